Background: an optimization exercise with open tools, aiming at small area, a short achievable clock period and few clock cycles per item. Do not read the settings as production practice.
At most, simulation tests tie the RTL to the original design; equivalence was not proved.
The runs stand in the order in which they began. Some may have run side by side, so a run need not build on the results above it, and the first need not be the original design.
Not every run is shown, and edits may drop behaviour that the tests do not exercise.
No functional check of the RTL was part of runs 3 to 5 and 8 to 14.

[flow/run.sh]
#!/bin/bash
# synth_recipe.tcl (not shown) runs the flow's synth.tcl, then flattens the netlist and writes it again
# the make line also repeats each setting of config.mk as NAME=value (left out here)
make -C /OpenROAD-flow-scripts/flow DESIGN_CONFIG=/design/flow/config.mk WORK_HOME=/design/flow/orfs CLKGATE_MAP_FILE= SYNTH_SCRIPT=/design/flow/synth_recipe.tcl finish
[flow/config.mk]
export PLATFORM = sky130hd
export DESIGN_NAME = matrixProcessor
export DESIGN_NICKNAME = matrixProcessor
export VERILOG_FILES = /design/flow/design.v
export SDC_FILE = /design/flow/constraint.sdc
export NUM_CORES = 4
export LEC_CHECK = 0
export ABC_CLOCK_PERIOD_IN_PS = 16000
export CAP_MARGIN = 20
export CORE_MARGIN = 2
export CORE_UTILIZATION = 40
export SETUP_SLACK_MARGIN = 2
export SLEW_MARGIN = 20
[flow/constraint.sdc]
create_clock -name core_clock -period 20.0 [get_ports {clk}]
set_input_delay 4.0000 -clock core_clock [delete_from_list [all_inputs] [get_ports {clk}]]
set_output_delay 4.0000 -clock core_clock [all_outputs]
set_load 0.01 [all_outputs]
[flow/design.v]
`default_nettype none
module fuseMultAdd #(
	parameter WIDTH = 32
) (
	input wire clk,
	input wire rst_n,
	input wire signed [WIDTH - 1:0] a,
	input wire signed [WIDTH - 1:0] b,
	input wire signed [$clog2(WIDTH) - 1:0] scaleFactor,
	output wire signed [WIDTH - 1:0] accumulatorOut,
	input wire signed [WIDTH - 1:0] seed,
	input wire updateAccumulator,
	input wire en
);
	reg signed [WIDTH - 1:0] accumulator;
	wire signed [(2 * WIDTH) - 1:0] product;
	wire signed [WIDTH - 1:0] shiftResult;
	assign product = a * b;
	assign shiftResult = product >>> scaleFactor;
	wire signed [WIDTH - 1:0] accumulatorSrc;
	assign accumulatorSrc = (updateAccumulator) ? seed : accumulator;
	wire signed [WIDTH - 1:0] currentSum;
	assign currentSum = accumulatorSrc + shiftResult;
	assign accumulatorOut = currentSum;
	always @(posedge clk) begin
		if (~rst_n) begin
			accumulator <= 0;
		end else begin
			if (en) begin
				accumulator <= currentSum;
			end
		end
	end
endmodule
`default_nettype none
module divider #(
		parameter WIDTH=32
	) (
	input wire clk,
	input wire rst_n,
	input wire start,
	input wire signed [WIDTH - 1:0] numerator,
	input wire signed [WIDTH - 1:0] denominator, 
	output wire signed [WIDTH - 1:0] quotient,
	output wire finished
	);
	parameter WAIT = 1'b0;
	parameter DIVIDE = 1'b1;
	reg signCorrect;
	reg [(WIDTH * 2) - 1:0] quotientInternal;
	reg [(WIDTH * 2) - 1:0] dividendSignCorrect;  
	reg [WIDTH - 1:0] divisorSignCorrect;
	reg [WIDTH - 1:0] remainder;
	wire [WIDTH - 1:0] nextRemainder;
	assign quotient = signCorrect ? (~(quotientInternal[WIDTH - 1:0])) + 1 : quotientInternal[31:0];
	reg state;
	reg [$clog2(WIDTH * 2) - 1:0] count;
	assign finished = ~state;
	assign nextRemainder = {remainder, dividendSignCorrect[count]};
	always @(posedge clk) begin
		if (~rst_n) begin
			state <= WAIT;
		end else begin
		if (start) begin  
			state <= DIVIDE;
			count <= (WIDTH * 2) - 1;
			signCorrect <= numerator[31] ^ denominator[31];
			dividendSignCorrect <= (numerator[31] ? ~numerator + 1 : numerator) << 16;
			divisorSignCorrect <= (denominator[31] ? ~denominator + 1 : denominator);
			remainder <= 0;
			quotientInternal <= 0;
		end
		if (state == DIVIDE) begin  
			if (nextRemainder >= divisorSignCorrect) begin
				remainder <= nextRemainder - divisorSignCorrect;
				quotientInternal[count] <= 1;
			end else begin
				remainder <= nextRemainder;
			end
			if (count == 0) begin
				state <= WAIT;
			end
			count <= count - 1;
		end
		end
	end
endmodule
`default_nettype none
module matrixProcessorController (
	input wire clk,
	input wire rst_n,
	input wire start,
	input wire workItemCountZero,
	input wire [3:0] matrixRegValue,
	input wire divFinished,
	output logic matrixRegIncrument,
	output logic writeEn,
	output logic pmvcWriteEn,
	output logic wiSource,
	output logic wiInit,
	output logic load,
	output logic loadMatrix,
	output logic loadVector,
	output logic resetMatrixReg,
	output logic readAddrSrc,
	output logic enFMA,
	output logic startDiv
	);
	typedef enum logic [2:0] {IDLE, LOADMATRIX, LOADVECTOR, PROCESSING, STARTDIV, INVERTW, NORMALIZE} statetype;
	statetype state, nextstate;
	wire matrixMax = (matrixRegValue == 4'hF);
	wire vectorMax = (matrixRegValue == 4'h3);
	wire coordsMax = (matrixRegValue == 4'h2);  
	assign wiInit = (state == IDLE && start);
	always @(*) begin
		if (~rst_n) begin
			nextstate = IDLE;
			wiSource = 0;
			writeEn = 0;
			load = 0;
			loadMatrix = 0;
			loadVector = 0;
			matrixRegIncrument = 0;
			resetMatrixReg = 0;
			readAddrSrc = 0;
			enFMA = 0;
			pmvcWriteEn = 0;
			startDiv = 0;
		end else case (state)
			IDLE: begin
				if (start) nextstate = LOADMATRIX;
				else 	   nextstate = IDLE;
				wiSource = start;
				writeEn = 0;
				load = 0;
				loadMatrix = 0;
				loadVector = 0;
				matrixRegIncrument = 0;
				resetMatrixReg = 0;
				readAddrSrc = 0;
				enFMA = 0;
				pmvcWriteEn = 0;
				startDiv = 0;
			end
			LOADMATRIX: begin
				if (matrixMax) nextstate = LOADVECTOR;
				else 						nextstate = LOADMATRIX;
				wiSource = 0;
				writeEn = 0;
				load = 1;
				loadMatrix = 1;
				loadVector = 0;
				matrixRegIncrument = 1;
				resetMatrixReg = 0;  
				readAddrSrc = 0;
				enFMA = 0;
				pmvcWriteEn = 0;
				startDiv = 0;
			end
			LOADVECTOR: begin
				if (vectorMax)  nextstate = PROCESSING;  
				else 			nextstate = LOADVECTOR;
				wiSource = 0;
				writeEn = 0;
				load = 1;
				loadMatrix = 0;
				loadVector = 1;
				matrixRegIncrument = 1;
				resetMatrixReg = vectorMax;  
				readAddrSrc = 1;
				enFMA = 0;
				pmvcWriteEn = 0;
				startDiv = 0;
			end
			PROCESSING: begin
				if (matrixMax) 	nextstate = STARTDIV;
				else 			nextstate = PROCESSING;
				wiSource = 0;
				writeEn = 0;
				load = 1;
				loadMatrix = 0;
				loadVector = 0;
				matrixRegIncrument = 1;
				resetMatrixReg = 0;
				readAddrSrc = 0;
				enFMA = 1;
				pmvcWriteEn = (matrixRegValue[1:0] == 4'h3);
				startDiv = 0;
			end
			STARTDIV: begin
				nextstate = INVERTW;
				wiSource = 0;
				writeEn = 0;
				load = 1;
				loadMatrix = 0;
				loadVector = 0;
				matrixRegIncrument = 0;
				resetMatrixReg = 0;
				readAddrSrc = 0;
				enFMA = 0;
				pmvcWriteEn = 0;
				startDiv = 1;
			end
			INVERTW: begin
				if (divFinished) nextstate = NORMALIZE;
				else 			 nextstate = INVERTW;
				wiSource = 0;
				writeEn = 0;
				load = 0;
				loadMatrix = 0;
				loadVector = 0;
				matrixRegIncrument = 0;
				resetMatrixReg = 0;
				readAddrSrc = 0;
				enFMA = 0;
				pmvcWriteEn = 0;
				startDiv = 0;
			end
			NORMALIZE: begin
				if (workItemCountZero && vectorMax) 	nextstate = IDLE;
				else if (vectorMax)						nextstate = LOADVECTOR;
				else 									nextstate = NORMALIZE;
				wiSource = vectorMax;
				writeEn = 1;
				load = 0;
				loadMatrix = 0;
				loadVector = 0;
				matrixRegIncrument = 1;
				resetMatrixReg = vectorMax;
				readAddrSrc = 0;
				enFMA = 1;
				pmvcWriteEn = 0;
				startDiv = 0;
			end
			default: begin
				nextstate = IDLE;
				wiSource = 0;
				writeEn = 0;
				load = 0;
				loadMatrix = 0;
				loadVector = 0;
				matrixRegIncrument = 0;
				resetMatrixReg = 0;
				readAddrSrc = 0;
				enFMA = 0;
				pmvcWriteEn = 0;
				startDiv = 0;
			end
		endcase
	end
	always @(posedge clk) begin
		if (~rst_n) begin
			state <= IDLE;
		end else begin
			state <= nextstate;
		end
	end
endmodule
`default_nettype none
module matrixProcessorDatapath #(
	parameter WIDTH = 32
) (
	input wire clk,
	input wire rst_n,
	input wire start,
	input wire wiSource,
	input wire wiInit,
	input wire resetMatrixReg,
	input wire matrixRegIncrument,
	input wire load,  
	input wire loadMatrix,  
	input wire loadVector,
	input wire readAddrSrc,
	input wire enFMA,
	input wire controllerWriteEn,
	input wire pmvcWriteEn,
	input wire startDiv,
	input wire [13:0] workItemCount,  
	input wire [WIDTH - 1:0] matrixInAddr,  
	input wire [WIDTH - 1:0] dataInAddr,
	input wire [WIDTH - 1:0] dataOutAddr,
	input wire [WIDTH - 1:0] dataIn,
	output wire [WIDTH - 1:0] readAddr,
	output wire [WIDTH - 1:0] writeAddr,
	output wire [WIDTH - 1:0] writeData,
	output wire workItemCountZero,
	output wire [3:0] matrixRegValue,
	output wire writeEn,
	output wire divFinished
	);
	reg [13:0] workItemReg;
	reg [3:0] matrixReg;
	wire [13:0] workItemNext;
	wire [3:0] matrixCountNext;
	assign workItemNext = wiInit ? workItemCount : (workItemReg - 1);
	reg [3:0] matrixRegPipeline;
	reg dataConsumePipeline;
	reg loadMatrixPipeline;
	reg loadVectorPipeline;
	reg writeEnPipeline;
	wire updateAccumulator;
	reg updateAccumulatorPipeline;
	reg pmvcWriteEnPipeline;
	assign updateAccumulator = load ? (matrixReg[1:0] == 0) : 1;
	reg [WIDTH - 1:0] matrixCache [15:0];  
	reg [WIDTH - 1:0] vectorCache [3:0];  
	reg [WIDTH - 1:0] postMultVecCache [3:0];  
	reg [WIDTH - 1:0] matrixReadReg;
	reg [WIDTH - 1:0] vectorReadReg;
	wire [17:0] vectorReadIndex;
	assign vectorReadIndex = {workItemReg, matrixReg[1:0]};
	wire [17:0] vectorWriteIndex;
	assign vectorWriteIndex = {workItemReg, matrixReg[1:0]};
	wire [WIDTH - 1:0] writeAddrInternal;
	reg [WIDTH - 1:0] writeAddrPipeline;
	assign readAddr = (readAddrSrc ? (dataInAddr) : matrixInAddr) + (readAddrSrc ? (vectorReadIndex << 2) : (matrixReg << 2));
	assign writeAddrInternal = dataOutAddr + vectorWriteIndex;
	assign writeAddr = writeAddrPipeline;
	wire [WIDTH - 1:0] multResult;
	wire [WIDTH - 1:0] quotient;
	assign writeData = multResult;
	assign writeEn = writeEnPipeline;
	assign workItemCountZero = (workItemReg == 0);
	assign matrixRegValue = matrixReg;
	wire [WIDTH - 1:0] nonVecMultInput;
	wire [WIDTH - 1:0] vecMultInput;
	assign nonVecMultInput = (load && !writeEnPipeline) ? matrixReadReg : quotient;
	assign vecMultInput = (load && !writeEnPipeline) ? vectorReadReg : postMultVecCache[matrixRegPipeline[1:0]];
	wire [WIDTH - 1:0] debug = postMultVecCache[matrixRegPipeline[1:0]];
	fuseMultAdd #(.WIDTH(WIDTH)) fma(
		.clk(clk),
		.rst_n(rst_n),
		.a(nonVecMultInput),
		.b(vecMultInput),
		.scaleFactor(5'd16),
		.accumulatorOut(multResult),
		.seed(0),
		.updateAccumulator(updateAccumulatorPipeline),
		.en(enFMA)
	);
	divider #(.WIDTH(WIDTH)) div(
		.clk(clk),
		.rst_n(rst_n),
		.start(startDiv),
		.numerator(32'h10000),
		.denominator(multResult),
		.quotient(quotient),
		.finished(divFinished)
	);
	always @(posedge clk) begin
		if (~rst_n) begin
			matrixReg <= 0;
			matrixRegPipeline <= 0;
			writeEnPipeline <= 0;
			updateAccumulatorPipeline <= 0;
			dataConsumePipeline <= 0;
			loadMatrixPipeline <= 0;
			loadVectorPipeline <= 0;
		end else begin
			if (wiSource) begin
				workItemReg <= workItemNext;
			end
			if (resetMatrixReg) begin
				matrixReg <= 4'b0;
			end else if (matrixRegIncrument) begin
				matrixReg <= matrixReg + 1;
			end
			if (load) begin
				dataConsumePipeline <= 1;
				loadMatrixPipeline <= loadMatrix;
				loadVectorPipeline <= loadVector;
			end else begin
				dataConsumePipeline <= 0;
			end
			if (dataConsumePipeline && loadMatrixPipeline) begin
				matrixCache[matrixRegPipeline] <= dataIn;
			end
			if (dataConsumePipeline && loadVectorPipeline) begin
				vectorCache[matrixRegPipeline] <= dataIn;
			end
			if (controllerWriteEn) begin
				writeAddrPipeline <= writeAddrInternal;
			end
			if (pmvcWriteEnPipeline) begin
				postMultVecCache[matrixRegPipeline[3:2]] <= multResult;
			end 
			matrixRegPipeline <= matrixReg;
			writeEnPipeline <= controllerWriteEn;
			updateAccumulatorPipeline <= updateAccumulator;
			pmvcWriteEnPipeline <= pmvcWriteEn;
			matrixReadReg <= matrixCache[matrixReg];
			vectorReadReg <= vectorCache[matrixReg[1:0]];
		end
	end
endmodule
`default_nettype none
module matrixProcessor #(
	parameter WIDTH = 32
) (
	input wire clk,
	input wire rst_n,
	input wire start,
	input wire [13:0] workItemCount,  
	input wire [WIDTH - 1:0] matrixInAddr,  
	input wire [WIDTH - 1:0] dataInAddr,
	input wire [WIDTH - 1:0] dataOutAddr,
	input wire [WIDTH - 1:0] dataIn,
	output wire [WIDTH - 1:0] readAddr,
	output wire [WIDTH - 1:0] writeAddr,
	output wire [WIDTH - 1:0] writeData,
	output wire writeEn
	);
	wire controllerWriteEn, pmvcWriteEn;
	wire wiSource, wiInit;
	wire workItemCountZero;
	wire [3:0] matrixRegValue;
	wire resetMatrixReg, matrixRegIncrument;
	wire load, loadMatrix, loadVector;
	wire readAddrSrc;
	wire enFMA;
	wire startDiv;
	wire divFinished;
	matrixProcessorDatapath #(.WIDTH(WIDTH)) datapath (
		.clk(clk),
		.rst_n(rst_n),
		.start(start),
		.wiSource(wiSource),
		.wiInit(wiInit),
		.resetMatrixReg(resetMatrixReg),
		.matrixRegIncrument(matrixRegIncrument),
		.workItemCount(workItemCount),
		.matrixInAddr(matrixInAddr),
		.dataInAddr(dataInAddr),
		.dataOutAddr(dataOutAddr),
		.dataIn(dataIn),
		.readAddr(readAddr),
		.writeAddr(writeAddr),
		.writeData(writeData),
		.workItemCountZero(workItemCountZero),
		.matrixRegValue(matrixRegValue),
		.load(load),
		.loadMatrix(loadMatrix),
		.loadVector(loadVector),
		.readAddrSrc(readAddrSrc),
		.enFMA(enFMA),
		.controllerWriteEn(controllerWriteEn),
		.pmvcWriteEn(pmvcWriteEn),
		.writeEn(writeEn),
		.startDiv(startDiv),
		.divFinished(divFinished)
	);
	matrixProcessorController controller (
		.clk(clk),
		.rst_n(rst_n),
		.start(start),
		.workItemCountZero(workItemCountZero),
		.matrixRegValue(matrixRegValue),
		.divFinished(divFinished),
		.matrixRegIncrument(matrixRegIncrument),
		.writeEn(controllerWriteEn),
		.pmvcWriteEn(pmvcWriteEn),
		.wiSource(wiSource),
		.wiInit(wiInit),
		.load(load),
		.loadMatrix(loadMatrix),
		.loadVector(loadVector),
		.resetMatrixReg(resetMatrixReg),
		.readAddrSrc(readAddrSrc),
		.enFMA(enFMA),
		.startDiv(startDiv)
	);
endmodule
==> results by group, run 1 <==
Layout
  – Share of cells above drive strength 1: 18.5%
  – Most frequent cells in the layout: edfxtp_1, inv_1, fa_1, nor2_1, nand2_1
  – Layout Nets: 7815
  – Final instance area: 88000 um2
  – Commonest non-fill, non-tap cell in the layout: edfxtp_1
  – Fill cells: 16300
  – Syn-to-layout area delta: 19.4%
  – Non-Filler Instances: 9108

Hold path
  – Hold_sp: datapath.fma.accumulator[21]
  – Min-Delay Endpoint: datapath.fma.accumulator[21]
  – Hold path cells: 2
  – Hold Crit Class: flip-flop to flip-flop

Job
  – Total of max-cap violations: 0

Yosys
  – Distinct cells, synth: 84
  – Post-synth EDFFs: 981
  – Post-Syn Area: 73700 um2
  – Register area share after synthesis: 41.3%
  – Main synth FF type: edfxtp_1
  – Average size of a mapped cell: 12.2 um2
  – Yosys warning count: 4
  – Post-synthesis register bit count: 1030
  – Ys async rst share: 0%
  – Cells after Synth: 6024

Placed design
  – Placer Congestion: 1.02
  – Cell Area, Placed: 80300 um2
  – Placed Cells: 8682
  – PortBufs: 241
  – Detailed Place HPWL: 172000 um

CTS
  – Num CTS Buffers: 96
  – Clk latency of the worst-skew pair: 0.72 ns
  – CTS tree: built
  – Worst-path clk slew: 0.07 ns
  – CTS root buffer: clkbuf_16
  – CTS Buffer Depth: 3
  – H-tree levels: 3
  – Clock tree sinks: 1030

Setup path
  – R2r endpoint: datapath.div.divisorSignCorrect[31]
  – CP arrival: 14.50 ns
  – Crit Path Category: input pin to output port
  – CP max FO: 7
  – Reg-to-reg slack, setup: 3.54 ns
  – Critical Path Most Common Cell: fa_1
  – FF-to-FF Start: datapath.div.quotientInternal[0]
  – CP Capture Type: output port
  – R2R depth: 91
  – Slowest CP cell: or4b_4
  – Worst EP required: 16.00 ns
  – Max stage delay on crit path: 0.62 ns
  – Worst Setup Start Kind: input pin

STA
  – Setup_tns: 0 ns
  – Final Max Tran Viols: 0
  – Final Setup Violations: 0
  – F_max: 54.1 MHz
  – Final hold slack: 0.464 ns
  – Worst slew pin tran: 1.08 ns
  – Final Hold Fails: 0
  – Final period util: 92.5%
  – Unrepaired setup endpoints after global routing: true
  – Clock Skew: 0.0545 ns
  – Min Clock Period, post-route: 18.50 ns
  – Worst slew margin: 28.2%

Die
  – Die span in y: 433 um
  – Die width: 433 um
  – Die area: 188000 um2
  – Top Ports: 242
  – Core area: 183000 um2
  – Rows: 157
  – Initial Utilization: 40.3%

Routing
  – Post-DRT Antenna Nets: 0
  – Drt wl/cell: 25.5 um
  – Number of DRC markers in iteration 0: 4492
  – First-pass DRT Iterations: 6
  – Remaining DRCs: 0
  – DR vias/cell: 5.38
  – Final wirelength: 232000 um
  – DR vias: 49000

Global routing
  – Number of antenna violations at the first check in global routing: 10
  – First-pass GRT wire length: 339000 um
  – Gr usage total: 24.8%
  – Vias in the first global route: 50400
  – Pin count of the biggest net entering global routing: 145
  – Gr ovfl total: 0

Run status
  – Outcome: timing/DRC/antenna clean
state kept, by name, summed over array words and instances (netlist names), 3 cells and up:
signal and cells:
datapath.matrixReg 4, datapath.div.remainder 31, datapath.fma.accumulator 32, datapath.workItemReg 14, datapath.div.count 6, datapath.matrixCache 512, datapath.postMultVecCache 128, datapath.matrixRegPipeline 4
controller.state 3, datapath.writeAddrPipeline 32, datapath.div.quotientInternal 32, datapath.matrixReadReg 32, datapath.vectorCache 128, datapath.vectorReadReg 32, datapath.div.divisorSignCorrect 32
synth_stat cells, drive strengths merged (11+ instances only):
| cell type | n | area share (%) |
|---|---|---|
| o21bai | 20 | 0.20 |
| nand4 | 14 | 0.13 |
| and2 | 38 | 0.32 |
| clkbuf | 202 | 1.0 |
| fa | 842 | 23 |
| dfxtp | 49 | 1.3 |
| o21a | 26 | 0.26 |
| a31oi | 11 | 0.093 |
| nor2 | 752 | 3.8 |
| o21ai | 102 | 0.70 |
| nor3 | 38 | 0.26 |
| nand2b | 54 | 0.46 |
| inv | 898 | 4.6 |
| nand2 | 558 | 2.8 |
| a21o | 75 | 0.76 |
| mux4 | 224 | 6.8 |
| buf | 53 | 0.33 |
| nor3b | 11 | 0.11 |
| nand3 | 40 | 0.27 |
| xnor2 | 153 | 1.8 |
| mux2 | 22 | 0.34 |
| o31ai | 12 | 0.13 |
| edfxtp | 981 | 40 |
| xor2 | 96 | 1.1 |
| a32o | 17 | 0.23 |
| and3 | 17 | 0.14 |
| a22o | 14 | 0.17 |
| ha | 268 | 4.5 |
| mux2i | 68 | 0.96 |
| a21oi | 129 | 0.89 |
| or2 | 20 | 0.17 |
| a21boi | 33 | 0.34 |
| nor2b | 75 | 0.64 |
| nor4 | 16 | 0.16 |
cell families (layout without fill, tap and decap cells):
family | Yosys count | in the layout | share of synthesized area [%]
XOR/XNOR | 250 | 250 | 3.01
flip-flops | 1030 | 1030 | 41.3
buffers and inverters | 1153 | 1769 | 5.93
AND/OR/NAND/NOR | 1671 | 1672 | 9.76
other | 0 | 3 | 0
AO/OA/AOI/OAI | 496 | 496 | 4.45
adder cells (fa/ha/maj) | 1110 | 1110 | 27.4
multiplexers | 314 | 314 | 8.14
layout make-up:
cell class	count	area [um2]	share of cell area (%)
multi-input combinational	3842	40900	46.4
timing repair buffer	692	6980	7.93
inverter	898	3380	3.84
clock inverter	54	652	0.741
sequential	1030	30500	34.6
clock buffer	125	2580	2.93
tap	2464	3080	3.50
antenna	3	7.51	0.00853
worst max-delay path: cells and delay by family:
family | cells | cell delay, ns
AO/OA/AOI/OAI | 20 | 4.00
XOR/XNOR | 2 | 0.51
adder cells (fa/ha/maj) | 10 | 3.87
buffers and inverters | 9 | 0.85
AND/OR/NAND/NOR | 6 | 1.23
per-layer routing:
layer	up-vias	track usage, %	wire (um)
li1	21100	-	-
met1	25400	32.6	92400
met2	1922	40.3	111000
met3	492	3.34	14900
met4	16	12.3	13500
met5	-	0	108
worst max-delay path by stage:
stage	from	endpoint	slack (ns)	cells after the start
global placement	rst_n	writeData[31]	0.31	43
CTS	rst_n	writeData[31]	1.70	48
global route	rst_n	writeData[31]	1.26	47
detailed placement	rst_n	writeData[31]	0.15	43
finish	rst_n	writeData[31]	1.51	47
floorplan	rst_n	writeData[31]	1.73	51
per-stage QoR:
step	setup slack [ns]	utilization, %
floorplan	1.73	-
global placement	0.311	43.9
detailed placement	0.151	43.9
CTS	1.70	47.5
global route	1.26	48.1
finish	1.51	48.1
timing repair:
action / 4_1_cts / 5_1_grt
resized for setup: 391 / 163
hold buffers: 0 / 0
endpoints found under the hold margin: 0 / 0
gates cloned: 11 / 0
endpoints found under the setup margin: 27 / 28
buffers inserted: 183 / 48
pin swaps: 112 / 102
Testbench counts, summed over its fixed seeds: cycles 148,068, items 1,630.
Power of run 1 is not shown: default switching activity piles up to over one toggle a cycle in this logic, so the estimate is an artifact.
--- run 2: outline of the changes from run 1 ---
flow/design.v: 472 -> 2637 lines; modules unchanged: 0
  fxMulStage1: new, 2479 lines, shown in part
  recipStep2: new, 18 lines
  matrixProcessor: edited, 76 -> 135 lines
  removed: fuseMultAdd, divider, matrixProcessorController, matrixProcessorDatapath
==> module fxMulStage1 as of run 2, first 71 of 2479 lines <==
module fxMulStage1 (
	input wire [31:0] a,
	input wire [31:0] b,
	output wire [31:0] hi0,
	output wire [31:0] hi1,
	output wire [31:0] hi2,
	output wire [1:0] c16
);
	wire t1 = a[0] & b[0];
	wire t2 = a[1] & b[0];
	wire t3 = a[2] & b[0];
	wire t4 = a[3] & b[0];
	wire t5 = a[4] & b[0];
	wire t6 = a[5] & b[0];
	wire t7 = a[6] & b[0];
	wire t8 = a[7] & b[0];
	wire t9 = a[8] & b[0];
	wire t10 = a[9] & b[0];
	wire t11 = a[10] & b[0];
	wire t12 = a[11] & b[0];
	wire t13 = a[12] & b[0];
	wire t14 = a[13] & b[0];
	wire t15 = a[14] & b[0];
	wire t16 = a[15] & b[0];
	wire t17 = a[16] & b[0];
	wire t18 = a[17] & b[0];
	wire t19 = a[18] & b[0];
	wire t20 = a[19] & b[0];
	wire t21 = a[20] & b[0];
	wire t22 = a[21] & b[0];
	wire t23 = a[22] & b[0];
	wire t24 = a[23] & b[0];
	wire t25 = a[24] & b[0];
	wire t26 = a[25] & b[0];
	wire t27 = a[26] & b[0];
	wire t28 = a[27] & b[0];
	wire t29 = a[28] & b[0];
	wire t30 = a[29] & b[0];
	wire t31 = a[30] & b[0];
	wire t32 = ~(a[31] & b[0]);
	wire t33 = a[0] & b[1];
	wire t34 = a[1] & b[1];
	wire t35 = a[2] & b[1];
	wire t36 = a[3] & b[1];
	wire t37 = a[4] & b[1];
	wire t38 = a[5] & b[1];
	wire t39 = a[6] & b[1];
	wire t40 = a[7] & b[1];
	wire t41 = a[8] & b[1];
	wire t42 = a[9] & b[1];
	wire t43 = a[10] & b[1];
	wire t44 = a[11] & b[1];
	wire t45 = a[12] & b[1];
	wire t46 = a[13] & b[1];
	wire t47 = a[14] & b[1];
	wire t48 = a[15] & b[1];
	wire t49 = a[16] & b[1];
	wire t50 = a[17] & b[1];
	wire t51 = a[18] & b[1];
	wire t52 = a[19] & b[1];
	wire t53 = a[20] & b[1];
	wire t54 = a[21] & b[1];
	wire t55 = a[22] & b[1];
	wire t56 = a[23] & b[1];
	wire t57 = a[24] & b[1];
	wire t58 = a[25] & b[1];
	wire t59 = a[26] & b[1];
	wire t60 = a[27] & b[1];
	wire t61 = a[28] & b[1];
	wire t62 = a[29] & b[1];
	wire t63 = a[30] & b[1];
==> module recipStep2 as of run 2 <==
module recipStep2 (
	input wire [31:0] rem,
	input wire [31:0] m,
	output wire [31:0] remNext,
	output wire q1,
	output wire q0
	);
	wire [34:0] r4 = {1'b0, rem, 2'b00};
	wire [34:0] m1 = {3'b000, m};
	wire [34:0] m2 = {2'b00, m, 1'b0};
	wire [34:0] t1 = {1'b0, rem, 1'b0} - m1;       
	wire [34:0] ta = r4 - m1 - m2;                 
	wire [34:0] tb = r4 - m1;                      
	assign q1 = ~t1[34];
	assign q0 = q1 ? ~ta[34] : ~tb[34];
	assign remNext = q1 ? (q0 ? ta[31:0] : {t1[30:0], 1'b0})
	                    : (q0 ? tb[31:0] : {rem[29:0], 2'b00});
endmodule
==> module matrixProcessor as of run 2 <==
module matrixProcessor #(
	parameter WIDTH = 32
) (
	input wire clk,
	input wire rst_n,
	input wire start,
	input wire [13:0] workItemCount,
	input wire [WIDTH - 1:0] matrixInAddr,
	input wire [WIDTH - 1:0] dataInAddr,
	input wire [WIDTH - 1:0] dataOutAddr,
	input wire [WIDTH - 1:0] dataIn,
	output reg [WIDTH - 1:0] readAddr,
	output reg [WIDTH - 1:0] writeAddr,
	output reg [WIDTH - 1:0] writeData,
	output reg writeEn
	);
	reg busy;
	reg [4:0] rs;
	reg pro;           
	reg macOn;         
	reg divOn;         
	reg wrOn;          
	reg [13:0] fcnt;   
	wire finalW = busy & wrOn & ~divOn & (rs == 5'd3);
	wire accept = start & (~busy | finalW);
	wire frameEnd = (rs == 5'd19);
	wire [4:0] rsNext = accept ? 5'd16 : (frameEnd ? 5'd0 : rs + 5'd1);
	wire wrOnNext = accept ? 1'b0 : (frameEnd ? divOn : wrOn);
	wire busyNext = accept | (busy & ~finalW);
	always @(posedge clk) begin
		if (~rst_n) begin
			busy <= 1'b0;
			writeEn <= 1'b0;
		end else begin
			busy <= busyNext;
			writeEn <= busyNext & wrOnNext & (rsNext <= 5'd3);
		end
	end
	reg atRs0;     
	reg atMac;     
	reg atVLoad;   
	reg atS2Mac;   
	always @(posedge clk) begin
		atRs0 <= (rsNext == 5'd0);
		atMac <= (rsNext >= 5'd1) & (rsNext <= 5'd16);
		atVLoad <= (rsNext >= 5'd17) | (rsNext == 5'd0);
		atS2Mac <= (rsNext >= 5'd3) & (rsNext <= 5'd18);
	end
	always @(posedge clk) begin
		rs <= rsNext;
		wrOn <= wrOnNext;
		if (accept) begin
			pro <= 1'b1;
			macOn <= 1'b0;
			divOn <= 1'b0;
			fcnt <= 14'd0;
		end else if (frameEnd) begin
			pro <= 1'b0;
			divOn <= macOn;
			macOn <= pro | (macOn & (fcnt != workItemCount));
			if (~pro) fcnt <= fcnt + 14'd1;
		end
	end
	reg [WIDTH - 1:0] vptr;   
	wire [WIDTH - 1:0] readAddrInc = readAddr + 32'd4;
	always @(posedge clk) begin
		if (accept) readAddr <= dataInAddr;
		else if (frameEnd) readAddr <= matrixInAddr;
		else if (rs == 5'd15) readAddr <= vptr;
		else readAddr <= readAddrInc;
		if (frameEnd) vptr <= readAddrInc;
		writeAddr <= accept ? dataOutAddr : writeAddr + {31'd0, writeEn};
	end
	reg [WIDTH - 1:0] vb0, vb1, vb2, vb3;
	reg [WIDTH - 1:0] opA, opB;
	reg [WIDTH - 1:0] racc [0:3];
	reg [WIDTH - 1:0] rh0, rh1, rh2;   
	reg [WIDTH - 1:0] m;               
	reg wneg;                          
	reg [WIDTH - 1:0] q;               
	reg [WIDTH - 1:0] rem;
	wire [WIDTH - 1:0] qs = wneg ? (~q + 32'd1) : q;
	wire [WIDTH - 1:0] w = wneg ? (~m + 32'd1) : m;
	always @(posedge clk) begin
		vb0 <= vb1;
		vb1 <= vb2;
		vb2 <= vb3;
		vb3 <= atVLoad ? dataIn : vb0;
		opA <= atMac ? dataIn : qs;
		case (rs)
			5'd17: opB <= rh0;
			5'd18: opB <= rh1;
			5'd19: opB <= rh2;
			5'd0:  opB <= w;
			default: opB <= vb0;
		endcase
	end
	wire [WIDTH - 1:0] t0, t1, t2;
	wire [1:0] tc;
	fxMulStage1 mul1 (.a(opA), .b(opB), .hi0(t0), .hi1(t1), .hi2(t2), .c16(tc));
	reg [WIDTH - 1:0] p0, p1, p2;
	reg [1:0] pc;
	always @(posedge clk) begin
		p0 <= t0;
		p1 <= t1;
		p2 <= t2;
		pc <= tc;
	end
	wire [3:0] j2 = rs[3:0] - 4'd3;
	wire accHold = atS2Mac & (j2[1:0] != 2'd0);
	wire [WIDTH - 1:0] accIn = accHold ? writeData : {WIDTH{1'b0}};
	wire [WIDTH - 1:0] sum = accIn + p0 + p1 + p2 + {30'd0, pc};
	always @(posedge clk) begin
		writeData <= sum;
		if (atS2Mac & (j2[1:0] == 2'd3)) racc[j2[3:2]] <= sum;
	end
	wire [WIDTH - 1:0] r3 = racc[3];
	wire remInit = ~((r3 == 32'd0) | (r3 == 32'd1) | (r3 == 32'hFFFFFFFF));
	wire [WIDTH - 1:0] rem2;
	wire qb1, qb0;
	recipStep2 st (.rem(rem), .m(m), .remNext(rem2), .q1(qb1), .q0(qb0));
	always @(posedge clk) begin
		if (atRs0) begin
			rh0 <= racc[0];
			rh1 <= racc[1];
			rh2 <= racc[2];
			m <= r3[WIDTH - 1] ? (~r3 + 32'd1) : r3;
			wneg <= r3[WIDTH - 1];
			rem <= {31'd0, remInit};
		end else begin
			rem <= rem2;
		end
		if (atMac) q <= {q[WIDTH - 3:0], qb1, qb0};
	end
endmodule
--- a/flow/config.mk
+++ b/flow/config.mk
@@ -6,8 +6,7 @@
 export NUM_CORES = 4
 export LEC_CHECK = 0
-export ABC_CLOCK_PERIOD_IN_PS = 16000
+export ABC_CLOCK_PERIOD_IN_PS = 4500
 export CAP_MARGIN = 20
 export CORE_MARGIN = 2
-export CORE_UTILIZATION = 40
-export SETUP_SLACK_MARGIN = 2
+export CORE_UTILIZATION = 55
 export SLEW_MARGIN = 20
==> run 2 against run 1 <==
Against the previous run: register-to-register slack better by 8.7 ns; synthesized cell count down 4.3%; critical path type is now flip-flop to flip-flop; flip-flop and latch count fell by 262; highest routed layer unchanged; setup slack improved by 11 ns; still clean; non-clock buffer count fell by 373; sequential share of layout area decreased by 6.0 points.
==> results by group, run 2 <==
Run status
  – Outcome: timing/DRC/antenna clean

Yosys
  – Distinct cells, synth: 78 (-7.1%)
  – Leading area contributor after synthesis: fa_1
  – Top cells by area, synth: fa_1, edfxtp_1, dfxtp_1
  – Post-synth top area share: 27.6% (-12 points)
  – Average size of a mapped cell: 10.2 um2 (-16%)
  – Post-synth EDFFs: 323 (-67%)
  – Cells after Synth: 5765 (-4.3%)
  – Main synth FF type: dfxtp_1
  – Ys async rst share: 0% (unchanged)
  – Yosys warning count: 1 (-3)
  – Post-synthesis register bit count: 768 (-25%)
  – Register area share after synthesis: 31.6% (-9.7 points)
  – Commonest cells in the netlist: inv_1, fa_1, and2_1
  – Most frequent cell after synthesis: inv_1
  – Post-Syn Area: 59000 um2 (-20%)

Global routing
  – Number of antenna violations at the first check in global routing: 18 (+8)
  – Vias in the first global route: 43300 (-14%)
  – Busiest grt layer: met2
  – Met2 Usage GRT: 53.1% (+13 points)
  – Pin count of the biggest net entering global routing: 93 (-36%)
  – Gr ovfl total: 0 (unchanged)
  – Gr usage total: 33.1% (+8.4 points)
  – Met1 usage: 46.2% (+14 points)
  – First-pass GRT wire length: 273000 um (-19%)
  – Met3 GRT Util: 4.72% (+1.4 points)

Setup path
  – CP arrival: 8.27 ns (-6.23 ns)
  – Top Family by Delay on Critical Path: compound AO/OA/AOI/OAI gates
  – Buf/Inv on CP: 2 (-7)
  – Crit-path cells: inv_1, ha_1, a211oi_1, nor2_1, o311ai_0, a21oi_1, nor4_1, xnor2_1, ha_1, nand4_1, nor2_1, a211oi_1, o221a_2, a21oi_1, a41oi_1, o21a_1, nand3_1, nand2_1, inv_1, o311a_1
  – CP Depth: 20 (-57%)
  – Reg-to-reg slack, setup: 12.26 ns (+8.72 ns)
  – Crit Path Category: flip-flop to flip-flop
  – Max stage delay on crit path: 0.84 ns (+0.22 ns)
  – Slowest CP cell: nor4_1
  – R2r endpoint: rem[7]
  – CP Capture Type: flip-flop
  – R2R depth: 20 (-78%)
  – CP max FO: 18 (+11)
  – Worst Setup Start Kind: flip-flop
  – Worst EP required: 20.53 ns (+4.53 ns)
  – FF-to-FF Start: m[1]

Hold path
  – Hold Crit Class: flip-flop to flip-flop
  – Hold_sp: vb3[3]
  – Hold path cells: 0 (-2)
  – Min-Delay Endpoint: vb2[3]

STA
  – Clock Skew: 0.0325 ns (-0.0220 ns)
  – Final Setup Violations: 0 (unchanged)
  – Worst slew margin: 23.5% (-4.7 points)
  – Final period util: 38.7% (-54 points)
  – Min Clock Period, post-route: 7.74 ns (-10.76 ns)
  – F_max: 129 MHz (+140%)
  – Unrepaired setup endpoints after global routing: false
  – Final hold slack: 0.322 ns (-0.142 ns)
  – Final Hold Fails: 0 (unchanged)
  – Setup_tns: 0 ns (unchanged)
  – Final Max Tran Viols: 0 (unchanged)
  – Worst slew pin tran: 1.15 ns (+0.0704 ns)

Routing
  – Number of DRC markers in iteration 0: 3423 (-24%)
  – Remaining DRCs: 0 (unchanged)
  – DR vias: 42100 (-14%)
  – Final wirelength: 180000 um (-22%)
  – Drt wl/cell: 24.5 um (-3.8%)
  – First-pass DRT Iterations: 6 (unchanged)
  – Post-DRT Antenna Nets: 0 (unchanged)
  – DR vias/cell: 5.72 (+6.4%)

CTS
  – CTS root buffer: clkbuf_16
  – Worst-path clk slew: 0.06 ns (about the same)
  – Post-cts gate resize count: 0 (-100%)
  – Clk latency of the worst-skew pair: 0.65 ns (-0.07 ns)
  – H-tree levels: 3 (unchanged)
  – CTS tree: built
  – Post-CTS setup buffer count: 0 (-100%)
  – Clock tree sinks: 768 (-25%)
  – Num CTS Buffers: 79 (-18%)
  – CTS Buffer Depth: 3 (unchanged)
  – Post-CTS Hold Buffers: 0 (unchanged)

Die
  – Die area: 110000 um2 (-42%)
  – Top Ports: 242 (unchanged)
  – Rows: 120 (-24%)
  – Initial Utilization: 55.2% (+15 points)
  – Core area: 107000 um2 (-42%)
  – Die width: 331 um (-24%)
  – Die span in y: 331 um (-24%)

Layout
  – Syn-to-layout area delta: 10.9%
  – Share of cells above drive strength 1: 5.45% (-13 points)
  – Largest register FFs: 128 (-75%)
  – Layout Nets: 7024 (-10%)
  – Commonest non-fill, non-tap cell in the layout: inv_1
  – Most frequent cells in the layout: inv_1, fa_1, and2_1, nand2_1, dfxtp_1

Placed design
  – Detailed Place HPWL: 125000 um (-27%)
  – PortBufs: 241 (unchanged)
  – Placer Congestion: 0.947 (-7.1%)

Job
  – Total of max-cap violations: 0 (unchanged)
-- run 2: cell count changes in the layout (fill, tap and decap cells not counted), sizes merged, moves of 86 or more --
| cell | delta |
|---|---|
| dfxtp | +396 |
| and2 | +731 |
| ha | -86 |
| buf | -379 |
| mux4 | -224 |
| edfxtp | -658 |
| nor2 | -575 |
-- run 2: cell type report --
type,count,area (um2)
fill,9182,41400
multi-input combinational,3818,36000
sequential,768,18700
inverter,897,3370
timing repair buffer,319,3020
clock buffer,101,2140
tap,1403,1760
clock inverter,45,429
antenna,4,10.0
-- run 2: metrics by stage --
stage / cells / utilization [%] / instance area [um2] / setup WS, ns
2_1_floorplan: 5765 / - / 59000 / 14.73
3_3_place_gp: 7204 / 58.8 / 62800 / 12.58
3_5_place_dp: 7204 / 58.8 / 62800 / 12.48
4_1_cts: 7350 / 61.2 / 65300 / 12.45
5_1_grt: 7351 / 61.2 / 65400 / 11.89
6_report: 7355 / 61.2 / 65400 / 12.26
-- run 2: cell families (layout without fill, tap and decap cells) --
group | Yosys count | count (layout) | synth area share (%)
adders and majority gates | 996 | 996 | 31.5
and+or+nand+nor | 1738 | 1738 | 15.6
DFF | 768 | 768 | 31.6
buffers and inverters | 1179 | 1362 | 7.53
xor gates and xnor gates | 318 | 318 | 4.72
muxes | 69 | 69 | 1.25
other | 0 | 4 | 0
AOI/OAI and AO/OA | 697 | 697 | 7.84
-- run 2: worst max-delay path by stage --
stage               slack, ns       to     start
floorplan               14.73  rem[15]  st.t1[0]
global placement        12.58  rem[21]  st.t1[0]
detailed placement      12.48  rem[17]      m[1]
CTS                     12.45  rem[17]      m[1]
global route            11.89  rem[17]      m[1]
finish                  12.26   rem[7]      m[1]
-- run 2: worst register-to-register path, cell delays in order (launching register included) --
cell and delay (ns):
edfxtp_1 0.46, inv_1 0.20, ha_1 0.36, a211oi_1 0.25
nor2_1 0.13, o311ai_0 0.76, a21oi_1 0.29, nor4_1 0.84
xnor2_1 0.26, ha_1 0.44, nand4_1 0.19, nor2_1 0.07
a211oi_1 0.30, o221a_2 0.29, a21oi_1 0.13, a41oi_1 0.29
o21a_1 0.30, nand3_1 0.66, nand2_1 0.63, inv_1 0.35
o311a_1 0.42
-- run 2: routing by layer --
layer | part of all wire [%] | vias up | wire length (um)
li1 | - | 18600 | -
met1 | 42 | 21500 | 76000
met2 | 46 | 1616 | 83700
met3 | 7.2 | 351 | 13000
met4 | 4.0 | 4 | 7290
met5 | 0.014 | - | 25
Testbench counts for the RTL of run 2, summed over its fixed seeds: cycles 34,848, items 1,630.
Power of run 2 is left out for the same reason.
==> run 3: changes to the inputs <==
--- a/flow/design.v
+++ b/flow/design.v
@@ -2524,6 +2524,7 @@
 	reg wrOn;          
 	reg [13:0] fcnt;   
+	reg accept;        
+	reg notLast;       
 	wire finalW = busy & wrOn & ~divOn & (rs == 5'd3);
-	wire accept = start & (~busy | finalW);
 	wire frameEnd = (rs == 5'd19);
 	wire [4:0] rsNext = accept ? 5'd16 : (frameEnd ? 5'd0 : rs + 5'd1);
@@ -2534,5 +2535,7 @@
 			busy <= 1'b0;
 			writeEn <= 1'b0;
+			accept <= 1'b0;
 		end else begin
+			accept <= start & (~busy | finalW);
 			busy <= busyNext;
 			writeEn <= busyNext & wrOnNext & (rsNext <= 5'd3);
@@ -2550,4 +2553,5 @@
 	end
 	always @(posedge clk) begin
+		notLast <= (fcnt != workItemCount);
 		rs <= rsNext;
 		wrOn <= wrOnNext;
@@ -2560,5 +2564,5 @@
 			pro <= 1'b0;
 			divOn <= macOn;
-			macOn <= pro | (macOn & (fcnt != workItemCount));
+			macOn <= pro | (macOn & notLast);
 			if (~pro) fcnt <= fcnt + 14'd1;
 		end
--- a/flow/config.mk
+++ b/flow/config.mk
@@ -7,6 +7,6 @@
 export LEC_CHECK = 0
 export ABC_CLOCK_PERIOD_IN_PS = 4500
-export CAP_MARGIN = 20
+export CAP_MARGIN = 50
 export CORE_MARGIN = 2
 export CORE_UTILIZATION = 55
-export SLEW_MARGIN = 20
+export SLEW_MARGIN = 70
==> run 3 against run 2 <==
Against the previous run: area after synthesis shrank 0.48%; global-route usage up 0.21 points; critical path depth down 19; wire length decreased by 1.0%; worst hold slack lost 0.021 ns; utilization increased by 2.4 points; cell count down 0.58%; sequential share of layout area decreased by 0.68 points; synthesized cell count fell by 1.9%; clock skew up 0.0034 ns; die area is 0.47% lower; critical path type is now flip-flop to output port; largest cell class unchanged; highest routed layer unchanged.
==> results by group, run 3 <==
STA
  – Worst slew margin: 67.2% (+44 points)
  – Clock Skew: 0.0358 ns (+0.00337 ns)
  – Final Max Tran Viols: 0 (unchanged)
  – Setup_tns: 0 ns (unchanged)
  – Final Hold Fails: 0 (unchanged)
  – Worst slew pin tran: 0.492 ns (-0.655 ns)
  – F_max: 173 MHz (+34%)
  – Final Setup Violations: 0 (unchanged)
  – Final period util: 28.9% (-9.8 points)
  – Min Clock Period, post-route: 5.79 ns (-1.95 ns)
  – Unrepaired setup endpoints after global routing: false

Layout
  – Most frequent cells in the layout: inv_1, fa_1, and2_1, nand2_1, dfxtp_1
  – Share of cells above drive strength 1: 7.71% (+2.3 points)
  – Largest register FFs: 128 (unchanged)
  – Layout Nets: 6984 (-0.57%)
  – Syn-to-layout area delta: 14.5%
  – Register area: 18700 um2 (+0.34%)
  – Fill cells: 8694 (-5.3%)
  – Commonest non-fill, non-tap cell in the layout: inv_1
  – Area of the multi-input gates: 36200 um2 (+0.64%)

Job
  – Total of max-cap violations: 0 (unchanged)

Yosys
  – Yosys warning count: 1 (unchanged)
  – Post-synthesis compound-gate area fraction: 7.18% (-0.66 points)
  – Distinct cells, synth: 74 (-5.1%)
  – Adder-Cell Fraction of Synth Area: 31.7% (+0.15 points)
  – Post-Synth Simple-Gate Area: 14.9% (-0.74 points)
  – Commonest cells in the netlist: inv_1, fa_1, and2_1
  – Post-synth EDFFs: 323 (unchanged)
  – Cells after Synth: 5655 (-1.9%)
  – Synth Area in XOR/XNOR: 4.82% (+0.097 points)
  – Post-Syn Area: 58700 um2 (-0.48%)
  – Post-synth top area share: 27.8% (+0.13 points)
  – Main synth FF type: dfxtp_1
  – Top cells by area, synth: fa_1, edfxtp_1, dfxtp_1
  – Post-synthesis mux area share: 2.16% (+0.91 points)
  – Most frequent cell after synthesis: inv_1
  – Register area share after synthesis: 31.8% (+0.22 points)
  – Leading area contributor after synthesis: fa_1
  – Post-synthesis register bit count: 770 (+0.26%)
  – Largest family of logic cells by synthesized area: adder cells
  – Average size of a mapped cell: 10.4 um2 (+1.5%)
  – Ys async rst share: 0% (unchanged)

CTS
  – CTS root buffer: clkbuf_16
  – Post-CTS setup buffer count: 0 (unchanged)
  – Num CTS Buffers: 82 (+3.8%)
  – Clock tree sinks: 770 (+0.26%)
  – H-tree levels: 3 (unchanged)
  – Clk latency of the worst-skew pair: 0.65 ns (about the same)
  – Post-CTS Hold Buffers: 0 (unchanged)
  – CTS tree: built
  – CTS Buffer Depth: 3 (unchanged)
  – Worst-path clk slew: 0.07 ns (about the same)
  – Post-cts gate resize count: 0 (unchanged)

Global routing
  – Vias in the first global route: 42500 (-1.8%)
  – Number of antenna violations at the first check in global routing: 15 (-3)
  – Gr usage total: 33.3% (+0.21 points)
  – First-pass GRT wire length: 268000 um (-1.7%)
  – Gr ovfl total: 0 (unchanged)
  – Pin count of the biggest net entering global routing: 64 (-31%)

Die
  – Top Ports: 242 (unchanged)
  – Die area: 109000 um2 (-0.47%)
  – Rows: 119 (-0.83%)
  – Die width: 331 um (-0.24%)
  – Die span in y: 331 um (-0.24%)
  – Core area: 106000 um2 (-1.1%)
  – Initial Utilization: 55.6% (+0.35 points)

Routing
  – First-pass DRT Iterations: 5 (-1)
  – Number of DRC markers in iteration 0: 3374 (-1.4%)
  – Post-DRT Antenna Nets: 0 (unchanged)
  – Remaining DRCs: 0 (unchanged)
  – Final wirelength: 178000 um (-1.0%)
  – Drt wl/cell: 24.4 um (-0.46%)
  – DR vias: 41400 (-1.6%)
  – DR vias/cell: 5.66 (-1.0%)

Placed design
  – Detailed Place HPWL: 125000 um (+0.29%)
  – Placer Congestion: 0.909 (-3.9%)
  – PortBufs: 241 (unchanged)

Setup path
  – Top Family by Delay on Critical Path: buffers and inverters
  – Crit Path Category: flip-flop to output port
  – Worst EP required: 16.00 ns (-4.53 ns)
  – Buf/Inv on CP: 1 (-1)
  – Worst Setup Start Kind: flip-flop
  – CP max FO: 2 (-16)
  – CP arrival: 1.79 ns (-6.48 ns)
  – Crit-path cells: clkdlybuf4s50_1
  – Slowest CP cell: clkdlybuf4s50_1
  – Max stage delay on crit path: 0.61 ns (-0.23 ns)
  – CP Capture Type: output port

Run status
  – Outcome: timing/DRC/antenna clean

Hold path
  – Hold Crit Class: flip-flop to flip-flop
==> run 3: cell count changes in the layout (fill, tap and decap cells not counted), sizes merged, moves of 18 or more <==
cell and delta:
buf +47, mux2 +18, o21ai -24, nor3 -19, mux2i +33, a31oi -28
a21oi +18, nand2 -64
==> run 3: path summary, 6_finish.rpt <==
kind / startpoint / slack [ns] / depth (start not counted) / end
worst max register to register: m[1] / 14.26 / 21 / rem[24]
worst min-delay path: vb3[21] / 0.30 / 0 / vb2[21]
worst max-delay path: writeData[20] / 14.21 / 1 / writeData[20]
worst min register to register: vb3[21] / 0.30 / 0 / vb2[21]
==> run 3: per-layer routing <==
layer	vias up	track usage [%]	wire (um)
li1	18300	-	-
met1	21100	46.4	74900
met2	1669	53.2	83100
met3	348	6.17	14100
met4	4	10.5	6050
met5	-	0	23
==> run 3: worst reg2reg max path, cell delays in order, from the launching register on <==
cell	delay (ns)
edfxtp_1	0.50
inv_1	0.24
ha_1	0.32
a21oi_1	0.13
nand4b_1	0.25
a31oi_1	0.36
o21ai_0	0.21
and4_1	0.24
o21ai_1	0.32
a31oi_1	0.19
o21ai_0	0.27
xor2_1	0.24
ha_1	0.33
a21o_1	0.19
a21oi_1	0.22
o21ai_0	0.13
a211oi_2	0.36
nand3_1	0.18
nand4_1	0.13
clkbuf_8	0.38
mux2i_1	0.15
a221oi_1	0.30
==> run 3: layout make-up <==
cell class                 instances  area share [%]
clock inverter                    42           0.771
timing repair buffer             379            6.42
tap                             1391            2.59
inverter                         898            5.02
antenna                            9          0.0335
multi-input combinational       3712            53.9
sequential                       770            27.9
clock buffer                     111            3.40
==> run 3: metrics by stage <==
step	instances	cell area [um2]	setup slack [ns]	util [%]	hold WS, ns
final	7312	67200	14.21	63.6	0.301
after global routing	7306	67200	13.80	63.6	0.307
after CTS	7294	66900	14.20	63.3	0.292
after detailed placement	7141	64100	14.35	60.7	0.312
after global placement	7088	62400	13.83	59.2	0.310
after floorplan	5655	58700	14.95	-	0.310
==> run 3: logic make-up (layout without fill, tap and decap cells) <==
group                    Yosys count  after routing
AND/OR/NAND/NOR                 1626           1626
adder cells (fa/ha/maj)          996            996
flip-flops                       770            770
other                              0              9
XOR/XNOR                         323            323
AO/OA/AOI/OAI                    647            647
buffers and inverters           1173           1430
multiplexers                     120            120
Power of run 3 is left out for the same reason.
==> run 4: changes to the inputs <==
==> flow/flow/run.sh (new file) <==
#!/bin/bash
set -euo pipefail
bash standard.sh SETUP_SLACK_MARGIN=14.5 finish > flow_make.log 2>&1
==> flow/standard.sh (new file) <==
#!/bin/bash
# synth_recipe.tcl (not shown) runs the flow's synth.tcl, then flattens the netlist and writes it again
# the make line also repeats each setting of config.mk as NAME=value (left out here)
make -C /OpenROAD-flow-scripts/flow DESIGN_CONFIG=/design/flow/config.mk WORK_HOME=/design/flow/orfs CLKGATE_MAP_FILE= SYNTH_SCRIPT=/design/flow/synth_recipe.tcl "${@:-finish}"
--- a/flow/config.mk
+++ b/flow/config.mk
@@ -7,6 +7,6 @@
 export LEC_CHECK = 0
 export ABC_CLOCK_PERIOD_IN_PS = 4500
-export CAP_MARGIN = 50
+export CAP_MARGIN = 20
 export CORE_MARGIN = 2
 export CORE_UTILIZATION = 55
-export SLEW_MARGIN = 70
+export SLEW_MARGIN = 20
removed: flow/run.sh
==> run 4 against run 3 <==
Against the previous run: cell count is 0.46% lower; critical path type unchanged; still clean; synthesized cell count stayed put; fmax up 6.8%; count of clock-buffer cells in the layout down 2; wire length is 0.71% higher; sequential share of layout area increased by 0.65 points; global-route usage shrank 0.051 points; worst hold slack better by 0.0085 ns.
==> results by group, run 4 <==
Setup path
  – Reg-to-reg slack, setup: 14.67 ns (+0.41 ns)
  – Crit-path cells: dlygate4sd2_1
  – CP Launch Point: writeData[1]
  – R2R depth: 23 (+9.5%)
  – CP arrival: 1.42 ns (-0.37 ns)
  – CP Depth: 1 (unchanged)
  – Buf/Inv on CP: 1 (unchanged)
  – Top Family by Delay on Critical Path: flip-flops
  – Worst Setup Start Kind: flip-flop
  – Crit Path Category: flip-flop to output port
  – FF-to-FF Start: m[2]
  – Worst EP required: 16.00 ns (about the same)
  – CP Capture Type: output port
  – Slowest CP cell: dfxtp_1
  – R2r endpoint: rem[1]
  – CP max FO: 3 (+1)
  – Max stage delay on crit path: 0.44 ns (-0.17 ns)
  – Worst setup path end: writeData[1]

Die
  – Core area: 106000 um2 (unchanged)
  – Top Ports: 242 (unchanged)
  – Rows: 119 (unchanged)
  – Die span in y: 331 um (unchanged)
  – Initial Utilization: 55.6% (unchanged)
  – Die width: 331 um (unchanged)
  – Die area: 109000 um2 (unchanged)

Yosys
  – Ys async rst share: 0% (unchanged)
  – Leading area contributor after synthesis: fa_1
  – Yosys warning count: 1 (unchanged)
  – Top cells by area, synth: fa_1, edfxtp_1, dfxtp_1
  – Post-synth EDFFs: 323 (unchanged)
  – Synth Area in XOR/XNOR: 4.82% (unchanged)
  – Register area share after synthesis: 31.8% (unchanged)
  – Distinct cells, synth: 74 (unchanged)
  – Average size of a mapped cell: 10.4 um2 (unchanged)
  – Most frequent cell after synthesis: inv_1
  – Largest family of logic cells by synthesized area: adder cells
  – Post-synthesis mux area share: 2.16% (unchanged)
  – Commonest cells in the netlist: inv_1, fa_1, and2_1
  – Adder-Cell Fraction of Synth Area: 31.7% (unchanged)
  – Post-Syn Area: 58700 um2 (unchanged)
  – Post-Synth Simple-Gate Area: 14.9% (unchanged)
  – Main synth FF type: dfxtp_1
  – Cells after Synth: 5655 (unchanged)
  – Post-synthesis compound-gate area fraction: 7.18% (unchanged)
  – Post-synthesis register bit count: 770 (unchanged)
  – Post-synth top area share: 27.8% (unchanged)

Layout
  – Final instance area: 65800 um2 (-2.1%)
  – Most frequent cells in the layout: inv_1, fa_1, and2_1, nand2_1, dfxtp_1
  – Commonest non-fill, non-tap cell in the layout: inv_1
  – Share of cells above drive strength 1: 7.41% (-0.30 points)
  – Syn-to-layout area delta: 12.1%
  – Layout Nets: 6952 (-0.46%)
  – Largest register FFs: 128 (unchanged)

Routing
  – Number of DRC markers in iteration 0: 3671 (+8.8%)
  – DR vias/cell: 5.70 (+0.70%)
  – Final wirelength: 179000 um (+0.71%)
  – First-pass DRT Iterations: 5 (unchanged)
  – Remaining DRCs: 0 (unchanged)
  – Post-DRT Antenna Nets: 0 (unchanged)
  – DR vias: 41500 (+0.23%)
  – Drt wl/cell: 24.7 um (+1.2%)

STA
  – Min Clock Period, post-route: 5.42 ns (-0.367 ns)
  – Worst slew pin tran: 1.21 ns (+0.715 ns)
  – Unrepaired setup endpoints after global routing: false
  – Final Max Tran Viols: 0 (unchanged)
  – Final period util: 27.1% (-1.8 points)
  – F_max: 185 MHz (+6.8%)
  – Final Hold Fails: 0 (unchanged)
  – Final Setup Violations: 0 (unchanged)
  – Clock Skew: 0.0333 ns (-0.00254 ns)
  – Final hold slack: 0.310 ns (+0.00852 ns)
  – Setup_tns: 0 ns (unchanged)
  – Setup slack after layout: 14.58 ns (+0.367 ns)
  – Worst slew margin: 19.5% (-48 points)

Global routing
  – First-pass GRT wire length: 267000 um (-0.41%)
  – Number of antenna violations at the first check in global routing: 20 (+5)
  – Pin count of the biggest net entering global routing: 96 (+50%)
  – Gr usage total: 33.3% (-0.051 points)
  – Gr ovfl total: 0 (unchanged)
  – Vias in the first global route: 42200 (-0.68%)

Placed design
  – Cell Area, Placed: 62400 um2 (-2.5%)
  – Detailed Place HPWL: 121000 um (-3.5%)
  – Worst slack at placement: 13.54 ns (-0.805 ns)
  – Placer Congestion: 0.909 (unchanged)
  – PortBufs: 241 (unchanged)

CTS
  – CTS tree: built
  – Num CTS Buffers: 82 (unchanged)
  – Post-CTS Hold Buffers: 0 (unchanged)
  – CTS root buffer: clkbuf_16
  – Clk latency of the worst-skew pair: 0.66 ns (about the same)
  – CTS Buffer Depth: 3 (unchanged)
  – H-tree levels: 3 (unchanged)
  – Worst-path clk slew: 0.06 ns (about the same)
  – Clock tree sinks: 770 (unchanged)

Job
  – Total of max-cap violations: 0 (unchanged)

Run status
  – Outcome: timing/DRC/antenna clean

Hold path
  – Hold Crit Class: flip-flop to flip-flop
## run 4: logic make-up (layout without fill, tap and decap cells)
group,Yosys count,after routing
AOI/OAI and AO/OA,647,647
xor gates and xnor gates,323,323
adders and majority gates,996,996
buffers and inverters,1173,1398
DFF,770,770
muxes,120,120
other,0,6
and+or+nand+nor,1626,1627
## run 4: area by class of cell
| type | count | area, um2 |
|---|---|---|
| multi-input cells | 3713 | 35900 |
| clock inverters | 45 | 470 |
| inverters | 898 | 3370 |
| well taps | 1391 | 1740 |
| fillers | 8899 | 39800 |
| diodes | 6 | 15.0 |
| repair buffers | 346 | 3170 |
| flip-flops and latches | 770 | 18800 |
| clock buffers | 109 | 2310 |
## run 4: timing repair
| item | CTS | global route |
|---|---|---|
| pin swaps | 1 | 9 |
| gates resized for setup | 150 | 48 |
| setup buffers | 3 | 21 |
| setup endpoints to repair | 165 | 39 |
| cloned | 1 | 2 |
## run 4: metal layers
layer / track usage, % / up-vias / wire length [um]
met5: 0 / - / 0
met4: 9.76 / 0 / 5800
met3: 6.59 / 363 / 15800
met2: 53.1 / 1816 / 83100
met1: 46.3 / 21100 / 74700
li1: - / 18300 / -
## run 4: metrics by stage
stage | cells | util (%)
floorplan | 5655 | -
global route | 7273 | 62.3
CTS | 7246 | 61.8
global placement | 7088 | 59.2
finish | 7278 | 62.3
detailed placement | 7088 | 59.2
## run 4: worst min-delay path by stage
stage             from      end  cells after the start
3_3_place_gp   vb2[27]  vb1[27]                      0
5_1_grt        vb1[27]  vb0[27]                      0
4_1_cts        vb1[27]  vb0[27]                      0
6_report       vb1[27]  vb0[27]                      0
3_5_place_dp    vb1[4]   vb0[4]                      0
2_1_floorplan   vb1[0]   vb0[0]                      0
Power of run 4 is left out for the same reason.
==> run 5: changes to the inputs <==
==> flow/flow/run.sh (replaced) <==
#!/bin/bash
set -euo pipefail
bash standard.sh SETUP_SLACK_MARGIN=15.0 MATCH_CELL_FOOTPRINT=0 \
	"BUFFER_PORTS_ARGS=-buffer_cell sky130_fd_sc_hd__buf_4" finish > flow_make.log 2>&1
==> run 5 against run 4 <==
Against the previous run: sequential share of layout area down 0.26 points; cell count grew 1.6%; first-iteration DRC count fell by 8.7%; final area increased by 2.0%; setup slack better by 0.24 ns; non-clock buffer count increased by 127.
==> results by group, run 5 <==
Run status
  – Outcome: timing/DRC/antenna clean

Die
  – Die area: 109000 um2 (unchanged)
  – Rows: 119 (unchanged)
  – Initial Utilization: 55.6% (unchanged)
  – Die span in y: 331 um (unchanged)
  – Die width: 331 um (unchanged)
  – Core area: 106000 um2 (unchanged)
  – Top Ports: 242 (unchanged)

Setup path
  – CP arrival: 1.18 ns (-0.24 ns)
  – Worst Setup Start Kind: flip-flop
  – Slowest CP cell: edfxtp_1
  – Crit Path Category: flip-flop to output port
  – Worst EP required: 16.00 ns (about the same)
  – Top Family by Delay on Critical Path: flip-flops
  – Buf/Inv on CP: 1 (unchanged)
  – CP Capture Type: output port
  – CP max FO: 2 (-1)
  – Max stage delay on crit path: 0.41 ns (-0.03 ns)
  – Crit-path cells: buf_6

Layout
  – Most frequent cells in the layout: inv_1, fa_1, and2_1, nand2_1, buf_4
  – Largest register FFs: 128 (unchanged)
  – Syn-to-layout area delta: 14.3%
  – Commonest non-fill, non-tap cell in the layout: inv_1
  – Share of cells above drive strength 1: 15.2% (+7.8 points)
  – Final instance area: 67100 um2 (+2.0%)
  – Fin util: 63.5% (+1.2 points)
  – Layout Nets: 7077 (+1.8%)

Routing
  – Remaining DRCs: 0 (unchanged)
  – DR vias: 42100 (+1.4%)
  – First-pass DRT Iterations: 6 (+1)
  – DR vias/cell: 5.69 (-0.20%)
  – Number of DRC markers in iteration 0: 3350 (-8.7%)
  – Drt wl/cell: 24.7 um (+0.21%)
  – Post-DRT Antenna Nets: 0 (unchanged)
  – Final wirelength: 183000 um (+1.8%)

CTS
  – Clock tree sinks: 770 (unchanged)
  – CTS root buffer: clkbuf_16
  – Clk latency of the worst-skew pair: 0.64 ns (-0.02 ns)
  – Num CTS Buffers: 80 (-2.4%)
  – Post-CTS Hold Buffers: 0 (unchanged)
  – CTS tree: built
  – H-tree levels: 3 (unchanged)
  – Worst-path clk slew: 0.06 ns (about the same)
  – CTS Buffer Depth: 3 (unchanged)

Yosys
  – Post-synth top area share: 27.8% (unchanged)
  – Distinct cells, synth: 74 (unchanged)
  – Cells after Synth: 5655 (unchanged)
  – Post-Syn Area: 58700 um2 (unchanged)
  – Top cells by area, synth: fa_1, edfxtp_1, dfxtp_1
  – Yosys warning count: 1 (unchanged)
  – Post-synthesis register bit count: 770 (unchanged)
  – Register area share after synthesis: 31.8% (unchanged)
  – Ys async rst share: 0% (unchanged)
  – Average size of a mapped cell: 10.4 um2 (unchanged)
  – Post-synth EDFFs: 323 (unchanged)
  – Commonest cells in the netlist: inv_1, fa_1, and2_1
  – Leading area contributor after synthesis: fa_1
  – Main synth FF type: dfxtp_1
  – Most frequent cell after synthesis: inv_1

STA
  – Min Clock Period, post-route: 5.18 ns (-0.240 ns)
  – Worst slew margin: 26.8% (+7.2 points)
  – Worst slew pin tran: 1.10 ns (-0.109 ns)
  – Final Setup Violations: 0 (unchanged)
  – Final Hold Fails: 0 (unchanged)
  – Setup_tns: 0 ns (unchanged)
  – Setup slack after layout: 14.82 ns (+0.240 ns)
  – Final period util: 25.9% (-1.2 points)
  – Final Max Tran Viols: 0 (unchanged)
  – F_max: 193 MHz (+4.6%)
  – Unrepaired setup endpoints after global routing: true
  – Clock Skew: 0.0311 ns (-0.00217 ns)

Global routing
  – Gr usage total: 33.7% (+0.43 points)
  – Vias in the first global route: 43000 (+1.9%)
  – First-pass GRT wire length: 271000 um (+1.5%)
  – Number of antenna violations at the first check in global routing: 17 (-15%)
  – Pin count of the biggest net entering global routing: 96 (unchanged)
  – Gr ovfl total: 0 (unchanged)

Placed design
  – Detailed Place HPWL: 123000 um (+1.7%)
  – PortBufs: 241 (unchanged)
  – Placer Congestion: 0.909 (about the same)
  – Worst slack at placement: 13.54 ns (-0.00480 ns)
  – Cell Area, Placed: 61900 um2 (-0.83%)

Job
  – Total of max-cap violations: 0 (unchanged)

Hold path
  – Hold Crit Class: flip-flop to flip-flop
==> run 5: cell counts after synthesis <==
No cell type changed its count.
==> run 5: what timing repair did <==
action / 4_1_cts / 5_1_grt
cloned: 2 / 2
resized for setup: 304 / 84
endpoints found under the setup margin: 190 / 150
buffers inserted: 90 / 51
pin swaps: 15 / 39
==> run 5: area by class of cell <==
| type | count | area [um2] |
|---|---|---|
| multi-input combinational | 3713 | 36200 |
| antenna | 2 | 5.00 |
| tap | 1391 | 1740 |
| timing repair buffer | 473 | 4050 |
| inverter | 898 | 3370 |
| clock inverter | 46 | 514 |
| fill | 8780 | 38500 |
| sequential | 770 | 19000 |
| clock buffer | 101 | 2210 |
==> run 5: kinds of logic (layout without fill, tap and decap cells) <==
logic type	after synthesis	count (layout)	synth area share, %
buffers and inverters	1173	1518	7.54
xor gates and xnor gates	323	323	4.82
and+or+nand+nor	1626	1627	14.9
adders and majority gates	996	996	31.7
other	0	2	0
muxes	120	120	2.16
DFF	770	770	31.8
AOI/OAI and AO/OA	647	647	7.18
==> run 5: worst paths after layout <==
path / startpoint / to / slack [ns] / cells after the start
worst max-delay path: readAddr[1] / readAddr[1] / 14.82 / 1
worst min-delay path: vb3[21] / vb2[21] / 0.30 / 0
worst max register to register: m[7] / rem[3] / 15.12 / 22
worst min register to register: vb3[21] / vb2[21] / 0.30 / 0
==> run 5: layer usage <==
metal,part of all wire [%],track usage [%]
met5,0,0
met3,8.3,5.61
met2,47,55.0
met4,3.6,10.7
met1,41,46.3
==> run 5: metrics by stage <==
| stage | hold WS [ns] | instances |
|---|---|---|
| finish | 0.298 | 7394 |
| global route | 0.320 | 7393 |
| CTS | 0.299 | 7338 |
| detailed placement | 0.312 | 7099 |
| global placement | 0.310 | 7099 |
| floorplan | 0.310 | 5655 |
Power of run 5 is left out for the same reason.
==> run 6: changes to the inputs <==
--- a/flow/design.v
+++ b/flow/design.v
@@ -2568,12 +2568,14 @@
 		end
 	end
-	reg [WIDTH - 1:0] vptr;   
+	reg [WIDTH - 1:2] vptr;   
 	wire [WIDTH - 1:0] readAddrInc = readAddr + 32'd4;
+	wire readMatrixNext = (rsNext <= 5'd15);
 	always @(posedge clk) begin
-		if (accept) readAddr <= dataInAddr;
-		else if (frameEnd) readAddr <= matrixInAddr;
-		else if (rs == 5'd15) readAddr <= vptr;
-		else readAddr <= readAddrInc;
-		if (frameEnd) vptr <= readAddrInc;
+		if (accept) readAddr[31:2] <= dataInAddr[31:2];
+		else if (frameEnd) readAddr[31:2] <= matrixInAddr[31:2];
+		else if (rs == 5'd15) readAddr[31:2] <= vptr[31:2];
+		else readAddr[31:2] <= readAddrInc[31:2];
+		readAddr[1:0] <= readMatrixNext ? matrixInAddr[1:0] : dataInAddr[1:0];
+		if (frameEnd) vptr[31:2] <= readAddrInc[31:2];
 		writeAddr <= accept ? dataOutAddr : writeAddr + {31'd0, writeEn};
 	end
==> run 6 against run 5 <==
Against the previous run: still clean on timing, DRC and antenna; worst hold slack improved by 0.014 ns; wire length fell by 0.54%; die area rose by 0.45%.
==> results by group, run 6 <==
Run status
  – Outcome: timing/DRC/antenna clean

Yosys
  – Top cells by area, synth: fa_1, edfxtp_1, dfxtp_1
  – Average size of a mapped cell: 10.3 um2 (-0.98%)
  – Leading area contributor after synthesis: fa_1
  – Register area share after synthesis: 31.5% (-0.28 points)
  – Commonest cells in the netlist: inv_1, fa_1, and2_1
  – Yosys warning count: 1 (unchanged)
  – Post-Syn Area: 58900 um2 (+0.45%)
  – Main synth FF type: dfxtp_1
  – Ys async rst share: 0% (unchanged)
  – Most frequent cell after synthesis: inv_1
  – Distinct cells, synth: 82 (+11%)
  – Post-synth top area share: 27.6% (-0.13 points)
  – Post-synth EDFFs: 319 (-1.2%)
  – Cells after Synth: 5737 (+1.5%)
  – Post-synthesis register bit count: 768 (-0.26%)

Routing
  – Remaining DRCs: 0 (unchanged)
  – DR vias: 42500 (+0.99%)
  – First-pass DRT Iterations: 8 (+2)
  – DR vias/cell: 5.67 (-0.34%)
  – Post-DRT Antenna Nets: 0 (unchanged)
  – Drt wl/cell: 24.3 um (-1.9%)
  – Number of DRC markers in iteration 0: 3796 (+13%)
  – Final wirelength: 182000 um (-0.54%)

Layout
  – Fill cells: 8978 (+2.3%)
  – Fin util: 63.3% (-0.24 points)
  – Commonest non-fill, non-tap cell in the layout: inv_1
  – Layout Nets: 7156 (+1.1%)
  – Syn-to-layout area delta: 14.5%
  – Most frequent cells in the layout: inv_1, fa_1, and2_1, nand2_1, buf_4
  – Largest register FFs: 128 (unchanged)
  – Share of cells above drive strength 1: 15.4% (+0.16 points)

Die
  – Die span in y: 331 um (+0.22%)
  – Initial Utilization: 55.3% (-0.29 points)
  – Die width: 331 um (+0.22%)
  – Rows: 120 (+0.84%)
  – Top Ports: 242 (unchanged)
  – Core area: 107000 um2 (+0.98%)
  – Die area: 110000 um2 (+0.45%)

STA
  – Final hold slack: 0.312 ns (+0.0136 ns)
  – Worst slew pin tran: 1.24 ns (+0.138 ns)
  – Worst slew margin: 17.5% (-9.2 points)
  – Unrepaired setup endpoints after global routing: true
  – Clock Skew: 0.0670 ns (+0.0359 ns)
  – F_max: 191 MHz (-1.3%)
  – Final Setup Violations: 0 (unchanged)
  – Final Max Tran Viols: 0 (unchanged)
  – Final period util: 26.2% (+0.35 points)
  – Setup slack after layout: 14.75 ns (-0.0699 ns)
  – Final Hold Fails: 0 (unchanged)
  – Setup_tns: 0 ns (unchanged)
  – Min Clock Period, post-route: 5.25 ns (+0.0699 ns)

Setup path
  – Buf/Inv on CP: 1 (unchanged)
  – R2r endpoint: rem[15]
  – CP arrival: 1.25 ns (+0.07 ns)
  – Reg-to-reg slack, setup: 15.11 ns (about the same)
  – Worst Setup Start Kind: flip-flop
  – Max stage delay on crit path: 0.43 ns (+0.02 ns)
  – Worst EP required: 16.00 ns (about the same)
  – Top Family by Delay on Critical Path: flip-flops
  – R2R depth: 20 (-9.1%)
  – Crit Path Category: flip-flop to output port
  – FF-to-FF Start: m[2]
  – Slowest CP cell: dfxtp_4
  – CP Capture Type: output port
  – Crit-path cells: buf_6
  – CP max FO: 2 (unchanged)

Hold path
  – Hold path cells: 0 (unchanged)
  – Hold Crit Class: flip-flop to flip-flop
  – Min-Delay Endpoint: vb1[29]
  – Hold_sp: vb2[29]

Global routing
  – Vias in the first global route: 43100 (+0.058%)
  – First-pass GRT wire length: 272000 um (+0.31%)
  – Gr ovfl total: 0 (unchanged)
  – Pin count of the biggest net entering global routing: 74 (-23%)
  – Gr usage total: 33.2% (-0.51 points)
  – Number of antenna violations at the first check in global routing: 15 (-2)

CTS
  – CTS Buffer Depth: 3 (unchanged)
  – Num CTS Buffers: 84 (+5.0%)
  – CTS tree: built
  – CTS root buffer: clkbuf_16
  – Clock tree sinks: 768 (-0.26%)
  – Worst-path clk slew: 0.08 ns (+0.02 ns)
  – Clk latency of the worst-skew pair: 0.68 ns (+0.04 ns)
  – H-tree levels: 3 (unchanged)

Placed design
  – Worst slack at placement: 13.77 ns (+0.238 ns)
  – PortBufs: 241 (unchanged)
  – Detailed Place HPWL: 124000 um (+1.4%)
  – Placer Congestion: 0.927 (+2.1%)

Job
  – Total of max-cap violations: 0 (unchanged)
## run 6: cell types whose count changed after synthesis, sizes merged, moves of 12 or more
| cell | change |
|---|---|
| mux2i | -25 |
| xor2 | -12 |
| a21o | -17 |
| nand2 | +60 |
| a21oi | -13 |
| o21ai | +25 |
## run 6: logic make-up (layout without fill, tap and decap cells)
logic type	after synthesis	after routing	synth area share, %
AO/OA/AOI/OAI	677	677	7.57
multiplexers	102	102	1.86
flip-flops	768	768	31.5
adder cells (fa/ha/maj)	996	996	31.5
AND/OR/NAND/NOR	1699	1700	15.3
XOR/XNOR	315	315	4.74
buffers and inverters	1180	1529	7.55
other	0	3	0
## run 6: what timing repair did
item,CTS,global route
pin swaps,11,40
setup endpoints to repair,189,155
gates resized for setup,296,102
cloned,1,0
buffers inserted,91,53
hold buffers,0,0
## run 6: worst max path at each step
stage                              from             to  slack [ns]  depth (start not counted)
after global placement             m[1]        rem[27]       13.84                         22
after global routing      writeData[20]  writeData[20]       14.73                          1
final                     writeData[20]  writeData[20]       14.75                          1
after CTS                 writeData[20]  writeData[20]       14.72                          1
after detailed placement           m[1]        rem[29]       13.77                         23
after floorplan                    m[1]        rem[27]       15.20                         24
## run 6: metal layers
metal  share of wire, %  wire length [um]  GRT usage (%)
met5             0.0061                11              0
met2                 45             82600           51.7
met3                8.4             15300           5.96
met4                3.6              6540           10.6
met1                 42             77200           47.4
## run 6: layout make-up
cell class	count	area, um2	area share (%)
Multi-Input combinational cell	3790	36500	54.1
Sequential cell	768	18900	28.0
Timing Repair Buffer	468	3970	5.88
Inverter	903	3410	5.05
Clock buffer	101	2280	3.38
Tap cell	1403	1760	2.60
Clock inverter	57	648	0.961
Antenna cell	3	7.51	0.0111
## run 6: stage by stage
| stage | instances | area, um2 |
|---|---|---|
| CTS | 7436 | 66600 |
| finish | 7493 | 67500 |
| global route | 7491 | 67500 |
| global placement | 7186 | 62200 |
| floorplan | 5737 | 58900 |
| detailed placement | 7186 | 62200 |
Testbench counts for the RTL of run 6, summed over its fixed seeds: cycles 34,928, items 1,630.
Power of run 6 is left out for the same reason.
==> run 7: changes to the inputs <==
--- a/flow/config.mk
+++ b/flow/config.mk
@@ -6,4 +6,5 @@
 export NUM_CORES = 4
 export LEC_CHECK = 0
+export ABC_AREA = 1
 export ABC_CLOCK_PERIOD_IN_PS = 4500
 export CAP_MARGIN = 20
==> run 7 against run 6 <==
Against the previous run: fmax increased by 0.88%; largest cell class unchanged; critical endpoint is now writeData[14]; non-clock buffer count decreased by 51; register-to-register slack about the same; flip-flop and latch count unchanged; critical path depth unchanged; wire length increased by 11%; still clean on timing, DRC and antenna; utilization decreased by 0.46 points; worst hold slack got worse by 0.0070 ns; sequential share of layout area decreased by 0.94 points.
==> results by group, run 7 <==
Run status
  – Outcome: timing/DRC/antenna clean

STA
  – Setup_tns: 0 ns (unchanged)
  – Setup slack after layout: 14.80 ns (+0.0456 ns)
  – Clock Skew: 0.0782 ns (+0.0112 ns)
  – Final Hold Fails: 0 (unchanged)
  – F_max: 192 MHz (+0.88%)
  – Worst slew margin: 16.4% (-1.1 points)
  – Min Clock Period, post-route: 5.20 ns (-0.0456 ns)
  – Final Max Tran Viols: 0 (unchanged)
  – Unrepaired setup endpoints after global routing: true
  – Final period util: 26.0% (-0.23 points)
  – Final Setup Violations: 0 (unchanged)
  – Worst slew pin tran: 1.25 ns (+0.0167 ns)

Global routing
  – Pin count of the biggest net entering global routing: 87 (+18%)
  – Gr ovfl total: 0 (unchanged)
  – First-pass GRT wire length: 304000 um (+12%)
  – Number of antenna violations at the first check in global routing: 9 (-6)
  – Vias in the first global route: 49600 (+15%)
  – Gr usage total: 35.3% (+2.1 points)

Setup path
  – CP max FO: 2 (unchanged)
  – CP arrival: 1.20 ns (-0.05 ns)
  – Max stage delay on crit path: 0.38 ns (-0.05 ns)
  – Top Family by Delay on Critical Path: flip-flops
  – Crit Path Category: flip-flop to output port
  – Buf/Inv on CP: 1 (unchanged)
  – Slowest CP cell: dfxtp_4
  – CP Capture Type: output port
  – Crit-path cells: buf_6
  – Worst EP required: 16.00 ns (about the same)
  – Worst Setup Start Kind: flip-flop

Placed design
  – Detailed Place HPWL: 144000 um (+16%)
  – Placer Congestion: 0.958 (+3.3%)
  – Worst slack at placement: 14.34 ns (+0.568 ns)
  – Cell Area, Placed: 64800 um2 (+4.3%)
  – PortBufs: 241 (unchanged)
  – Placed Cells: 8849 (+23%)

CTS
  – Worst-path clk slew: 0.06 ns (-0.02 ns)
  – CTS root buffer: clkbuf_16
  – Clk latency of the worst-skew pair: 0.71 ns (+0.03 ns)
  – H-tree levels: 3 (unchanged)
  – Post-CTS Hold Buffers: 0 (unchanged)
  – CTS Buffer Depth: 3 (unchanged)
  – Clock tree sinks: 768 (unchanged)
  – Num CTS Buffers: 86 (+2.4%)
  – CTS tree: built

Routing
  – Remaining DRCs: 0 (unchanged)
  – Post-DRT Antenna Nets: 0 (unchanged)
  – DR vias: 48800 (+15%)
  – DR vias/cell: 5.36 (-5.5%)
  – First-pass DRT Iterations: 5 (-3)
  – Number of DRC markers in iteration 0: 4547 (+20%)
  – Final wirelength: 202000 um (+11%)
  – Drt wl/cell: 22.1 um (-8.7%)

Layout
  – Final instance area: 69600 um2 (+3.2%)
  – Most frequent cells in the layout: inv_1, nand2_1, fa_1, nor2_1, dfxtp_1
  – Fill cells: 9707 (+8.1%)
  – Commonest non-fill, non-tap cell in the layout: inv_1
  – Layout Nets: 8693 (+21%)
  – Share of cells above drive strength 1: 10.5% (-4.9 points)
  – Largest register FFs: 128 (unchanged)
  – Syn-to-layout area delta: 13.0%
  – Non-Filler Instances: 9115 (+22%)

Job
  – Total of max-cap violations: 0 (unchanged)

Yosys
  – Cells after Synth: 7315 (+28%)
  – Top cells by area, synth: fa_1, edfxtp_1, dfxtp_1
  – Commonest cells in the netlist: inv_1, nand2_1, fa_1
  – Most frequent cell after synthesis: inv_1
  – Ys async rst share: 0% (unchanged)
  – Post-Syn Area: 61600 um2 (+4.5%)
  – Post-synth EDFFs: 319 (unchanged)
  – Leading area contributor after synthesis: fa_1
  – Post-synth top area share: 26.5% (-1.2 points)
  – Main synth FF type: dfxtp_1
  – Average size of a mapped cell: 8.42 um2 (-18%)
  – Distinct cells, synth: 66 (-20%)
  – Yosys warning count: 1 (unchanged)
  – Post-synthesis register bit count: 768 (unchanged)
  – Register area share after synthesis: 30.1% (-1.4 points)

Hold path
  – Hold Crit Class: flip-flop to flip-flop

Die
  – Rows: 122 (+1.7%)
  – Die width: 339 um (+2.2%)
  – Core area: 111000 um2 (+4.0%)
  – Die area: 115000 um2 (+4.5%)
  – Top Ports: 242 (unchanged)
  – Initial Utilization: 55.6% (+0.29 points)
  – Die span in y: 339 um (+2.2%)
run 7: metal layers:
metal / vias to the layer above / track usage (%) / share of wire, %
li1: 22200 / - / -
met1: 23800 / 47.7 / 40
met2: 2318 / 55.5 / 45
met3: 493 / 7.96 / 10
met4: 4 / 13.6 / 4.3
met5: - / 0 / 0.013
run 7: final cells by class:
| class | count | area [um2] | share of cell area [%] |
|---|---|---|---|
| repair buffers | 417 | 3670 | 5.27 |
| well taps | 1488 | 1860 | 2.67 |
| diodes | 1 | 2.50 | 0.00359 |
| clock inverters | 57 | 727 | 1.04 |
| clock buffers | 105 | 2310 | 3.31 |
| inverters | 1931 | 7250 | 10.4 |
| repair inverters | 1 | 7.51 | 0.0108 |
| multi-input cells | 4347 | 35000 | 50.2 |
| flip-flops and latches | 768 | 18800 | 27.0 |
run 7: path summary, 6_finish.rpt:
check,start,end,slack [ns],depth (start not counted)
worst min-delay path,vb3[6],vb2[6],0.30,0
worst max-delay path,writeData[14],writeData[14],14.80,1
worst max register to register,opB[9],p2[18],15.12,12
worst min register to register,vb3[6],vb2[6],0.30,0
run 7: logic make-up after synthesis:
kind of cell    share of synthesized area [%]
compound gates                           6.25
xor+xnor                                 3.46
fa+ha+maj                                30.2
buf+inv                                  13.5
flops                                    30.1
mux                                     0.457
simple gates                             16.0
run 7: what timing repair did:
action / 4_1_cts / 5_1_grt
pin swaps: 4 / 10
cloned: 5 / 2
endpoints found under the setup margin: 156 / 177
endpoints found under the hold margin: 0 / 0
setup buffers: 68 / 28
gates resized for setup: 250 / 71
run 7: through the flow:
stage / util (%) / hold slack [ns]
3_3_place_gp: 58.5 / 0.310
2_1_floorplan: - / 0.310
4_1_cts: 62.4 / 0.296
6_report: 62.8 / 0.305
3_5_place_dp: 58.5 / 0.312
5_1_grt: 62.8 / 0.303
Power of run 7 is left out for the same reason.
==> run 8: changes to the inputs <==
--- a/flow/design.v
+++ b/flow/design.v
@@ -8,920 +8,920 @@
 	output wire [1:0] c16
 );
-	wire t1 = a[0] & b[0];
-	wire t2 = a[1] & b[0];
-	wire t3 = a[2] & b[0];
-	wire t4 = a[3] & b[0];
-	wire t5 = a[4] & b[0];
-	wire t6 = a[5] & b[0];
-	wire t7 = a[6] & b[0];
-	wire t8 = a[7] & b[0];
-	wire t9 = a[8] & b[0];
-	wire t10 = a[9] & b[0];
-	wire t11 = a[10] & b[0];
-	wire t12 = a[11] & b[0];
-	wire t13 = a[12] & b[0];
-	wire t14 = a[13] & b[0];
-	wire t15 = a[14] & b[0];
-	wire t16 = a[15] & b[0];
-	wire t17 = a[16] & b[0];
-	wire t18 = a[17] & b[0];
-	wire t19 = a[18] & b[0];
-	wire t20 = a[19] & b[0];
-	wire t21 = a[20] & b[0];
-	wire t22 = a[21] & b[0];
-	wire t23 = a[22] & b[0];
-	wire t24 = a[23] & b[0];
-	wire t25 = a[24] & b[0];
-	wire t26 = a[25] & b[0];
-	wire t27 = a[26] & b[0];
-	wire t28 = a[27] & b[0];
-	wire t29 = a[28] & b[0];
-	wire t30 = a[29] & b[0];
-	wire t31 = a[30] & b[0];
-	wire t32 = ~(a[31] & b[0]);
-	wire t33 = a[0] & b[1];
-	wire t34 = a[1] & b[1];
-	wire t35 = a[2] & b[1];
-	wire t36 = a[3] & b[1];
-	wire t37 = a[4] & b[1];
-	wire t38 = a[5] & b[1];
-	wire t39 = a[6] & b[1];
-	wire t40 = a[7] & b[1];
-	wire t41 = a[8] & b[1];
-	wire t42 = a[9] & b[1];
-	wire t43 = a[10] & b[1];
-	wire t44 = a[11] & b[1];
-	wire t45 = a[12] & b[1];
-	wire t46 = a[13] & b[1];
-	wire t47 = a[14] & b[1];
-	wire t48 = a[15] & b[1];
-	wire t49 = a[16] & b[1];
-	wire t50 = a[17] & b[1];
-	wire t51 = a[18] & b[1];
-	wire t52 = a[19] & b[1];
-	wire t53 = a[20] & b[1];
-	wire t54 = a[21] & b[1];
-	wire t55 = a[22] & b[1];
-	wire t56 = a[23] & b[1];
-	wire t57 = a[24] & b[1];
-	wire t58 = a[25] & b[1];
-	wire t59 = a[26] & b[1];
-	wire t60 = a[27] & b[1];
-	wire t61 = a[28] & b[1];
-	wire t62 = a[29] & b[1];
-	wire t63 = a[30] & b[1];
-	wire t64 = ~(a[31] & b[1]);
-	wire t65 = a[0] & b[2];
-	wire t66 = a[1] & b[2];
-	wire t67 = a[2] & b[2];
-	wire t68 = a[3] & b[2];
-	wire t69 = a[4] & b[2];
-	wire t70 = a[5] & b[2];
-	wire t71 = a[6] & b[2];
-	wire t72 = a[7] & b[2];
-	wire t73 = a[8] & b[2];
-	wire t74 = a[9] & b[2];
-	wire t75 = a[10] & b[2];
-	wire t76 = a[11] & b[2];
-	wire t77 = a[12] & b[2];
-	wire t78 = a[13] & b[2];
-	wire t79 = a[14] & b[2];
-	wire t80 = a[15] & b[2];
-	wire t81 = a[16] & b[2];
-	wire t82 = a[17] & b[2];
-	wire t83 = a[18] & b[2];
-	wire t84 = a[19] & b[2];
-	wire t85 = a[20] & b[2];
-	wire t86 = a[21] & b[2];
-	wire t87 = a[22] & b[2];
-	wire t88 = a[23] & b[2];
-	wire t89 = a[24] & b[2];
-	wire t90 = a[25] & b[2];
-	wire t91 = a[26] & b[2];
-	wire t92 = a[27] & b[2];
-	wire t93 = a[28] & b[2];
-	wire t94 = a[29] & b[2];
-	wire t95 = a[30] & b[2];
-	wire t96 = ~(a[31] & b[2]);
-	wire t97 = a[0] & b[3];
-	wire t98 = a[1] & b[3];
-	wire t99 = a[2] & b[3];
-	wire t100 = a[3] & b[3];
-	wire t101 = a[4] & b[3];
-	wire t102 = a[5] & b[3];
-	wire t103 = a[6] & b[3];
-	wire t104 = a[7] & b[3];
-	wire t105 = a[8] & b[3];
-	wire t106 = a[9] & b[3];
-	wire t107 = a[10] & b[3];
-	wire t108 = a[11] & b[3];
-	wire t109 = a[12] & b[3];
-	wire t110 = a[13] & b[3];
-	wire t111 = a[14] & b[3];
-	wire t112 = a[15] & b[3];
-	wire t113 = a[16] & b[3];
-	wire t114 = a[17] & b[3];
-	wire t115 = a[18] & b[3];
-	wire t116 = a[19] & b[3];
-	wire t117 = a[20] & b[3];
-	wire t118 = a[21] & b[3];
-	wire t119 = a[22] & b[3];
-	wire t120 = a[23] & b[3];
-	wire t121 = a[24] & b[3];
-	wire t122 = a[25] & b[3];
-	wire t123 = a[26] & b[3];
-	wire t124 = a[27] & b[3];
-	wire t125 = a[28] & b[3];
-	wire t126 = a[29] & b[3];
-	wire t127 = a[30] & b[3];
-	wire t128 = ~(a[31] & b[3]);
-	wire t129 = a[0] & b[4];
-	wire t130 = a[1] & b[4];
-	wire t131 = a[2] & b[4];
-	wire t132 = a[3] & b[4];
-	wire t133 = a[4] & b[4];
-	wire t134 = a[5] & b[4];
-	wire t135 = a[6] & b[4];
-	wire t136 = a[7] & b[4];
-	wire t137 = a[8] & b[4];
-	wire t138 = a[9] & b[4];
-	wire t139 = a[10] & b[4];
-	wire t140 = a[11] & b[4];
-	wire t141 = a[12] & b[4];
-	wire t142 = a[13] & b[4];
-	wire t143 = a[14] & b[4];
-	wire t144 = a[15] & b[4];
-	wire t145 = a[16] & b[4];
-	wire t146 = a[17] & b[4];
-	wire t147 = a[18] & b[4];
-	wire t148 = a[19] & b[4];
-	wire t149 = a[20] & b[4];
-	wire t150 = a[21] & b[4];
-	wire t151 = a[22] & b[4];
-	wire t152 = a[23] & b[4];
-	wire t153 = a[24] & b[4];
-	wire t154 = a[25] & b[4];
-	wire t155 = a[26] & b[4];
-	wire t156 = a[27] & b[4];
-	wire t157 = a[28] & b[4];
-	wire t158 = a[29] & b[4];
-	wire t159 = a[30] & b[4];
-	wire t160 = ~(a[31] & b[4]);
-	wire t161 = a[0] & b[5];
-	wire t162 = a[1] & b[5];
-	wire t163 = a[2] & b[5];
-	wire t164 = a[3] & b[5];
-	wire t165 = a[4] & b[5];
-	wire t166 = a[5] & b[5];
-	wire t167 = a[6] & b[5];
-	wire t168 = a[7] & b[5];
-	wire t169 = a[8] & b[5];
-	wire t170 = a[9] & b[5];
-	wire t171 = a[10] & b[5];
-	wire t172 = a[11] & b[5];
-	wire t173 = a[12] & b[5];
-	wire t174 = a[13] & b[5];
-	wire t175 = a[14] & b[5];
-	wire t176 = a[15] & b[5];
-	wire t177 = a[16] & b[5];
-	wire t178 = a[17] & b[5];
-	wire t179 = a[18] & b[5];
-	wire t180 = a[19] & b[5];
-	wire t181 = a[20] & b[5];
-	wire t182 = a[21] & b[5];
-	wire t183 = a[22] & b[5];
-	wire t184 = a[23] & b[5];
-	wire t185 = a[24] & b[5];
-	wire t186 = a[25] & b[5];
-	wire t187 = a[26] & b[5];
-	wire t188 = a[27] & b[5];
-	wire t189 = a[28] & b[5];
-	wire t190 = a[29] & b[5];
-	wire t191 = a[30] & b[5];
-	wire t192 = ~(a[31] & b[5]);
-	wire t193 = a[0] & b[6];
-	wire t194 = a[1] & b[6];
-	wire t195 = a[2] & b[6];
-	wire t196 = a[3] & b[6];
-	wire t197 = a[4] & b[6];
-	wire t198 = a[5] & b[6];
-	wire t199 = a[6] & b[6];
-	wire t200 = a[7] & b[6];
-	wire t201 = a[8] & b[6];
-	wire t202 = a[9] & b[6];
-	wire t203 = a[10] & b[6];
-	wire t204 = a[11] & b[6];
-	wire t205 = a[12] & b[6];
-	wire t206 = a[13] & b[6];
-	wire t207 = a[14] & b[6];
-	wire t208 = a[15] & b[6];
-	wire t209 = a[16] & b[6];
-	wire t210 = a[17] & b[6];
-	wire t211 = a[18] & b[6];
-	wire t212 = a[19] & b[6];
-	wire t213 = a[20] & b[6];
-	wire t214 = a[21] & b[6];
-	wire t215 = a[22] & b[6];
-	wire t216 = a[23] & b[6];
-	wire t217 = a[24] & b[6];
-	wire t218 = a[25] & b[6];
-	wire t219 = a[26] & b[6];
-	wire t220 = a[27] & b[6];
-	wire t221 = a[28] & b[6];
-	wire t222 = a[29] & b[6];
-	wire t223 = a[30] & b[6];
-	wire t224 = ~(a[31] & b[6]);
-	wire t225 = a[0] & b[7];
-	wire t226 = a[1] & b[7];
-	wire t227 = a[2] & b[7];
-	wire t228 = a[3] & b[7];
-	wire t229 = a[4] & b[7];
-	wire t230 = a[5] & b[7];
-	wire t231 = a[6] & b[7];
-	wire t232 = a[7] & b[7];
-	wire t233 = a[8] & b[7];
-	wire t234 = a[9] & b[7];
-	wire t235 = a[10] & b[7];
-	wire t236 = a[11] & b[7];
-	wire t237 = a[12] & b[7];
-	wire t238 = a[13] & b[7];
-	wire t239 = a[14] & b[7];
-	wire t240 = a[15] & b[7];
-	wire t241 = a[16] & b[7];
-	wire t242 = a[17] & b[7];
-	wire t243 = a[18] & b[7];
-	wire t244 = a[19] & b[7];
-	wire t245 = a[20] & b[7];
-	wire t246 = a[21] & b[7];
-	wire t247 = a[22] & b[7];
-	wire t248 = a[23] & b[7];
-	wire t249 = a[24] & b[7];
-	wire t250 = a[25] & b[7];
-	wire t251 = a[26] & b[7];
-	wire t252 = a[27] & b[7];
-	wire t253 = a[28] & b[7];
-	wire t254 = a[29] & b[7];
-	wire t255 = a[30] & b[7];
-	wire t256 = ~(a[31] & b[7]);
-	wire t257 = a[0] & b[8];
-	wire t258 = a[1] & b[8];
-	wire t259 = a[2] & b[8];
-	wire t260 = a[3] & b[8];
-	wire t261 = a[4] & b[8];
-	wire t262 = a[5] & b[8];
-	wire t263 = a[6] & b[8];
-	wire t264 = a[7] & b[8];
-	wire t265 = a[8] & b[8];
-	wire t266 = a[9] & b[8];
-	wire t267 = a[10] & b[8];
-	wire t268 = a[11] & b[8];
-	wire t269 = a[12] & b[8];
-	wire t270 = a[13] & b[8];
-	wire t271 = a[14] & b[8];
-	wire t272 = a[15] & b[8];
-	wire t273 = a[16] & b[8];
-	wire t274 = a[17] & b[8];
-	wire t275 = a[18] & b[8];
-	wire t276 = a[19] & b[8];
-	wire t277 = a[20] & b[8];
-	wire t278 = a[21] & b[8];
-	wire t279 = a[22] & b[8];
-	wire t280 = a[23] & b[8];
-	wire t281 = a[24] & b[8];
-	wire t282 = a[25] & b[8];
-	wire t283 = a[26] & b[8];
-	wire t284 = a[27] & b[8];
-	wire t285 = a[28] & b[8];
-	wire t286 = a[29] & b[8];
-	wire t287 = a[30] & b[8];
-	wire t288 = ~(a[31] & b[8]);
-	wire t289 = a[0] & b[9];
-	wire t290 = a[1] & b[9];
-	wire t291 = a[2] & b[9];
-	wire t292 = a[3] & b[9];
-	wire t293 = a[4] & b[9];
-	wire t294 = a[5] & b[9];
-	wire t295 = a[6] & b[9];
-	wire t296 = a[7] & b[9];
-	wire t297 = a[8] & b[9];
-	wire t298 = a[9] & b[9];
-	wire t299 = a[10] & b[9];
-	wire t300 = a[11] & b[9];
-	wire t301 = a[12] & b[9];
-	wire t302 = a[13] & b[9];
-	wire t303 = a[14] & b[9];
-	wire t304 = a[15] & b[9];
-	wire t305 = a[16] & b[9];
-	wire t306 = a[17] & b[9];
-	wire t307 = a[18] & b[9];
-	wire t308 = a[19] & b[9];
-	wire t309 = a[20] & b[9];
-	wire t310 = a[21] & b[9];
-	wire t311 = a[22] & b[9];
-	wire t312 = a[23] & b[9];
-	wire t313 = a[24] & b[9];
-	wire t314 = a[25] & b[9];
-	wire t315 = a[26] & b[9];
-	wire t316 = a[27] & b[9];
-	wire t317 = a[28] & b[9];
-	wire t318 = a[29] & b[9];
-	wire t319 = a[30] & b[9];
-	wire t320 = ~(a[31] & b[9]);
-	wire t321 = a[0] & b[10];
-	wire t322 = a[1] & b[10];
-	wire t323 = a[2] & b[10];
-	wire t324 = a[3] & b[10];
-	wire t325 = a[4] & b[10];
-	wire t326 = a[5] & b[10];
-	wire t327 = a[6] & b[10];
-	wire t328 = a[7] & b[10];
-	wire t329 = a[8] & b[10];
-	wire t330 = a[9] & b[10];
-	wire t331 = a[10] & b[10];
-	wire t332 = a[11] & b[10];
-	wire t333 = a[12] & b[10];
-	wire t334 = a[13] & b[10];
-	wire t335 = a[14] & b[10];
-	wire t336 = a[15] & b[10];
-	wire t337 = a[16] & b[10];
-	wire t338 = a[17] & b[10];
-	wire t339 = a[18] & b[10];
-	wire t340 = a[19] & b[10];
-	wire t341 = a[20] & b[10];
-	wire t342 = a[21] & b[10];
-	wire t343 = a[22] & b[10];
-	wire t344 = a[23] & b[10];
-	wire t345 = a[24] & b[10];
-	wire t346 = a[25] & b[10];
-	wire t347 = a[26] & b[10];
-	wire t348 = a[27] & b[10];
-	wire t349 = a[28] & b[10];
-	wire t350 = a[29] & b[10];
-	wire t351 = a[30] & b[10];
-	wire t352 = ~(a[31] & b[10]);
-	wire t353 = a[0] & b[11];
-	wire t354 = a[1] & b[11];
-	wire t355 = a[2] & b[11];
-	wire t356 = a[3] & b[11];
-	wire t357 = a[4] & b[11];
-	wire t358 = a[5] & b[11];
-	wire t359 = a[6] & b[11];
-	wire t360 = a[7] & b[11];
-	wire t361 = a[8] & b[11];
-	wire t362 = a[9] & b[11];
-	wire t363 = a[10] & b[11];
-	wire t364 = a[11] & b[11];
-	wire t365 = a[12] & b[11];
-	wire t366 = a[13] & b[11];
-	wire t367 = a[14] & b[11];
-	wire t368 = a[15] & b[11];
-	wire t369 = a[16] & b[11];
-	wire t370 = a[17] & b[11];
-	wire t371 = a[18] & b[11];
-	wire t372 = a[19] & b[11];
-	wire t373 = a[20] & b[11];
-	wire t374 = a[21] & b[11];
-	wire t375 = a[22] & b[11];
-	wire t376 = a[23] & b[11];
-	wire t377 = a[24] & b[11];
-	wire t378 = a[25] & b[11];
-	wire t379 = a[26] & b[11];
-	wire t380 = a[27] & b[11];
-	wire t381 = a[28] & b[11];
-	wire t382 = a[29] & b[11];
-	wire t383 = a[30] & b[11];
-	wire t384 = ~(a[31] & b[11]);
-	wire t385 = a[0] & b[12];
-	wire t386 = a[1] & b[12];
-	wire t387 = a[2] & b[12];
-	wire t388 = a[3] & b[12];
-	wire t389 = a[4] & b[12];
-	wire t390 = a[5] & b[12];
-	wire t391 = a[6] & b[12];
-	wire t392 = a[7] & b[12];
-	wire t393 = a[8] & b[12];
-	wire t394 = a[9] & b[12];
-	wire t395 = a[10] & b[12];
-	wire t396 = a[11] & b[12];
-	wire t397 = a[12] & b[12];
-	wire t398 = a[13] & b[12];
-	wire t399 = a[14] & b[12];
-	wire t400 = a[15] & b[12];
-	wire t401 = a[16] & b[12];
-	wire t402 = a[17] & b[12];
-	wire t403 = a[18] & b[12];
-	wire t404 = a[19] & b[12];
-	wire t405 = a[20] & b[12];
-	wire t406 = a[21] & b[12];
-	wire t407 = a[22] & b[12];
-	wire t408 = a[23] & b[12];
-	wire t409 = a[24] & b[12];
-	wire t410 = a[25] & b[12];
-	wire t411 = a[26] & b[12];
-	wire t412 = a[27] & b[12];
-	wire t413 = a[28] & b[12];
-	wire t414 = a[29] & b[12];
-	wire t415 = a[30] & b[12];
-	wire t416 = ~(a[31] & b[12]);
-	wire t417 = a[0] & b[13];
-	wire t418 = a[1] & b[13];
-	wire t419 = a[2] & b[13];
-	wire t420 = a[3] & b[13];
-	wire t421 = a[4] & b[13];
-	wire t422 = a[5] & b[13];
-	wire t423 = a[6] & b[13];
-	wire t424 = a[7] & b[13];
-	wire t425 = a[8] & b[13];
-	wire t426 = a[9] & b[13];
-	wire t427 = a[10] & b[13];
-	wire t428 = a[11] & b[13];
-	wire t429 = a[12] & b[13];
-	wire t430 = a[13] & b[13];
-	wire t431 = a[14] & b[13];
-	wire t432 = a[15] & b[13];
-	wire t433 = a[16] & b[13];
-	wire t434 = a[17] & b[13];
-	wire t435 = a[18] & b[13];
-	wire t436 = a[19] & b[13];
-	wire t437 = a[20] & b[13];
-	wire t438 = a[21] & b[13];
-	wire t439 = a[22] & b[13];
-	wire t440 = a[23] & b[13];
-	wire t441 = a[24] & b[13];
-	wire t442 = a[25] & b[13];
-	wire t443 = a[26] & b[13];
-	wire t444 = a[27] & b[13];
-	wire t445 = a[28] & b[13];
-	wire t446 = a[29] & b[13];
-	wire t447 = a[30] & b[13];
-	wire t448 = ~(a[31] & b[13]);
-	wire t449 = a[0] & b[14];
-	wire t450 = a[1] & b[14];
-	wire t451 = a[2] & b[14];
-	wire t452 = a[3] & b[14];
-	wire t453 = a[4] & b[14];
-	wire t454 = a[5] & b[14];
-	wire t455 = a[6] & b[14];
-	wire t456 = a[7] & b[14];
-	wire t457 = a[8] & b[14];
-	wire t458 = a[9] & b[14];
-	wire t459 = a[10] & b[14];
-	wire t460 = a[11] & b[14];
-	wire t461 = a[12] & b[14];
-	wire t462 = a[13] & b[14];
-	wire t463 = a[14] & b[14];
-	wire t464 = a[15] & b[14];
-	wire t465 = a[16] & b[14];
-	wire t466 = a[17] & b[14];
-	wire t467 = a[18] & b[14];
-	wire t468 = a[19] & b[14];
-	wire t469 = a[20] & b[14];
-	wire t470 = a[21] & b[14];
-	wire t471 = a[22] & b[14];
-	wire t472 = a[23] & b[14];
-	wire t473 = a[24] & b[14];
-	wire t474 = a[25] & b[14];
-	wire t475 = a[26] & b[14];
-	wire t476 = a[27] & b[14];
-	wire t477 = a[28] & b[14];
-	wire t478 = a[29] & b[14];
-	wire t479 = a[30] & b[14];
-	wire t480 = ~(a[31] & b[14]);
-	wire t481 = a[0] & b[15];
-	wire t482 = a[1] & b[15];
-	wire t483 = a[2] & b[15];
-	wire t484 = a[3] & b[15];
-	wire t485 = a[4] & b[15];
-	wire t486 = a[5] & b[15];
-	wire t487 = a[6] & b[15];
-	wire t488 = a[7] & b[15];
-	wire t489 = a[8] & b[15];
-	wire t490 = a[9] & b[15];
-	wire t491 = a[10] & b[15];
-	wire t492 = a[11] & b[15];
-	wire t493 = a[12] & b[15];
-	wire t494 = a[13] & b[15];
-	wire t495 = a[14] & b[15];
-	wire t496 = a[15] & b[15];
-	wire t497 = a[16] & b[15];
-	wire t498 = a[17] & b[15];
-	wire t499 = a[18] & b[15];
-	wire t500 = a[19] & b[15];
-	wire t501 = a[20] & b[15];
-	wire t502 = a[21] & b[15];
-	wire t503 = a[22] & b[15];
-	wire t504 = a[23] & b[15];
-	wire t505 = a[24] & b[15];
-	wire t506 = a[25] & b[15];
-	wire t507 = a[26] & b[15];
-	wire t508 = a[27] & b[15];
-	wire t509 = a[28] & b[15];
-	wire t510 = a[29] & b[15];
-	wire t511 = a[30] & b[15];
-	wire t512 = ~(a[31] & b[15]);
-	wire t513 = a[0] & b[16];
-	wire t514 = a[1] & b[16];
-	wire t515 = a[2] & b[16];
-	wire t516 = a[3] & b[16];
-	wire t517 = a[4] & b[16];
-	wire t518 = a[5] & b[16];
-	wire t519 = a[6] & b[16];
-	wire t520 = a[7] & b[16];
-	wire t521 = a[8] & b[16];
-	wire t522 = a[9] & b[16];
-	wire t523 = a[10] & b[16];
-	wire t524 = a[11] & b[16];
-	wire t525 = a[12] & b[16];
-	wire t526 = a[13] & b[16];
-	wire t527 = a[14] & b[16];
-	wire t528 = a[15] & b[16];
-	wire t529 = a[16] & b[16];
-	wire t530 = a[17] & b[16];
-	wire t531 = a[18] & b[16];
-	wire t532 = a[19] & b[16];
-	wire t533 = a[20] & b[16];
-	wire t534 = a[21] & b[16];
-	wire t535 = a[22] & b[16];
-	wire t536 = a[23] & b[16];
-	wire t537 = a[24] & b[16];
-	wire t538 = a[25] & b[16];
-	wire t539 = a[26] & b[16];
-	wire t540 = a[27] & b[16];
-	wire t541 = a[28] & b[16];
-	wire t542 = a[29] & b[16];
-	wire t543 = a[30] & b[16];
-	wire t544 = ~(a[31] & b[16]);
-	wire t545 = a[0] & b[17];
-	wire t546 = a[1] & b[17];
-	wire t547 = a[2] & b[17];
-	wire t548 = a[3] & b[17];
-	wire t549 = a[4] & b[17];
-	wire t550 = a[5] & b[17];
-	wire t551 = a[6] & b[17];
-	wire t552 = a[7] & b[17];
-	wire t553 = a[8] & b[17];
-	wire t554 = a[9] & b[17];
-	wire t555 = a[10] & b[17];
-	wire t556 = a[11] & b[17];
-	wire t557 = a[12] & b[17];
-	wire t558 = a[13] & b[17];
-	wire t559 = a[14] & b[17];
-	wire t560 = a[15] & b[17];
-	wire t561 = a[16] & b[17];
-	wire t562 = a[17] & b[17];
-	wire t563 = a[18] & b[17];
-	wire t564 = a[19] & b[17];
-	wire t565 = a[20] & b[17];
-	wire t566 = a[21] & b[17];
-	wire t567 = a[22] & b[17];
-	wire t568 = a[23] & b[17];
-	wire t569 = a[24] & b[17];
-	wire t570 = a[25] & b[17];
-	wire t571 = a[26] & b[17];
-	wire t572 = a[27] & b[17];
-	wire t573 = a[28] & b[17];
-	wire t574 = a[29] & b[17];
-	wire t575 = a[30] & b[17];
-	wire t576 = a[0] & b[18];
-	wire t577 = a[1] & b[18];
-	wire t578 = a[2] & b[18];
-	wire t579 = a[3] & b[18];
-	wire t580 = a[4] & b[18];
-	wire t581 = a[5] & b[18];
-	wire t582 = a[6] & b[18];
-	wire t583 = a[7] & b[18];
-	wire t584 = a[8] & b[18];
-	wire t585 = a[9] & b[18];
-	wire t586 = a[10] & b[18];
-	wire t587 = a[11] & b[18];
-	wire t588 = a[12] & b[18];
-	wire t589 = a[13] & b[18];
-	wire t590 = a[14] & b[18];
-	wire t591 = a[15] & b[18];
-	wire t592 = a[16] & b[18];
-	wire t593 = a[17] & b[18];
-	wire t594 = a[18] & b[18];
-	wire t595 = a[19] & b[18];
-	wire t596 = a[20] & b[18];
-	wire t597 = a[21] & b[18];
-	wire t598 = a[22] & b[18];
-	wire t599 = a[23] & b[18];
-	wire t600 = a[24] & b[18];
-	wire t601 = a[25] & b[18];
-	wire t602 = a[26] & b[18];
-	wire t603 = a[27] & b[18];
-	wire t604 = a[28] & b[18];
-	wire t605 = a[29] & b[18];
-	wire t606 = a[0] & b[19];
-	wire t607 = a[1] & b[19];
-	wire t608 = a[2] & b[19];
-	wire t609 = a[3] & b[19];
-	wire t610 = a[4] & b[19];
-	wire t611 = a[5] & b[19];
-	wire t612 = a[6] & b[19];
-	wire t613 = a[7] & b[19];
-	wire t614 = a[8] & b[19];
-	wire t615 = a[9] & b[19];
-	wire t616 = a[10] & b[19];
-	wire t617 = a[11] & b[19];
-	wire t618 = a[12] & b[19];
-	wire t619 = a[13] & b[19];
-	wire t620 = a[14] & b[19];
-	wire t621 = a[15] & b[19];
-	wire t622 = a[16] & b[19];
-	wire t623 = a[17] & b[19];
-	wire t624 = a[18] & b[19];
-	wire t625 = a[19] & b[19];
-	wire t626 = a[20] & b[19];
-	wire t627 = a[21] & b[19];
-	wire t628 = a[22] & b[19];
-	wire t629 = a[23] & b[19];
-	wire t630 = a[24] & b[19];
-	wire t631 = a[25] & b[19];
-	wire t632 = a[26] & b[19];
-	wire t633 = a[27] & b[19];
-	wire t634 = a[28] & b[19];
-	wire t635 = a[0] & b[20];
-	wire t636 = a[1] & b[20];
-	wire t637 = a[2] & b[20];
-	wire t638 = a[3] & b[20];
-	wire t639 = a[4] & b[20];
-	wire t640 = a[5] & b[20];
-	wire t641 = a[6] & b[20];
-	wire t642 = a[7] & b[20];
-	wire t643 = a[8] & b[20];
-	wire t644 = a[9] & b[20];
-	wire t645 = a[10] & b[20];
-	wire t646 = a[11] & b[20];
-	wire t647 = a[12] & b[20];
-	wire t648 = a[13] & b[20];
-	wire t649 = a[14] & b[20];
-	wire t650 = a[15] & b[20];
-	wire t651 = a[16] & b[20];
-	wire t652 = a[17] & b[20];
-	wire t653 = a[18] & b[20];
-	wire t654 = a[19] & b[20];
-	wire t655 = a[20] & b[20];
-	wire t656 = a[21] & b[20];
-	wire t657 = a[22] & b[20];
-	wire t658 = a[23] & b[20];
-	wire t659 = a[24] & b[20];
-	wire t660 = a[25] & b[20];
-	wire t661 = a[26] & b[20];
-	wire t662 = a[27] & b[20];
-	wire t663 = a[0] & b[21];
-	wire t664 = a[1] & b[21];
-	wire t665 = a[2] & b[21];
-	wire t666 = a[3] & b[21];
-	wire t667 = a[4] & b[21];
-	wire t668 = a[5] & b[21];
-	wire t669 = a[6] & b[21];
-	wire t670 = a[7] & b[21];
-	wire t671 = a[8] & b[21];
-	wire t672 = a[9] & b[21];
-	wire t673 = a[10] & b[21];
-	wire t674 = a[11] & b[21];
-	wire t675 = a[12] & b[21];
-	wire t676 = a[13] & b[21];
-	wire t677 = a[14] & b[21];
-	wire t678 = a[15] & b[21];
-	wire t679 = a[16] & b[21];
-	wire t680 = a[17] & b[21];
-	wire t681 = a[18] & b[21];
-	wire t682 = a[19] & b[21];
-	wire t683 = a[20] & b[21];
-	wire t684 = a[21] & b[21];
-	wire t685 = a[22] & b[21];
-	wire t686 = a[23] & b[21];
-	wire t687 = a[24] & b[21];
-	wire t688 = a[25] & b[21];
-	wire t689 = a[26] & b[21];
-	wire t690 = a[0] & b[22];
-	wire t691 = a[1] & b[22];
-	wire t692 = a[2] & b[22];
-	wire t693 = a[3] & b[22];
-	wire t694 = a[4] & b[22];
-	wire t695 = a[5] & b[22];
-	wire t696 = a[6] & b[22];
-	wire t697 = a[7] & b[22];
-	wire t698 = a[8] & b[22];
-	wire t699 = a[9] & b[22];
-	wire t700 = a[10] & b[22];
-	wire t701 = a[11] & b[22];
-	wire t702 = a[12] & b[22];
-	wire t703 = a[13] & b[22];
-	wire t704 = a[14] & b[22];
-	wire t705 = a[15] & b[22];
-	wire t706 = a[16] & b[22];
-	wire t707 = a[17] & b[22];
-	wire t708 = a[18] & b[22];
-	wire t709 = a[19] & b[22];
-	wire t710 = a[20] & b[22];
-	wire t711 = a[21] & b[22];
-	wire t712 = a[22] & b[22];
-	wire t713 = a[23] & b[22];
-	wire t714 = a[24] & b[22];
-	wire t715 = a[25] & b[22];
-	wire t716 = a[0] & b[23];
-	wire t717 = a[1] & b[23];
-	wire t718 = a[2] & b[23];
-	wire t719 = a[3] & b[23];
-	wire t720 = a[4] & b[23];
-	wire t721 = a[5] & b[23];
-	wire t722 = a[6] & b[23];
-	wire t723 = a[7] & b[23];
-	wire t724 = a[8] & b[23];
-	wire t725 = a[9] & b[23];
-	wire t726 = a[10] & b[23];
-	wire t727 = a[11] & b[23];
-	wire t728 = a[12] & b[23];
-	wire t729 = a[13] & b[23];
-	wire t730 = a[14] & b[23];
-	wire t731 = a[15] & b[23];
-	wire t732 = a[16] & b[23];
-	wire t733 = a[17] & b[23];
-	wire t734 = a[18] & b[23];
-	wire t735 = a[19] & b[23];
-	wire t736 = a[20] & b[23];
-	wire t737 = a[21] & b[23];
-	wire t738 = a[22] & b[23];
-	wire t739 = a[23] & b[23];
-	wire t740 = a[24] & b[23];
-	wire t741 = a[0] & b[24];
-	wire t742 = a[1] & b[24];
-	wire t743 = a[2] & b[24];
-	wire t744 = a[3] & b[24];
-	wire t745 = a[4] & b[24];
-	wire t746 = a[5] & b[24];
-	wire t747 = a[6] & b[24];
-	wire t748 = a[7] & b[24];
-	wire t749 = a[8] & b[24];
-	wire t750 = a[9] & b[24];
-	wire t751 = a[10] & b[24];
-	wire t752 = a[11] & b[24];
-	wire t753 = a[12] & b[24];
-	wire t754 = a[13] & b[24];
-	wire t755 = a[14] & b[24];
-	wire t756 = a[15] & b[24];
-	wire t757 = a[16] & b[24];
-	wire t758 = a[17] & b[24];
-	wire t759 = a[18] & b[24];
-	wire t760 = a[19] & b[24];
-	wire t761 = a[20] & b[24];
-	wire t762 = a[21] & b[24];
-	wire t763 = a[22] & b[24];
-	wire t764 = a[23] & b[24];
-	wire t765 = a[0] & b[25];
-	wire t766 = a[1] & b[25];
-	wire t767 = a[2] & b[25];
-	wire t768 = a[3] & b[25];
-	wire t769 = a[4] & b[25];
-	wire t770 = a[5] & b[25];
-	wire t771 = a[6] & b[25];
-	wire t772 = a[7] & b[25];
-	wire t773 = a[8] & b[25];
-	wire t774 = a[9] & b[25];
-	wire t775 = a[10] & b[25];
-	wire t776 = a[11] & b[25];
-	wire t777 = a[12] & b[25];
-	wire t778 = a[13] & b[25];
-	wire t779 = a[14] & b[25];
-	wire t780 = a[15] & b[25];
-	wire t781 = a[16] & b[25];
-	wire t782 = a[17] & b[25];
-	wire t783 = a[18] & b[25];
-	wire t784 = a[19] & b[25];
-	wire t785 = a[20] & b[25];
-	wire t786 = a[21] & b[25];
-	wire t787 = a[22] & b[25];
-	wire t788 = a[0] & b[26];
-	wire t789 = a[1] & b[26];
-	wire t790 = a[2] & b[26];
-	wire t791 = a[3] & b[26];
-	wire t792 = a[4] & b[26];
-	wire t793 = a[5] & b[26];
-	wire t794 = a[6] & b[26];
-	wire t795 = a[7] & b[26];
-	wire t796 = a[8] & b[26];
-	wire t797 = a[9] & b[26];
-	wire t798 = a[10] & b[26];
-	wire t799 = a[11] & b[26];
-	wire t800 = a[12] & b[26];
-	wire t801 = a[13] & b[26];
-	wire t802 = a[14] & b[26];
-	wire t803 = a[15] & b[26];
-	wire t804 = a[16] & b[26];
-	wire t805 = a[17] & b[26];
-	wire t806 = a[18] & b[26];
-	wire t807 = a[19] & b[26];
-	wire t808 = a[20] & b[26];
-	wire t809 = a[21] & b[26];
-	wire t810 = a[0] & b[27];
-	wire t811 = a[1] & b[27];
-	wire t812 = a[2] & b[27];
-	wire t813 = a[3] & b[27];
-	wire t814 = a[4] & b[27];
-	wire t815 = a[5] & b[27];
-	wire t816 = a[6] & b[27];
-	wire t817 = a[7] & b[27];
-	wire t818 = a[8] & b[27];
-	wire t819 = a[9] & b[27];
-	wire t820 = a[10] & b[27];
-	wire t821 = a[11] & b[27];
-	wire t822 = a[12] & b[27];
-	wire t823 = a[13] & b[27];
-	wire t824 = a[14] & b[27];
-	wire t825 = a[15] & b[27];
-	wire t826 = a[16] & b[27];
-	wire t827 = a[17] & b[27];
-	wire t828 = a[18] & b[27];
-	wire t829 = a[19] & b[27];
-	wire t830 = a[20] & b[27];
-	wire t831 = a[0] & b[28];
-	wire t832 = a[1] & b[28];
-	wire t833 = a[2] & b[28];
-	wire t834 = a[3] & b[28];
-	wire t835 = a[4] & b[28];
-	wire t836 = a[5] & b[28];
-	wire t837 = a[6] & b[28];
-	wire t838 = a[7] & b[28];
-	wire t839 = a[8] & b[28];
-	wire t840 = a[9] & b[28];
-	wire t841 = a[10] & b[28];
-	wire t842 = a[11] & b[28];
-	wire t843 = a[12] & b[28];
-	wire t844 = a[13] & b[28];
-	wire t845 = a[14] & b[28];
-	wire t846 = a[15] & b[28];
-	wire t847 = a[16] & b[28];
-	wire t848 = a[17] & b[28];
-	wire t849 = a[18] & b[28];
-	wire t850 = a[19] & b[28];
-	wire t851 = a[0] & b[29];
-	wire t852 = a[1] & b[29];
-	wire t853 = a[2] & b[29];
-	wire t854 = a[3] & b[29];
-	wire t855 = a[4] & b[29];
-	wire t856 = a[5] & b[29];
-	wire t857 = a[6] & b[29];
-	wire t858 = a[7] & b[29];
-	wire t859 = a[8] & b[29];
-	wire t860 = a[9] & b[29];
-	wire t861 = a[10] & b[29];
-	wire t862 = a[11] & b[29];
-	wire t863 = a[12] & b[29];
-	wire t864 = a[13] & b[29];
-	wire t865 = a[14] & b[29];
-	wire t866 = a[15] & b[29];
-	wire t867 = a[16] & b[29];
-	wire t868 = a[17] & b[29];
-	wire t869 = a[18] & b[29];
-	wire t870 = a[0] & b[30];
-	wire t871 = a[1] & b[30];
-	wire t872 = a[2] & b[30];
-	wire t873 = a[3] & b[30];
-	wire t874 = a[4] & b[30];
-	wire t875 = a[5] & b[30];
-	wire t876 = a[6] & b[30];
-	wire t877 = a[7] & b[30];
-	wire t878 = a[8] & b[30];
-	wire t879 = a[9] & b[30];
-	wire t880 = a[10] & b[30];
-	wire t881 = a[11] & b[30];
-	wire t882 = a[12] & b[30];
-	wire t883 = a[13] & b[30];
-	wire t884 = a[14] & b[30];
-	wire t885 = a[15] & b[30];
-	wire t886 = a[16] & b[30];
-	wire t887 = a[17] & b[30];
-	wire t888 = ~(a[0] & b[31]);
-	wire t889 = ~(a[1] & b[31]);
-	wire t890 = ~(a[2] & b[31]);
-	wire t891 = ~(a[3] & b[31]);
-	wire t892 = ~(a[4] & b[31]);
-	wire t893 = ~(a[5] & b[31]);
-	wire t894 = ~(a[6] & b[31]);
-	wire t895 = ~(a[7] & b[31]);
-	wire t896 = ~(a[8] & b[31]);
-	wire t897 = ~(a[9] & b[31]);
-	wire t898 = ~(a[10] & b[31]);
-	wire t899 = ~(a[11] & b[31]);
-	wire t900 = ~(a[12] & b[31]);
-	wire t901 = ~(a[13] & b[31]);
-	wire t902 = ~(a[14] & b[31]);
-	wire t903 = ~(a[15] & b[31]);
-	wire t904 = ~(a[16] & b[31]);
-	wire t905 = t29 ^ t60;
-	wire t906 = t29 & t60;
+	wire t1 = ~(a[0] & b[0]);
+	wire t2 = ~(a[1] & b[0]);
+	wire t3 = ~(a[2] & b[0]);
+	wire t4 = ~(a[3] & b[0]);
+	wire t5 = ~(a[4] & b[0]);
+	wire t6 = ~(a[5] & b[0]);
+	wire t7 = ~(a[6] & b[0]);
+	wire t8 = ~(a[7] & b[0]);
+	wire t9 = ~(a[8] & b[0]);
+	wire t10 = ~(a[9] & b[0]);
+	wire t11 = ~(a[10] & b[0]);
+	wire t12 = ~(a[11] & b[0]);
+	wire t13 = ~(a[12] & b[0]);
+	wire t14 = ~(a[13] & b[0]);
+	wire t15 = ~(a[14] & b[0]);
+	wire t16 = ~(a[15] & b[0]);
+	wire t17 = ~(a[16] & b[0]);
+	wire t18 = ~(a[17] & b[0]);
+	wire t19 = ~(a[18] & b[0]);
+	wire t20 = ~(a[19] & b[0]);
+	wire t21 = ~(a[20] & b[0]);
+	wire t22 = ~(a[21] & b[0]);
+	wire t23 = ~(a[22] & b[0]);
+	wire t24 = ~(a[23] & b[0]);
+	wire t25 = ~(a[24] & b[0]);
+	wire t26 = ~(a[25] & b[0]);
+	wire t27 = ~(a[26] & b[0]);
+	wire t28 = ~(a[27] & b[0]);
+	wire t29 = ~(a[28] & b[0]);
+	wire t30 = ~(a[29] & b[0]);
+	wire t31 = ~(a[30] & b[0]);
+	wire t32 = a[31] & b[0];
+	wire t33 = ~(a[0] & b[1]);
+	wire t34 = ~(a[1] & b[1]);
+	wire t35 = ~(a[2] & b[1]);
+	wire t36 = ~(a[3] & b[1]);
+	wire t37 = ~(a[4] & b[1]);
+	wire t38 = ~(a[5] & b[1]);
+	wire t39 = ~(a[6] & b[1]);
+	wire t40 = ~(a[7] & b[1]);
+	wire t41 = ~(a[8] & b[1]);
+	wire t42 = ~(a[9] & b[1]);
+	wire t43 = ~(a[10] & b[1]);
+	wire t44 = ~(a[11] & b[1]);
+	wire t45 = ~(a[12] & b[1]);
+	wire t46 = ~(a[13] & b[1]);
+	wire t47 = ~(a[14] & b[1]);
+	wire t48 = ~(a[15] & b[1]);
+	wire t49 = ~(a[16] & b[1]);
+	wire t50 = ~(a[17] & b[1]);
+	wire t51 = ~(a[18] & b[1]);
+	wire t52 = ~(a[19] & b[1]);
+	wire t53 = ~(a[20] & b[1]);
+	wire t54 = ~(a[21] & b[1]);
+	wire t55 = ~(a[22] & b[1]);
+	wire t56 = ~(a[23] & b[1]);
+	wire t57 = ~(a[24] & b[1]);
+	wire t58 = ~(a[25] & b[1]);
+	wire t59 = ~(a[26] & b[1]);
+	wire t60 = ~(a[27] & b[1]);
+	wire t61 = ~(a[28] & b[1]);
+	wire t62 = ~(a[29] & b[1]);
+	wire t63 = ~(a[30] & b[1]);
+	wire t64 = a[31] & b[1];
+	wire t65 = ~(a[0] & b[2]);
+	wire t66 = ~(a[1] & b[2]);
+	wire t67 = ~(a[2] & b[2]);
+	wire t68 = ~(a[3] & b[2]);
+	wire t69 = ~(a[4] & b[2]);
+	wire t70 = ~(a[5] & b[2]);
+	wire t71 = ~(a[6] & b[2]);
+	wire t72 = ~(a[7] & b[2]);
+	wire t73 = ~(a[8] & b[2]);
+	wire t74 = ~(a[9] & b[2]);
+	wire t75 = ~(a[10] & b[2]);
+	wire t76 = ~(a[11] & b[2]);
+	wire t77 = ~(a[12] & b[2]);
+	wire t78 = ~(a[13] & b[2]);
+	wire t79 = ~(a[14] & b[2]);
+	wire t80 = ~(a[15] & b[2]);
+	wire t81 = ~(a[16] & b[2]);
+	wire t82 = ~(a[17] & b[2]);
+	wire t83 = ~(a[18] & b[2]);
+	wire t84 = ~(a[19] & b[2]);
+	wire t85 = ~(a[20] & b[2]);
+	wire t86 = ~(a[21] & b[2]);
+	wire t87 = ~(a[22] & b[2]);
+	wire t88 = ~(a[23] & b[2]);
+	wire t89 = ~(a[24] & b[2]);
+	wire t90 = ~(a[25] & b[2]);
+	wire t91 = ~(a[26] & b[2]);
+	wire t92 = ~(a[27] & b[2]);
+	wire t93 = ~(a[28] & b[2]);
+	wire t94 = ~(a[29] & b[2]);
+	wire t95 = ~(a[30] & b[2]);
+	wire t96 = a[31] & b[2];
+	wire t97 = ~(a[0] & b[3]);
+	wire t98 = ~(a[1] & b[3]);
+	wire t99 = ~(a[2] & b[3]);
+	wire t100 = ~(a[3] & b[3]);
+	wire t101 = ~(a[4] & b[3]);
+	wire t102 = ~(a[5] & b[3]);
+	wire t103 = ~(a[6] & b[3]);
+	wire t104 = ~(a[7] & b[3]);
+	wire t105 = ~(a[8] & b[3]);
+	wire t106 = ~(a[9] & b[3]);
+	wire t107 = ~(a[10] & b[3]);
+	wire t108 = ~(a[11] & b[3]);
+	wire t109 = ~(a[12] & b[3]);
+	wire t110 = ~(a[13] & b[3]);
+	wire t111 = ~(a[14] & b[3]);
+	wire t112 = ~(a[15] & b[3]);
+	wire t113 = ~(a[16] & b[3]);
+	wire t114 = ~(a[17] & b[3]);
+	wire t115 = ~(a[18] & b[3]);
+	wire t116 = ~(a[19] & b[3]);
+	wire t117 = ~(a[20] & b[3]);
+	wire t118 = ~(a[21] & b[3]);
+	wire t119 = ~(a[22] & b[3]);
+	wire t120 = ~(a[23] & b[3]);
+	wire t121 = ~(a[24] & b[3]);
+	wire t122 = ~(a[25] & b[3]);
+	wire t123 = ~(a[26] & b[3]);
+	wire t124 = ~(a[27] & b[3]);
+	wire t125 = ~(a[28] & b[3]);
+	wire t126 = ~(a[29] & b[3]);
+	wire t127 = ~(a[30] & b[3]);
+	wire t128 = a[31] & b[3];
+	wire t129 = ~(a[0] & b[4]);
+	wire t130 = ~(a[1] & b[4]);
+	wire t131 = ~(a[2] & b[4]);
+	wire t132 = ~(a[3] & b[4]);
+	wire t133 = ~(a[4] & b[4]);
+	wire t134 = ~(a[5] & b[4]);
+	wire t135 = ~(a[6] & b[4]);
+	wire t136 = ~(a[7] & b[4]);
+	wire t137 = ~(a[8] & b[4]);
+	wire t138 = ~(a[9] & b[4]);
+	wire t139 = ~(a[10] & b[4]);
+	wire t140 = ~(a[11] & b[4]);
+	wire t141 = ~(a[12] & b[4]);
+	wire t142 = ~(a[13] & b[4]);
+	wire t143 = ~(a[14] & b[4]);
+	wire t144 = ~(a[15] & b[4]);
+	wire t145 = ~(a[16] & b[4]);
+	wire t146 = ~(a[17] & b[4]);
+	wire t147 = ~(a[18] & b[4]);
+	wire t148 = ~(a[19] & b[4]);
+	wire t149 = ~(a[20] & b[4]);
+	wire t150 = ~(a[21] & b[4]);
+	wire t151 = ~(a[22] & b[4]);
+	wire t152 = ~(a[23] & b[4]);
+	wire t153 = ~(a[24] & b[4]);
+	wire t154 = ~(a[25] & b[4]);
+	wire t155 = ~(a[26] & b[4]);
+	wire t156 = ~(a[27] & b[4]);
+	wire t157 = ~(a[28] & b[4]);
+	wire t158 = ~(a[29] & b[4]);
+	wire t159 = ~(a[30] & b[4]);
+	wire t160 = a[31] & b[4];
+	wire t161 = ~(a[0] & b[5]);
+	wire t162 = ~(a[1] & b[5]);
+	wire t163 = ~(a[2] & b[5]);
+	wire t164 = ~(a[3] & b[5]);
+	wire t165 = ~(a[4] & b[5]);
+	wire t166 = ~(a[5] & b[5]);
+	wire t167 = ~(a[6] & b[5]);
+	wire t168 = ~(a[7] & b[5]);
+	wire t169 = ~(a[8] & b[5]);
+	wire t170 = ~(a[9] & b[5]);
+	wire t171 = ~(a[10] & b[5]);
+	wire t172 = ~(a[11] & b[5]);
+	wire t173 = ~(a[12] & b[5]);
+	wire t174 = ~(a[13] & b[5]);
+	wire t175 = ~(a[14] & b[5]);
+	wire t176 = ~(a[15] & b[5]);
+	wire t177 = ~(a[16] & b[5]);
+	wire t178 = ~(a[17] & b[5]);
+	wire t179 = ~(a[18] & b[5]);
+	wire t180 = ~(a[19] & b[5]);
+	wire t181 = ~(a[20] & b[5]);
+	wire t182 = ~(a[21] & b[5]);
+	wire t183 = ~(a[22] & b[5]);
+	wire t184 = ~(a[23] & b[5]);
+	wire t185 = ~(a[24] & b[5]);
+	wire t186 = ~(a[25] & b[5]);
+	wire t187 = ~(a[26] & b[5]);
+	wire t188 = ~(a[27] & b[5]);
+	wire t189 = ~(a[28] & b[5]);
+	wire t190 = ~(a[29] & b[5]);
+	wire t191 = ~(a[30] & b[5]);
+	wire t192 = a[31] & b[5];
+	wire t193 = ~(a[0] & b[6]);
+	wire t194 = ~(a[1] & b[6]);
+	wire t195 = ~(a[2] & b[6]);
+	wire t196 = ~(a[3] & b[6]);
+	wire t197 = ~(a[4] & b[6]);
+	wire t198 = ~(a[5] & b[6]);
+	wire t199 = ~(a[6] & b[6]);
+	wire t200 = ~(a[7] & b[6]);
+	wire t201 = ~(a[8] & b[6]);
+	wire t202 = ~(a[9] & b[6]);
+	wire t203 = ~(a[10] & b[6]);
+	wire t204 = ~(a[11] & b[6]);
+	wire t205 = ~(a[12] & b[6]);
+	wire t206 = ~(a[13] & b[6]);
+	wire t207 = ~(a[14] & b[6]);
+	wire t208 = ~(a[15] & b[6]);
+	wire t209 = ~(a[16] & b[6]);
+	wire t210 = ~(a[17] & b[6]);
+	wire t211 = ~(a[18] & b[6]);
+	wire t212 = ~(a[19] & b[6]);
+	wire t213 = ~(a[20] & b[6]);
+	wire t214 = ~(a[21] & b[6]);
+	wire t215 = ~(a[22] & b[6]);
+	wire t216 = ~(a[23] & b[6]);
+	wire t217 = ~(a[24] & b[6]);
+	wire t218 = ~(a[25] & b[6]);
+	wire t219 = ~(a[26] & b[6]);
+	wire t220 = ~(a[27] & b[6]);
+	wire t221 = ~(a[28] & b[6]);
+	wire t222 = ~(a[29] & b[6]);
+	wire t223 = ~(a[30] & b[6]);
+	wire t224 = a[31] & b[6];
+	wire t225 = ~(a[0] & b[7]);
+	wire t226 = ~(a[1] & b[7]);
+	wire t227 = ~(a[2] & b[7]);
+	wire t228 = ~(a[3] & b[7]);
+	wire t229 = ~(a[4] & b[7]);
+	wire t230 = ~(a[5] & b[7]);
+	wire t231 = ~(a[6] & b[7]);
+	wire t232 = ~(a[7] & b[7]);
+	wire t233 = ~(a[8] & b[7]);
+	wire t234 = ~(a[9] & b[7]);
+	wire t235 = ~(a[10] & b[7]);
+	wire t236 = ~(a[11] & b[7]);
+	wire t237 = ~(a[12] & b[7]);
+	wire t238 = ~(a[13] & b[7]);
+	wire t239 = ~(a[14] & b[7]);
+	wire t240 = ~(a[15] & b[7]);
+	wire t241 = ~(a[16] & b[7]);
+	wire t242 = ~(a[17] & b[7]);
+	wire t243 = ~(a[18] & b[7]);
+	wire t244 = ~(a[19] & b[7]);
+	wire t245 = ~(a[20] & b[7]);
+	wire t246 = ~(a[21] & b[7]);
+	wire t247 = ~(a[22] & b[7]);
+	wire t248 = ~(a[23] & b[7]);
+	wire t249 = ~(a[24] & b[7]);
+	wire t250 = ~(a[25] & b[7]);
+	wire t251 = ~(a[26] & b[7]);
+	wire t252 = ~(a[27] & b[7]);
+	wire t253 = ~(a[28] & b[7]);
+	wire t254 = ~(a[29] & b[7]);
+	wire t255 = ~(a[30] & b[7]);
+	wire t256 = a[31] & b[7];
+	wire t257 = ~(a[0] & b[8]);
+	wire t258 = ~(a[1] & b[8]);
+	wire t259 = ~(a[2] & b[8]);
+	wire t260 = ~(a[3] & b[8]);
+	wire t261 = ~(a[4] & b[8]);
+	wire t262 = ~(a[5] & b[8]);
+	wire t263 = ~(a[6] & b[8]);
+	wire t264 = ~(a[7] & b[8]);
+	wire t265 = ~(a[8] & b[8]);
+	wire t266 = ~(a[9] & b[8]);
+	wire t267 = ~(a[10] & b[8]);
+	wire t268 = ~(a[11] & b[8]);
+	wire t269 = ~(a[12] & b[8]);
+	wire t270 = ~(a[13] & b[8]);
+	wire t271 = ~(a[14] & b[8]);
+	wire t272 = ~(a[15] & b[8]);
+	wire t273 = ~(a[16] & b[8]);
+	wire t274 = ~(a[17] & b[8]);
+	wire t275 = ~(a[18] & b[8]);
+	wire t276 = ~(a[19] & b[8]);
+	wire t277 = ~(a[20] & b[8]);
+	wire t278 = ~(a[21] & b[8]);
+	wire t279 = ~(a[22] & b[8]);
+	wire t280 = ~(a[23] & b[8]);
+	wire t281 = ~(a[24] & b[8]);
+	wire t282 = ~(a[25] & b[8]);
+	wire t283 = ~(a[26] & b[8]);
+	wire t284 = ~(a[27] & b[8]);
+	wire t285 = ~(a[28] & b[8]);
+	wire t286 = ~(a[29] & b[8]);
+	wire t287 = ~(a[30] & b[8]);
+	wire t288 = a[31] & b[8];
+	wire t289 = ~(a[0] & b[9]);
+	wire t290 = ~(a[1] & b[9]);
+	wire t291 = ~(a[2] & b[9]);
+	wire t292 = ~(a[3] & b[9]);
+	wire t293 = ~(a[4] & b[9]);
+	wire t294 = ~(a[5] & b[9]);
+	wire t295 = ~(a[6] & b[9]);
+	wire t296 = ~(a[7] & b[9]);
+	wire t297 = ~(a[8] & b[9]);
+	wire t298 = ~(a[9] & b[9]);
+	wire t299 = ~(a[10] & b[9]);
+	wire t300 = ~(a[11] & b[9]);
+	wire t301 = ~(a[12] & b[9]);
+	wire t302 = ~(a[13] & b[9]);
+	wire t303 = ~(a[14] & b[9]);
+	wire t304 = ~(a[15] & b[9]);
+	wire t305 = ~(a[16] & b[9]);
+	wire t306 = ~(a[17] & b[9]);
+	wire t307 = ~(a[18] & b[9]);
+	wire t308 = ~(a[19] & b[9]);
+	wire t309 = ~(a[20] & b[9]);
+	wire t310 = ~(a[21] & b[9]);
+	wire t311 = ~(a[22] & b[9]);
+	wire t312 = ~(a[23] & b[9]);
+	wire t313 = ~(a[24] & b[9]);
+	wire t314 = ~(a[25] & b[9]);
+	wire t315 = ~(a[26] & b[9]);
+	wire t316 = ~(a[27] & b[9]);
+	wire t317 = ~(a[28] & b[9]);
+	wire t318 = ~(a[29] & b[9]);
+	wire t319 = ~(a[30] & b[9]);
+	wire t320 = a[31] & b[9];
+	wire t321 = ~(a[0] & b[10]);
+	wire t322 = ~(a[1] & b[10]);
+	wire t323 = ~(a[2] & b[10]);
+	wire t324 = ~(a[3] & b[10]);
+	wire t325 = ~(a[4] & b[10]);
+	wire t326 = ~(a[5] & b[10]);
+	wire t327 = ~(a[6] & b[10]);
+	wire t328 = ~(a[7] & b[10]);
+	wire t329 = ~(a[8] & b[10]);
+	wire t330 = ~(a[9] & b[10]);
+	wire t331 = ~(a[10] & b[10]);
+	wire t332 = ~(a[11] & b[10]);
+	wire t333 = ~(a[12] & b[10]);
+	wire t334 = ~(a[13] & b[10]);
+	wire t335 = ~(a[14] & b[10]);
+	wire t336 = ~(a[15] & b[10]);
+	wire t337 = ~(a[16] & b[10]);
+	wire t338 = ~(a[17] & b[10]);
+	wire t339 = ~(a[18] & b[10]);
+	wire t340 = ~(a[19] & b[10]);
+	wire t341 = ~(a[20] & b[10]);
+	wire t342 = ~(a[21] & b[10]);
+	wire t343 = ~(a[22] & b[10]);
+	wire t344 = ~(a[23] & b[10]);
+	wire t345 = ~(a[24] & b[10]);
+	wire t346 = ~(a[25] & b[10]);
+	wire t347 = ~(a[26] & b[10]);
+	wire t348 = ~(a[27] & b[10]);
+	wire t349 = ~(a[28] & b[10]);
+	wire t350 = ~(a[29] & b[10]);
+	wire t351 = ~(a[30] & b[10]);
+	wire t352 = a[31] & b[10];
+	wire t353 = ~(a[0] & b[11]);
+	wire t354 = ~(a[1] & b[11]);
+	wire t355 = ~(a[2] & b[11]);
+	wire t356 = ~(a[3] & b[11]);
+	wire t357 = ~(a[4] & b[11]);
+	wire t358 = ~(a[5] & b[11]);
+	wire t359 = ~(a[6] & b[11]);
+	wire t360 = ~(a[7] & b[11]);
+	wire t361 = ~(a[8] & b[11]);
+	wire t362 = ~(a[9] & b[11]);
+	wire t363 = ~(a[10] & b[11]);
+	wire t364 = ~(a[11] & b[11]);
+	wire t365 = ~(a[12] & b[11]);
+	wire t366 = ~(a[13] & b[11]);
+	wire t367 = ~(a[14] & b[11]);
+	wire t368 = ~(a[15] & b[11]);
+	wire t369 = ~(a[16] & b[11]);
+	wire t370 = ~(a[17] & b[11]);
+	wire t371 = ~(a[18] & b[11]);
+	wire t372 = ~(a[19] & b[11]);
+	wire t373 = ~(a[20] & b[11]);
+	wire t374 = ~(a[21] & b[11]);
+	wire t375 = ~(a[22] & b[11]);
+	wire t376 = ~(a[23] & b[11]);
+	wire t377 = ~(a[24] & b[11]);
+	wire t378 = ~(a[25] & b[11]);
+	wire t379 = ~(a[26] & b[11]);
+	wire t380 = ~(a[27] & b[11]);
+	wire t381 = ~(a[28] & b[11]);
+	wire t382 = ~(a[29] & b[11]);
+	wire t383 = ~(a[30] & b[11]);
+	wire t384 = a[31] & b[11];
+	wire t385 = ~(a[0] & b[12]);
+	wire t386 = ~(a[1] & b[12]);
+	wire t387 = ~(a[2] & b[12]);
+	wire t388 = ~(a[3] & b[12]);
+	wire t389 = ~(a[4] & b[12]);
+	wire t390 = ~(a[5] & b[12]);
+	wire t391 = ~(a[6] & b[12]);
+	wire t392 = ~(a[7] & b[12]);
+	wire t393 = ~(a[8] & b[12]);
+	wire t394 = ~(a[9] & b[12]);
+	wire t395 = ~(a[10] & b[12]);
+	wire t396 = ~(a[11] & b[12]);
+	wire t397 = ~(a[12] & b[12]);
+	wire t398 = ~(a[13] & b[12]);
+	wire t399 = ~(a[14] & b[12]);
+	wire t400 = ~(a[15] & b[12]);
+	wire t401 = ~(a[16] & b[12]);
+	wire t402 = ~(a[17] & b[12]);
+	wire t403 = ~(a[18] & b[12]);
+	wire t404 = ~(a[19] & b[12]);
+	wire t405 = ~(a[20] & b[12]);
+	wire t406 = ~(a[21] & b[12]);
+	wire t407 = ~(a[22] & b[12]);
+	wire t408 = ~(a[23] & b[12]);
+	wire t409 = ~(a[24] & b[12]);
+	wire t410 = ~(a[25] & b[12]);
+	wire t411 = ~(a[26] & b[12]);
+	wire t412 = ~(a[27] & b[12]);
+	wire t413 = ~(a[28] & b[12]);
+	wire t414 = ~(a[29] & b[12]);
+	wire t415 = ~(a[30] & b[12]);
+	wire t416 = a[31] & b[12];
+	wire t417 = ~(a[0] & b[13]);
+	wire t418 = ~(a[1] & b[13]);
+	wire t419 = ~(a[2] & b[13]);
+	wire t420 = ~(a[3] & b[13]);
+	wire t421 = ~(a[4] & b[13]);
+	wire t422 = ~(a[5] & b[13]);
+	wire t423 = ~(a[6] & b[13]);
+	wire t424 = ~(a[7] & b[13]);
+	wire t425 = ~(a[8] & b[13]);
+	wire t426 = ~(a[9] & b[13]);
+	wire t427 = ~(a[10] & b[13]);
+	wire t428 = ~(a[11] & b[13]);
+	wire t429 = ~(a[12] & b[13]);
+	wire t430 = ~(a[13] & b[13]);
+	wire t431 = ~(a[14] & b[13]);
+	wire t432 = ~(a[15] & b[13]);
+	wire t433 = ~(a[16] & b[13]);
+	wire t434 = ~(a[17] & b[13]);
+	wire t435 = ~(a[18] & b[13]);
+	wire t436 = ~(a[19] & b[13]);
+	wire t437 = ~(a[20] & b[13]);
+	wire t438 = ~(a[21] & b[13]);
+	wire t439 = ~(a[22] & b[13]);
+	wire t440 = ~(a[23] & b[13]);
+	wire t441 = ~(a[24] & b[13]);
+	wire t442 = ~(a[25] & b[13]);
+	wire t443 = ~(a[26] & b[13]);
+	wire t444 = ~(a[27] & b[13]);
+	wire t445 = ~(a[28] & b[13]);
+	wire t446 = ~(a[29] & b[13]);
+	wire t447 = ~(a[30] & b[13]);
+	wire t448 = a[31] & b[13];
+	wire t449 = ~(a[0] & b[14]);
+	wire t450 = ~(a[1] & b[14]);
+	wire t451 = ~(a[2] & b[14]);
+	wire t452 = ~(a[3] & b[14]);
+	wire t453 = ~(a[4] & b[14]);
+	wire t454 = ~(a[5] & b[14]);
+	wire t455 = ~(a[6] & b[14]);
+	wire t456 = ~(a[7] & b[14]);
+	wire t457 = ~(a[8] & b[14]);
+	wire t458 = ~(a[9] & b[14]);
+	wire t459 = ~(a[10] & b[14]);
+	wire t460 = ~(a[11] & b[14]);
+	wire t461 = ~(a[12] & b[14]);
+	wire t462 = ~(a[13] & b[14]);
+	wire t463 = ~(a[14] & b[14]);
+	wire t464 = ~(a[15] & b[14]);
+	wire t465 = ~(a[16] & b[14]);
+	wire t466 = ~(a[17] & b[14]);
+	wire t467 = ~(a[18] & b[14]);
+	wire t468 = ~(a[19] & b[14]);
+	wire t469 = ~(a[20] & b[14]);
+	wire t470 = ~(a[21] & b[14]);
+	wire t471 = ~(a[22] & b[14]);
+	wire t472 = ~(a[23] & b[14]);
+	wire t473 = ~(a[24] & b[14]);
+	wire t474 = ~(a[25] & b[14]);
+	wire t475 = ~(a[26] & b[14]);
+	wire t476 = ~(a[27] & b[14]);
+	wire t477 = ~(a[28] & b[14]);
+	wire t478 = ~(a[29] & b[14]);
+	wire t479 = ~(a[30] & b[14]);
+	wire t480 = a[31] & b[14];
+	wire t481 = ~(a[0] & b[15]);
+	wire t482 = ~(a[1] & b[15]);
+	wire t483 = ~(a[2] & b[15]);
+	wire t484 = ~(a[3] & b[15]);
+	wire t485 = ~(a[4] & b[15]);
+	wire t486 = ~(a[5] & b[15]);
+	wire t487 = ~(a[6] & b[15]);
+	wire t488 = ~(a[7] & b[15]);
+	wire t489 = ~(a[8] & b[15]);
+	wire t490 = ~(a[9] & b[15]);
+	wire t491 = ~(a[10] & b[15]);
+	wire t492 = ~(a[11] & b[15]);
+	wire t493 = ~(a[12] & b[15]);
+	wire t494 = ~(a[13] & b[15]);
+	wire t495 = ~(a[14] & b[15]);
+	wire t496 = ~(a[15] & b[15]);
+	wire t497 = ~(a[16] & b[15]);
+	wire t498 = ~(a[17] & b[15]);
+	wire t499 = ~(a[18] & b[15]);
+	wire t500 = ~(a[19] & b[15]);
+	wire t501 = ~(a[20] & b[15]);
+	wire t502 = ~(a[21] & b[15]);
+	wire t503 = ~(a[22] & b[15]);
+	wire t504 = ~(a[23] & b[15]);
+	wire t505 = ~(a[24] & b[15]);
+	wire t506 = ~(a[25] & b[15]);
+	wire t507 = ~(a[26] & b[15]);
+	wire t508 = ~(a[27] & b[15]);
+	wire t509 = ~(a[28] & b[15]);
+	wire t510 = ~(a[29] & b[15]);
+	wire t511 = ~(a[30] & b[15]);
+	wire t512 = a[31] & b[15];
+	wire t513 = ~(a[0] & b[16]);
+	wire t514 = ~(a[1] & b[16]);
+	wire t515 = ~(a[2] & b[16]);
+	wire t516 = ~(a[3] & b[16]);
+	wire t517 = ~(a[4] & b[16]);
+	wire t518 = ~(a[5] & b[16]);
+	wire t519 = ~(a[6] & b[16]);
+	wire t520 = ~(a[7] & b[16]);
+	wire t521 = ~(a[8] & b[16]);
+	wire t522 = ~(a[9] & b[16]);
+	wire t523 = ~(a[10] & b[16]);
+	wire t524 = ~(a[11] & b[16]);
+	wire t525 = ~(a[12] & b[16]);
+	wire t526 = ~(a[13] & b[16]);
+	wire t527 = ~(a[14] & b[16]);
+	wire t528 = ~(a[15] & b[16]);
+	wire t529 = ~(a[16] & b[16]);
+	wire t530 = ~(a[17] & b[16]);
+	wire t531 = ~(a[18] & b[16]);
+	wire t532 = ~(a[19] & b[16]);
+	wire t533 = ~(a[20] & b[16]);
+	wire t534 = ~(a[21] & b[16]);
+	wire t535 = ~(a[22] & b[16]);
+	wire t536 = ~(a[23] & b[16]);
+	wire t537 = ~(a[24] & b[16]);
+	wire t538 = ~(a[25] & b[16]);
+	wire t539 = ~(a[26] & b[16]);
+	wire t540 = ~(a[27] & b[16]);
+	wire t541 = ~(a[28] & b[16]);
+	wire t542 = ~(a[29] & b[16]);
+	wire t543 = ~(a[30] & b[16]);
+	wire t544 = a[31] & b[16];
+	wire t545 = ~(a[0] & b[17]);
+	wire t546 = ~(a[1] & b[17]);
+	wire t547 = ~(a[2] & b[17]);
+	wire t548 = ~(a[3] & b[17]);
+	wire t549 = ~(a[4] & b[17]);
+	wire t550 = ~(a[5] & b[17]);
+	wire t551 = ~(a[6] & b[17]);
+	wire t552 = ~(a[7] & b[17]);
+	wire t553 = ~(a[8] & b[17]);
+	wire t554 = ~(a[9] & b[17]);
+	wire t555 = ~(a[10] & b[17]);
+	wire t556 = ~(a[11] & b[17]);
+	wire t557 = ~(a[12] & b[17]);
+	wire t558 = ~(a[13] & b[17]);
+	wire t559 = ~(a[14] & b[17]);
+	wire t560 = ~(a[15] & b[17]);
+	wire t561 = ~(a[16] & b[17]);
+	wire t562 = ~(a[17] & b[17]);
+	wire t563 = ~(a[18] & b[17]);
+	wire t564 = ~(a[19] & b[17]);
+	wire t565 = ~(a[20] & b[17]);
+	wire t566 = ~(a[21] & b[17]);
+	wire t567 = ~(a[22] & b[17]);
+	wire t568 = ~(a[23] & b[17]);
+	wire t569 = ~(a[24] & b[17]);
+	wire t570 = ~(a[25] & b[17]);
+	wire t571 = ~(a[26] & b[17]);
+	wire t572 = ~(a[27] & b[17]);
+	wire t573 = ~(a[28] & b[17]);
+	wire t574 = ~(a[29] & b[17]);
+	wire t575 = ~(a[30] & b[17]);
+	wire t576 = ~(a[0] & b[18]);
+	wire t577 = ~(a[1] & b[18]);
+	wire t578 = ~(a[2] & b[18]);
+	wire t579 = ~(a[3] & b[18]);
+	wire t580 = ~(a[4] & b[18]);
+	wire t581 = ~(a[5] & b[18]);
+	wire t582 = ~(a[6] & b[18]);
+	wire t583 = ~(a[7] & b[18]);
+	wire t584 = ~(a[8] & b[18]);
+	wire t585 = ~(a[9] & b[18]);
+	wire t586 = ~(a[10] & b[18]);
+	wire t587 = ~(a[11] & b[18]);
+	wire t588 = ~(a[12] & b[18]);
+	wire t589 = ~(a[13] & b[18]);
+	wire t590 = ~(a[14] & b[18]);
+	wire t591 = ~(a[15] & b[18]);
+	wire t592 = ~(a[16] & b[18]);
+	wire t593 = ~(a[17] & b[18]);
+	wire t594 = ~(a[18] & b[18]);
+	wire t595 = ~(a[19] & b[18]);
+	wire t596 = ~(a[20] & b[18]);
+	wire t597 = ~(a[21] & b[18]);
+	wire t598 = ~(a[22] & b[18]);
+	wire t599 = ~(a[23] & b[18]);
+	wire t600 = ~(a[24] & b[18]);
+	wire t601 = ~(a[25] & b[18]);
+	wire t602 = ~(a[26] & b[18]);
+	wire t603 = ~(a[27] & b[18]);
+	wire t604 = ~(a[28] & b[18]);
+	wire t605 = ~(a[29] & b[18]);
+	wire t606 = ~(a[0] & b[19]);
+	wire t607 = ~(a[1] & b[19]);
+	wire t608 = ~(a[2] & b[19]);
+	wire t609 = ~(a[3] & b[19]);
+	wire t610 = ~(a[4] & b[19]);
+	wire t611 = ~(a[5] & b[19]);
+	wire t612 = ~(a[6] & b[19]);
+	wire t613 = ~(a[7] & b[19]);
+	wire t614 = ~(a[8] & b[19]);
+	wire t615 = ~(a[9] & b[19]);
+	wire t616 = ~(a[10] & b[19]);
+	wire t617 = ~(a[11] & b[19]);
+	wire t618 = ~(a[12] & b[19]);
+	wire t619 = ~(a[13] & b[19]);
+	wire t620 = ~(a[14] & b[19]);
+	wire t621 = ~(a[15] & b[19]);
+	wire t622 = ~(a[16] & b[19]);
+	wire t623 = ~(a[17] & b[19]);
+	wire t624 = ~(a[18] & b[19]);
+	wire t625 = ~(a[19] & b[19]);
+	wire t626 = ~(a[20] & b[19]);
+	wire t627 = ~(a[21] & b[19]);
+	wire t628 = ~(a[22] & b[19]);
+	wire t629 = ~(a[23] & b[19]);
+	wire t630 = ~(a[24] & b[19]);
+	wire t631 = ~(a[25] & b[19]);
+	wire t632 = ~(a[26] & b[19]);
+	wire t633 = ~(a[27] & b[19]);
+	wire t634 = ~(a[28] & b[19]);
+	wire t635 = ~(a[0] & b[20]);
+	wire t636 = ~(a[1] & b[20]);
+	wire t637 = ~(a[2] & b[20]);
+	wire t638 = ~(a[3] & b[20]);
+	wire t639 = ~(a[4] & b[20]);
+	wire t640 = ~(a[5] & b[20]);
+	wire t641 = ~(a[6] & b[20]);
+	wire t642 = ~(a[7] & b[20]);
+	wire t643 = ~(a[8] & b[20]);
+	wire t644 = ~(a[9] & b[20]);
+	wire t645 = ~(a[10] & b[20]);
+	wire t646 = ~(a[11] & b[20]);
+	wire t647 = ~(a[12] & b[20]);
+	wire t648 = ~(a[13] & b[20]);
+	wire t649 = ~(a[14] & b[20]);
+	wire t650 = ~(a[15] & b[20]);
+	wire t651 = ~(a[16] & b[20]);
+	wire t652 = ~(a[17] & b[20]);
+	wire t653 = ~(a[18] & b[20]);
+	wire t654 = ~(a[19] & b[20]);
+	wire t655 = ~(a[20] & b[20]);
+	wire t656 = ~(a[21] & b[20]);
+	wire t657 = ~(a[22] & b[20]);
+	wire t658 = ~(a[23] & b[20]);
+	wire t659 = ~(a[24] & b[20]);
+	wire t660 = ~(a[25] & b[20]);
+	wire t661 = ~(a[26] & b[20]);
+	wire t662 = ~(a[27] & b[20]);
+	wire t663 = ~(a[0] & b[21]);
+	wire t664 = ~(a[1] & b[21]);
+	wire t665 = ~(a[2] & b[21]);
+	wire t666 = ~(a[3] & b[21]);
+	wire t667 = ~(a[4] & b[21]);
+	wire t668 = ~(a[5] & b[21]);
+	wire t669 = ~(a[6] & b[21]);
+	wire t670 = ~(a[7] & b[21]);
+	wire t671 = ~(a[8] & b[21]);
+	wire t672 = ~(a[9] & b[21]);
+	wire t673 = ~(a[10] & b[21]);
+	wire t674 = ~(a[11] & b[21]);
+	wire t675 = ~(a[12] & b[21]);
+	wire t676 = ~(a[13] & b[21]);
+	wire t677 = ~(a[14] & b[21]);
+	wire t678 = ~(a[15] & b[21]);
+	wire t679 = ~(a[16] & b[21]);
+	wire t680 = ~(a[17] & b[21]);
+	wire t681 = ~(a[18] & b[21]);
+	wire t682 = ~(a[19] & b[21]);
+	wire t683 = ~(a[20] & b[21]);
+	wire t684 = ~(a[21] & b[21]);
+	wire t685 = ~(a[22] & b[21]);
+	wire t686 = ~(a[23] & b[21]);
+	wire t687 = ~(a[24] & b[21]);
+	wire t688 = ~(a[25] & b[21]);
+	wire t689 = ~(a[26] & b[21]);
+	wire t690 = ~(a[0] & b[22]);
+	wire t691 = ~(a[1] & b[22]);
+	wire t692 = ~(a[2] & b[22]);
+	wire t693 = ~(a[3] & b[22]);
+	wire t694 = ~(a[4] & b[22]);
+	wire t695 = ~(a[5] & b[22]);
+	wire t696 = ~(a[6] & b[22]);
+	wire t697 = ~(a[7] & b[22]);
+	wire t698 = ~(a[8] & b[22]);
+	wire t699 = ~(a[9] & b[22]);
+	wire t700 = ~(a[10] & b[22]);
+	wire t701 = ~(a[11] & b[22]);
+	wire t702 = ~(a[12] & b[22]);
+	wire t703 = ~(a[13] & b[22]);
+	wire t704 = ~(a[14] & b[22]);
+	wire t705 = ~(a[15] & b[22]);
+	wire t706 = ~(a[16] & b[22]);
+	wire t707 = ~(a[17] & b[22]);
+	wire t708 = ~(a[18] & b[22]);
+	wire t709 = ~(a[19] & b[22]);
+	wire t710 = ~(a[20] & b[22]);
+	wire t711 = ~(a[21] & b[22]);
+	wire t712 = ~(a[22] & b[22]);
+	wire t713 = ~(a[23] & b[22]);
+	wire t714 = ~(a[24] & b[22]);
+	wire t715 = ~(a[25] & b[22]);
+	wire t716 = ~(a[0] & b[23]);
+	wire t717 = ~(a[1] & b[23]);
+	wire t718 = ~(a[2] & b[23]);
+	wire t719 = ~(a[3] & b[23]);
+	wire t720 = ~(a[4] & b[23]);
+	wire t721 = ~(a[5] & b[23]);
+	wire t722 = ~(a[6] & b[23]);
+	wire t723 = ~(a[7] & b[23]);
+	wire t724 = ~(a[8] & b[23]);
+	wire t725 = ~(a[9] & b[23]);
+	wire t726 = ~(a[10] & b[23]);
+	wire t727 = ~(a[11] & b[23]);
+	wire t728 = ~(a[12] & b[23]);
+	wire t729 = ~(a[13] & b[23]);
+	wire t730 = ~(a[14] & b[23]);
+	wire t731 = ~(a[15] & b[23]);
+	wire t732 = ~(a[16] & b[23]);
+	wire t733 = ~(a[17] & b[23]);
+	wire t734 = ~(a[18] & b[23]);
+	wire t735 = ~(a[19] & b[23]);
+	wire t736 = ~(a[20] & b[23]);
+	wire t737 = ~(a[21] & b[23]);
+	wire t738 = ~(a[22] & b[23]);
+	wire t739 = ~(a[23] & b[23]);
+	wire t740 = ~(a[24] & b[23]);
+	wire t741 = ~(a[0] & b[24]);
+	wire t742 = ~(a[1] & b[24]);
+	wire t743 = ~(a[2] & b[24]);
+	wire t744 = ~(a[3] & b[24]);
+	wire t745 = ~(a[4] & b[24]);
+	wire t746 = ~(a[5] & b[24]);
+	wire t747 = ~(a[6] & b[24]);
+	wire t748 = ~(a[7] & b[24]);
+	wire t749 = ~(a[8] & b[24]);
+	wire t750 = ~(a[9] & b[24]);
+	wire t751 = ~(a[10] & b[24]);
+	wire t752 = ~(a[11] & b[24]);
+	wire t753 = ~(a[12] & b[24]);
+	wire t754 = ~(a[13] & b[24]);
+	wire t755 = ~(a[14] & b[24]);
+	wire t756 = ~(a[15] & b[24]);
+	wire t757 = ~(a[16] & b[24]);
+	wire t758 = ~(a[17] & b[24]);
+	wire t759 = ~(a[18] & b[24]);
+	wire t760 = ~(a[19] & b[24]);
+	wire t761 = ~(a[20] & b[24]);
+	wire t762 = ~(a[21] & b[24]);
+	wire t763 = ~(a[22] & b[24]);
+	wire t764 = ~(a[23] & b[24]);
+	wire t765 = ~(a[0] & b[25]);
+	wire t766 = ~(a[1] & b[25]);
+	wire t767 = ~(a[2] & b[25]);
+	wire t768 = ~(a[3] & b[25]);
+	wire t769 = ~(a[4] & b[25]);
+	wire t770 = ~(a[5] & b[25]);
+	wire t771 = ~(a[6] & b[25]);
+	wire t772 = ~(a[7] & b[25]);
+	wire t773 = ~(a[8] & b[25]);
+	wire t774 = ~(a[9] & b[25]);
+	wire t775 = ~(a[10] & b[25]);
+	wire t776 = ~(a[11] & b[25]);
+	wire t777 = ~(a[12] & b[25]);
+	wire t778 = ~(a[13] & b[25]);
+	wire t779 = ~(a[14] & b[25]);
+	wire t780 = ~(a[15] & b[25]);
+	wire t781 = ~(a[16] & b[25]);
+	wire t782 = ~(a[17] & b[25]);
+	wire t783 = ~(a[18] & b[25]);
+	wire t784 = ~(a[19] & b[25]);
+	wire t785 = ~(a[20] & b[25]);
+	wire t786 = ~(a[21] & b[25]);
+	wire t787 = ~(a[22] & b[25]);
+	wire t788 = ~(a[0] & b[26]);
+	wire t789 = ~(a[1] & b[26]);
+	wire t790 = ~(a[2] & b[26]);
+	wire t791 = ~(a[3] & b[26]);
+	wire t792 = ~(a[4] & b[26]);
+	wire t793 = ~(a[5] & b[26]);
+	wire t794 = ~(a[6] & b[26]);
+	wire t795 = ~(a[7] & b[26]);
+	wire t796 = ~(a[8] & b[26]);
+	wire t797 = ~(a[9] & b[26]);
+	wire t798 = ~(a[10] & b[26]);
+	wire t799 = ~(a[11] & b[26]);
+	wire t800 = ~(a[12] & b[26]);
+	wire t801 = ~(a[13] & b[26]);
+	wire t802 = ~(a[14] & b[26]);
+	wire t803 = ~(a[15] & b[26]);
+	wire t804 = ~(a[16] & b[26]);
+	wire t805 = ~(a[17] & b[26]);
+	wire t806 = ~(a[18] & b[26]);
+	wire t807 = ~(a[19] & b[26]);
+	wire t808 = ~(a[20] & b[26]);
+	wire t809 = ~(a[21] & b[26]);
+	wire t810 = ~(a[0] & b[27]);
+	wire t811 = ~(a[1] & b[27]);
+	wire t812 = ~(a[2] & b[27]);
+	wire t813 = ~(a[3] & b[27]);
+	wire t814 = ~(a[4] & b[27]);
+	wire t815 = ~(a[5] & b[27]);
+	wire t816 = ~(a[6] & b[27]);
+	wire t817 = ~(a[7] & b[27]);
+	wire t818 = ~(a[8] & b[27]);
+	wire t819 = ~(a[9] & b[27]);
+	wire t820 = ~(a[10] & b[27]);
+	wire t821 = ~(a[11] & b[27]);
+	wire t822 = ~(a[12] & b[27]);
+	wire t823 = ~(a[13] & b[27]);
+	wire t824 = ~(a[14] & b[27]);
+	wire t825 = ~(a[15] & b[27]);
+	wire t826 = ~(a[16] & b[27]);
+	wire t827 = ~(a[17] & b[27]);
+	wire t828 = ~(a[18] & b[27]);
+	wire t829 = ~(a[19] & b[27]);
+	wire t830 = ~(a[20] & b[27]);
+	wire t831 = ~(a[0] & b[28]);
+	wire t832 = ~(a[1] & b[28]);
+	wire t833 = ~(a[2] & b[28]);
+	wire t834 = ~(a[3] & b[28]);
+	wire t835 = ~(a[4] & b[28]);
+	wire t836 = ~(a[5] & b[28]);
+	wire t837 = ~(a[6] & b[28]);
+	wire t838 = ~(a[7] & b[28]);
+	wire t839 = ~(a[8] & b[28]);
+	wire t840 = ~(a[9] & b[28]);
+	wire t841 = ~(a[10] & b[28]);
+	wire t842 = ~(a[11] & b[28]);
+	wire t843 = ~(a[12] & b[28]);
+	wire t844 = ~(a[13] & b[28]);
+	wire t845 = ~(a[14] & b[28]);
+	wire t846 = ~(a[15] & b[28]);
+	wire t847 = ~(a[16] & b[28]);
+	wire t848 = ~(a[17] & b[28]);
+	wire t849 = ~(a[18] & b[28]);
+	wire t850 = ~(a[19] & b[28]);
+	wire t851 = ~(a[0] & b[29]);
+	wire t852 = ~(a[1] & b[29]);
+	wire t853 = ~(a[2] & b[29]);
+	wire t854 = ~(a[3] & b[29]);
+	wire t855 = ~(a[4] & b[29]);
+	wire t856 = ~(a[5] & b[29]);
+	wire t857 = ~(a[6] & b[29]);
+	wire t858 = ~(a[7] & b[29]);
+	wire t859 = ~(a[8] & b[29]);
+	wire t860 = ~(a[9] & b[29]);
+	wire t861 = ~(a[10] & b[29]);
+	wire t862 = ~(a[11] & b[29]);
+	wire t863 = ~(a[12] & b[29]);
+	wire t864 = ~(a[13] & b[29]);
+	wire t865 = ~(a[14] & b[29]);
+	wire t866 = ~(a[15] & b[29]);
+	wire t867 = ~(a[16] & b[29]);
+	wire t868 = ~(a[17] & b[29]);
+	wire t869 = ~(a[18] & b[29]);
+	wire t870 = ~(a[0] & b[30]);
+	wire t871 = ~(a[1] & b[30]);
+	wire t872 = ~(a[2] & b[30]);
+	wire t873 = ~(a[3] & b[30]);
+	wire t874 = ~(a[4] & b[30]);
+	wire t875 = ~(a[5] & b[30]);
+	wire t876 = ~(a[6] & b[30]);
+	wire t877 = ~(a[7] & b[30]);
+	wire t878 = ~(a[8] & b[30]);
+	wire t879 = ~(a[9] & b[30]);
+	wire t880 = ~(a[10] & b[30]);
+	wire t881 = ~(a[11] & b[30]);
+	wire t882 = ~(a[12] & b[30]);
+	wire t883 = ~(a[13] & b[30]);
+	wire t884 = ~(a[14] & b[30]);
+	wire t885 = ~(a[15] & b[30]);
+	wire t886 = ~(a[16] & b[30]);
+	wire t887 = ~(a[17] & b[30]);
+	wire t888 = a[0] & b[31];
+	wire t889 = a[1] & b[31];
+	wire t890 = a[2] & b[31];
+	wire t891 = a[3] & b[31];
+	wire t892 = a[4] & b[31];
+	wire t893 = a[5] & b[31];
+	wire t894 = a[6] & b[31];
+	wire t895 = a[7] & b[31];
+	wire t896 = a[8] & b[31];
+	wire t897 = a[9] & b[31];
+	wire t898 = a[10] & b[31];
+	wire t899 = a[11] & b[31];
+	wire t900 = a[12] & b[31];
+	wire t901 = a[13] & b[31];
+	wire t902 = a[14] & b[31];
+	wire t903 = a[15] & b[31];
+	wire t904 = a[16] & b[31];
+	wire t905 = ~(t29 ^ t60);
+	wire t906 = t29 | t60;
 	wire t907 = t30 ^ t61 ^ t92;
 	wire t908 = (t30 & t61) | (t30 & t92) | (t61 & t92);
-	wire t909 = t123 ^ t154;
-	wire t910 = t123 & t154;
+	wire t909 = ~(t123 ^ t154);
+	wire t910 = t123 | t154;
 	wire t911 = t31 ^ t62 ^ t93;
 	wire t912 = (t31 & t62) | (t31 & t93) | (t62 & t93);
 	wire t913 = t124 ^ t155 ^ t186;
 	wire t914 = (t124 & t155) | (t124 & t186) | (t155 & t186);
-	wire t915 = t217 ^ t248;
-	wire t916 = t217 & t248;
+	wire t915 = ~(t217 ^ t248);
+	wire t916 = t217 | t248;
 	wire t917 = t32 ^ t63 ^ t94;
 	wire t918 = (t32 & t63) | (t32 & t94) | (t63 & t94);
@@ -930,6 +930,6 @@
 	wire t921 = t218 ^ t249 ^ t280;
 	wire t922 = (t218 & t249) | (t218 & t280) | (t249 & t280);
-	wire t923 = t311 ^ t342;
-	wire t924 = t311 & t342;
+	wire t923 = ~(t311 ^ t342);
+	wire t924 = t311 | t342;
 	wire t925 = t64 ^ t95 ^ t126;
 	wire t926 = (t64 & t95) | (t64 & t126) | (t95 & t126);
@@ -952,16 +952,16 @@
 	wire t943 = t160 ^ t191 ^ t222;
 	wire t944 = (t160 & t191) | (t160 & t222) | (t191 & t222);
-	wire t945 = t20 ^ t51;
-	wire t946 = t20 & t51;
+	wire t945 = ~(t20 ^ t51);
+	wire t946 = t20 | t51;
 	wire t947 = t21 ^ t52 ^ t83;
 	wire t948 = (t21 & t52) | (t21 & t83) | (t52 & t83);
-	wire t949 = t114 ^ t145;
-	wire t950 = t114 & t145;
+	wire t949 = ~(t114 ^ t145);
+	wire t950 = t114 | t145;
 	wire t951 = t22 ^ t53 ^ t84;
 	wire t952 = (t22 & t53) | (t22 & t84) | (t53 & t84);
 	wire t953 = t115 ^ t146 ^ t177;
 	wire t954 = (t115 & t146) | (t115 & t177) | (t146 & t177);
-	wire t955 = t208 ^ t239;
-	wire t956 = t208 & t239;
+	wire t955 = ~(t208 ^ t239);
+	wire t956 = t208 | t239;
 	wire t957 = t23 ^ t54 ^ t85;
 	wire t958 = (t23 & t54) | (t23 & t85) | (t54 & t85);
@@ -970,6 +970,6 @@
 	wire t961 = t209 ^ t240 ^ t271;
 	wire t962 = (t209 & t240) | (t209 & t271) | (t240 & t271);
-	wire t963 = t302 ^ t333;
-	wire t964 = t302 & t333;
+	wire t963 = ~(t302 ^ t333);
+	wire t964 = t302 | t333;
 	wire t965 = t24 ^ t55 ^ t86;
 	wire t966 = (t24 & t55) | (t24 & t86) | (t55 & t86);
@@ -980,6 +980,6 @@
 	wire t971 = t303 ^ t334 ^ t365;
 	wire t972 = (t303 & t334) | (t303 & t365) | (t334 & t365);
-	wire t973 = t396 ^ t427;
-	wire t974 = t396 & t427;
+	wire t973 = ~(t396 ^ t427);
+	wire t974 = t396 | t427;
 	wire t975 = t25 ^ t56 ^ t87;
 	wire t976 = (t25 & t56) | (t25 & t87) | (t56 & t87);
@@ -992,6 +992,6 @@
 	wire t983 = t397 ^ t428 ^ t459;
 	wire t984 = (t397 & t428) | (t397 & t459) | (t428 & t459);
-	wire t985 = t490 ^ t521;
-	wire t986 = t490 & t521;
+	wire t985 = ~(t490 ^ t521);
+	wire t986 = t490 | t521;
 	wire t987 = t26 ^ t57 ^ t88;
 	wire t988 = (t26 & t57) | (t26 & t88) | (t57 & t88);
@@ -1006,6 +1006,6 @@
 	wire t997 = t491 ^ t522 ^ t553;
 	wire t998 = (t491 & t522) | (t491 & t553) | (t522 & t553);
-	wire t999 = t583 ^ t612;
-	wire t1000 = t583 & t612;
+	wire t999 = ~(t583 ^ t612);
+	wire t1000 = t583 | t612;
 	wire t1001 = t27 ^ t58 ^ t89;
 	wire t1002 = (t27 & t58) | (t27 & t89) | (t58 & t89);
@@ -1022,6 +1022,6 @@
 	wire t1013 = t584 ^ t613 ^ t641;
 	wire t1014 = (t584 & t613) | (t584 & t641) | (t613 & t641);
-	wire t1015 = t668 ^ t694;
-	wire t1016 = t668 & t694;
+	wire t1015 = ~(t668 ^ t694);
+	wire t1016 = t668 | t694;
 	wire t1017 = t28 ^ t59 ^ t90;
 	wire t1018 = (t28 & t59) | (t28 & t90) | (t59 & t90);
@@ -1040,6 +1040,6 @@
 	wire t1031 = t669 ^ t695 ^ t720;
 	wire t1032 = (t669 & t695) | (t669 & t720) | (t695 & t720);
-	wire t1033 = t744 ^ t767;
-	wire t1034 = t744 & t767;
+	wire t1033 = ~(t744 ^ t767);
+	wire t1034 = t744 | t767;
 	wire t1035 = t91 ^ t122 ^ t153;
 	wire t1036 = (t91 & t122) | (t91 & t153) | (t122 & t153);
@@ -1126,6 +1126,6 @@
 	wire t1117 = t835 ^ t854 ^ t872;
 	wire t1118 = (t835 & t854) | (t835 & t872) | (t854 & t872);
-	wire t1119 = t889 ^ 1'b1 ^ t918;
-	wire t1120 = (t889 & 1'b1) | (t889 & t918) | (1'b1 & t918);
+	wire t1119 = t889 ^ 1'b0 ^ t918;
+	wire t1120 = (t889 & 1'b0) | (t889 & t918) | (1'b0 & t918);
 	wire t1121 = t920 ^ t922 ^ t924;
 	wire t1122 = (t920 & t922) | (t920 & t924) | (t922 & t924);
@@ -1276,16 +1276,16 @@
 	wire t1267 = t448 ^ t479 ^ t510;
 	wire t1268 = (t448 & t479) | (t448 & t510) | (t479 & t510);
-	wire t1269 = t14 ^ t45;
-	wire t1270 = t14 & t45;
+	wire t1269 = ~(t14 ^ t45);
+	wire t1270 = t14 | t45;
 	wire t1271 = t15 ^ t46 ^ t77;
 	wire t1272 = (t15 & t46) | (t15 & t77) | (t46 & t77);
-	wire t1273 = t108 ^ t139;
-	wire t1274 = t108 & t139;
+	wire t1273 = ~(t108 ^ t139);
+	wire t1274 = t108 | t139;
 	wire t1275 = t16 ^ t47 ^ t78;
 	wire t1276 = (t16 & t47) | (t16 & t78) | (t47 & t78);
 	wire t1277 = t109 ^ t140 ^ t171;
 	wire t1278 = (t109 & t140) | (t109 & t171) | (t140 & t171);
-	wire t1279 = t202 ^ t233;
-	wire t1280 = t202 & t233;
+	wire t1279 = ~(t202 ^ t233);
+	wire t1280 = t202 | t233;
 	wire t1281 = t17 ^ t48 ^ t79;
 	wire t1282 = (t17 & t48) | (t17 & t79) | (t48 & t79);
@@ -1294,6 +1294,6 @@
 	wire t1285 = t203 ^ t234 ^ t265;
 	wire t1286 = (t203 & t234) | (t203 & t265) | (t234 & t265);
-	wire t1287 = t296 ^ t327;
-	wire t1288 = t296 & t327;
+	wire t1287 = ~(t296 ^ t327);
+	wire t1288 = t296 | t327;
 	wire t1289 = t18 ^ t49 ^ t80;
 	wire t1290 = (t18 & t49) | (t18 & t80) | (t49 & t80);
@@ -1304,6 +1304,6 @@
 	wire t1295 = t297 ^ t328 ^ t359;
 	wire t1296 = (t297 & t328) | (t297 & t359) | (t328 & t359);
-	wire t1297 = t390 ^ t421;
-	wire t1298 = t390 & t421;
+	wire t1297 = ~(t390 ^ t421);
+	wire t1298 = t390 | t421;
 	wire t1299 = t19 ^ t50 ^ t81;
 	wire t1300 = (t19 & t50) | (t19 & t81) | (t50 & t81);
@@ -1316,6 +1316,6 @@
 	wire t1307 = t391 ^ t422 ^ t453;
 	wire t1308 = (t391 & t422) | (t391 & t453) | (t422 & t453);
-	wire t1309 = t484 ^ t515;
-	wire t1310 = t484 & t515;
+	wire t1309 = ~(t484 ^ t515);
+	wire t1310 = t484 | t515;
 	wire t1311 = t82 ^ t113 ^ t144;
 	wire t1312 = (t82 & t113) | (t82 & t144) | (t113 & t144);
@@ -1660,16 +1660,16 @@
 	wire t1651 = t787 ^ t809 ^ t830;
 	wire t1652 = (t787 & t809) | (t787 & t830) | (t809 & t830);
-	wire t1653 = t10 ^ t41;
-	wire t1654 = t10 & t41;
+	wire t1653 = ~(t10 ^ t41);
+	wire t1654 = t10 | t41;
 	wire t1655 = t11 ^ t42 ^ t73;
 	wire t1656 = (t11 & t42) | (t11 & t73) | (t42 & t73);
-	wire t1657 = t104 ^ t135;
-	wire t1658 = t104 & t135;
+	wire t1657 = ~(t104 ^ t135);
+	wire t1658 = t104 | t135;
 	wire t1659 = t12 ^ t43 ^ t74;
 	wire t1660 = (t12 & t43) | (t12 & t74) | (t43 & t74);
 	wire t1661 = t105 ^ t136 ^ t167;
 	wire t1662 = (t105 & t136) | (t105 & t167) | (t136 & t167);
-	wire t1663 = t198 ^ t229;
-	wire t1664 = t198 & t229;
+	wire t1663 = ~(t198 ^ t229);
+	wire t1664 = t198 | t229;
 	wire t1665 = t13 ^ t44 ^ t75;
 	wire t1666 = (t13 & t44) | (t13 & t75) | (t44 & t75);
@@ -1678,6 +1678,6 @@
 	wire t1669 = t199 ^ t230 ^ t261;
 	wire t1670 = (t199 & t230) | (t199 & t261) | (t230 & t261);
-	wire t1671 = t292 ^ t323;
-	wire t1672 = t292 & t323;
+	wire t1671 = ~(t292 ^ t323);
+	wire t1672 = t292 | t323;
 	wire t1673 = t76 ^ t107 ^ t138;
 	wire t1674 = (t76 & t107) | (t76 & t138) | (t107 & t138);
@@ -1960,16 +1960,16 @@
 	wire t1951 = t1645 ^ t1647 ^ t1649;
 	wire t1952 = (t1645 & t1647) | (t1645 & t1649) | (t1647 & t1649);
-	wire t1953 = t7 ^ t38;
-	wire t1954 = t7 & t38;
+	wire t1953 = ~(t7 ^ t38);
+	wire t1954 = t7 | t38;
 	wire t1955 = t8 ^ t39 ^ t70;
 	wire t1956 = (t8 & t39) | (t8 & t70) | (t39 & t70);
-	wire t1957 = t101 ^ t132;
-	wire t1958 = t101 & t132;
+	wire t1957 = ~(t101 ^ t132);
+	wire t1958 = t101 | t132;
 	wire t1959 = t9 ^ t40 ^ t71;
 	wire t1960 = (t9 & t40) | (t9 & t71) | (t40 & t71);
 	wire t1961 = t102 ^ t133 ^ t164;
 	wire t1962 = (t102 & t133) | (t102 & t164) | (t133 & t164);
-	wire t1963 = t195 ^ t226;
-	wire t1964 = t195 & t226;
+	wire t1963 = ~(t195 ^ t226);
+	wire t1964 = t195 | t226;
 	wire t1965 = t72 ^ t103 ^ t134;
 	wire t1966 = (t72 & t103) | (t72 & t134) | (t103 & t134);
@@ -2206,10 +2206,10 @@
 	wire t2197 = t1947 ^ t1949 ^ t1951;
 	wire t2198 = (t1947 & t1949) | (t1947 & t1951) | (t1949 & t1951);
-	wire t2199 = t5 ^ t36;
-	wire t2200 = t5 & t36;
+	wire t2199 = ~(t5 ^ t36);
+	wire t2200 = t5 | t36;
 	wire t2201 = t6 ^ t37 ^ t68;
 	wire t2202 = (t6 & t37) | (t6 & t68) | (t37 & t68);
-	wire t2203 = t99 ^ t130;
-	wire t2204 = t99 & t130;
+	wire t2203 = ~(t99 ^ t130);
+	wire t2204 = t99 | t130;
 	wire t2205 = t69 ^ t100 ^ t131;
 	wire t2206 = (t69 & t100) | (t69 & t131) | (t100 & t131);
@@ -2380,6 +2380,6 @@
 	wire t2371 = t2193 ^ t2195 ^ t2197;
 	wire t2372 = (t2193 & t2195) | (t2193 & t2197) | (t2195 & t2197);
-	wire t2373 = t4 ^ t35;
-	wire t2374 = t4 & t35;
+	wire t2373 = ~(t4 ^ t35);
+	wire t2374 = t4 | t35;
 	wire t2375 = t67 ^ t98 ^ t129;
 	wire t2376 = (t67 & t98) | (t67 & t129) | (t98 & t129);
@@ -2470,7 +2470,7 @@
 	wire t2461 = t2366 ^ t2368 ^ t2369;
 	wire t2462 = (t2366 & t2368) | (t2366 & t2369) | (t2368 & t2369);
-	wire [47:0] r0 = {t2371, t2367, t2363, t2359, t2355, t2351, t2347, t2343, t2339, t2335, t2331, t2327, t2323, t2319, t2315, t2311, t2307, t2303, t2299, t2295, t2291, t2287, t2283, t2279, t2275, t2271, t2267, t2263, t2259, t2255, t2251, t2247, t2243, t2239, t2235, t2231, t2227, t2223, t2219, t2215, t2211, t2207, t2203, t2199, t66, t3, t2, t1};
-	wire [47:0] r1 = {t2460, t2458, t2456, t2454, t2452, t2450, t2448, t2446, t2444, t2442, t2440, t2438, t2436, t2434, t2432, t2430, t2428, t2426, t2424, t2422, t2420, t2418, t2416, t2414, t2412, t2410, t2408, t2406, t2404, t2402, t2400, t2398, t2396, t2394, t2392, t2390, t2388, t2386, t2384, t2382, t2380, t2378, t2376, t2374, t97, t34, t33, 1'b0};
-	wire [47:0] r2 = {t2461, t2459, t2457, t2455, t2453, t2451, t2449, t2447, t2445, t2443, t2441, t2439, t2437, t2435, t2433, t2431, t2429, t2427, t2425, t2423, t2421, t2419, t2417, t2415, t2413, t2411, t2409, t2407, t2405, t2403, t2401, t2399, t2397, t2395, t2393, t2391, t2389, t2387, t2385, t2383, t2381, t2379, t2377, t2375, t2373, t65, 1'b0, 1'b0};
+	wire [47:0] r0 = ~{t2371, t2367, t2363, t2359, t2355, t2351, t2347, t2343, t2339, t2335, t2331, t2327, t2323, t2319, t2315, t2311, t2307, t2303, t2299, t2295, t2291, t2287, t2283, t2279, t2275, t2271, t2267, t2263, t2259, t2255, t2251, t2247, t2243, t2239, t2235, t2231, t2227, t2223, t2219, t2215, t2211, t2207, t2203, t2199, t66, t3, t2, t1};
+	wire [47:0] r1 = ~{t2460, t2458, t2456, t2454, t2452, t2450, t2448, t2446, t2444, t2442, t2440, t2438, t2436, t2434, t2432, t2430, t2428, t2426, t2424, t2422, t2420, t2418, t2416, t2414, t2412, t2410, t2408, t2406, t2404, t2402, t2400, t2398, t2396, t2394, t2392, t2390, t2388, t2386, t2384, t2382, t2380, t2378, t2376, t2374, t97, t34, t33, 1'b1};
+	wire [47:0] r2 = ~{t2461, t2459, t2457, t2455, t2453, t2451, t2449, t2447, t2445, t2443, t2441, t2439, t2437, t2435, t2433, t2431, t2429, t2427, t2425, t2423, t2421, t2419, t2417, t2415, t2413, t2411, t2409, t2407, t2405, t2403, t2401, t2399, t2397, t2395, t2393, t2391, t2389, t2387, t2385, t2383, t2381, t2379, t2377, t2375, t2373, t65, 1'b1, 1'b1};
 	wire [17:0] lo = {2'b0, r0[15:0]} + {2'b0, r1[15:0]} + {2'b0, r2[15:0]};
 	assign hi0 = r0[47:16];
@@ -2524,7 +2524,7 @@
 	reg wrOn;          
 	reg [13:0] fcnt;   
-	reg accept;        
 	reg notLast;       
 	wire finalW = busy & wrOn & ~divOn & (rs == 5'd3);
+	wire accept = start & (~busy | finalW);
 	wire frameEnd = (rs == 5'd19);
 	wire [4:0] rsNext = accept ? 5'd16 : (frameEnd ? 5'd0 : rs + 5'd1);
@@ -2535,7 +2535,5 @@
 			busy <= 1'b0;
 			writeEn <= 1'b0;
-			accept <= 1'b0;
 		end else begin
-			accept <= start & (~busy | finalW);
 			busy <= busyNext;
 			writeEn <= busyNext & wrOnNext & (rsNext <= 5'd3);
--- a/flow/config.mk
+++ b/flow/config.mk
@@ -6,5 +6,4 @@
 export NUM_CORES = 4
 export LEC_CHECK = 0
-export ABC_AREA = 1
 export ABC_CLOCK_PERIOD_IN_PS = 4500
 export CAP_MARGIN = 20
==> run 8 against run 7 <==
Against the previous run: still clean; fmax is essentially flat; cell count shrank 17%; area after synthesis shrank 4.3%; worst hold slack gained 0.014 ns; critical endpoint is now writeData[3]; largest cell class unchanged.
==> results by group, run 8 <==
Run status
  – Outcome: timing/DRC/antenna clean

CTS
  – Num CTS Buffers: 83 (-3.5%)
  – CTS tree: built
  – Clk latency of the worst-skew pair: 0.68 ns (-0.03 ns)
  – H-tree levels: 3 (unchanged)
  – Post-CTS Hold Buffers: 0 (unchanged)
  – CTS root buffer: clkbuf_16
  – Worst-path clk slew: 0.06 ns (about the same)
  – CTS Buffer Depth: 3 (unchanged)
  – Clock tree sinks: 767 (-0.13%)

Placed design
  – Placer Congestion: 0.944 (-1.5%)
  – PortBufs: 241 (unchanged)
  – Detailed Place HPWL: 127000 um (-12%)
  – Worst slack at placement: 13.85 ns (-0.490 ns)
  – Placed Cells: 7210 (-19%)

Yosys
  – Cells after Synth: 5758 (-21%)
  – Post-synth top area share: 27.7% (+1.2 points)
  – Ys async rst share: 0% (unchanged)
  – Average size of a mapped cell: 10.2 um2 (+22%)
  – Commonest cells in the netlist: inv_1, fa_1, and2_1
  – Main synth FF type: dfxtp_1
  – Adder-Cell Fraction of Synth Area: 31.5% (+1.4 points)
  – Post-synthesis mux area share: 1.66% (+1.2 points)
  – Post-synthesis register bit count: 767 (-0.13%)
  – Post-Synth Simple-Gate Area: 15.3% (-0.75 points)
  – Post-synthesis compound-gate area fraction: 7.65% (+1.4 points)
  – Largest family of logic cells by synthesized area: adder cells
  – Register area share after synthesis: 31.5% (+1.3 points)
  – Post-Syn Area: 58900 um2 (-4.3%)
  – Yosys warning count: 1 (unchanged)
  – Post-synth EDFFs: 319 (unchanged)
  – Distinct cells, synth: 89 (+35%)
  – Leading area contributor after synthesis: fa_1
  – Top cells by area, synth: fa_1, edfxtp_1, dfxtp_1
  – Most frequent cell after synthesis: inv_1
  – Synth Area in XOR/XNOR: 4.85% (+1.4 points)

Setup path
  – CP max FO: 2 (unchanged)
  – CP arrival: 1.20 ns (about the same)
  – Worst Setup Start Kind: flip-flop
  – R2R depth: 22 (+10)
  – Worst EP required: 16.00 ns (about the same)
  – CP Launch Point: writeData[3]
  – FF-to-FF Start: m[8]
  – CP Capture Type: output port
  – Buf/Inv on CP: 1 (unchanged)
  – Slowest CP cell: dfxtp_4
  – Crit Path Category: flip-flop to output port
  – Max stage delay on crit path: 0.41 ns (+0.03 ns)
  – CP Depth: 1 (unchanged)
  – Crit-path cells: buf_6
  – Top Family by Delay on Critical Path: flip-flops

Global routing
  – Number of antenna violations at the first check in global routing: 12 (+3)
  – Vias in the first global route: 43500 (-12%)
  – First-pass GRT wire length: 277000 um (-8.8%)
  – Gr usage total: 33.9% (-1.3 points)
  – Pin count of the biggest net entering global routing: 84 (-3.4%)
  – Gr ovfl total: 0 (unchanged)

Routing
  – Drt wl/cell: 25.1 um (+13%)
  – Remaining DRCs: 0 (unchanged)
  – Post-DRT Antenna Nets: 0 (unchanged)
  – Number of DRC markers in iteration 0: 3389 (-25%)
  – First-pass DRT Iterations: 5 (unchanged)
  – DR vias/cell: 5.68 (+6.0%)
  – Final wirelength: 189000 um (-6.5%)
  – DR vias: 42700 (-12%)

STA
  – Worst slew pin tran: 1.23 ns (-0.0261 ns)
  – Min Clock Period, post-route: 5.20 ns (+0.00170 ns)
  – F_max: 192 MHz (about the same)
  – Worst slew margin: 18.2% (+1.7 points)
  – Final Setup Violations: 0 (unchanged)
  – Final Hold Fails: 0 (unchanged)
  – Final period util: 26.0% (about the same)
  – Unrepaired setup endpoints after global routing: true
  – Setup_tns: 0 ns (unchanged)
  – Final Max Tran Viols: 0 (unchanged)
  – Setup slack after layout: 14.80 ns (-0.00170 ns)
  – Clock Skew: 0.0479 ns (-0.0303 ns)

Layout
  – Syn-to-layout area delta: 15.1%
  – Non-Filler Instances: 7527 (-17%)
  – Share of cells above drive strength 1: 15.0% (+4.4 points)
  – Largest register FFs: 128 (unchanged)
  – Layout Nets: 7191 (-17%)
  – Commonest non-fill, non-tap cell in the layout: inv_1
  – Most frequent cells in the layout: inv_1, fa_1, and2_1, nand2_1, buf_4
  – Fin util: 63.6% (+0.79 points)

Hold path
  – Hold_sp: vb1[0]
  – Hold Crit Class: flip-flop to flip-flop
  – Hold path cells: 0 (unchanged)

Die
  – Top Ports: 242 (unchanged)
  – Rows: 120 (-1.6%)
  – Die span in y: 331 um (-2.2%)
  – Die area: 110000 um2 (-4.3%)
  – Initial Utilization: 55.3% (-0.30 points)
  – Die width: 331 um (-2.2%)
  – Core area: 107000 um2 (-3.8%)

Job
  – Total of max-cap violations: 0 (unchanged)
[run 8: cell types whose count changed after synthesis, moves of 104 or more]
cell	previous run	this run
nor2_1	382	175
and2_1	1	758
xnor2_1	87	191
inv_1	1911	905
nand2_1	1621	502
nand3_1	195	56
[run 8: final timing paths]
path,end,slack [ns]
min reg2reg,vb0[0],0.32
max reg2reg,rem[26],14.97
min,vb0[0],0.32
max,writeData[3],14.80
[run 8: timing repair]
| action | in CTS | in global routing |
|---|---|---|
| endpoints found under the setup margin | 163 | 168 |
| setup buffers | 115 | 34 |
| cloned | 1 | 8 |
| pin swaps | 33 | 56 |
| gates resized for setup | 311 | 130 |
[run 8: final cells by class]
class,instances,area (um2)
Inverter,906,3400
Tap cell,1403,1760
Sequential cell,767,18800
Antenna cell,4,10.0
Multi-Input combinational cell,3811,36500
Fill cell,8776,38800
Timing Repair Buffer,481,4410
Clock buffer,110,2290
Clock inverter,45,608
[run 8: cell families after synthesis]
logic type / Yosys count
compound gates: 687
simple gates: 1712
xor+xnor: 322
flops: 767
buf+inv: 1181
fa+ha+maj: 996
mux: 93
[run 8: stage by stage]
stage / hold slack (ns) / area, um2
floorplan: 0.310 / 59000
global placement: 0.310 / 62200
detailed placement: 0.312 / 62200
CTS: 0.322 / 66900
global route: 0.322 / 67800
finish: 0.319 / 67800
[run 8: routing by layer]
metal | global-route usage, % | vias to the layer above | share of wire [%]
li1 | - | 18800 | -
met1 | 45.2 | 21800 | 40
met2 | 54.8 | 1714 | 47
met3 | 5.47 | 448 | 7.8
met4 | 15.4 | 2 | 5.2
met5 | 0 | - | 0.0069
Power of run 8 is left out for the same reason.
==> run 9: changes to the inputs <==
==> flow/flow/run.sh (replaced) <==
#!/bin/bash
set -euo pipefail
bash standard.sh SETUP_SLACK_MARGIN=14.85 MATCH_CELL_FOOTPRINT=0 \
	"BUFFER_PORTS_ARGS=-buffer_cell sky130_fd_sc_hd__buf_4" finish > flow_make.log 2>&1
--- a/flow/config.mk
+++ b/flow/config.mk
@@ -9,4 +9,4 @@
 export CAP_MARGIN = 20
 export CORE_MARGIN = 2
-export CORE_UTILIZATION = 55
+export CORE_UTILIZATION = 62
 export SLEW_MARGIN = 20
==> run 9 against run 8 <==
Against the previous run: via count is 0.53% higher; cell count is 2.2% lower; synthesized cell count stayed put; worst hold slack worse by 0.014 ns; area after synthesis stayed put; wire length is 5.5% lower; largest cell class unchanged.
==> results by group, run 9 <==
Yosys
  – Average size of a mapped cell: 10.2 um2 (unchanged)
  – Cells after Synth: 5758 (unchanged)
  – Most frequent cell after synthesis: inv_1
  – Post-synth EDFFs: 319 (unchanged)
  – Post-synthesis register bit count: 767 (unchanged)
  – Leading area contributor after synthesis: fa_1
  – Main synth FF type: dfxtp_1
  – Distinct cells, synth: 89 (unchanged)
  – Top cells by area, synth: fa_1, edfxtp_1, dfxtp_1
  – Post-synth top area share: 27.7% (unchanged)
  – Post-Syn Area: 58900 um2 (unchanged)
  – Ys async rst share: 0% (unchanged)
  – Commonest cells in the netlist: inv_1, fa_1, and2_1
  – Yosys warning count: 1 (unchanged)
  – Register area share after synthesis: 31.5% (unchanged)

Setup path
  – CP Capture Type: output port
  – R2r endpoint: rem[26]
  – Worst EP required: 16.00 ns (about the same)
  – Reg-to-reg slack, setup: 14.85 ns (-0.12 ns)
  – CP Launch Point: writeData[11]
  – CP arrival: 1.19 ns (about the same)
  – Worst Setup Start Kind: flip-flop
  – Buf/Inv on CP: 1 (unchanged)
  – Slowest CP cell: dfxtp_4
  – Worst setup path end: writeData[11]
  – Crit Path Category: flip-flop to output port
  – R2R depth: 22 (unchanged)
  – CP Depth: 1 (unchanged)
  – FF-to-FF Start: m[5]
  – CP max FO: 2 (unchanged)
  – Crit-path cells: buf_6
  – Max stage delay on crit path: 0.41 ns (about the same)
  – Top Family by Delay on Critical Path: flip-flops

Placed design
  – Cell Area, Placed: 62000 um2 (-0.43%)
  – Detailed Place HPWL: 121000 um (-4.2%)
  – Placer Congestion: 0.982 (+4.0%)
  – PortBufs: 241 (unchanged)

Layout
  – Most frequent cells in the layout: inv_1, fa_1, and2_1, nand2_1, buf_4
  – Commonest non-fill, non-tap cell in the layout: inv_1
  – Area of the multi-input gates: 36400 um2 (-0.37%)
  – Share of cells above drive strength 1: 14.0% (-0.95 points)
  – Layout Nets: 7161 (-0.42%)
  – Fill cells: 7137 (-19%)
  – Final instance area: 66700 um2 (-1.6%)
  – Largest register FFs: 128 (unchanged)
  – Syn-to-layout area delta: 13.2%
  – Register area: 18800 um2 (-0.23%)

STA
  – Final Hold Fails: 0 (unchanged)
  – F_max: 193 MHz (+0.34%)
  – Setup_tns: 0 ns (unchanged)
  – Min Clock Period, post-route: 5.19 ns (-0.0175 ns)
  – Worst slew margin: 14.8% (-3.4 points)
  – Worst slew pin tran: 1.28 ns (+0.0510 ns)
  – Clock Skew: 0.0328 ns (-0.0150 ns)
  – Final Setup Violations: 0 (unchanged)
  – Final period util: 25.9% (-0.087 points)
  – Unrepaired setup endpoints after global routing: true
  – Final Max Tran Viols: 0 (unchanged)

Hold path
  – Hold Crit Class: flip-flop to flip-flop

Routing
  – Number of DRC markers in iteration 0: 3966 (+17%)
  – DR vias: 43000 (+0.53%)
  – Final wirelength: 178000 um (-5.5%)
  – Post-DRT Antenna Nets: 0 (unchanged)
  – DR vias/cell: 5.84 (+2.8%)
  – Remaining DRCs: 0 (unchanged)
  – First-pass DRT Iterations: 6 (+1)
  – Drt wl/cell: 24.2 um (-3.4%)

Global routing
  – Vias in the first global route: 44000 (+1.1%)
  – Number of antenna violations at the first check in global routing: 9 (-3)
  – First-pass GRT wire length: 269000 um (-2.9%)
  – Gr usage total: 36.9% (+3.0 points)
  – Gr ovfl total: 0 (unchanged)
  – Pin count of the biggest net entering global routing: 85 (+1.2%)

CTS
  – CTS Buffer Depth: 3 (unchanged)
  – Clock tree sinks: 767 (unchanged)
  – Num CTS Buffers: 80 (-3.6%)
  – Clk latency of the worst-skew pair: 0.66 ns (-0.02 ns)
  – CTS tree: built
  – Worst-path clk slew: 0.07 ns (about the same)
  – H-tree levels: 3 (unchanged)
  – CTS root buffer: clkbuf_16
  – Post-CTS Hold Buffers: 0 (unchanged)

Run status
  – Outcome: timing/DRC/antenna clean

Job
  – Total of max-cap violations: 0 (unchanged)

Die
  – Die width: 312 um (-5.7%)
  – Core area: 94600 um2 (-11%)
  – Initial Utilization: 62.3% (+7.0 points)
  – Die area: 97500 um2 (-11%)
  – Rows: 113 (-5.8%)
  – Top Ports: 242 (unchanged)
  – Die span in y: 312 um (-5.7%)
## run 9: routing by layer
metal	vias to the layer above	GRT usage [%]	routed length, um
li1	18800	-	-
met2	2127	59.0	83300
met3	540	7.88	16100
met4	2	17.2	9210
met1	21500	48.6	69700
met5	-	0	9
## run 9: cells by family (layout without fill, tap and decap cells)
family	after synthesis	in the layout	synth area share, %
and+or+nand+nor	1712	1712	15.3
buffers and inverters	1181	1510	7.59
muxes	93	93	1.66
DFF	767	767	31.5
adders and majority gates	996	996	31.5
AOI/OAI and AO/OA	687	687	7.65
xor gates and xnor gates	322	322	4.85
other	0	8	0
## run 9: area by class of cell
class,instances,share of cell area (%)
diodes,8,0.0300
clock buffers,109,3.38
clock inverters,40,0.745
inverters,906,5.10
multi-input cells,3810,54.5
flip-flops and latches,767,28.2
well taps,1265,2.37
repair buffers,455,5.68
## run 9: through the flow
stage	worst slack [ns]	util, %	cells	hold slack (ns)
after global routing	14.65	70.5	7353	0.314
after detailed placement	13.80	65.5	7066	0.312
after global placement	13.85	65.5	7063	0.310
final	14.81	70.5	7360	0.304
after CTS	14.81	69.8	7318	0.302
after floorplan	14.86	-	5758	0.310
## run 9: worst min-delay path by stage
stage                       start       to  slack (ns)  depth (start not counted)
after floorplan            vb1[0]   vb0[0]        0.31                          0
after global placement    vb3[19]  vb2[19]        0.31                          0
after detailed placement  vb1[31]  vb0[31]        0.31                          0
after CTS                 vb2[22]  vb1[22]        0.30                          0
after global routing      vb2[22]  vb1[22]        0.31                          0
final                     vb2[22]  vb1[22]        0.30                          0
## run 9: what timing repair did
action	in CTS	in global routing
pin swaps	29	46
gates resized for setup	210	85
hold endpoints to repair	0	0
buffers inserted	103	30
setup endpoints to repair	146	79
cloned	0	2
Power of run 9 is left out for the same reason.
==> run 10: changes to the inputs <==
--- a/flow/design.v
+++ b/flow/design.v
@@ -8,920 +8,920 @@
 	output wire [1:0] c16
 );
-	wire t1 = ~(a[0] & b[0]);
-	wire t2 = ~(a[1] & b[0]);
-	wire t3 = ~(a[2] & b[0]);
-	wire t4 = ~(a[3] & b[0]);
-	wire t5 = ~(a[4] & b[0]);
-	wire t6 = ~(a[5] & b[0]);
-	wire t7 = ~(a[6] & b[0]);
-	wire t8 = ~(a[7] & b[0]);
-	wire t9 = ~(a[8] & b[0]);
-	wire t10 = ~(a[9] & b[0]);
-	wire t11 = ~(a[10] & b[0]);
-	wire t12 = ~(a[11] & b[0]);
-	wire t13 = ~(a[12] & b[0]);
-	wire t14 = ~(a[13] & b[0]);
-	wire t15 = ~(a[14] & b[0]);
-	wire t16 = ~(a[15] & b[0]);
-	wire t17 = ~(a[16] & b[0]);
-	wire t18 = ~(a[17] & b[0]);
-	wire t19 = ~(a[18] & b[0]);
-	wire t20 = ~(a[19] & b[0]);
-	wire t21 = ~(a[20] & b[0]);
-	wire t22 = ~(a[21] & b[0]);
-	wire t23 = ~(a[22] & b[0]);
-	wire t24 = ~(a[23] & b[0]);
-	wire t25 = ~(a[24] & b[0]);
-	wire t26 = ~(a[25] & b[0]);
-	wire t27 = ~(a[26] & b[0]);
-	wire t28 = ~(a[27] & b[0]);
-	wire t29 = ~(a[28] & b[0]);
-	wire t30 = ~(a[29] & b[0]);
-	wire t31 = ~(a[30] & b[0]);
-	wire t32 = a[31] & b[0];
-	wire t33 = ~(a[0] & b[1]);
-	wire t34 = ~(a[1] & b[1]);
-	wire t35 = ~(a[2] & b[1]);
-	wire t36 = ~(a[3] & b[1]);
-	wire t37 = ~(a[4] & b[1]);
-	wire t38 = ~(a[5] & b[1]);
-	wire t39 = ~(a[6] & b[1]);
-	wire t40 = ~(a[7] & b[1]);
-	wire t41 = ~(a[8] & b[1]);
-	wire t42 = ~(a[9] & b[1]);
-	wire t43 = ~(a[10] & b[1]);
-	wire t44 = ~(a[11] & b[1]);
-	wire t45 = ~(a[12] & b[1]);
-	wire t46 = ~(a[13] & b[1]);
-	wire t47 = ~(a[14] & b[1]);
-	wire t48 = ~(a[15] & b[1]);
-	wire t49 = ~(a[16] & b[1]);
-	wire t50 = ~(a[17] & b[1]);
-	wire t51 = ~(a[18] & b[1]);
-	wire t52 = ~(a[19] & b[1]);
-	wire t53 = ~(a[20] & b[1]);
-	wire t54 = ~(a[21] & b[1]);
-	wire t55 = ~(a[22] & b[1]);
-	wire t56 = ~(a[23] & b[1]);
-	wire t57 = ~(a[24] & b[1]);
-	wire t58 = ~(a[25] & b[1]);
-	wire t59 = ~(a[26] & b[1]);
-	wire t60 = ~(a[27] & b[1]);
-	wire t61 = ~(a[28] & b[1]);
-	wire t62 = ~(a[29] & b[1]);
-	wire t63 = ~(a[30] & b[1]);
-	wire t64 = a[31] & b[1];
-	wire t65 = ~(a[0] & b[2]);
-	wire t66 = ~(a[1] & b[2]);
-	wire t67 = ~(a[2] & b[2]);
-	wire t68 = ~(a[3] & b[2]);
-	wire t69 = ~(a[4] & b[2]);
-	wire t70 = ~(a[5] & b[2]);
-	wire t71 = ~(a[6] & b[2]);
-	wire t72 = ~(a[7] & b[2]);
-	wire t73 = ~(a[8] & b[2]);
-	wire t74 = ~(a[9] & b[2]);
-	wire t75 = ~(a[10] & b[2]);
-	wire t76 = ~(a[11] & b[2]);
-	wire t77 = ~(a[12] & b[2]);
-	wire t78 = ~(a[13] & b[2]);
-	wire t79 = ~(a[14] & b[2]);
-	wire t80 = ~(a[15] & b[2]);
-	wire t81 = ~(a[16] & b[2]);
-	wire t82 = ~(a[17] & b[2]);
-	wire t83 = ~(a[18] & b[2]);
-	wire t84 = ~(a[19] & b[2]);
-	wire t85 = ~(a[20] & b[2]);
-	wire t86 = ~(a[21] & b[2]);
-	wire t87 = ~(a[22] & b[2]);
-	wire t88 = ~(a[23] & b[2]);
-	wire t89 = ~(a[24] & b[2]);
-	wire t90 = ~(a[25] & b[2]);
-	wire t91 = ~(a[26] & b[2]);
-	wire t92 = ~(a[27] & b[2]);
-	wire t93 = ~(a[28] & b[2]);
-	wire t94 = ~(a[29] & b[2]);
-	wire t95 = ~(a[30] & b[2]);
-	wire t96 = a[31] & b[2];
-	wire t97 = ~(a[0] & b[3]);
-	wire t98 = ~(a[1] & b[3]);
-	wire t99 = ~(a[2] & b[3]);
-	wire t100 = ~(a[3] & b[3]);
-	wire t101 = ~(a[4] & b[3]);
-	wire t102 = ~(a[5] & b[3]);
-	wire t103 = ~(a[6] & b[3]);
-	wire t104 = ~(a[7] & b[3]);
-	wire t105 = ~(a[8] & b[3]);
-	wire t106 = ~(a[9] & b[3]);
-	wire t107 = ~(a[10] & b[3]);
-	wire t108 = ~(a[11] & b[3]);
-	wire t109 = ~(a[12] & b[3]);
-	wire t110 = ~(a[13] & b[3]);
-	wire t111 = ~(a[14] & b[3]);
-	wire t112 = ~(a[15] & b[3]);
-	wire t113 = ~(a[16] & b[3]);
-	wire t114 = ~(a[17] & b[3]);
-	wire t115 = ~(a[18] & b[3]);
-	wire t116 = ~(a[19] & b[3]);
-	wire t117 = ~(a[20] & b[3]);
-	wire t118 = ~(a[21] & b[3]);
-	wire t119 = ~(a[22] & b[3]);
-	wire t120 = ~(a[23] & b[3]);
-	wire t121 = ~(a[24] & b[3]);
-	wire t122 = ~(a[25] & b[3]);
-	wire t123 = ~(a[26] & b[3]);
-	wire t124 = ~(a[27] & b[3]);
-	wire t125 = ~(a[28] & b[3]);
-	wire t126 = ~(a[29] & b[3]);
-	wire t127 = ~(a[30] & b[3]);
-	wire t128 = a[31] & b[3];
-	wire t129 = ~(a[0] & b[4]);
-	wire t130 = ~(a[1] & b[4]);
-	wire t131 = ~(a[2] & b[4]);
-	wire t132 = ~(a[3] & b[4]);
-	wire t133 = ~(a[4] & b[4]);
-	wire t134 = ~(a[5] & b[4]);
-	wire t135 = ~(a[6] & b[4]);
-	wire t136 = ~(a[7] & b[4]);
-	wire t137 = ~(a[8] & b[4]);
-	wire t138 = ~(a[9] & b[4]);
-	wire t139 = ~(a[10] & b[4]);
-	wire t140 = ~(a[11] & b[4]);
-	wire t141 = ~(a[12] & b[4]);
-	wire t142 = ~(a[13] & b[4]);
-	wire t143 = ~(a[14] & b[4]);
-	wire t144 = ~(a[15] & b[4]);
-	wire t145 = ~(a[16] & b[4]);
-	wire t146 = ~(a[17] & b[4]);
-	wire t147 = ~(a[18] & b[4]);
-	wire t148 = ~(a[19] & b[4]);
-	wire t149 = ~(a[20] & b[4]);
-	wire t150 = ~(a[21] & b[4]);
-	wire t151 = ~(a[22] & b[4]);
-	wire t152 = ~(a[23] & b[4]);
-	wire t153 = ~(a[24] & b[4]);
-	wire t154 = ~(a[25] & b[4]);
-	wire t155 = ~(a[26] & b[4]);
-	wire t156 = ~(a[27] & b[4]);
-	wire t157 = ~(a[28] & b[4]);
-	wire t158 = ~(a[29] & b[4]);
-	wire t159 = ~(a[30] & b[4]);
-	wire t160 = a[31] & b[4];
-	wire t161 = ~(a[0] & b[5]);
-	wire t162 = ~(a[1] & b[5]);
-	wire t163 = ~(a[2] & b[5]);
-	wire t164 = ~(a[3] & b[5]);
-	wire t165 = ~(a[4] & b[5]);
-	wire t166 = ~(a[5] & b[5]);
-	wire t167 = ~(a[6] & b[5]);
-	wire t168 = ~(a[7] & b[5]);
-	wire t169 = ~(a[8] & b[5]);
-	wire t170 = ~(a[9] & b[5]);
-	wire t171 = ~(a[10] & b[5]);
-	wire t172 = ~(a[11] & b[5]);
-	wire t173 = ~(a[12] & b[5]);
-	wire t174 = ~(a[13] & b[5]);
-	wire t175 = ~(a[14] & b[5]);
-	wire t176 = ~(a[15] & b[5]);
-	wire t177 = ~(a[16] & b[5]);
-	wire t178 = ~(a[17] & b[5]);
-	wire t179 = ~(a[18] & b[5]);
-	wire t180 = ~(a[19] & b[5]);
-	wire t181 = ~(a[20] & b[5]);
-	wire t182 = ~(a[21] & b[5]);
-	wire t183 = ~(a[22] & b[5]);
-	wire t184 = ~(a[23] & b[5]);
-	wire t185 = ~(a[24] & b[5]);
-	wire t186 = ~(a[25] & b[5]);
-	wire t187 = ~(a[26] & b[5]);
-	wire t188 = ~(a[27] & b[5]);
-	wire t189 = ~(a[28] & b[5]);
-	wire t190 = ~(a[29] & b[5]);
-	wire t191 = ~(a[30] & b[5]);
-	wire t192 = a[31] & b[5];
-	wire t193 = ~(a[0] & b[6]);
-	wire t194 = ~(a[1] & b[6]);
-	wire t195 = ~(a[2] & b[6]);
-	wire t196 = ~(a[3] & b[6]);
-	wire t197 = ~(a[4] & b[6]);
-	wire t198 = ~(a[5] & b[6]);
-	wire t199 = ~(a[6] & b[6]);
-	wire t200 = ~(a[7] & b[6]);
-	wire t201 = ~(a[8] & b[6]);
-	wire t202 = ~(a[9] & b[6]);
-	wire t203 = ~(a[10] & b[6]);
-	wire t204 = ~(a[11] & b[6]);
-	wire t205 = ~(a[12] & b[6]);
-	wire t206 = ~(a[13] & b[6]);
-	wire t207 = ~(a[14] & b[6]);
-	wire t208 = ~(a[15] & b[6]);
-	wire t209 = ~(a[16] & b[6]);
-	wire t210 = ~(a[17] & b[6]);
-	wire t211 = ~(a[18] & b[6]);
-	wire t212 = ~(a[19] & b[6]);
-	wire t213 = ~(a[20] & b[6]);
-	wire t214 = ~(a[21] & b[6]);
-	wire t215 = ~(a[22] & b[6]);
-	wire t216 = ~(a[23] & b[6]);
-	wire t217 = ~(a[24] & b[6]);
-	wire t218 = ~(a[25] & b[6]);
-	wire t219 = ~(a[26] & b[6]);
-	wire t220 = ~(a[27] & b[6]);
-	wire t221 = ~(a[28] & b[6]);
-	wire t222 = ~(a[29] & b[6]);
-	wire t223 = ~(a[30] & b[6]);
-	wire t224 = a[31] & b[6];
-	wire t225 = ~(a[0] & b[7]);
-	wire t226 = ~(a[1] & b[7]);
-	wire t227 = ~(a[2] & b[7]);
-	wire t228 = ~(a[3] & b[7]);
-	wire t229 = ~(a[4] & b[7]);
-	wire t230 = ~(a[5] & b[7]);
-	wire t231 = ~(a[6] & b[7]);
-	wire t232 = ~(a[7] & b[7]);
-	wire t233 = ~(a[8] & b[7]);
-	wire t234 = ~(a[9] & b[7]);
-	wire t235 = ~(a[10] & b[7]);
-	wire t236 = ~(a[11] & b[7]);
-	wire t237 = ~(a[12] & b[7]);
-	wire t238 = ~(a[13] & b[7]);
-	wire t239 = ~(a[14] & b[7]);
-	wire t240 = ~(a[15] & b[7]);
-	wire t241 = ~(a[16] & b[7]);
-	wire t242 = ~(a[17] & b[7]);
-	wire t243 = ~(a[18] & b[7]);
-	wire t244 = ~(a[19] & b[7]);
-	wire t245 = ~(a[20] & b[7]);
-	wire t246 = ~(a[21] & b[7]);
-	wire t247 = ~(a[22] & b[7]);
-	wire t248 = ~(a[23] & b[7]);
-	wire t249 = ~(a[24] & b[7]);
-	wire t250 = ~(a[25] & b[7]);
-	wire t251 = ~(a[26] & b[7]);
-	wire t252 = ~(a[27] & b[7]);
-	wire t253 = ~(a[28] & b[7]);
-	wire t254 = ~(a[29] & b[7]);
-	wire t255 = ~(a[30] & b[7]);
-	wire t256 = a[31] & b[7];
-	wire t257 = ~(a[0] & b[8]);
-	wire t258 = ~(a[1] & b[8]);
-	wire t259 = ~(a[2] & b[8]);
-	wire t260 = ~(a[3] & b[8]);
-	wire t261 = ~(a[4] & b[8]);
-	wire t262 = ~(a[5] & b[8]);
-	wire t263 = ~(a[6] & b[8]);
-	wire t264 = ~(a[7] & b[8]);
-	wire t265 = ~(a[8] & b[8]);
-	wire t266 = ~(a[9] & b[8]);
-	wire t267 = ~(a[10] & b[8]);
-	wire t268 = ~(a[11] & b[8]);
-	wire t269 = ~(a[12] & b[8]);
-	wire t270 = ~(a[13] & b[8]);
-	wire t271 = ~(a[14] & b[8]);
-	wire t272 = ~(a[15] & b[8]);
-	wire t273 = ~(a[16] & b[8]);
-	wire t274 = ~(a[17] & b[8]);
-	wire t275 = ~(a[18] & b[8]);
-	wire t276 = ~(a[19] & b[8]);
-	wire t277 = ~(a[20] & b[8]);
-	wire t278 = ~(a[21] & b[8]);
-	wire t279 = ~(a[22] & b[8]);
-	wire t280 = ~(a[23] & b[8]);
-	wire t281 = ~(a[24] & b[8]);
-	wire t282 = ~(a[25] & b[8]);
-	wire t283 = ~(a[26] & b[8]);
-	wire t284 = ~(a[27] & b[8]);
-	wire t285 = ~(a[28] & b[8]);
-	wire t286 = ~(a[29] & b[8]);
-	wire t287 = ~(a[30] & b[8]);
-	wire t288 = a[31] & b[8];
-	wire t289 = ~(a[0] & b[9]);
-	wire t290 = ~(a[1] & b[9]);
-	wire t291 = ~(a[2] & b[9]);
-	wire t292 = ~(a[3] & b[9]);
-	wire t293 = ~(a[4] & b[9]);
-	wire t294 = ~(a[5] & b[9]);
-	wire t295 = ~(a[6] & b[9]);
-	wire t296 = ~(a[7] & b[9]);
-	wire t297 = ~(a[8] & b[9]);
-	wire t298 = ~(a[9] & b[9]);
-	wire t299 = ~(a[10] & b[9]);
-	wire t300 = ~(a[11] & b[9]);
-	wire t301 = ~(a[12] & b[9]);
-	wire t302 = ~(a[13] & b[9]);
-	wire t303 = ~(a[14] & b[9]);
-	wire t304 = ~(a[15] & b[9]);
-	wire t305 = ~(a[16] & b[9]);
-	wire t306 = ~(a[17] & b[9]);
-	wire t307 = ~(a[18] & b[9]);
-	wire t308 = ~(a[19] & b[9]);
-	wire t309 = ~(a[20] & b[9]);
-	wire t310 = ~(a[21] & b[9]);
-	wire t311 = ~(a[22] & b[9]);
-	wire t312 = ~(a[23] & b[9]);
-	wire t313 = ~(a[24] & b[9]);
-	wire t314 = ~(a[25] & b[9]);
-	wire t315 = ~(a[26] & b[9]);
-	wire t316 = ~(a[27] & b[9]);
-	wire t317 = ~(a[28] & b[9]);
-	wire t318 = ~(a[29] & b[9]);
-	wire t319 = ~(a[30] & b[9]);
-	wire t320 = a[31] & b[9];
-	wire t321 = ~(a[0] & b[10]);
-	wire t322 = ~(a[1] & b[10]);
-	wire t323 = ~(a[2] & b[10]);
-	wire t324 = ~(a[3] & b[10]);
-	wire t325 = ~(a[4] & b[10]);
-	wire t326 = ~(a[5] & b[10]);
-	wire t327 = ~(a[6] & b[10]);
-	wire t328 = ~(a[7] & b[10]);
-	wire t329 = ~(a[8] & b[10]);
-	wire t330 = ~(a[9] & b[10]);
-	wire t331 = ~(a[10] & b[10]);
-	wire t332 = ~(a[11] & b[10]);
-	wire t333 = ~(a[12] & b[10]);
-	wire t334 = ~(a[13] & b[10]);
-	wire t335 = ~(a[14] & b[10]);
-	wire t336 = ~(a[15] & b[10]);
-	wire t337 = ~(a[16] & b[10]);
-	wire t338 = ~(a[17] & b[10]);
-	wire t339 = ~(a[18] & b[10]);
-	wire t340 = ~(a[19] & b[10]);
-	wire t341 = ~(a[20] & b[10]);
-	wire t342 = ~(a[21] & b[10]);
-	wire t343 = ~(a[22] & b[10]);
-	wire t344 = ~(a[23] & b[10]);
-	wire t345 = ~(a[24] & b[10]);
-	wire t346 = ~(a[25] & b[10]);
-	wire t347 = ~(a[26] & b[10]);
-	wire t348 = ~(a[27] & b[10]);
-	wire t349 = ~(a[28] & b[10]);
-	wire t350 = ~(a[29] & b[10]);
-	wire t351 = ~(a[30] & b[10]);
-	wire t352 = a[31] & b[10];
-	wire t353 = ~(a[0] & b[11]);
-	wire t354 = ~(a[1] & b[11]);
-	wire t355 = ~(a[2] & b[11]);
-	wire t356 = ~(a[3] & b[11]);
-	wire t357 = ~(a[4] & b[11]);
-	wire t358 = ~(a[5] & b[11]);
-	wire t359 = ~(a[6] & b[11]);
-	wire t360 = ~(a[7] & b[11]);
-	wire t361 = ~(a[8] & b[11]);
-	wire t362 = ~(a[9] & b[11]);
-	wire t363 = ~(a[10] & b[11]);
-	wire t364 = ~(a[11] & b[11]);
-	wire t365 = ~(a[12] & b[11]);
-	wire t366 = ~(a[13] & b[11]);
-	wire t367 = ~(a[14] & b[11]);
-	wire t368 = ~(a[15] & b[11]);
-	wire t369 = ~(a[16] & b[11]);
-	wire t370 = ~(a[17] & b[11]);
-	wire t371 = ~(a[18] & b[11]);
-	wire t372 = ~(a[19] & b[11]);
-	wire t373 = ~(a[20] & b[11]);
-	wire t374 = ~(a[21] & b[11]);
-	wire t375 = ~(a[22] & b[11]);
-	wire t376 = ~(a[23] & b[11]);
-	wire t377 = ~(a[24] & b[11]);
-	wire t378 = ~(a[25] & b[11]);
-	wire t379 = ~(a[26] & b[11]);
-	wire t380 = ~(a[27] & b[11]);
-	wire t381 = ~(a[28] & b[11]);
-	wire t382 = ~(a[29] & b[11]);
-	wire t383 = ~(a[30] & b[11]);
-	wire t384 = a[31] & b[11];
-	wire t385 = ~(a[0] & b[12]);
-	wire t386 = ~(a[1] & b[12]);
-	wire t387 = ~(a[2] & b[12]);
-	wire t388 = ~(a[3] & b[12]);
-	wire t389 = ~(a[4] & b[12]);
-	wire t390 = ~(a[5] & b[12]);
-	wire t391 = ~(a[6] & b[12]);
-	wire t392 = ~(a[7] & b[12]);
-	wire t393 = ~(a[8] & b[12]);
-	wire t394 = ~(a[9] & b[12]);
-	wire t395 = ~(a[10] & b[12]);
-	wire t396 = ~(a[11] & b[12]);
-	wire t397 = ~(a[12] & b[12]);
-	wire t398 = ~(a[13] & b[12]);
-	wire t399 = ~(a[14] & b[12]);
-	wire t400 = ~(a[15] & b[12]);
-	wire t401 = ~(a[16] & b[12]);
-	wire t402 = ~(a[17] & b[12]);
-	wire t403 = ~(a[18] & b[12]);
-	wire t404 = ~(a[19] & b[12]);
-	wire t405 = ~(a[20] & b[12]);
-	wire t406 = ~(a[21] & b[12]);
-	wire t407 = ~(a[22] & b[12]);
-	wire t408 = ~(a[23] & b[12]);
-	wire t409 = ~(a[24] & b[12]);
-	wire t410 = ~(a[25] & b[12]);
-	wire t411 = ~(a[26] & b[12]);
-	wire t412 = ~(a[27] & b[12]);
-	wire t413 = ~(a[28] & b[12]);
-	wire t414 = ~(a[29] & b[12]);
-	wire t415 = ~(a[30] & b[12]);
-	wire t416 = a[31] & b[12];
-	wire t417 = ~(a[0] & b[13]);
-	wire t418 = ~(a[1] & b[13]);
-	wire t419 = ~(a[2] & b[13]);
-	wire t420 = ~(a[3] & b[13]);
-	wire t421 = ~(a[4] & b[13]);
-	wire t422 = ~(a[5] & b[13]);
-	wire t423 = ~(a[6] & b[13]);
-	wire t424 = ~(a[7] & b[13]);
-	wire t425 = ~(a[8] & b[13]);
-	wire t426 = ~(a[9] & b[13]);
-	wire t427 = ~(a[10] & b[13]);
-	wire t428 = ~(a[11] & b[13]);
-	wire t429 = ~(a[12] & b[13]);
-	wire t430 = ~(a[13] & b[13]);
-	wire t431 = ~(a[14] & b[13]);
-	wire t432 = ~(a[15] & b[13]);
-	wire t433 = ~(a[16] & b[13]);
-	wire t434 = ~(a[17] & b[13]);
-	wire t435 = ~(a[18] & b[13]);
-	wire t436 = ~(a[19] & b[13]);
-	wire t437 = ~(a[20] & b[13]);
-	wire t438 = ~(a[21] & b[13]);
-	wire t439 = ~(a[22] & b[13]);
-	wire t440 = ~(a[23] & b[13]);
-	wire t441 = ~(a[24] & b[13]);
-	wire t442 = ~(a[25] & b[13]);
-	wire t443 = ~(a[26] & b[13]);
-	wire t444 = ~(a[27] & b[13]);
-	wire t445 = ~(a[28] & b[13]);
-	wire t446 = ~(a[29] & b[13]);
-	wire t447 = ~(a[30] & b[13]);
-	wire t448 = a[31] & b[13];
-	wire t449 = ~(a[0] & b[14]);
-	wire t450 = ~(a[1] & b[14]);
-	wire t451 = ~(a[2] & b[14]);
-	wire t452 = ~(a[3] & b[14]);
-	wire t453 = ~(a[4] & b[14]);
-	wire t454 = ~(a[5] & b[14]);
-	wire t455 = ~(a[6] & b[14]);
-	wire t456 = ~(a[7] & b[14]);
-	wire t457 = ~(a[8] & b[14]);
-	wire t458 = ~(a[9] & b[14]);
-	wire t459 = ~(a[10] & b[14]);
-	wire t460 = ~(a[11] & b[14]);
-	wire t461 = ~(a[12] & b[14]);
-	wire t462 = ~(a[13] & b[14]);
-	wire t463 = ~(a[14] & b[14]);
-	wire t464 = ~(a[15] & b[14]);
-	wire t465 = ~(a[16] & b[14]);
-	wire t466 = ~(a[17] & b[14]);
-	wire t467 = ~(a[18] & b[14]);
-	wire t468 = ~(a[19] & b[14]);
-	wire t469 = ~(a[20] & b[14]);
-	wire t470 = ~(a[21] & b[14]);
-	wire t471 = ~(a[22] & b[14]);
-	wire t472 = ~(a[23] & b[14]);
-	wire t473 = ~(a[24] & b[14]);
-	wire t474 = ~(a[25] & b[14]);
-	wire t475 = ~(a[26] & b[14]);
-	wire t476 = ~(a[27] & b[14]);
-	wire t477 = ~(a[28] & b[14]);
-	wire t478 = ~(a[29] & b[14]);
-	wire t479 = ~(a[30] & b[14]);
-	wire t480 = a[31] & b[14];
-	wire t481 = ~(a[0] & b[15]);
-	wire t482 = ~(a[1] & b[15]);
-	wire t483 = ~(a[2] & b[15]);
-	wire t484 = ~(a[3] & b[15]);
-	wire t485 = ~(a[4] & b[15]);
-	wire t486 = ~(a[5] & b[15]);
-	wire t487 = ~(a[6] & b[15]);
-	wire t488 = ~(a[7] & b[15]);
-	wire t489 = ~(a[8] & b[15]);
-	wire t490 = ~(a[9] & b[15]);
-	wire t491 = ~(a[10] & b[15]);
-	wire t492 = ~(a[11] & b[15]);
-	wire t493 = ~(a[12] & b[15]);
-	wire t494 = ~(a[13] & b[15]);
-	wire t495 = ~(a[14] & b[15]);
-	wire t496 = ~(a[15] & b[15]);
-	wire t497 = ~(a[16] & b[15]);
-	wire t498 = ~(a[17] & b[15]);
-	wire t499 = ~(a[18] & b[15]);
-	wire t500 = ~(a[19] & b[15]);
-	wire t501 = ~(a[20] & b[15]);
-	wire t502 = ~(a[21] & b[15]);
-	wire t503 = ~(a[22] & b[15]);
-	wire t504 = ~(a[23] & b[15]);
-	wire t505 = ~(a[24] & b[15]);
-	wire t506 = ~(a[25] & b[15]);
-	wire t507 = ~(a[26] & b[15]);
-	wire t508 = ~(a[27] & b[15]);
-	wire t509 = ~(a[28] & b[15]);
-	wire t510 = ~(a[29] & b[15]);
-	wire t511 = ~(a[30] & b[15]);
-	wire t512 = a[31] & b[15];
-	wire t513 = ~(a[0] & b[16]);
-	wire t514 = ~(a[1] & b[16]);
-	wire t515 = ~(a[2] & b[16]);
-	wire t516 = ~(a[3] & b[16]);
-	wire t517 = ~(a[4] & b[16]);
-	wire t518 = ~(a[5] & b[16]);
-	wire t519 = ~(a[6] & b[16]);
-	wire t520 = ~(a[7] & b[16]);
-	wire t521 = ~(a[8] & b[16]);
-	wire t522 = ~(a[9] & b[16]);
-	wire t523 = ~(a[10] & b[16]);
-	wire t524 = ~(a[11] & b[16]);
-	wire t525 = ~(a[12] & b[16]);
-	wire t526 = ~(a[13] & b[16]);
-	wire t527 = ~(a[14] & b[16]);
-	wire t528 = ~(a[15] & b[16]);
-	wire t529 = ~(a[16] & b[16]);
-	wire t530 = ~(a[17] & b[16]);
-	wire t531 = ~(a[18] & b[16]);
-	wire t532 = ~(a[19] & b[16]);
-	wire t533 = ~(a[20] & b[16]);
-	wire t534 = ~(a[21] & b[16]);
-	wire t535 = ~(a[22] & b[16]);
-	wire t536 = ~(a[23] & b[16]);
-	wire t537 = ~(a[24] & b[16]);
-	wire t538 = ~(a[25] & b[16]);
-	wire t539 = ~(a[26] & b[16]);
-	wire t540 = ~(a[27] & b[16]);
-	wire t541 = ~(a[28] & b[16]);
-	wire t542 = ~(a[29] & b[16]);
-	wire t543 = ~(a[30] & b[16]);
-	wire t544 = a[31] & b[16];
-	wire t545 = ~(a[0] & b[17]);
-	wire t546 = ~(a[1] & b[17]);
-	wire t547 = ~(a[2] & b[17]);
-	wire t548 = ~(a[3] & b[17]);
-	wire t549 = ~(a[4] & b[17]);
-	wire t550 = ~(a[5] & b[17]);
-	wire t551 = ~(a[6] & b[17]);
-	wire t552 = ~(a[7] & b[17]);
-	wire t553 = ~(a[8] & b[17]);
-	wire t554 = ~(a[9] & b[17]);
-	wire t555 = ~(a[10] & b[17]);
-	wire t556 = ~(a[11] & b[17]);
-	wire t557 = ~(a[12] & b[17]);
-	wire t558 = ~(a[13] & b[17]);
-	wire t559 = ~(a[14] & b[17]);
-	wire t560 = ~(a[15] & b[17]);
-	wire t561 = ~(a[16] & b[17]);
-	wire t562 = ~(a[17] & b[17]);
-	wire t563 = ~(a[18] & b[17]);
-	wire t564 = ~(a[19] & b[17]);
-	wire t565 = ~(a[20] & b[17]);
-	wire t566 = ~(a[21] & b[17]);
-	wire t567 = ~(a[22] & b[17]);
-	wire t568 = ~(a[23] & b[17]);
-	wire t569 = ~(a[24] & b[17]);
-	wire t570 = ~(a[25] & b[17]);
-	wire t571 = ~(a[26] & b[17]);
-	wire t572 = ~(a[27] & b[17]);
-	wire t573 = ~(a[28] & b[17]);
-	wire t574 = ~(a[29] & b[17]);
-	wire t575 = ~(a[30] & b[17]);
-	wire t576 = ~(a[0] & b[18]);
-	wire t577 = ~(a[1] & b[18]);
-	wire t578 = ~(a[2] & b[18]);
-	wire t579 = ~(a[3] & b[18]);
-	wire t580 = ~(a[4] & b[18]);
-	wire t581 = ~(a[5] & b[18]);
-	wire t582 = ~(a[6] & b[18]);
-	wire t583 = ~(a[7] & b[18]);
-	wire t584 = ~(a[8] & b[18]);
-	wire t585 = ~(a[9] & b[18]);
-	wire t586 = ~(a[10] & b[18]);
-	wire t587 = ~(a[11] & b[18]);
-	wire t588 = ~(a[12] & b[18]);
-	wire t589 = ~(a[13] & b[18]);
-	wire t590 = ~(a[14] & b[18]);
-	wire t591 = ~(a[15] & b[18]);
-	wire t592 = ~(a[16] & b[18]);
-	wire t593 = ~(a[17] & b[18]);
-	wire t594 = ~(a[18] & b[18]);
-	wire t595 = ~(a[19] & b[18]);
-	wire t596 = ~(a[20] & b[18]);
-	wire t597 = ~(a[21] & b[18]);
-	wire t598 = ~(a[22] & b[18]);
-	wire t599 = ~(a[23] & b[18]);
-	wire t600 = ~(a[24] & b[18]);
-	wire t601 = ~(a[25] & b[18]);
-	wire t602 = ~(a[26] & b[18]);
-	wire t603 = ~(a[27] & b[18]);
-	wire t604 = ~(a[28] & b[18]);
-	wire t605 = ~(a[29] & b[18]);
-	wire t606 = ~(a[0] & b[19]);
-	wire t607 = ~(a[1] & b[19]);
-	wire t608 = ~(a[2] & b[19]);
-	wire t609 = ~(a[3] & b[19]);
-	wire t610 = ~(a[4] & b[19]);
-	wire t611 = ~(a[5] & b[19]);
-	wire t612 = ~(a[6] & b[19]);
-	wire t613 = ~(a[7] & b[19]);
-	wire t614 = ~(a[8] & b[19]);
-	wire t615 = ~(a[9] & b[19]);
-	wire t616 = ~(a[10] & b[19]);
-	wire t617 = ~(a[11] & b[19]);
-	wire t618 = ~(a[12] & b[19]);
-	wire t619 = ~(a[13] & b[19]);
-	wire t620 = ~(a[14] & b[19]);
-	wire t621 = ~(a[15] & b[19]);
-	wire t622 = ~(a[16] & b[19]);
-	wire t623 = ~(a[17] & b[19]);
-	wire t624 = ~(a[18] & b[19]);
-	wire t625 = ~(a[19] & b[19]);
-	wire t626 = ~(a[20] & b[19]);
-	wire t627 = ~(a[21] & b[19]);
-	wire t628 = ~(a[22] & b[19]);
-	wire t629 = ~(a[23] & b[19]);
-	wire t630 = ~(a[24] & b[19]);
-	wire t631 = ~(a[25] & b[19]);
-	wire t632 = ~(a[26] & b[19]);
-	wire t633 = ~(a[27] & b[19]);
-	wire t634 = ~(a[28] & b[19]);
-	wire t635 = ~(a[0] & b[20]);
-	wire t636 = ~(a[1] & b[20]);
-	wire t637 = ~(a[2] & b[20]);
-	wire t638 = ~(a[3] & b[20]);
-	wire t639 = ~(a[4] & b[20]);
-	wire t640 = ~(a[5] & b[20]);
-	wire t641 = ~(a[6] & b[20]);
-	wire t642 = ~(a[7] & b[20]);
-	wire t643 = ~(a[8] & b[20]);
-	wire t644 = ~(a[9] & b[20]);
-	wire t645 = ~(a[10] & b[20]);
-	wire t646 = ~(a[11] & b[20]);
-	wire t647 = ~(a[12] & b[20]);
-	wire t648 = ~(a[13] & b[20]);
-	wire t649 = ~(a[14] & b[20]);
-	wire t650 = ~(a[15] & b[20]);
-	wire t651 = ~(a[16] & b[20]);
-	wire t652 = ~(a[17] & b[20]);
-	wire t653 = ~(a[18] & b[20]);
-	wire t654 = ~(a[19] & b[20]);
-	wire t655 = ~(a[20] & b[20]);
-	wire t656 = ~(a[21] & b[20]);
-	wire t657 = ~(a[22] & b[20]);
-	wire t658 = ~(a[23] & b[20]);
-	wire t659 = ~(a[24] & b[20]);
-	wire t660 = ~(a[25] & b[20]);
-	wire t661 = ~(a[26] & b[20]);
-	wire t662 = ~(a[27] & b[20]);
-	wire t663 = ~(a[0] & b[21]);
-	wire t664 = ~(a[1] & b[21]);
-	wire t665 = ~(a[2] & b[21]);
-	wire t666 = ~(a[3] & b[21]);
-	wire t667 = ~(a[4] & b[21]);
-	wire t668 = ~(a[5] & b[21]);
-	wire t669 = ~(a[6] & b[21]);
-	wire t670 = ~(a[7] & b[21]);
-	wire t671 = ~(a[8] & b[21]);
-	wire t672 = ~(a[9] & b[21]);
-	wire t673 = ~(a[10] & b[21]);
-	wire t674 = ~(a[11] & b[21]);
-	wire t675 = ~(a[12] & b[21]);
-	wire t676 = ~(a[13] & b[21]);
-	wire t677 = ~(a[14] & b[21]);
-	wire t678 = ~(a[15] & b[21]);
-	wire t679 = ~(a[16] & b[21]);
-	wire t680 = ~(a[17] & b[21]);
-	wire t681 = ~(a[18] & b[21]);
-	wire t682 = ~(a[19] & b[21]);
-	wire t683 = ~(a[20] & b[21]);
-	wire t684 = ~(a[21] & b[21]);
-	wire t685 = ~(a[22] & b[21]);
-	wire t686 = ~(a[23] & b[21]);
-	wire t687 = ~(a[24] & b[21]);
-	wire t688 = ~(a[25] & b[21]);
-	wire t689 = ~(a[26] & b[21]);
-	wire t690 = ~(a[0] & b[22]);
-	wire t691 = ~(a[1] & b[22]);
-	wire t692 = ~(a[2] & b[22]);
-	wire t693 = ~(a[3] & b[22]);
-	wire t694 = ~(a[4] & b[22]);
-	wire t695 = ~(a[5] & b[22]);
-	wire t696 = ~(a[6] & b[22]);
-	wire t697 = ~(a[7] & b[22]);
-	wire t698 = ~(a[8] & b[22]);
-	wire t699 = ~(a[9] & b[22]);
-	wire t700 = ~(a[10] & b[22]);
-	wire t701 = ~(a[11] & b[22]);
-	wire t702 = ~(a[12] & b[22]);
-	wire t703 = ~(a[13] & b[22]);
-	wire t704 = ~(a[14] & b[22]);
-	wire t705 = ~(a[15] & b[22]);
-	wire t706 = ~(a[16] & b[22]);
-	wire t707 = ~(a[17] & b[22]);
-	wire t708 = ~(a[18] & b[22]);
-	wire t709 = ~(a[19] & b[22]);
-	wire t710 = ~(a[20] & b[22]);
-	wire t711 = ~(a[21] & b[22]);
-	wire t712 = ~(a[22] & b[22]);
-	wire t713 = ~(a[23] & b[22]);
-	wire t714 = ~(a[24] & b[22]);
-	wire t715 = ~(a[25] & b[22]);
-	wire t716 = ~(a[0] & b[23]);
-	wire t717 = ~(a[1] & b[23]);
-	wire t718 = ~(a[2] & b[23]);
-	wire t719 = ~(a[3] & b[23]);
-	wire t720 = ~(a[4] & b[23]);
-	wire t721 = ~(a[5] & b[23]);
-	wire t722 = ~(a[6] & b[23]);
-	wire t723 = ~(a[7] & b[23]);
-	wire t724 = ~(a[8] & b[23]);
-	wire t725 = ~(a[9] & b[23]);
-	wire t726 = ~(a[10] & b[23]);
-	wire t727 = ~(a[11] & b[23]);
-	wire t728 = ~(a[12] & b[23]);
-	wire t729 = ~(a[13] & b[23]);
-	wire t730 = ~(a[14] & b[23]);
-	wire t731 = ~(a[15] & b[23]);
-	wire t732 = ~(a[16] & b[23]);
-	wire t733 = ~(a[17] & b[23]);
-	wire t734 = ~(a[18] & b[23]);
-	wire t735 = ~(a[19] & b[23]);
-	wire t736 = ~(a[20] & b[23]);
-	wire t737 = ~(a[21] & b[23]);
-	wire t738 = ~(a[22] & b[23]);
-	wire t739 = ~(a[23] & b[23]);
-	wire t740 = ~(a[24] & b[23]);
-	wire t741 = ~(a[0] & b[24]);
-	wire t742 = ~(a[1] & b[24]);
-	wire t743 = ~(a[2] & b[24]);
-	wire t744 = ~(a[3] & b[24]);
-	wire t745 = ~(a[4] & b[24]);
-	wire t746 = ~(a[5] & b[24]);
-	wire t747 = ~(a[6] & b[24]);
-	wire t748 = ~(a[7] & b[24]);
-	wire t749 = ~(a[8] & b[24]);
-	wire t750 = ~(a[9] & b[24]);
-	wire t751 = ~(a[10] & b[24]);
-	wire t752 = ~(a[11] & b[24]);
-	wire t753 = ~(a[12] & b[24]);
-	wire t754 = ~(a[13] & b[24]);
-	wire t755 = ~(a[14] & b[24]);
-	wire t756 = ~(a[15] & b[24]);
-	wire t757 = ~(a[16] & b[24]);
-	wire t758 = ~(a[17] & b[24]);
-	wire t759 = ~(a[18] & b[24]);
-	wire t760 = ~(a[19] & b[24]);
-	wire t761 = ~(a[20] & b[24]);
-	wire t762 = ~(a[21] & b[24]);
-	wire t763 = ~(a[22] & b[24]);
-	wire t764 = ~(a[23] & b[24]);
-	wire t765 = ~(a[0] & b[25]);
-	wire t766 = ~(a[1] & b[25]);
-	wire t767 = ~(a[2] & b[25]);
-	wire t768 = ~(a[3] & b[25]);
-	wire t769 = ~(a[4] & b[25]);
-	wire t770 = ~(a[5] & b[25]);
-	wire t771 = ~(a[6] & b[25]);
-	wire t772 = ~(a[7] & b[25]);
-	wire t773 = ~(a[8] & b[25]);
-	wire t774 = ~(a[9] & b[25]);
-	wire t775 = ~(a[10] & b[25]);
-	wire t776 = ~(a[11] & b[25]);
-	wire t777 = ~(a[12] & b[25]);
-	wire t778 = ~(a[13] & b[25]);
-	wire t779 = ~(a[14] & b[25]);
-	wire t780 = ~(a[15] & b[25]);
-	wire t781 = ~(a[16] & b[25]);
-	wire t782 = ~(a[17] & b[25]);
-	wire t783 = ~(a[18] & b[25]);
-	wire t784 = ~(a[19] & b[25]);
-	wire t785 = ~(a[20] & b[25]);
-	wire t786 = ~(a[21] & b[25]);
-	wire t787 = ~(a[22] & b[25]);
-	wire t788 = ~(a[0] & b[26]);
-	wire t789 = ~(a[1] & b[26]);
-	wire t790 = ~(a[2] & b[26]);
-	wire t791 = ~(a[3] & b[26]);
-	wire t792 = ~(a[4] & b[26]);
-	wire t793 = ~(a[5] & b[26]);
-	wire t794 = ~(a[6] & b[26]);
-	wire t795 = ~(a[7] & b[26]);
-	wire t796 = ~(a[8] & b[26]);
-	wire t797 = ~(a[9] & b[26]);
-	wire t798 = ~(a[10] & b[26]);
-	wire t799 = ~(a[11] & b[26]);
-	wire t800 = ~(a[12] & b[26]);
-	wire t801 = ~(a[13] & b[26]);
-	wire t802 = ~(a[14] & b[26]);
-	wire t803 = ~(a[15] & b[26]);
-	wire t804 = ~(a[16] & b[26]);
-	wire t805 = ~(a[17] & b[26]);
-	wire t806 = ~(a[18] & b[26]);
-	wire t807 = ~(a[19] & b[26]);
-	wire t808 = ~(a[20] & b[26]);
-	wire t809 = ~(a[21] & b[26]);
-	wire t810 = ~(a[0] & b[27]);
-	wire t811 = ~(a[1] & b[27]);
-	wire t812 = ~(a[2] & b[27]);
-	wire t813 = ~(a[3] & b[27]);
-	wire t814 = ~(a[4] & b[27]);
-	wire t815 = ~(a[5] & b[27]);
-	wire t816 = ~(a[6] & b[27]);
-	wire t817 = ~(a[7] & b[27]);
-	wire t818 = ~(a[8] & b[27]);
-	wire t819 = ~(a[9] & b[27]);
-	wire t820 = ~(a[10] & b[27]);
-	wire t821 = ~(a[11] & b[27]);
-	wire t822 = ~(a[12] & b[27]);
-	wire t823 = ~(a[13] & b[27]);
-	wire t824 = ~(a[14] & b[27]);
-	wire t825 = ~(a[15] & b[27]);
-	wire t826 = ~(a[16] & b[27]);
-	wire t827 = ~(a[17] & b[27]);
-	wire t828 = ~(a[18] & b[27]);
-	wire t829 = ~(a[19] & b[27]);
-	wire t830 = ~(a[20] & b[27]);
-	wire t831 = ~(a[0] & b[28]);
-	wire t832 = ~(a[1] & b[28]);
-	wire t833 = ~(a[2] & b[28]);
-	wire t834 = ~(a[3] & b[28]);
-	wire t835 = ~(a[4] & b[28]);
-	wire t836 = ~(a[5] & b[28]);
-	wire t837 = ~(a[6] & b[28]);
-	wire t838 = ~(a[7] & b[28]);
-	wire t839 = ~(a[8] & b[28]);
-	wire t840 = ~(a[9] & b[28]);
-	wire t841 = ~(a[10] & b[28]);
-	wire t842 = ~(a[11] & b[28]);
-	wire t843 = ~(a[12] & b[28]);
-	wire t844 = ~(a[13] & b[28]);
-	wire t845 = ~(a[14] & b[28]);
-	wire t846 = ~(a[15] & b[28]);
-	wire t847 = ~(a[16] & b[28]);
-	wire t848 = ~(a[17] & b[28]);
-	wire t849 = ~(a[18] & b[28]);
-	wire t850 = ~(a[19] & b[28]);
-	wire t851 = ~(a[0] & b[29]);
-	wire t852 = ~(a[1] & b[29]);
-	wire t853 = ~(a[2] & b[29]);
-	wire t854 = ~(a[3] & b[29]);
-	wire t855 = ~(a[4] & b[29]);
-	wire t856 = ~(a[5] & b[29]);
-	wire t857 = ~(a[6] & b[29]);
-	wire t858 = ~(a[7] & b[29]);
-	wire t859 = ~(a[8] & b[29]);
-	wire t860 = ~(a[9] & b[29]);
-	wire t861 = ~(a[10] & b[29]);
-	wire t862 = ~(a[11] & b[29]);
-	wire t863 = ~(a[12] & b[29]);
-	wire t864 = ~(a[13] & b[29]);
-	wire t865 = ~(a[14] & b[29]);
-	wire t866 = ~(a[15] & b[29]);
-	wire t867 = ~(a[16] & b[29]);
-	wire t868 = ~(a[17] & b[29]);
-	wire t869 = ~(a[18] & b[29]);
-	wire t870 = ~(a[0] & b[30]);
-	wire t871 = ~(a[1] & b[30]);
-	wire t872 = ~(a[2] & b[30]);
-	wire t873 = ~(a[3] & b[30]);
-	wire t874 = ~(a[4] & b[30]);
-	wire t875 = ~(a[5] & b[30]);
-	wire t876 = ~(a[6] & b[30]);
-	wire t877 = ~(a[7] & b[30]);
-	wire t878 = ~(a[8] & b[30]);
-	wire t879 = ~(a[9] & b[30]);
-	wire t880 = ~(a[10] & b[30]);
-	wire t881 = ~(a[11] & b[30]);
-	wire t882 = ~(a[12] & b[30]);
-	wire t883 = ~(a[13] & b[30]);
-	wire t884 = ~(a[14] & b[30]);
-	wire t885 = ~(a[15] & b[30]);
-	wire t886 = ~(a[16] & b[30]);
-	wire t887 = ~(a[17] & b[30]);
-	wire t888 = a[0] & b[31];
-	wire t889 = a[1] & b[31];
-	wire t890 = a[2] & b[31];
-	wire t891 = a[3] & b[31];
-	wire t892 = a[4] & b[31];
-	wire t893 = a[5] & b[31];
-	wire t894 = a[6] & b[31];
-	wire t895 = a[7] & b[31];
-	wire t896 = a[8] & b[31];
-	wire t897 = a[9] & b[31];
-	wire t898 = a[10] & b[31];
-	wire t899 = a[11] & b[31];
-	wire t900 = a[12] & b[31];
-	wire t901 = a[13] & b[31];
-	wire t902 = a[14] & b[31];
-	wire t903 = a[15] & b[31];
-	wire t904 = a[16] & b[31];
-	wire t905 = ~(t29 ^ t60);
-	wire t906 = t29 | t60;
+	wire t1 = a[0] & b[0];
+	wire t2 = a[1] & b[0];
+	wire t3 = a[2] & b[0];
+	wire t4 = a[3] & b[0];
+	wire t5 = a[4] & b[0];
+	wire t6 = a[5] & b[0];
+	wire t7 = a[6] & b[0];
+	wire t8 = a[7] & b[0];
+	wire t9 = a[8] & b[0];
+	wire t10 = a[9] & b[0];
+	wire t11 = a[10] & b[0];
+	wire t12 = a[11] & b[0];
+	wire t13 = a[12] & b[0];
+	wire t14 = a[13] & b[0];
+	wire t15 = a[14] & b[0];
+	wire t16 = a[15] & b[0];
+	wire t17 = a[16] & b[0];
+	wire t18 = a[17] & b[0];
+	wire t19 = a[18] & b[0];
+	wire t20 = a[19] & b[0];
+	wire t21 = a[20] & b[0];
+	wire t22 = a[21] & b[0];
+	wire t23 = a[22] & b[0];
+	wire t24 = a[23] & b[0];
+	wire t25 = a[24] & b[0];
+	wire t26 = a[25] & b[0];
+	wire t27 = a[26] & b[0];
+	wire t28 = a[27] & b[0];
+	wire t29 = a[28] & b[0];
+	wire t30 = a[29] & b[0];
+	wire t31 = a[30] & b[0];
+	wire t32 = ~(a[31] & b[0]);
+	wire t33 = a[0] & b[1];
+	wire t34 = a[1] & b[1];
+	wire t35 = a[2] & b[1];
+	wire t36 = a[3] & b[1];
+	wire t37 = a[4] & b[1];
+	wire t38 = a[5] & b[1];
+	wire t39 = a[6] & b[1];
+	wire t40 = a[7] & b[1];
+	wire t41 = a[8] & b[1];
+	wire t42 = a[9] & b[1];
+	wire t43 = a[10] & b[1];
+	wire t44 = a[11] & b[1];
+	wire t45 = a[12] & b[1];
+	wire t46 = a[13] & b[1];
+	wire t47 = a[14] & b[1];
+	wire t48 = a[15] & b[1];
+	wire t49 = a[16] & b[1];
+	wire t50 = a[17] & b[1];
+	wire t51 = a[18] & b[1];
+	wire t52 = a[19] & b[1];
+	wire t53 = a[20] & b[1];
+	wire t54 = a[21] & b[1];
+	wire t55 = a[22] & b[1];
+	wire t56 = a[23] & b[1];
+	wire t57 = a[24] & b[1];
+	wire t58 = a[25] & b[1];
+	wire t59 = a[26] & b[1];
+	wire t60 = a[27] & b[1];
+	wire t61 = a[28] & b[1];
+	wire t62 = a[29] & b[1];
+	wire t63 = a[30] & b[1];
+	wire t64 = ~(a[31] & b[1]);
+	wire t65 = a[0] & b[2];
+	wire t66 = a[1] & b[2];
+	wire t67 = a[2] & b[2];
+	wire t68 = a[3] & b[2];
+	wire t69 = a[4] & b[2];
+	wire t70 = a[5] & b[2];
+	wire t71 = a[6] & b[2];
+	wire t72 = a[7] & b[2];
+	wire t73 = a[8] & b[2];
+	wire t74 = a[9] & b[2];
+	wire t75 = a[10] & b[2];
+	wire t76 = a[11] & b[2];
+	wire t77 = a[12] & b[2];
+	wire t78 = a[13] & b[2];
+	wire t79 = a[14] & b[2];
+	wire t80 = a[15] & b[2];
+	wire t81 = a[16] & b[2];
+	wire t82 = a[17] & b[2];
+	wire t83 = a[18] & b[2];
+	wire t84 = a[19] & b[2];
+	wire t85 = a[20] & b[2];
+	wire t86 = a[21] & b[2];
+	wire t87 = a[22] & b[2];
+	wire t88 = a[23] & b[2];
+	wire t89 = a[24] & b[2];
+	wire t90 = a[25] & b[2];
+	wire t91 = a[26] & b[2];
+	wire t92 = a[27] & b[2];
+	wire t93 = a[28] & b[2];
+	wire t94 = a[29] & b[2];
+	wire t95 = a[30] & b[2];
+	wire t96 = ~(a[31] & b[2]);
+	wire t97 = a[0] & b[3];
+	wire t98 = a[1] & b[3];
+	wire t99 = a[2] & b[3];
+	wire t100 = a[3] & b[3];
+	wire t101 = a[4] & b[3];
+	wire t102 = a[5] & b[3];
+	wire t103 = a[6] & b[3];
+	wire t104 = a[7] & b[3];
+	wire t105 = a[8] & b[3];
+	wire t106 = a[9] & b[3];
+	wire t107 = a[10] & b[3];
+	wire t108 = a[11] & b[3];
+	wire t109 = a[12] & b[3];
+	wire t110 = a[13] & b[3];
+	wire t111 = a[14] & b[3];
+	wire t112 = a[15] & b[3];
+	wire t113 = a[16] & b[3];
+	wire t114 = a[17] & b[3];
+	wire t115 = a[18] & b[3];
+	wire t116 = a[19] & b[3];
+	wire t117 = a[20] & b[3];
+	wire t118 = a[21] & b[3];
+	wire t119 = a[22] & b[3];
+	wire t120 = a[23] & b[3];
+	wire t121 = a[24] & b[3];
+	wire t122 = a[25] & b[3];
+	wire t123 = a[26] & b[3];
+	wire t124 = a[27] & b[3];
+	wire t125 = a[28] & b[3];
+	wire t126 = a[29] & b[3];
+	wire t127 = a[30] & b[3];
+	wire t128 = ~(a[31] & b[3]);
+	wire t129 = a[0] & b[4];
+	wire t130 = a[1] & b[4];
+	wire t131 = a[2] & b[4];
+	wire t132 = a[3] & b[4];
+	wire t133 = a[4] & b[4];
+	wire t134 = a[5] & b[4];
+	wire t135 = a[6] & b[4];
+	wire t136 = a[7] & b[4];
+	wire t137 = a[8] & b[4];
+	wire t138 = a[9] & b[4];
+	wire t139 = a[10] & b[4];
+	wire t140 = a[11] & b[4];
+	wire t141 = a[12] & b[4];
+	wire t142 = a[13] & b[4];
+	wire t143 = a[14] & b[4];
+	wire t144 = a[15] & b[4];
+	wire t145 = a[16] & b[4];
+	wire t146 = a[17] & b[4];
+	wire t147 = a[18] & b[4];
+	wire t148 = a[19] & b[4];
+	wire t149 = a[20] & b[4];
+	wire t150 = a[21] & b[4];
+	wire t151 = a[22] & b[4];
+	wire t152 = a[23] & b[4];
+	wire t153 = a[24] & b[4];
+	wire t154 = a[25] & b[4];
+	wire t155 = a[26] & b[4];
+	wire t156 = a[27] & b[4];
+	wire t157 = a[28] & b[4];
+	wire t158 = a[29] & b[4];
+	wire t159 = a[30] & b[4];
+	wire t160 = ~(a[31] & b[4]);
+	wire t161 = a[0] & b[5];
+	wire t162 = a[1] & b[5];
+	wire t163 = a[2] & b[5];
+	wire t164 = a[3] & b[5];
+	wire t165 = a[4] & b[5];
+	wire t166 = a[5] & b[5];
+	wire t167 = a[6] & b[5];
+	wire t168 = a[7] & b[5];
+	wire t169 = a[8] & b[5];
+	wire t170 = a[9] & b[5];
+	wire t171 = a[10] & b[5];
+	wire t172 = a[11] & b[5];
+	wire t173 = a[12] & b[5];
+	wire t174 = a[13] & b[5];
+	wire t175 = a[14] & b[5];
+	wire t176 = a[15] & b[5];
+	wire t177 = a[16] & b[5];
+	wire t178 = a[17] & b[5];
+	wire t179 = a[18] & b[5];
+	wire t180 = a[19] & b[5];
+	wire t181 = a[20] & b[5];
+	wire t182 = a[21] & b[5];
+	wire t183 = a[22] & b[5];
+	wire t184 = a[23] & b[5];
+	wire t185 = a[24] & b[5];
+	wire t186 = a[25] & b[5];
+	wire t187 = a[26] & b[5];
+	wire t188 = a[27] & b[5];
+	wire t189 = a[28] & b[5];
+	wire t190 = a[29] & b[5];
+	wire t191 = a[30] & b[5];
+	wire t192 = ~(a[31] & b[5]);
+	wire t193 = a[0] & b[6];
+	wire t194 = a[1] & b[6];
+	wire t195 = a[2] & b[6];
+	wire t196 = a[3] & b[6];
+	wire t197 = a[4] & b[6];
+	wire t198 = a[5] & b[6];
+	wire t199 = a[6] & b[6];
+	wire t200 = a[7] & b[6];
+	wire t201 = a[8] & b[6];
+	wire t202 = a[9] & b[6];
+	wire t203 = a[10] & b[6];
+	wire t204 = a[11] & b[6];
+	wire t205 = a[12] & b[6];
+	wire t206 = a[13] & b[6];
+	wire t207 = a[14] & b[6];
+	wire t208 = a[15] & b[6];
+	wire t209 = a[16] & b[6];
+	wire t210 = a[17] & b[6];
+	wire t211 = a[18] & b[6];
+	wire t212 = a[19] & b[6];
+	wire t213 = a[20] & b[6];
+	wire t214 = a[21] & b[6];
+	wire t215 = a[22] & b[6];
+	wire t216 = a[23] & b[6];
+	wire t217 = a[24] & b[6];
+	wire t218 = a[25] & b[6];
+	wire t219 = a[26] & b[6];
+	wire t220 = a[27] & b[6];
+	wire t221 = a[28] & b[6];
+	wire t222 = a[29] & b[6];
+	wire t223 = a[30] & b[6];
+	wire t224 = ~(a[31] & b[6]);
+	wire t225 = a[0] & b[7];
+	wire t226 = a[1] & b[7];
+	wire t227 = a[2] & b[7];
+	wire t228 = a[3] & b[7];
+	wire t229 = a[4] & b[7];
+	wire t230 = a[5] & b[7];
+	wire t231 = a[6] & b[7];
+	wire t232 = a[7] & b[7];
+	wire t233 = a[8] & b[7];
+	wire t234 = a[9] & b[7];
+	wire t235 = a[10] & b[7];
+	wire t236 = a[11] & b[7];
+	wire t237 = a[12] & b[7];
+	wire t238 = a[13] & b[7];
+	wire t239 = a[14] & b[7];
+	wire t240 = a[15] & b[7];
+	wire t241 = a[16] & b[7];
+	wire t242 = a[17] & b[7];
+	wire t243 = a[18] & b[7];
+	wire t244 = a[19] & b[7];
+	wire t245 = a[20] & b[7];
+	wire t246 = a[21] & b[7];
+	wire t247 = a[22] & b[7];
+	wire t248 = a[23] & b[7];
+	wire t249 = a[24] & b[7];
+	wire t250 = a[25] & b[7];
+	wire t251 = a[26] & b[7];
+	wire t252 = a[27] & b[7];
+	wire t253 = a[28] & b[7];
+	wire t254 = a[29] & b[7];
+	wire t255 = a[30] & b[7];
+	wire t256 = ~(a[31] & b[7]);
+	wire t257 = a[0] & b[8];
+	wire t258 = a[1] & b[8];
+	wire t259 = a[2] & b[8];
+	wire t260 = a[3] & b[8];
+	wire t261 = a[4] & b[8];
+	wire t262 = a[5] & b[8];
+	wire t263 = a[6] & b[8];
+	wire t264 = a[7] & b[8];
+	wire t265 = a[8] & b[8];
+	wire t266 = a[9] & b[8];
+	wire t267 = a[10] & b[8];
+	wire t268 = a[11] & b[8];
+	wire t269 = a[12] & b[8];
+	wire t270 = a[13] & b[8];
+	wire t271 = a[14] & b[8];
+	wire t272 = a[15] & b[8];
+	wire t273 = a[16] & b[8];
+	wire t274 = a[17] & b[8];
+	wire t275 = a[18] & b[8];
+	wire t276 = a[19] & b[8];
+	wire t277 = a[20] & b[8];
+	wire t278 = a[21] & b[8];
+	wire t279 = a[22] & b[8];
+	wire t280 = a[23] & b[8];
+	wire t281 = a[24] & b[8];
+	wire t282 = a[25] & b[8];
+	wire t283 = a[26] & b[8];
+	wire t284 = a[27] & b[8];
+	wire t285 = a[28] & b[8];
+	wire t286 = a[29] & b[8];
+	wire t287 = a[30] & b[8];
+	wire t288 = ~(a[31] & b[8]);
+	wire t289 = a[0] & b[9];
+	wire t290 = a[1] & b[9];
+	wire t291 = a[2] & b[9];
+	wire t292 = a[3] & b[9];
+	wire t293 = a[4] & b[9];
+	wire t294 = a[5] & b[9];
+	wire t295 = a[6] & b[9];
+	wire t296 = a[7] & b[9];
+	wire t297 = a[8] & b[9];
+	wire t298 = a[9] & b[9];
+	wire t299 = a[10] & b[9];
+	wire t300 = a[11] & b[9];
+	wire t301 = a[12] & b[9];
+	wire t302 = a[13] & b[9];
+	wire t303 = a[14] & b[9];
+	wire t304 = a[15] & b[9];
+	wire t305 = a[16] & b[9];
+	wire t306 = a[17] & b[9];
+	wire t307 = a[18] & b[9];
+	wire t308 = a[19] & b[9];
+	wire t309 = a[20] & b[9];
+	wire t310 = a[21] & b[9];
+	wire t311 = a[22] & b[9];
+	wire t312 = a[23] & b[9];
+	wire t313 = a[24] & b[9];
+	wire t314 = a[25] & b[9];
+	wire t315 = a[26] & b[9];
+	wire t316 = a[27] & b[9];
+	wire t317 = a[28] & b[9];
+	wire t318 = a[29] & b[9];
+	wire t319 = a[30] & b[9];
+	wire t320 = ~(a[31] & b[9]);
+	wire t321 = a[0] & b[10];
+	wire t322 = a[1] & b[10];
+	wire t323 = a[2] & b[10];
+	wire t324 = a[3] & b[10];
+	wire t325 = a[4] & b[10];
+	wire t326 = a[5] & b[10];
+	wire t327 = a[6] & b[10];
+	wire t328 = a[7] & b[10];
+	wire t329 = a[8] & b[10];
+	wire t330 = a[9] & b[10];
+	wire t331 = a[10] & b[10];
+	wire t332 = a[11] & b[10];
+	wire t333 = a[12] & b[10];
+	wire t334 = a[13] & b[10];
+	wire t335 = a[14] & b[10];
+	wire t336 = a[15] & b[10];
+	wire t337 = a[16] & b[10];
+	wire t338 = a[17] & b[10];
+	wire t339 = a[18] & b[10];
+	wire t340 = a[19] & b[10];
+	wire t341 = a[20] & b[10];
+	wire t342 = a[21] & b[10];
+	wire t343 = a[22] & b[10];
+	wire t344 = a[23] & b[10];
+	wire t345 = a[24] & b[10];
+	wire t346 = a[25] & b[10];
+	wire t347 = a[26] & b[10];
+	wire t348 = a[27] & b[10];
+	wire t349 = a[28] & b[10];
+	wire t350 = a[29] & b[10];
+	wire t351 = a[30] & b[10];
+	wire t352 = ~(a[31] & b[10]);
+	wire t353 = a[0] & b[11];
+	wire t354 = a[1] & b[11];
+	wire t355 = a[2] & b[11];
+	wire t356 = a[3] & b[11];
+	wire t357 = a[4] & b[11];
+	wire t358 = a[5] & b[11];
+	wire t359 = a[6] & b[11];
+	wire t360 = a[7] & b[11];
+	wire t361 = a[8] & b[11];
+	wire t362 = a[9] & b[11];
+	wire t363 = a[10] & b[11];
+	wire t364 = a[11] & b[11];
+	wire t365 = a[12] & b[11];
+	wire t366 = a[13] & b[11];
+	wire t367 = a[14] & b[11];
+	wire t368 = a[15] & b[11];
+	wire t369 = a[16] & b[11];
+	wire t370 = a[17] & b[11];
+	wire t371 = a[18] & b[11];
+	wire t372 = a[19] & b[11];
+	wire t373 = a[20] & b[11];
+	wire t374 = a[21] & b[11];
+	wire t375 = a[22] & b[11];
+	wire t376 = a[23] & b[11];
+	wire t377 = a[24] & b[11];
+	wire t378 = a[25] & b[11];
+	wire t379 = a[26] & b[11];
+	wire t380 = a[27] & b[11];
+	wire t381 = a[28] & b[11];
+	wire t382 = a[29] & b[11];
+	wire t383 = a[30] & b[11];
+	wire t384 = ~(a[31] & b[11]);
+	wire t385 = a[0] & b[12];
+	wire t386 = a[1] & b[12];
+	wire t387 = a[2] & b[12];
+	wire t388 = a[3] & b[12];
+	wire t389 = a[4] & b[12];
+	wire t390 = a[5] & b[12];
+	wire t391 = a[6] & b[12];
+	wire t392 = a[7] & b[12];
+	wire t393 = a[8] & b[12];
+	wire t394 = a[9] & b[12];
+	wire t395 = a[10] & b[12];
+	wire t396 = a[11] & b[12];
+	wire t397 = a[12] & b[12];
+	wire t398 = a[13] & b[12];
+	wire t399 = a[14] & b[12];
+	wire t400 = a[15] & b[12];
+	wire t401 = a[16] & b[12];
+	wire t402 = a[17] & b[12];
+	wire t403 = a[18] & b[12];
+	wire t404 = a[19] & b[12];
+	wire t405 = a[20] & b[12];
+	wire t406 = a[21] & b[12];
+	wire t407 = a[22] & b[12];
+	wire t408 = a[23] & b[12];
+	wire t409 = a[24] & b[12];
+	wire t410 = a[25] & b[12];
+	wire t411 = a[26] & b[12];
+	wire t412 = a[27] & b[12];
+	wire t413 = a[28] & b[12];
+	wire t414 = a[29] & b[12];
+	wire t415 = a[30] & b[12];
+	wire t416 = ~(a[31] & b[12]);
+	wire t417 = a[0] & b[13];
+	wire t418 = a[1] & b[13];
+	wire t419 = a[2] & b[13];
+	wire t420 = a[3] & b[13];
+	wire t421 = a[4] & b[13];
+	wire t422 = a[5] & b[13];
+	wire t423 = a[6] & b[13];
+	wire t424 = a[7] & b[13];
+	wire t425 = a[8] & b[13];
+	wire t426 = a[9] & b[13];
+	wire t427 = a[10] & b[13];
+	wire t428 = a[11] & b[13];
+	wire t429 = a[12] & b[13];
+	wire t430 = a[13] & b[13];
+	wire t431 = a[14] & b[13];
+	wire t432 = a[15] & b[13];
+	wire t433 = a[16] & b[13];
+	wire t434 = a[17] & b[13];
+	wire t435 = a[18] & b[13];
+	wire t436 = a[19] & b[13];
+	wire t437 = a[20] & b[13];
+	wire t438 = a[21] & b[13];
+	wire t439 = a[22] & b[13];
+	wire t440 = a[23] & b[13];
+	wire t441 = a[24] & b[13];
+	wire t442 = a[25] & b[13];
+	wire t443 = a[26] & b[13];
+	wire t444 = a[27] & b[13];
+	wire t445 = a[28] & b[13];
+	wire t446 = a[29] & b[13];
+	wire t447 = a[30] & b[13];
+	wire t448 = ~(a[31] & b[13]);
+	wire t449 = a[0] & b[14];
+	wire t450 = a[1] & b[14];
+	wire t451 = a[2] & b[14];
+	wire t452 = a[3] & b[14];
+	wire t453 = a[4] & b[14];
+	wire t454 = a[5] & b[14];
+	wire t455 = a[6] & b[14];
+	wire t456 = a[7] & b[14];
+	wire t457 = a[8] & b[14];
+	wire t458 = a[9] & b[14];
+	wire t459 = a[10] & b[14];
+	wire t460 = a[11] & b[14];
+	wire t461 = a[12] & b[14];
+	wire t462 = a[13] & b[14];
+	wire t463 = a[14] & b[14];
+	wire t464 = a[15] & b[14];
+	wire t465 = a[16] & b[14];
+	wire t466 = a[17] & b[14];
+	wire t467 = a[18] & b[14];
+	wire t468 = a[19] & b[14];
+	wire t469 = a[20] & b[14];
+	wire t470 = a[21] & b[14];
+	wire t471 = a[22] & b[14];
+	wire t472 = a[23] & b[14];
+	wire t473 = a[24] & b[14];
+	wire t474 = a[25] & b[14];
+	wire t475 = a[26] & b[14];
+	wire t476 = a[27] & b[14];
+	wire t477 = a[28] & b[14];
+	wire t478 = a[29] & b[14];
+	wire t479 = a[30] & b[14];
+	wire t480 = ~(a[31] & b[14]);
+	wire t481 = a[0] & b[15];
+	wire t482 = a[1] & b[15];
+	wire t483 = a[2] & b[15];
+	wire t484 = a[3] & b[15];
+	wire t485 = a[4] & b[15];
+	wire t486 = a[5] & b[15];
+	wire t487 = a[6] & b[15];
+	wire t488 = a[7] & b[15];
+	wire t489 = a[8] & b[15];
+	wire t490 = a[9] & b[15];
+	wire t491 = a[10] & b[15];
+	wire t492 = a[11] & b[15];
+	wire t493 = a[12] & b[15];
+	wire t494 = a[13] & b[15];
+	wire t495 = a[14] & b[15];
+	wire t496 = a[15] & b[15];
+	wire t497 = a[16] & b[15];
+	wire t498 = a[17] & b[15];
+	wire t499 = a[18] & b[15];
+	wire t500 = a[19] & b[15];
+	wire t501 = a[20] & b[15];
+	wire t502 = a[21] & b[15];
+	wire t503 = a[22] & b[15];
+	wire t504 = a[23] & b[15];
+	wire t505 = a[24] & b[15];
+	wire t506 = a[25] & b[15];
+	wire t507 = a[26] & b[15];
+	wire t508 = a[27] & b[15];
+	wire t509 = a[28] & b[15];
+	wire t510 = a[29] & b[15];
+	wire t511 = a[30] & b[15];
+	wire t512 = ~(a[31] & b[15]);
+	wire t513 = a[0] & b[16];
+	wire t514 = a[1] & b[16];
+	wire t515 = a[2] & b[16];
+	wire t516 = a[3] & b[16];
+	wire t517 = a[4] & b[16];
+	wire t518 = a[5] & b[16];
+	wire t519 = a[6] & b[16];
+	wire t520 = a[7] & b[16];
+	wire t521 = a[8] & b[16];
+	wire t522 = a[9] & b[16];
+	wire t523 = a[10] & b[16];
+	wire t524 = a[11] & b[16];
+	wire t525 = a[12] & b[16];
+	wire t526 = a[13] & b[16];
+	wire t527 = a[14] & b[16];
+	wire t528 = a[15] & b[16];
+	wire t529 = a[16] & b[16];
+	wire t530 = a[17] & b[16];
+	wire t531 = a[18] & b[16];
+	wire t532 = a[19] & b[16];
+	wire t533 = a[20] & b[16];
+	wire t534 = a[21] & b[16];
+	wire t535 = a[22] & b[16];
+	wire t536 = a[23] & b[16];
+	wire t537 = a[24] & b[16];
+	wire t538 = a[25] & b[16];
+	wire t539 = a[26] & b[16];
+	wire t540 = a[27] & b[16];
+	wire t541 = a[28] & b[16];
+	wire t542 = a[29] & b[16];
+	wire t543 = a[30] & b[16];
+	wire t544 = ~(a[31] & b[16]);
+	wire t545 = a[0] & b[17];
+	wire t546 = a[1] & b[17];
+	wire t547 = a[2] & b[17];
+	wire t548 = a[3] & b[17];
+	wire t549 = a[4] & b[17];
+	wire t550 = a[5] & b[17];
+	wire t551 = a[6] & b[17];
+	wire t552 = a[7] & b[17];
+	wire t553 = a[8] & b[17];
+	wire t554 = a[9] & b[17];
+	wire t555 = a[10] & b[17];
+	wire t556 = a[11] & b[17];
+	wire t557 = a[12] & b[17];
+	wire t558 = a[13] & b[17];
+	wire t559 = a[14] & b[17];
+	wire t560 = a[15] & b[17];
+	wire t561 = a[16] & b[17];
+	wire t562 = a[17] & b[17];
+	wire t563 = a[18] & b[17];
+	wire t564 = a[19] & b[17];
+	wire t565 = a[20] & b[17];
+	wire t566 = a[21] & b[17];
+	wire t567 = a[22] & b[17];
+	wire t568 = a[23] & b[17];
+	wire t569 = a[24] & b[17];
+	wire t570 = a[25] & b[17];
+	wire t571 = a[26] & b[17];
+	wire t572 = a[27] & b[17];
+	wire t573 = a[28] & b[17];
+	wire t574 = a[29] & b[17];
+	wire t575 = a[30] & b[17];
+	wire t576 = a[0] & b[18];
+	wire t577 = a[1] & b[18];
+	wire t578 = a[2] & b[18];
+	wire t579 = a[3] & b[18];
+	wire t580 = a[4] & b[18];
+	wire t581 = a[5] & b[18];
+	wire t582 = a[6] & b[18];
+	wire t583 = a[7] & b[18];
+	wire t584 = a[8] & b[18];
+	wire t585 = a[9] & b[18];
+	wire t586 = a[10] & b[18];
+	wire t587 = a[11] & b[18];
+	wire t588 = a[12] & b[18];
+	wire t589 = a[13] & b[18];
+	wire t590 = a[14] & b[18];
+	wire t591 = a[15] & b[18];
+	wire t592 = a[16] & b[18];
+	wire t593 = a[17] & b[18];
+	wire t594 = a[18] & b[18];
+	wire t595 = a[19] & b[18];
+	wire t596 = a[20] & b[18];
+	wire t597 = a[21] & b[18];
+	wire t598 = a[22] & b[18];
+	wire t599 = a[23] & b[18];
+	wire t600 = a[24] & b[18];
+	wire t601 = a[25] & b[18];
+	wire t602 = a[26] & b[18];
+	wire t603 = a[27] & b[18];
+	wire t604 = a[28] & b[18];
+	wire t605 = a[29] & b[18];
+	wire t606 = a[0] & b[19];
+	wire t607 = a[1] & b[19];
+	wire t608 = a[2] & b[19];
+	wire t609 = a[3] & b[19];
+	wire t610 = a[4] & b[19];
+	wire t611 = a[5] & b[19];
+	wire t612 = a[6] & b[19];
+	wire t613 = a[7] & b[19];
+	wire t614 = a[8] & b[19];
+	wire t615 = a[9] & b[19];
+	wire t616 = a[10] & b[19];
+	wire t617 = a[11] & b[19];
+	wire t618 = a[12] & b[19];
+	wire t619 = a[13] & b[19];
+	wire t620 = a[14] & b[19];
+	wire t621 = a[15] & b[19];
+	wire t622 = a[16] & b[19];
+	wire t623 = a[17] & b[19];
+	wire t624 = a[18] & b[19];
+	wire t625 = a[19] & b[19];
+	wire t626 = a[20] & b[19];
+	wire t627 = a[21] & b[19];
+	wire t628 = a[22] & b[19];
+	wire t629 = a[23] & b[19];
+	wire t630 = a[24] & b[19];
+	wire t631 = a[25] & b[19];
+	wire t632 = a[26] & b[19];
+	wire t633 = a[27] & b[19];
+	wire t634 = a[28] & b[19];
+	wire t635 = a[0] & b[20];
+	wire t636 = a[1] & b[20];
+	wire t637 = a[2] & b[20];
+	wire t638 = a[3] & b[20];
+	wire t639 = a[4] & b[20];
+	wire t640 = a[5] & b[20];
+	wire t641 = a[6] & b[20];
+	wire t642 = a[7] & b[20];
+	wire t643 = a[8] & b[20];
+	wire t644 = a[9] & b[20];
+	wire t645 = a[10] & b[20];
+	wire t646 = a[11] & b[20];
+	wire t647 = a[12] & b[20];
+	wire t648 = a[13] & b[20];
+	wire t649 = a[14] & b[20];
+	wire t650 = a[15] & b[20];
+	wire t651 = a[16] & b[20];
+	wire t652 = a[17] & b[20];
+	wire t653 = a[18] & b[20];
+	wire t654 = a[19] & b[20];
+	wire t655 = a[20] & b[20];
+	wire t656 = a[21] & b[20];
+	wire t657 = a[22] & b[20];
+	wire t658 = a[23] & b[20];
+	wire t659 = a[24] & b[20];
+	wire t660 = a[25] & b[20];
+	wire t661 = a[26] & b[20];
+	wire t662 = a[27] & b[20];
+	wire t663 = a[0] & b[21];
+	wire t664 = a[1] & b[21];
+	wire t665 = a[2] & b[21];
+	wire t666 = a[3] & b[21];
+	wire t667 = a[4] & b[21];
+	wire t668 = a[5] & b[21];
+	wire t669 = a[6] & b[21];
+	wire t670 = a[7] & b[21];
+	wire t671 = a[8] & b[21];
+	wire t672 = a[9] & b[21];
+	wire t673 = a[10] & b[21];
+	wire t674 = a[11] & b[21];
+	wire t675 = a[12] & b[21];
+	wire t676 = a[13] & b[21];
+	wire t677 = a[14] & b[21];
+	wire t678 = a[15] & b[21];
+	wire t679 = a[16] & b[21];
+	wire t680 = a[17] & b[21];
+	wire t681 = a[18] & b[21];
+	wire t682 = a[19] & b[21];
+	wire t683 = a[20] & b[21];
+	wire t684 = a[21] & b[21];
+	wire t685 = a[22] & b[21];
+	wire t686 = a[23] & b[21];
+	wire t687 = a[24] & b[21];
+	wire t688 = a[25] & b[21];
+	wire t689 = a[26] & b[21];
+	wire t690 = a[0] & b[22];
+	wire t691 = a[1] & b[22];
+	wire t692 = a[2] & b[22];
+	wire t693 = a[3] & b[22];
+	wire t694 = a[4] & b[22];
+	wire t695 = a[5] & b[22];
+	wire t696 = a[6] & b[22];
+	wire t697 = a[7] & b[22];
+	wire t698 = a[8] & b[22];
+	wire t699 = a[9] & b[22];
+	wire t700 = a[10] & b[22];
+	wire t701 = a[11] & b[22];
+	wire t702 = a[12] & b[22];
+	wire t703 = a[13] & b[22];
+	wire t704 = a[14] & b[22];
+	wire t705 = a[15] & b[22];
+	wire t706 = a[16] & b[22];
+	wire t707 = a[17] & b[22];
+	wire t708 = a[18] & b[22];
+	wire t709 = a[19] & b[22];
+	wire t710 = a[20] & b[22];
+	wire t711 = a[21] & b[22];
+	wire t712 = a[22] & b[22];
+	wire t713 = a[23] & b[22];
+	wire t714 = a[24] & b[22];
+	wire t715 = a[25] & b[22];
+	wire t716 = a[0] & b[23];
+	wire t717 = a[1] & b[23];
+	wire t718 = a[2] & b[23];
+	wire t719 = a[3] & b[23];
+	wire t720 = a[4] & b[23];
+	wire t721 = a[5] & b[23];
+	wire t722 = a[6] & b[23];
+	wire t723 = a[7] & b[23];
+	wire t724 = a[8] & b[23];
+	wire t725 = a[9] & b[23];
+	wire t726 = a[10] & b[23];
+	wire t727 = a[11] & b[23];
+	wire t728 = a[12] & b[23];
+	wire t729 = a[13] & b[23];
+	wire t730 = a[14] & b[23];
+	wire t731 = a[15] & b[23];
+	wire t732 = a[16] & b[23];
+	wire t733 = a[17] & b[23];
+	wire t734 = a[18] & b[23];
+	wire t735 = a[19] & b[23];
+	wire t736 = a[20] & b[23];
+	wire t737 = a[21] & b[23];
+	wire t738 = a[22] & b[23];
+	wire t739 = a[23] & b[23];
+	wire t740 = a[24] & b[23];
+	wire t741 = a[0] & b[24];
+	wire t742 = a[1] & b[24];
+	wire t743 = a[2] & b[24];
+	wire t744 = a[3] & b[24];
+	wire t745 = a[4] & b[24];
+	wire t746 = a[5] & b[24];
+	wire t747 = a[6] & b[24];
+	wire t748 = a[7] & b[24];
+	wire t749 = a[8] & b[24];
+	wire t750 = a[9] & b[24];
+	wire t751 = a[10] & b[24];
+	wire t752 = a[11] & b[24];
+	wire t753 = a[12] & b[24];
+	wire t754 = a[13] & b[24];
+	wire t755 = a[14] & b[24];
+	wire t756 = a[15] & b[24];
+	wire t757 = a[16] & b[24];
+	wire t758 = a[17] & b[24];
+	wire t759 = a[18] & b[24];
+	wire t760 = a[19] & b[24];
+	wire t761 = a[20] & b[24];
+	wire t762 = a[21] & b[24];
+	wire t763 = a[22] & b[24];
+	wire t764 = a[23] & b[24];
+	wire t765 = a[0] & b[25];
+	wire t766 = a[1] & b[25];
+	wire t767 = a[2] & b[25];
+	wire t768 = a[3] & b[25];
+	wire t769 = a[4] & b[25];
+	wire t770 = a[5] & b[25];
+	wire t771 = a[6] & b[25];
+	wire t772 = a[7] & b[25];
+	wire t773 = a[8] & b[25];
+	wire t774 = a[9] & b[25];
+	wire t775 = a[10] & b[25];
+	wire t776 = a[11] & b[25];
+	wire t777 = a[12] & b[25];
+	wire t778 = a[13] & b[25];
+	wire t779 = a[14] & b[25];
+	wire t780 = a[15] & b[25];
+	wire t781 = a[16] & b[25];
+	wire t782 = a[17] & b[25];
+	wire t783 = a[18] & b[25];
+	wire t784 = a[19] & b[25];
+	wire t785 = a[20] & b[25];
+	wire t786 = a[21] & b[25];
+	wire t787 = a[22] & b[25];
+	wire t788 = a[0] & b[26];
+	wire t789 = a[1] & b[26];
+	wire t790 = a[2] & b[26];
+	wire t791 = a[3] & b[26];
+	wire t792 = a[4] & b[26];
+	wire t793 = a[5] & b[26];
+	wire t794 = a[6] & b[26];
+	wire t795 = a[7] & b[26];
+	wire t796 = a[8] & b[26];
+	wire t797 = a[9] & b[26];
+	wire t798 = a[10] & b[26];
+	wire t799 = a[11] & b[26];
+	wire t800 = a[12] & b[26];
+	wire t801 = a[13] & b[26];
+	wire t802 = a[14] & b[26];
+	wire t803 = a[15] & b[26];
+	wire t804 = a[16] & b[26];
+	wire t805 = a[17] & b[26];
+	wire t806 = a[18] & b[26];
+	wire t807 = a[19] & b[26];
+	wire t808 = a[20] & b[26];
+	wire t809 = a[21] & b[26];
+	wire t810 = a[0] & b[27];
+	wire t811 = a[1] & b[27];
+	wire t812 = a[2] & b[27];
+	wire t813 = a[3] & b[27];
+	wire t814 = a[4] & b[27];
+	wire t815 = a[5] & b[27];
+	wire t816 = a[6] & b[27];
+	wire t817 = a[7] & b[27];
+	wire t818 = a[8] & b[27];
+	wire t819 = a[9] & b[27];
+	wire t820 = a[10] & b[27];
+	wire t821 = a[11] & b[27];
+	wire t822 = a[12] & b[27];
+	wire t823 = a[13] & b[27];
+	wire t824 = a[14] & b[27];
+	wire t825 = a[15] & b[27];
+	wire t826 = a[16] & b[27];
+	wire t827 = a[17] & b[27];
+	wire t828 = a[18] & b[27];
+	wire t829 = a[19] & b[27];
+	wire t830 = a[20] & b[27];
+	wire t831 = a[0] & b[28];
+	wire t832 = a[1] & b[28];
+	wire t833 = a[2] & b[28];
+	wire t834 = a[3] & b[28];
+	wire t835 = a[4] & b[28];
+	wire t836 = a[5] & b[28];
+	wire t837 = a[6] & b[28];
+	wire t838 = a[7] & b[28];
+	wire t839 = a[8] & b[28];
+	wire t840 = a[9] & b[28];
+	wire t841 = a[10] & b[28];
+	wire t842 = a[11] & b[28];
+	wire t843 = a[12] & b[28];
+	wire t844 = a[13] & b[28];
+	wire t845 = a[14] & b[28];
+	wire t846 = a[15] & b[28];
+	wire t847 = a[16] & b[28];
+	wire t848 = a[17] & b[28];
+	wire t849 = a[18] & b[28];
+	wire t850 = a[19] & b[28];
+	wire t851 = a[0] & b[29];
+	wire t852 = a[1] & b[29];
+	wire t853 = a[2] & b[29];
+	wire t854 = a[3] & b[29];
+	wire t855 = a[4] & b[29];
+	wire t856 = a[5] & b[29];
+	wire t857 = a[6] & b[29];
+	wire t858 = a[7] & b[29];
+	wire t859 = a[8] & b[29];
+	wire t860 = a[9] & b[29];
+	wire t861 = a[10] & b[29];
+	wire t862 = a[11] & b[29];
+	wire t863 = a[12] & b[29];
+	wire t864 = a[13] & b[29];
+	wire t865 = a[14] & b[29];
+	wire t866 = a[15] & b[29];
+	wire t867 = a[16] & b[29];
+	wire t868 = a[17] & b[29];
+	wire t869 = a[18] & b[29];
+	wire t870 = a[0] & b[30];
+	wire t871 = a[1] & b[30];
+	wire t872 = a[2] & b[30];
+	wire t873 = a[3] & b[30];
+	wire t874 = a[4] & b[30];
+	wire t875 = a[5] & b[30];
+	wire t876 = a[6] & b[30];
+	wire t877 = a[7] & b[30];
+	wire t878 = a[8] & b[30];
+	wire t879 = a[9] & b[30];
+	wire t880 = a[10] & b[30];
+	wire t881 = a[11] & b[30];
+	wire t882 = a[12] & b[30];
+	wire t883 = a[13] & b[30];
+	wire t884 = a[14] & b[30];
+	wire t885 = a[15] & b[30];
+	wire t886 = a[16] & b[30];
+	wire t887 = a[17] & b[30];
+	wire t888 = ~(a[0] & b[31]);
+	wire t889 = ~(a[1] & b[31]);
+	wire t890 = ~(a[2] & b[31]);
+	wire t891 = ~(a[3] & b[31]);
+	wire t892 = ~(a[4] & b[31]);
+	wire t893 = ~(a[5] & b[31]);
+	wire t894 = ~(a[6] & b[31]);
+	wire t895 = ~(a[7] & b[31]);
+	wire t896 = ~(a[8] & b[31]);
+	wire t897 = ~(a[9] & b[31]);
+	wire t898 = ~(a[10] & b[31]);
+	wire t899 = ~(a[11] & b[31]);
+	wire t900 = ~(a[12] & b[31]);
+	wire t901 = ~(a[13] & b[31]);
+	wire t902 = ~(a[14] & b[31]);
+	wire t903 = ~(a[15] & b[31]);
+	wire t904 = ~(a[16] & b[31]);
+	wire t905 = t29 ^ t60;
+	wire t906 = t29 & t60;
 	wire t907 = t30 ^ t61 ^ t92;
 	wire t908 = (t30 & t61) | (t30 & t92) | (t61 & t92);
-	wire t909 = ~(t123 ^ t154);
-	wire t910 = t123 | t154;
+	wire t909 = t123 ^ t154;
+	wire t910 = t123 & t154;
 	wire t911 = t31 ^ t62 ^ t93;
 	wire t912 = (t31 & t62) | (t31 & t93) | (t62 & t93);
 	wire t913 = t124 ^ t155 ^ t186;
 	wire t914 = (t124 & t155) | (t124 & t186) | (t155 & t186);
-	wire t915 = ~(t217 ^ t248);
-	wire t916 = t217 | t248;
+	wire t915 = t217 ^ t248;
+	wire t916 = t217 & t248;
 	wire t917 = t32 ^ t63 ^ t94;
 	wire t918 = (t32 & t63) | (t32 & t94) | (t63 & t94);
@@ -930,6 +930,6 @@
 	wire t921 = t218 ^ t249 ^ t280;
 	wire t922 = (t218 & t249) | (t218 & t280) | (t249 & t280);
-	wire t923 = ~(t311 ^ t342);
-	wire t924 = t311 | t342;
+	wire t923 = t311 ^ t342;
+	wire t924 = t311 & t342;
 	wire t925 = t64 ^ t95 ^ t126;
 	wire t926 = (t64 & t95) | (t64 & t126) | (t95 & t126);
@@ -952,16 +952,16 @@
 	wire t943 = t160 ^ t191 ^ t222;
 	wire t944 = (t160 & t191) | (t160 & t222) | (t191 & t222);
-	wire t945 = ~(t20 ^ t51);
-	wire t946 = t20 | t51;
+	wire t945 = t20 ^ t51;
+	wire t946 = t20 & t51;
 	wire t947 = t21 ^ t52 ^ t83;
 	wire t948 = (t21 & t52) | (t21 & t83) | (t52 & t83);
-	wire t949 = ~(t114 ^ t145);
-	wire t950 = t114 | t145;
+	wire t949 = t114 ^ t145;
+	wire t950 = t114 & t145;
 	wire t951 = t22 ^ t53 ^ t84;
 	wire t952 = (t22 & t53) | (t22 & t84) | (t53 & t84);
 	wire t953 = t115 ^ t146 ^ t177;
 	wire t954 = (t115 & t146) | (t115 & t177) | (t146 & t177);
-	wire t955 = ~(t208 ^ t239);
-	wire t956 = t208 | t239;
+	wire t955 = t208 ^ t239;
+	wire t956 = t208 & t239;
 	wire t957 = t23 ^ t54 ^ t85;
 	wire t958 = (t23 & t54) | (t23 & t85) | (t54 & t85);
@@ -970,6 +970,6 @@
 	wire t961 = t209 ^ t240 ^ t271;
 	wire t962 = (t209 & t240) | (t209 & t271) | (t240 & t271);
-	wire t963 = ~(t302 ^ t333);
-	wire t964 = t302 | t333;
+	wire t963 = t302 ^ t333;
+	wire t964 = t302 & t333;
 	wire t965 = t24 ^ t55 ^ t86;
 	wire t966 = (t24 & t55) | (t24 & t86) | (t55 & t86);
@@ -980,6 +980,6 @@
 	wire t971 = t303 ^ t334 ^ t365;
 	wire t972 = (t303 & t334) | (t303 & t365) | (t334 & t365);
-	wire t973 = ~(t396 ^ t427);
-	wire t974 = t396 | t427;
+	wire t973 = t396 ^ t427;
+	wire t974 = t396 & t427;
 	wire t975 = t25 ^ t56 ^ t87;
 	wire t976 = (t25 & t56) | (t25 & t87) | (t56 & t87);
@@ -992,6 +992,6 @@
 	wire t983 = t397 ^ t428 ^ t459;
 	wire t984 = (t397 & t428) | (t397 & t459) | (t428 & t459);
-	wire t985 = ~(t490 ^ t521);
-	wire t986 = t490 | t521;
+	wire t985 = t490 ^ t521;
+	wire t986 = t490 & t521;
 	wire t987 = t26 ^ t57 ^ t88;
 	wire t988 = (t26 & t57) | (t26 & t88) | (t57 & t88);
@@ -1006,6 +1006,6 @@
 	wire t997 = t491 ^ t522 ^ t553;
 	wire t998 = (t491 & t522) | (t491 & t553) | (t522 & t553);
-	wire t999 = ~(t583 ^ t612);
-	wire t1000 = t583 | t612;
+	wire t999 = t583 ^ t612;
+	wire t1000 = t583 & t612;
 	wire t1001 = t27 ^ t58 ^ t89;
 	wire t1002 = (t27 & t58) | (t27 & t89) | (t58 & t89);
@@ -1022,6 +1022,6 @@
 	wire t1013 = t584 ^ t613 ^ t641;
 	wire t1014 = (t584 & t613) | (t584 & t641) | (t613 & t641);
-	wire t1015 = ~(t668 ^ t694);
-	wire t1016 = t668 | t694;
+	wire t1015 = t668 ^ t694;
+	wire t1016 = t668 & t694;
 	wire t1017 = t28 ^ t59 ^ t90;
 	wire t1018 = (t28 & t59) | (t28 & t90) | (t59 & t90);
@@ -1040,6 +1040,6 @@
 	wire t1031 = t669 ^ t695 ^ t720;
 	wire t1032 = (t669 & t695) | (t669 & t720) | (t695 & t720);
-	wire t1033 = ~(t744 ^ t767);
-	wire t1034 = t744 | t767;
+	wire t1033 = t744 ^ t767;
+	wire t1034 = t744 & t767;
 	wire t1035 = t91 ^ t122 ^ t153;
 	wire t1036 = (t91 & t122) | (t91 & t153) | (t122 & t153);
@@ -1126,6 +1126,6 @@
 	wire t1117 = t835 ^ t854 ^ t872;
 	wire t1118 = (t835 & t854) | (t835 & t872) | (t854 & t872);
-	wire t1119 = t889 ^ 1'b0 ^ t918;
-	wire t1120 = (t889 & 1'b0) | (t889 & t918) | (1'b0 & t918);
+	wire t1119 = t889 ^ 1'b1 ^ t918;
+	wire t1120 = (t889 & 1'b1) | (t889 & t918) | (1'b1 & t918);
 	wire t1121 = t920 ^ t922 ^ t924;
 	wire t1122 = (t920 & t922) | (t920 & t924) | (t922 & t924);
@@ -1276,16 +1276,16 @@
 	wire t1267 = t448 ^ t479 ^ t510;
 	wire t1268 = (t448 & t479) | (t448 & t510) | (t479 & t510);
-	wire t1269 = ~(t14 ^ t45);
-	wire t1270 = t14 | t45;
+	wire t1269 = t14 ^ t45;
+	wire t1270 = t14 & t45;
 	wire t1271 = t15 ^ t46 ^ t77;
 	wire t1272 = (t15 & t46) | (t15 & t77) | (t46 & t77);
-	wire t1273 = ~(t108 ^ t139);
-	wire t1274 = t108 | t139;
+	wire t1273 = t108 ^ t139;
+	wire t1274 = t108 & t139;
 	wire t1275 = t16 ^ t47 ^ t78;
 	wire t1276 = (t16 & t47) | (t16 & t78) | (t47 & t78);
 	wire t1277 = t109 ^ t140 ^ t171;
 	wire t1278 = (t109 & t140) | (t109 & t171) | (t140 & t171);
-	wire t1279 = ~(t202 ^ t233);
-	wire t1280 = t202 | t233;
+	wire t1279 = t202 ^ t233;
+	wire t1280 = t202 & t233;
 	wire t1281 = t17 ^ t48 ^ t79;
 	wire t1282 = (t17 & t48) | (t17 & t79) | (t48 & t79);
@@ -1294,6 +1294,6 @@
 	wire t1285 = t203 ^ t234 ^ t265;
 	wire t1286 = (t203 & t234) | (t203 & t265) | (t234 & t265);
-	wire t1287 = ~(t296 ^ t327);
-	wire t1288 = t296 | t327;
+	wire t1287 = t296 ^ t327;
+	wire t1288 = t296 & t327;
 	wire t1289 = t18 ^ t49 ^ t80;
 	wire t1290 = (t18 & t49) | (t18 & t80) | (t49 & t80);
@@ -1304,6 +1304,6 @@
 	wire t1295 = t297 ^ t328 ^ t359;
 	wire t1296 = (t297 & t328) | (t297 & t359) | (t328 & t359);
-	wire t1297 = ~(t390 ^ t421);
-	wire t1298 = t390 | t421;
+	wire t1297 = t390 ^ t421;
+	wire t1298 = t390 & t421;
 	wire t1299 = t19 ^ t50 ^ t81;
 	wire t1300 = (t19 & t50) | (t19 & t81) | (t50 & t81);
@@ -1316,6 +1316,6 @@
 	wire t1307 = t391 ^ t422 ^ t453;
 	wire t1308 = (t391 & t422) | (t391 & t453) | (t422 & t453);
-	wire t1309 = ~(t484 ^ t515);
-	wire t1310 = t484 | t515;
+	wire t1309 = t484 ^ t515;
+	wire t1310 = t484 & t515;
 	wire t1311 = t82 ^ t113 ^ t144;
 	wire t1312 = (t82 & t113) | (t82 & t144) | (t113 & t144);
@@ -1660,16 +1660,16 @@
 	wire t1651 = t787 ^ t809 ^ t830;
 	wire t1652 = (t787 & t809) | (t787 & t830) | (t809 & t830);
-	wire t1653 = ~(t10 ^ t41);
-	wire t1654 = t10 | t41;
+	wire t1653 = t10 ^ t41;
+	wire t1654 = t10 & t41;
 	wire t1655 = t11 ^ t42 ^ t73;
 	wire t1656 = (t11 & t42) | (t11 & t73) | (t42 & t73);
-	wire t1657 = ~(t104 ^ t135);
-	wire t1658 = t104 | t135;
+	wire t1657 = t104 ^ t135;
+	wire t1658 = t104 & t135;
 	wire t1659 = t12 ^ t43 ^ t74;
 	wire t1660 = (t12 & t43) | (t12 & t74) | (t43 & t74);
 	wire t1661 = t105 ^ t136 ^ t167;
 	wire t1662 = (t105 & t136) | (t105 & t167) | (t136 & t167);
-	wire t1663 = ~(t198 ^ t229);
-	wire t1664 = t198 | t229;
+	wire t1663 = t198 ^ t229;
+	wire t1664 = t198 & t229;
 	wire t1665 = t13 ^ t44 ^ t75;
 	wire t1666 = (t13 & t44) | (t13 & t75) | (t44 & t75);
@@ -1678,6 +1678,6 @@
 	wire t1669 = t199 ^ t230 ^ t261;
 	wire t1670 = (t199 & t230) | (t199 & t261) | (t230 & t261);
-	wire t1671 = ~(t292 ^ t323);
-	wire t1672 = t292 | t323;
+	wire t1671 = t292 ^ t323;
+	wire t1672 = t292 & t323;
 	wire t1673 = t76 ^ t107 ^ t138;
 	wire t1674 = (t76 & t107) | (t76 & t138) | (t107 & t138);
@@ -1960,16 +1960,16 @@
 	wire t1951 = t1645 ^ t1647 ^ t1649;
 	wire t1952 = (t1645 & t1647) | (t1645 & t1649) | (t1647 & t1649);
-	wire t1953 = ~(t7 ^ t38);
-	wire t1954 = t7 | t38;
+	wire t1953 = t7 ^ t38;
+	wire t1954 = t7 & t38;
 	wire t1955 = t8 ^ t39 ^ t70;
 	wire t1956 = (t8 & t39) | (t8 & t70) | (t39 & t70);
-	wire t1957 = ~(t101 ^ t132);
-	wire t1958 = t101 | t132;
+	wire t1957 = t101 ^ t132;
+	wire t1958 = t101 & t132;
 	wire t1959 = t9 ^ t40 ^ t71;
 	wire t1960 = (t9 & t40) | (t9 & t71) | (t40 & t71);
 	wire t1961 = t102 ^ t133 ^ t164;
 	wire t1962 = (t102 & t133) | (t102 & t164) | (t133 & t164);
-	wire t1963 = ~(t195 ^ t226);
-	wire t1964 = t195 | t226;
+	wire t1963 = t195 ^ t226;
+	wire t1964 = t195 & t226;
 	wire t1965 = t72 ^ t103 ^ t134;
 	wire t1966 = (t72 & t103) | (t72 & t134) | (t103 & t134);
@@ -2206,10 +2206,10 @@
 	wire t2197 = t1947 ^ t1949 ^ t1951;
 	wire t2198 = (t1947 & t1949) | (t1947 & t1951) | (t1949 & t1951);
-	wire t2199 = ~(t5 ^ t36);
-	wire t2200 = t5 | t36;
+	wire t2199 = t5 ^ t36;
+	wire t2200 = t5 & t36;
 	wire t2201 = t6 ^ t37 ^ t68;
 	wire t2202 = (t6 & t37) | (t6 & t68) | (t37 & t68);
-	wire t2203 = ~(t99 ^ t130);
-	wire t2204 = t99 | t130;
+	wire t2203 = t99 ^ t130;
+	wire t2204 = t99 & t130;
 	wire t2205 = t69 ^ t100 ^ t131;
 	wire t2206 = (t69 & t100) | (t69 & t131) | (t100 & t131);
@@ -2380,6 +2380,6 @@
 	wire t2371 = t2193 ^ t2195 ^ t2197;
 	wire t2372 = (t2193 & t2195) | (t2193 & t2197) | (t2195 & t2197);
-	wire t2373 = ~(t4 ^ t35);
-	wire t2374 = t4 | t35;
+	wire t2373 = t4 ^ t35;
+	wire t2374 = t4 & t35;
 	wire t2375 = t67 ^ t98 ^ t129;
 	wire t2376 = (t67 & t98) | (t67 & t129) | (t98 & t129);
@@ -2470,7 +2470,7 @@
 	wire t2461 = t2366 ^ t2368 ^ t2369;
 	wire t2462 = (t2366 & t2368) | (t2366 & t2369) | (t2368 & t2369);
-	wire [47:0] r0 = ~{t2371, t2367, t2363, t2359, t2355, t2351, t2347, t2343, t2339, t2335, t2331, t2327, t2323, t2319, t2315, t2311, t2307, t2303, t2299, t2295, t2291, t2287, t2283, t2279, t2275, t2271, t2267, t2263, t2259, t2255, t2251, t2247, t2243, t2239, t2235, t2231, t2227, t2223, t2219, t2215, t2211, t2207, t2203, t2199, t66, t3, t2, t1};
-	wire [47:0] r1 = ~{t2460, t2458, t2456, t2454, t2452, t2450, t2448, t2446, t2444, t2442, t2440, t2438, t2436, t2434, t2432, t2430, t2428, t2426, t2424, t2422, t2420, t2418, t2416, t2414, t2412, t2410, t2408, t2406, t2404, t2402, t2400, t2398, t2396, t2394, t2392, t2390, t2388, t2386, t2384, t2382, t2380, t2378, t2376, t2374, t97, t34, t33, 1'b1};
-	wire [47:0] r2 = ~{t2461, t2459, t2457, t2455, t2453, t2451, t2449, t2447, t2445, t2443, t2441, t2439, t2437, t2435, t2433, t2431, t2429, t2427, t2425, t2423, t2421, t2419, t2417, t2415, t2413, t2411, t2409, t2407, t2405, t2403, t2401, t2399, t2397, t2395, t2393, t2391, t2389, t2387, t2385, t2383, t2381, t2379, t2377, t2375, t2373, t65, 1'b1, 1'b1};
+	wire [47:0] r0 = {t2371, t2367, t2363, t2359, t2355, t2351, t2347, t2343, t2339, t2335, t2331, t2327, t2323, t2319, t2315, t2311, t2307, t2303, t2299, t2295, t2291, t2287, t2283, t2279, t2275, t2271, t2267, t2263, t2259, t2255, t2251, t2247, t2243, t2239, t2235, t2231, t2227, t2223, t2219, t2215, t2211, t2207, t2203, t2199, t66, t3, t2, t1};
+	wire [47:0] r1 = {t2460, t2458, t2456, t2454, t2452, t2450, t2448, t2446, t2444, t2442, t2440, t2438, t2436, t2434, t2432, t2430, t2428, t2426, t2424, t2422, t2420, t2418, t2416, t2414, t2412, t2410, t2408, t2406, t2404, t2402, t2400, t2398, t2396, t2394, t2392, t2390, t2388, t2386, t2384, t2382, t2380, t2378, t2376, t2374, t97, t34, t33, 1'b0};
+	wire [47:0] r2 = {t2461, t2459, t2457, t2455, t2453, t2451, t2449, t2447, t2445, t2443, t2441, t2439, t2437, t2435, t2433, t2431, t2429, t2427, t2425, t2423, t2421, t2419, t2417, t2415, t2413, t2411, t2409, t2407, t2405, t2403, t2401, t2399, t2397, t2395, t2393, t2391, t2389, t2387, t2385, t2383, t2381, t2379, t2377, t2375, t2373, t65, 1'b0, 1'b0};
 	wire [17:0] lo = {2'b0, r0[15:0]} + {2'b0, r1[15:0]} + {2'b0, r2[15:0]};
 	assign hi0 = r0[47:16];
==> flow/flow/run.sh (replaced) <==
#!/bin/bash
# The standard layout with these changes to how it is made:
# - synthesis maps the logic without Yosys's early "abc -fast" pass (the
#   registers are the standard synthesis's; full adders are then found in the
#   RTL's own adder structure rather than in ABC's restructured gates);
# - timing repair aims well past the clock period: repair_timing treats any
#   path with less than SETUP_SLACK_MARGIN of slack as failing;
set -euo pipefail
bash standard.sh SYNTH_ARGS=-noabc SETUP_SLACK_MARGIN=15.0 MATCH_CELL_FOOTPRINT=0 \
	"BUFFER_PORTS_ARGS=-buffer_cell sky130_fd_sc_hd__buf_4" finish > flow_make.log 2>&1
--- a/flow/config.mk
+++ b/flow/config.mk
@@ -9,4 +9,4 @@
 export CAP_MARGIN = 20
 export CORE_MARGIN = 2
-export CORE_UTILIZATION = 62
+export CORE_UTILIZATION = 55
 export SLEW_MARGIN = 20
==> run 10 against run 9 <==
Against the previous run: fmax fell by 2.2%; final area down 2.2%; utilization shrank 6.4 points; critical path depth grew 21; clock skew increased by 0.0071 ns; non-clock buffer count increased by 21; synthesized cell count down 14%; register-to-register slack worse by 0.15 ns; worst hold slack improved by 0.0027 ns; first-iteration DRC count down 10%; largest cell class unchanged.
==> results by group, run 10 <==
Setup path
  – Worst Setup Start Kind: flip-flop
  – CP Capture Type: flip-flop
  – Slowest CP cell: or4b_4
  – R2r endpoint: rem[28]
  – Top Family by Delay on Critical Path: compound AO/OA/AOI/OAI gates
  – CP max FO: 5 (+3)
  – FF-to-FF Start: m[2]
  – Max stage delay on crit path: 0.48 ns (+0.07 ns)
  – Reg-to-reg slack, setup: 14.70 ns (-0.15 ns)
  – R2R depth: 22 (unchanged)
  – Crit-path cells: inv_2, ha_4, or3b_4, a221oi_4, a2111oi_4, a311oi_4, a41oi_2, o221ai_1, a21oi_1, xnor2_1, ha_1, a21oi_2, nor2b_1, a2111oi_2, o21ai_1, a211oi_2, buf_4, and3_4, xnor2_4, buf_6, or4b_4, o211ai_2
  – Worst EP required: 20.57 ns (+4.57 ns)
  – CP arrival: 5.87 ns (+4.68 ns)
  – Buf/Inv on CP: 3 (+2)
  – Crit Path Category: flip-flop to flip-flop

STA
  – Final Max Tran Viols: 0 (unchanged)
  – Setup_tns: 0 ns (unchanged)
  – Worst slew margin: 19.1% (+4.3 points)
  – Final Setup Violations: 0 (unchanged)
  – Final period util: 26.5% (+0.58 points)
  – Min Clock Period, post-route: 5.30 ns (+0.116 ns)
  – F_max: 189 MHz (-2.2%)
  – Worst slew pin tran: 1.21 ns (-0.0661 ns)
  – Clock Skew: 0.0400 ns (+0.00714 ns)
  – Unrepaired setup endpoints after global routing: true
  – Final Hold Fails: 0 (unchanged)

Layout
  – Commonest non-fill, non-tap cell in the layout: and2_1
  – Most frequent cells in the layout: and2_1, fa_1, buf_4, nand2_1, edfxtp_1
  – Final instance area: 65200 um2 (-2.2%)
  – Fill cells: 8085 (+13%)
  – Syn-to-layout area delta: 15.5%
  – Share of cells above drive strength 1: 17.4% (+3.4 points)
  – Fin util: 64.1% (-6.4 points)
  – Largest register FFs: 128 (unchanged)
  – Layout Nets: 6413 (-10%)
  – Register area: 18800 um2 (+0.23%)
  – Area of the multi-input gates: 37100 um2 (+2.0%)

Routing
  – Drt wl/cell: 26.2 um (+8.3%)
  – Remaining DRCs: 0 (unchanged)
  – Number of DRC markers in iteration 0: 3564 (-10%)
  – DR vias: 39900 (-7.1%)
  – DR vias/cell: 5.94 (+1.8%)
  – First-pass DRT Iterations: 6 (unchanged)
  – Final wirelength: 176000 um (-1.2%)
  – Post-DRT Antenna Nets: 0 (unchanged)

Yosys
  – Leading area contributor after synthesis: fa_1
  – Post-synth EDFFs: 319 (unchanged)
  – Ys async rst share: 0% (unchanged)
  – Commonest cells in the netlist: and2_1, fa_1, dfxtp_1
  – Post-synthesis register bit count: 767 (unchanged)
  – Register area share after synthesis: 32.9% (+1.4 points)
  – Main synth FF type: dfxtp_1
  – Post-synth top area share: 28.9% (+1.2 points)
  – Top cells by area, synth: fa_1, edfxtp_1, dfxtp_1
  – Cells after Synth: 4976 (-14%)
  – Yosys warning count: 1 (unchanged)
  – Distinct cells, synth: 89 (unchanged)
  – Most frequent cell after synthesis: and2_1
  – Average size of a mapped cell: 11.3 um2 (+11%)
  – Post-Syn Area: 56400 um2 (-4.2%)

CTS
  – Clock tree sinks: 767 (unchanged)
  – CTS root buffer: clkbuf_16
  – Num CTS Buffers: 84 (+5.0%)
  – Clk latency of the worst-skew pair: 0.66 ns (about the same)
  – Worst-path clk slew: 0.06 ns (about the same)
  – H-tree levels: 3 (unchanged)
  – CTS tree: built
  – CTS Buffer Depth: 3 (unchanged)
  – Post-CTS Hold Buffers: 0 (unchanged)

Die
  – Die area: 105000 um2 (+7.9%)
  – Initial Utilization: 55.5% (-6.8 points)
  – Top Ports: 242 (unchanged)
  – Core area: 102000 um2 (+7.6%)
  – Die span in y: 324 um (+3.9%)
  – Rows: 117 (+3.5%)
  – Die width: 324 um (+3.9%)

Global routing
  – Busiest grt layer: met2
  – Met3 GRT Util: 6.08% (-1.8 points)
  – Number of antenna violations at the first check in global routing: 11 (+2)
  – Pin count of the biggest net entering global routing: 136 (+60%)
  – Vias in the first global route: 41200 (-6.2%)
  – Met2 Usage GRT: 53.7% (-5.4 points)
  – Gr ovfl total: 0 (unchanged)
  – Gr usage total: 33.4% (-3.5 points)
  – Met1 usage: 45.9% (-2.7 points)
  – First-pass GRT wire length: 263000 um (-2.4%)

Hold path
  – Min-Delay Endpoint: vb2[24]
  – Hold path cells: 0 (unchanged)
  – Hold_sp: vb3[24]
  – Hold Crit Class: flip-flop to flip-flop

Job
  – Total of max-cap violations: 0 (unchanged)

Placed design
  – Cell Area, Placed: 59600 um2 (-3.9%)
  – Placer Congestion: 0.906 (-7.7%)
  – Detailed Place HPWL: 116000 um (-4.5%)
  – PortBufs: 241 (unchanged)

Run status
  – Outcome: timing/DRC/antenna clean
run 10: cell count changes after synthesis, sizes merged, moves of 8 or more:
cell    previous run  this run
inv              905       148
nand2            502       329
and2             758       881
o21ai            190       157
o211ai             9        24
o21a              32        45
nand3             56        68
a211oi            37        26
o31ai             25        36
a21o              49        59
clkbuf           258       248
a21oi            161       153
o22ai              1         9
run 10: worst max-delay path by stage:
stage | start | end | slack (ns) | depth (start not counted)
2_1_floorplan | start | atS2Mac | 14.95 | 6
3_3_place_gp | m[3] | rem[2] | 13.76 | 20
3_5_place_dp | m[3] | rem[2] | 13.72 | 20
4_1_cts | m[2] | rem[29] | 14.70 | 21
5_1_grt | m[2] | rem[28] | 14.59 | 22
6_report | m[2] | rem[28] | 14.70 | 22
run 10: per-layer routing:
| layer | routed length (um) | share of wire (%) |
|---|---|---|
| met2 | 82900 | 47 |
| met4 | 5770 | 3.3 |
| met3 | 14900 | 8.4 |
| met1 | 72700 | 41 |
| met5 | 26 | 0.015 |
run 10: cells by family after synthesis:
kind of cell | after synthesis | share of synthesized area [%]
AND/OR/NAND/NOR | 1693 | 16.5
AO/OA/AOI/OAI | 692 | 8.16
multiplexers | 89 | 1.66
adder cells (fa/ha/maj) | 998 | 33.0
flip-flops | 767 | 32.9
buffers and inverters | 418 | 2.81
XOR/XNOR | 319 | 5.02
run 10: final cells by class:
| type | count | share of cell area (%) |
|---|---|---|
| inverter | 148 | 0.856 |
| clock buffer | 119 | 3.70 |
| tap | 1368 | 2.62 |
| multi-input combinational | 3793 | 56.9 |
| sequential | 767 | 28.9 |
| timing repair buffer | 476 | 6.45 |
| antenna | 8 | 0.0307 |
| clock inverter | 37 | 0.591 |
run 10: timing repair:
action,4_1_cts,5_1_grt
pin swaps,38,56
gates resized for setup,297,137
buffers inserted,103,64
gates cloned,3,2
setup endpoints to repair,187,166
run 10: through the flow:
step | instances | setup slack, ns | hold slack, ns
3_5_place_dp | 6380 | 13.72 | 0.312
3_3_place_gp | 6380 | 13.76 | 0.310
4_1_cts | 6642 | 14.70 | 0.313
5_1_grt | 6708 | 14.59 | 0.317
2_1_floorplan | 4976 | 14.95 | 0.310
6_report | 6716 | 14.70 | 0.307
Power of run 10 is left out for the same reason.
==> run 11: changes to the inputs <==
--- a/flow/design.v
+++ b/flow/design.v
@@ -2487,10 +2487,13 @@
 	output wire q0
 	);
+	wire [34:0] r2 = {2'b00, rem, 1'b0};
 	wire [34:0] r4 = {1'b0, rem, 2'b00};
-	wire [34:0] m1 = {3'b000, m};
-	wire [34:0] m2 = {2'b00, m, 1'b0};
-	wire [34:0] t1 = {1'b0, rem, 1'b0} - m1;       
-	wire [34:0] ta = r4 - m1 - m2;                 
-	wire [34:0] tb = r4 - m1;                      
+	wire [34:0] nm1 = ~{3'b000, m};
+	wire [34:0] nm2 = ~{2'b00, m, 1'b0};
+	wire [34:0] cs = r4 ^ nm1 ^ nm2;
+	wire [34:0] cc = (r4 & nm1) | (r4 & nm2) | (nm1 & nm2);
+	wire [34:0] t1 = r2 + nm1 + 35'd1;                  
+	wire [34:0] ta = cs + {cc[33:0], 1'b0} + 35'd2;     
+	wire [34:0] tb = r4 + nm1 + 35'd1;                  
 	assign q1 = ~t1[34];
 	assign q0 = q1 ? ~ta[34] : ~tb[34];
@@ -2543,10 +2546,15 @@
 	reg atMac;     
 	reg atVLoad;   
-	reg atS2Mac;   
+	reg accHold;   
+	reg [3:0] rowEnd;   
 	always @(posedge clk) begin
 		atRs0 <= (rsNext == 5'd0);
 		atMac <= (rsNext >= 5'd1) & (rsNext <= 5'd16);
 		atVLoad <= (rsNext >= 5'd17) | (rsNext == 5'd0);
-		atS2Mac <= (rsNext >= 5'd3) & (rsNext <= 5'd18);
+		accHold <= (rsNext >= 5'd3) & (rsNext <= 5'd18) & (rsNext[1:0] != 2'd3);
+		rowEnd[0] <= (rsNext == 5'd6);
+		rowEnd[1] <= (rsNext == 5'd10);
+		rowEnd[2] <= (rsNext == 5'd14);
+		rowEnd[3] <= (rsNext == 5'd18);
 	end
 	always @(posedge clk) begin
@@ -2613,11 +2621,12 @@
 		pc <= tc;
 	end
-	wire [3:0] j2 = rs[3:0] - 4'd3;
-	wire accHold = atS2Mac & (j2[1:0] != 2'd0);
 	wire [WIDTH - 1:0] accIn = accHold ? writeData : {WIDTH{1'b0}};
 	wire [WIDTH - 1:0] sum = accIn + p0 + p1 + p2 + {30'd0, pc};
 	always @(posedge clk) begin
 		writeData <= sum;
-		if (atS2Mac & (j2[1:0] == 2'd3)) racc[j2[3:2]] <= sum;
+		if (rowEnd[0]) racc[0] <= sum;
+		if (rowEnd[1]) racc[1] <= sum;
+		if (rowEnd[2]) racc[2] <= sum;
+		if (rowEnd[3]) racc[3] <= sum;
 	end
 	wire [WIDTH - 1:0] r3 = racc[3];
==> run 11 against run 10 <==
Against the previous run: synthesized cell count increased by 3.4%; via count grew 0.35%; first-iteration DRC count fell by 10%; global-route usage grew 0.67 points; cell count rose by 1.2%; critical endpoint is now writeData[6]; register-to-register slack better by 0.48 ns; setup slack improved by 0.086 ns; flip-flop and latch count grew 4; utilization decreased by 1.6 points; wire length grew 1.9%; worst hold slack got worse by 0.012 ns.
==> results by group, run 11 <==
STA
  – Final period util: 26.1% (-0.43 points)
  – Unrepaired setup endpoints after global routing: true
  – Worst slew margin: 14.6% (-4.5 points)
  – F_max: 192 MHz (+1.6%)
  – Final Max Tran Viols: 0 (unchanged)
  – Final Setup Violations: 0 (unchanged)
  – Final Hold Fails: 0 (unchanged)
  – Min Clock Period, post-route: 5.22 ns (-0.0858 ns)
  – Clock Skew: 0.0638 ns (+0.0238 ns)
  – Setup_tns: 0 ns (unchanged)
  – Worst slew pin tran: 1.28 ns (+0.0685 ns)

Setup path
  – CP max FO: 2 (-3)
  – Crit-path cells: buf_6
  – Slowest CP cell: dfxtp_4
  – CP Launch Point: writeData[6]
  – FF-to-FF Start: opA[9]
  – Max stage delay on crit path: 0.40 ns (-0.08 ns)
  – CP Capture Type: output port
  – Worst Setup Start Kind: flip-flop
  – CP Depth: 1 (-95%)
  – CP arrival: 1.22 ns (-4.65 ns)
  – R2r endpoint: pc[1]
  – Worst EP required: 16.00 ns (-4.57 ns)
  – R2R depth: 10 (-55%)
  – Buf/Inv on CP: 1 (-2)
  – Reg-to-reg slack, setup: 15.18 ns (+0.48 ns)
  – Crit Path Category: flip-flop to output port
  – Top Family by Delay on Critical Path: flip-flops
  – Worst setup path end: writeData[6]

Placed design
  – Placed Cells: 6556 (+2.8%)
  – Detailed Place HPWL: 124000 um (+7.4%)
  – PortBufs: 241 (unchanged)
  – Placer Congestion: 0.913 (+0.77%)

Routing
  – DR vias: 40100 (+0.35%)
  – Final wirelength: 180000 um (+1.9%)
  – Post-DRT Antenna Nets: 0 (unchanged)
  – First-pass DRT Iterations: 7 (+1)
  – Remaining DRCs: 0 (unchanged)
  – Number of DRC markers in iteration 0: 3200 (-10%)
  – DR vias/cell: 5.89 (-0.86%)
  – Drt wl/cell: 26.4 um (+0.62%)

CTS
  – Clock tree sinks: 771 (+0.52%)
  – Clk latency of the worst-skew pair: 0.71 ns (+0.05 ns)
  – CTS Buffer Depth: 3 (unchanged)
  – CTS tree: built
  – Worst-path clk slew: 0.06 ns (about the same)
  – CTS root buffer: clkbuf_16
  – Post-CTS Hold Buffers: 0 (unchanged)
  – Num CTS Buffers: 85 (+1.2%)
  – H-tree levels: 3 (unchanged)

Global routing
  – Pin count of the biggest net entering global routing: 75 (-45%)
  – First-pass GRT wire length: 269000 um (+2.5%)
  – Number of antenna violations at the first check in global routing: 15 (+4)
  – Gr usage total: 34.1% (+0.67 points)
  – Gr ovfl total: 0 (unchanged)
  – Vias in the first global route: 41900 (+1.7%)

Layout
  – Non-Filler Instances: 6798 (+1.2%)
  – Layout Nets: 6545 (+2.1%)
  – Commonest non-fill, non-tap cell in the layout: and2_1
  – Largest register FFs: 128 (unchanged)
  – Most frequent cells in the layout: and2_1, fa_1, nand2_1, dfxtp_1, edfxtp_1
  – Fin util: 62.5% (-1.6 points)
  – Share of cells above drive strength 1: 13.3% (-4.1 points)
  – Syn-to-layout area delta: 12.5%

Die
  – Initial Utilization: 55.6% (+0.078 points)
  – Die span in y: 328 um (+1.1%)
  – Top Ports: 242 (unchanged)
  – Rows: 118 (+0.85%)
  – Die width: 328 um (+1.1%)
  – Die area: 107000 um2 (+2.1%)
  – Core area: 104000 um2 (+2.0%)

Job
  – Total of max-cap violations: 0 (unchanged)

Yosys
  – Most frequent cell after synthesis: and2_1
  – Post-synthesis register bit count: 771 (+0.52%)
  – Yosys warning count: 2 (+1)
  – Commonest cells in the netlist: and2_1, fa_1, dfxtp_1
  – Ys async rst share: 0% (unchanged)
  – Cells after Synth: 5143 (+3.4%)
  – Post-synth EDFFs: 319 (unchanged)
  – Register area share after synthesis: 32.3% (-0.56 points)
  – Leading area contributor after synthesis: fa_1
  – Main synth FF type: dfxtp_1
  – Post-Syn Area: 57700 um2 (+2.2%)
  – Top cells by area, synth: fa_1, edfxtp_1, dfxtp_1
  – Post-synth top area share: 29.3% (+0.43 points)
  – Distinct cells, synth: 77 (-13%)
  – Average size of a mapped cell: 11.2 um2 (-1.2%)

Run status
  – Outcome: timing/DRC/antenna clean

Hold path
  – Hold Crit Class: flip-flop to flip-flop
## run 11: cell types whose count changed in the layout (fill, tap and decap cells not counted), sizes merged, moves of 27 or more
cell | previous run | this run
inv | 155 | 251
buf | 473 | 387
ha | 183 | 217
mux2i | 51 | 20
fa | 815 | 845
o21ai | 157 | 184
## run 11: logic make-up (layout without fill, tap and decap cells)
logic type                 count (synthesis)  after routing  synth area share (%)
AOI/OAI and AO/OA                        718            718                  8.19
xor gates and xnor gates                 311            311                  4.72
adders and majority gates               1062           1062                  34.0
buffers and inverters                    521            787                  3.48
DFF                                      771            771                  32.3
muxes                                     58             58                  1.09
other                                      0              9                     0
and+or+nand+nor                         1702           1702                  16.2
## run 11: through the flow
stage	instance area [um2]	worst slack [ns]	hold slack, ns
4_1_cts	64700	14.76	0.292
2_1_floorplan	57700	14.99	0.310
5_1_grt	64800	14.75	0.299
3_3_place_gp	60700	14.16	0.310
3_5_place_dp	60700	14.09	0.312
6_report	64900	14.78	0.295
## run 11: layout make-up
cell class                      count  area [um2]
Antenna cell                        9        22.5
Clock buffer                      101        2280
Clock inverter                     57         653
Fill cell                        8486       38900
Inverter                          240         903
Multi-Input combinational cell   3851       37100
Sequential cell                   771       18900
Tap cell                         1380        1730
Timing Repair Buffer              389        3330
## run 11: how the worst min path moves through the flow
stage / cells after the start / startpoint / end / slack, ns
finish: 0 / vb1[6] / vb0[6] / 0.29
global route: 0 / vb1[6] / vb0[6] / 0.30
CTS: 0 / vb1[6] / vb0[6] / 0.29
detailed placement: 0 / vb1[28] / vb0[28] / 0.31
global placement: 0 / vb2[24] / vb1[24] / 0.31
floorplan: 0 / vb1[0] / vb0[0] / 0.31
## run 11: timing repair
| item | in CTS | in global routing |
|---|---|---|
| setup buffers | 63 | 12 |
| endpoints found under the hold margin | 0 | 0 |
| gates resized for setup | 223 | 21 |
| setup endpoints to repair | 102 | 131 |
## run 11: routing by layer
layer | vias to the layer above | share of wire (%) | GRT usage (%)
li1 | 17500 | - | -
met1 | 20500 | 41 | 45.2
met3 | 375 | 7.2 | 5.73
met4 | 0 | 4.7 | 14.8
met5 | - | 0 | 0
met2 | 1649 | 47 | 55.5
Power of run 11 is left out for the same reason.
==> run 12: changes to the inputs <==
--- a/flow/flow/run.sh
+++ b/flow/flow/run.sh
@@ -7,4 +7,4 @@
 #   path with less than SETUP_SLACK_MARGIN of slack as failing;
 set -euo pipefail
-bash standard.sh SYNTH_ARGS=-noabc SETUP_SLACK_MARGIN=15.0 MATCH_CELL_FOOTPRINT=0 \
+bash standard.sh SETUP_SLACK_MARGIN=15.0 MATCH_CELL_FOOTPRINT=0 \
 	"BUFFER_PORTS_ARGS=-buffer_cell sky130_fd_sc_hd__buf_4" finish > flow_make.log 2>&1
==> run 12 against run 11 <==
Against the previous run: still clean; clock skew rose by 0.019 ns; flip-flop and latch count unchanged; worst hold slack improved by 0.0014 ns; synthesized cell count grew 14%; fmax up 0.35%; final area increased by 4.1%; via count is 6.7% higher; register-to-register slack about the same; non-clock buffer count up 19; count of clock-buffer cells in the layout up 14.
==> results by group, run 12 <==
Run status
  – Outcome: timing/DRC/antenna clean

Hold path
  – Hold path cells: 0 (unchanged)
  – Hold_sp: vb1[27]
  – Hold Crit Class: flip-flop to flip-flop
  – Min-Delay Endpoint: vb0[27]

Placed design
  – Placer Congestion: 0.911 (-0.19%)
  – Detailed Place HPWL: 124000 um (-0.48%)
  – PortBufs: 241 (unchanged)

STA
  – Final Max Tran Viols: 0 (unchanged)
  – Min Clock Period, post-route: 5.20 ns (-0.0183 ns)
  – Final Setup Violations: 0 (unchanged)
  – Worst slew pin tran: 1.11 ns (-0.167 ns)
  – Unrepaired setup endpoints after global routing: true
  – Setup_tns: 0 ns (unchanged)
  – Clock Skew: 0.0830 ns (+0.0192 ns)
  – F_max: 192 MHz (+0.35%)
  – Worst slew margin: 25.7% (+11 points)
  – Final Hold Fails: 0 (unchanged)
  – Final period util: 26.0% (-0.091 points)

Die
  – Die area: 112000 um2 (+3.8%)
  – Core area: 108000 um2 (+4.4%)
  – Top Ports: 242 (unchanged)
  – Rows: 121 (+2.5%)
  – Initial Utilization: 55.2% (-0.32 points)
  – Die width: 334 um (+1.9%)
  – Die span in y: 334 um (+1.9%)

Global routing
  – Met3 GRT Util: 5.31% (-0.42 points)
  – First-pass GRT wire length: 271000 um (+0.76%)
  – Gr usage total: 32.6% (-1.4 points)
  – Vias in the first global route: 44100 (+5.2%)
  – Pin count of the biggest net entering global routing: 86 (+15%)
  – Met2 Usage GRT: 52.7% (-2.7 points)
  – Number of antenna violations at the first check in global routing: 7 (-8)
  – Gr ovfl total: 0 (unchanged)
  – Met1 usage: 45.2% (about the same)
  – Busiest grt layer: met2

Setup path
  – CP Capture Type: output port
  – R2r endpoint: racc[0][22]
  – Crit-path cells: buf_6
  – Worst EP required: 16.00 ns (about the same)
  – Reg-to-reg slack, setup: 15.17 ns (about the same)
  – Max stage delay on crit path: 0.41 ns (about the same)
  – CP arrival: 1.20 ns (-0.02 ns)
  – Worst Setup Start Kind: flip-flop
  – Crit Path Category: flip-flop to output port
  – CP max FO: 2 (unchanged)
  – Top Family by Delay on Critical Path: flip-flops
  – Slowest CP cell: dfxtp_4
  – Buf/Inv on CP: 1 (unchanged)
  – FF-to-FF Start: p0[0]
  – R2R depth: 15 (+5)

Yosys
  – Most frequent cell after synthesis: inv_1
  – Leading area contributor after synthesis: fa_1
  – Adder-Cell Fraction of Synth Area: 32.7% (-1.3 points)
  – Post-synthesis compound-gate area fraction: 7.54% (-0.65 points)
  – Post-synthesis register bit count: 771 (unchanged)
  – Post-synth EDFFs: 319 (unchanged)
  – Average size of a mapped cell: 10.2 um2 (-9.2%)
  – Post-synthesis mux area share: 1.44% (+0.35 points)
  – Distinct cells, synth: 94 (+22%)
  – Post-Syn Area: 59900 um2 (+3.8%)
  – Post-synth top area share: 28.2% (-1.1 points)
  – Top cells by area, synth: fa_1, edfxtp_1, dfxtp_1
  – Register area share after synthesis: 31.1% (-1.2 points)
  – Ys async rst share: 0% (unchanged)
  – Main synth FF type: dfxtp_1
  – Largest family of logic cells by synthesized area: adder cells
  – Cells after Synth: 5880 (+14%)
  – Synth Area in XOR/XNOR: 4.53% (-0.19 points)
  – Commonest cells in the netlist: inv_1, fa_1, and2_1
  – Post-Synth Simple-Gate Area: 14.8% (-1.4 points)
  – Yosys warning count: 2 (unchanged)

Layout
  – Fill cells: 9257 (+9.1%)
  – Commonest non-fill, non-tap cell in the layout: inv_1
  – Largest register FFs: 128 (unchanged)
  – Layout Nets: 7308 (+12%)
  – Share of cells above drive strength 1: 12.0% (-1.3 points)
  – Most frequent cells in the layout: inv_1, fa_1, and2_1, nand2_1, dfxtp_1
  – Syn-to-layout area delta: 12.7%

CTS
  – CTS tree: built
  – CTS Buffer Depth: 3 (unchanged)
  – Worst-path clk slew: 0.06 ns (about the same)
  – Num CTS Buffers: 85 (unchanged)
  – Clock tree sinks: 771 (unchanged)
  – Clk latency of the worst-skew pair: 0.70 ns (about the same)
  – CTS root buffer: clkbuf_16
  – H-tree levels: 3 (unchanged)

Routing
  – Number of DRC markers in iteration 0: 3434 (+7.3%)
  – DR vias/cell: 5.63 (-4.4%)
  – DR vias: 42700 (+6.7%)
  – First-pass DRT Iterations: 6 (-1)
  – Final wirelength: 181000 um (+0.96%)
  – Drt wl/cell: 23.9 um (-9.6%)
  – Remaining DRCs: 0 (unchanged)
  – Post-DRT Antenna Nets: 0 (unchanged)

Job
  – Total of max-cap violations: 0 (unchanged)
[run 12: changes by cell type in the layout (fill, tap and decap cells not counted), sizes merged, moves of 12 or more]
cell,delta
a211oi,-20
and2,-259
and3,-17
buf,+18
clkbuf,+15
inv,+731
mux2i,+31
nand2,+284
nand3,+16
nor4,+12
o211ai,-23
o21a,-15
o31ai,+13
or3,-12
[run 12: final cells by class]
class	count	area, um2	area share (%)
multi-input cells	3868	36600	54.3
well taps	1414	1770	2.62
repair buffers	408	3660	5.43
inverters	969	3640	5.40
diodes	1	2.50	0.00371
clock buffers	115	2380	3.53
clock inverters	45	526	0.779
flip-flops and latches	771	18900	28.0
[run 12: per-stage QoR]
| stage | cell area [um2] | worst slack, ns | hold WS (ns) | util (%) | instances |
|---|---|---|---|---|---|
| floorplan | 59900 | 15.03 | 0.310 | - | 5880 |
| global placement | 63000 | 14.32 | 0.310 | 58.1 | 7336 |
| detailed placement | 63000 | 14.30 | 0.312 | 58.1 | 7336 |
| CTS | 67000 | 14.76 | 0.299 | 61.8 | 7563 |
| global route | 67500 | 14.75 | 0.320 | 62.3 | 7590 |
| finish | 67500 | 14.80 | 0.296 | 62.3 | 7591 |
[run 12: worst reg2reg max path, delay by kind of cell (launching register included)]
family | cells | cell delay, ns
fa+ha+maj | 3 | 1.29
flops | 1 | 0.31
buf+inv | 1 | 0.07
xor+xnor | 1 | 0.76
simple gates | 2 | 0.23
compound gates | 8 | 1.79
[run 12: what timing repair did]
item | 4_1_cts | 5_1_grt
gates cloned | 0 | 5
hold buffers | 0 | 0
pin swaps | 0 | 6
resized for setup | 246 | 63
endpoints found under the hold margin | 0 | 0
setup endpoints to repair | 152 | 144
buffers inserted | 67 | 21
[run 12: worst max-delay path by stage]
| stage | from | endpoint | slack, ns | depth (start not counted) |
|---|---|---|---|---|
| floorplan | start | atMac | 15.03 | 6 |
| CTS | writeData[11] | writeData[11] | 14.76 | 1 |
| detailed placement | m[1] | rem[5] | 14.30 | 16 |
| finish | writeData[11] | writeData[11] | 14.80 | 1 |
| global placement | start | atMac | 14.32 | 6 |
| global route | writeData[11] | writeData[11] | 14.75 | 1 |
[run 12: per-layer routing]
layer	vias up	part of all wire [%]
met5	-	0.0044
met4	2	3.5
met3	324	8.1
met2	1640	47
met1	21700	42
li1	19100	-
[run 12: cells by family (layout without fill, tap and decap cells)]
logic type | count (synthesis) | in the layout
AND/OR/NAND/NOR | 1737 | 1739
buffers and inverters | 1243 | 1537
adder cells (fa/ha/maj) | 1060 | 1060
flip-flops | 771 | 771
AO/OA/AOI/OAI | 677 | 677
XOR/XNOR | 310 | 310
multiplexers | 82 | 82
other | 0 | 1
Power of run 12 is left out for the same reason.
==> run 13: changes to the inputs <==
--- a/flow/design.v
+++ b/flow/design.v
@@ -2482,18 +2482,19 @@
 module recipStep2 (
 	input wire [31:0] rem,
-	input wire [31:0] m,
+	input wire [31:0] w,
 	output wire [31:0] remNext,
 	output wire q1,
 	output wire q0
 	);
+	wire c = ~w[31];
+	wire [34:0] x1 = {3'b111, w ^ {32{c}}};
+	wire [34:0] x2 = {x1[33:0], 1'b0};
 	wire [34:0] r2 = {2'b00, rem, 1'b0};
 	wire [34:0] r4 = {1'b0, rem, 2'b00};
-	wire [34:0] nm1 = ~{3'b000, m};
-	wire [34:0] nm2 = ~{2'b00, m, 1'b0};
-	wire [34:0] cs = r4 ^ nm1 ^ nm2;
-	wire [34:0] cc = (r4 & nm1) | (r4 & nm2) | (nm1 & nm2);
-	wire [34:0] t1 = r2 + nm1 + 35'd1;                  
-	wire [34:0] ta = cs + {cc[33:0], 1'b0} + 35'd2;     
-	wire [34:0] tb = r4 + nm1 + 35'd1;                  
+	wire [34:0] cs = r4 ^ x1 ^ x2;
+	wire [34:0] cc = (r4 & x1) | (r4 & x2) | (x1 & x2);
+	wire [34:0] t1 = r2 + x1 + {34'd0, c};                      
+	wire [34:0] ta = cs + {cc[33:0], 1'b0} + {33'd0, c, c};     
+	wire [34:0] tb = r4 + x1 + {34'd0, c};                      
 	assign q1 = ~t1[34];
 	assign q0 = q1 ? ~ta[34] : ~tb[34];
@@ -2590,10 +2591,8 @@
 	reg [WIDTH - 1:0] racc [0:3];
 	reg [WIDTH - 1:0] rh0, rh1, rh2;   
-	reg [WIDTH - 1:0] m;               
-	reg wneg;                          
+	reg [WIDTH - 1:0] w;               
 	reg [WIDTH - 1:0] q;               
 	reg [WIDTH - 1:0] rem;
-	wire [WIDTH - 1:0] qs = wneg ? (~q + 32'd1) : q;
-	wire [WIDTH - 1:0] w = wneg ? (~m + 32'd1) : m;
+	wire [WIDTH - 1:0] qs = w[WIDTH - 1] ? (~q + 32'd1) : q;
 	always @(posedge clk) begin
 		vb0 <= vb1;
@@ -2634,5 +2633,5 @@
 	wire [WIDTH - 1:0] rem2;
 	wire qb1, qb0;
-	recipStep2 st (.rem(rem), .m(m), .remNext(rem2), .q1(qb1), .q0(qb0));
+	recipStep2 st (.rem(rem), .w(w), .remNext(rem2), .q1(qb1), .q0(qb0));
 	always @(posedge clk) begin
 		if (atRs0) begin
@@ -2640,6 +2639,5 @@
 			rh1 <= racc[1];
 			rh2 <= racc[2];
-			m <= r3[WIDTH - 1] ? (~r3 + 32'd1) : r3;
-			wneg <= r3[WIDTH - 1];
+			w <= r3;
 			rem <= {31'd0, remInit};
 		end else begin
--- a/flow/flow/run.sh
+++ b/flow/flow/run.sh
@@ -7,4 +7,4 @@
 #   path with less than SETUP_SLACK_MARGIN of slack as failing;
 set -euo pipefail
-bash standard.sh SETUP_SLACK_MARGIN=15.0 MATCH_CELL_FOOTPRINT=0 \
+bash standard.sh SYNTH_ARGS=-noabc SETUP_SLACK_MARGIN=15.0 MATCH_CELL_FOOTPRINT=0 \
 	"BUFFER_PORTS_ARGS=-buffer_cell sky130_fd_sc_hd__buf_4" finish > flow_make.log 2>&1
==> run 13 against run 12 <==
Against the previous run: final area shrank 6.2%; critical path type unchanged; highest routed layer unchanged; critical path depth is the same; register-to-register slack got worse by 0.06 ns; setup slack gained 0.026 ns; sequential share of layout area is 1.8 points higher; critical endpoint is now writeData[21]; worst hold slack improved by 0.025 ns.
==> results by group, run 13 <==
STA
  – Min Clock Period, post-route: 5.17 ns (-0.0258 ns)
  – Setup_tns: 0 ns (unchanged)
  – Final Hold Fails: 0 (unchanged)
  – F_max: 193 MHz (+0.50%)
  – Worst slew pin tran: 1.16 ns (+0.0492 ns)
  – Final Setup Violations: 0 (unchanged)
  – Final Max Tran Viols: 0 (unchanged)
  – Worst slew margin: 22.4% (-3.3 points)
  – Unrepaired setup endpoints after global routing: true
  – Final period util: 25.9% (-0.13 points)
  – Clock Skew: 0.0265 ns (-0.0565 ns)

Routing
  – DR vias/cell: 5.91 (+5.0%)
  – Post-DRT Antenna Nets: 0 (unchanged)
  – Drt wl/cell: 26.2 um (+9.6%)
  – Number of DRC markers in iteration 0: 3151 (-8.2%)
  – DR vias: 38500 (-10%)
  – Remaining DRCs: 0 (unchanged)
  – First-pass DRT Iterations: 6 (unchanged)
  – Final wirelength: 170000 um (-6.0%)

Die
  – Initial Utilization: 55.7% (+0.43 points)
  – Die span in y: 323 um (-3.3%)
  – Die area: 104000 um2 (-6.5%)
  – Rows: 116 (-4.1%)
  – Top Ports: 242 (unchanged)
  – Core area: 100000 um2 (-7.3%)
  – Die width: 323 um (-3.3%)

Layout
  – Share of cells above drive strength 1: 14.9% (+2.9 points)
  – Syn-to-layout area delta: 13.3%
  – Fill cells: 8153 (-12%)
  – Largest register FFs: 128 (unchanged)
  – Most frequent cells in the layout: and2_1, fa_1, edfxtp_1, dfxtp_1, nand2_1
  – Layout Nets: 6249 (-14%)
  – Commonest non-fill, non-tap cell in the layout: and2_1

Setup path
  – Worst Setup Start Kind: flip-flop
  – Crit Path Category: flip-flop to output port
  – CP max FO: 2 (unchanged)
  – Max stage delay on crit path: 0.40 ns (about the same)
  – CP Capture Type: output port
  – Worst EP required: 16.00 ns (about the same)
  – Crit-path cells: buf_6
  – CP arrival: 1.17 ns (-0.03 ns)
  – Buf/Inv on CP: 1 (unchanged)
  – Top Family by Delay on Critical Path: flip-flops
  – Slowest CP cell: dfxtp_4

Yosys
  – Distinct cells, synth: 79 (-16%)
  – Leading area contributor after synthesis: fa_1
  – Post-synthesis register bit count: 770 (-0.13%)
  – Main synth FF type: dfxtp_1
  – Post-synth top area share: 30.3% (+2.0 points)
  – Register area share after synthesis: 33.3% (+2.2 points)
  – Most frequent cell after synthesis: and2_1
  – Commonest cells in the netlist: and2_1, fa_1, dfxtp_1
  – Cells after Synth: 4864 (-17%)
  – Top cells by area, synth: fa_1, edfxtp_1, dfxtp_1
  – Average size of a mapped cell: 11.5 um2 (+13%)
  – Ys async rst share: 0% (unchanged)
  – Yosys warning count: 2 (unchanged)
  – Post-Syn Area: 55900 um2 (-6.6%)
  – Post-synth EDFFs: 318 (-0.31%)

Hold path
  – Hold Crit Class: flip-flop to flip-flop

CTS
  – Post-CTS Hold Buffers: 0 (unchanged)
  – Num CTS Buffers: 83 (-2.4%)
  – Worst-path clk slew: 0.06 ns (about the same)
  – H-tree levels: 3 (unchanged)
  – CTS tree: built
  – Clk latency of the worst-skew pair: 0.66 ns (-0.04 ns)
  – CTS Buffer Depth: 3 (unchanged)
  – Clock tree sinks: 770 (-0.13%)
  – CTS root buffer: clkbuf_16

Global routing
  – Met2 Usage GRT: 52.5% (-0.21 points)
  – Gr usage total: 33.1% (+0.47 points)
  – Busiest grt layer: met2
  – Gr ovfl total: 0 (unchanged)
  – Vias in the first global route: 40000 (-9.2%)
  – First-pass GRT wire length: 253000 um (-6.5%)
  – Met3 GRT Util: 5.88% (+0.57 points)
  – Number of antenna violations at the first check in global routing: 7 (unchanged)
  – Pin count of the biggest net entering global routing: 76 (-12%)
  – Met1 usage: 45.9% (+0.69 points)

Run status
  – Outcome: timing/DRC/antenna clean

Placed design
  – Placer Congestion: 0.916 (+0.50%)
  – PortBufs: 241 (unchanged)
  – Detailed Place HPWL: 115000 um (-7.0%)

Job
  – Total of max-cap violations: 0 (unchanged)
## run 13: path summary, 6_finish.rpt
check | end | start | cells after the start | slack, ns
worst min-delay path | vb2[3] | vb3[3] | 0 | 0.32
worst max register to register | pc[1] | opB[1] | 13 | 15.11
worst min register to register | vb2[3] | vb3[3] | 0 | 0.32
worst max-delay path | writeData[21] | writeData[21] | 1 | 14.83
## run 13: layer usage
| layer | wire, um | up-vias |
|---|---|---|
| li1 | - | 16700 |
| met1 | 70900 | 19700 |
| met2 | 79200 | 1640 |
| met3 | 13200 | 412 |
| met4 | 6950 | 4 |
| met5 | 27 | - |
## run 13: logic make-up after synthesis
logic type / Yosys count / synth area share, %
adder cells (fa/ha/maj): 1029 / 34.4
flip-flops: 770 / 33.3
AND/OR/NAND/NOR: 1652 / 16.1
other: 2 / 0.0134
AO/OA/AOI/OAI: 667 / 7.81
XOR/XNOR: 285 / 4.46
multiplexers: 69 / 1.32
buffers and inverters: 390 / 2.67
## run 13: what timing repair did
action | CTS | global route
setup buffers | 69 | 17
resized for setup | 250 | 50
setup endpoints to repair | 138 | 137
cloned | 1 | 2
pin swaps | 0 | 2
## run 13: metrics by stage
stage          cell area [um2]  worst slack (ns)  hold WS (ns)  std cells  util, %
2_1_floorplan            55900             14.94         0.310       4866        -
5_1_grt                  63300             14.76         0.325       6506     63.1
3_3_place_gp             59000             14.10         0.310       6258     58.7
6_report                 63300             14.83         0.321       6507     63.1
4_1_cts                  62900             14.78         0.316       6484     62.6
3_5_place_dp             59000             14.04         0.312       6258     58.7
## run 13: area by class of cell
class                   instances  area (um2)  share of cell area, %
repair buffers                395        3420                   5.40
inverters                     117         444                  0.701
clock buffers                 119        2300                   3.63
clock inverters                37         437                  0.689
diodes                          4        10.0                 0.0158
flip-flops and latches        770       18900                   29.8
multi-input cells            3708       36200                   57.1
well taps                    1357        1700                   2.68
Power of run 13 is left out for the same reason.
==> run 14: changes to the inputs <==
--- a/flow/flow/run.sh
+++ b/flow/flow/run.sh
@@ -8,3 +8,3 @@
 set -euo pipefail
 bash standard.sh SYNTH_ARGS=-noabc SETUP_SLACK_MARGIN=15.0 MATCH_CELL_FOOTPRINT=0 \
-	"BUFFER_PORTS_ARGS=-buffer_cell sky130_fd_sc_hd__buf_4" finish > flow_make.log 2>&1
+	"BUFFER_PORTS_ARGS=-buffer_cell sky130_fd_sc_hd__buf_1" finish > flow_make.log 2>&1
==> run 14 against run 13 <==
Against the previous run: via count fell by 0.89%; still clean; sequential share of layout area rose by 0.29 points; critical endpoint unchanged; setup slack improved by 0.00090 ns; synthesized cell count did not move; worst hold slack improved by 0.0012 ns; area after synthesis did not move.
==> results by group, run 14 <==
Global routing
  – Busiest grt layer: met2
  – Pin count of the biggest net entering global routing: 78 (+2.6%)
  – Vias in the first global route: 39700 (-0.93%)
  – Met3 GRT Util: 6.13% (+0.25 points)
  – Number of antenna violations at the first check in global routing: 7 (unchanged)
  – Met1 usage: 45.7% (-0.21 points)
  – First-pass GRT wire length: 253000 um (-0.16%)
  – Gr usage total: 33.1% (about the same)
  – Gr ovfl total: 0 (unchanged)
  – Met2 Usage GRT: 53.0% (+0.47 points)

STA
  – Final Max Tran Viols: 0 (unchanged)
  – Setup_tns: 0 ns (unchanged)
  – Worst slew margin: 17.6% (-4.8 points)
  – F_max: 193 MHz (about the same)
  – Setup slack after layout: 14.83 ns (+0.000900 ns)
  – Unrepaired setup endpoints after global routing: true
  – Final Hold Fails: 0 (unchanged)
  – Final period util: 25.9% (about the same)
  – Final hold slack: 0.322 ns (+0.00115 ns)
  – Worst slew pin tran: 1.24 ns (+0.0725 ns)
  – Clock Skew: 0.0338 ns (+0.00733 ns)
  – Min Clock Period, post-route: 5.17 ns (-0.000900 ns)
  – Final Setup Violations: 0 (unchanged)

Setup path
  – Buf/Inv on CP: 1 (unchanged)
  – CP Depth: 1 (unchanged)
  – R2R depth: 12 (-1)
  – CP arrival: 1.17 ns (about the same)
  – Worst EP required: 16.00 ns (about the same)
  – Max stage delay on crit path: 0.41 ns (about the same)
  – Crit Path Category: flip-flop to output port
  – Crit-path cells: buf_6
  – CP Capture Type: output port
  – Worst Setup Start Kind: flip-flop
  – Slowest CP cell: dfxtp_4
  – Top Family by Delay on Critical Path: flip-flops
  – CP max FO: 2 (unchanged)

CTS
  – Worst-path clk slew: 0.06 ns (about the same)
  – H-tree levels: 3 (unchanged)
  – CTS Buffer Depth: 3 (unchanged)
  – Clk latency of the worst-skew pair: 0.64 ns (-0.02 ns)
  – CTS tree: built
  – Clock tree sinks: 770 (unchanged)
  – CTS root buffer: clkbuf_16
  – Num CTS Buffers: 82 (-1.2%)

Run status
  – Outcome: timing/DRC/antenna clean

Layout
  – Share of cells above drive strength 1: 11.9% (-3.0 points)
  – Fill cells: 8267 (+1.4%)
  – Syn-to-layout area delta: 12.1%
  – Commonest non-fill, non-tap cell in the layout: and2_1
  – Largest register FFs: 128 (unchanged)
  – Register area: 18900 um2 (about the same)
  – Final instance area: 62700 um2 (-1.0%)
  – Layout Nets: 6249 (unchanged)
  – Area of the multi-input gates: 36000 um2 (-0.44%)
  – Most frequent cells in the layout: and2_1, fa_1, edfxtp_1, dfxtp_1, nand2_1

Die
  – Die area: 104000 um2 (unchanged)
  – Top Ports: 242 (unchanged)
  – Core area: 100000 um2 (unchanged)
  – Initial Utilization: 55.7% (unchanged)
  – Die width: 323 um (unchanged)
  – Die span in y: 323 um (unchanged)
  – Rows: 116 (unchanged)

Routing
  – Remaining DRCs: 0 (unchanged)
  – Number of DRC markers in iteration 0: 3158 (+0.22%)
  – Drt wl/cell: 26.1 um (-0.26%)
  – DR vias/cell: 5.86 (-0.91%)
  – First-pass DRT Iterations: 6 (unchanged)
  – DR vias: 38100 (-0.89%)
  – Post-DRT Antenna Nets: 0 (unchanged)
  – Final wirelength: 170000 um (-0.24%)

Yosys
  – Synth Area in XOR/XNOR: 4.46% (unchanged)
  – Largest family of logic cells by synthesized area: adder cells
  – Post-synth EDFFs: 318 (unchanged)
  – Commonest cells in the netlist: and2_1, fa_1, dfxtp_1
  – Ys async rst share: 0% (unchanged)
  – Average size of a mapped cell: 11.5 um2 (unchanged)
  – Register area share after synthesis: 33.3% (unchanged)
  – Top cells by area, synth: fa_1, edfxtp_1, dfxtp_1
  – Post-synthesis mux area share: 1.32% (unchanged)
  – Distinct cells, synth: 79 (unchanged)
  – Adder-Cell Fraction of Synth Area: 34.4% (unchanged)
  – Cells after Synth: 4864 (unchanged)
  – Main synth FF type: dfxtp_1
  – Post-Syn Area: 55900 um2 (unchanged)
  – Yosys warning count: 2 (unchanged)
  – Post-Synth Simple-Gate Area: 16.1% (unchanged)
  – Most frequent cell after synthesis: and2_1
  – Post-synth top area share: 30.3% (unchanged)
  – Post-synthesis compound-gate area fraction: 7.81% (unchanged)
  – Post-synthesis register bit count: 770 (unchanged)
  – Leading area contributor after synthesis: fa_1

Placed design
  – PortBufs: 241 (unchanged)
  – Detailed Place HPWL: 114000 um (-0.93%)
  – Cell Area, Placed: 58100 um2 (-1.5%)
  – Placer Congestion: 0.882 (-3.8%)
  – Worst slack at placement: 14.01 ns (-0.0354 ns)

Hold path
  – Hold path cells: 0 (unchanged)
  – Hold Crit Class: flip-flop to flip-flop

Job
  – Total of max-cap violations: 0 (unchanged)
run 14: changes by cell type in the layout (fill, tap and decap cells not counted), moves of 3 or more:
cell	previous run	this run
buf_1	0	144
buf_4	287	146
xnor2_1	143	155
clkbuf_1	26	15
xnor2_2	17	10
clkinv_1	5	10
xnor2_4	5	0
dfxtp_2	96	100
dfxtp_4	41	37
bufinv_16	6	9
run 14: worst paths after layout:
path                 start             to  slack [ns]
max          writeData[21]  writeData[21]       14.83
min                vb2[19]        vb1[19]        0.32
max reg2reg        opA[14]          pc[1]       15.18
min reg2reg        vb2[19]        vb1[19]        0.32
run 14: logic make-up (layout without fill, tap and decap cells):
kind of cell    after synthesis  after routing
compound gates              667            667
xor+xnor                    285            285
flops                       770            770
mux                          69             69
other cells                   2             10
fa+ha+maj                  1029           1029
buf+inv                     390            668
simple gates               1652           1653
run 14: final cells by class:
class | count | area share [%]
Antenna cell | 6 | 0.0239
Timing Repair Buffer | 397 | 4.60
Sequential cell | 770 | 30.1
Tap cell | 1357 | 2.71
Clock buffer | 107 | 3.64
Clock inverter | 47 | 0.824
Inverter | 117 | 0.708
Multi-Input combinational cell | 3707 | 57.4
run 14: per-stage QoR:
stage / util [%] / std cells
floorplan: - / 4866
global placement: 57.8 / 6260
detailed placement: 57.8 / 6260
CTS: 62.1 / 6481
global route: 62.4 / 6503
finish: 62.4 / 6508
run 14: what timing repair did:
action	CTS	global route
setup buffers	66	20
endpoints found under the setup margin	153	136
cloned	1	1
gates resized for setup	467	27
hold buffers	0	0
pin swaps	1	0
run 14: metal layers:
metal  vias up  routed length [um]
li1      16700                   -
met1     19500               71500
met2      1559               79200
met3       394               12900
met4         0                6290
met5         -                   0
Power of run 14 is left out for the same reason.
==> run 15: changes to the inputs <==
--- a/flow/design.v
+++ b/flow/design.v
@@ -2528,9 +2528,12 @@
 	reg wrOn;          
 	reg [13:0] fcnt;   
+	reg tailDiv;       
 	reg notLast;       
 	wire finalW = busy & wrOn & ~divOn & (rs == 5'd3);
 	wire accept = start & (~busy | finalW);
 	wire frameEnd = (rs == 5'd19);
-	wire [4:0] rsNext = accept ? 5'd16 : (frameEnd ? 5'd0 : rs + 5'd1);
+	reg [4:0] divLast;   
+	wire divDone = tailDiv & (rs == divLast);
+	wire [4:0] rsNext = accept ? 5'd16 : (frameEnd ? 5'd0 : (divDone ? 5'd17 : rs + 5'd1));
 	wire wrOnNext = accept ? 1'b0 : (frameEnd ? divOn : wrOn);
 	wire busyNext = accept | (busy & ~finalW);
@@ -2631,4 +2634,14 @@
 	wire [WIDTH - 1:0] r3 = racc[3];
 	wire remInit = ~((r3 == 32'd0) | (r3 == 32'd1) | (r3 == 32'hFFFFFFFF));
+	wire [WIDTH - 1:0] r3Mag = r3 ^ {WIDTH{r3[WIDTH - 1]}};
+	reg [5:0] r3Len;
+	integer bi;
+	always @(*) begin
+		r3Len = 6'd0;
+		for (bi = 0; bi < WIDTH; bi = bi + 1)
+			if (r3Mag[bi]) r3Len = bi[5:0] + 6'd1;
+	end
+	wire [3:0] skip = (r3Len < 6'd2) ? 4'd0 : ((r3Len >= 6'd28) ? 4'd13 : r3Len[4:1] - 4'd1);
+	wire tailNow = divOn & ~macOn;
 	wire [WIDTH - 1:0] rem2;
 	wire qb1, qb0;
@@ -2640,9 +2653,18 @@
 			rh2 <= racc[2];
 			w <= r3;
-			rem <= {31'd0, remInit};
+			if (tailNow & remInit) begin
+				rem <= 32'd1 << {skip, 1'b0};
+				divLast <= 5'd16 - {1'b0, skip};
+			end else begin
+				rem <= {31'd0, remInit};
+				divLast <= 5'd16;
+			end
+			q <= {WIDTH{1'b0}};
 		end else begin
 			rem <= rem2;
 		end
 		if (atMac) q <= {q[WIDTH - 3:0], qb1, qb0};
+		if (accept) tailDiv <= 1'b0;
+		else if (atRs0) tailDiv <= tailNow;
 	end
 endmodule
==> run 15 against run 14 <==
Against the previous run: count of clock-buffer cells in the layout up 16; flip-flop and latch count up 6; highest routed layer is now met5; critical path depth unchanged; fmax down 1.6%; area after synthesis up 2.3%; worst hold slack worse by 0.031 ns; still clean; utilization down 0.13 points.
==> results by group, run 15 <==
Routing
  – Drt wl/cell: 27.6 um (+5.9%)
  – First-pass DRT Iterations: 5 (-1)
  – DR vias/cell: 6.02 (+2.7%)
  – DR vias: 40400 (+6.0%)
  – Remaining DRCs: 0 (unchanged)
  – Number of DRC markers in iteration 0: 3486 (+10%)
  – Final wirelength: 186000 um (+9.2%)
  – Post-DRT Antenna Nets: 0 (unchanged)

Layout
  – Fin util: 62.3% (-0.13 points)
  – Syn-to-layout area delta: 12.6%
  – Share of cells above drive strength 1: 12.3% (+0.36 points)
  – Commonest non-fill, non-tap cell in the layout: and2_1
  – Layout Nets: 6423 (+2.8%)
  – Final instance area: 64400 um2 (+2.7%)
  – Most frequent cells in the layout: and2_1, fa_1, edfxtp_1, dfxtp_1, nand2_1
  – Largest register FFs: 128 (unchanged)
  – Fill cells: 8495 (+2.8%)

CTS
  – CTS Buffer Depth: 3 (unchanged)
  – Num CTS Buffers: 88 (+7.3%)
  – Clock tree sinks: 776 (+0.78%)
  – CTS root buffer: clkbuf_16
  – Worst-path clk slew: 0.06 ns (about the same)
  – CTS tree: built
  – Clk latency of the worst-skew pair: 0.71 ns (+0.07 ns)
  – H-tree levels: 3 (unchanged)
  – Post-CTS Hold Buffers: 0 (unchanged)

STA
  – Clock Skew: 0.0735 ns (+0.0397 ns)
  – Worst slew pin tran: 1.11 ns (-0.121 ns)
  – Worst slew margin: 25.6% (+8.0 points)
  – Final Hold Fails: 0 (unchanged)
  – Final hold slack: 0.291 ns (-0.0313 ns)
  – F_max: 190 MHz (-1.6%)
  – Final Setup Violations: 0 (unchanged)
  – Setup_tns: 0 ns (unchanged)
  – Unrepaired setup endpoints after global routing: true
  – Min Clock Period, post-route: 5.25 ns (+0.0824 ns)
  – Final period util: 26.3% (+0.41 points)
  – Final Max Tran Viols: 0 (unchanged)

Yosys
  – Commonest cells in the netlist: and2_1, fa_1, dfxtp_1
  – Register area share after synthesis: 32.8% (-0.44 points)
  – Post-Syn Area: 57200 um2 (+2.3%)
  – Cells after Synth: 5011 (+3.0%)
  – Post-synth top area share: 29.6% (-0.67 points)
  – Post-synthesis register bit count: 776 (+0.78%)
  – Average size of a mapped cell: 11.4 um2 (-0.73%)
  – Yosys warning count: 2 (unchanged)
  – Ys async rst share: 0% (unchanged)
  – Top cells by area, synth: fa_1, edfxtp_1, dfxtp_1
  – Distinct cells, synth: 86 (+8.9%)
  – Post-synth EDFFs: 323 (+1.6%)
  – Main synth FF type: dfxtp_1
  – Leading area contributor after synthesis: fa_1
  – Most frequent cell after synthesis: and2_1

Die
  – Die width: 326 um (+1.1%)
  – Core area: 103000 um2 (+2.9%)
  – Rows: 118 (+1.7%)
  – Die span in y: 326 um (+1.1%)
  – Die area: 107000 um2 (+2.2%)
  – Initial Utilization: 55.3% (-0.34 points)
  – Top Ports: 242 (unchanged)

Setup path
  – Buf/Inv on CP: 1 (unchanged)
  – Max stage delay on crit path: 0.42 ns (about the same)
  – CP arrival: 1.25 ns (+0.08 ns)
  – Crit Path Category: flip-flop to output port
  – Worst Setup Start Kind: flip-flop
  – Worst EP required: 16.00 ns (about the same)
  – CP max FO: 2 (unchanged)
  – CP Capture Type: output port
  – Crit-path cells: buf_6
  – Top Family by Delay on Critical Path: flip-flops
  – Slowest CP cell: dfxtp_4

Global routing
  – Gr usage total: 35.3% (+2.2 points)
  – Number of antenna violations at the first check in global routing: 15 (+8)
  – Vias in the first global route: 41800 (+5.5%)
  – Gr ovfl total: 0 (unchanged)
  – Pin count of the biggest net entering global routing: 87 (+12%)
  – First-pass GRT wire length: 275000 um (+8.5%)

Placed design
  – Detailed Place HPWL: 129000 um (+13%)
  – PortBufs: 241 (unchanged)
  – Cell Area, Placed: 59400 um2 (+2.4%)
  – Placer Congestion: 0.914 (+3.7%)

Hold path
  – Hold Crit Class: flip-flop to flip-flop

Job
  – Total of max-cap violations: 0 (unchanged)

Run status
  – Outcome: timing/DRC/antenna clean
==> run 15: repair_timing <==
action,in CTS,in global routing
pin swaps,0,3
buffers inserted,73,18
gates resized for setup,465,28
setup endpoints to repair,145,147
==> run 15: cell families after synthesis <==
logic type	synth area share, %
and+or+nand+nor	16.4
adders and majority gates	33.7
DFF	32.8
AOI/OAI and AO/OA	8.56
buffers and inverters	2.62
xor gates and xnor gates	4.43
muxes	1.47
other	0.0131
==> run 15: worst reg2reg max path, stage by stage, from the launching register on <==
cell	delay, ns
dfxtp_1	0.32
buf_4	0.45
and2_1	0.31
fa_1	0.46
fa_1	0.55
fa_1	0.60
fa_1	0.49
fa_1	0.49
fa_1	0.53
fa_1	0.51
==> run 15: cell type report <==
| class | count | area (um2) | share of cell area, % |
|---|---|---|---|
| multi-input cells | 3845 | 37100 | 57.7 |
| flip-flops and latches | 776 | 19100 | 29.6 |
| repair buffers | 408 | 2900 | 4.50 |
| clock buffers | 123 | 2510 | 3.90 |
| well taps | 1380 | 1730 | 2.68 |
| clock inverters | 43 | 529 | 0.822 |
| inverters | 125 | 475 | 0.739 |
| diodes | 13 | 32.5 | 0.0505 |
==> run 15: metrics by stage <==
step | setup WS, ns | instances
after floorplan | 14.98 | 5013
after global placement | 14.55 | 6443
after detailed placement | 14.50 | 6443
after CTS | 14.74 | 6682
after global routing | 14.74 | 6700
final | 14.75 | 6713
==> run 15: path summary, 6_finish.rpt <==
check / to / start / cells after the start / slack [ns]
worst max-delay path: writeData[16] / writeData[16] / 1 / 14.75
worst max register to register: p2[16] / opB[4] / 9 / 15.13
worst min-delay path: vb1[25] / vb2[25] / 0 / 0.29
worst min register to register: vb1[25] / vb2[25] / 0 / 0.29
==> run 15: routing by layer <==
layer	vias to the layer above	part of all wire, %	global-route usage (%)
met1	20800	41	48.5
li1	17300	-	-
met3	420	9.0	7.68
met4	2	4.1	13.5
met2	1888	45	55.3
met5	-	0.0070	0
Testbench counts for the RTL of run 15, summed over its fixed seeds: cycles 34,168, items 1,630.
Power of run 15 is left out for the same reason.
==> run 16: changes to the inputs <==
--- a/flow/flow/run.sh
+++ b/flow/flow/run.sh
@@ -7,4 +7,4 @@
 #   path with less than SETUP_SLACK_MARGIN of slack as failing;
 set -euo pipefail
-bash standard.sh SYNTH_ARGS=-noabc SETUP_SLACK_MARGIN=15.0 MATCH_CELL_FOOTPRINT=0 \
+bash standard.sh SYNTH_ARGS=-noabc SETUP_SLACK_MARGIN=14.85 MATCH_CELL_FOOTPRINT=0 \
 	"BUFFER_PORTS_ARGS=-buffer_cell sky130_fd_sc_hd__buf_1" finish > flow_make.log 2>&1
--- a/flow/config.mk
+++ b/flow/config.mk
@@ -9,4 +9,4 @@
 export CAP_MARGIN = 20
 export CORE_MARGIN = 2
-export CORE_UTILIZATION = 55
+export CORE_UTILIZATION = 60
 export SLEW_MARGIN = 20
==> run 16 against run 15 <==
Against the previous run: non-clock buffer count shrank 34; critical endpoint is now writeData[12]; critical path depth is the same; area after synthesis is the same; critical path type unchanged; wire length shrank 5.7%; first-iteration DRC count grew 4.2%; sequential share of layout area grew 0.28 points.
==> results by group, run 16 <==
Setup path
  – Crit-path cells: buf_6
  – Crit Path Category: flip-flop to output port
  – Max stage delay on crit path: 0.42 ns (about the same)
  – Worst EP required: 16.00 ns (about the same)
  – Top Family by Delay on Critical Path: flip-flops
  – R2R depth: 13 (+4)
  – CP Capture Type: output port
  – Worst Setup Start Kind: flip-flop
  – CP max FO: 2 (unchanged)
  – CP arrival: 1.20 ns (-0.05 ns)
  – Slowest CP cell: dfxtp_4
  – CP Launch Point: writeData[12]
  – CP Depth: 1 (unchanged)
  – FF-to-FF Start: p0[8]
  – Buf/Inv on CP: 1 (unchanged)

Global routing
  – Vias in the first global route: 41700 (-0.29%)
  – Met3 GRT Util: 7.96% (+0.28 points)
  – Met2 Usage GRT: 57.9% (+2.6 points)
  – Pin count of the biggest net entering global routing: 96 (+10%)
  – Number of antenna violations at the first check in global routing: 12 (-3)
  – Gr usage total: 36.3% (+0.96 points)
  – Met1 usage: 48.3% (-0.18 points)
  – First-pass GRT wire length: 263000 um (-4.1%)
  – Gr ovfl total: 0 (unchanged)
  – Busiest grt layer: met2

Layout
  – Non-Filler Instances: 6558 (-2.3%)
  – Commonest non-fill, non-tap cell in the layout: and2_1
  – Layout Nets: 6388 (-0.54%)
  – Largest register FFs: 128 (unchanged)
  – Share of cells above drive strength 1: 11.4% (-0.86 points)
  – Most frequent cells in the layout: and2_1, fa_1, dfxtp_1, edfxtp_1, nand2_1
  – Syn-to-layout area delta: 11.2%

Routing
  – Final wirelength: 175000 um (-5.7%)
  – First-pass DRT Iterations: 5 (unchanged)
  – Drt wl/cell: 26.7 um (-3.5%)
  – DR vias/cell: 6.09 (+1.2%)
  – Post-DRT Antenna Nets: 0 (unchanged)
  – Number of DRC markers in iteration 0: 3631 (+4.2%)
  – Remaining DRCs: 0 (unchanged)
  – DR vias: 40000 (-1.1%)

STA
  – Clock Skew: 0.0389 ns (-0.0347 ns)
  – Worst slew margin: 22.8% (-2.8 points)
  – Min Clock Period, post-route: 5.20 ns (-0.0514 ns)
  – Final period util: 26.0% (-0.26 points)
  – Setup_tns: 0 ns (unchanged)
  – Unrepaired setup endpoints after global routing: true
  – F_max: 192 MHz (+0.99%)
  – Final Hold Fails: 0 (unchanged)
  – Worst slew pin tran: 1.16 ns (+0.0438 ns)
  – Final Max Tran Viols: 0 (unchanged)
  – Final hold slack: 0.318 ns (+0.0275 ns)
  – Final Setup Violations: 0 (unchanged)

Yosys
  – Adder-Cell Fraction of Synth Area: 33.7% (unchanged)
  – Post-Syn Area: 57200 um2 (unchanged)
  – Post-synthesis register bit count: 776 (unchanged)
  – Distinct cells, synth: 86 (unchanged)
  – Post-synth EDFFs: 323 (unchanged)
  – Top cells by area, synth: fa_1, edfxtp_1, dfxtp_1
  – Ys async rst share: 0% (unchanged)
  – Commonest cells in the netlist: and2_1, fa_1, dfxtp_1
  – Yosys warning count: 2 (unchanged)
  – Most frequent cell after synthesis: and2_1
  – Post-synth top area share: 29.6% (unchanged)
  – Post-Synth Simple-Gate Area: 16.4% (unchanged)
  – Post-synthesis mux area share: 1.47% (unchanged)
  – Largest family of logic cells by synthesized area: adder cells
  – Main synth FF type: dfxtp_1
  – Post-synthesis compound-gate area fraction: 8.56% (unchanged)
  – Leading area contributor after synthesis: fa_1
  – Average size of a mapped cell: 11.4 um2 (unchanged)
  – Cells after Synth: 5011 (unchanged)
  – Synth Area in XOR/XNOR: 4.43% (unchanged)
  – Register area share after synthesis: 32.8% (unchanged)

Die
  – Rows: 113 (-4.2%)
  – Core area: 94700 um2 (-8.3%)
  – Initial Utilization: 60.4% (+5.0 points)
  – Die span in y: 313 um (-4.2%)
  – Die width: 313 um (-4.2%)
  – Top Ports: 242 (unchanged)
  – Die area: 97800 um2 (-8.2%)

Hold path
  – Hold Crit Class: flip-flop to flip-flop
  – Hold path cells: 0 (unchanged)
  – Hold_sp: vb1[8]

CTS
  – CTS tree: built
  – Post-CTS Hold Buffers: 0 (unchanged)
  – CTS root buffer: clkbuf_16
  – Clock tree sinks: 776 (unchanged)
  – H-tree levels: 3 (unchanged)
  – CTS Buffer Depth: 3 (unchanged)
  – Num CTS Buffers: 87 (-1.1%)
  – Worst-path clk slew: 0.06 ns (about the same)
  – Clk latency of the worst-skew pair: 0.67 ns (-0.04 ns)

Placed design
  – Detailed Place HPWL: 121000 um (-6.7%)
  – Placer Congestion: 0.924 (+1.1%)
  – Placed Cells: 6327 (-1.8%)
  – PortBufs: 241 (unchanged)

Run status
  – Outcome: timing/DRC/antenna clean

Job
  – Total of max-cap violations: 0 (unchanged)
==> run 16: final timing paths <==
| check | slack, ns | end |
|---|---|---|
| max | 14.80 | writeData[12] |
| min | 0.32 | vb0[8] |
| max reg2reg | 14.98 | racc[0][31] |
| min reg2reg | 0.32 | vb0[8] |
==> run 16: layer usage <==
layer | vias up | wire length [um]
met1 | 20300 | 70300
met5 | - | 29
met2 | 1936 | 81200
met4 | 4 | 8370
li1 | 17300 | -
met3 | 486 | 15000
==> run 16: metrics by stage <==
stage,util [%],cell area (um2),worst slack [ns]
3_5_place_dp,62.6,59300,14.43
3_3_place_gp,62.6,59300,14.51
2_1_floorplan,-,57200,14.87
4_1_cts,66.9,63400,14.78
5_1_grt,67.1,63600,14.78
6_report,67.1,63600,14.80
==> run 16: area by class of cell <==
cell class / count / area, um2
inverter: 125 / 475
antenna: 10 / 25.0
timing repair buffer: 374 / 2390
tap: 1265 / 1580
multi-input combinational: 3845 / 37100
clock inverter: 44 / 494
clock buffer: 119 / 2510
sequential: 776 / 19000
fill: 7341 / 31100
==> run 16: kinds of logic after synthesis <==
kind of cell    Yosys count
xor+xnor                289
flops                   776
compound gates          735
mux                      79
buf+inv                 392
other cells               2
fa+ha+maj              1034
simple gates           1704
==> run 16: what timing repair did <==
| action | 4_1_cts | 5_1_grt |
|---|---|---|
| endpoints found under the hold margin | 0 | 0 |
| resized for setup | 351 | 40 |
| setup endpoints to repair | 131 | 83 |
| pin swaps | 0 | 1 |
| cloned | 0 | 0 |
| setup buffers | 54 | 4 |
Power of run 16 is left out for the same reason.
==> run 17: changes to the inputs <==
--- a/flow/design.v
+++ b/flow/design.v
@@ -5,6 +5,5 @@
 	output wire [31:0] hi0,
 	output wire [31:0] hi1,
-	output wire [31:0] hi2,
-	output wire [1:0] c16
+	output wire c16
 );
 	wire t1 = a[0] & b[0];
@@ -2470,12 +2469,102 @@
 	wire t2461 = t2366 ^ t2368 ^ t2369;
 	wire t2462 = (t2366 & t2368) | (t2366 & t2369) | (t2368 & t2369);
-	wire [47:0] r0 = {t2371, t2367, t2363, t2359, t2355, t2351, t2347, t2343, t2339, t2335, t2331, t2327, t2323, t2319, t2315, t2311, t2307, t2303, t2299, t2295, t2291, t2287, t2283, t2279, t2275, t2271, t2267, t2263, t2259, t2255, t2251, t2247, t2243, t2239, t2235, t2231, t2227, t2223, t2219, t2215, t2211, t2207, t2203, t2199, t66, t3, t2, t1};
-	wire [47:0] r1 = {t2460, t2458, t2456, t2454, t2452, t2450, t2448, t2446, t2444, t2442, t2440, t2438, t2436, t2434, t2432, t2430, t2428, t2426, t2424, t2422, t2420, t2418, t2416, t2414, t2412, t2410, t2408, t2406, t2404, t2402, t2400, t2398, t2396, t2394, t2392, t2390, t2388, t2386, t2384, t2382, t2380, t2378, t2376, t2374, t97, t34, t33, 1'b0};
-	wire [47:0] r2 = {t2461, t2459, t2457, t2455, t2453, t2451, t2449, t2447, t2445, t2443, t2441, t2439, t2437, t2435, t2433, t2431, t2429, t2427, t2425, t2423, t2421, t2419, t2417, t2415, t2413, t2411, t2409, t2407, t2405, t2403, t2401, t2399, t2397, t2395, t2393, t2391, t2389, t2387, t2385, t2383, t2381, t2379, t2377, t2375, t2373, t65, 1'b0, 1'b0};
-	wire [17:0] lo = {2'b0, r0[15:0]} + {2'b0, r1[15:0]} + {2'b0, r2[15:0]};
+	wire t2463 = t3 ^ t34;
+	wire t2464 = t3 & t34;
+	wire t2465 = t66 ^ t97 ^ t2373;
+	wire t2466 = (t66 & t97) | (t66 & t2373) | (t97 & t2373);
+	wire t2467 = t2199 ^ t2374 ^ t2375;
+	wire t2468 = (t2199 & t2374) | (t2199 & t2375) | (t2374 & t2375);
+	wire t2469 = t2203 ^ t2376 ^ t2377;
+	wire t2470 = (t2203 & t2376) | (t2203 & t2377) | (t2376 & t2377);
+	wire t2471 = t2207 ^ t2378 ^ t2379;
+	wire t2472 = (t2207 & t2378) | (t2207 & t2379) | (t2378 & t2379);
+	wire t2473 = t2211 ^ t2380 ^ t2381;
+	wire t2474 = (t2211 & t2380) | (t2211 & t2381) | (t2380 & t2381);
+	wire t2475 = t2215 ^ t2382 ^ t2383;
+	wire t2476 = (t2215 & t2382) | (t2215 & t2383) | (t2382 & t2383);
+	wire t2477 = t2219 ^ t2384 ^ t2385;
+	wire t2478 = (t2219 & t2384) | (t2219 & t2385) | (t2384 & t2385);
+	wire t2479 = t2223 ^ t2386 ^ t2387;
+	wire t2480 = (t2223 & t2386) | (t2223 & t2387) | (t2386 & t2387);
+	wire t2481 = t2227 ^ t2388 ^ t2389;
+	wire t2482 = (t2227 & t2388) | (t2227 & t2389) | (t2388 & t2389);
+	wire t2483 = t2231 ^ t2390 ^ t2391;
+	wire t2484 = (t2231 & t2390) | (t2231 & t2391) | (t2390 & t2391);
+	wire t2485 = t2235 ^ t2392 ^ t2393;
+	wire t2486 = (t2235 & t2392) | (t2235 & t2393) | (t2392 & t2393);
+	wire t2487 = t2239 ^ t2394 ^ t2395;
+	wire t2488 = (t2239 & t2394) | (t2239 & t2395) | (t2394 & t2395);
+	wire t2489 = t2243 ^ t2396 ^ t2397;
+	wire t2490 = (t2243 & t2396) | (t2243 & t2397) | (t2396 & t2397);
+	wire t2491 = t2247 ^ t2398 ^ t2399;
+	wire t2492 = (t2247 & t2398) | (t2247 & t2399) | (t2398 & t2399);
+	wire t2493 = t2251 ^ t2400 ^ t2401;
+	wire t2494 = (t2251 & t2400) | (t2251 & t2401) | (t2400 & t2401);
+	wire t2495 = t2255 ^ t2402 ^ t2403;
+	wire t2496 = (t2255 & t2402) | (t2255 & t2403) | (t2402 & t2403);
+	wire t2497 = t2259 ^ t2404 ^ t2405;
+	wire t2498 = (t2259 & t2404) | (t2259 & t2405) | (t2404 & t2405);
+	wire t2499 = t2263 ^ t2406 ^ t2407;
+	wire t2500 = (t2263 & t2406) | (t2263 & t2407) | (t2406 & t2407);
+	wire t2501 = t2267 ^ t2408 ^ t2409;
+	wire t2502 = (t2267 & t2408) | (t2267 & t2409) | (t2408 & t2409);
+	wire t2503 = t2271 ^ t2410 ^ t2411;
+	wire t2504 = (t2271 & t2410) | (t2271 & t2411) | (t2410 & t2411);
+	wire t2505 = t2275 ^ t2412 ^ t2413;
+	wire t2506 = (t2275 & t2412) | (t2275 & t2413) | (t2412 & t2413);
+	wire t2507 = t2279 ^ t2414 ^ t2415;
+	wire t2508 = (t2279 & t2414) | (t2279 & t2415) | (t2414 & t2415);
+	wire t2509 = t2283 ^ t2416 ^ t2417;
+	wire t2510 = (t2283 & t2416) | (t2283 & t2417) | (t2416 & t2417);
+	wire t2511 = t2287 ^ t2418 ^ t2419;
+	wire t2512 = (t2287 & t2418) | (t2287 & t2419) | (t2418 & t2419);
+	wire t2513 = t2291 ^ t2420 ^ t2421;
+	wire t2514 = (t2291 & t2420) | (t2291 & t2421) | (t2420 & t2421);
+	wire t2515 = t2295 ^ t2422 ^ t2423;
+	wire t2516 = (t2295 & t2422) | (t2295 & t2423) | (t2422 & t2423);
+	wire t2517 = t2299 ^ t2424 ^ t2425;
+	wire t2518 = (t2299 & t2424) | (t2299 & t2425) | (t2424 & t2425);
+	wire t2519 = t2303 ^ t2426 ^ t2427;
+	wire t2520 = (t2303 & t2426) | (t2303 & t2427) | (t2426 & t2427);
+	wire t2521 = t2307 ^ t2428 ^ t2429;
+	wire t2522 = (t2307 & t2428) | (t2307 & t2429) | (t2428 & t2429);
+	wire t2523 = t2311 ^ t2430 ^ t2431;
+	wire t2524 = (t2311 & t2430) | (t2311 & t2431) | (t2430 & t2431);
+	wire t2525 = t2315 ^ t2432 ^ t2433;
+	wire t2526 = (t2315 & t2432) | (t2315 & t2433) | (t2432 & t2433);
+	wire t2527 = t2319 ^ t2434 ^ t2435;
+	wire t2528 = (t2319 & t2434) | (t2319 & t2435) | (t2434 & t2435);
+	wire t2529 = t2323 ^ t2436 ^ t2437;
+	wire t2530 = (t2323 & t2436) | (t2323 & t2437) | (t2436 & t2437);
+	wire t2531 = t2327 ^ t2438 ^ t2439;
+	wire t2532 = (t2327 & t2438) | (t2327 & t2439) | (t2438 & t2439);
+	wire t2533 = t2331 ^ t2440 ^ t2441;
+	wire t2534 = (t2331 & t2440) | (t2331 & t2441) | (t2440 & t2441);
+	wire t2535 = t2335 ^ t2442 ^ t2443;
+	wire t2536 = (t2335 & t2442) | (t2335 & t2443) | (t2442 & t2443);
+	wire t2537 = t2339 ^ t2444 ^ t2445;
+	wire t2538 = (t2339 & t2444) | (t2339 & t2445) | (t2444 & t2445);
+	wire t2539 = t2343 ^ t2446 ^ t2447;
+	wire t2540 = (t2343 & t2446) | (t2343 & t2447) | (t2446 & t2447);
+	wire t2541 = t2347 ^ t2448 ^ t2449;
+	wire t2542 = (t2347 & t2448) | (t2347 & t2449) | (t2448 & t2449);
+	wire t2543 = t2351 ^ t2450 ^ t2451;
+	wire t2544 = (t2351 & t2450) | (t2351 & t2451) | (t2450 & t2451);
+	wire t2545 = t2355 ^ t2452 ^ t2453;
+	wire t2546 = (t2355 & t2452) | (t2355 & t2453) | (t2452 & t2453);
+	wire t2547 = t2359 ^ t2454 ^ t2455;
+	wire t2548 = (t2359 & t2454) | (t2359 & t2455) | (t2454 & t2455);
+	wire t2549 = t2363 ^ t2456 ^ t2457;
+	wire t2550 = (t2363 & t2456) | (t2363 & t2457) | (t2456 & t2457);
+	wire t2551 = t2367 ^ t2458 ^ t2459;
+	wire t2552 = (t2367 & t2458) | (t2367 & t2459) | (t2458 & t2459);
+	wire t2553 = t2371 ^ t2460 ^ t2461;
+	wire t2554 = (t2371 & t2460) | (t2371 & t2461) | (t2460 & t2461);
+	wire [47:0] r0 = {t2552, t2550, t2548, t2546, t2544, t2542, t2540, t2538, t2536, t2534, t2532, t2530, t2528, t2526, t2524, t2522, t2520, t2518, t2516, t2514, t2512, t2510, t2508, t2506, t2504, t2502, t2500, t2498, t2496, t2494, t2492, t2490, t2488, t2486, t2484, t2482, t2480, t2478, t2476, t2474, t2472, t2470, t2468, t2466, t2464, t65, t2, t1};
+	wire [47:0] r1 = {t2553, t2551, t2549, t2547, t2545, t2543, t2541, t2539, t2537, t2535, t2533, t2531, t2529, t2527, t2525, t2523, t2521, t2519, t2517, t2515, t2513, t2511, t2509, t2507, t2505, t2503, t2501, t2499, t2497, t2495, t2493, t2491, t2489, t2487, t2485, t2483, t2481, t2479, t2477, t2475, t2473, t2471, t2469, t2467, t2465, t2463, t33, 1'b0};
+	wire [16:0] lo = {1'b0, r0[15:0]} + {1'b0, r1[15:0]};
 	assign hi0 = r0[47:16];
 	assign hi1 = r1[47:16];
-	assign hi2 = r2[47:16];
-	assign c16 = lo[17:16];
+	assign c16 = lo[16];
 endmodule
 `default_nettype none
@@ -2612,17 +2701,16 @@
 		endcase
 	end
-	wire [WIDTH - 1:0] t0, t1, t2;
-	wire [1:0] tc;
-	fxMulStage1 mul1 (.a(opA), .b(opB), .hi0(t0), .hi1(t1), .hi2(t2), .c16(tc));
-	reg [WIDTH - 1:0] p0, p1, p2;
-	reg [1:0] pc;
+	wire [WIDTH - 1:0] t0, t1;
+	wire tc;
+	fxMulStage1 mul1 (.a(opA), .b(opB), .hi0(t0), .hi1(t1), .c16(tc));
+	reg [WIDTH - 1:0] p0, p1;
+	reg pc;
 	always @(posedge clk) begin
 		p0 <= t0;
 		p1 <= t1;
-		p2 <= t2;
 		pc <= tc;
 	end
 	wire [WIDTH - 1:0] accIn = accHold ? writeData : {WIDTH{1'b0}};
-	wire [WIDTH - 1:0] sum = accIn + p0 + p1 + p2 + {30'd0, pc};
+	wire [WIDTH - 1:0] sum = accIn + p0 + p1 + {31'd0, pc};
 	always @(posedge clk) begin
 		writeData <= sum;
--- a/flow/flow/run.sh
+++ b/flow/flow/run.sh
@@ -7,4 +7,4 @@
 #   path with less than SETUP_SLACK_MARGIN of slack as failing;
 set -euo pipefail
-bash standard.sh SYNTH_ARGS=-noabc SETUP_SLACK_MARGIN=14.85 MATCH_CELL_FOOTPRINT=0 \
+bash standard.sh SYNTH_ARGS=-noabc SETUP_SLACK_MARGIN=15.0 MATCH_CELL_FOOTPRINT=0 \
 	"BUFFER_PORTS_ARGS=-buffer_cell sky130_fd_sc_hd__buf_1" finish > flow_make.log 2>&1
--- a/flow/config.mk
+++ b/flow/config.mk
@@ -9,4 +9,4 @@
 export CAP_MARGIN = 20
 export CORE_MARGIN = 2
-export CORE_UTILIZATION = 60
+export CORE_UTILIZATION = 55
 export SLEW_MARGIN = 20
==> run 17 against run 16 <==
Against the previous run: first-iteration DRC count is 5.6% lower; global-route usage is 1.5 points lower; wire length is 2.6% higher; flip-flop and latch count is 33 lower; cell count is 0.88% higher; critical path type unchanged.
==> results by group, run 17 <==
Global routing
  – Gr ovfl total: 0 (unchanged)
  – Pin count of the biggest net entering global routing: 87 (-9.4%)
  – Gr usage total: 34.7% (-1.5 points)
  – Number of antenna violations at the first check in global routing: 18 (+6)
  – Vias in the first global route: 40700 (-2.4%)
  – First-pass GRT wire length: 264000 um (+0.32%)

Run status
  – Outcome: timing/DRC/antenna clean

Layout
  – Final instance area: 63400 um2 (-0.33%)
  – Syn-to-layout area delta: 12.9%
  – Fill cells: 8295 (+13%)
  – Commonest non-fill, non-tap cell in the layout: and2_1
  – Largest register FFs: 128 (unchanged)
  – Share of cells above drive strength 1: 12.0% (+0.57 points)
  – Layout Nets: 6343 (-0.70%)
  – Most frequent cells in the layout: and2_1, fa_1, edfxtp_1, nand2_1, dfxtp_1

Yosys
  – Register area share after synthesis: 32.3% (-0.56 points)
  – Post-synthesis register bit count: 743 (-4.3%)
  – Post-synth top area share: 30.1% (+0.49 points)
  – Synth Area in XOR/XNOR: 4.51% (+0.084 points)
  – Post-Synth Simple-Gate Area: 16.7% (+0.37 points)
  – Cells after Synth: 4937 (-1.5%)
  – Yosys warning count: 2 (unchanged)
  – Largest family of logic cells by synthesized area: adder cells
  – Post-Syn Area: 56100 um2 (-1.9%)
  – Ys async rst share: 0% (unchanged)
  – Post-synthesis mux area share: 1.13% (-0.34 points)
  – Distinct cells, synth: 78 (-9.3%)
  – Post-synthesis compound-gate area fraction: 8.39% (-0.17 points)
  – Main synth FF type: dfxtp_1
  – Top cells by area, synth: fa_1, edfxtp_1, dfxtp_1
  – Leading area contributor after synthesis: fa_1
  – Average size of a mapped cell: 11.4 um2 (-0.38%)
  – Most frequent cell after synthesis: and2_1
  – Commonest cells in the netlist: and2_1, fa_1, dfxtp_1
  – Adder-Cell Fraction of Synth Area: 34.4% (+0.63 points)
  – Post-synth EDFFs: 323 (unchanged)

Routing
  – Drt wl/cell: 27.1 um (+1.7%)
  – DR vias/cell: 5.99 (-1.7%)
  – DR vias: 39600 (-0.81%)
  – Number of DRC markers in iteration 0: 3426 (-5.6%)
  – Final wirelength: 179000 um (+2.6%)
  – First-pass DRT Iterations: 8 (+3)
  – Post-DRT Antenna Nets: 0 (unchanged)
  – Remaining DRCs: 0 (unchanged)

STA
  – F_max: 193 MHz (+0.42%)
  – Unrepaired setup endpoints after global routing: true
  – Worst slew pin tran: 1.05 ns (-0.106 ns)
  – Final Setup Violations: 0 (unchanged)
  – Setup_tns: 0 ns (unchanged)
  – Clock Skew: 0.0519 ns (+0.0131 ns)
  – Final Hold Fails: 0 (unchanged)
  – Min Clock Period, post-route: 5.18 ns (-0.0220 ns)
  – Final period util: 25.9% (-0.11 points)
  – Worst slew margin: 29.8% (+7.1 points)
  – Final Max Tran Viols: 0 (unchanged)

Die
  – Top Ports: 242 (unchanged)
  – Initial Utilization: 55.3% (-5.0 points)
  – Die span in y: 323 um (+3.4%)
  – Die width: 323 um (+3.4%)
  – Die area: 105000 um2 (+7.0%)
  – Core area: 101000 um2 (+7.1%)
  – Rows: 117 (+3.5%)

CTS
  – Post-CTS Hold Buffers: 0 (unchanged)
  – Num CTS Buffers: 82 (-5.7%)
  – CTS tree: built
  – CTS root buffer: clkbuf_16
  – CTS Buffer Depth: 3 (unchanged)
  – Clk latency of the worst-skew pair: 0.68 ns (about the same)
  – H-tree levels: 3 (unchanged)
  – Clock tree sinks: 743 (-4.3%)
  – Worst-path clk slew: 0.06 ns (about the same)

Setup path
  – Top Family by Delay on Critical Path: flip-flops
  – Buf/Inv on CP: 1 (unchanged)
  – CP arrival: 1.18 ns (-0.02 ns)
  – Max stage delay on crit path: 0.40 ns (-0.02 ns)
  – Crit Path Category: flip-flop to output port
  – Slowest CP cell: dfxtp_4
  – CP max FO: 2 (unchanged)
  – Worst Setup Start Kind: flip-flop
  – Worst EP required: 16.00 ns (about the same)
  – Crit-path cells: buf_6
  – CP Capture Type: output port

Placed design
  – Placer Congestion: 0.924 (about the same)
  – PortBufs: 241 (unchanged)
  – Detailed Place HPWL: 122000 um (+1.5%)
  – Cell Area, Placed: 58400 um2 (-1.5%)

Job
  – Total of max-cap violations: 0 (unchanged)

Hold path
  – Hold Crit Class: flip-flop to flip-flop
## run 17: per-layer routing
metal | vias up | routed length, um | global-route usage, %
li1 | 17100 | - | -
met1 | 20400 | 72200 | 46.1
met2 | 1776 | 85800 | 57.2
met3 | 427 | 14400 | 6.10
met4 | 0 | 7050 | 13.1
met5 | - | 0 | 0
## run 17: stage by stage
stage                     instances  setup WS [ns]  hold WS, ns  utilization (%)
after floorplan                4939          15.04        0.310                -
after global placement         6352          13.96        0.310             57.5
after detailed placement       6352          13.84        0.312             57.5
after CTS                      6581          14.78        0.310             62.0
after global routing           6609          14.79        0.321             62.5
final                          6616          14.82        0.309             62.5
## run 17: worst paths after layout
kind	from	to	cells after the start	slack, ns
max	writeData[19]	writeData[19]	1	14.82
min	vb3[3]	vb2[3]	0	0.31
max reg2reg	opB[14]	p1[13]	9	15.10
min reg2reg	vb3[3]	vb2[3]	0	0.31
## run 17: cells by family after synthesis
family / count (synthesis)
buffers and inverters: 386
XOR/XNOR: 289
flip-flops: 743
AND/OR/NAND/NOR: 1702
other: 2
adder cells (fa/ha/maj): 1035
multiplexers: 59
AO/OA/AOI/OAI: 721
## run 17: timing repair
action                                 CTS  global route
setup endpoints to repair              189           174
pin swaps                                1             2
setup buffers                           75            19
resized for setup                      488            65
endpoints found under the hold margin    0             0
gates cloned                             0             1
## run 17: layout make-up
cell class | instances | area (um2) | area share, %
antenna | 15 | 37.5 | 0.0592
inverter | 115 | 434 | 0.685
sequential | 743 | 18400 | 29.0
tap | 1368 | 1710 | 2.70
timing repair buffer | 410 | 3060 | 4.83
clock inverter | 39 | 577 | 0.910
multi-input combinational | 3811 | 36800 | 58.1
clock buffer | 115 | 2340 | 3.70
Testbench counts for the RTL of run 17, summed over its fixed seeds: cycles 34,168, items 1,630.
Power of run 17 is left out for the same reason.
==> run 18: changes to the inputs <==
==> flow/design.v: back to that of run 15 <==
--- a/flow/flow/run.sh
+++ b/flow/flow/run.sh
@@ -6,5 +6,8 @@
 # - timing repair aims well past the clock period: repair_timing treats any
 #   path with less than SETUP_SLACK_MARGIN of slack as failing;
+# - port buffers are plain buffers, and gates may be resized to any cell of
+#   the same function;
 set -euo pipefail
 bash standard.sh SYNTH_ARGS=-noabc SETUP_SLACK_MARGIN=15.0 MATCH_CELL_FOOTPRINT=0 \
-	"BUFFER_PORTS_ARGS=-buffer_cell sky130_fd_sc_hd__buf_1" finish > flow_make.log 2>&1
+	"BUFFER_PORTS_ARGS=-buffer_cell sky130_fd_sc_hd__buf_1" \
+	"CTS_ARGS=-sink_clustering_enable -repair_clock_nets -dont_use_dummy_load" finish > flow_make.log 2>&1
==> run 18 against run 17 <==
Against the previous run: count of clock-buffer cells in the layout fell by 27; die area rose by 1.9%; cell count rose by 0.20%; clock skew rose by 0.055 ns; highest routed layer is now met5; still clean on timing, DRC and antenna; area after synthesis rose by 1.9%; non-clock buffer count fell by 1; critical endpoint is now writeData[16]; largest cell class unchanged; sequential share of layout area rose by 0.96 points.
==> results by group, run 18 <==
Die
  – Initial Utilization: 55.3% (about the same)
  – Top Ports: 242 (unchanged)
  – Rows: 118 (+0.85%)
  – Core area: 103000 um2 (+1.9%)
  – Die width: 326 um (+0.93%)
  – Die area: 107000 um2 (+1.9%)
  – Die span in y: 326 um (+0.93%)

Global routing
  – Pin count of the biggest net entering global routing: 87 (unchanged)
  – First-pass GRT wire length: 274000 um (+3.6%)
  – Gr ovfl total: 0 (unchanged)
  – Gr usage total: 35.2% (+0.47 points)
  – Vias in the first global route: 41700 (+2.3%)
  – Number of antenna violations at the first check in global routing: 17 (-1)

STA
  – Final period util: 26.1% (+0.21 points)
  – Final Hold Fails: 0 (unchanged)
  – F_max: 192 MHz (-0.79%)
  – Final Max Tran Viols: 0 (unchanged)
  – Worst slew margin: 23.4% (-6.4 points)
  – Unrepaired setup endpoints after global routing: true
  – Setup_tns: 0 ns (unchanged)
  – Min Clock Period, post-route: 5.22 ns (+0.0411 ns)
  – Worst slew pin tran: 1.15 ns (+0.0946 ns)
  – Clock Skew: 0.106 ns (+0.0545 ns)
  – Final Setup Violations: 0 (unchanged)

Yosys
  – Register area share after synthesis: 32.8% (+0.56 points)
  – Post-Syn Area: 57200 um2 (+1.9%)
  – Top cells by area, synth: fa_1, edfxtp_1, dfxtp_1
  – Main synth FF type: dfxtp_1
  – Average size of a mapped cell: 11.4 um2 (+0.39%)
  – Commonest cells in the netlist: and2_1, fa_1, dfxtp_1
  – Most frequent cell after synthesis: and2_1
  – Yosys warning count: 2 (unchanged)
  – Ys async rst share: 0% (unchanged)
  – Cells after Synth: 5011 (+1.5%)
  – Post-synth EDFFs: 323 (unchanged)
  – Post-synthesis register bit count: 776 (+4.4%)
  – Post-synth top area share: 29.6% (-0.49 points)
  – Leading area contributor after synthesis: fa_1
  – Distinct cells, synth: 86 (+10%)

CTS
  – Num CTS Buffers: 88 (+7.3%)
  – CTS root buffer: clkbuf_16
  – CTS Buffer Depth: 3 (unchanged)
  – Clk latency of the worst-skew pair: 0.70 ns (+0.02 ns)
  – Clock tree sinks: 776 (+4.4%)
  – H-tree levels: 3 (unchanged)
  – CTS tree: built
  – Worst-path clk slew: 0.06 ns (about the same)

Hold path
  – Hold Crit Class: flip-flop to flip-flop
  – Hold_sp: vb2[25]
  – Hold path cells: 0 (unchanged)
  – Min-Delay Endpoint: vb1[25]

Placed design
  – Detailed Place HPWL: 129000 um (+5.6%)
  – PortBufs: 241 (unchanged)
  – Placer Congestion: 0.914 (-1.1%)

Layout
  – Layout Nets: 6424 (+1.3%)
  – Share of cells above drive strength 1: 11.5% (-0.54 points)
  – Most frequent cells in the layout: and2_1, fa_1, edfxtp_1, dfxtp_1, nand2_1
  – Largest register FFs: 128 (unchanged)
  – Commonest non-fill, non-tap cell in the layout: and2_1
  – Syn-to-layout area delta: 11.1%

Setup path
  – Crit Path Category: flip-flop to output port
  – R2R depth: 14 (+5)
  – Buf/Inv on CP: 1 (unchanged)
  – Worst EP required: 16.00 ns (about the same)
  – Top Family by Delay on Critical Path: flip-flops
  – Crit-path cells: buf_6
  – CP Depth: 1 (unchanged)
  – Reg-to-reg slack, setup: 15.07 ns (-0.03 ns)
  – R2r endpoint: racc[3][26]
  – Max stage delay on crit path: 0.42 ns (+0.02 ns)
  – Slowest CP cell: dfxtp_4
  – Worst Setup Start Kind: flip-flop
  – CP Capture Type: output port
  – CP max FO: 2 (unchanged)
  – CP arrival: 1.22 ns (+0.04 ns)
  – FF-to-FF Start: p0[0]

Routing
  – Final wirelength: 185000 um (+3.2%)
  – Post-DRT Antenna Nets: 0 (unchanged)
  – Drt wl/cell: 27.9 um (+3.0%)
  – DR vias: 40100 (+1.3%)
  – DR vias/cell: 6.06 (+1.1%)
  – First-pass DRT Iterations: 6 (-2)
  – Number of DRC markers in iteration 0: 3521 (+2.8%)
  – Remaining DRCs: 0 (unchanged)

Job
  – Total of max-cap violations: 0 (unchanged)

Run status
  – Outcome: timing/DRC/antenna clean
[run 18: cell types whose count changed after synthesis, sizes merged, moves of 11 or more]
cell    before  now
a21oi      125  148
a31oi       69   45
a211oi      29   55
clkbuf     256  239
nand2      307  318
nand2b      37   22
mux2i       23   37
nand3       62   51
dfxtp      420  453
buf         15   28
[run 18: cell type report]
cell class	instances	area [um2]
fill	8548	39800
clock buffer	88	2200
inverter	125	475
multi-input combinational	3845	37200
tap	1380	1730
sequential	776	19100
antenna	6	15.0
timing repair buffer	409	2910
[run 18: repair_timing]
action	CTS	global route
setup endpoints to repair	146	147
gates resized for setup	465	32
buffers inserted	73	19
hold buffers	0	0
pin swaps	0	5
[run 18: stage by stage]
step / instance area [um2] / util, % / hold slack, ns / worst slack [ns] / cells
finish: 63500 / 61.5 / 0.262 / 14.78 / 6629
global route: 63500 / 61.5 / 0.266 / 14.76 / 6623
CTS: 63200 / 61.2 / 0.253 / 14.77 / 6604
detailed placement: 59400 / 57.5 / 0.312 / 14.50 / 6443
global placement: 59400 / 57.5 / 0.309 / 14.55 / 6443
floorplan: 57200 / - / 0.310 / 14.98 / 5013
[run 18: cells by family after synthesis]
kind of cell,after synthesis,synth area share [%]
AO/OA/AOI/OAI,735,8.56
XOR/XNOR,289,4.43
adder cells (fa/ha/maj),1034,33.7
buffers and inverters,392,2.62
flip-flops,776,32.8
multiplexers,79,1.47
other,2,0.0131
AND/OR/NAND/NOR,1704,16.4
[run 18: layer usage]
layer  up-vias  share of wire (%)  global-route usage, %
li1      17200                  -                      -
met1     20600                 41                   48.4
met4         4                4.0                   13.5
met2      1952                 45                   55.1
met5         -              0.015                      0
met3       392                9.7                   7.63
[run 18: worst max-delay path by stage]
stage	start	end
3_3_place_gp	w[31]	rem[18]
6_report	writeData[16]	writeData[16]
3_5_place_dp	w[31]	rem[18]
4_1_cts	writeData[13]	writeData[13]
5_1_grt	writeData[16]	writeData[16]
2_1_floorplan	start	rowEnd[2]
Testbench counts for the RTL of run 18, summed over its fixed seeds: cycles 34,168, items 1,630.
Power of run 18 is left out for the same reason.
==> run 19: changes to the inputs <==
==> flow/design.v: back to that of run 17 <==
==> run 19 against run 18 <==
Against the previous run: critical path depth unchanged; synthesized cell count down 1.5%; die area fell by 1.8%; via count decreased by 1.8%; sequential share of layout area decreased by 0.53 points; setup slack improved by 0.053 ns; still clean; flip-flop and latch count fell by 33; wire length is 3.3% lower; fmax up 1.0%.
==> results by group, run 19 <==
Yosys
  – Top cells by area, synth: fa_1, edfxtp_1, dfxtp_1
  – Yosys warning count: 2 (unchanged)
  – Largest family of logic cells by synthesized area: adder cells
  – Post-synth top area share: 30.1% (+0.49 points)
  – Post-synth EDFFs: 323 (unchanged)
  – Main synth FF type: dfxtp_1
  – Synth Area in XOR/XNOR: 4.51% (+0.084 points)
  – Distinct cells, synth: 78 (-9.3%)
  – Most frequent cell after synthesis: and2_1
  – Post-synthesis compound-gate area fraction: 8.39% (-0.17 points)
  – Adder-Cell Fraction of Synth Area: 34.4% (+0.63 points)
  – Ys async rst share: 0% (unchanged)
  – Average size of a mapped cell: 11.4 um2 (-0.38%)
  – Post-synthesis mux area share: 1.13% (-0.34 points)
  – Commonest cells in the netlist: and2_1, fa_1, dfxtp_1
  – Post-Syn Area: 56100 um2 (-1.9%)
  – Register area share after synthesis: 32.3% (-0.56 points)
  – Leading area contributor after synthesis: fa_1
  – Post-synthesis register bit count: 743 (-4.3%)
  – Cells after Synth: 4937 (-1.5%)
  – Post-Synth Simple-Gate Area: 16.7% (+0.37 points)

Routing
  – Final wirelength: 179000 um (-3.3%)
  – DR vias/cell: 6.02 (-0.56%)
  – DR vias: 39400 (-1.8%)
  – Number of DRC markers in iteration 0: 3335 (-5.3%)
  – Post-DRT Antenna Nets: 0 (unchanged)
  – Drt wl/cell: 27.4 um (-2.0%)
  – Remaining DRCs: 0 (unchanged)
  – First-pass DRT Iterations: 5 (-1)

Placed design
  – Placer Congestion: 0.924 (+1.1%)
  – PortBufs: 241 (unchanged)
  – Detailed Place HPWL: 122000 um (-5.3%)

STA
  – Final period util: 25.8% (-0.26 points)
  – Final hold slack: 0.297 ns (+0.0348 ns)
  – Final Hold Fails: 0 (unchanged)
  – Clock Skew: 0.0884 ns (-0.0181 ns)
  – Unrepaired setup endpoints after global routing: true
  – Min Clock Period, post-route: 5.17 ns (-0.0525 ns)
  – F_max: 193 MHz (+1.0%)
  – Setup_tns: 0 ns (unchanged)
  – Worst slew pin tran: 1.18 ns (+0.0343 ns)
  – Final Setup Violations: 0 (unchanged)
  – Worst slew margin: 20.8% (-2.7 points)
  – Final Max Tran Viols: 0 (unchanged)

Global routing
  – Gr usage total: 34.7% (-0.55 points)
  – Pin count of the biggest net entering global routing: 87 (unchanged)
  – Vias in the first global route: 40500 (-2.8%)
  – Gr ovfl total: 0 (unchanged)
  – Number of antenna violations at the first check in global routing: 15 (-2)
  – First-pass GRT wire length: 263000 um (-3.7%)

Layout
  – Share of cells above drive strength 1: 11.2% (-0.29 points)
  – Most frequent cells in the layout: and2_1, fa_1, edfxtp_1, nand2_1, dfxtp_1
  – Layout Nets: 6346 (-1.2%)
  – Syn-to-layout area delta: 11.3%
  – Largest register FFs: 128 (unchanged)
  – Commonest non-fill, non-tap cell in the layout: and2_1
  – Fin util: 61.6% (+0.077 points)

Setup path
  – Crit-path cells: buf_6
  – CP arrival: 1.17 ns (-0.05 ns)
  – Slowest CP cell: dfxtp_4
  – CP Capture Type: output port
  – Crit Path Category: flip-flop to output port
  – Max stage delay on crit path: 0.39 ns (-0.03 ns)
  – Buf/Inv on CP: 1 (unchanged)
  – Worst Setup Start Kind: flip-flop
  – Top Family by Delay on Critical Path: flip-flops
  – Worst EP required: 16.00 ns (about the same)
  – CP max FO: 2 (unchanged)

CTS
  – CTS tree: built
  – Worst-path clk slew: 0.06 ns (about the same)
  – Num CTS Buffers: 82 (-6.8%)
  – H-tree levels: 3 (unchanged)
  – CTS root buffer: clkbuf_16
  – Clk latency of the worst-skew pair: 0.67 ns (-0.03 ns)
  – Post-CTS Hold Buffers: 0 (unchanged)
  – CTS Buffer Depth: 3 (unchanged)
  – Clock tree sinks: 743 (-4.3%)

Die
  – Die span in y: 323 um (-0.92%)
  – Die area: 105000 um2 (-1.8%)
  – Rows: 117 (-0.85%)
  – Core area: 101000 um2 (-1.8%)
  – Die width: 323 um (-0.92%)
  – Initial Utilization: 55.3% (about the same)
  – Top Ports: 242 (unchanged)

Hold path
  – Hold Crit Class: flip-flop to flip-flop

Run status
  – Outcome: timing/DRC/antenna clean

Job
  – Total of max-cap violations: 0 (unchanged)
==> run 19: cell types whose count changed after synthesis, sizes merged, moves of 11 or more <==
cell    delta
clkbuf    +17
a31oi     +24
nand2     -11
nand2b    +15
a21oi     -23
dfxtp     -33
a211oi    -26
buf       -13
nand3     +11
mux2i     -14
==> run 19: cell type report <==
cell class | instances | area [um2]
Fill cell | 8399 | 39000
Multi-Input combinational cell | 3812 | 36800
Timing Repair Buffer | 412 | 3040
Tap cell | 1368 | 1710
Antenna cell | 11 | 27.5
Sequential cell | 743 | 18400
Clock buffer | 82 | 2050
Inverter | 115 | 434
==> run 19: cells by family (layout without fill, tap and decap cells) <==
group / after synthesis / count (layout)
AND/OR/NAND/NOR: 1702 / 1702
AO/OA/AOI/OAI: 721 / 723
other: 2 / 15
buffers and inverters: 386 / 609
XOR/XNOR: 289 / 289
multiplexers: 59 / 59
adder cells (fa/ha/maj): 1035 / 1035
flip-flops: 743 / 743
==> run 19: per-stage QoR <==
stage	instances	cell area (um2)	setup WS, ns
after floorplan	4939	56100	15.04
after global placement	6352	58400	13.96
after detailed placement	6352	58400	13.84
after CTS	6511	62000	14.79
after global routing	6541	62500	14.80
final	6543	62500	14.83
==> run 19: per-layer routing <==
| layer | wire length (um) | part of all wire (%) | up-vias | GRT usage (%) |
|---|---|---|---|---|
| met5 | 11 | 0.0061 | - | 0 |
| met4 | 6760 | 3.8 | 2 | 12.5 |
| met3 | 14200 | 7.9 | 418 | 6.50 |
| met2 | 85900 | 48 | 1750 | 57.3 |
| met1 | 72200 | 40 | 20200 | 45.8 |
| li1 | - | - | 17000 | - |
==> run 19: path summary, 6_finish.rpt <==
| kind | startpoint | to | slack (ns) | depth (start not counted) |
|---|---|---|---|---|
| min reg2reg | vb3[3] | vb2[3] | 0.30 | 0 |
| max | writeData[19] | writeData[19] | 14.83 | 1 |
| max reg2reg | opA[18] | p1[10] | 15.07 | 9 |
| min | vb3[3] | vb2[3] | 0.30 | 0 |
==> run 19: timing repair <==
item	CTS	global route
endpoints found under the setup margin	191	177
resized for setup	485	56
cloned	0	2
buffers inserted	77	19
pin swaps	1	2
Testbench counts for the RTL of run 19, summed over its fixed seeds: cycles 34,168, items 1,630.
Power of run 19 is left out for the same reason.
==> run 20: changes to the inputs <==
--- a/flow/design.v
+++ b/flow/design.v
@@ -7,920 +7,922 @@
 	output wire c16
 );
-	wire t1 = a[0] & b[0];
-	wire t2 = a[1] & b[0];
-	wire t3 = a[2] & b[0];
-	wire t4 = a[3] & b[0];
-	wire t5 = a[4] & b[0];
-	wire t6 = a[5] & b[0];
-	wire t7 = a[6] & b[0];
-	wire t8 = a[7] & b[0];
-	wire t9 = a[8] & b[0];
-	wire t10 = a[9] & b[0];
-	wire t11 = a[10] & b[0];
-	wire t12 = a[11] & b[0];
-	wire t13 = a[12] & b[0];
-	wire t14 = a[13] & b[0];
-	wire t15 = a[14] & b[0];
-	wire t16 = a[15] & b[0];
-	wire t17 = a[16] & b[0];
-	wire t18 = a[17] & b[0];
-	wire t19 = a[18] & b[0];
-	wire t20 = a[19] & b[0];
-	wire t21 = a[20] & b[0];
-	wire t22 = a[21] & b[0];
-	wire t23 = a[22] & b[0];
-	wire t24 = a[23] & b[0];
-	wire t25 = a[24] & b[0];
-	wire t26 = a[25] & b[0];
-	wire t27 = a[26] & b[0];
-	wire t28 = a[27] & b[0];
-	wire t29 = a[28] & b[0];
-	wire t30 = a[29] & b[0];
-	wire t31 = a[30] & b[0];
-	wire t32 = ~(a[31] & b[0]);
-	wire t33 = a[0] & b[1];
-	wire t34 = a[1] & b[1];
-	wire t35 = a[2] & b[1];
-	wire t36 = a[3] & b[1];
-	wire t37 = a[4] & b[1];
-	wire t38 = a[5] & b[1];
-	wire t39 = a[6] & b[1];
-	wire t40 = a[7] & b[1];
-	wire t41 = a[8] & b[1];
-	wire t42 = a[9] & b[1];
-	wire t43 = a[10] & b[1];
-	wire t44 = a[11] & b[1];
-	wire t45 = a[12] & b[1];
-	wire t46 = a[13] & b[1];
-	wire t47 = a[14] & b[1];
-	wire t48 = a[15] & b[1];
-	wire t49 = a[16] & b[1];
-	wire t50 = a[17] & b[1];
-	wire t51 = a[18] & b[1];
-	wire t52 = a[19] & b[1];
-	wire t53 = a[20] & b[1];
-	wire t54 = a[21] & b[1];
-	wire t55 = a[22] & b[1];
-	wire t56 = a[23] & b[1];
-	wire t57 = a[24] & b[1];
-	wire t58 = a[25] & b[1];
-	wire t59 = a[26] & b[1];
-	wire t60 = a[27] & b[1];
-	wire t61 = a[28] & b[1];
-	wire t62 = a[29] & b[1];
-	wire t63 = a[30] & b[1];
-	wire t64 = ~(a[31] & b[1]);
-	wire t65 = a[0] & b[2];
-	wire t66 = a[1] & b[2];
-	wire t67 = a[2] & b[2];
-	wire t68 = a[3] & b[2];
-	wire t69 = a[4] & b[2];
-	wire t70 = a[5] & b[2];
-	wire t71 = a[6] & b[2];
-	wire t72 = a[7] & b[2];
-	wire t73 = a[8] & b[2];
-	wire t74 = a[9] & b[2];
-	wire t75 = a[10] & b[2];
-	wire t76 = a[11] & b[2];
-	wire t77 = a[12] & b[2];
-	wire t78 = a[13] & b[2];
-	wire t79 = a[14] & b[2];
-	wire t80 = a[15] & b[2];
-	wire t81 = a[16] & b[2];
-	wire t82 = a[17] & b[2];
-	wire t83 = a[18] & b[2];
-	wire t84 = a[19] & b[2];
-	wire t85 = a[20] & b[2];
-	wire t86 = a[21] & b[2];
-	wire t87 = a[22] & b[2];
-	wire t88 = a[23] & b[2];
-	wire t89 = a[24] & b[2];
-	wire t90 = a[25] & b[2];
-	wire t91 = a[26] & b[2];
-	wire t92 = a[27] & b[2];
-	wire t93 = a[28] & b[2];
-	wire t94 = a[29] & b[2];
-	wire t95 = a[30] & b[2];
-	wire t96 = ~(a[31] & b[2]);
-	wire t97 = a[0] & b[3];
-	wire t98 = a[1] & b[3];
-	wire t99 = a[2] & b[3];
-	wire t100 = a[3] & b[3];
-	wire t101 = a[4] & b[3];
-	wire t102 = a[5] & b[3];
-	wire t103 = a[6] & b[3];
-	wire t104 = a[7] & b[3];
-	wire t105 = a[8] & b[3];
-	wire t106 = a[9] & b[3];
-	wire t107 = a[10] & b[3];
-	wire t108 = a[11] & b[3];
-	wire t109 = a[12] & b[3];
-	wire t110 = a[13] & b[3];
-	wire t111 = a[14] & b[3];
-	wire t112 = a[15] & b[3];
-	wire t113 = a[16] & b[3];
-	wire t114 = a[17] & b[3];
-	wire t115 = a[18] & b[3];
-	wire t116 = a[19] & b[3];
-	wire t117 = a[20] & b[3];
-	wire t118 = a[21] & b[3];
-	wire t119 = a[22] & b[3];
-	wire t120 = a[23] & b[3];
-	wire t121 = a[24] & b[3];
-	wire t122 = a[25] & b[3];
-	wire t123 = a[26] & b[3];
-	wire t124 = a[27] & b[3];
-	wire t125 = a[28] & b[3];
-	wire t126 = a[29] & b[3];
-	wire t127 = a[30] & b[3];
-	wire t128 = ~(a[31] & b[3]);
-	wire t129 = a[0] & b[4];
-	wire t130 = a[1] & b[4];
-	wire t131 = a[2] & b[4];
-	wire t132 = a[3] & b[4];
-	wire t133 = a[4] & b[4];
-	wire t134 = a[5] & b[4];
-	wire t135 = a[6] & b[4];
-	wire t136 = a[7] & b[4];
-	wire t137 = a[8] & b[4];
-	wire t138 = a[9] & b[4];
-	wire t139 = a[10] & b[4];
-	wire t140 = a[11] & b[4];
-	wire t141 = a[12] & b[4];
-	wire t142 = a[13] & b[4];
-	wire t143 = a[14] & b[4];
-	wire t144 = a[15] & b[4];
-	wire t145 = a[16] & b[4];
-	wire t146 = a[17] & b[4];
-	wire t147 = a[18] & b[4];
-	wire t148 = a[19] & b[4];
-	wire t149 = a[20] & b[4];
-	wire t150 = a[21] & b[4];
-	wire t151 = a[22] & b[4];
-	wire t152 = a[23] & b[4];
-	wire t153 = a[24] & b[4];
-	wire t154 = a[25] & b[4];
-	wire t155 = a[26] & b[4];
-	wire t156 = a[27] & b[4];
-	wire t157 = a[28] & b[4];
-	wire t158 = a[29] & b[4];
-	wire t159 = a[30] & b[4];
-	wire t160 = ~(a[31] & b[4]);
-	wire t161 = a[0] & b[5];
-	wire t162 = a[1] & b[5];
-	wire t163 = a[2] & b[5];
-	wire t164 = a[3] & b[5];
-	wire t165 = a[4] & b[5];
-	wire t166 = a[5] & b[5];
-	wire t167 = a[6] & b[5];
-	wire t168 = a[7] & b[5];
-	wire t169 = a[8] & b[5];
-	wire t170 = a[9] & b[5];
-	wire t171 = a[10] & b[5];
-	wire t172 = a[11] & b[5];
-	wire t173 = a[12] & b[5];
-	wire t174 = a[13] & b[5];
-	wire t175 = a[14] & b[5];
-	wire t176 = a[15] & b[5];
-	wire t177 = a[16] & b[5];
-	wire t178 = a[17] & b[5];
-	wire t179 = a[18] & b[5];
-	wire t180 = a[19] & b[5];
-	wire t181 = a[20] & b[5];
-	wire t182 = a[21] & b[5];
-	wire t183 = a[22] & b[5];
-	wire t184 = a[23] & b[5];
-	wire t185 = a[24] & b[5];
-	wire t186 = a[25] & b[5];
-	wire t187 = a[26] & b[5];
-	wire t188 = a[27] & b[5];
-	wire t189 = a[28] & b[5];
-	wire t190 = a[29] & b[5];
-	wire t191 = a[30] & b[5];
-	wire t192 = ~(a[31] & b[5]);
-	wire t193 = a[0] & b[6];
-	wire t194 = a[1] & b[6];
-	wire t195 = a[2] & b[6];
-	wire t196 = a[3] & b[6];
-	wire t197 = a[4] & b[6];
-	wire t198 = a[5] & b[6];
-	wire t199 = a[6] & b[6];
-	wire t200 = a[7] & b[6];
-	wire t201 = a[8] & b[6];
-	wire t202 = a[9] & b[6];
-	wire t203 = a[10] & b[6];
-	wire t204 = a[11] & b[6];
-	wire t205 = a[12] & b[6];
-	wire t206 = a[13] & b[6];
-	wire t207 = a[14] & b[6];
-	wire t208 = a[15] & b[6];
-	wire t209 = a[16] & b[6];
-	wire t210 = a[17] & b[6];
-	wire t211 = a[18] & b[6];
-	wire t212 = a[19] & b[6];
-	wire t213 = a[20] & b[6];
-	wire t214 = a[21] & b[6];
-	wire t215 = a[22] & b[6];
-	wire t216 = a[23] & b[6];
-	wire t217 = a[24] & b[6];
-	wire t218 = a[25] & b[6];
-	wire t219 = a[26] & b[6];
-	wire t220 = a[27] & b[6];
-	wire t221 = a[28] & b[6];
-	wire t222 = a[29] & b[6];
-	wire t223 = a[30] & b[6];
-	wire t224 = ~(a[31] & b[6]);
-	wire t225 = a[0] & b[7];
-	wire t226 = a[1] & b[7];
-	wire t227 = a[2] & b[7];
-	wire t228 = a[3] & b[7];
-	wire t229 = a[4] & b[7];
-	wire t230 = a[5] & b[7];
-	wire t231 = a[6] & b[7];
-	wire t232 = a[7] & b[7];
-	wire t233 = a[8] & b[7];
-	wire t234 = a[9] & b[7];
-	wire t235 = a[10] & b[7];
-	wire t236 = a[11] & b[7];
-	wire t237 = a[12] & b[7];
-	wire t238 = a[13] & b[7];
-	wire t239 = a[14] & b[7];
-	wire t240 = a[15] & b[7];
-	wire t241 = a[16] & b[7];
-	wire t242 = a[17] & b[7];
-	wire t243 = a[18] & b[7];
-	wire t244 = a[19] & b[7];
-	wire t245 = a[20] & b[7];
-	wire t246 = a[21] & b[7];
-	wire t247 = a[22] & b[7];
-	wire t248 = a[23] & b[7];
-	wire t249 = a[24] & b[7];
-	wire t250 = a[25] & b[7];
-	wire t251 = a[26] & b[7];
-	wire t252 = a[27] & b[7];
-	wire t253 = a[28] & b[7];
-	wire t254 = a[29] & b[7];
-	wire t255 = a[30] & b[7];
-	wire t256 = ~(a[31] & b[7]);
-	wire t257 = a[0] & b[8];
-	wire t258 = a[1] & b[8];
-	wire t259 = a[2] & b[8];
-	wire t260 = a[3] & b[8];
-	wire t261 = a[4] & b[8];
-	wire t262 = a[5] & b[8];
-	wire t263 = a[6] & b[8];
-	wire t264 = a[7] & b[8];
-	wire t265 = a[8] & b[8];
-	wire t266 = a[9] & b[8];
-	wire t267 = a[10] & b[8];
-	wire t268 = a[11] & b[8];
-	wire t269 = a[12] & b[8];
-	wire t270 = a[13] & b[8];
-	wire t271 = a[14] & b[8];
-	wire t272 = a[15] & b[8];
-	wire t273 = a[16] & b[8];
-	wire t274 = a[17] & b[8];
-	wire t275 = a[18] & b[8];
-	wire t276 = a[19] & b[8];
-	wire t277 = a[20] & b[8];
-	wire t278 = a[21] & b[8];
-	wire t279 = a[22] & b[8];
-	wire t280 = a[23] & b[8];
-	wire t281 = a[24] & b[8];
-	wire t282 = a[25] & b[8];
-	wire t283 = a[26] & b[8];
-	wire t284 = a[27] & b[8];
-	wire t285 = a[28] & b[8];
-	wire t286 = a[29] & b[8];
-	wire t287 = a[30] & b[8];
-	wire t288 = ~(a[31] & b[8]);
-	wire t289 = a[0] & b[9];
-	wire t290 = a[1] & b[9];
-	wire t291 = a[2] & b[9];
-	wire t292 = a[3] & b[9];
-	wire t293 = a[4] & b[9];
-	wire t294 = a[5] & b[9];
-	wire t295 = a[6] & b[9];
-	wire t296 = a[7] & b[9];
-	wire t297 = a[8] & b[9];
-	wire t298 = a[9] & b[9];
-	wire t299 = a[10] & b[9];
-	wire t300 = a[11] & b[9];
-	wire t301 = a[12] & b[9];
-	wire t302 = a[13] & b[9];
-	wire t303 = a[14] & b[9];
-	wire t304 = a[15] & b[9];
-	wire t305 = a[16] & b[9];
-	wire t306 = a[17] & b[9];
-	wire t307 = a[18] & b[9];
-	wire t308 = a[19] & b[9];
-	wire t309 = a[20] & b[9];
-	wire t310 = a[21] & b[9];
-	wire t311 = a[22] & b[9];
-	wire t312 = a[23] & b[9];
-	wire t313 = a[24] & b[9];
-	wire t314 = a[25] & b[9];
-	wire t315 = a[26] & b[9];
-	wire t316 = a[27] & b[9];
-	wire t317 = a[28] & b[9];
-	wire t318 = a[29] & b[9];
-	wire t319 = a[30] & b[9];
-	wire t320 = ~(a[31] & b[9]);
-	wire t321 = a[0] & b[10];
-	wire t322 = a[1] & b[10];
-	wire t323 = a[2] & b[10];
-	wire t324 = a[3] & b[10];
-	wire t325 = a[4] & b[10];
-	wire t326 = a[5] & b[10];
-	wire t327 = a[6] & b[10];
-	wire t328 = a[7] & b[10];
-	wire t329 = a[8] & b[10];
-	wire t330 = a[9] & b[10];
-	wire t331 = a[10] & b[10];
-	wire t332 = a[11] & b[10];
-	wire t333 = a[12] & b[10];
-	wire t334 = a[13] & b[10];
-	wire t335 = a[14] & b[10];
-	wire t336 = a[15] & b[10];
-	wire t337 = a[16] & b[10];
-	wire t338 = a[17] & b[10];
-	wire t339 = a[18] & b[10];
-	wire t340 = a[19] & b[10];
-	wire t341 = a[20] & b[10];
-	wire t342 = a[21] & b[10];
-	wire t343 = a[22] & b[10];
-	wire t344 = a[23] & b[10];
-	wire t345 = a[24] & b[10];
-	wire t346 = a[25] & b[10];
-	wire t347 = a[26] & b[10];
-	wire t348 = a[27] & b[10];
-	wire t349 = a[28] & b[10];
-	wire t350 = a[29] & b[10];
-	wire t351 = a[30] & b[10];
-	wire t352 = ~(a[31] & b[10]);
-	wire t353 = a[0] & b[11];
-	wire t354 = a[1] & b[11];
-	wire t355 = a[2] & b[11];
-	wire t356 = a[3] & b[11];
-	wire t357 = a[4] & b[11];
-	wire t358 = a[5] & b[11];
-	wire t359 = a[6] & b[11];
-	wire t360 = a[7] & b[11];
-	wire t361 = a[8] & b[11];
-	wire t362 = a[9] & b[11];
-	wire t363 = a[10] & b[11];
-	wire t364 = a[11] & b[11];
-	wire t365 = a[12] & b[11];
-	wire t366 = a[13] & b[11];
-	wire t367 = a[14] & b[11];
-	wire t368 = a[15] & b[11];
-	wire t369 = a[16] & b[11];
-	wire t370 = a[17] & b[11];
-	wire t371 = a[18] & b[11];
-	wire t372 = a[19] & b[11];
-	wire t373 = a[20] & b[11];
-	wire t374 = a[21] & b[11];
-	wire t375 = a[22] & b[11];
-	wire t376 = a[23] & b[11];
-	wire t377 = a[24] & b[11];
-	wire t378 = a[25] & b[11];
-	wire t379 = a[26] & b[11];
-	wire t380 = a[27] & b[11];
-	wire t381 = a[28] & b[11];
-	wire t382 = a[29] & b[11];
-	wire t383 = a[30] & b[11];
-	wire t384 = ~(a[31] & b[11]);
-	wire t385 = a[0] & b[12];
-	wire t386 = a[1] & b[12];
-	wire t387 = a[2] & b[12];
-	wire t388 = a[3] & b[12];
-	wire t389 = a[4] & b[12];
-	wire t390 = a[5] & b[12];
-	wire t391 = a[6] & b[12];
-	wire t392 = a[7] & b[12];
-	wire t393 = a[8] & b[12];
-	wire t394 = a[9] & b[12];
-	wire t395 = a[10] & b[12];
-	wire t396 = a[11] & b[12];
-	wire t397 = a[12] & b[12];
-	wire t398 = a[13] & b[12];
-	wire t399 = a[14] & b[12];
-	wire t400 = a[15] & b[12];
-	wire t401 = a[16] & b[12];
-	wire t402 = a[17] & b[12];
-	wire t403 = a[18] & b[12];
-	wire t404 = a[19] & b[12];
-	wire t405 = a[20] & b[12];
-	wire t406 = a[21] & b[12];
-	wire t407 = a[22] & b[12];
-	wire t408 = a[23] & b[12];
-	wire t409 = a[24] & b[12];
-	wire t410 = a[25] & b[12];
-	wire t411 = a[26] & b[12];
-	wire t412 = a[27] & b[12];
-	wire t413 = a[28] & b[12];
-	wire t414 = a[29] & b[12];
-	wire t415 = a[30] & b[12];
-	wire t416 = ~(a[31] & b[12]);
-	wire t417 = a[0] & b[13];
-	wire t418 = a[1] & b[13];
-	wire t419 = a[2] & b[13];
-	wire t420 = a[3] & b[13];
-	wire t421 = a[4] & b[13];
-	wire t422 = a[5] & b[13];
-	wire t423 = a[6] & b[13];
-	wire t424 = a[7] & b[13];
-	wire t425 = a[8] & b[13];
-	wire t426 = a[9] & b[13];
-	wire t427 = a[10] & b[13];
-	wire t428 = a[11] & b[13];
-	wire t429 = a[12] & b[13];
-	wire t430 = a[13] & b[13];
-	wire t431 = a[14] & b[13];
-	wire t432 = a[15] & b[13];
-	wire t433 = a[16] & b[13];
-	wire t434 = a[17] & b[13];
-	wire t435 = a[18] & b[13];
-	wire t436 = a[19] & b[13];
-	wire t437 = a[20] & b[13];
-	wire t438 = a[21] & b[13];
-	wire t439 = a[22] & b[13];
-	wire t440 = a[23] & b[13];
-	wire t441 = a[24] & b[13];
-	wire t442 = a[25] & b[13];
-	wire t443 = a[26] & b[13];
-	wire t444 = a[27] & b[13];
-	wire t445 = a[28] & b[13];
-	wire t446 = a[29] & b[13];
-	wire t447 = a[30] & b[13];
-	wire t448 = ~(a[31] & b[13]);
-	wire t449 = a[0] & b[14];
-	wire t450 = a[1] & b[14];
-	wire t451 = a[2] & b[14];
-	wire t452 = a[3] & b[14];
-	wire t453 = a[4] & b[14];
-	wire t454 = a[5] & b[14];
-	wire t455 = a[6] & b[14];
-	wire t456 = a[7] & b[14];
-	wire t457 = a[8] & b[14];
-	wire t458 = a[9] & b[14];
-	wire t459 = a[10] & b[14];
-	wire t460 = a[11] & b[14];
-	wire t461 = a[12] & b[14];
-	wire t462 = a[13] & b[14];
-	wire t463 = a[14] & b[14];
-	wire t464 = a[15] & b[14];
-	wire t465 = a[16] & b[14];
-	wire t466 = a[17] & b[14];
-	wire t467 = a[18] & b[14];
-	wire t468 = a[19] & b[14];
-	wire t469 = a[20] & b[14];
-	wire t470 = a[21] & b[14];
-	wire t471 = a[22] & b[14];
-	wire t472 = a[23] & b[14];
-	wire t473 = a[24] & b[14];
-	wire t474 = a[25] & b[14];
-	wire t475 = a[26] & b[14];
-	wire t476 = a[27] & b[14];
-	wire t477 = a[28] & b[14];
-	wire t478 = a[29] & b[14];
-	wire t479 = a[30] & b[14];
-	wire t480 = ~(a[31] & b[14]);
-	wire t481 = a[0] & b[15];
-	wire t482 = a[1] & b[15];
-	wire t483 = a[2] & b[15];
-	wire t484 = a[3] & b[15];
-	wire t485 = a[4] & b[15];
-	wire t486 = a[5] & b[15];
-	wire t487 = a[6] & b[15];
-	wire t488 = a[7] & b[15];
-	wire t489 = a[8] & b[15];
-	wire t490 = a[9] & b[15];
-	wire t491 = a[10] & b[15];
-	wire t492 = a[11] & b[15];
-	wire t493 = a[12] & b[15];
-	wire t494 = a[13] & b[15];
-	wire t495 = a[14] & b[15];
-	wire t496 = a[15] & b[15];
-	wire t497 = a[16] & b[15];
-	wire t498 = a[17] & b[15];
-	wire t499 = a[18] & b[15];
-	wire t500 = a[19] & b[15];
-	wire t501 = a[20] & b[15];
-	wire t502 = a[21] & b[15];
-	wire t503 = a[22] & b[15];
-	wire t504 = a[23] & b[15];
-	wire t505 = a[24] & b[15];
-	wire t506 = a[25] & b[15];
-	wire t507 = a[26] & b[15];
-	wire t508 = a[27] & b[15];
-	wire t509 = a[28] & b[15];
-	wire t510 = a[29] & b[15];
-	wire t511 = a[30] & b[15];
-	wire t512 = ~(a[31] & b[15]);
-	wire t513 = a[0] & b[16];
-	wire t514 = a[1] & b[16];
-	wire t515 = a[2] & b[16];
-	wire t516 = a[3] & b[16];
-	wire t517 = a[4] & b[16];
-	wire t518 = a[5] & b[16];
-	wire t519 = a[6] & b[16];
-	wire t520 = a[7] & b[16];
-	wire t521 = a[8] & b[16];
-	wire t522 = a[9] & b[16];
-	wire t523 = a[10] & b[16];
-	wire t524 = a[11] & b[16];
-	wire t525 = a[12] & b[16];
-	wire t526 = a[13] & b[16];
-	wire t527 = a[14] & b[16];
-	wire t528 = a[15] & b[16];
-	wire t529 = a[16] & b[16];
-	wire t530 = a[17] & b[16];
-	wire t531 = a[18] & b[16];
-	wire t532 = a[19] & b[16];
-	wire t533 = a[20] & b[16];
-	wire t534 = a[21] & b[16];
-	wire t535 = a[22] & b[16];
-	wire t536 = a[23] & b[16];
-	wire t537 = a[24] & b[16];
-	wire t538 = a[25] & b[16];
-	wire t539 = a[26] & b[16];
-	wire t540 = a[27] & b[16];
-	wire t541 = a[28] & b[16];
-	wire t542 = a[29] & b[16];
-	wire t543 = a[30] & b[16];
-	wire t544 = ~(a[31] & b[16]);
-	wire t545 = a[0] & b[17];
-	wire t546 = a[1] & b[17];
-	wire t547 = a[2] & b[17];
-	wire t548 = a[3] & b[17];
-	wire t549 = a[4] & b[17];
-	wire t550 = a[5] & b[17];
-	wire t551 = a[6] & b[17];
-	wire t552 = a[7] & b[17];
-	wire t553 = a[8] & b[17];
-	wire t554 = a[9] & b[17];
-	wire t555 = a[10] & b[17];
-	wire t556 = a[11] & b[17];
-	wire t557 = a[12] & b[17];
-	wire t558 = a[13] & b[17];
-	wire t559 = a[14] & b[17];
-	wire t560 = a[15] & b[17];
-	wire t561 = a[16] & b[17];
-	wire t562 = a[17] & b[17];
-	wire t563 = a[18] & b[17];
-	wire t564 = a[19] & b[17];
-	wire t565 = a[20] & b[17];
-	wire t566 = a[21] & b[17];
-	wire t567 = a[22] & b[17];
-	wire t568 = a[23] & b[17];
-	wire t569 = a[24] & b[17];
-	wire t570 = a[25] & b[17];
-	wire t571 = a[26] & b[17];
-	wire t572 = a[27] & b[17];
-	wire t573 = a[28] & b[17];
-	wire t574 = a[29] & b[17];
-	wire t575 = a[30] & b[17];
-	wire t576 = a[0] & b[18];
-	wire t577 = a[1] & b[18];
-	wire t578 = a[2] & b[18];
-	wire t579 = a[3] & b[18];
-	wire t580 = a[4] & b[18];
-	wire t581 = a[5] & b[18];
-	wire t582 = a[6] & b[18];
-	wire t583 = a[7] & b[18];
-	wire t584 = a[8] & b[18];
-	wire t585 = a[9] & b[18];
-	wire t586 = a[10] & b[18];
-	wire t587 = a[11] & b[18];
-	wire t588 = a[12] & b[18];
-	wire t589 = a[13] & b[18];
-	wire t590 = a[14] & b[18];
-	wire t591 = a[15] & b[18];
-	wire t592 = a[16] & b[18];
-	wire t593 = a[17] & b[18];
-	wire t594 = a[18] & b[18];
-	wire t595 = a[19] & b[18];
-	wire t596 = a[20] & b[18];
-	wire t597 = a[21] & b[18];
-	wire t598 = a[22] & b[18];
-	wire t599 = a[23] & b[18];
-	wire t600 = a[24] & b[18];
-	wire t601 = a[25] & b[18];
-	wire t602 = a[26] & b[18];
-	wire t603 = a[27] & b[18];
-	wire t604 = a[28] & b[18];
-	wire t605 = a[29] & b[18];
-	wire t606 = a[0] & b[19];
-	wire t607 = a[1] & b[19];
-	wire t608 = a[2] & b[19];
-	wire t609 = a[3] & b[19];
-	wire t610 = a[4] & b[19];
-	wire t611 = a[5] & b[19];
-	wire t612 = a[6] & b[19];
-	wire t613 = a[7] & b[19];
-	wire t614 = a[8] & b[19];
-	wire t615 = a[9] & b[19];
-	wire t616 = a[10] & b[19];
-	wire t617 = a[11] & b[19];
-	wire t618 = a[12] & b[19];
-	wire t619 = a[13] & b[19];
-	wire t620 = a[14] & b[19];
-	wire t621 = a[15] & b[19];
-	wire t622 = a[16] & b[19];
-	wire t623 = a[17] & b[19];
-	wire t624 = a[18] & b[19];
-	wire t625 = a[19] & b[19];
-	wire t626 = a[20] & b[19];
-	wire t627 = a[21] & b[19];
-	wire t628 = a[22] & b[19];
-	wire t629 = a[23] & b[19];
-	wire t630 = a[24] & b[19];
-	wire t631 = a[25] & b[19];
-	wire t632 = a[26] & b[19];
-	wire t633 = a[27] & b[19];
-	wire t634 = a[28] & b[19];
-	wire t635 = a[0] & b[20];
-	wire t636 = a[1] & b[20];
-	wire t637 = a[2] & b[20];
-	wire t638 = a[3] & b[20];
-	wire t639 = a[4] & b[20];
-	wire t640 = a[5] & b[20];
-	wire t641 = a[6] & b[20];
-	wire t642 = a[7] & b[20];
-	wire t643 = a[8] & b[20];
-	wire t644 = a[9] & b[20];
-	wire t645 = a[10] & b[20];
-	wire t646 = a[11] & b[20];
-	wire t647 = a[12] & b[20];
-	wire t648 = a[13] & b[20];
-	wire t649 = a[14] & b[20];
-	wire t650 = a[15] & b[20];
-	wire t651 = a[16] & b[20];
-	wire t652 = a[17] & b[20];
-	wire t653 = a[18] & b[20];
-	wire t654 = a[19] & b[20];
-	wire t655 = a[20] & b[20];
-	wire t656 = a[21] & b[20];
-	wire t657 = a[22] & b[20];
-	wire t658 = a[23] & b[20];
-	wire t659 = a[24] & b[20];
-	wire t660 = a[25] & b[20];
-	wire t661 = a[26] & b[20];
-	wire t662 = a[27] & b[20];
-	wire t663 = a[0] & b[21];
-	wire t664 = a[1] & b[21];
-	wire t665 = a[2] & b[21];
-	wire t666 = a[3] & b[21];
-	wire t667 = a[4] & b[21];
-	wire t668 = a[5] & b[21];
-	wire t669 = a[6] & b[21];
-	wire t670 = a[7] & b[21];
-	wire t671 = a[8] & b[21];
-	wire t672 = a[9] & b[21];
-	wire t673 = a[10] & b[21];
-	wire t674 = a[11] & b[21];
-	wire t675 = a[12] & b[21];
-	wire t676 = a[13] & b[21];
-	wire t677 = a[14] & b[21];
-	wire t678 = a[15] & b[21];
-	wire t679 = a[16] & b[21];
-	wire t680 = a[17] & b[21];
-	wire t681 = a[18] & b[21];
-	wire t682 = a[19] & b[21];
-	wire t683 = a[20] & b[21];
-	wire t684 = a[21] & b[21];
-	wire t685 = a[22] & b[21];
-	wire t686 = a[23] & b[21];
-	wire t687 = a[24] & b[21];
-	wire t688 = a[25] & b[21];
-	wire t689 = a[26] & b[21];
-	wire t690 = a[0] & b[22];
-	wire t691 = a[1] & b[22];
-	wire t692 = a[2] & b[22];
-	wire t693 = a[3] & b[22];
-	wire t694 = a[4] & b[22];
-	wire t695 = a[5] & b[22];
-	wire t696 = a[6] & b[22];
-	wire t697 = a[7] & b[22];
-	wire t698 = a[8] & b[22];
-	wire t699 = a[9] & b[22];
-	wire t700 = a[10] & b[22];
-	wire t701 = a[11] & b[22];
-	wire t702 = a[12] & b[22];
-	wire t703 = a[13] & b[22];
-	wire t704 = a[14] & b[22];
-	wire t705 = a[15] & b[22];
-	wire t706 = a[16] & b[22];
-	wire t707 = a[17] & b[22];
-	wire t708 = a[18] & b[22];
-	wire t709 = a[19] & b[22];
-	wire t710 = a[20] & b[22];
-	wire t711 = a[21] & b[22];
-	wire t712 = a[22] & b[22];
-	wire t713 = a[23] & b[22];
-	wire t714 = a[24] & b[22];
-	wire t715 = a[25] & b[22];
-	wire t716 = a[0] & b[23];
-	wire t717 = a[1] & b[23];
-	wire t718 = a[2] & b[23];
-	wire t719 = a[3] & b[23];
-	wire t720 = a[4] & b[23];
-	wire t721 = a[5] & b[23];
-	wire t722 = a[6] & b[23];
-	wire t723 = a[7] & b[23];
-	wire t724 = a[8] & b[23];
-	wire t725 = a[9] & b[23];
-	wire t726 = a[10] & b[23];
-	wire t727 = a[11] & b[23];
-	wire t728 = a[12] & b[23];
-	wire t729 = a[13] & b[23];
-	wire t730 = a[14] & b[23];
-	wire t731 = a[15] & b[23];
-	wire t732 = a[16] & b[23];
-	wire t733 = a[17] & b[23];
-	wire t734 = a[18] & b[23];
-	wire t735 = a[19] & b[23];
-	wire t736 = a[20] & b[23];
-	wire t737 = a[21] & b[23];
-	wire t738 = a[22] & b[23];
-	wire t739 = a[23] & b[23];
-	wire t740 = a[24] & b[23];
-	wire t741 = a[0] & b[24];
-	wire t742 = a[1] & b[24];
-	wire t743 = a[2] & b[24];
-	wire t744 = a[3] & b[24];
-	wire t745 = a[4] & b[24];
-	wire t746 = a[5] & b[24];
-	wire t747 = a[6] & b[24];
-	wire t748 = a[7] & b[24];
-	wire t749 = a[8] & b[24];
-	wire t750 = a[9] & b[24];
-	wire t751 = a[10] & b[24];
-	wire t752 = a[11] & b[24];
-	wire t753 = a[12] & b[24];
-	wire t754 = a[13] & b[24];
-	wire t755 = a[14] & b[24];
-	wire t756 = a[15] & b[24];
-	wire t757 = a[16] & b[24];
-	wire t758 = a[17] & b[24];
-	wire t759 = a[18] & b[24];
-	wire t760 = a[19] & b[24];
-	wire t761 = a[20] & b[24];
-	wire t762 = a[21] & b[24];
-	wire t763 = a[22] & b[24];
-	wire t764 = a[23] & b[24];
-	wire t765 = a[0] & b[25];
-	wire t766 = a[1] & b[25];
-	wire t767 = a[2] & b[25];
-	wire t768 = a[3] & b[25];
-	wire t769 = a[4] & b[25];
-	wire t770 = a[5] & b[25];
-	wire t771 = a[6] & b[25];
-	wire t772 = a[7] & b[25];
-	wire t773 = a[8] & b[25];
-	wire t774 = a[9] & b[25];
-	wire t775 = a[10] & b[25];
-	wire t776 = a[11] & b[25];
-	wire t777 = a[12] & b[25];
-	wire t778 = a[13] & b[25];
-	wire t779 = a[14] & b[25];
-	wire t780 = a[15] & b[25];
-	wire t781 = a[16] & b[25];
-	wire t782 = a[17] & b[25];
-	wire t783 = a[18] & b[25];
-	wire t784 = a[19] & b[25];
-	wire t785 = a[20] & b[25];
-	wire t786 = a[21] & b[25];
-	wire t787 = a[22] & b[25];
-	wire t788 = a[0] & b[26];
-	wire t789 = a[1] & b[26];
-	wire t790 = a[2] & b[26];
-	wire t791 = a[3] & b[26];
-	wire t792 = a[4] & b[26];
-	wire t793 = a[5] & b[26];
-	wire t794 = a[6] & b[26];
-	wire t795 = a[7] & b[26];
-	wire t796 = a[8] & b[26];
-	wire t797 = a[9] & b[26];
-	wire t798 = a[10] & b[26];
-	wire t799 = a[11] & b[26];
-	wire t800 = a[12] & b[26];
-	wire t801 = a[13] & b[26];
-	wire t802 = a[14] & b[26];
-	wire t803 = a[15] & b[26];
-	wire t804 = a[16] & b[26];
-	wire t805 = a[17] & b[26];
-	wire t806 = a[18] & b[26];
-	wire t807 = a[19] & b[26];
-	wire t808 = a[20] & b[26];
-	wire t809 = a[21] & b[26];
-	wire t810 = a[0] & b[27];
-	wire t811 = a[1] & b[27];
-	wire t812 = a[2] & b[27];
-	wire t813 = a[3] & b[27];
-	wire t814 = a[4] & b[27];
-	wire t815 = a[5] & b[27];
-	wire t816 = a[6] & b[27];
-	wire t817 = a[7] & b[27];
-	wire t818 = a[8] & b[27];
-	wire t819 = a[9] & b[27];
-	wire t820 = a[10] & b[27];
-	wire t821 = a[11] & b[27];
-	wire t822 = a[12] & b[27];
-	wire t823 = a[13] & b[27];
-	wire t824 = a[14] & b[27];
-	wire t825 = a[15] & b[27];
-	wire t826 = a[16] & b[27];
-	wire t827 = a[17] & b[27];
-	wire t828 = a[18] & b[27];
-	wire t829 = a[19] & b[27];
-	wire t830 = a[20] & b[27];
-	wire t831 = a[0] & b[28];
-	wire t832 = a[1] & b[28];
-	wire t833 = a[2] & b[28];
-	wire t834 = a[3] & b[28];
-	wire t835 = a[4] & b[28];
-	wire t836 = a[5] & b[28];
-	wire t837 = a[6] & b[28];
-	wire t838 = a[7] & b[28];
-	wire t839 = a[8] & b[28];
-	wire t840 = a[9] & b[28];
-	wire t841 = a[10] & b[28];
-	wire t842 = a[11] & b[28];
-	wire t843 = a[12] & b[28];
-	wire t844 = a[13] & b[28];
-	wire t845 = a[14] & b[28];
-	wire t846 = a[15] & b[28];
-	wire t847 = a[16] & b[28];
-	wire t848 = a[17] & b[28];
-	wire t849 = a[18] & b[28];
-	wire t850 = a[19] & b[28];
-	wire t851 = a[0] & b[29];
-	wire t852 = a[1] & b[29];
-	wire t853 = a[2] & b[29];
-	wire t854 = a[3] & b[29];
-	wire t855 = a[4] & b[29];
-	wire t856 = a[5] & b[29];
-	wire t857 = a[6] & b[29];
-	wire t858 = a[7] & b[29];
-	wire t859 = a[8] & b[29];
-	wire t860 = a[9] & b[29];
-	wire t861 = a[10] & b[29];
-	wire t862 = a[11] & b[29];
-	wire t863 = a[12] & b[29];
-	wire t864 = a[13] & b[29];
-	wire t865 = a[14] & b[29];
-	wire t866 = a[15] & b[29];
-	wire t867 = a[16] & b[29];
-	wire t868 = a[17] & b[29];
-	wire t869 = a[18] & b[29];
-	wire t870 = a[0] & b[30];
-	wire t871 = a[1] & b[30];
-	wire t872 = a[2] & b[30];
-	wire t873 = a[3] & b[30];
-	wire t874 = a[4] & b[30];
-	wire t875 = a[5] & b[30];
-	wire t876 = a[6] & b[30];
-	wire t877 = a[7] & b[30];
-	wire t878 = a[8] & b[30];
-	wire t879 = a[9] & b[30];
-	wire t880 = a[10] & b[30];
-	wire t881 = a[11] & b[30];
-	wire t882 = a[12] & b[30];
-	wire t883 = a[13] & b[30];
-	wire t884 = a[14] & b[30];
-	wire t885 = a[15] & b[30];
-	wire t886 = a[16] & b[30];
-	wire t887 = a[17] & b[30];
-	wire t888 = ~(a[0] & b[31]);
-	wire t889 = ~(a[1] & b[31]);
-	wire t890 = ~(a[2] & b[31]);
-	wire t891 = ~(a[3] & b[31]);
-	wire t892 = ~(a[4] & b[31]);
-	wire t893 = ~(a[5] & b[31]);
-	wire t894 = ~(a[6] & b[31]);
-	wire t895 = ~(a[7] & b[31]);
-	wire t896 = ~(a[8] & b[31]);
-	wire t897 = ~(a[9] & b[31]);
-	wire t898 = ~(a[10] & b[31]);
-	wire t899 = ~(a[11] & b[31]);
-	wire t900 = ~(a[12] & b[31]);
-	wire t901 = ~(a[13] & b[31]);
-	wire t902 = ~(a[14] & b[31]);
-	wire t903 = ~(a[15] & b[31]);
-	wire t904 = ~(a[16] & b[31]);
-	wire t905 = t29 ^ t60;
-	wire t906 = t29 & t60;
+	wire [31:0] na = ~a;
+	wire [31:0] nb = ~b;
+	wire t1 = na[0] | nb[0];
+	wire t2 = na[1] | nb[0];
+	wire t3 = na[2] | nb[0];
+	wire t4 = na[3] | nb[0];
+	wire t5 = na[4] | nb[0];
+	wire t6 = na[5] | nb[0];
+	wire t7 = na[6] | nb[0];
+	wire t8 = na[7] | nb[0];
+	wire t9 = na[8] | nb[0];
+	wire t10 = na[9] | nb[0];
+	wire t11 = na[10] | nb[0];
+	wire t12 = na[11] | nb[0];
+	wire t13 = na[12] | nb[0];
+	wire t14 = na[13] | nb[0];
+	wire t15 = na[14] | nb[0];
+	wire t16 = na[15] | nb[0];
+	wire t17 = na[16] | nb[0];
+	wire t18 = na[17] | nb[0];
+	wire t19 = na[18] | nb[0];
+	wire t20 = na[19] | nb[0];
+	wire t21 = na[20] | nb[0];
+	wire t22 = na[21] | nb[0];
+	wire t23 = na[22] | nb[0];
+	wire t24 = na[23] | nb[0];
+	wire t25 = na[24] | nb[0];
+	wire t26 = na[25] | nb[0];
+	wire t27 = na[26] | nb[0];
+	wire t28 = na[27] | nb[0];
+	wire t29 = na[28] | nb[0];
+	wire t30 = na[29] | nb[0];
+	wire t31 = na[30] | nb[0];
+	wire t32 = a[31] & b[0];
+	wire t33 = na[0] | nb[1];
+	wire t34 = na[1] | nb[1];
+	wire t35 = na[2] | nb[1];
+	wire t36 = na[3] | nb[1];
+	wire t37 = na[4] | nb[1];
+	wire t38 = na[5] | nb[1];
+	wire t39 = na[6] | nb[1];
+	wire t40 = na[7] | nb[1];
+	wire t41 = na[8] | nb[1];
+	wire t42 = na[9] | nb[1];
+	wire t43 = na[10] | nb[1];
+	wire t44 = na[11] | nb[1];
+	wire t45 = na[12] | nb[1];
+	wire t46 = na[13] | nb[1];
+	wire t47 = na[14] | nb[1];
+	wire t48 = na[15] | nb[1];
+	wire t49 = na[16] | nb[1];
+	wire t50 = na[17] | nb[1];
+	wire t51 = na[18] | nb[1];
+	wire t52 = na[19] | nb[1];
+	wire t53 = na[20] | nb[1];
+	wire t54 = na[21] | nb[1];
+	wire t55 = na[22] | nb[1];
+	wire t56 = na[23] | nb[1];
+	wire t57 = na[24] | nb[1];
+	wire t58 = na[25] | nb[1];
+	wire t59 = na[26] | nb[1];
+	wire t60 = na[27] | nb[1];
+	wire t61 = na[28] | nb[1];
+	wire t62 = na[29] | nb[1];
+	wire t63 = na[30] | nb[1];
+	wire t64 = a[31] & b[1];
+	wire t65 = na[0] | nb[2];
+	wire t66 = na[1] | nb[2];
+	wire t67 = na[2] | nb[2];
+	wire t68 = na[3] | nb[2];
+	wire t69 = na[4] | nb[2];
+	wire t70 = na[5] | nb[2];
+	wire t71 = na[6] | nb[2];
+	wire t72 = na[7] | nb[2];
+	wire t73 = na[8] | nb[2];
+	wire t74 = na[9] | nb[2];
+	wire t75 = na[10] | nb[2];
+	wire t76 = na[11] | nb[2];
+	wire t77 = na[12] | nb[2];
+	wire t78 = na[13] | nb[2];
+	wire t79 = na[14] | nb[2];
+	wire t80 = na[15] | nb[2];
+	wire t81 = na[16] | nb[2];
+	wire t82 = na[17] | nb[2];
+	wire t83 = na[18] | nb[2];
+	wire t84 = na[19] | nb[2];
+	wire t85 = na[20] | nb[2];
+	wire t86 = na[21] | nb[2];
+	wire t87 = na[22] | nb[2];
+	wire t88 = na[23] | nb[2];
+	wire t89 = na[24] | nb[2];
+	wire t90 = na[25] | nb[2];
+	wire t91 = na[26] | nb[2];
+	wire t92 = na[27] | nb[2];
+	wire t93 = na[28] | nb[2];
+	wire t94 = na[29] | nb[2];
+	wire t95 = na[30] | nb[2];
+	wire t96 = a[31] & b[2];
+	wire t97 = na[0] | nb[3];
+	wire t98 = na[1] | nb[3];
+	wire t99 = na[2] | nb[3];
+	wire t100 = na[3] | nb[3];
+	wire t101 = na[4] | nb[3];
+	wire t102 = na[5] | nb[3];
+	wire t103 = na[6] | nb[3];
+	wire t104 = na[7] | nb[3];
+	wire t105 = na[8] | nb[3];
+	wire t106 = na[9] | nb[3];
+	wire t107 = na[10] | nb[3];
+	wire t108 = na[11] | nb[3];
+	wire t109 = na[12] | nb[3];
+	wire t110 = na[13] | nb[3];
+	wire t111 = na[14] | nb[3];
+	wire t112 = na[15] | nb[3];
+	wire t113 = na[16] | nb[3];
+	wire t114 = na[17] | nb[3];
+	wire t115 = na[18] | nb[3];
+	wire t116 = na[19] | nb[3];
+	wire t117 = na[20] | nb[3];
+	wire t118 = na[21] | nb[3];
+	wire t119 = na[22] | nb[3];
+	wire t120 = na[23] | nb[3];
+	wire t121 = na[24] | nb[3];
+	wire t122 = na[25] | nb[3];
+	wire t123 = na[26] | nb[3];
+	wire t124 = na[27] | nb[3];
+	wire t125 = na[28] | nb[3];
+	wire t126 = na[29] | nb[3];
+	wire t127 = na[30] | nb[3];
+	wire t128 = a[31] & b[3];
+	wire t129 = na[0] | nb[4];
+	wire t130 = na[1] | nb[4];
+	wire t131 = na[2] | nb[4];
+	wire t132 = na[3] | nb[4];
+	wire t133 = na[4] | nb[4];
+	wire t134 = na[5] | nb[4];
+	wire t135 = na[6] | nb[4];
+	wire t136 = na[7] | nb[4];
+	wire t137 = na[8] | nb[4];
+	wire t138 = na[9] | nb[4];
+	wire t139 = na[10] | nb[4];
+	wire t140 = na[11] | nb[4];
+	wire t141 = na[12] | nb[4];
+	wire t142 = na[13] | nb[4];
+	wire t143 = na[14] | nb[4];
+	wire t144 = na[15] | nb[4];
+	wire t145 = na[16] | nb[4];
+	wire t146 = na[17] | nb[4];
+	wire t147 = na[18] | nb[4];
+	wire t148 = na[19] | nb[4];
+	wire t149 = na[20] | nb[4];
+	wire t150 = na[21] | nb[4];
+	wire t151 = na[22] | nb[4];
+	wire t152 = na[23] | nb[4];
+	wire t153 = na[24] | nb[4];
+	wire t154 = na[25] | nb[4];
+	wire t155 = na[26] | nb[4];
+	wire t156 = na[27] | nb[4];
+	wire t157 = na[28] | nb[4];
+	wire t158 = na[29] | nb[4];
+	wire t159 = na[30] | nb[4];
+	wire t160 = a[31] & b[4];
+	wire t161 = na[0] | nb[5];
+	wire t162 = na[1] | nb[5];
+	wire t163 = na[2] | nb[5];
+	wire t164 = na[3] | nb[5];
+	wire t165 = na[4] | nb[5];
+	wire t166 = na[5] | nb[5];
+	wire t167 = na[6] | nb[5];
+	wire t168 = na[7] | nb[5];
+	wire t169 = na[8] | nb[5];
+	wire t170 = na[9] | nb[5];
+	wire t171 = na[10] | nb[5];
+	wire t172 = na[11] | nb[5];
+	wire t173 = na[12] | nb[5];
+	wire t174 = na[13] | nb[5];
+	wire t175 = na[14] | nb[5];
+	wire t176 = na[15] | nb[5];
+	wire t177 = na[16] | nb[5];
+	wire t178 = na[17] | nb[5];
+	wire t179 = na[18] | nb[5];
+	wire t180 = na[19] | nb[5];
+	wire t181 = na[20] | nb[5];
+	wire t182 = na[21] | nb[5];
+	wire t183 = na[22] | nb[5];
+	wire t184 = na[23] | nb[5];
+	wire t185 = na[24] | nb[5];
+	wire t186 = na[25] | nb[5];
+	wire t187 = na[26] | nb[5];
+	wire t188 = na[27] | nb[5];
+	wire t189 = na[28] | nb[5];
+	wire t190 = na[29] | nb[5];
+	wire t191 = na[30] | nb[5];
+	wire t192 = a[31] & b[5];
+	wire t193 = na[0] | nb[6];
+	wire t194 = na[1] | nb[6];
+	wire t195 = na[2] | nb[6];
+	wire t196 = na[3] | nb[6];
+	wire t197 = na[4] | nb[6];
+	wire t198 = na[5] | nb[6];
+	wire t199 = na[6] | nb[6];
+	wire t200 = na[7] | nb[6];
+	wire t201 = na[8] | nb[6];
+	wire t202 = na[9] | nb[6];
+	wire t203 = na[10] | nb[6];
+	wire t204 = na[11] | nb[6];
+	wire t205 = na[12] | nb[6];
+	wire t206 = na[13] | nb[6];
+	wire t207 = na[14] | nb[6];
+	wire t208 = na[15] | nb[6];
+	wire t209 = na[16] | nb[6];
+	wire t210 = na[17] | nb[6];
+	wire t211 = na[18] | nb[6];
+	wire t212 = na[19] | nb[6];
+	wire t213 = na[20] | nb[6];
+	wire t214 = na[21] | nb[6];
+	wire t215 = na[22] | nb[6];
+	wire t216 = na[23] | nb[6];
+	wire t217 = na[24] | nb[6];
+	wire t218 = na[25] | nb[6];
+	wire t219 = na[26] | nb[6];
+	wire t220 = na[27] | nb[6];
+	wire t221 = na[28] | nb[6];
+	wire t222 = na[29] | nb[6];
+	wire t223 = na[30] | nb[6];
+	wire t224 = a[31] & b[6];
+	wire t225 = na[0] | nb[7];
+	wire t226 = na[1] | nb[7];
+	wire t227 = na[2] | nb[7];
+	wire t228 = na[3] | nb[7];
+	wire t229 = na[4] | nb[7];
+	wire t230 = na[5] | nb[7];
+	wire t231 = na[6] | nb[7];
+	wire t232 = na[7] | nb[7];
+	wire t233 = na[8] | nb[7];
+	wire t234 = na[9] | nb[7];
+	wire t235 = na[10] | nb[7];
+	wire t236 = na[11] | nb[7];
+	wire t237 = na[12] | nb[7];
+	wire t238 = na[13] | nb[7];
+	wire t239 = na[14] | nb[7];
+	wire t240 = na[15] | nb[7];
+	wire t241 = na[16] | nb[7];
+	wire t242 = na[17] | nb[7];
+	wire t243 = na[18] | nb[7];
+	wire t244 = na[19] | nb[7];
+	wire t245 = na[20] | nb[7];
+	wire t246 = na[21] | nb[7];
+	wire t247 = na[22] | nb[7];
+	wire t248 = na[23] | nb[7];
+	wire t249 = na[24] | nb[7];
+	wire t250 = na[25] | nb[7];
+	wire t251 = na[26] | nb[7];
+	wire t252 = na[27] | nb[7];
+	wire t253 = na[28] | nb[7];
+	wire t254 = na[29] | nb[7];
+	wire t255 = na[30] | nb[7];
+	wire t256 = a[31] & b[7];
+	wire t257 = na[0] | nb[8];
+	wire t258 = na[1] | nb[8];
+	wire t259 = na[2] | nb[8];
+	wire t260 = na[3] | nb[8];
+	wire t261 = na[4] | nb[8];
+	wire t262 = na[5] | nb[8];
+	wire t263 = na[6] | nb[8];
+	wire t264 = na[7] | nb[8];
+	wire t265 = na[8] | nb[8];
+	wire t266 = na[9] | nb[8];
+	wire t267 = na[10] | nb[8];
+	wire t268 = na[11] | nb[8];
+	wire t269 = na[12] | nb[8];
+	wire t270 = na[13] | nb[8];
+	wire t271 = na[14] | nb[8];
+	wire t272 = na[15] | nb[8];
+	wire t273 = na[16] | nb[8];
+	wire t274 = na[17] | nb[8];
+	wire t275 = na[18] | nb[8];
+	wire t276 = na[19] | nb[8];
+	wire t277 = na[20] | nb[8];
+	wire t278 = na[21] | nb[8];
+	wire t279 = na[22] | nb[8];
+	wire t280 = na[23] | nb[8];
+	wire t281 = na[24] | nb[8];
+	wire t282 = na[25] | nb[8];
+	wire t283 = na[26] | nb[8];
+	wire t284 = na[27] | nb[8];
+	wire t285 = na[28] | nb[8];
+	wire t286 = na[29] | nb[8];
+	wire t287 = na[30] | nb[8];
+	wire t288 = a[31] & b[8];
+	wire t289 = na[0] | nb[9];
+	wire t290 = na[1] | nb[9];
+	wire t291 = na[2] | nb[9];
+	wire t292 = na[3] | nb[9];
+	wire t293 = na[4] | nb[9];
+	wire t294 = na[5] | nb[9];
+	wire t295 = na[6] | nb[9];
+	wire t296 = na[7] | nb[9];
+	wire t297 = na[8] | nb[9];
+	wire t298 = na[9] | nb[9];
+	wire t299 = na[10] | nb[9];
+	wire t300 = na[11] | nb[9];
+	wire t301 = na[12] | nb[9];
+	wire t302 = na[13] | nb[9];
+	wire t303 = na[14] | nb[9];
+	wire t304 = na[15] | nb[9];
+	wire t305 = na[16] | nb[9];
+	wire t306 = na[17] | nb[9];
+	wire t307 = na[18] | nb[9];
+	wire t308 = na[19] | nb[9];
+	wire t309 = na[20] | nb[9];
+	wire t310 = na[21] | nb[9];
+	wire t311 = na[22] | nb[9];
+	wire t312 = na[23] | nb[9];
+	wire t313 = na[24] | nb[9];
+	wire t314 = na[25] | nb[9];
+	wire t315 = na[26] | nb[9];
+	wire t316 = na[27] | nb[9];
+	wire t317 = na[28] | nb[9];
+	wire t318 = na[29] | nb[9];
+	wire t319 = na[30] | nb[9];
+	wire t320 = a[31] & b[9];
+	wire t321 = na[0] | nb[10];
+	wire t322 = na[1] | nb[10];
+	wire t323 = na[2] | nb[10];
+	wire t324 = na[3] | nb[10];
+	wire t325 = na[4] | nb[10];
+	wire t326 = na[5] | nb[10];
+	wire t327 = na[6] | nb[10];
+	wire t328 = na[7] | nb[10];
+	wire t329 = na[8] | nb[10];
+	wire t330 = na[9] | nb[10];
+	wire t331 = na[10] | nb[10];
+	wire t332 = na[11] | nb[10];
+	wire t333 = na[12] | nb[10];
+	wire t334 = na[13] | nb[10];
+	wire t335 = na[14] | nb[10];
+	wire t336 = na[15] | nb[10];
+	wire t337 = na[16] | nb[10];
+	wire t338 = na[17] | nb[10];
+	wire t339 = na[18] | nb[10];
+	wire t340 = na[19] | nb[10];
+	wire t341 = na[20] | nb[10];
+	wire t342 = na[21] | nb[10];
+	wire t343 = na[22] | nb[10];
+	wire t344 = na[23] | nb[10];
+	wire t345 = na[24] | nb[10];
+	wire t346 = na[25] | nb[10];
+	wire t347 = na[26] | nb[10];
+	wire t348 = na[27] | nb[10];
+	wire t349 = na[28] | nb[10];
+	wire t350 = na[29] | nb[10];
+	wire t351 = na[30] | nb[10];
+	wire t352 = a[31] & b[10];
+	wire t353 = na[0] | nb[11];
+	wire t354 = na[1] | nb[11];
+	wire t355 = na[2] | nb[11];
+	wire t356 = na[3] | nb[11];
+	wire t357 = na[4] | nb[11];
+	wire t358 = na[5] | nb[11];
+	wire t359 = na[6] | nb[11];
+	wire t360 = na[7] | nb[11];
+	wire t361 = na[8] | nb[11];
+	wire t362 = na[9] | nb[11];
+	wire t363 = na[10] | nb[11];
+	wire t364 = na[11] | nb[11];
+	wire t365 = na[12] | nb[11];
+	wire t366 = na[13] | nb[11];
+	wire t367 = na[14] | nb[11];
+	wire t368 = na[15] | nb[11];
+	wire t369 = na[16] | nb[11];
+	wire t370 = na[17] | nb[11];
+	wire t371 = na[18] | nb[11];
+	wire t372 = na[19] | nb[11];
+	wire t373 = na[20] | nb[11];
+	wire t374 = na[21] | nb[11];
+	wire t375 = na[22] | nb[11];
+	wire t376 = na[23] | nb[11];
+	wire t377 = na[24] | nb[11];
+	wire t378 = na[25] | nb[11];
+	wire t379 = na[26] | nb[11];
+	wire t380 = na[27] | nb[11];
+	wire t381 = na[28] | nb[11];
+	wire t382 = na[29] | nb[11];
+	wire t383 = na[30] | nb[11];
+	wire t384 = a[31] & b[11];
+	wire t385 = na[0] | nb[12];
+	wire t386 = na[1] | nb[12];
+	wire t387 = na[2] | nb[12];
+	wire t388 = na[3] | nb[12];
+	wire t389 = na[4] | nb[12];
+	wire t390 = na[5] | nb[12];
+	wire t391 = na[6] | nb[12];
+	wire t392 = na[7] | nb[12];
+	wire t393 = na[8] | nb[12];
+	wire t394 = na[9] | nb[12];
+	wire t395 = na[10] | nb[12];
+	wire t396 = na[11] | nb[12];
+	wire t397 = na[12] | nb[12];
+	wire t398 = na[13] | nb[12];
+	wire t399 = na[14] | nb[12];
+	wire t400 = na[15] | nb[12];
+	wire t401 = na[16] | nb[12];
+	wire t402 = na[17] | nb[12];
+	wire t403 = na[18] | nb[12];
+	wire t404 = na[19] | nb[12];
+	wire t405 = na[20] | nb[12];
+	wire t406 = na[21] | nb[12];
+	wire t407 = na[22] | nb[12];
+	wire t408 = na[23] | nb[12];
+	wire t409 = na[24] | nb[12];
+	wire t410 = na[25] | nb[12];
+	wire t411 = na[26] | nb[12];
+	wire t412 = na[27] | nb[12];
+	wire t413 = na[28] | nb[12];
+	wire t414 = na[29] | nb[12];
+	wire t415 = na[30] | nb[12];
+	wire t416 = a[31] & b[12];
+	wire t417 = na[0] | nb[13];
+	wire t418 = na[1] | nb[13];
+	wire t419 = na[2] | nb[13];
+	wire t420 = na[3] | nb[13];
+	wire t421 = na[4] | nb[13];
+	wire t422 = na[5] | nb[13];
+	wire t423 = na[6] | nb[13];
+	wire t424 = na[7] | nb[13];
+	wire t425 = na[8] | nb[13];
+	wire t426 = na[9] | nb[13];
+	wire t427 = na[10] | nb[13];
+	wire t428 = na[11] | nb[13];
+	wire t429 = na[12] | nb[13];
+	wire t430 = na[13] | nb[13];
+	wire t431 = na[14] | nb[13];
+	wire t432 = na[15] | nb[13];
+	wire t433 = na[16] | nb[13];
+	wire t434 = na[17] | nb[13];
+	wire t435 = na[18] | nb[13];
+	wire t436 = na[19] | nb[13];
+	wire t437 = na[20] | nb[13];
+	wire t438 = na[21] | nb[13];
+	wire t439 = na[22] | nb[13];
+	wire t440 = na[23] | nb[13];
+	wire t441 = na[24] | nb[13];
+	wire t442 = na[25] | nb[13];
+	wire t443 = na[26] | nb[13];
+	wire t444 = na[27] | nb[13];
+	wire t445 = na[28] | nb[13];
+	wire t446 = na[29] | nb[13];
+	wire t447 = na[30] | nb[13];
+	wire t448 = a[31] & b[13];
+	wire t449 = na[0] | nb[14];
+	wire t450 = na[1] | nb[14];
+	wire t451 = na[2] | nb[14];
+	wire t452 = na[3] | nb[14];
+	wire t453 = na[4] | nb[14];
+	wire t454 = na[5] | nb[14];
+	wire t455 = na[6] | nb[14];
+	wire t456 = na[7] | nb[14];
+	wire t457 = na[8] | nb[14];
+	wire t458 = na[9] | nb[14];
+	wire t459 = na[10] | nb[14];
+	wire t460 = na[11] | nb[14];
+	wire t461 = na[12] | nb[14];
+	wire t462 = na[13] | nb[14];
+	wire t463 = na[14] | nb[14];
+	wire t464 = na[15] | nb[14];
+	wire t465 = na[16] | nb[14];
+	wire t466 = na[17] | nb[14];
+	wire t467 = na[18] | nb[14];
+	wire t468 = na[19] | nb[14];
+	wire t469 = na[20] | nb[14];
+	wire t470 = na[21] | nb[14];
+	wire t471 = na[22] | nb[14];
+	wire t472 = na[23] | nb[14];
+	wire t473 = na[24] | nb[14];
+	wire t474 = na[25] | nb[14];
+	wire t475 = na[26] | nb[14];
+	wire t476 = na[27] | nb[14];
+	wire t477 = na[28] | nb[14];
+	wire t478 = na[29] | nb[14];
+	wire t479 = na[30] | nb[14];
+	wire t480 = a[31] & b[14];
+	wire t481 = na[0] | nb[15];
+	wire t482 = na[1] | nb[15];
+	wire t483 = na[2] | nb[15];
+	wire t484 = na[3] | nb[15];
+	wire t485 = na[4] | nb[15];
+	wire t486 = na[5] | nb[15];
+	wire t487 = na[6] | nb[15];
+	wire t488 = na[7] | nb[15];
+	wire t489 = na[8] | nb[15];
+	wire t490 = na[9] | nb[15];
+	wire t491 = na[10] | nb[15];
+	wire t492 = na[11] | nb[15];
+	wire t493 = na[12] | nb[15];
+	wire t494 = na[13] | nb[15];
+	wire t495 = na[14] | nb[15];
+	wire t496 = na[15] | nb[15];
+	wire t497 = na[16] | nb[15];
+	wire t498 = na[17] | nb[15];
+	wire t499 = na[18] | nb[15];
+	wire t500 = na[19] | nb[15];
+	wire t501 = na[20] | nb[15];
+	wire t502 = na[21] | nb[15];
+	wire t503 = na[22] | nb[15];
+	wire t504 = na[23] | nb[15];
+	wire t505 = na[24] | nb[15];
+	wire t506 = na[25] | nb[15];
+	wire t507 = na[26] | nb[15];
+	wire t508 = na[27] | nb[15];
+	wire t509 = na[28] | nb[15];
+	wire t510 = na[29] | nb[15];
+	wire t511 = na[30] | nb[15];
+	wire t512 = a[31] & b[15];
+	wire t513 = na[0] | nb[16];
+	wire t514 = na[1] | nb[16];
+	wire t515 = na[2] | nb[16];
+	wire t516 = na[3] | nb[16];
+	wire t517 = na[4] | nb[16];
+	wire t518 = na[5] | nb[16];
+	wire t519 = na[6] | nb[16];
+	wire t520 = na[7] | nb[16];
+	wire t521 = na[8] | nb[16];
+	wire t522 = na[9] | nb[16];
+	wire t523 = na[10] | nb[16];
+	wire t524 = na[11] | nb[16];
+	wire t525 = na[12] | nb[16];
+	wire t526 = na[13] | nb[16];
+	wire t527 = na[14] | nb[16];
+	wire t528 = na[15] | nb[16];
+	wire t529 = na[16] | nb[16];
+	wire t530 = na[17] | nb[16];
+	wire t531 = na[18] | nb[16];
+	wire t532 = na[19] | nb[16];
+	wire t533 = na[20] | nb[16];
+	wire t534 = na[21] | nb[16];
+	wire t535 = na[22] | nb[16];
+	wire t536 = na[23] | nb[16];
+	wire t537 = na[24] | nb[16];
+	wire t538 = na[25] | nb[16];
+	wire t539 = na[26] | nb[16];
+	wire t540 = na[27] | nb[16];
+	wire t541 = na[28] | nb[16];
+	wire t542 = na[29] | nb[16];
+	wire t543 = na[30] | nb[16];
+	wire t544 = a[31] & b[16];
+	wire t545 = na[0] | nb[17];
+	wire t546 = na[1] | nb[17];
+	wire t547 = na[2] | nb[17];
+	wire t548 = na[3] | nb[17];
+	wire t549 = na[4] | nb[17];
+	wire t550 = na[5] | nb[17];
+	wire t551 = na[6] | nb[17];
+	wire t552 = na[7] | nb[17];
+	wire t553 = na[8] | nb[17];
+	wire t554 = na[9] | nb[17];
+	wire t555 = na[10] | nb[17];
+	wire t556 = na[11] | nb[17];
+	wire t557 = na[12] | nb[17];
+	wire t558 = na[13] | nb[17];
+	wire t559 = na[14] | nb[17];
+	wire t560 = na[15] | nb[17];
+	wire t561 = na[16] | nb[17];
+	wire t562 = na[17] | nb[17];
+	wire t563 = na[18] | nb[17];
+	wire t564 = na[19] | nb[17];
+	wire t565 = na[20] | nb[17];
+	wire t566 = na[21] | nb[17];
+	wire t567 = na[22] | nb[17];
+	wire t568 = na[23] | nb[17];
+	wire t569 = na[24] | nb[17];
+	wire t570 = na[25] | nb[17];
+	wire t571 = na[26] | nb[17];
+	wire t572 = na[27] | nb[17];
+	wire t573 = na[28] | nb[17];
+	wire t574 = na[29] | nb[17];
+	wire t575 = na[30] | nb[17];
+	wire t576 = na[0] | nb[18];
+	wire t577 = na[1] | nb[18];
+	wire t578 = na[2] | nb[18];
+	wire t579 = na[3] | nb[18];
+	wire t580 = na[4] | nb[18];
+	wire t581 = na[5] | nb[18];
+	wire t582 = na[6] | nb[18];
+	wire t583 = na[7] | nb[18];
+	wire t584 = na[8] | nb[18];
+	wire t585 = na[9] | nb[18];
+	wire t586 = na[10] | nb[18];
+	wire t587 = na[11] | nb[18];
+	wire t588 = na[12] | nb[18];
+	wire t589 = na[13] | nb[18];
+	wire t590 = na[14] | nb[18];
+	wire t591 = na[15] | nb[18];
+	wire t592 = na[16] | nb[18];
+	wire t593 = na[17] | nb[18];
+	wire t594 = na[18] | nb[18];
+	wire t595 = na[19] | nb[18];
+	wire t596 = na[20] | nb[18];
+	wire t597 = na[21] | nb[18];
+	wire t598 = na[22] | nb[18];
+	wire t599 = na[23] | nb[18];
+	wire t600 = na[24] | nb[18];
+	wire t601 = na[25] | nb[18];
+	wire t602 = na[26] | nb[18];
+	wire t603 = na[27] | nb[18];
+	wire t604 = na[28] | nb[18];
+	wire t605 = na[29] | nb[18];
+	wire t606 = na[0] | nb[19];
+	wire t607 = na[1] | nb[19];
+	wire t608 = na[2] | nb[19];
+	wire t609 = na[3] | nb[19];
+	wire t610 = na[4] | nb[19];
+	wire t611 = na[5] | nb[19];
+	wire t612 = na[6] | nb[19];
+	wire t613 = na[7] | nb[19];
+	wire t614 = na[8] | nb[19];
+	wire t615 = na[9] | nb[19];
+	wire t616 = na[10] | nb[19];
+	wire t617 = na[11] | nb[19];
+	wire t618 = na[12] | nb[19];
+	wire t619 = na[13] | nb[19];
+	wire t620 = na[14] | nb[19];
+	wire t621 = na[15] | nb[19];
+	wire t622 = na[16] | nb[19];
+	wire t623 = na[17] | nb[19];
+	wire t624 = na[18] | nb[19];
+	wire t625 = na[19] | nb[19];
+	wire t626 = na[20] | nb[19];
+	wire t627 = na[21] | nb[19];
+	wire t628 = na[22] | nb[19];
+	wire t629 = na[23] | nb[19];
+	wire t630 = na[24] | nb[19];
+	wire t631 = na[25] | nb[19];
+	wire t632 = na[26] | nb[19];
+	wire t633 = na[27] | nb[19];
+	wire t634 = na[28] | nb[19];
+	wire t635 = na[0] | nb[20];
+	wire t636 = na[1] | nb[20];
+	wire t637 = na[2] | nb[20];
+	wire t638 = na[3] | nb[20];
+	wire t639 = na[4] | nb[20];
+	wire t640 = na[5] | nb[20];
+	wire t641 = na[6] | nb[20];
+	wire t642 = na[7] | nb[20];
+	wire t643 = na[8] | nb[20];
+	wire t644 = na[9] | nb[20];
+	wire t645 = na[10] | nb[20];
+	wire t646 = na[11] | nb[20];
+	wire t647 = na[12] | nb[20];
+	wire t648 = na[13] | nb[20];
+	wire t649 = na[14] | nb[20];
+	wire t650 = na[15] | nb[20];
+	wire t651 = na[16] | nb[20];
+	wire t652 = na[17] | nb[20];
+	wire t653 = na[18] | nb[20];
+	wire t654 = na[19] | nb[20];
+	wire t655 = na[20] | nb[20];
+	wire t656 = na[21] | nb[20];
+	wire t657 = na[22] | nb[20];
+	wire t658 = na[23] | nb[20];
+	wire t659 = na[24] | nb[20];
+	wire t660 = na[25] | nb[20];
+	wire t661 = na[26] | nb[20];
+	wire t662 = na[27] | nb[20];
+	wire t663 = na[0] | nb[21];
+	wire t664 = na[1] | nb[21];
+	wire t665 = na[2] | nb[21];
+	wire t666 = na[3] | nb[21];
+	wire t667 = na[4] | nb[21];
+	wire t668 = na[5] | nb[21];
+	wire t669 = na[6] | nb[21];
+	wire t670 = na[7] | nb[21];
+	wire t671 = na[8] | nb[21];
+	wire t672 = na[9] | nb[21];
+	wire t673 = na[10] | nb[21];
+	wire t674 = na[11] | nb[21];
+	wire t675 = na[12] | nb[21];
+	wire t676 = na[13] | nb[21];
+	wire t677 = na[14] | nb[21];
+	wire t678 = na[15] | nb[21];
+	wire t679 = na[16] | nb[21];
+	wire t680 = na[17] | nb[21];
+	wire t681 = na[18] | nb[21];
+	wire t682 = na[19] | nb[21];
+	wire t683 = na[20] | nb[21];
+	wire t684 = na[21] | nb[21];
+	wire t685 = na[22] | nb[21];
+	wire t686 = na[23] | nb[21];
+	wire t687 = na[24] | nb[21];
+	wire t688 = na[25] | nb[21];
+	wire t689 = na[26] | nb[21];
+	wire t690 = na[0] | nb[22];
+	wire t691 = na[1] | nb[22];
+	wire t692 = na[2] | nb[22];
+	wire t693 = na[3] | nb[22];
+	wire t694 = na[4] | nb[22];
+	wire t695 = na[5] | nb[22];
+	wire t696 = na[6] | nb[22];
+	wire t697 = na[7] | nb[22];
+	wire t698 = na[8] | nb[22];
+	wire t699 = na[9] | nb[22];
+	wire t700 = na[10] | nb[22];
+	wire t701 = na[11] | nb[22];
+	wire t702 = na[12] | nb[22];
+	wire t703 = na[13] | nb[22];
+	wire t704 = na[14] | nb[22];
+	wire t705 = na[15] | nb[22];
+	wire t706 = na[16] | nb[22];
+	wire t707 = na[17] | nb[22];
+	wire t708 = na[18] | nb[22];
+	wire t709 = na[19] | nb[22];
+	wire t710 = na[20] | nb[22];
+	wire t711 = na[21] | nb[22];
+	wire t712 = na[22] | nb[22];
+	wire t713 = na[23] | nb[22];
+	wire t714 = na[24] | nb[22];
+	wire t715 = na[25] | nb[22];
+	wire t716 = na[0] | nb[23];
+	wire t717 = na[1] | nb[23];
+	wire t718 = na[2] | nb[23];
+	wire t719 = na[3] | nb[23];
+	wire t720 = na[4] | nb[23];
+	wire t721 = na[5] | nb[23];
+	wire t722 = na[6] | nb[23];
+	wire t723 = na[7] | nb[23];
+	wire t724 = na[8] | nb[23];
+	wire t725 = na[9] | nb[23];
+	wire t726 = na[10] | nb[23];
+	wire t727 = na[11] | nb[23];
+	wire t728 = na[12] | nb[23];
+	wire t729 = na[13] | nb[23];
+	wire t730 = na[14] | nb[23];
+	wire t731 = na[15] | nb[23];
+	wire t732 = na[16] | nb[23];
+	wire t733 = na[17] | nb[23];
+	wire t734 = na[18] | nb[23];
+	wire t735 = na[19] | nb[23];
+	wire t736 = na[20] | nb[23];
+	wire t737 = na[21] | nb[23];
+	wire t738 = na[22] | nb[23];
+	wire t739 = na[23] | nb[23];
+	wire t740 = na[24] | nb[23];
+	wire t741 = na[0] | nb[24];
+	wire t742 = na[1] | nb[24];
+	wire t743 = na[2] | nb[24];
+	wire t744 = na[3] | nb[24];
+	wire t745 = na[4] | nb[24];
+	wire t746 = na[5] | nb[24];
+	wire t747 = na[6] | nb[24];
+	wire t748 = na[7] | nb[24];
+	wire t749 = na[8] | nb[24];
+	wire t750 = na[9] | nb[24];
+	wire t751 = na[10] | nb[24];
+	wire t752 = na[11] | nb[24];
+	wire t753 = na[12] | nb[24];
+	wire t754 = na[13] | nb[24];
+	wire t755 = na[14] | nb[24];
+	wire t756 = na[15] | nb[24];
+	wire t757 = na[16] | nb[24];
+	wire t758 = na[17] | nb[24];
+	wire t759 = na[18] | nb[24];
+	wire t760 = na[19] | nb[24];
+	wire t761 = na[20] | nb[24];
+	wire t762 = na[21] | nb[24];
+	wire t763 = na[22] | nb[24];
+	wire t764 = na[23] | nb[24];
+	wire t765 = na[0] | nb[25];
+	wire t766 = na[1] | nb[25];
+	wire t767 = na[2] | nb[25];
+	wire t768 = na[3] | nb[25];
+	wire t769 = na[4] | nb[25];
+	wire t770 = na[5] | nb[25];
+	wire t771 = na[6] | nb[25];
+	wire t772 = na[7] | nb[25];
+	wire t773 = na[8] | nb[25];
+	wire t774 = na[9] | nb[25];
+	wire t775 = na[10] | nb[25];
+	wire t776 = na[11] | nb[25];
+	wire t777 = na[12] | nb[25];
+	wire t778 = na[13] | nb[25];
+	wire t779 = na[14] | nb[25];
+	wire t780 = na[15] | nb[25];
+	wire t781 = na[16] | nb[25];
+	wire t782 = na[17] | nb[25];
+	wire t783 = na[18] | nb[25];
+	wire t784 = na[19] | nb[25];
+	wire t785 = na[20] | nb[25];
+	wire t786 = na[21] | nb[25];
+	wire t787 = na[22] | nb[25];
+	wire t788 = na[0] | nb[26];
+	wire t789 = na[1] | nb[26];
+	wire t790 = na[2] | nb[26];
+	wire t791 = na[3] | nb[26];
+	wire t792 = na[4] | nb[26];
+	wire t793 = na[5] | nb[26];
+	wire t794 = na[6] | nb[26];
+	wire t795 = na[7] | nb[26];
+	wire t796 = na[8] | nb[26];
+	wire t797 = na[9] | nb[26];
+	wire t798 = na[10] | nb[26];
+	wire t799 = na[11] | nb[26];
+	wire t800 = na[12] | nb[26];
+	wire t801 = na[13] | nb[26];
+	wire t802 = na[14] | nb[26];
+	wire t803 = na[15] | nb[26];
+	wire t804 = na[16] | nb[26];
+	wire t805 = na[17] | nb[26];
+	wire t806 = na[18] | nb[26];
+	wire t807 = na[19] | nb[26];
+	wire t808 = na[20] | nb[26];
+	wire t809 = na[21] | nb[26];
+	wire t810 = na[0] | nb[27];
+	wire t811 = na[1] | nb[27];
+	wire t812 = na[2] | nb[27];
+	wire t813 = na[3] | nb[27];
+	wire t814 = na[4] | nb[27];
+	wire t815 = na[5] | nb[27];
+	wire t816 = na[6] | nb[27];
+	wire t817 = na[7] | nb[27];
+	wire t818 = na[8] | nb[27];
+	wire t819 = na[9] | nb[27];
+	wire t820 = na[10] | nb[27];
+	wire t821 = na[11] | nb[27];
+	wire t822 = na[12] | nb[27];
+	wire t823 = na[13] | nb[27];
+	wire t824 = na[14] | nb[27];
+	wire t825 = na[15] | nb[27];
+	wire t826 = na[16] | nb[27];
+	wire t827 = na[17] | nb[27];
+	wire t828 = na[18] | nb[27];
+	wire t829 = na[19] | nb[27];
+	wire t830 = na[20] | nb[27];
+	wire t831 = na[0] | nb[28];
+	wire t832 = na[1] | nb[28];
+	wire t833 = na[2] | nb[28];
+	wire t834 = na[3] | nb[28];
+	wire t835 = na[4] | nb[28];
+	wire t836 = na[5] | nb[28];
+	wire t837 = na[6] | nb[28];
+	wire t838 = na[7] | nb[28];
+	wire t839 = na[8] | nb[28];
+	wire t840 = na[9] | nb[28];
+	wire t841 = na[10] | nb[28];
+	wire t842 = na[11] | nb[28];
+	wire t843 = na[12] | nb[28];
+	wire t844 = na[13] | nb[28];
+	wire t845 = na[14] | nb[28];
+	wire t846 = na[15] | nb[28];
+	wire t847 = na[16] | nb[28];
+	wire t848 = na[17] | nb[28];
+	wire t849 = na[18] | nb[28];
+	wire t850 = na[19] | nb[28];
+	wire t851 = na[0] | nb[29];
+	wire t852 = na[1] | nb[29];
+	wire t853 = na[2] | nb[29];
+	wire t854 = na[3] | nb[29];
+	wire t855 = na[4] | nb[29];
+	wire t856 = na[5] | nb[29];
+	wire t857 = na[6] | nb[29];
+	wire t858 = na[7] | nb[29];
+	wire t859 = na[8] | nb[29];
+	wire t860 = na[9] | nb[29];
+	wire t861 = na[10] | nb[29];
+	wire t862 = na[11] | nb[29];
+	wire t863 = na[12] | nb[29];
+	wire t864 = na[13] | nb[29];
+	wire t865 = na[14] | nb[29];
+	wire t866 = na[15] | nb[29];
+	wire t867 = na[16] | nb[29];
+	wire t868 = na[17] | nb[29];
+	wire t869 = na[18] | nb[29];
+	wire t870 = na[0] | nb[30];
+	wire t871 = na[1] | nb[30];
+	wire t872 = na[2] | nb[30];
+	wire t873 = na[3] | nb[30];
+	wire t874 = na[4] | nb[30];
+	wire t875 = na[5] | nb[30];
+	wire t876 = na[6] | nb[30];
+	wire t877 = na[7] | nb[30];
+	wire t878 = na[8] | nb[30];
+	wire t879 = na[9] | nb[30];
+	wire t880 = na[10] | nb[30];
+	wire t881 = na[11] | nb[30];
+	wire t882 = na[12] | nb[30];
+	wire t883 = na[13] | nb[30];
+	wire t884 = na[14] | nb[30];
+	wire t885 = na[15] | nb[30];
+	wire t886 = na[16] | nb[30];
+	wire t887 = na[17] | nb[30];
+	wire t888 = a[0] & b[31];
+	wire t889 = a[1] & b[31];
+	wire t890 = a[2] & b[31];
+	wire t891 = a[3] & b[31];
+	wire t892 = a[4] & b[31];
+	wire t893 = a[5] & b[31];
+	wire t894 = a[6] & b[31];
+	wire t895 = a[7] & b[31];
+	wire t896 = a[8] & b[31];
+	wire t897 = a[9] & b[31];
+	wire t898 = a[10] & b[31];
+	wire t899 = a[11] & b[31];
+	wire t900 = a[12] & b[31];
+	wire t901 = a[13] & b[31];
+	wire t902 = a[14] & b[31];
+	wire t903 = a[15] & b[31];
+	wire t904 = a[16] & b[31];
+	wire t905 = ~(t29 ^ t60);
+	wire t906 = t29 | t60;
 	wire t907 = t30 ^ t61 ^ t92;
 	wire t908 = (t30 & t61) | (t30 & t92) | (t61 & t92);
-	wire t909 = t123 ^ t154;
-	wire t910 = t123 & t154;
+	wire t909 = ~(t123 ^ t154);
+	wire t910 = t123 | t154;
 	wire t911 = t31 ^ t62 ^ t93;
 	wire t912 = (t31 & t62) | (t31 & t93) | (t62 & t93);
 	wire t913 = t124 ^ t155 ^ t186;
 	wire t914 = (t124 & t155) | (t124 & t186) | (t155 & t186);
-	wire t915 = t217 ^ t248;
-	wire t916 = t217 & t248;
+	wire t915 = ~(t217 ^ t248);
+	wire t916 = t217 | t248;
 	wire t917 = t32 ^ t63 ^ t94;
 	wire t918 = (t32 & t63) | (t32 & t94) | (t63 & t94);
@@ -929,6 +931,6 @@
 	wire t921 = t218 ^ t249 ^ t280;
 	wire t922 = (t218 & t249) | (t218 & t280) | (t249 & t280);
-	wire t923 = t311 ^ t342;
-	wire t924 = t311 & t342;
+	wire t923 = ~(t311 ^ t342);
+	wire t924 = t311 | t342;
 	wire t925 = t64 ^ t95 ^ t126;
 	wire t926 = (t64 & t95) | (t64 & t126) | (t95 & t126);
@@ -951,16 +953,16 @@
 	wire t943 = t160 ^ t191 ^ t222;
 	wire t944 = (t160 & t191) | (t160 & t222) | (t191 & t222);
-	wire t945 = t20 ^ t51;
-	wire t946 = t20 & t51;
+	wire t945 = ~(t20 ^ t51);
+	wire t946 = t20 | t51;
 	wire t947 = t21 ^ t52 ^ t83;
 	wire t948 = (t21 & t52) | (t21 & t83) | (t52 & t83);
-	wire t949 = t114 ^ t145;
-	wire t950 = t114 & t145;
+	wire t949 = ~(t114 ^ t145);
+	wire t950 = t114 | t145;
 	wire t951 = t22 ^ t53 ^ t84;
 	wire t952 = (t22 & t53) | (t22 & t84) | (t53 & t84);
 	wire t953 = t115 ^ t146 ^ t177;
 	wire t954 = (t115 & t146) | (t115 & t177) | (t146 & t177);
-	wire t955 = t208 ^ t239;
-	wire t956 = t208 & t239;
+	wire t955 = ~(t208 ^ t239);
+	wire t956 = t208 | t239;
 	wire t957 = t23 ^ t54 ^ t85;
 	wire t958 = (t23 & t54) | (t23 & t85) | (t54 & t85);
@@ -969,6 +971,6 @@
 	wire t961 = t209 ^ t240 ^ t271;
 	wire t962 = (t209 & t240) | (t209 & t271) | (t240 & t271);
-	wire t963 = t302 ^ t333;
-	wire t964 = t302 & t333;
+	wire t963 = ~(t302 ^ t333);
+	wire t964 = t302 | t333;
 	wire t965 = t24 ^ t55 ^ t86;
 	wire t966 = (t24 & t55) | (t24 & t86) | (t55 & t86);
@@ -979,6 +981,6 @@
 	wire t971 = t303 ^ t334 ^ t365;
 	wire t972 = (t303 & t334) | (t303 & t365) | (t334 & t365);
-	wire t973 = t396 ^ t427;
-	wire t974 = t396 & t427;
+	wire t973 = ~(t396 ^ t427);
+	wire t974 = t396 | t427;
 	wire t975 = t25 ^ t56 ^ t87;
 	wire t976 = (t25 & t56) | (t25 & t87) | (t56 & t87);
@@ -991,6 +993,6 @@
 	wire t983 = t397 ^ t428 ^ t459;
 	wire t984 = (t397 & t428) | (t397 & t459) | (t428 & t459);
-	wire t985 = t490 ^ t521;
-	wire t986 = t490 & t521;
+	wire t985 = ~(t490 ^ t521);
+	wire t986 = t490 | t521;
 	wire t987 = t26 ^ t57 ^ t88;
 	wire t988 = (t26 & t57) | (t26 & t88) | (t57 & t88);
@@ -1005,6 +1007,6 @@
 	wire t997 = t491 ^ t522 ^ t553;
 	wire t998 = (t491 & t522) | (t491 & t553) | (t522 & t553);
-	wire t999 = t583 ^ t612;
-	wire t1000 = t583 & t612;
+	wire t999 = ~(t583 ^ t612);
+	wire t1000 = t583 | t612;
 	wire t1001 = t27 ^ t58 ^ t89;
 	wire t1002 = (t27 & t58) | (t27 & t89) | (t58 & t89);
@@ -1021,6 +1023,6 @@
 	wire t1013 = t584 ^ t613 ^ t641;
 	wire t1014 = (t584 & t613) | (t584 & t641) | (t613 & t641);
-	wire t1015 = t668 ^ t694;
-	wire t1016 = t668 & t694;
+	wire t1015 = ~(t668 ^ t694);
+	wire t1016 = t668 | t694;
 	wire t1017 = t28 ^ t59 ^ t90;
 	wire t1018 = (t28 & t59) | (t28 & t90) | (t59 & t90);
@@ -1039,6 +1041,6 @@
 	wire t1031 = t669 ^ t695 ^ t720;
 	wire t1032 = (t669 & t695) | (t669 & t720) | (t695 & t720);
-	wire t1033 = t744 ^ t767;
-	wire t1034 = t744 & t767;
+	wire t1033 = ~(t744 ^ t767);
+	wire t1034 = t744 | t767;
 	wire t1035 = t91 ^ t122 ^ t153;
 	wire t1036 = (t91 & t122) | (t91 & t153) | (t122 & t153);
@@ -1125,6 +1127,6 @@
 	wire t1117 = t835 ^ t854 ^ t872;
 	wire t1118 = (t835 & t854) | (t835 & t872) | (t854 & t872);
-	wire t1119 = t889 ^ 1'b1 ^ t918;
-	wire t1120 = (t889 & 1'b1) | (t889 & t918) | (1'b1 & t918);
+	wire t1119 = t889 ^ 1'b0 ^ t918;
+	wire t1120 = (t889 & 1'b0) | (t889 & t918) | (1'b0 & t918);
 	wire t1121 = t920 ^ t922 ^ t924;
 	wire t1122 = (t920 & t922) | (t920 & t924) | (t922 & t924);
@@ -1275,16 +1277,16 @@
 	wire t1267 = t448 ^ t479 ^ t510;
 	wire t1268 = (t448 & t479) | (t448 & t510) | (t479 & t510);
-	wire t1269 = t14 ^ t45;
-	wire t1270 = t14 & t45;
+	wire t1269 = ~(t14 ^ t45);
+	wire t1270 = t14 | t45;
 	wire t1271 = t15 ^ t46 ^ t77;
 	wire t1272 = (t15 & t46) | (t15 & t77) | (t46 & t77);
-	wire t1273 = t108 ^ t139;
-	wire t1274 = t108 & t139;
+	wire t1273 = ~(t108 ^ t139);
+	wire t1274 = t108 | t139;
 	wire t1275 = t16 ^ t47 ^ t78;
 	wire t1276 = (t16 & t47) | (t16 & t78) | (t47 & t78);
 	wire t1277 = t109 ^ t140 ^ t171;
 	wire t1278 = (t109 & t140) | (t109 & t171) | (t140 & t171);
-	wire t1279 = t202 ^ t233;
-	wire t1280 = t202 & t233;
+	wire t1279 = ~(t202 ^ t233);
+	wire t1280 = t202 | t233;
 	wire t1281 = t17 ^ t48 ^ t79;
 	wire t1282 = (t17 & t48) | (t17 & t79) | (t48 & t79);
@@ -1293,6 +1295,6 @@
 	wire t1285 = t203 ^ t234 ^ t265;
 	wire t1286 = (t203 & t234) | (t203 & t265) | (t234 & t265);
-	wire t1287 = t296 ^ t327;
-	wire t1288 = t296 & t327;
+	wire t1287 = ~(t296 ^ t327);
+	wire t1288 = t296 | t327;
 	wire t1289 = t18 ^ t49 ^ t80;
 	wire t1290 = (t18 & t49) | (t18 & t80) | (t49 & t80);
@@ -1303,6 +1305,6 @@
 	wire t1295 = t297 ^ t328 ^ t359;
 	wire t1296 = (t297 & t328) | (t297 & t359) | (t328 & t359);
-	wire t1297 = t390 ^ t421;
-	wire t1298 = t390 & t421;
+	wire t1297 = ~(t390 ^ t421);
+	wire t1298 = t390 | t421;
 	wire t1299 = t19 ^ t50 ^ t81;
 	wire t1300 = (t19 & t50) | (t19 & t81) | (t50 & t81);
@@ -1315,6 +1317,6 @@
 	wire t1307 = t391 ^ t422 ^ t453;
 	wire t1308 = (t391 & t422) | (t391 & t453) | (t422 & t453);
-	wire t1309 = t484 ^ t515;
-	wire t1310 = t484 & t515;
+	wire t1309 = ~(t484 ^ t515);
+	wire t1310 = t484 | t515;
 	wire t1311 = t82 ^ t113 ^ t144;
 	wire t1312 = (t82 & t113) | (t82 & t144) | (t113 & t144);
@@ -1659,16 +1661,16 @@
 	wire t1651 = t787 ^ t809 ^ t830;
 	wire t1652 = (t787 & t809) | (t787 & t830) | (t809 & t830);
-	wire t1653 = t10 ^ t41;
-	wire t1654 = t10 & t41;
+	wire t1653 = ~(t10 ^ t41);
+	wire t1654 = t10 | t41;
 	wire t1655 = t11 ^ t42 ^ t73;
 	wire t1656 = (t11 & t42) | (t11 & t73) | (t42 & t73);
-	wire t1657 = t104 ^ t135;
-	wire t1658 = t104 & t135;
+	wire t1657 = ~(t104 ^ t135);
+	wire t1658 = t104 | t135;
 	wire t1659 = t12 ^ t43 ^ t74;
 	wire t1660 = (t12 & t43) | (t12 & t74) | (t43 & t74);
 	wire t1661 = t105 ^ t136 ^ t167;
 	wire t1662 = (t105 & t136) | (t105 & t167) | (t136 & t167);
-	wire t1663 = t198 ^ t229;
-	wire t1664 = t198 & t229;
+	wire t1663 = ~(t198 ^ t229);
+	wire t1664 = t198 | t229;
 	wire t1665 = t13 ^ t44 ^ t75;
 	wire t1666 = (t13 & t44) | (t13 & t75) | (t44 & t75);
@@ -1677,6 +1679,6 @@
 	wire t1669 = t199 ^ t230 ^ t261;
 	wire t1670 = (t199 & t230) | (t199 & t261) | (t230 & t261);
-	wire t1671 = t292 ^ t323;
-	wire t1672 = t292 & t323;
+	wire t1671 = ~(t292 ^ t323);
+	wire t1672 = t292 | t323;
 	wire t1673 = t76 ^ t107 ^ t138;
 	wire t1674 = (t76 & t107) | (t76 & t138) | (t107 & t138);
@@ -1959,16 +1961,16 @@
 	wire t1951 = t1645 ^ t1647 ^ t1649;
 	wire t1952 = (t1645 & t1647) | (t1645 & t1649) | (t1647 & t1649);
-	wire t1953 = t7 ^ t38;
-	wire t1954 = t7 & t38;
+	wire t1953 = ~(t7 ^ t38);
+	wire t1954 = t7 | t38;
 	wire t1955 = t8 ^ t39 ^ t70;
 	wire t1956 = (t8 & t39) | (t8 & t70) | (t39 & t70);
-	wire t1957 = t101 ^ t132;
-	wire t1958 = t101 & t132;
+	wire t1957 = ~(t101 ^ t132);
+	wire t1958 = t101 | t132;
 	wire t1959 = t9 ^ t40 ^ t71;
 	wire t1960 = (t9 & t40) | (t9 & t71) | (t40 & t71);
 	wire t1961 = t102 ^ t133 ^ t164;
 	wire t1962 = (t102 & t133) | (t102 & t164) | (t133 & t164);
-	wire t1963 = t195 ^ t226;
-	wire t1964 = t195 & t226;
+	wire t1963 = ~(t195 ^ t226);
+	wire t1964 = t195 | t226;
 	wire t1965 = t72 ^ t103 ^ t134;
 	wire t1966 = (t72 & t103) | (t72 & t134) | (t103 & t134);
@@ -2205,10 +2207,10 @@
 	wire t2197 = t1947 ^ t1949 ^ t1951;
 	wire t2198 = (t1947 & t1949) | (t1947 & t1951) | (t1949 & t1951);
-	wire t2199 = t5 ^ t36;
-	wire t2200 = t5 & t36;
+	wire t2199 = ~(t5 ^ t36);
+	wire t2200 = t5 | t36;
 	wire t2201 = t6 ^ t37 ^ t68;
 	wire t2202 = (t6 & t37) | (t6 & t68) | (t37 & t68);
-	wire t2203 = t99 ^ t130;
-	wire t2204 = t99 & t130;
+	wire t2203 = ~(t99 ^ t130);
+	wire t2204 = t99 | t130;
 	wire t2205 = t69 ^ t100 ^ t131;
 	wire t2206 = (t69 & t100) | (t69 & t131) | (t100 & t131);
@@ -2379,6 +2381,6 @@
 	wire t2371 = t2193 ^ t2195 ^ t2197;
 	wire t2372 = (t2193 & t2195) | (t2193 & t2197) | (t2195 & t2197);
-	wire t2373 = t4 ^ t35;
-	wire t2374 = t4 & t35;
+	wire t2373 = ~(t4 ^ t35);
+	wire t2374 = t4 | t35;
 	wire t2375 = t67 ^ t98 ^ t129;
 	wire t2376 = (t67 & t98) | (t67 & t129) | (t98 & t129);
@@ -2469,6 +2471,6 @@
 	wire t2461 = t2366 ^ t2368 ^ t2369;
 	wire t2462 = (t2366 & t2368) | (t2366 & t2369) | (t2368 & t2369);
-	wire t2463 = t3 ^ t34;
-	wire t2464 = t3 & t34;
+	wire t2463 = ~(t3 ^ t34);
+	wire t2464 = t3 | t34;
 	wire t2465 = t66 ^ t97 ^ t2373;
 	wire t2466 = (t66 & t97) | (t66 & t2373) | (t97 & t2373);
@@ -2561,6 +2563,6 @@
 	wire t2553 = t2371 ^ t2460 ^ t2461;
 	wire t2554 = (t2371 & t2460) | (t2371 & t2461) | (t2460 & t2461);
-	wire [47:0] r0 = {t2552, t2550, t2548, t2546, t2544, t2542, t2540, t2538, t2536, t2534, t2532, t2530, t2528, t2526, t2524, t2522, t2520, t2518, t2516, t2514, t2512, t2510, t2508, t2506, t2504, t2502, t2500, t2498, t2496, t2494, t2492, t2490, t2488, t2486, t2484, t2482, t2480, t2478, t2476, t2474, t2472, t2470, t2468, t2466, t2464, t65, t2, t1};
-	wire [47:0] r1 = {t2553, t2551, t2549, t2547, t2545, t2543, t2541, t2539, t2537, t2535, t2533, t2531, t2529, t2527, t2525, t2523, t2521, t2519, t2517, t2515, t2513, t2511, t2509, t2507, t2505, t2503, t2501, t2499, t2497, t2495, t2493, t2491, t2489, t2487, t2485, t2483, t2481, t2479, t2477, t2475, t2473, t2471, t2469, t2467, t2465, t2463, t33, 1'b0};
+	wire [47:0] r0 = ~{t2552, t2550, t2548, t2546, t2544, t2542, t2540, t2538, t2536, t2534, t2532, t2530, t2528, t2526, t2524, t2522, t2520, t2518, t2516, t2514, t2512, t2510, t2508, t2506, t2504, t2502, t2500, t2498, t2496, t2494, t2492, t2490, t2488, t2486, t2484, t2482, t2480, t2478, t2476, t2474, t2472, t2470, t2468, t2466, t2464, t65, t2, t1};
+	wire [47:0] r1 = ~{t2553, t2551, t2549, t2547, t2545, t2543, t2541, t2539, t2537, t2535, t2533, t2531, t2529, t2527, t2525, t2523, t2521, t2519, t2517, t2515, t2513, t2511, t2509, t2507, t2505, t2503, t2501, t2499, t2497, t2495, t2493, t2491, t2489, t2487, t2485, t2483, t2481, t2479, t2477, t2475, t2473, t2471, t2469, t2467, t2465, t2463, t33, 1'b1};
 	wire [16:0] lo = {1'b0, r0[15:0]} + {1'b0, r1[15:0]};
 	assign hi0 = r0[47:16];
==> run 20 against run 19 <==
Against the previous run: area after synthesis down 1.8%; first-iteration DRC count up 26%; die area down 1.8%; critical endpoint is now writeData[10]; register-to-register slack worse by 0.02 ns; count of clock-buffer cells in the layout up 1; wire length up 4.0%; clock skew up 0.0017 ns; final area up 0.31%; non-clock buffer count up 68; cell count up 2.5%; highest routed layer is now met4; utilization up 1.3 points; critical path depth unchanged.
==> results by group, run 20 <==
Die
  – Die width: 321 um (-0.90%)
  – Top Ports: 242 (unchanged)
  – Die span in y: 321 um (-0.90%)
  – Die area: 103000 um2 (-1.8%)
  – Core area: 99700 um2 (-1.7%)
  – Rows: 116 (-0.85%)
  – Initial Utilization: 55.3% (-0.059 points)

Yosys
  – Post-synth top area share: 30.6% (+0.56 points)
  – Ys async rst share: 0% (unchanged)
  – Most frequent cell after synthesis: nand2_1
  – Post-Syn Area: 55100 um2 (-1.8%)
  – Leading area contributor after synthesis: fa_1
  – Post-synth EDFFs: 323 (unchanged)
  – Average size of a mapped cell: 10.8 um2 (-5.2%)
  – Top cells by area, synth: fa_1, edfxtp_1, dfxtp_1
  – Post-synthesis register bit count: 743 (unchanged)
  – Register area share after synthesis: 32.9% (+0.60 points)
  – Yosys warning count: 2 (unchanged)
  – Cells after Synth: 5112 (+3.5%)
  – Commonest cells in the netlist: nand2_1, fa_1, dfxtp_1
  – Distinct cells, synth: 87 (+12%)
  – Main synth FF type: dfxtp_1

STA
  – Setup_tns: 0 ns (unchanged)
  – Final Setup Violations: 0 (unchanged)
  – Clock Skew: 0.0901 ns (+0.00175 ns)
  – Min Clock Period, post-route: 5.16 ns (-0.00740 ns)
  – F_max: 194 MHz (+0.14%)
  – Final hold slack: 0.289 ns (-0.00779 ns)
  – Worst slew margin: 24.8% (+4.1 points)
  – Final period util: 25.8% (-0.037 points)
  – Final Max Tran Viols: 0 (unchanged)
  – Setup slack after layout: 14.84 ns (+0.00740 ns)
  – Unrepaired setup endpoints after global routing: true
  – Worst slew pin tran: 1.13 ns (-0.0538 ns)
  – Final Hold Fails: 0 (unchanged)

CTS
  – CTS tree: built
  – Clk latency of the worst-skew pair: 0.67 ns (about the same)
  – CTS root buffer: clkbuf_16
  – Worst-path clk slew: 0.06 ns (about the same)
  – H-tree levels: 3 (unchanged)
  – CTS Buffer Depth: 3 (unchanged)
  – Clock tree sinks: 743 (unchanged)
  – Num CTS Buffers: 83 (+1.2%)

Setup path
  – R2r endpoint: p1[15]
  – Slowest CP cell: dfxtp_4
  – Buf/Inv on CP: 1 (unchanged)
  – CP arrival: 1.16 ns (about the same)
  – Top Family by Delay on Critical Path: flip-flops
  – CP Capture Type: output port
  – Worst EP required: 16.00 ns (about the same)
  – CP Depth: 1 (unchanged)
  – Worst setup path end: writeData[10]
  – Worst Setup Start Kind: flip-flop
  – R2R depth: 11 (+2)
  – Crit Path Category: flip-flop to output port
  – CP Launch Point: writeData[10]
  – Crit-path cells: buf_6
  – Max stage delay on crit path: 0.40 ns (about the same)
  – CP max FO: 2 (unchanged)
  – FF-to-FF Start: opA[27]
  – Reg-to-reg slack, setup: 15.05 ns (-0.02 ns)

Placed design
  – Placed Cells: 6460 (+1.7%)
  – Detailed Place HPWL: 123000 um (+0.69%)
  – Worst slack at placement: 13.92 ns (+0.0770 ns)
  – Placer Congestion: 0.962 (+4.1%)
  – PortBufs: 241 (unchanged)

Layout
  – Register area: 18400 um2 (about the same)
  – Layout Nets: 6582 (+3.7%)
  – Share of cells above drive strength 1: 12.4% (+1.3 points)
  – Syn-to-layout area delta: 13.7%
  – Largest register FFs: 128 (unchanged)
  – Most frequent cells in the layout: nand2_1, fa_1, edfxtp_1, dfxtp_1, inv_1
  – Fill cells: 8143 (-3.0%)
  – Non-Filler Instances: 6704 (+2.5%)
  – Area of the multi-input gates: 35400 um2 (-3.7%)
  – Commonest non-fill, non-tap cell in the layout: nand2_1

Hold path
  – Hold Crit Class: flip-flop to flip-flop

Run status
  – Outcome: timing/DRC/antenna clean

Routing
  – First-pass DRT Iterations: 5 (unchanged)
  – DR vias: 41400 (+5.0%)
  – Number of DRC markers in iteration 0: 4202 (+26%)
  – Final wirelength: 186000 um (+4.0%)
  – Drt wl/cell: 27.8 um (+1.5%)
  – Post-DRT Antenna Nets: 0 (unchanged)
  – DR vias/cell: 6.17 (+2.5%)
  – Remaining DRCs: 0 (unchanged)

Global routing
  – Pin count of the biggest net entering global routing: 94 (+8.0%)
  – Gr usage total: 36.2% (+1.5 points)
  – First-pass GRT wire length: 272000 um (+3.1%)
  – Vias in the first global route: 41900 (+3.5%)
  – Gr ovfl total: 0 (unchanged)
  – Number of antenna violations at the first check in global routing: 8 (-7)

Job
  – Total of max-cap violations: 0 (unchanged)
-- run 20: changes by cell type in the layout (fill, tap and decap cells not counted), moves of 21 or more --
cell	delta
and2_1	-735
nand2_1	+717
inv_1	+158
buf_4	+26
a21oi_1	+25
buf_12	+23
o211ai_1	-21
-- run 20: kinds of logic after synthesis --
| logic type | Yosys count | share of synthesized area (%) |
|---|---|---|
| multiplexers | 85 | 1.65 |
| other | 2 | 0.0136 |
| AND/OR/NAND/NOR | 1690 | 13.5 |
| buffers and inverters | 554 | 3.82 |
| AO/OA/AOI/OAI | 716 | 8.56 |
| XOR/XNOR | 288 | 4.58 |
| flip-flops | 743 | 32.9 |
| adder cells (fa/ha/maj) | 1034 | 35.0 |
-- run 20: worst min path at each step --
stage | startpoint | end | slack [ns] | cells past startpoint
2_1_floorplan | vb1[0] | vb0[0] | 0.31 | 0
3_3_place_gp | vb3[24] | vb2[24] | 0.31 | 0
3_5_place_dp | vb1[15] | vb0[15] | 0.31 | 0
4_1_cts | vb1[31] | vb0[31] | 0.29 | 0
5_1_grt | vb1[31] | vb0[31] | 0.29 | 0
6_report | vb1[31] | vb0[31] | 0.29 | 0
-- run 20: repair_timing --
| action | in CTS | in global routing |
|---|---|---|
| buffers inserted | 86 | 51 |
| endpoints found under the setup margin | 190 | 159 |
| resized for setup | 579 | 85 |
| hold buffers | 0 | 0 |
| pin swaps | 4 | 16 |
| cloned | 11 | 7 |
-- run 20: cell type report --
cell class,count,share of cell area [%]
sequential,743,29.4
clock buffer,83,3.32
inverter,274,1.65
tap,1298,2.59
timing repair buffer,480,6.53
multi-input combinational,3821,56.5
antenna,5,0.0200
-- run 20: layer usage --
| metal | vias to the layer above | track usage [%] | part of all wire, % |
|---|---|---|---|
| met1 | 21000 | 49.4 | 40 |
| met3 | 552 | 8.51 | 11 |
| met2 | 2324 | 55.9 | 45 |
| met5 | - | 0 | 0 |
| met4 | 0 | 15.1 | 4.9 |
| li1 | 17500 | - | - |
-- run 20: per-stage QoR --
stage	utilization, %	area, um2
3_3_place_gp	57.5	57300
5_1_grt	62.8	62600
2_1_floorplan	-	55200
6_report	62.8	62700
4_1_cts	61.9	61700
3_5_place_dp	57.5	57300
Testbench counts for the RTL of run 20, summed over its fixed seeds: cycles 34,168, items 1,630.
Power of run 20 is left out for the same reason.

## re-timing with driven ports
How much do the figures lean on ideal ports? The routed layouts below were timed once more, with nothing changed but the port constraints. Step 1, drivers: a clkbuf_16 drives clk and a buf_2 each remaining input, both assumed. Step 2 times the ports against the registers' clock, not the clock port: input delays grow and output delays shrink by t, the midpoint of the rising clock arrivals with the driver on. Slacks: ideal ports / drivers / drivers and shift; pairs: ideal ports / drivers.
| run | shift t [ns] | setup WS [ns] | worst setup path at the end | worst slew at a driven data input, ns |
|---|---|---|---|---|
| run 1 | 0.769 | 1.505 / 1.416 / 0.915 | input to register | 0.10 |
| run 2 | 0.720 | 12.261 / 12.261 / 12.261 | register to register | 0.06 |
| run 3 | 0.718 | 14.215 / 14.132 / 14.261 | register to register | 0.08 |
| run 4 | 0.720 | 14.582 / 14.500 / 14.673 | register to register | 0.08 |
| run 5 | 0.709 | 14.822 / 14.736 / 14.986 | input to register | 0.09 |
| run 6 | 0.721 | 14.752 / 14.681 / 15.106 | input to register | 0.13 |
| run 7 | 0.752 | 14.797 / 14.717 / 15.070 | input to register | 0.08 |
| run 8 | 0.737 | 14.796 / 14.717 / 14.554 | input to register | 0.07 |
| run 9 | 0.720 | 14.813 / 14.738 / 14.636 | input to register | 0.08 |
| run 10 | 0.712 | 14.698 / 14.698 / 14.494 | input to register | 0.07 |
| run 11 | 0.750 | 14.783 / 14.709 / 14.482 | input to register | 0.07 |
| run 12 | 0.738 | 14.802 / 14.725 / 14.553 | input to register | 0.06 |
| run 13 | 0.726 | 14.828 / 14.746 / 14.472 | input to register | 0.09 |
| run 14 | 0.703 | 14.828 / 14.749 / 14.492 | input to register | 0.09 |
| run 15 | 0.759 | 14.746 / 14.664 / 14.483 | input to register | 0.10 |
| run 16 | 0.736 | 14.798 / 14.717 / 14.386 | input to register | 0.09 |
| run 17 | 0.725 | 14.819 / 14.744 / 14.492 | input to register | 0.10 |
| run 18 | 0.727 | 14.778 / 14.698 / 14.505 | input to register | 0.10 |
| run 19 | 0.700 | 14.831 / 14.757 / 14.477 | input to register | 0.09 |
| run 20 | 0.702 | 14.838 / 14.758 / 14.491 | input to register | 0.12 |
After both steps every run listed still meets setup and hold. For run 1, which loses most, drivers alone change the setup slack by -0.089 ns; drivers and shift together by -0.590 ns.
